From an optimization exercise on the open Yosys and OpenROAD flow, aimed at small area, a short achievable clock period and few clock cycles; shortcuts taken in it are not production practice. RTL that was checked went through simulation tests only; none was proved equivalent to the original. The runs stand in the order in which they began. Some may have run side by side, so a run need not build on the results above it, and the first need not be the original design. Not every run is shown, and edits may drop behaviour that the tests do not exercise. Only the layout flow was run in runs 2 to 5, 8, 9, 21 and 22; the RTL was not checked for function there. Power figures rest on the tool's default switching activity, not on a simulated workload.

**flow/constraint.sdc**
```tcl
create_clock -name core_clock -period 10.0 [get_ports {clk}]
set_input_delay 2.0000 -clock core_clock [delete_from_list [all_inputs] [get_ports {clk}]]
set_output_delay 2.0000 -clock core_clock [all_outputs]
set_load 0.01 [all_outputs]
```
**flow/run.sh**
```bash
#!/bin/bash
# synth_recipe.tcl (not shown) runs the flow's synth.tcl, then flattens the netlist and writes it again
# the make line also repeats each setting of config.mk as NAME=value (left out here)
make -C /OpenROAD-flow-scripts/flow DESIGN_CONFIG=/design/flow/config.mk WORK_HOME=/design/flow/orfs CLKGATE_MAP_FILE= SYNTH_SCRIPT=/design/flow/synth_recipe.tcl finish
```
**flow/config.mk**
```make
export PLATFORM = sky130hd
export DESIGN_NAME = gift_shop_part1
export DESIGN_NICKNAME = gift_shop_part1
export VERILOG_FILES = /design/flow/design.v
export SDC_FILE = /design/flow/constraint.sdc
export NUM_CORES = 4
export LEC_CHECK = 0
export CAP_MARGIN = 20
export CORE_MARGIN = 2
export CORE_UTILIZATION = 40
export PLACE_DENSITY = 0.6
export SLEW_MARGIN = 20
```
**flow/design.v**
```verilog
module gift_shop_part1(
    input clk, 
    input rst,
    input [31:0] data_in,   
    input valid_in,         
    output ready,       
    output reg finished,
    output reg [63:0] result
);
    localparam LENGTH = 34; 
    localparam HEX_LENGTH = 40;
    reg [1:0] word_cnt;
    reg [79:0] range_buffer;
    reg range_ready;
    wire [HEX_LENGTH-1:0] range_start_in;
    wire [HEX_LENGTH-1:0] range_end_in;
    assign range_start_in = range_buffer[79:40];
    assign range_end_in = range_buffer[39:0];
    assign ready = !rst;  
    reg stage1_valid;
    reg [HEX_LENGTH-1:0] stage1_range_start;
    reg [HEX_LENGTH-1:0] stage1_range_end;
    reg [31:0] stage1_start_len;
    reg [31:0] stage1_end_len;
    reg stage2_valid;
    reg [HEX_LENGTH-1:0] stage2_range_start;
    reg [HEX_LENGTH-1:0] stage2_range_end;
    reg [31:0] stage2_start_len;
    reg stage3_valid;
    reg [39:0] stage3_high_nibbles_start, stage3_high_nibbles_end;
    reg [39:0] stage3_low_nibbles_start,  stage3_low_nibbles_end;
    reg [31:0] stage3_half_len;
    reg stage4_valid;
    reg [31:0] stage4_half_len;
    reg [319:0] stage4_t_fstart, stage4_t_fend;
    reg [319:0] stage4_t_sstart, stage4_t_send;
    reg stage5_valid;
    reg [31:0] stage5_half_len;
    reg [159:0] stage5_L1_fstart, stage5_L1_fend;
    reg [159:0] stage5_L1_sstart, stage5_L1_send;
    reg stage6_valid;
    reg [31:0] stage6_half_len;
    reg [31:0] stage6_f_start, stage6_f_end;
    reg [31:0] stage6_s_start, stage6_s_end;
    reg stage7_valid;
    reg stage7_range_valid;
    reg [31:0] stage7_half_start;
    reg [31:0] stage7_half_end;
    reg [31:0] stage7_half_len;
    wire [31:0] stage2_half_len_wire;
    reg stage8_valid;
    reg stage8_range_valid;
    reg [31:0] stage8_mul_const;
    reg [31:0] stage8_sum_const;
    reg [31:0] stage8_addition;
    reg [31:0] stage8_half_len;
    wire [31:0] stage7_sub_const;
    reg stage10_valid, stage10_range_valid;
    reg [63:0] stage10_prod_mid;    
    reg [31:0] stage10_addition_q; 
    reg [31:0] stage10_half_len_q;
    reg stage9_valid, stage9_range_valid;
    reg [63:0] stage9_prod_partial;
    reg [31:0] stage9_addition_q;
    reg [31:0] stage9_half_len_q;
    reg [63:0] stage12_factor;
    reg  stage11_valid;
    reg stage11_range_valid;
    reg [63:0] stage11_immediate_sum;
    reg [31:0] stage11_half_len;
    reg stage12_valid, stage12_range_valid;
    reg [63:0] stage12_immediate_sum;
    reg stage13_valid, stage13_range_valid;
    reg [63:0] stage13_prod_partial;
    reg stage14_valid;
    reg stage14_range_valid;
    reg [63:0] stage14_result;
    reg [63:0] sum;
    reg [31:0] ranges_completed;
    function [31:0] length;
        input [HEX_LENGTH-1:0] number;
        begin
            if(number[39:36] != 0) length = 32'd10;
            else if(number[35:32] != 0) length = 32'd9;
            else if(number[31:28] != 0) length = 32'd8;
            else if(number[27:24] != 0) length = 32'd7;
            else if(number[23:20] != 0) length = 32'd6;
            else if(number[19:16] != 0) length = 32'd5;
            else if(number[15:12] != 0) length = 32'd4;
            else if(number[11:8] != 0) length = 32'd3;
            else if(number[7:4] != 0) length = 32'd2;
            else length = 32'd1;
        end
    endfunction
    function [319:0] extract_decimal_stage1; 
        input [39:0] bcd;
        input [31:0] num_digits;
        reg [31:0] t0, t1, t2, t3, t4, t5, t6, t7, t8, t9;
        begin
            t0 = (num_digits >= 1) ? bcd[3:0] : 32'd0;
            t1 = (num_digits >= 2) ? bcd[7:4] * 10 : 32'd0;
            t2 = (num_digits >= 3) ? bcd[11:8] * 100 : 32'd0;
            t3 = (num_digits >= 4) ? bcd[15:12] * 1000 : 32'd0;
            t4 = (num_digits >= 5) ? bcd[19:16] * 10000 : 32'd0;
            t5 = (num_digits >= 6) ? bcd[23:20] * 100000 : 32'd0;
            t6 = (num_digits >= 7) ? bcd[27:24] * 1000000 : 32'd0;
            t7 = (num_digits >= 8) ? bcd[31:28] * 10000000 : 32'd0;
            t8 = (num_digits >= 9) ? bcd[35:32] * 100000000 : 32'd0;
            t9 = (num_digits >= 10) ? bcd[39:36] * 1000000000 : 32'd0;
            extract_decimal_stage1 = {t9, t8, t7, t6, t5, t4, t3, t2, t1, t0};
        end
    endfunction
    function [159:0] extract_decimal_stage2; 
        input [319:0] stage1_output;  
        reg [31:0] t0, t1, t2, t3, t4, t5, t6, t7, t8, t9;
        reg [31:0] sum_L1_0, sum_L1_1, sum_L1_2, sum_L1_3, sum_L1_4;
        begin
            t0 = stage1_output[31:0];
            t1 = stage1_output[63:32];
            t2 = stage1_output[95:64];
            t3 = stage1_output[127:96];
            t4 = stage1_output[159:128];
            t5 = stage1_output[191:160];
            t6 = stage1_output[223:192];
            t7 = stage1_output[255:224];
            t8 = stage1_output[287:256];
            t9 = stage1_output[319:288];
            sum_L1_0 = t0 + t1;
            sum_L1_1 = t2 + t3;
            sum_L1_2 = t4 + t5;
            sum_L1_3 = t6 + t7;
            sum_L1_4 = t8 + t9;
            extract_decimal_stage2 = {sum_L1_4, sum_L1_3, sum_L1_2, sum_L1_1, sum_L1_0};
        end
    endfunction
    function [31:0] extract_decimal_stage3;
        input [159:0] stage2_output; 
        reg [31:0] sum_L1_0, sum_L1_1, sum_L1_2, sum_L1_3, sum_L1_4;
        reg [31:0] sum_L2_0, sum_L2_1, sum_L2_2;
        begin
            sum_L1_0 = stage2_output[31:0];
            sum_L1_1 = stage2_output[63:32];
            sum_L1_2 = stage2_output[95:64];
            sum_L1_3 = stage2_output[127:96];
            sum_L1_4 = stage2_output[159:128];
            sum_L2_0 = sum_L1_0 + sum_L1_1;
            sum_L2_1 = sum_L1_2 + sum_L1_3;
            sum_L2_2 = sum_L1_4;
            extract_decimal_stage3 = sum_L2_0 + sum_L2_1 + sum_L2_2;
        end
    endfunction
    function [63:0] power_ten;
        input [31:0] exp;
        begin
            case(exp)
                0: power_ten = 64'd1;
                1: power_ten = 64'd10;
                2: power_ten = 64'd100;
                3: power_ten = 64'd1000;
                4: power_ten = 64'd10000;
                5: power_ten = 64'd100000;
                default: power_ten = 64'd1;
            endcase
        end
    endfunction
    localparam CHUNK1 = 2'd0;
    localparam CHUNK2 = 2'd1;
    localparam CHUNK3 = 2'd2;
    always @(posedge clk) begin
        if (rst) begin
            word_cnt <= 0;
            range_ready <= 0;
        end else begin
            range_ready <= 0;
            if (valid_in && ready) begin
                case(word_cnt)
                    CHUNK1: begin
                        range_buffer[31:0] <= data_in;
                        word_cnt <= 2'd1;
                    end
                    CHUNK2: begin
                        range_buffer[63:32] <= data_in;
                        word_cnt <= 2'd2;
                    end
                    CHUNK3: begin
                        range_buffer[79:64] <= data_in[15:0];
                        range_ready <= 1;
                        word_cnt <= 2'd0;
                    end
                endcase
            end
        end
    end
    always @(posedge clk) begin
        if (rst) begin
            stage1_valid <= 0;
        end else begin
            if (range_ready) begin
                stage1_valid <= 1;
                stage1_range_start <= range_start_in;
                stage1_range_end <= range_end_in;
                stage1_start_len <= length(range_start_in);
                stage1_end_len <= length(range_end_in);
            end else begin
                stage1_valid <= 0;
            end
        end
    end
    always @(posedge clk) begin
        if (rst) begin
            stage2_valid <= 0;
        end else begin
            if (stage1_valid) begin
                if (stage1_start_len[0] == 1'b1 && stage1_end_len[0] == 1'b1 && 
                    stage1_start_len >= stage1_end_len) begin
                    stage2_range_start <= 40'h0000000002;
                    stage2_range_end <= 40'h0000000001;
                    stage2_start_len <= 32'd2;
                    stage2_valid <= 1;
                end else begin
                    if (stage1_start_len[0] == 1'b1) begin
                        stage2_range_start <= 40'h1 << (stage1_start_len << 2);
                        stage2_start_len <= stage1_start_len + 1;
                    end else begin
                        stage2_range_start <= stage1_range_start;
                        stage2_start_len <= stage1_start_len;
                    end
                    if (stage1_end_len[0] == 1'b1) begin 
                        stage2_range_end <= 40'h9999999999;
                    end else begin
                        stage2_range_end <= stage1_range_end;
                    end
                    stage2_valid <= 1;
                end
            end else begin
                stage2_valid <= 0;
            end
        end
    end
    assign stage2_half_len_wire = stage2_start_len >> 1;
    always @(posedge clk) begin
        if (rst) begin
            stage3_valid <= 0;
        end else begin
            stage3_valid <= stage2_valid;
            if (stage2_valid) begin
                stage3_half_len <= stage2_half_len_wire;
                stage3_high_nibbles_start <= stage2_range_start >> (stage2_half_len_wire << 2);
                stage3_high_nibbles_end <= stage2_range_end >> (stage2_half_len_wire << 2);
                stage3_low_nibbles_start <= stage2_range_start;
                stage3_low_nibbles_end <= stage2_range_end;
            end
        end
    end
    always @(posedge clk) begin
        if (rst) begin
            stage4_valid <= 0;
        end else begin
            stage4_valid <= stage3_valid;
            if (stage3_valid) begin
                stage4_half_len <= stage3_half_len;
                stage4_t_fstart <= extract_decimal_stage1(stage3_high_nibbles_start, stage3_half_len);
                stage4_t_fend <= extract_decimal_stage1(stage3_high_nibbles_end, stage3_half_len);
                stage4_t_sstart <= extract_decimal_stage1(stage3_low_nibbles_start, stage3_half_len);
                stage4_t_send <= extract_decimal_stage1(stage3_low_nibbles_end, stage3_half_len);
            end
        end
    end
    always @(posedge clk) begin
        if (rst) begin
            stage5_valid <= 0;
        end else begin
            stage5_valid <= stage4_valid;
            if (stage4_valid) begin
                stage5_half_len <= stage4_half_len;
                stage5_L1_fstart <= extract_decimal_stage2(stage4_t_fstart);
                stage5_L1_fend <= extract_decimal_stage2(stage4_t_fend);
                stage5_L1_sstart <= extract_decimal_stage2(stage4_t_sstart);
                stage5_L1_send <= extract_decimal_stage2(stage4_t_send);
            end
        end
    end
    always @(posedge clk) begin
        if (rst) begin
            stage6_valid <= 0;
        end else begin
            stage6_valid <= stage5_valid;
            if (stage5_valid) begin
                stage6_half_len <= stage5_half_len;
                stage6_f_start <= extract_decimal_stage3(stage5_L1_fstart);
                stage6_f_end <= extract_decimal_stage3(stage5_L1_fend);
                stage6_s_start <= extract_decimal_stage3(stage5_L1_sstart);
                stage6_s_end <= extract_decimal_stage3(stage5_L1_send);
            end
        end
    end
    always @(posedge clk) begin
        if (rst) begin
            stage7_valid <= 0;
            stage7_range_valid <= 0;
        end else begin
            stage7_valid <= stage6_valid;
            stage7_range_valid <= stage6_valid;
            if (stage6_valid) begin
                stage7_half_len <= stage6_half_len;
                stage7_half_start <= (stage6_s_start > stage6_f_start) ? (stage6_f_start + 1) : stage6_f_start;
                stage7_half_end <= (stage6_s_end < stage6_f_end) ? (stage6_f_end - 1) : stage6_f_end;
            end
        end
    end 
    assign stage7_sub_const = stage7_half_end - stage7_half_start;
    always @(posedge clk) begin
        if (rst) begin
            stage8_valid <= 0;
            stage8_range_valid <= 0;
        end else begin
            stage8_range_valid <= stage7_range_valid;
            if (stage7_valid && (stage7_half_end >= stage7_half_start)) begin
                stage8_sum_const <= stage7_half_start + stage7_half_end;
                stage8_half_len <= stage7_half_len;
                if (stage7_sub_const[0]) begin
                    stage8_addition <= 0;
                    stage8_mul_const <= (stage7_sub_const >> 1) + 1;
                end else begin
                    stage8_addition <= (stage7_half_start + stage7_half_end) >> 1;
                    stage8_mul_const <= stage7_sub_const >> 1;
                end
                stage8_valid <= 1;
            end else begin
                stage8_valid <= 0;
            end
        end
    end
    always @(posedge clk) begin
        if (rst) begin
            stage9_valid <= 0;
            stage9_range_valid <= 0;
        end else begin
            stage9_valid <= stage8_valid;
            stage9_range_valid <= stage8_range_valid;
            if (stage8_valid) begin
                stage9_prod_partial <= stage8_mul_const * stage8_sum_const;
                stage9_addition_q <= stage8_addition;
                stage9_half_len_q <= stage8_half_len;
            end
        end
    end
    always @(posedge clk) begin
        if (rst) begin
            stage10_valid <= 0;
            stage10_range_valid <= 0;
        end else begin
            stage10_valid <= stage9_valid;
            stage10_range_valid <= stage9_range_valid;
            if (stage9_valid) begin
                stage10_prod_mid <= stage9_prod_partial;
                stage10_addition_q <= stage9_addition_q;
                stage10_half_len_q <= stage9_half_len_q;
            end
        end
    end
    always @(posedge clk) begin
        if (rst) begin
            stage11_valid <= 0;
            stage11_range_valid <= 0;
        end else begin
            stage11_valid <= stage10_valid;
            stage11_range_valid <= stage10_range_valid;
            if (stage10_valid) begin
                stage11_immediate_sum <= stage10_prod_mid + stage10_addition_q;
                stage11_half_len <= stage10_half_len_q;
            end
        end
    end
    always @(posedge clk) begin
        if(rst) begin
            stage12_valid <= 0;
            stage12_range_valid <= 0;
        end else begin
            stage12_valid <= stage11_valid;
            stage12_range_valid <= stage11_range_valid;
            stage12_immediate_sum <= stage11_immediate_sum;
            stage12_factor <= power_ten(stage11_half_len) + 1;
        end
    end
    always @(posedge clk) begin
        if (rst) begin
            stage13_valid <= 0;
            stage13_range_valid <= 0;
        end else begin
            stage13_valid <= stage12_valid;
            stage13_range_valid <= stage12_range_valid;
            if (stage12_valid) begin
                stage13_prod_partial <= stage12_immediate_sum * stage12_factor;
            end
        end
    end
    always @(posedge clk) begin
        if (rst) begin
            stage14_valid <= 0;
            stage14_range_valid <= 0;
        end else begin
            stage14_valid <= stage13_valid;
            stage14_range_valid <= stage13_range_valid;
            if (stage13_valid) begin
                stage14_result <= stage13_prod_partial;
            end
        end
    end
    always @(posedge clk) begin
        if (rst) begin
            sum <= 0;
            finished <= 0;
            result <= 0;
            ranges_completed <= 0;
        end else begin
            if (stage14_valid) begin
                sum <= sum + stage14_result;
            end
            if (stage14_range_valid) begin
                ranges_completed <= ranges_completed + 1;
            end
            if (ranges_completed == LENGTH - 1 && stage14_range_valid && !finished) begin
                finished <= 1;
                result <= sum + (stage14_valid ? stage14_result : 64'd0);
            end
        end
    end
endmodule
```
==> results of run 1 <==
[layout make-up]
class                   instances  share of cell area (%)
diodes                         10                  0.0118
clock buffers                 325                    3.37
clock inverters               156                   0.790
inverters                    2559                    4.54
multi-input cells           12686                    54.7
flip-flops and latches       2292                    31.6
well taps                    6450                    3.81
repair buffers                270                    1.12
[flip-flops by register name, summed over array words and instances, names as in the netlist, 64 cells and up]
| name | cells |
|---|---|
| stage4_t_fend | 141 |
| stage4_t_fstart | 141 |
| stage4_t_send | 141 |
| stage4_t_sstart | 141 |
| stage5_L1_fend | 87 |
| stage5_L1_fstart | 87 |
| stage5_L1_send | 87 |
| stage5_L1_sstart | 87 |
| range_buffer | 80 |
| result | 64 |
| stage10_prod_mid | 64 |
| stage11_immediate_sum | 64 |
| stage12_immediate_sum | 64 |
| stage13_prod_partial | 64 |
| stage14_result | 64 |
| stage9_prod_partial | 64 |
| sum | 64 |
[Yosys cell counts (195+ instances only)]
library cell,n,area share [%]
ha_1,2174,14
nand3_1,216,0.56
nor3_1,195,0.50
clkbuf_1,559,1.1
and2_1,1228,3.9
a21oi_1,793,2.0
nor2_1,993,1.9
xnor2_1,745,3.4
inv_1,2555,4.9
xor2_1,311,1.4
nand2_1,1508,2.9
a21o_1,364,1.4
nor2b_1,338,1.1
edfxtp_1,2107,33
o21ai_0,407,1.0
fa_1,1870,19
[layer usage]
| layer | vias up | track usage (%) | part of all wire (%) |
|---|---|---|---|
| li1 | 60203 | - | - |
| met1 | 61033 | 23.7 | 44 |
| met2 | 2292 | 31.7 | 48 |
| met3 | 666 | 1.97 | 4.0 |
| met4 | 6 | 6.60 | 3.9 |
| met5 | - | 0 | 0.0089 |
[power groups by stage]
stage               clock network (mW)  registers, mW  logic (mW)
finish                            9.85           11.0        12.2
global route                      10.5           11.0        14.1
CTS                               10.1           11.0        12.3
detailed placement                   0           11.2        12.3
global placement                     0           11.2        12.1
floorplan                            0           11.2        9.51
[cells by family (layout without fill, tap and decap cells)]
group,after synthesis,after routing
muxes,123,123
adders and majority gates,4044,4044
AOI/OAI and AO/OA,2394,2394
buffers and inverters,3155,3310
and+or+nand+nor,5067,5067
other,1,11
DFF,2292,2292
xor gates and xnor gates,1057,1057
[cells in the final DEF (no fill, tap or decap), types with 24 or more instances in the layout]
master and count:
clkbuf_1 45, dfxtp_1 184, fa_1 1870, nor2b_1 324, and3_1 105, xor2_1 311, a211oi_1 80, mux2i_1 107
xnor2_1 745, nand4_1 85, o31ai_1 32, nor2_1 990, clkinv_2 42, nor3_1 192, bufinv_16 24, nor3b_1 25
clkdlybuf4s50_1 99, a31o_2 26, o21bai_1 142, a21oi_1 790, ha_1 2174, nand2_1 1508, o21a_1 99, a21boi_0 59
nand2b_1 110, and2_1 1227, nor4_1 64, a21o_1 364, clkbuf_16 276, or2_2 61, inv_1 2555, buf_4 163
edfxtp_1 2107, or3_1 60, o211ai_1 31, clkinv_1 49, nand3_1 216, o21ai_0 407, a31oi_1 85
[how the worst max path moves through the flow]
stage	from	to	slack, ps	depth (start not counted)
floorplan	rst	stage4_half_len[0]$_DFFE_PP_	-1260	4
detailed placement	stage12_factor[2]$_DFFE_PN_	stage13_prod_partial[58]$_DFFE_PP_	510	30
global placement	stage12_factor[2]$_DFFE_PN_	stage13_prod_partial[58]$_DFFE_PP_	640	30
CTS	stage12_factor[2]$_DFFE_PN_	stage13_prod_partial[58]$_DFFE_PP_	500	30
finish	stage12_factor[2]$_DFFE_PN_	stage13_prod_partial[58]$_DFFE_PP_	510	30
global route	stage12_factor[2]$_DFFE_PN_	stage13_prod_partial[61]$_DFFE_PP_	90	31
[worst reg2reg max path: cells and delay by family (launching register included)]
family,cells,cell delay [ps]
adder cells (fa/ha/maj),11,4750
buffers and inverters,6,580
flip-flops,1,920
XOR/XNOR,1,170
AO/OA/AOI/OAI,10,2310
AND/OR/NAND/NOR,2,500
[per-stage QoR]
step	worst slack [ps]	instance area, sq um
2_1_floorplan	-1260	195000
3_3_place_gp	639	203000
3_5_place_dp	512	203000
4_1_cts	499	212000
5_1_grt	88.4	212000
6_report	512	212000
==> flow_summary.ini, run 1 <==
[power]
p_leak_nw = 93.1
power_switching_mw = 11.2
combPwrFrac_pct = 36.9
pwr-share-seq_pct = 33.3
power.density_nw_per_um2 = 156
p_clk_share_pct = 29.8
switching_share_pct = 33.8
power_mw = 33.1
ir_drop_mv = 0.350
power.internal_mw = 21.9

[die]
core_sq_um = 485000
start_util_pct = 40.1
rows = 256
num_io_pins = 101
die-area_sq_um = 492000
die_w_um = 701
die_y_um = 701

[layout]
final_core_util_pct = 43.7
drive_gt1_share_pct = 4.09
fin_cells = 24748
multi_input_area_sq_um = 116000
area_delta_synth_final_pct = 8.87
fin_nets = 22158
regArea_sq_um = 67000
fillers = 45679

[timing]
finalMaxSlewViolations = 0
timing.final.crit_share_pct = 94.9
setup_viol = 0
max_freq_mhz = 105
fin_worst_skew_ps = 97.9
hold_violations = 0
fin_crit_ps = 9490
hold_ws_ps = 399
relSlewSlack_pct = 23.4
setup_tns_ps = 0
tightest_slew_ps = 1150
rsz0062_at_grt = no

[drt]
ant_nets = 0
post_drt_wl_per_cell_um = 18.2
drt-total-wl_um = 449000
drc = 0
drtPass1Iterations = 7
dr.first_iter.drc_count = 6766
detail_route.vias_per_cell = 5.02
vias = 124200

[flow_run]
maxCapViolCount = 0

[synth]
synthSimpleGateAreaFrac_pct = 12.9
ys_warn_count = 1
synth_fa_ha_area_share_pct = 33.2
synth_compound_area_share_pct = 7.91
synthMuxAreaShare_pct = 0.655
ys_seq_area_share_pct = 34.4
synth-edff-count = 2107
postSynthAreaPerCell_sq_um = 10.7
synthFlopType = edfxtp_1
ys_ff_latch = 2292
yosys.cell_types.count = 111
synthCells = 18133
netlist_area_sq_um = 195000
async_flop_share_pct = 0
synth-xor-area-share_pct = 4.77
synth_top_family_by_area = adder cells

[worst_setup_path]
crit_family = adder cells
critPathLaunchType = register
crit_slowest_cell = edfxtp_1
r2r_setup_slack_ps = 510
end_kind = register
cp_num_buf_inv = 6
crit_path_frequent_cell = fa_1
r2r.worst_path.cells = 30
crit_type = register to register
reg2reg_to = stage13_prod_partial[58]$_DFFE_PP_
arrival_ps = 10090
required_ps = 10600
timing.rr.start = stage12_factor[2]$_DFFE_PN_
cp_max_fo = 21
critPathMaxStageDelay_ps = 920

[clock_network]
clock_path_buffers = 4
clock_sinks = 2292
cts-root-buf = clkbuf_16
htreeDepth = 5
clk_pin_slew_ps = 60
ctsResizeCount = 0
cts_tree = done
holdBufCountCts = 0
postCtsSetupRepairBufs = 0
clock_latency_ps = 970
cts_buffers = 270

[hold_path]
whs_endpoint = stage6_s_start[0]$_DFFE_PP_
min_from = stage5_L1_sstart[0]$_DFFE_PP_
min_path_cells = 0
min_path_type = register to register

[placed_design]
routabilityCongestion = 0.881
portBuffers = 100
dp_cells = 24255
hpwl_um = 357000

[global_route]
track_usage_pct = 18.3
grt_pass1_wl_um = 717000
grt_pass1_vias = 129367
antenna_found_initial = 22
grt_max_degree = 162
grt_remaining_overflow = 0

[outcome]
status = timing/DRC/antenna clean
Testbench counts, summed over its fixed seeds: cycles 7,488.
==> run 2: changes to the inputs <==
==> flow/design.v (replaced) <==
module gift_shop_part1(
    input clk,
    input rst,
    input [31:0] data_in,
    input valid_in,
    output ready,
    output reg finished,
    output [63:0] result
);
    assign ready = !rst;
    reg [1:0]  wc;
    reg [31:0] r0;       
    reg [31:0] r1;       
    reg [15:0] r2;       
    reg eph, sph;        
    reg m1, m2, m3;      
    reg [16:0] b_r;
    reg [2:0]  k_r;
    reg [37:0] z;
    reg [53:0] acc;
    reg [5:0]  rcnt;
    assign result = {10'd0, acc};
    function [16:0] pow10;
        input [2:0] e;
        case (e)
            3'd0: pow10 = 17'd1;
            3'd1: pow10 = 17'd10;
            3'd2: pow10 = 17'd100;
            3'd3: pow10 = 17'd1000;
            3'd4: pow10 = 17'd10000;
            default: pow10 = 17'd100000;
        endcase
    endfunction
    wire [39:0] un = eph ? {r1[7:0], r0} : {r2, r1[31:8]};
    reg  [3:0]  nd;
    integer i;
    always @* begin
        nd = 4'd1;
        for (i = 1; i < 10; i = i + 1)
            if (un[4*i +: 4] != 4'd0) nd = i + 1;
    end
    wire [2:0]  ku = eph ? nd[3:1] : k_r;
    wire [39:0] ush = un >> {ku, 2'b00};
    reg  [19:0] hmask;
    always @* begin
        case (ku)
            3'd1: hmask = 20'h0000f;
            3'd2: hmask = 20'h000ff;
            3'd3: hmask = 20'h00fff;
            3'd4: hmask = 20'h0ffff;
            3'd5: hmask = 20'hfffff;
            default: hmask = 20'h00000;
        endcase
    end
    wire [19:0] hh = ush[19:0] & hmask;
    wire [19:0] ll = un[19:0] & hmask;
    wire lt = ll < hh;
    wire gt = ll > hh;
    wire [16:0] hb = hh[3:0] + hh[7:4] * 4'd10 + hh[11:8] * 7'd100
                   + hh[15:12] * 10'd1000 + hh[19:16] * 14'd10000;
    wire [16:0] b_e = nd[0] ? pow10(nd[3:1]) - 17'd1 : hb - lt;
    wire [16:0] a_s = (nd == {k_r, 1'b0}) ? hb + gt : pow10(k_r - 3'd1);
    wire zero_s = (k_r == 3'd0) || (nd > {k_r, 1'b0});
    wire [17:0] u = a_s + b_r;
    wire [16:0] v = b_r + 17'd1 - a_s;
    wire [17:0] p_s = u[0] ? u : {1'b0, u[17:1]};
    wire [16:0] q_s = zero_s ? 17'd0 : (u[0] ? {1'b0, v[16:1]} : v);
    wire [16:0] mx = m3 ? z[33:17] : z[16:0];
    wire [17:0] my = m1 ? z[34:17] : {1'b0, pow10(z[37:35])};
    wire [34:0] pr = mx * my;
    always @(posedge clk) begin
        if (rst) begin
            wc <= 2'd0;
            eph <= 1'b0;
            sph <= 1'b0;
            m1 <= 1'b0;
            m2 <= 1'b0;
            m3 <= 1'b0;
            acc <= 54'd0;
            rcnt <= 6'd0;
            finished <= 1'b0;
        end else begin
            eph <= valid_in && wc == 2'd1;
            sph <= valid_in && wc == 2'd2;
            m1 <= sph;
            m2 <= m1;
            m3 <= m2;
            if (valid_in) wc <= (wc == 2'd2) ? 2'd0 : wc + 2'd1;
            if ((m1 || m2 || m3) && !finished)
                acc <= acc + (m3 ? {2'b0, pr, 17'd0} : {19'd0, pr});
            if (m3) rcnt <= rcnt + 6'd1;
            if (m3 && rcnt == 6'd33) finished <= 1'b1;
        end
        if (valid_in && wc == 2'd0) r0 <= data_in;
        if (valid_in && wc == 2'd1) r1 <= data_in;
        if (valid_in && wc == 2'd2) r2 <= data_in[15:0];
        if (eph) begin
            b_r <= b_e;
            k_r <= nd[3:1];
        end
        if (sph) z <= {k_r, p_s, q_s};
        if (m1) z[34:0] <= {2'b0, pr[32:0]};
    end
endmodule
==> run 2 against run 1 <==
Critical path depth up 5. Register-to-register slack worse by 60 ps. Via count down 81%. Critical path type unchanged.
==> flow_summary.ini, run 2 <==
[clock_network]
clk_pin_slew_ps = 60
cts_buffers = 25
clock_sinks = 206
cts-root-buf = clkbuf_16
holdBufCountCts = 0
clock_path_buffers = 3
clock_latency_ps = 570
htreeDepth = 1
cts_tree = done

[global_route]
met1_usage_pct = 32.1
grt_pass1_wl_um = 137000
grt-busiest-layer = met2
met2_usage_pct = 40.0
grt_pass1_vias = 23742
track_usage_pct = 23.7
grt_max_degree = 60
use_met3_pct = 1.94
grt_remaining_overflow = 0
antenna_found_initial = 0

[worst_setup_path]
end_kind = register
critPathLaunchType = register
crit_family = adder cells
crit_slowest_cell = or4_4
critPathMaxStageDelay_ps = 550
r2r.worst_path.cells = 35
crit_type = register to register
cp_max_fo = 11
r2r_setup_slack_ps = 450
cp_num_buf_inv = 5
arrival_ps = 9860
cp_num_cells = 35
crit_path_frequent_cell = fa_1
timing.rr.start = r1[25]$_DFFE_PP_
reg2reg_to = z[15]$_DFFE_PP_
required_ps = 10310

[die]
die_w_um = 271
num_io_pins = 101
core_sq_um = 70300
start_util_pct = 40.5
die-area_sq_um = 73300
die_y_um = 271
rows = 97

[drt]
drc = 0
vias = 24174
drtPass1Iterations = 6
dr.first_iter.drc_count = 1883
drt-total-wl_um = 87900
ant_nets = 0
post_drt_wl_per_cell_um = 19.8
detail_route.vias_per_cell = 5.44

[synth]
synth-edff-count = 133
async_flop_share_pct = 0
synth_compound_area_share_pct = 15.1
synthFlopType = edfxtp_1
post-synth-top-area-cell = fa_1
synth_fa_ha_area_share_pct = 32.2
postSynthAreaPerCell_sq_um = 8.46
synthSimpleGateAreaFrac_pct = 17.7
netlist_area_sq_um = 28500
ys_ff_latch = 206
ys_top_cells_by_area = fa_1, edfxtp_1, ha_1
ys_warn_count = 1
netlist_top_cells_count = nand2_1, inv_1, ha_1
synthCells = 3365
synth_top_area_share_pct = 18.7
yosys.cell_types.count = 90
synth_top_family_by_area = adder cells
synthMuxAreaShare_pct = 3.57
ys_seq_area_share_pct = 19.2
synth_most_common_cell = nand2_1
synth-xor-area-share_pct = 4.58

[layout]
regMostFlops = acc
fin_nets = 4091
final_common_cell = nand2_1
antenna_cells = 0
most-common-layout-cells = nand2_1, inv_1, ha_1
largest_reg_flops = 54
drive_gt1_share_pct = 8.51
final_core_util_pct = 45.8
fillers = 6942
area_delta_synth_final_pct = 13.1
multi_input_area_sq_um = 21100
reg_top3 = acc: 54 flops, z: 38 flops
regArea_sq_um = 5470

[hold_path]
min_path_cells = 2
whs_endpoint = acc[2]$_SDFFE_PP0P_
min_path_type = register to register
min_from = acc[2]$_SDFFE_PP0P_

[outcome]
status = timing/DRC/antenna clean

[timing]
tightest_slew_ps = 819
relSlewSlack_pct = 45.0
setup_viol = 0
fin_worst_skew_ps = 36.5
finalMaxSlewViolations = 0
timing.final.crit_share_pct = 95.5
fin_crit_ps = 9550
max_freq_mhz = 105
hold_violations = 0

[placed_design]
hpwl_um = 71700
portBuffers = 90
routabilityCongestion = 0.940

[flow_run]
maxCapViolCount = 0
## run 2: cell count changes after synthesis, sizes merged, moves of 1011 or more
| cell | before | now |
|---|---|---|
| and2 | 1229 | 52 |
| edfxtp | 2107 | 133 |
| fa | 1870 | 266 |
| ha | 2174 | 308 |
| inv | 2555 | 415 |
| nand2 | 1508 | 497 |
## run 2: area by class of cell
type                       count  area share [%]
inverter                     417            4.86
clock buffer                  33            2.23
tap                          940            3.65
timing repair buffer         229            6.12
sequential                   206            17.0
multi-input combinational   2603            65.7
clock inverter                13           0.493
## run 2: worst register-to-register path: cells and delay by family (launching register included)
family                     cells  cell delay (ps)
AOI/OAI and AO/OA              9             1720
xor gates and xnor gates       2              370
adders and majority gates      8             3210
buffers and inverters          5              590
DFF                            1              410
muxes                          2              580
and+or+nand+nor                9             2430
## run 2: stage by stage
step                instances  hold slack, ps  setup WS (ps)  TNS, ps  area [sq um]
finish                   4441             477            451        0         32200
global route             4441             506          -35.1    -77.7         32200
CTS                      4428             482           80.1        0         31900
detailed placement       4382             473          -37.8    -37.8         31000
global placement         4382             463            110        0         31000
floorplan                3374             406            178        0         28500
## run 2: worst max path at each step
stage / start / to
after global placement: r1[25]$_DFFE_PP_ / z[15]$_DFFE_PP_
after floorplan: eph$_SDFF_PP0_ / z[15]$_DFFE_PP_
after CTS: r1[25]$_DFFE_PP_ / z[15]$_DFFE_PP_
after global routing: r1[13]$_DFFE_PP_ / z[15]$_DFFE_PP_
after detailed placement: r1[25]$_DFFE_PP_ / z[15]$_DFFE_PP_
final: r1[25]$_DFFE_PP_ / z[15]$_DFFE_PP_
## run 2: cells by family after synthesis
| family | Yosys count |
|---|---|
| AND/OR/NAND/NOR | 1113 |
| AO/OA/AOI/OAI | 662 |
| adder cells (fa/ha/maj) | 574 |
| buffers and inverters | 565 |
| flip-flops | 206 |
| XOR/XNOR | 149 |
| multiplexers | 95 |
| other | 1 |
## run 2: repair_timing
item,CTS,global route
endpoints found under the setup margin,1,25
endpoints found under the hold margin,0,0
pin swaps,0,14
cloned,0,0
setup buffers,0,13
gates resized for setup,1,58
## run 2: routing by layer
| layer | share of wire [%] | vias up |
|---|---|---|
| li1 | - | 11583 |
| met1 | 44 | 11746 |
| met2 | 48 | 706 |
| met3 | 4.9 | 139 |
| met4 | 3.6 | 0 |
| met5 | 0 | - |
Power of run 2 is left out: the tool's default activity adds up to more than one toggle a clock period on the data nets, which glitch-free logic cannot reach.
==> run 3: changes to the inputs <==
==> flow/design.v (replaced) <==
module gift_shop_part1(
    input clk,
    input rst,
    input [31:0] data_in,
    input valid_in,
    output ready,
    output reg finished,
    output [63:0] result
);
    assign ready = !rst;
    reg [1:0]  wc;
    reg [31:0] r0;       
    reg [31:0] r1;       
    reg [15:0] r2;       
    reg eph, sph, s2, m1, m2, m3, m4;
    reg [16:0] b_r;      
    reg [16:0] c_r;      
    reg [2:0]  k_r;
    reg        zero_r;
    reg [37:0] z;        
    reg [34:0] pp;       
    reg [53:0] acc;
    reg [5:0]  rcnt;
    assign result = {10'd0, acc};
    function [16:0] pow10;
        input [2:0] e;
        case (e)
            3'd0: pow10 = 17'd1;
            3'd1: pow10 = 17'd10;
            3'd2: pow10 = 17'd100;
            3'd3: pow10 = 17'd1000;
            3'd4: pow10 = 17'd10000;
            default: pow10 = 17'd100000;
        endcase
    endfunction
    function [16:0] nines;
        input [2:0] e;
        case (e)
            3'd1: nines = 17'd9;
            3'd2: nines = 17'd99;
            3'd3: nines = 17'd999;
            3'd4: nines = 17'd9999;
            3'd5: nines = 17'd99999;
            default: nines = 17'd0;
        endcase
    endfunction
    wire [39:0] un = eph ? {r1[7:0], r0} : {r2, r1[31:8]};
    reg  [3:0]  nd;
    integer i;
    always @* begin
        nd = 4'd1;
        for (i = 1; i < 10; i = i + 1)
            if (un[4*i +: 4] != 4'd0) nd = i + 1;
    end
    wire [2:0] ku = eph ? nd[3:1] : k_r;
    reg  [19:0] hh, ll;
    always @* begin
        case (ku)
            3'd1: begin hh = {16'd0, un[7:4]};    ll = {16'd0, un[3:0]};  end
            3'd2: begin hh = {12'd0, un[15:8]};   ll = {12'd0, un[7:0]};  end
            3'd3: begin hh = {8'd0,  un[23:12]};  ll = {8'd0,  un[11:0]}; end
            3'd4: begin hh = {4'd0,  un[31:16]};  ll = {4'd0,  un[15:0]}; end
            3'd5: begin hh = un[39:20];           ll = un[19:0];          end
            default: begin hh = 20'd0; ll = 20'd0; end
        endcase
    end
    wire lt = ll < hh;
    wire gt = ll > hh;
    wire f  = eph ? lt : !gt;
    wire [16:0] hconv = hh[3:0] + hh[7:4] * 4'd10 + hh[11:8] * 7'd100
                      + hh[15:12] * 10'd1000 + hh[19:16] * 14'd10000 - f;
    wire [3:0] k2 = {k_r, 1'b0};
    wire use_alt = eph ? nd[0] : (nd != k2);
    wire [16:0] alt = nines(eph ? nd[3:1] : k_r - 3'd1);
    wire [16:0] ures = use_alt ? alt : hconv;
    wire zero_s = (k_r == 3'd0) || (nd > k2);
    wire [17:0] u = b_r + c_r + 18'd1;
    wire [16:0] v = b_r - c_r;
    wire [17:0] p_s = u[0] ? u : {1'b0, u[17:1]};
    wire [16:0] q_s = zero_r ? 17'd0 : (u[0] ? {1'b0, v[16:1]} : v);
    wire [16:0] mx = m1 ? z[16:0] : m2 ? pp[16:0] : z[33:17];
    wire [17:0] my = m1 ? z[34:17] : {1'b0, pow10(z[37:35])};
    wire [34:0] pr = mx * my;
    always @(posedge clk) begin
        if (rst) begin
            wc <= 2'd0;
            eph <= 1'b0;
            sph <= 1'b0;
            s2 <= 1'b0;
            m1 <= 1'b0;
            m2 <= 1'b0;
            m3 <= 1'b0;
            m4 <= 1'b0;
            acc <= 54'd0;
            rcnt <= 6'd0;
            finished <= 1'b0;
        end else begin
            eph <= valid_in && wc == 2'd1;
            sph <= valid_in && wc == 2'd2;
            s2 <= sph;
            m1 <= s2;
            m2 <= m1;
            m3 <= m2;
            m4 <= m3;
            if (valid_in) wc <= (wc == 2'd2) ? 2'd0 : wc + 2'd1;
            if ((m2 || m3 || m4) && !finished)
                acc <= acc + (m4 ? {2'b0, pp, 17'd0} : {19'd0, pp});
            if (m4) rcnt <= rcnt + 6'd1;
            if (m4 && rcnt == 6'd33) finished <= 1'b1;
        end
        if (valid_in && wc == 2'd0) r0 <= data_in;
        if (valid_in && wc == 2'd1) r1 <= data_in;
        if (valid_in && wc == 2'd2) r2 <= data_in[15:0];
        if (eph) begin
            b_r <= ures;
            k_r <= nd[3:1];
        end
        if (sph) begin
            c_r <= ures;
            zero_r <= zero_s;
        end
        if (s2) z <= {k_r, p_s, q_s};
        if (m2) z[33:17] <= {1'b0, pp[32:17]};
        pp <= pr;
    end
endmodule
==> run 3 against run 2 <==
Fmax is 9.1% higher. Cell count decreased by 6.6%. Still clean. Clock skew is 17 ps lower. Register-to-register slack gained 800 ps. Area after synthesis down 0.44%. Critical path depth decreased by 8. Non-clock buffer count is 105 lower. Utilization down 1.3 points. Hold slack got worse by 21 ps. Global-route usage shrank 2.0 points.
==> flow_summary.ini, run 3 <==
[outcome]
status = timing/DRC/antenna clean

[timing]
hold_ws_ps = 457
relSlewSlack_pct = 26.4
setup_tns_ps = 0
finalMaxSlewViolations = 0
hold_violations = 0
max_freq_mhz = 114
tightest_slew_ps = 1100
timing.final.crit_share_pct = 87.5
rsz0062_at_grt = no
setup_viol = 0
fin_crit_ps = 8750
fin_worst_skew_ps = 19.9

[power]
switching_share_pct = 40.9
power.density_nw_per_um2 = 201
ir_drop_mv = 0.323
power_switching_mw = 2.57
pwr-share-seq_pct = 25.8
power.internal_mw = 3.71
combPwrFrac_pct = 55.9
p_clk_share_pct = 18.4
power_mw = 6.28
p_leak_nw = 14.1

[synth]
ys_ff_latch = 261
synthCells = 3147
ys_top_cells_by_area = fa_1, edfxtp_1, ha_1
netlist_area_sq_um = 28400
post-synth-top-area-cell = fa_1
postSynthAreaPerCell_sq_um = 9.01
yosys.cell_types.count = 84
ys_seq_area_share_pct = 23.8
synth-edff-count = 152
async_flop_share_pct = 0
netlist_top_cells_count = inv_1, nand2_1, ha_1
synth_most_common_cell = inv_1
synth_top_area_share_pct = 19.0
synthFlopType = edfxtp_1
ys_warn_count = 1

[worst_setup_path]
startpoint = r2[4]$_DFFE_PP_
crit_slowest_cell = a22oi_2
timing.rr.start = r2[4]$_DFFE_PP_
crit_path_end = b_r[16]$_DFFE_PP_
end_kind = register
cp_max_fo = 19
critPathLaunchType = register
reg2reg_to = b_r[16]$_DFFE_PP_
arrival_ps = 9030
required_ps = 10280
critPathMaxStageDelay_ps = 790
crit_path_frequent_cell = ha_1
r2r.worst_path.cells = 27
crit_type = register to register
r2r_setup_slack_ps = 1250

[layout]
area_delta_synth_final_pct = 10.2
regMostFlops = acc
drive_gt1_share_pct = 5.33
postLayoutCellArea_sq_um = 31300
fin_cells = 4149
antenna_cells = 0
fin_nets = 3794
largest_reg_flops = 54
reg_top3 = acc: 54 flops, z: 38 flops, pp: 35 flops
final_common_cell = inv_1
most-common-layout-cells = inv_1, nand2_1, ha_1

[clock_network]
clk_pin_slew_ps = 60
clock_sinks = 261
postCtsSetupRepairBufs = 0
clock_latency_ps = 580
cts-root-buf = clkbuf_16
holdBufCountCts = 0
clock_path_buffers = 3
cts_buffers = 29
htreeDepth = 1
ctsResizeCount = 0
cts_tree = done

[global_route]
grt_max_degree = 70
grt_remaining_overflow = 0
grt_pass1_wl_um = 126000
grt_pass1_vias = 22158
track_usage_pct = 21.7
antenna_found_initial = 0

[drt]
drtPass1Iterations = 5
vias = 21820
dr.first_iter.drc_count = 1525
post_drt_wl_per_cell_um = 19.0
detail_route.vias_per_cell = 5.26
drt-total-wl_um = 78700
drc = 0
ant_nets = 0

[die]
start_util_pct = 40.4
die_w_um = 270
die_y_um = 270
die-area_sq_um = 73000
core_sq_um = 70100
rows = 97
num_io_pins = 101

[flow_run]
maxCapViolCount = 0

[placed_design]
place_area_sq_um = 30200
hpwl_um = 62700
portBuffers = 90
routabilityCongestion = 0.922
dp_cells = 4095

[hold_path]
min_from = m3$_SDFF_PP0_
min_path_type = register to register
[run 3: cell count changes after synthesis, sizes merged, moves of 14 or more]
cell and change:
a211oi -27, a31oi -27, clkbuf -14, dfxtp +36, edfxtp +19, nand2 -87, nor2 -33, nor3 -19
o211ai -19
[run 3: critical path, delay by kind of cell, from the launching register on]
kind	cells	cell delay, ps
fa+ha+maj	7	2910
flops	1	390
compound gates	10	3460
xor+xnor	2	290
buf+inv	3	240
simple gates	5	1130
[run 3: area by class of cell]
| class | instances | area, sq um |
|---|---|---|
| flip-flops and latches | 261 | 6750 |
| repair buffers | 124 | 1150 |
| well taps | 940 | 1180 |
| fillers | 7014 | 38900 |
| multi-input cells | 2353 | 19600 |
| inverters | 417 | 1570 |
| clock inverters | 16 | 204 |
| clock buffers | 38 | 821 |
[run 3: power groups by stage]
stage          Sequential [mW]  Combinational (mW)  Clock [mW]
2_1_floorplan             1.53                2.79           0
3_3_place_gp              1.64                3.48           0
3_5_place_dp              1.64                3.49           0
4_1_cts                   1.62                3.54        1.17
5_1_grt                   1.62                4.05        1.21
6_report                  1.62                3.51        1.15
[run 3: worst min-delay path by stage]
stage	slack [ps]	endpoint	cells after the start
after floorplan	430	z[36]$_DFFE_PP_	0
after global placement	450	m4$_SDFF_PP0_	1
after detailed placement	450	m4$_SDFF_PP0_	1
after CTS	460	m4$_SDFF_PP0_	1
after global routing	470	m4$_SDFF_PP0_	1
final	460	m4$_SDFF_PP0_	1
[run 3: logic make-up (layout without fill, tap and decap cells)]
kind of cell             count (synthesis)  after routing  share of synthesized area, %
AND/OR/NAND/NOR                        960            960                          15.4
adder cells (fa/ha/maj)                573            573                          32.4
multiplexers                           110            110                          4.43
XOR/XNOR                               125            125                          3.86
other                                    1             10                        0.0132
buffers and inverters                  542            595                          7.35
flip-flops                             261            261                          23.8
AO/OA/AOI/OAI                          575            575                          12.7
[run 3: per-stage QoR]
stage                     util (%)  setup WS, ps
after floorplan                  -          1830
after global placement        43.1          1430
after detailed placement      43.1          1300
after CTS                     44.6          1270
after global routing          44.6           605
final                         44.6          1250
[run 3: layer usage]
metal	GRT usage, %	share of wire (%)	vias up
met4	5.96	3.0	0
met2	36.8	48	529
met1	29.3	45	10565
met5	0	0	-
li1	-	-	10606
met3	2.42	4.4	120
==> run 4: changes to the inputs <==
==> flow/design.v (replaced) <==
module gift_shop_part1(
    input clk,
    input rst,
    input [31:0] data_in,
    input valid_in,
    output ready,
    output reg finished,
    output [63:0] result
);
    assign ready = !rst;
    reg [1:0]  wc;
    reg [31:0] ra, rb;
    reg eph, sph, m1, m2, m3, m4;
    reg [2:0]  kz;
    reg [17:0] zu;
    reg [16:0] zv;
    reg [15:0] th;
    reg [34:0] pp;
    reg [53:0] acc;
    reg [5:0]  rcnt;
    assign result = {10'd0, acc};
    function [16:0] nines;
        input [2:0] e;
        case (e)
            3'd1: nines = 17'd9;
            3'd2: nines = 17'd99;
            3'd3: nines = 17'd999;
            3'd4: nines = 17'd9999;
            3'd5: nines = 17'd99999;
            default: nines = 17'd0;
        endcase
    endfunction
    function [16:0] hfac;    
        input [2:0] e;
        case (e)
            3'd1: hfac = 17'd11;
            3'd2: hfac = 17'd101;
            3'd3: hfac = 17'd1001;
            3'd4: hfac = 17'd10001;
            default: hfac = 17'd100001;
        endcase
    endfunction
    function [6:0] m10; input [3:0] d;
        case (d) 4'd0: m10 = 0; 4'd1: m10 = 10; 4'd2: m10 = 20; 4'd3: m10 = 30; 4'd4: m10 = 40;
        4'd5: m10 = 50; 4'd6: m10 = 60; 4'd7: m10 = 70; 4'd8: m10 = 80; default: m10 = 90; endcase
    endfunction
    function [9:0] m100; input [3:0] d;
        case (d) 4'd0: m100 = 0; 4'd1: m100 = 100; 4'd2: m100 = 200; 4'd3: m100 = 300; 4'd4: m100 = 400;
        4'd5: m100 = 500; 4'd6: m100 = 600; 4'd7: m100 = 700; 4'd8: m100 = 800; default: m100 = 900; endcase
    endfunction
    function [13:0] m1000; input [3:0] d;
        case (d) 4'd0: m1000 = 0; 4'd1: m1000 = 1000; 4'd2: m1000 = 2000; 4'd3: m1000 = 3000; 4'd4: m1000 = 4000;
        4'd5: m1000 = 5000; 4'd6: m1000 = 6000; 4'd7: m1000 = 7000; 4'd8: m1000 = 8000; default: m1000 = 9000; endcase
    endfunction
    function [16:0] m10000; input [3:0] d;
        case (d) 4'd0: m10000 = 0; 4'd1: m10000 = 10000; 4'd2: m10000 = 20000; 4'd3: m10000 = 30000; 4'd4: m10000 = 40000;
        4'd5: m10000 = 50000; 4'd6: m10000 = 60000; 4'd7: m10000 = 70000; 4'd8: m10000 = 80000; default: m10000 = 90000; endcase
    endfunction
    wire [16:0] b_in = ra[16:0];
    wire [2:0]  k_in = ra[19:17];
    wire [39:0] un = eph ? {rb[7:0], ra} : {ra[31:24], rb[7:0], rb[31:8]};
    reg  [3:0]  nd;
    integer i;
    always @* begin
        nd = 4'd1;
        for (i = 1; i < 10; i = i + 1)
            if (un[4*i +: 4] != 4'd0) nd = i + 1;
    end
    wire [2:0] ku = eph ? nd[3:1] : k_in;
    reg  [19:0] hh, ll;
    always @* begin
        case (ku)
            3'd1: begin hh = {16'd0, un[7:4]};    ll = {16'd0, un[3:0]};  end
            3'd2: begin hh = {12'd0, un[15:8]};   ll = {12'd0, un[7:0]};  end
            3'd3: begin hh = {8'd0,  un[23:12]};  ll = {8'd0,  un[11:0]}; end
            3'd4: begin hh = {4'd0,  un[31:16]};  ll = {4'd0,  un[15:0]}; end
            3'd5: begin hh = un[39:20];           ll = un[19:0];          end
            default: begin hh = 20'd0; ll = 20'd0; end
        endcase
    end
    wire [20:0] cmp = {1'b0, ll} + {1'b0, ~hh} + {20'd0, eph};
    wire f = !cmp[20];
    wire [3:0] k2 = {k_in, 1'b0};
    wire use_alt = eph ? nd[0] : (nd != k2);
    wire zero_s = (k_in == 3'd0) || (nd > k2);
    wire [2:0] kalt = eph ? nd[3:1] : k_in - 3'd1;
    reg [19:0] hd;
    always @* begin
        case (kalt)
            3'd1: hd = 20'h00009;
            3'd2: hd = 20'h00099;
            3'd3: hd = 20'h00999;
            3'd4: hd = 20'h09999;
            3'd5: hd = 20'h99999;
            default: hd = 20'h00000;
        endcase
        if (!use_alt) hd = hh;
    end
    wire fx = f && !use_alt;
    wire [16:0] v0 = {13'd0, hd[3:0]};
    wire [16:0] v1 = {10'd0, m10(hd[7:4])};
    wire [16:0] v2 = {7'd0, m100(hd[11:8])};
    wire [16:0] v3 = {3'd0, m1000(hd[15:12])};
    wire [16:0] v4 = m10000(hd[19:16]);
    wire [16:0] xb = eph ? 17'h1ffff : b_in;
    wire [17:0] u_s = {1'b0, xb} + v0 + v1 + v2 + v3 + v4 + {17'd0, !fx};
    wire [16:0] v_s0 = b_in - (v0 + v1 + v2 + v3 + v4) + {16'd0, fx};
    wire [16:0] v_s = zero_s ? 17'd0 : v_s0;
    wire [16:0] ures = u_s[16:0];
    wire [16:0] mx = m1 ? zv : m2 ? pp[17:1] : {1'b0, th};
    wire [17:0] my = m1 ? zu : {1'b0, hfac(kz)};
    wire [34:0] pr = mx * my;
    always @(posedge clk) begin
        if (rst) begin
            wc <= 2'd0;
            eph <= 1'b0;
            sph <= 1'b0;
            m1 <= 1'b0;
            m2 <= 1'b0;
            m3 <= 1'b0;
            m4 <= 1'b0;
            acc <= 54'd0;
            rcnt <= 6'd0;
            finished <= 1'b0;
        end else begin
            eph <= valid_in && wc == 2'd1;
            sph <= valid_in && wc == 2'd2;
            m1 <= sph;
            m2 <= m1;
            m3 <= m2;
            m4 <= m3;
            if (valid_in) wc <= (wc == 2'd2) ? 2'd0 : wc + 2'd1;
            if ((m3 || m4) && !finished)
                acc <= acc + (m4 ? {2'b0, pp[34:0], 17'd0} : {19'd0, pp});
            if (m4) rcnt <= rcnt + 6'd1;
            if (m4 && rcnt == 6'd33) finished <= 1'b1;
        end
        if (valid_in && wc == 2'd0) ra <= data_in;
        if (valid_in && wc == 2'd1) rb <= data_in;
        if (valid_in && wc == 2'd2) begin
            rb[7:0] <= data_in[7:0];
            ra[31:24] <= data_in[15:8];
        end
        if (eph) ra[19:0] <= {nd[3:1], ures};
        if (sph) kz <= k_in;
        zu <= u_s;
        zv <= v_s;
        th <= pp[33:18];
        pp <= pr;
    end
endmodule
--- a/flow/config.mk
+++ b/flow/config.mk
@@ -11,2 +11,3 @@
 export PLACE_DENSITY = 0.6
+export SETUP_SLACK_MARGIN = 5
 export SLEW_MARGIN = 20
==> run 4 against run 3 <==
Still clean on timing, DRC and antenna. Cell count up 2.3%. Utilization rose by 6.4 points. Clock power is 9% lower. Critical path depth increased by 5. Largest cell class unchanged.
==> flow_summary.ini, run 4 <==
[outcome]
status = timing/DRC/antenna clean

[synth]
async_flop_share_pct = 0
netlist_top_cells_count = inv_1, nand2_1, fa_1
ys_ff_latch = 222
synthCells = 3086
postSynthAreaPerCell_sq_um = 8.73
ys_seq_area_share_pct = 19.0
synthFlopType = dfxtp_1
synth_most_common_cell = inv_1
post-synth-top-area-cell = fa_1
ys_warn_count = 1
yosys.cell_types.count = 87
ys_top_cells_by_area = fa_1, ha_1, dfxtp_1
synth_top_area_share_pct = 21.8
netlist_area_sq_um = 26900
synth-edff-count = 67

[clock_network]
cts_buffers = 26
clk_pin_slew_ps = 60
holdBufCountCts = 0
clock_path_buffers = 3
cts-root-buf = clkbuf_16
clock_sinks = 222
htreeDepth = 1
cts_tree = done
clock_latency_ps = 580

[layout]
area_delta_synth_final_pct = 26.5
fillers = 6130
regMostFlops = acc
drive_gt1_share_pct = 22.4
fin_cells = 4246
most-common-layout-cells = inv_1, nand2_1, fa_1
postLayoutCellArea_sq_um = 34100
fin_nets = 3971
largest_reg_flops = 54
final_common_cell = inv_1
reg_top3 = acc: 54 flops, pp: 35 flops

[worst_setup_path]
critPathLaunchType = register
critPathMaxStageDelay_ps = 600
crit_path_frequent_cell = ha_4
reg2reg_to = zv[14]$_SDFF_PP0_
crit_type = register to register
crit_slowest_cell = or4_4
cp_max_fo = 4
timing.rr.start = rb[26]$_DFFE_PP_
r2r.worst_path.cells = 32
required_ps = 10430
arrival_ps = 7770
end_kind = register
r2r_setup_slack_ps = 2670

[timing]
fin_worst_skew_ps = 45.4
tightest_slew_ps = 1060
hold_violations = 0
finalMaxSlewViolations = 0
setup_tns_ps = 0
setup_slack_ps = 2670
setup_viol = 0
timing.final.crit_share_pct = 73.3
fin_crit_ps = 7330
rsz0062_at_grt = yes
max_freq_mhz = 136
relSlewSlack_pct = 29.2

[global_route]
grt_remaining_overflow = 0
grt_max_degree = 61
grt_pass1_vias = 23606
grt_pass1_wl_um = 135000
track_usage_pct = 25.0
antenna_found_initial = 2

[drt]
drc = 0
post_drt_wl_per_cell_um = 20.7
vias = 23360
drt-total-wl_um = 87900
detail_route.vias_per_cell = 5.50
ant_nets = 0
drtPass1Iterations = 5
dr.first_iter.drc_count = 1985

[die]
num_io_pins = 101
die_w_um = 264
die-area_sq_um = 69400
core_sq_um = 66900
rows = 95
die_y_um = 264
start_util_pct = 40.3

[hold_path]
min_from = pp[21]$_DFF_P_
min_path_cells = 0
whs_endpoint = th[3]$_DFF_P_
min_path_type = register to register

[power]
ir_drop_mv = 0.282
p_leak_nw = 14.9
power_mw = 6.80
power.density_nw_per_um2 = 200

[placed_design]
post-place-ws_ps = 1900
place_area_sq_um = 29400
routabilityCongestion = 0.924
dp_cells = 3961
portBuffers = 90
hpwl_um = 65300

[flow_run]
maxCapViolCount = 0
run 4: layer usage:
metal  global-route usage (%)  vias up  part of all wire, %  routed length (um)
met1                     31.9    11484                   41               36300
met2                     43.3      799                   48               42600
met5                        0        -                0.014                  12
li1                         -    10842                    -                   -
met3                     2.49      233                  5.3                4630
met4                     10.6        2                  4.9                4320
run 4: critical path: cells and delay by family (launching register included):
kind / cells / cell delay [ps]
AO/OA/AOI/OAI: 13 / 2540
XOR/XNOR: 1 / 140
adder cells (fa/ha/maj): 7 / 2400
buffers and inverters: 6 / 580
flip-flops: 1 / 430
AND/OR/NAND/NOR: 5 / 1120
run 4: per-stage QoR:
stage               hold slack (ps)  utilization, %
floorplan                       340               -
global placement                366            44.0
detailed placement              367            44.0
global route                    384            50.9
CTS                             376            49.5
finish                          376            50.9
run 4: how the worst max path moves through the flow:
| stage | depth (start not counted) | to | from |
|---|---|---|---|
| 2_1_floorplan | 31 | zv[16]$_SDFF_PP0_ | rb[24]$_DFFE_PP_ |
| 3_3_place_gp | 29 | zv[16]$_SDFF_PP0_ | rb[0]$_DFFE_PP_ |
| 3_5_place_dp | 30 | ra[16]$_DFFE_PP_ | rb[0]$_DFFE_PP_ |
| 4_1_cts | 33 | ra[13]$_DFFE_PP_ | rb[21]$_DFFE_PP_ |
| 5_1_grt | 32 | zv[14]$_SDFF_PP0_ | rb[26]$_DFFE_PP_ |
| 6_report | 32 | zv[14]$_SDFF_PP0_ | rb[26]$_DFFE_PP_ |
run 4: timing repair:
item	4_1_cts	5_1_grt
resized for setup	266	107
setup endpoints to repair	81	79
buffers inserted	161	68
gates cloned	6	1
pin swaps	179	146
run 4: power by group:
part	internal, mW	leakage, nW	switching (mW)
registers	1.08	1.89	0.193
logic	2.15	12.6	2.33
clock network	0.631	0.465	0.422
total	3.86	14.9	2.95
run 4: layout make-up:
cell class | count | area, sq um | area share (%)
timing repair buffer | 352 | 3400 | 9.98
multi-input combinational | 2325 | 21900 | 64.3
clock buffer | 31 | 692 | 2.03
tap | 873 | 1090 | 3.20
inverter | 425 | 1620 | 4.74
antenna | 1 | 2.50 | 0.00734
clock inverter | 17 | 248 | 0.727
sequential | 222 | 5130 | 15.0
run 4: kinds of logic after synthesis:
kind of cell             count (synthesis)  share of synthesized area, %
buffers and inverters                  552                          7.94
AND/OR/NAND/NOR                        973                          16.8
AO/OA/AOI/OAI                          534                          12.7
adder cells (fa/ha/maj)                584                          35.3
XOR/XNOR                               105                          3.41
other                                    1                        0.0139
multiplexers                           115                          4.80
flip-flops                             222                          19.0
==> run 5: changes to the inputs <==
--- a/flow/config.mk
+++ b/flow/config.mk
@@ -11,3 +11,2 @@
 export PLACE_DENSITY = 0.6
-export SETUP_SLACK_MARGIN = 5
 export SLEW_MARGIN = 20
==> run 5 against run 4 <==
Synthesized cell count did not move. Sequential power about the same. Flip-flop and latch count stayed put. Via count down 6.0%. Routed wire length is 7.0% lower. Fmax fell by 16%. Register-to-register slack got worse by 1400 ps. Cell area decreased by 13%.
==> flow_summary.ini, run 5 <==
[layout]
final_core_util_pct = 44.3
drive_gt1_share_pct = 6.20
most-common-layout-cells = inv_1, nand2_1, fa_1
reg_top3 = acc: 54 flops, pp: 35 flops
regMostFlops = acc
final_common_cell = inv_1
postLayoutCellArea_sq_um = 29600
multi_input_area_sq_um = 19700
fin_cells = 4019
fin_nets = 3747
antenna_cells = 0
largest_reg_flops = 54
fillers = 6675
area_delta_synth_final_pct = 9.96
regArea_sq_um = 5120

[clock_network]
clk_pin_slew_ps = 70
ctsResizeCount = 0
cts_buffers = 25
clock_path_buffers = 3
clock_sinks = 222
postCtsSetupRepairBufs = 0
htreeDepth = 1
holdBufCountCts = 0
clock_latency_ps = 560
cts_tree = done
cts-root-buf = clkbuf_16

[synth]
synthCells = 3086
yosys.cell_types.count = 87
synth_compound_area_share_pct = 12.7
postSynthAreaPerCell_sq_um = 8.73
ys_ff_latch = 222
synth_most_common_cell = inv_1
synthSimpleGateAreaFrac_pct = 16.8
netlist_area_sq_um = 26900
synth-xor-area-share_pct = 3.41
ys_warn_count = 1
synth_top_family_by_area = adder cells
synth-edff-count = 67
synth_top_area_share_pct = 21.8
ys_top_cells_by_area = fa_1, ha_1, dfxtp_1
netlist_top_cells_count = inv_1, nand2_1, fa_1
async_flop_share_pct = 0
ys_seq_area_share_pct = 19.0
synthMuxAreaShare_pct = 4.80
synthFlopType = dfxtp_1
post-synth-top-area-cell = fa_1
synth_fa_ha_area_share_pct = 35.3

[worst_setup_path]
crit_slowest_cell = or4_1
r2r_setup_slack_ps = 1240
critPathLaunchType = register
cp_max_fo = 15
critPathMaxStageDelay_ps = 590
required_ps = 10320
crit_path_frequent_cell = inv_1
arrival_ps = 9080
crit_type = register to register
end_kind = register

[drt]
vias = 21956
drt-total-wl_um = 81700
post_drt_wl_per_cell_um = 20.3
drc = 0
drtPass1Iterations = 6
detail_route.vias_per_cell = 5.46
ant_nets = 0
dr.first_iter.drc_count = 1497

[placed_design]
hpwl_um = 66100
place_area_sq_um = 28800
dp_cells = 3974
portBuffers = 90
routabilityCongestion = 0.959

[timing]
fin_worst_skew_ps = 16.8
fin_crit_ps = 8760
max_freq_mhz = 114
finalMaxSlewViolations = 0
relSlewSlack_pct = 25.5
setup_tns_ps = 0
rsz0062_at_grt = no
hold_violations = 0
timing.final.crit_share_pct = 87.6
tightest_slew_ps = 1120
setup_viol = 0

[power]
power.density_nw_per_um2 = 174
p_leak_nw = 13.2
combPwrFrac_pct = 56.8
power.internal_mw = 2.83
ir_drop_mv = 0.250
power_switching_mw = 2.32
p_clk_share_pct = 18.7
pwr-share-seq_pct = 24.6
switching_share_pct = 45.1

[die]
core_sq_um = 66900
start_util_pct = 40.3
die_w_um = 264
num_io_pins = 101
die_y_um = 264
die-area_sq_um = 69400
rows = 95

[global_route]
track_usage_pct = 23.7
grt_pass1_wl_um = 129000
grt_pass1_vias = 22063
grt_remaining_overflow = 0
antenna_found_initial = 1
grt_max_degree = 73

[flow_run]
maxCapViolCount = 0

[hold_path]
min_path_type = register to register

[outcome]
status = timing/DRC/antenna clean
-- run 5: cell types whose count changed in the layout (fill, tap and decap cells not counted), moves of 39 or more --
cell | previous run | this run
a21oi_1 | 147 | 195
buf_4 | 187 | 43
buf_6 | 48 | 0
ha_1 | 247 | 291
nand2_1 | 372 | 411
-- run 5: cell type report --
type | count | area share, %
clock buffers | 31 | 2.36
multi-input cells | 2321 | 66.6
repair buffers | 133 | 4.11
clock inverters | 14 | 0.532
inverters | 425 | 5.39
well taps | 873 | 3.69
flip-flops and latches | 222 | 17.3
-- run 5: power by group through the flow --
stage          combinational, mW  clock [mW]  sequential [mW]
3_5_place_dp                2.91           0             1.28
2_1_floorplan               2.17           0             1.16
4_1_cts                     2.92       0.980             1.26
5_1_grt                     3.32        1.02             1.27
6_report                    2.92       0.961             1.27
3_3_place_gp                2.90           0             1.28
-- run 5: final timing paths --
kind                           end             start  cells after the start
hold reg to reg     th[14]$_DFF_P_    pp[32]$_DFF_P_                      0
hold / removal      th[14]$_DFF_P_    pp[32]$_DFF_P_                      0
setup reg to reg  ra[14]$_DFFE_PP_  rb[21]$_DFFE_PP_                     32
setup / recovery  ra[14]$_DFFE_PP_  rb[21]$_DFFE_PP_                     32
-- run 5: cell families (layout without fill, tap and decap cells) --
| family | after synthesis | after routing |
|---|---|---|
| other cells | 1 | 10 |
| xor+xnor | 105 | 105 |
| buf+inv | 552 | 603 |
| flops | 222 | 222 |
| simple gates | 973 | 973 |
| fa+ha+maj | 584 | 584 |
| compound gates | 534 | 534 |
| mux | 115 | 115 |
-- run 5: per-layer routing --
metal	share of wire (%)	vias to the layer above	global-route usage (%)
li1	-	10378	-
met1	45	10775	32.5
met2	48	668	40.0
met3	4.8	135	2.00
met4	2.9	0	6.16
met5	0	-	0
-- run 5: stage by stage --
step / hold slack [ps] / power (mW) / setup slack (ps)
after floorplan: 340 / 3.33 / 2290
after global placement: 362 / 4.17 / 1630
after detailed placement: 358 / 4.18 / 1400
after CTS: 366 / 5.16 / 1390
after global routing: 380 / 5.61 / 626
final: 364 / 5.15 / 1240
-- run 5: worst max-delay path, delay by kind of cell, from the launching register on --
kind                     cells  cell delay, ps
AND/OR/NAND/NOR              5            1460
XOR/XNOR                     1             160
AO/OA/AOI/OAI               12            2820
multiplexers                 1             260
buffers and inverters        7             890
adder cells (fa/ha/maj)      6            2470
flip-flops                   1             460
==> run 6: changes to the inputs <==
==> flow/design.v (replaced) <==
module gift_shop_part1(
    input clk,
    input rst,
    input [31:0] data_in,
    input valid_in,
    output ready,
    output reg finished,
    output [63:0] result
);
    assign ready = !rst;
    reg [1:0]  wc;
    reg [31:0] ra, rb;
    reg [2:0]  ke;       
    reg eph, sph;        
    reg [5:1]  sele, sels;   
    reg [4:1]  nsel;         
    reg        altp;         
    reg        zp;           
    reg [17:0] ws, wcr;
    reg        fr, e2, s2, z2;
    reg [16:0] bq;           
    reg [16:0] xr;
    reg [17:0] yr;
    reg [2:0]  ka, k3;
    reg [15:0] th;
    reg [33:0] scs, scc;
    reg s1p1, s1p2, s1p3, s2p1, s2p2, s2p3, defer3;
    reg [53:0] acc;
    reg [5:0]  rcnt;
    assign result = {10'd0, acc};
    function [6:0] m10; input [3:0] d;
        case (d) 4'd0: m10 = 0; 4'd1: m10 = 10; 4'd2: m10 = 20; 4'd3: m10 = 30; 4'd4: m10 = 40;
        4'd5: m10 = 50; 4'd6: m10 = 60; 4'd7: m10 = 70; 4'd8: m10 = 80; default: m10 = 90; endcase
    endfunction
    function [9:0] m100; input [3:0] d;
        case (d) 4'd0: m100 = 0; 4'd1: m100 = 100; 4'd2: m100 = 200; 4'd3: m100 = 300; 4'd4: m100 = 400;
        4'd5: m100 = 500; 4'd6: m100 = 600; 4'd7: m100 = 700; 4'd8: m100 = 800; default: m100 = 900; endcase
    endfunction
    function [13:0] m1000; input [3:0] d;
        case (d) 4'd0: m1000 = 0; 4'd1: m1000 = 1000; 4'd2: m1000 = 2000; 4'd3: m1000 = 3000; 4'd4: m1000 = 4000;
        4'd5: m1000 = 5000; 4'd6: m1000 = 6000; 4'd7: m1000 = 7000; 4'd8: m1000 = 8000; default: m1000 = 9000; endcase
    endfunction
    function [16:0] m10000; input [3:0] d;
        case (d) 4'd0: m10000 = 0; 4'd1: m10000 = 10000; 4'd2: m10000 = 20000; 4'd3: m10000 = 30000; 4'd4: m10000 = 40000;
        4'd5: m10000 = 50000; 4'd6: m10000 = 60000; 4'd7: m10000 = 70000; 4'd8: m10000 = 80000; default: m10000 = 90000; endcase
    endfunction
    function [16:0] hfac;    
        input [2:0] e;
        case (e)
            3'd1: hfac = 17'd11;
            3'd2: hfac = 17'd101;
            3'd3: hfac = 17'd1001;
            3'd4: hfac = 17'd10001;
            default: hfac = 17'd100001;
        endcase
    endfunction
    wire [39:0] ncand = (wc == 2'd1) ? {data_in[7:0], ra} : {data_in[15:0], rb[31:8]};
    reg  [3:0]  ndc;
    integer i;
    always @* begin
        ndc = 4'd1;
        for (i = 1; i < 10; i = i + 1)
            if (ncand[4*i +: 4] != 4'd0) ndc = i + 1;
    end
    wire [3:0] ed [0:9];
    wire [3:0] sd [0:9];
    genvar g;
    generate
        for (g = 0; g < 8; g = g + 1) begin : g_e
            assign ed[g] = ra[4*g +: 4];
        end
        for (g = 0; g < 6; g = g + 1) begin : g_s
            assign sd[g] = rb[8 + 4*g +: 4];
        end
    endgenerate
    assign ed[8] = rb[3:0];
    assign ed[9] = rb[7:4];
    assign sd[6] = rb[3:0];
    assign sd[7] = rb[7:4];
    assign sd[8] = ra[27:24];
    assign sd[9] = ra[31:28];
    reg [19:0] hd, ll;
    integer j, k;
    always @* begin
        hd = 20'd0;
        ll = 20'd0;
        for (j = 0; j < 5; j = j + 1)
            for (k = j + 1; k <= 5; k = k + 1) begin
                hd[4*j +: 4] = hd[4*j +: 4] | ({4{sele[k]}} & ed[j + k]) | ({4{sels[k]}} & sd[j + k]);
                ll[4*j +: 4] = ll[4*j +: 4] | ({4{sele[k]}} & ed[j]) | ({4{sels[k]}} & sd[j]);
            end
    end
    wire lt = ll < hd;
    wire eq = ll == hd;
    wire fx = (lt || (sph && eq)) && !altp;
    wire [16:0] nc = (nsel[1] ? 17'd9 : 17'd0) | (nsel[2] ? 17'd99 : 17'd0)
                   | (nsel[3] ? 17'd999 : 17'd0) | (nsel[4] ? 17'd9999 : 17'd0);
    wire [17:0] v0 = {14'd0, hd[3:0]} - 18'd1;
    wire [6:0]  v1 = m10(hd[7:4]);
    wire [9:0]  v2 = m100(hd[11:8]);
    wire [13:0] v3 = m1000(hd[15:12]);
    wire [16:0] v4 = m10000(hd[19:16]) | nc;
    wire [17:0] ws_n, wc_n;
    tree_w tw(.v0(v0), .v1(v1), .v2(v2), .v3(v3), .v4(v4), .ws(ws_n), .wc(wc_n));
    wire [17:0] xb = e2 ? 18'h1ffff : {1'b0, bq};
    wire [17:0] us_ = xb ^ ws ^ wcr;
    wire [17:0] uc_ = (xb & ws) | (xb & wcr) | (ws & wcr);
    wire [18:0] usum = {us_, 1'b1} + {uc_[16:0], 1'b1, !fr};
    wire [17:0] u_s = usum[18:1];
    wire [16:0] vs_ = bq ^ ~ws[16:0] ^ ~wcr[16:0];
    wire [16:0] vc_ = (bq & ~ws[16:0]) | (bq & ~wcr[16:0]) | (~ws[16:0] & ~wcr[16:0]);
    wire [17:0] vsum = {vs_, 1'b1} + {vc_[15:0], 1'b1, fr};
    wire [16:0] v_s = z2 ? 17'd0 : vsum[17:1];
    wire [2:0] kn = (wc == 2'd1) ? ndc[3:1] : ke;
    wire alte = ndc[0];
    wire [3:0] k2 = {ke, 1'b0};
    wire alts = ndc != k2;
    wire [2:0] knine = (wc == 2'd1) ? ndc[3:1] : ke - 3'd1;
    wire [34:0] ms, mc;
    mul_cs mul(.a(xr), .b(yr), .s(ms), .c(mc));
    wire [53:0] ad_s = s2p3 ? {3'd0, scs, 17'd0} : {20'd0, scs};
    wire [53:0] ad_c = s2p3 ? {3'd0, scc, 17'd0} : {20'd0, scc};
    wire [53:0] sum2 = (s2p1 ? 54'd0 : acc) + ad_s + ad_c;
    wire load1 = s2;
    wire load2 = s2p1;
    wire want3 = s2p2 || defer3;
    wire load3 = want3 && !load1;
    always @(posedge clk) begin
        if (rst) begin
            wc <= 2'd0;
            eph <= 1'b0;
            sph <= 1'b0;
            sele <= 5'd0;
            sels <= 5'd0;
            e2 <= 1'b0;
            s2 <= 1'b0;
            nsel <= 4'd0;
            altp <= 1'b0;
            s1p1 <= 1'b0; s1p2 <= 1'b0; s1p3 <= 1'b0;
            s2p1 <= 1'b0; s2p2 <= 1'b0; s2p3 <= 1'b0;
            defer3 <= 1'b0;
            acc <= 54'd0;
            rcnt <= 6'd0;
            finished <= 1'b0;
        end else begin
            eph <= valid_in && wc == 2'd1;
            sph <= valid_in && wc == 2'd2;
            e2 <= eph;
            s2 <= sph;
            for (j = 1; j <= 5; j = j + 1) begin
                sele[j] <= valid_in && wc == 2'd1 && !alte && kn == j;
                sels[j] <= valid_in && wc == 2'd2 && !alts && kn == j;
            end
            for (j = 1; j <= 4; j = j + 1)
                nsel[j] <= valid_in && (wc == 2'd1 ? alte : wc == 2'd2 ? alts : 1'b0) && knine == j;
            altp <= valid_in && (wc == 2'd1 ? alte : wc == 2'd2 ? alts : 1'b0);
            zp <= (ke == 3'd0) || (ndc > k2);
            if (valid_in) wc <= (wc == 2'd2) ? 2'd0 : wc + 2'd1;
            s1p1 <= load1;
            s1p2 <= load2;
            s1p3 <= load3;
            s2p1 <= s1p1;
            s2p2 <= s1p2;
            s2p3 <= s1p3;
            defer3 <= want3 && load1;
            if ((s2p2 || s2p3) && !finished) acc <= sum2;
            if (s2p3) rcnt <= rcnt + 6'd1;
            if (s2p3 && rcnt == 6'd33) finished <= 1'b1;
        end
        if (valid_in && wc == 2'd0) ra <= data_in;
        if (valid_in && wc == 2'd1) begin
            rb <= data_in;
            ke <= ndc[3:1];
        end
        if (valid_in && wc == 2'd2) begin
            rb[7:0] <= data_in[7:0];
            ra[31:24] <= data_in[15:8];
        end
        if (load1) begin
            xr <= v_s;
            yr <= u_s;
            ka <= ke;
        end else if (load2) begin
            xr <= sum2[17:1];
            yr <= {1'b0, hfac(ka)};
        end else if (load3) begin
            xr <= {1'b0, th};
            yr <= {1'b0, hfac(k3)};
        end
        if (load2) begin
            th <= sum2[33:18];
            k3 <= ka;
        end
        ws <= ws_n;
        wcr <= wc_n;
        fr <= fx;
        z2 <= zp;
        if (e2) bq <= u_s[16:0];
        scs <= ms[33:0];
        scc <= mc[33:0];
    end
endmodule
module tree_w(input [17:0] v0, input [6:0] v1, input [9:0] v2, input [13:0] v3, input [16:0] v4, output [17:0] ws, output [17:0] wc);
  wire tw_s0 = v4[0] ^ v3[0];
  wire tw_c0 = v4[0] & v3[0];
  wire tw_s1 = v4[1] ^ v3[1] ^ v2[1];
  wire tw_c1 = (v4[1] & v3[1]) | (v4[1] & v2[1]) | (v3[1] & v2[1]);
  wire tw_s2 = v4[2] ^ v3[2] ^ v2[2];
  wire tw_c2 = (v4[2] & v3[2]) | (v4[2] & v2[2]) | (v3[2] & v2[2]);
  wire tw_s3 = v4[3] ^ v3[3] ^ v2[3];
  wire tw_c3 = (v4[3] & v3[3]) | (v4[3] & v2[3]) | (v3[3] & v2[3]);
  wire tw_s4 = v4[4] ^ v3[4] ^ v2[4];
  wire tw_c4 = (v4[4] & v3[4]) | (v4[4] & v2[4]) | (v3[4] & v2[4]);
  wire tw_s5 = v4[5] ^ v3[5] ^ v2[5];
  wire tw_c5 = (v4[5] & v3[5]) | (v4[5] & v2[5]) | (v3[5] & v2[5]);
  wire tw_s6 = v4[6] ^ v3[6] ^ v2[6];
  wire tw_c6 = (v4[6] & v3[6]) | (v4[6] & v2[6]) | (v3[6] & v2[6]);
  wire tw_s7 = v4[7] ^ v3[7];
  wire tw_c7 = v4[7] & v3[7];
  wire tw_s8 = v4[8] ^ v3[8];
  wire tw_c8 = v4[8] & v3[8];
  wire tw_s9 = v4[9] ^ v3[9];
  wire tw_c9 = v4[9] & v3[9];
  wire tw_s10 = v2[0] ^ v1[0];
  wire tw_c10 = v2[0] & v1[0];
  wire tw_s11 = v1[1] ^ v0[1] ^ tw_s1;
  wire tw_c11 = (v1[1] & v0[1]) | (v1[1] & tw_s1) | (v0[1] & tw_s1);
  wire tw_s12 = v1[2] ^ v0[2] ^ tw_s2;
  wire tw_c12 = (v1[2] & v0[2]) | (v1[2] & tw_s2) | (v0[2] & tw_s2);
  wire tw_s13 = v1[3] ^ v0[3] ^ tw_s3;
  wire tw_c13 = (v1[3] & v0[3]) | (v1[3] & tw_s3) | (v0[3] & tw_s3);
  wire tw_s14 = v1[4] ^ v0[4] ^ tw_s4;
  wire tw_c14 = (v1[4] & v0[4]) | (v1[4] & tw_s4) | (v0[4] & tw_s4);
  wire tw_s15 = v1[5] ^ v0[5] ^ tw_s5;
  wire tw_c15 = (v1[5] & v0[5]) | (v1[5] & tw_s5) | (v0[5] & tw_s5);
  wire tw_s16 = v1[6] ^ v0[6] ^ tw_s6;
  wire tw_c16 = (v1[6] & v0[6]) | (v1[6] & tw_s6) | (v0[6] & tw_s6);
  wire tw_s17 = v2[7] ^ v0[7] ^ tw_s7;
  wire tw_c17 = (v2[7] & v0[7]) | (v2[7] & tw_s7) | (v0[7] & tw_s7);
  wire tw_s18 = v2[8] ^ v0[8] ^ tw_s8;
  wire tw_c18 = (v2[8] & v0[8]) | (v2[8] & tw_s8) | (v0[8] & tw_s8);
  wire tw_s19 = v2[9] ^ v0[9] ^ tw_s9;
  wire tw_c19 = (v2[9] & v0[9]) | (v2[9] & tw_s9) | (v0[9] & tw_s9);
  wire tw_s20 = v4[10] ^ v3[10] ^ v0[10];
  wire tw_c20 = (v4[10] & v3[10]) | (v4[10] & v0[10]) | (v3[10] & v0[10]);
  wire tw_s21 = v4[11] ^ v3[11];
  wire tw_c21 = v4[11] & v3[11];
  wire tw_s22 = v4[12] ^ v3[12];
  wire tw_c22 = v4[12] & v3[12];
  wire tw_s23 = v4[13] ^ v3[13];
  wire tw_c23 = v4[13] & v3[13];
  wire tw_s24 = v0[0] ^ tw_s0;
  wire tw_c24 = v0[0] & tw_s0;
  wire tw_s25 = tw_c0 ^ tw_s11 ^ tw_c10;
  wire tw_c25 = (tw_c0 & tw_s11) | (tw_c0 & tw_c10) | (tw_s11 & tw_c10);
  wire tw_s26 = tw_c1 ^ tw_s12 ^ tw_c11;
  wire tw_c26 = (tw_c1 & tw_s12) | (tw_c1 & tw_c11) | (tw_s12 & tw_c11);
  wire tw_s27 = tw_c2 ^ tw_s13 ^ tw_c12;
  wire tw_c27 = (tw_c2 & tw_s13) | (tw_c2 & tw_c12) | (tw_s13 & tw_c12);
  wire tw_s28 = tw_c3 ^ tw_s14 ^ tw_c13;
  wire tw_c28 = (tw_c3 & tw_s14) | (tw_c3 & tw_c13) | (tw_s14 & tw_c13);
  wire tw_s29 = tw_c4 ^ tw_s15 ^ tw_c14;
  wire tw_c29 = (tw_c4 & tw_s15) | (tw_c4 & tw_c14) | (tw_s15 & tw_c14);
  wire tw_s30 = tw_c5 ^ tw_s16 ^ tw_c15;
  wire tw_c30 = (tw_c5 & tw_s16) | (tw_c5 & tw_c15) | (tw_s16 & tw_c15);
  wire tw_s31 = tw_c6 ^ tw_s17 ^ tw_c16;
  wire tw_c31 = (tw_c6 & tw_s17) | (tw_c6 & tw_c16) | (tw_s17 & tw_c16);
  wire tw_s32 = tw_c7 ^ tw_s18 ^ tw_c17;
  wire tw_c32 = (tw_c7 & tw_s18) | (tw_c7 & tw_c17) | (tw_s18 & tw_c17);
  wire tw_s33 = tw_c8 ^ tw_s19 ^ tw_c18;
  wire tw_c33 = (tw_c8 & tw_s19) | (tw_c8 & tw_c18) | (tw_s19 & tw_c18);
  wire tw_s34 = tw_c9 ^ tw_s20 ^ tw_c19;
  wire tw_c34 = (tw_c9 & tw_s20) | (tw_c9 & tw_c19) | (tw_s20 & tw_c19);
  wire tw_s35 = v0[11] ^ tw_s21 ^ tw_c20;
  wire tw_c35 = (v0[11] & tw_s21) | (v0[11] & tw_c20) | (tw_s21 & tw_c20);
  wire tw_s36 = v0[12] ^ tw_s22 ^ tw_c21;
  wire tw_c36 = (v0[12] & tw_s22) | (v0[12] & tw_c21) | (tw_s22 & tw_c21);
  wire tw_s37 = v0[13] ^ tw_s23 ^ tw_c22;
  wire tw_c37 = (v0[13] & tw_s23) | (v0[13] & tw_c22) | (tw_s23 & tw_c22);
  wire tw_s38 = v4[14] ^ v0[14] ^ tw_c23;
  wire tw_c38 = (v4[14] & v0[14]) | (v4[14] & tw_c23) | (v0[14] & tw_c23);
  wire tw_s39 = v4[15] ^ v0[15];
  wire tw_c39 = v4[15] & v0[15];
  wire tw_s40 = v4[16] ^ v0[16];
  wire tw_c40 = v4[16] & v0[16];
  wire [17:0] tw_ra = {tw_c40, tw_c39, tw_c38, tw_c37, tw_c36, tw_c35, tw_c34, tw_c33, tw_c32, tw_c31, tw_c30, tw_c29, tw_c28, tw_c27, tw_c26, tw_c25, tw_c24, tw_s24};
  wire [17:0] tw_rb = {v0[17], tw_s40, tw_s39, tw_s38, tw_s37, tw_s36, tw_s35, tw_s34, tw_s33, tw_s32, tw_s31, tw_s30, tw_s29, tw_s28, tw_s27, tw_s26, tw_s25, tw_s10};
  assign ws = tw_ra;
  assign wc = tw_rb;
endmodule
module mul_cs(input [16:0] a, input [17:0] b, output [34:0] s, output [34:0] c);
  wire pp_0_0 = a[0] & b[0];
  wire pp_0_1 = a[0] & b[1];
  wire pp_0_2 = a[0] & b[2];
  wire pp_0_3 = a[0] & b[3];
  wire pp_0_4 = a[0] & b[4];
  wire pp_0_5 = a[0] & b[5];
  wire pp_0_6 = a[0] & b[6];
  wire pp_0_7 = a[0] & b[7];
  wire pp_0_8 = a[0] & b[8];
  wire pp_0_9 = a[0] & b[9];
  wire pp_0_10 = a[0] & b[10];
  wire pp_0_11 = a[0] & b[11];
  wire pp_0_12 = a[0] & b[12];
  wire pp_0_13 = a[0] & b[13];
  wire pp_0_14 = a[0] & b[14];
  wire pp_0_15 = a[0] & b[15];
  wire pp_0_16 = a[0] & b[16];
  wire pp_0_17 = a[0] & b[17];
  wire pp_1_0 = a[1] & b[0];
  wire pp_1_1 = a[1] & b[1];
  wire pp_1_2 = a[1] & b[2];
  wire pp_1_3 = a[1] & b[3];
  wire pp_1_4 = a[1] & b[4];
  wire pp_1_5 = a[1] & b[5];
  wire pp_1_6 = a[1] & b[6];
  wire pp_1_7 = a[1] & b[7];
  wire pp_1_8 = a[1] & b[8];
  wire pp_1_9 = a[1] & b[9];
  wire pp_1_10 = a[1] & b[10];
  wire pp_1_11 = a[1] & b[11];
  wire pp_1_12 = a[1] & b[12];
  wire pp_1_13 = a[1] & b[13];
  wire pp_1_14 = a[1] & b[14];
  wire pp_1_15 = a[1] & b[15];
  wire pp_1_16 = a[1] & b[16];
  wire pp_1_17 = a[1] & b[17];
  wire pp_2_0 = a[2] & b[0];
  wire pp_2_1 = a[2] & b[1];
  wire pp_2_2 = a[2] & b[2];
  wire pp_2_3 = a[2] & b[3];
  wire pp_2_4 = a[2] & b[4];
  wire pp_2_5 = a[2] & b[5];
  wire pp_2_6 = a[2] & b[6];
  wire pp_2_7 = a[2] & b[7];
  wire pp_2_8 = a[2] & b[8];
  wire pp_2_9 = a[2] & b[9];
  wire pp_2_10 = a[2] & b[10];
  wire pp_2_11 = a[2] & b[11];
  wire pp_2_12 = a[2] & b[12];
  wire pp_2_13 = a[2] & b[13];
  wire pp_2_14 = a[2] & b[14];
  wire pp_2_15 = a[2] & b[15];
  wire pp_2_16 = a[2] & b[16];
  wire pp_2_17 = a[2] & b[17];
  wire pp_3_0 = a[3] & b[0];
  wire pp_3_1 = a[3] & b[1];
  wire pp_3_2 = a[3] & b[2];
  wire pp_3_3 = a[3] & b[3];
  wire pp_3_4 = a[3] & b[4];
  wire pp_3_5 = a[3] & b[5];
  wire pp_3_6 = a[3] & b[6];
  wire pp_3_7 = a[3] & b[7];
  wire pp_3_8 = a[3] & b[8];
  wire pp_3_9 = a[3] & b[9];
  wire pp_3_10 = a[3] & b[10];
  wire pp_3_11 = a[3] & b[11];
  wire pp_3_12 = a[3] & b[12];
  wire pp_3_13 = a[3] & b[13];
  wire pp_3_14 = a[3] & b[14];
  wire pp_3_15 = a[3] & b[15];
  wire pp_3_16 = a[3] & b[16];
  wire pp_3_17 = a[3] & b[17];
  wire pp_4_0 = a[4] & b[0];
  wire pp_4_1 = a[4] & b[1];
  wire pp_4_2 = a[4] & b[2];
  wire pp_4_3 = a[4] & b[3];
  wire pp_4_4 = a[4] & b[4];
  wire pp_4_5 = a[4] & b[5];
  wire pp_4_6 = a[4] & b[6];
  wire pp_4_7 = a[4] & b[7];
  wire pp_4_8 = a[4] & b[8];
  wire pp_4_9 = a[4] & b[9];
  wire pp_4_10 = a[4] & b[10];
  wire pp_4_11 = a[4] & b[11];
  wire pp_4_12 = a[4] & b[12];
  wire pp_4_13 = a[4] & b[13];
  wire pp_4_14 = a[4] & b[14];
  wire pp_4_15 = a[4] & b[15];
  wire pp_4_16 = a[4] & b[16];
  wire pp_4_17 = a[4] & b[17];
  wire pp_5_0 = a[5] & b[0];
  wire pp_5_1 = a[5] & b[1];
  wire pp_5_2 = a[5] & b[2];
  wire pp_5_3 = a[5] & b[3];
  wire pp_5_4 = a[5] & b[4];
  wire pp_5_5 = a[5] & b[5];
  wire pp_5_6 = a[5] & b[6];
  wire pp_5_7 = a[5] & b[7];
  wire pp_5_8 = a[5] & b[8];
  wire pp_5_9 = a[5] & b[9];
  wire pp_5_10 = a[5] & b[10];
  wire pp_5_11 = a[5] & b[11];
  wire pp_5_12 = a[5] & b[12];
  wire pp_5_13 = a[5] & b[13];
  wire pp_5_14 = a[5] & b[14];
  wire pp_5_15 = a[5] & b[15];
  wire pp_5_16 = a[5] & b[16];
  wire pp_5_17 = a[5] & b[17];
  wire pp_6_0 = a[6] & b[0];
  wire pp_6_1 = a[6] & b[1];
  wire pp_6_2 = a[6] & b[2];
  wire pp_6_3 = a[6] & b[3];
  wire pp_6_4 = a[6] & b[4];
  wire pp_6_5 = a[6] & b[5];
  wire pp_6_6 = a[6] & b[6];
  wire pp_6_7 = a[6] & b[7];
  wire pp_6_8 = a[6] & b[8];
  wire pp_6_9 = a[6] & b[9];
  wire pp_6_10 = a[6] & b[10];
  wire pp_6_11 = a[6] & b[11];
  wire pp_6_12 = a[6] & b[12];
  wire pp_6_13 = a[6] & b[13];
  wire pp_6_14 = a[6] & b[14];
  wire pp_6_15 = a[6] & b[15];
  wire pp_6_16 = a[6] & b[16];
  wire pp_6_17 = a[6] & b[17];
  wire pp_7_0 = a[7] & b[0];
  wire pp_7_1 = a[7] & b[1];
  wire pp_7_2 = a[7] & b[2];
  wire pp_7_3 = a[7] & b[3];
  wire pp_7_4 = a[7] & b[4];
  wire pp_7_5 = a[7] & b[5];
  wire pp_7_6 = a[7] & b[6];
  wire pp_7_7 = a[7] & b[7];
  wire pp_7_8 = a[7] & b[8];
  wire pp_7_9 = a[7] & b[9];
  wire pp_7_10 = a[7] & b[10];
  wire pp_7_11 = a[7] & b[11];
  wire pp_7_12 = a[7] & b[12];
  wire pp_7_13 = a[7] & b[13];
  wire pp_7_14 = a[7] & b[14];
  wire pp_7_15 = a[7] & b[15];
  wire pp_7_16 = a[7] & b[16];
  wire pp_7_17 = a[7] & b[17];
  wire pp_8_0 = a[8] & b[0];
  wire pp_8_1 = a[8] & b[1];
  wire pp_8_2 = a[8] & b[2];
  wire pp_8_3 = a[8] & b[3];
  wire pp_8_4 = a[8] & b[4];
  wire pp_8_5 = a[8] & b[5];
  wire pp_8_6 = a[8] & b[6];
  wire pp_8_7 = a[8] & b[7];
  wire pp_8_8 = a[8] & b[8];
  wire pp_8_9 = a[8] & b[9];
  wire pp_8_10 = a[8] & b[10];
  wire pp_8_11 = a[8] & b[11];
  wire pp_8_12 = a[8] & b[12];
  wire pp_8_13 = a[8] & b[13];
  wire pp_8_14 = a[8] & b[14];
  wire pp_8_15 = a[8] & b[15];
  wire pp_8_16 = a[8] & b[16];
  wire pp_8_17 = a[8] & b[17];
  wire pp_9_0 = a[9] & b[0];
  wire pp_9_1 = a[9] & b[1];
  wire pp_9_2 = a[9] & b[2];
  wire pp_9_3 = a[9] & b[3];
  wire pp_9_4 = a[9] & b[4];
  wire pp_9_5 = a[9] & b[5];
  wire pp_9_6 = a[9] & b[6];
  wire pp_9_7 = a[9] & b[7];
  wire pp_9_8 = a[9] & b[8];
  wire pp_9_9 = a[9] & b[9];
  wire pp_9_10 = a[9] & b[10];
  wire pp_9_11 = a[9] & b[11];
  wire pp_9_12 = a[9] & b[12];
  wire pp_9_13 = a[9] & b[13];
  wire pp_9_14 = a[9] & b[14];
  wire pp_9_15 = a[9] & b[15];
  wire pp_9_16 = a[9] & b[16];
  wire pp_9_17 = a[9] & b[17];
  wire pp_10_0 = a[10] & b[0];
  wire pp_10_1 = a[10] & b[1];
  wire pp_10_2 = a[10] & b[2];
  wire pp_10_3 = a[10] & b[3];
  wire pp_10_4 = a[10] & b[4];
  wire pp_10_5 = a[10] & b[5];
  wire pp_10_6 = a[10] & b[6];
  wire pp_10_7 = a[10] & b[7];
  wire pp_10_8 = a[10] & b[8];
  wire pp_10_9 = a[10] & b[9];
  wire pp_10_10 = a[10] & b[10];
  wire pp_10_11 = a[10] & b[11];
  wire pp_10_12 = a[10] & b[12];
  wire pp_10_13 = a[10] & b[13];
  wire pp_10_14 = a[10] & b[14];
  wire pp_10_15 = a[10] & b[15];
  wire pp_10_16 = a[10] & b[16];
  wire pp_10_17 = a[10] & b[17];
  wire pp_11_0 = a[11] & b[0];
  wire pp_11_1 = a[11] & b[1];
  wire pp_11_2 = a[11] & b[2];
  wire pp_11_3 = a[11] & b[3];
  wire pp_11_4 = a[11] & b[4];
  wire pp_11_5 = a[11] & b[5];
  wire pp_11_6 = a[11] & b[6];
  wire pp_11_7 = a[11] & b[7];
  wire pp_11_8 = a[11] & b[8];
  wire pp_11_9 = a[11] & b[9];
  wire pp_11_10 = a[11] & b[10];
  wire pp_11_11 = a[11] & b[11];
  wire pp_11_12 = a[11] & b[12];
  wire pp_11_13 = a[11] & b[13];
  wire pp_11_14 = a[11] & b[14];
  wire pp_11_15 = a[11] & b[15];
  wire pp_11_16 = a[11] & b[16];
  wire pp_11_17 = a[11] & b[17];
  wire pp_12_0 = a[12] & b[0];
  wire pp_12_1 = a[12] & b[1];
  wire pp_12_2 = a[12] & b[2];
  wire pp_12_3 = a[12] & b[3];
  wire pp_12_4 = a[12] & b[4];
  wire pp_12_5 = a[12] & b[5];
  wire pp_12_6 = a[12] & b[6];
  wire pp_12_7 = a[12] & b[7];
  wire pp_12_8 = a[12] & b[8];
  wire pp_12_9 = a[12] & b[9];
  wire pp_12_10 = a[12] & b[10];
  wire pp_12_11 = a[12] & b[11];
  wire pp_12_12 = a[12] & b[12];
  wire pp_12_13 = a[12] & b[13];
  wire pp_12_14 = a[12] & b[14];
  wire pp_12_15 = a[12] & b[15];
  wire pp_12_16 = a[12] & b[16];
  wire pp_12_17 = a[12] & b[17];
  wire pp_13_0 = a[13] & b[0];
  wire pp_13_1 = a[13] & b[1];
  wire pp_13_2 = a[13] & b[2];
  wire pp_13_3 = a[13] & b[3];
  wire pp_13_4 = a[13] & b[4];
  wire pp_13_5 = a[13] & b[5];
  wire pp_13_6 = a[13] & b[6];
  wire pp_13_7 = a[13] & b[7];
  wire pp_13_8 = a[13] & b[8];
  wire pp_13_9 = a[13] & b[9];
  wire pp_13_10 = a[13] & b[10];
  wire pp_13_11 = a[13] & b[11];
  wire pp_13_12 = a[13] & b[12];
  wire pp_13_13 = a[13] & b[13];
  wire pp_13_14 = a[13] & b[14];
  wire pp_13_15 = a[13] & b[15];
  wire pp_13_16 = a[13] & b[16];
  wire pp_13_17 = a[13] & b[17];
  wire pp_14_0 = a[14] & b[0];
  wire pp_14_1 = a[14] & b[1];
  wire pp_14_2 = a[14] & b[2];
  wire pp_14_3 = a[14] & b[3];
  wire pp_14_4 = a[14] & b[4];
  wire pp_14_5 = a[14] & b[5];
  wire pp_14_6 = a[14] & b[6];
  wire pp_14_7 = a[14] & b[7];
  wire pp_14_8 = a[14] & b[8];
  wire pp_14_9 = a[14] & b[9];
  wire pp_14_10 = a[14] & b[10];
  wire pp_14_11 = a[14] & b[11];
  wire pp_14_12 = a[14] & b[12];
  wire pp_14_13 = a[14] & b[13];
  wire pp_14_14 = a[14] & b[14];
  wire pp_14_15 = a[14] & b[15];
  wire pp_14_16 = a[14] & b[16];
  wire pp_14_17 = a[14] & b[17];
  wire pp_15_0 = a[15] & b[0];
  wire pp_15_1 = a[15] & b[1];
  wire pp_15_2 = a[15] & b[2];
  wire pp_15_3 = a[15] & b[3];
  wire pp_15_4 = a[15] & b[4];
  wire pp_15_5 = a[15] & b[5];
  wire pp_15_6 = a[15] & b[6];
  wire pp_15_7 = a[15] & b[7];
  wire pp_15_8 = a[15] & b[8];
  wire pp_15_9 = a[15] & b[9];
  wire pp_15_10 = a[15] & b[10];
  wire pp_15_11 = a[15] & b[11];
  wire pp_15_12 = a[15] & b[12];
  wire pp_15_13 = a[15] & b[13];
  wire pp_15_14 = a[15] & b[14];
  wire pp_15_15 = a[15] & b[15];
  wire pp_15_16 = a[15] & b[16];
  wire pp_15_17 = a[15] & b[17];
  wire pp_16_0 = a[16] & b[0];
  wire pp_16_1 = a[16] & b[1];
  wire pp_16_2 = a[16] & b[2];
  wire pp_16_3 = a[16] & b[3];
  wire pp_16_4 = a[16] & b[4];
  wire pp_16_5 = a[16] & b[5];
  wire pp_16_6 = a[16] & b[6];
  wire pp_16_7 = a[16] & b[7];
  wire pp_16_8 = a[16] & b[8];
  wire pp_16_9 = a[16] & b[9];
  wire pp_16_10 = a[16] & b[10];
  wire pp_16_11 = a[16] & b[11];
  wire pp_16_12 = a[16] & b[12];
  wire pp_16_13 = a[16] & b[13];
  wire pp_16_14 = a[16] & b[14];
  wire pp_16_15 = a[16] & b[15];
  wire pp_16_16 = a[16] & b[16];
  wire pp_16_17 = a[16] & b[17];
  wire hs0 = pp_13_0 ^ pp_12_1;
  wire hc0 = pp_13_0 & pp_12_1;
  wire fs1 = pp_14_0 ^ pp_13_1 ^ pp_12_2;
  wire fc1 = (pp_14_0 & pp_13_1) | (pp_14_0 & pp_12_2) | (pp_13_1 & pp_12_2);
  wire hs2 = pp_11_3 ^ pp_10_4;
  wire hc2 = pp_11_3 & pp_10_4;
  wire fs3 = pp_15_0 ^ pp_14_1 ^ pp_13_2;
  wire fc3 = (pp_15_0 & pp_14_1) | (pp_15_0 & pp_13_2) | (pp_14_1 & pp_13_2);
  wire fs4 = pp_12_3 ^ pp_11_4 ^ pp_10_5;
  wire fc4 = (pp_12_3 & pp_11_4) | (pp_12_3 & pp_10_5) | (pp_11_4 & pp_10_5);
  wire hs5 = pp_9_6 ^ pp_8_7;
  wire hc5 = pp_9_6 & pp_8_7;
  wire fs6 = pp_16_0 ^ pp_15_1 ^ pp_14_2;
  wire fc6 = (pp_16_0 & pp_15_1) | (pp_16_0 & pp_14_2) | (pp_15_1 & pp_14_2);
  wire fs7 = pp_13_3 ^ pp_12_4 ^ pp_11_5;
  wire fc7 = (pp_13_3 & pp_12_4) | (pp_13_3 & pp_11_5) | (pp_12_4 & pp_11_5);
  wire fs8 = pp_10_6 ^ pp_9_7 ^ pp_8_8;
  wire fc8 = (pp_10_6 & pp_9_7) | (pp_10_6 & pp_8_8) | (pp_9_7 & pp_8_8);
  wire hs9 = pp_7_9 ^ pp_6_10;
  wire hc9 = pp_7_9 & pp_6_10;
  wire fs10 = pp_16_1 ^ pp_15_2 ^ pp_14_3;
  wire fc10 = (pp_16_1 & pp_15_2) | (pp_16_1 & pp_14_3) | (pp_15_2 & pp_14_3);
  wire fs11 = pp_13_4 ^ pp_12_5 ^ pp_11_6;
  wire fc11 = (pp_13_4 & pp_12_5) | (pp_13_4 & pp_11_6) | (pp_12_5 & pp_11_6);
  wire fs12 = pp_10_7 ^ pp_9_8 ^ pp_8_9;
  wire fc12 = (pp_10_7 & pp_9_8) | (pp_10_7 & pp_8_9) | (pp_9_8 & pp_8_9);
  wire fs13 = pp_7_10 ^ pp_6_11 ^ pp_5_12;
  wire fc13 = (pp_7_10 & pp_6_11) | (pp_7_10 & pp_5_12) | (pp_6_11 & pp_5_12);
  wire fs14 = pp_16_2 ^ pp_15_3 ^ pp_14_4;
  wire fc14 = (pp_16_2 & pp_15_3) | (pp_16_2 & pp_14_4) | (pp_15_3 & pp_14_4);
  wire fs15 = pp_13_5 ^ pp_12_6 ^ pp_11_7;
  wire fc15 = (pp_13_5 & pp_12_6) | (pp_13_5 & pp_11_7) | (pp_12_6 & pp_11_7);
  wire fs16 = pp_10_8 ^ pp_9_9 ^ pp_8_10;
  wire fc16 = (pp_10_8 & pp_9_9) | (pp_10_8 & pp_8_10) | (pp_9_9 & pp_8_10);
  wire hs17 = pp_7_11 ^ pp_6_12;
  wire hc17 = pp_7_11 & pp_6_12;
  wire fs18 = pp_16_3 ^ pp_15_4 ^ pp_14_5;
  wire fc18 = (pp_16_3 & pp_15_4) | (pp_16_3 & pp_14_5) | (pp_15_4 & pp_14_5);
  wire fs19 = pp_13_6 ^ pp_12_7 ^ pp_11_8;
  wire fc19 = (pp_13_6 & pp_12_7) | (pp_13_6 & pp_11_8) | (pp_12_7 & pp_11_8);
  wire fs20 = pp_10_9 ^ pp_9_10 ^ pp_8_11;
  wire fc20 = (pp_10_9 & pp_9_10) | (pp_10_9 & pp_8_11) | (pp_9_10 & pp_8_11);
  wire fs21 = pp_16_4 ^ pp_15_5 ^ pp_14_6;
  wire fc21 = (pp_16_4 & pp_15_5) | (pp_16_4 & pp_14_6) | (pp_15_5 & pp_14_6);
  wire fs22 = pp_13_7 ^ pp_12_8 ^ pp_11_9;
  wire fc22 = (pp_13_7 & pp_12_8) | (pp_13_7 & pp_11_9) | (pp_12_8 & pp_11_9);
  wire fs23 = pp_16_5 ^ pp_15_6 ^ pp_14_7;
  wire fc23 = (pp_16_5 & pp_15_6) | (pp_16_5 & pp_14_7) | (pp_15_6 & pp_14_7);
  wire hs24 = pp_9_0 ^ pp_8_1;
  wire hc24 = pp_9_0 & pp_8_1;
  wire fs25 = pp_10_0 ^ pp_9_1 ^ pp_8_2;
  wire fc25 = (pp_10_0 & pp_9_1) | (pp_10_0 & pp_8_2) | (pp_9_1 & pp_8_2);
  wire hs26 = pp_7_3 ^ pp_6_4;
  wire hc26 = pp_7_3 & pp_6_4;
  wire fs27 = pp_11_0 ^ pp_10_1 ^ pp_9_2;
  wire fc27 = (pp_11_0 & pp_10_1) | (pp_11_0 & pp_9_2) | (pp_10_1 & pp_9_2);
  wire fs28 = pp_8_3 ^ pp_7_4 ^ pp_6_5;
  wire fc28 = (pp_8_3 & pp_7_4) | (pp_8_3 & pp_6_5) | (pp_7_4 & pp_6_5);
  wire hs29 = pp_5_6 ^ pp_4_7;
  wire hc29 = pp_5_6 & pp_4_7;
  wire fs30 = pp_12_0 ^ pp_11_1 ^ pp_10_2;
  wire fc30 = (pp_12_0 & pp_11_1) | (pp_12_0 & pp_10_2) | (pp_11_1 & pp_10_2);
  wire fs31 = pp_9_3 ^ pp_8_4 ^ pp_7_5;
  wire fc31 = (pp_9_3 & pp_8_4) | (pp_9_3 & pp_7_5) | (pp_8_4 & pp_7_5);
  wire fs32 = pp_6_6 ^ pp_5_7 ^ pp_4_8;
  wire fc32 = (pp_6_6 & pp_5_7) | (pp_6_6 & pp_4_8) | (pp_5_7 & pp_4_8);
  wire hs33 = pp_3_9 ^ pp_2_10;
  wire hc33 = pp_3_9 & pp_2_10;
  wire fs34 = pp_11_2 ^ pp_10_3 ^ pp_9_4;
  wire fc34 = (pp_11_2 & pp_10_3) | (pp_11_2 & pp_9_4) | (pp_10_3 & pp_9_4);
  wire fs35 = pp_8_5 ^ pp_7_6 ^ pp_6_7;
  wire fc35 = (pp_8_5 & pp_7_6) | (pp_8_5 & pp_6_7) | (pp_7_6 & pp_6_7);
  wire fs36 = pp_5_8 ^ pp_4_9 ^ pp_3_10;
  wire fc36 = (pp_5_8 & pp_4_9) | (pp_5_8 & pp_3_10) | (pp_4_9 & pp_3_10);
  wire fs37 = pp_2_11 ^ pp_1_12 ^ pp_0_13;
  wire fc37 = (pp_2_11 & pp_1_12) | (pp_2_11 & pp_0_13) | (pp_1_12 & pp_0_13);
  wire fs38 = pp_9_5 ^ pp_8_6 ^ pp_7_7;
  wire fc38 = (pp_9_5 & pp_8_6) | (pp_9_5 & pp_7_7) | (pp_8_6 & pp_7_7);
  wire fs39 = pp_6_8 ^ pp_5_9 ^ pp_4_10;
  wire fc39 = (pp_6_8 & pp_5_9) | (pp_6_8 & pp_4_10) | (pp_5_9 & pp_4_10);
  wire fs40 = pp_3_11 ^ pp_2_12 ^ pp_1_13;
  wire fc40 = (pp_3_11 & pp_2_12) | (pp_3_11 & pp_1_13) | (pp_2_12 & pp_1_13);
  wire fs41 = pp_0_14 ^ hs2 ^ fs1;
  wire fc41 = (pp_0_14 & hs2) | (pp_0_14 & fs1) | (hs2 & fs1);
  wire fs42 = pp_7_8 ^ pp_6_9 ^ pp_5_10;
  wire fc42 = (pp_7_8 & pp_6_9) | (pp_7_8 & pp_5_10) | (pp_6_9 & pp_5_10);
  wire fs43 = pp_4_11 ^ pp_3_12 ^ pp_2_13;
  wire fc43 = (pp_4_11 & pp_3_12) | (pp_4_11 & pp_2_13) | (pp_3_12 & pp_2_13);
  wire fs44 = pp_1_14 ^ pp_0_15 ^ hs5;
  wire fc44 = (pp_1_14 & pp_0_15) | (pp_1_14 & hs5) | (pp_0_15 & hs5);
  wire fs45 = fs4 ^ fs3 ^ hc2;
  wire fc45 = (fs4 & fs3) | (fs4 & hc2) | (fs3 & hc2);
  wire fs46 = pp_5_11 ^ pp_4_12 ^ pp_3_13;
  wire fc46 = (pp_5_11 & pp_4_12) | (pp_5_11 & pp_3_13) | (pp_4_12 & pp_3_13);
  wire fs47 = pp_2_14 ^ pp_1_15 ^ pp_0_16;
  wire fc47 = (pp_2_14 & pp_1_15) | (pp_2_14 & pp_0_16) | (pp_1_15 & pp_0_16);
  wire fs48 = hs9 ^ fs8 ^ fs7;
  wire fc48 = (hs9 & fs8) | (hs9 & fs7) | (fs8 & fs7);
  wire fs49 = fs6 ^ hc5 ^ fc4;
  wire fc49 = (fs6 & hc5) | (fs6 & fc4) | (hc5 & fc4);
  wire fs50 = pp_4_13 ^ pp_3_14 ^ pp_2_15;
  wire fc50 = (pp_4_13 & pp_3_14) | (pp_4_13 & pp_2_15) | (pp_3_14 & pp_2_15);
  wire fs51 = pp_1_16 ^ pp_0_17 ^ fs13;
  wire fc51 = (pp_1_16 & pp_0_17) | (pp_1_16 & fs13) | (pp_0_17 & fs13);
  wire fs52 = fs12 ^ fs11 ^ fs10;
  wire fc52 = (fs12 & fs11) | (fs12 & fs10) | (fs11 & fs10);
  wire fs53 = hc9 ^ fc8 ^ fc7;
  wire fc53 = (hc9 & fc8) | (hc9 & fc7) | (fc8 & fc7);
  wire fs54 = pp_5_13 ^ pp_4_14 ^ pp_3_15;
  wire fc54 = (pp_5_13 & pp_4_14) | (pp_5_13 & pp_3_15) | (pp_4_14 & pp_3_15);
  wire fs55 = pp_2_16 ^ pp_1_17 ^ hs17;
  wire fc55 = (pp_2_16 & pp_1_17) | (pp_2_16 & hs17) | (pp_1_17 & hs17);
  wire fs56 = fs16 ^ fs15 ^ fs14;
  wire fc56 = (fs16 & fs15) | (fs16 & fs14) | (fs15 & fs14);
  wire fs57 = fc13 ^ fc12 ^ fc11;
  wire fc57 = (fc13 & fc12) | (fc13 & fc11) | (fc12 & fc11);
  wire fs58 = pp_7_12 ^ pp_6_13 ^ pp_5_14;
  wire fc58 = (pp_7_12 & pp_6_13) | (pp_7_12 & pp_5_14) | (pp_6_13 & pp_5_14);
  wire fs59 = pp_4_15 ^ pp_3_16 ^ pp_2_17;
  wire fc59 = (pp_4_15 & pp_3_16) | (pp_4_15 & pp_2_17) | (pp_3_16 & pp_2_17);
  wire fs60 = fs20 ^ fs19 ^ fs18;
  wire fc60 = (fs20 & fs19) | (fs20 & fs18) | (fs19 & fs18);
  wire fs61 = hc17 ^ fc16 ^ fc15;
  wire fc61 = (hc17 & fc16) | (hc17 & fc15) | (fc16 & fc15);
  wire fs62 = pp_10_10 ^ pp_9_11 ^ pp_8_12;
  wire fc62 = (pp_10_10 & pp_9_11) | (pp_10_10 & pp_8_12) | (pp_9_11 & pp_8_12);
  wire fs63 = pp_7_13 ^ pp_6_14 ^ pp_5_15;
  wire fc63 = (pp_7_13 & pp_6_14) | (pp_7_13 & pp_5_15) | (pp_6_14 & pp_5_15);
  wire fs64 = pp_4_16 ^ pp_3_17 ^ fs22;
  wire fc64 = (pp_4_16 & pp_3_17) | (pp_4_16 & fs22) | (pp_3_17 & fs22);
  wire fs65 = fs21 ^ fc20 ^ fc19;
  wire fc65 = (fs21 & fc20) | (fs21 & fc19) | (fc20 & fc19);
  wire fs66 = pp_13_8 ^ pp_12_9 ^ pp_11_10;
  wire fc66 = (pp_13_8 & pp_12_9) | (pp_13_8 & pp_11_10) | (pp_12_9 & pp_11_10);
  wire fs67 = pp_10_11 ^ pp_9_12 ^ pp_8_13;
  wire fc67 = (pp_10_11 & pp_9_12) | (pp_10_11 & pp_8_13) | (pp_9_12 & pp_8_13);
  wire fs68 = pp_7_14 ^ pp_6_15 ^ pp_5_16;
  wire fc68 = (pp_7_14 & pp_6_15) | (pp_7_14 & pp_5_16) | (pp_6_15 & pp_5_16);
  wire fs69 = pp_4_17 ^ fs23 ^ fc22;
  wire fc69 = (pp_4_17 & fs23) | (pp_4_17 & fc22) | (fs23 & fc22);
  wire fs70 = pp_16_6 ^ pp_15_7 ^ pp_14_8;
  wire fc70 = (pp_16_6 & pp_15_7) | (pp_16_6 & pp_14_8) | (pp_15_7 & pp_14_8);
  wire fs71 = pp_13_9 ^ pp_12_10 ^ pp_11_11;
  wire fc71 = (pp_13_9 & pp_12_10) | (pp_13_9 & pp_11_11) | (pp_12_10 & pp_11_11);
  wire fs72 = pp_10_12 ^ pp_9_13 ^ pp_8_14;
  wire fc72 = (pp_10_12 & pp_9_13) | (pp_10_12 & pp_8_14) | (pp_9_13 & pp_8_14);
  wire fs73 = pp_7_15 ^ pp_6_16 ^ pp_5_17;
  wire fc73 = (pp_7_15 & pp_6_16) | (pp_7_15 & pp_5_17) | (pp_6_16 & pp_5_17);
  wire fs74 = pp_16_7 ^ pp_15_8 ^ pp_14_9;
  wire fc74 = (pp_16_7 & pp_15_8) | (pp_16_7 & pp_14_9) | (pp_15_8 & pp_14_9);
  wire fs75 = pp_13_10 ^ pp_12_11 ^ pp_11_12;
  wire fc75 = (pp_13_10 & pp_12_11) | (pp_13_10 & pp_11_12) | (pp_12_11 & pp_11_12);
  wire fs76 = pp_10_13 ^ pp_9_14 ^ pp_8_15;
  wire fc76 = (pp_10_13 & pp_9_14) | (pp_10_13 & pp_8_15) | (pp_9_14 & pp_8_15);
  wire fs77 = pp_16_8 ^ pp_15_9 ^ pp_14_10;
  wire fc77 = (pp_16_8 & pp_15_9) | (pp_16_8 & pp_14_10) | (pp_15_9 & pp_14_10);
  wire fs78 = pp_13_11 ^ pp_12_12 ^ pp_11_13;
  wire fc78 = (pp_13_11 & pp_12_12) | (pp_13_11 & pp_11_13) | (pp_12_12 & pp_11_13);
  wire fs79 = pp_16_9 ^ pp_15_10 ^ pp_14_11;
  wire fc79 = (pp_16_9 & pp_15_10) | (pp_16_9 & pp_14_11) | (pp_15_10 & pp_14_11);
  wire hs80 = pp_6_0 ^ pp_5_1;
  wire hc80 = pp_6_0 & pp_5_1;
  wire fs81 = pp_7_0 ^ pp_6_1 ^ pp_5_2;
  wire fc81 = (pp_7_0 & pp_6_1) | (pp_7_0 & pp_5_2) | (pp_6_1 & pp_5_2);
  wire hs82 = pp_4_3 ^ pp_3_4;
  wire hc82 = pp_4_3 & pp_3_4;
  wire fs83 = pp_8_0 ^ pp_7_1 ^ pp_6_2;
  wire fc83 = (pp_8_0 & pp_7_1) | (pp_8_0 & pp_6_2) | (pp_7_1 & pp_6_2);
  wire fs84 = pp_5_3 ^ pp_4_4 ^ pp_3_5;
  wire fc84 = (pp_5_3 & pp_4_4) | (pp_5_3 & pp_3_5) | (pp_4_4 & pp_3_5);
  wire hs85 = pp_2_6 ^ pp_1_7;
  wire hc85 = pp_2_6 & pp_1_7;
  wire fs86 = pp_7_2 ^ pp_6_3 ^ pp_5_4;
  wire fc86 = (pp_7_2 & pp_6_3) | (pp_7_2 & pp_5_4) | (pp_6_3 & pp_5_4);
  wire fs87 = pp_4_5 ^ pp_3_6 ^ pp_2_7;
  wire fc87 = (pp_4_5 & pp_3_6) | (pp_4_5 & pp_2_7) | (pp_3_6 & pp_2_7);
  wire fs88 = pp_1_8 ^ pp_0_9 ^ hs24;
  wire fc88 = (pp_1_8 & pp_0_9) | (pp_1_8 & hs24) | (pp_0_9 & hs24);
  wire fs89 = pp_5_5 ^ pp_4_6 ^ pp_3_7;
  wire fc89 = (pp_5_5 & pp_4_6) | (pp_5_5 & pp_3_7) | (pp_4_6 & pp_3_7);
  wire fs90 = pp_2_8 ^ pp_1_9 ^ pp_0_10;
  wire fc90 = (pp_2_8 & pp_1_9) | (pp_2_8 & pp_0_10) | (pp_1_9 & pp_0_10);
  wire fs91 = hs26 ^ fs25 ^ hc24;
  wire fc91 = (hs26 & fs25) | (hs26 & hc24) | (fs25 & hc24);
  wire fs92 = pp_3_8 ^ pp_2_9 ^ pp_1_10;
  wire fc92 = (pp_3_8 & pp_2_9) | (pp_3_8 & pp_1_10) | (pp_2_9 & pp_1_10);
  wire fs93 = pp_0_11 ^ hs29 ^ fs28;
  wire fc93 = (pp_0_11 & hs29) | (pp_0_11 & fs28) | (hs29 & fs28);
  wire fs94 = fs27 ^ hc26 ^ fc25;
  wire fc94 = (fs27 & hc26) | (fs27 & fc25) | (hc26 & fc25);
  wire fs95 = pp_1_11 ^ pp_0_12 ^ hs33;
  wire fc95 = (pp_1_11 & pp_0_12) | (pp_1_11 & hs33) | (pp_0_12 & hs33);
  wire fs96 = fs32 ^ fs31 ^ fs30;
  wire fc96 = (fs32 & fs31) | (fs32 & fs30) | (fs31 & fs30);
  wire fs97 = hc29 ^ fc28 ^ fc27;
  wire fc97 = (hc29 & fc28) | (hc29 & fc27) | (fc28 & fc27);
  wire fs98 = hs0 ^ fs37 ^ fs36;
  wire fc98 = (hs0 & fs37) | (hs0 & fs36) | (fs37 & fs36);
  wire fs99 = fs35 ^ fs34 ^ hc33;
  wire fc99 = (fs35 & fs34) | (fs35 & hc33) | (fs34 & hc33);
  wire fs100 = fc32 ^ fc31 ^ fc30;
  wire fc100 = (fc32 & fc31) | (fc32 & fc30) | (fc31 & fc30);
  wire fs101 = hc0 ^ fs41 ^ fs40;
  wire fc101 = (hc0 & fs41) | (hc0 & fs40) | (fs41 & fs40);
  wire fs102 = fs39 ^ fs38 ^ fc37;
  wire fc102 = (fs39 & fs38) | (fs39 & fc37) | (fs38 & fc37);
  wire fs103 = fc36 ^ fc35 ^ fc34;
  wire fc103 = (fc36 & fc35) | (fc36 & fc34) | (fc35 & fc34);
  wire fs104 = fc1 ^ fs45 ^ fs44;
  wire fc104 = (fc1 & fs45) | (fc1 & fs44) | (fs45 & fs44);
  wire fs105 = fs43 ^ fs42 ^ fc41;
  wire fc105 = (fs43 & fs42) | (fs43 & fc41) | (fs42 & fc41);
  wire fs106 = fc40 ^ fc39 ^ fc38;
  wire fc106 = (fc40 & fc39) | (fc40 & fc38) | (fc39 & fc38);
  wire fs107 = fc3 ^ fs49 ^ fs48;
  wire fc107 = (fc3 & fs49) | (fc3 & fs48) | (fs49 & fs48);
  wire fs108 = fs47 ^ fs46 ^ fc45;
  wire fc108 = (fs47 & fs46) | (fs47 & fc45) | (fs46 & fc45);
  wire fs109 = fc44 ^ fc43 ^ fc42;
  wire fc109 = (fc44 & fc43) | (fc44 & fc42) | (fc43 & fc42);
  wire fs110 = fc6 ^ fs53 ^ fs52;
  wire fc110 = (fc6 & fs53) | (fc6 & fs52) | (fs53 & fs52);
  wire fs111 = fs51 ^ fs50 ^ fc49;
  wire fc111 = (fs51 & fs50) | (fs51 & fc49) | (fs50 & fc49);
  wire fs112 = fc48 ^ fc47 ^ fc46;
  wire fc112 = (fc48 & fc47) | (fc48 & fc46) | (fc47 & fc46);
  wire fs113 = fc10 ^ fs57 ^ fs56;
  wire fc113 = (fc10 & fs57) | (fc10 & fs56) | (fs57 & fs56);
  wire fs114 = fs55 ^ fs54 ^ fc53;
  wire fc114 = (fs55 & fs54) | (fs55 & fc53) | (fs54 & fc53);
  wire fs115 = fc52 ^ fc51 ^ fc50;
  wire fc115 = (fc52 & fc51) | (fc52 & fc50) | (fc51 & fc50);
  wire fs116 = fc14 ^ fs61 ^ fs60;
  wire fc116 = (fc14 & fs61) | (fc14 & fs60) | (fs61 & fs60);
  wire fs117 = fs59 ^ fs58 ^ fc57;
  wire fc117 = (fs59 & fs58) | (fs59 & fc57) | (fs58 & fc57);
  wire fs118 = fc56 ^ fc55 ^ fc54;
  wire fc118 = (fc56 & fc55) | (fc56 & fc54) | (fc55 & fc54);
  wire fs119 = fc18 ^ fs65 ^ fs64;
  wire fc119 = (fc18 & fs65) | (fc18 & fs64) | (fs65 & fs64);
  wire fs120 = fs63 ^ fs62 ^ fc61;
  wire fc120 = (fs63 & fs62) | (fs63 & fc61) | (fs62 & fc61);
  wire fs121 = fc60 ^ fc59 ^ fc58;
  wire fc121 = (fc60 & fc59) | (fc60 & fc58) | (fc59 & fc58);
  wire fs122 = fc21 ^ fs69 ^ fs68;
  wire fc122 = (fc21 & fs69) | (fc21 & fs68) | (fs69 & fs68);
  wire fs123 = fs67 ^ fs66 ^ fc65;
  wire fc123 = (fs67 & fs66) | (fs67 & fc65) | (fs66 & fc65);
  wire fs124 = fc64 ^ fc63 ^ fc62;
  wire fc124 = (fc64 & fc63) | (fc64 & fc62) | (fc63 & fc62);
  wire fs125 = fc23 ^ fs73 ^ fs72;
  wire fc125 = (fc23 & fs73) | (fc23 & fs72) | (fs73 & fs72);
  wire fs126 = fs71 ^ fs70 ^ fc69;
  wire fc126 = (fs71 & fs70) | (fs71 & fc69) | (fs70 & fc69);
  wire fs127 = fc68 ^ fc67 ^ fc66;
  wire fc127 = (fc68 & fc67) | (fc68 & fc66) | (fc67 & fc66);
  wire fs128 = pp_7_16 ^ pp_6_17 ^ fs76;
  wire fc128 = (pp_7_16 & pp_6_17) | (pp_7_16 & fs76) | (pp_6_17 & fs76);
  wire fs129 = fs75 ^ fs74 ^ fc73;
  wire fc129 = (fs75 & fs74) | (fs75 & fc73) | (fs74 & fc73);
  wire fs130 = fc72 ^ fc71 ^ fc70;
  wire fc130 = (fc72 & fc71) | (fc72 & fc70) | (fc71 & fc70);
  wire fs131 = pp_10_14 ^ pp_9_15 ^ pp_8_16;
  wire fc131 = (pp_10_14 & pp_9_15) | (pp_10_14 & pp_8_16) | (pp_9_15 & pp_8_16);
  wire fs132 = pp_7_17 ^ fs78 ^ fs77;
  wire fc132 = (pp_7_17 & fs78) | (pp_7_17 & fs77) | (fs78 & fs77);
  wire fs133 = fc76 ^ fc75 ^ fc74;
  wire fc133 = (fc76 & fc75) | (fc76 & fc74) | (fc75 & fc74);
  wire fs134 = pp_13_12 ^ pp_12_13 ^ pp_11_14;
  wire fc134 = (pp_13_12 & pp_12_13) | (pp_13_12 & pp_11_14) | (pp_12_13 & pp_11_14);
  wire fs135 = pp_10_15 ^ pp_9_16 ^ pp_8_17;
  wire fc135 = (pp_10_15 & pp_9_16) | (pp_10_15 & pp_8_17) | (pp_9_16 & pp_8_17);
  wire fs136 = fs79 ^ fc78 ^ fc77;
  wire fc136 = (fs79 & fc78) | (fs79 & fc77) | (fc78 & fc77);
  wire fs137 = pp_16_10 ^ pp_15_11 ^ pp_14_12;
  wire fc137 = (pp_16_10 & pp_15_11) | (pp_16_10 & pp_14_12) | (pp_15_11 & pp_14_12);
  wire fs138 = pp_13_13 ^ pp_12_14 ^ pp_11_15;
  wire fc138 = (pp_13_13 & pp_12_14) | (pp_13_13 & pp_11_15) | (pp_12_14 & pp_11_15);
  wire fs139 = pp_10_16 ^ pp_9_17 ^ fc79;
  wire fc139 = (pp_10_16 & pp_9_17) | (pp_10_16 & fc79) | (pp_9_17 & fc79);
  wire fs140 = pp_16_11 ^ pp_15_12 ^ pp_14_13;
  wire fc140 = (pp_16_11 & pp_15_12) | (pp_16_11 & pp_14_13) | (pp_15_12 & pp_14_13);
  wire fs141 = pp_13_14 ^ pp_12_15 ^ pp_11_16;
  wire fc141 = (pp_13_14 & pp_12_15) | (pp_13_14 & pp_11_16) | (pp_12_15 & pp_11_16);
  wire fs142 = pp_16_12 ^ pp_15_13 ^ pp_14_14;
  wire fc142 = (pp_16_12 & pp_15_13) | (pp_16_12 & pp_14_14) | (pp_15_13 & pp_14_14);
  wire hs143 = pp_4_0 ^ pp_3_1;
  wire hc143 = pp_4_0 & pp_3_1;
  wire fs144 = pp_5_0 ^ pp_4_1 ^ pp_3_2;
  wire fc144 = (pp_5_0 & pp_4_1) | (pp_5_0 & pp_3_2) | (pp_4_1 & pp_3_2);
  wire hs145 = pp_2_3 ^ pp_1_4;
  wire hc145 = pp_2_3 & pp_1_4;
  wire fs146 = pp_4_2 ^ pp_3_3 ^ pp_2_4;
  wire fc146 = (pp_4_2 & pp_3_3) | (pp_4_2 & pp_2_4) | (pp_3_3 & pp_2_4);
  wire fs147 = pp_1_5 ^ pp_0_6 ^ hs80;
  wire fc147 = (pp_1_5 & pp_0_6) | (pp_1_5 & hs80) | (pp_0_6 & hs80);
  wire fs148 = pp_2_5 ^ pp_1_6 ^ pp_0_7;
  wire fc148 = (pp_2_5 & pp_1_6) | (pp_2_5 & pp_0_7) | (pp_1_6 & pp_0_7);
  wire fs149 = hs82 ^ fs81 ^ hc80;
  wire fc149 = (hs82 & fs81) | (hs82 & hc80) | (fs81 & hc80);
  wire fs150 = pp_0_8 ^ hs85 ^ fs84;
  wire fc150 = (pp_0_8 & hs85) | (pp_0_8 & fs84) | (hs85 & fs84);
  wire fs151 = fs83 ^ hc82 ^ fc81;
  wire fc151 = (fs83 & hc82) | (fs83 & fc81) | (hc82 & fc81);
  wire fs152 = fs88 ^ fs87 ^ fs86;
  wire fc152 = (fs88 & fs87) | (fs88 & fs86) | (fs87 & fs86);
  wire fs153 = hc85 ^ fc84 ^ fc83;
  wire fc153 = (hc85 & fc84) | (hc85 & fc83) | (fc84 & fc83);
  wire fs154 = fs91 ^ fs90 ^ fs89;
  wire fc154 = (fs91 & fs90) | (fs91 & fs89) | (fs90 & fs89);
  wire fs155 = fc88 ^ fc87 ^ fc86;
  wire fc155 = (fc88 & fc87) | (fc88 & fc86) | (fc87 & fc86);
  wire fs156 = fs94 ^ fs93 ^ fs92;
  wire fc156 = (fs94 & fs93) | (fs94 & fs92) | (fs93 & fs92);
  wire fs157 = fc91 ^ fc90 ^ fc89;
  wire fc157 = (fc91 & fc90) | (fc91 & fc89) | (fc90 & fc89);
  wire fs158 = fs97 ^ fs96 ^ fs95;
  wire fc158 = (fs97 & fs96) | (fs97 & fs95) | (fs96 & fs95);
  wire fs159 = fc94 ^ fc93 ^ fc92;
  wire fc159 = (fc94 & fc93) | (fc94 & fc92) | (fc93 & fc92);
  wire fs160 = fs100 ^ fs99 ^ fs98;
  wire fc160 = (fs100 & fs99) | (fs100 & fs98) | (fs99 & fs98);
  wire fs161 = fc97 ^ fc96 ^ fc95;
  wire fc161 = (fc97 & fc96) | (fc97 & fc95) | (fc96 & fc95);
  wire fs162 = fs103 ^ fs102 ^ fs101;
  wire fc162 = (fs103 & fs102) | (fs103 & fs101) | (fs102 & fs101);
  wire fs163 = fc100 ^ fc99 ^ fc98;
  wire fc163 = (fc100 & fc99) | (fc100 & fc98) | (fc99 & fc98);
  wire fs164 = fs106 ^ fs105 ^ fs104;
  wire fc164 = (fs106 & fs105) | (fs106 & fs104) | (fs105 & fs104);
  wire fs165 = fc103 ^ fc102 ^ fc101;
  wire fc165 = (fc103 & fc102) | (fc103 & fc101) | (fc102 & fc101);
  wire fs166 = fs109 ^ fs108 ^ fs107;
  wire fc166 = (fs109 & fs108) | (fs109 & fs107) | (fs108 & fs107);
  wire fs167 = fc106 ^ fc105 ^ fc104;
  wire fc167 = (fc106 & fc105) | (fc106 & fc104) | (fc105 & fc104);
  wire fs168 = fs112 ^ fs111 ^ fs110;
  wire fc168 = (fs112 & fs111) | (fs112 & fs110) | (fs111 & fs110);
  wire fs169 = fc109 ^ fc108 ^ fc107;
  wire fc169 = (fc109 & fc108) | (fc109 & fc107) | (fc108 & fc107);
  wire fs170 = fs115 ^ fs114 ^ fs113;
  wire fc170 = (fs115 & fs114) | (fs115 & fs113) | (fs114 & fs113);
  wire fs171 = fc112 ^ fc111 ^ fc110;
  wire fc171 = (fc112 & fc111) | (fc112 & fc110) | (fc111 & fc110);
  wire fs172 = fs118 ^ fs117 ^ fs116;
  wire fc172 = (fs118 & fs117) | (fs118 & fs116) | (fs117 & fs116);
  wire fs173 = fc115 ^ fc114 ^ fc113;
  wire fc173 = (fc115 & fc114) | (fc115 & fc113) | (fc114 & fc113);
  wire fs174 = fs121 ^ fs120 ^ fs119;
  wire fc174 = (fs121 & fs120) | (fs121 & fs119) | (fs120 & fs119);
  wire fs175 = fc118 ^ fc117 ^ fc116;
  wire fc175 = (fc118 & fc117) | (fc118 & fc116) | (fc117 & fc116);
  wire fs176 = fs124 ^ fs123 ^ fs122;
  wire fc176 = (fs124 & fs123) | (fs124 & fs122) | (fs123 & fs122);
  wire fs177 = fc121 ^ fc120 ^ fc119;
  wire fc177 = (fc121 & fc120) | (fc121 & fc119) | (fc120 & fc119);
  wire fs178 = fs127 ^ fs126 ^ fs125;
  wire fc178 = (fs127 & fs126) | (fs127 & fs125) | (fs126 & fs125);
  wire fs179 = fc124 ^ fc123 ^ fc122;
  wire fc179 = (fc124 & fc123) | (fc124 & fc122) | (fc123 & fc122);
  wire fs180 = fs130 ^ fs129 ^ fs128;
  wire fc180 = (fs130 & fs129) | (fs130 & fs128) | (fs129 & fs128);
  wire fs181 = fc127 ^ fc126 ^ fc125;
  wire fc181 = (fc127 & fc126) | (fc127 & fc125) | (fc126 & fc125);
  wire fs182 = fs133 ^ fs132 ^ fs131;
  wire fc182 = (fs133 & fs132) | (fs133 & fs131) | (fs132 & fs131);
  wire fs183 = fc130 ^ fc129 ^ fc128;
  wire fc183 = (fc130 & fc129) | (fc130 & fc128) | (fc129 & fc128);
  wire fs184 = fs136 ^ fs135 ^ fs134;
  wire fc184 = (fs136 & fs135) | (fs136 & fs134) | (fs135 & fs134);
  wire fs185 = fc133 ^ fc132 ^ fc131;
  wire fc185 = (fc133 & fc132) | (fc133 & fc131) | (fc132 & fc131);
  wire fs186 = fs139 ^ fs138 ^ fs137;
  wire fc186 = (fs139 & fs138) | (fs139 & fs137) | (fs138 & fs137);
  wire fs187 = fc136 ^ fc135 ^ fc134;
  wire fc187 = (fc136 & fc135) | (fc136 & fc134) | (fc135 & fc134);
  wire fs188 = pp_10_17 ^ fs141 ^ fs140;
  wire fc188 = (pp_10_17 & fs141) | (pp_10_17 & fs140) | (fs141 & fs140);
  wire fs189 = fc139 ^ fc138 ^ fc137;
  wire fc189 = (fc139 & fc138) | (fc139 & fc137) | (fc138 & fc137);
  wire fs190 = pp_13_15 ^ pp_12_16 ^ pp_11_17;
  wire fc190 = (pp_13_15 & pp_12_16) | (pp_13_15 & pp_11_17) | (pp_12_16 & pp_11_17);
  wire fs191 = fs142 ^ fc141 ^ fc140;
  wire fc191 = (fs142 & fc141) | (fs142 & fc140) | (fc141 & fc140);
  wire fs192 = pp_16_13 ^ pp_15_14 ^ pp_14_15;
  wire fc192 = (pp_16_13 & pp_15_14) | (pp_16_13 & pp_14_15) | (pp_15_14 & pp_14_15);
  wire fs193 = pp_13_16 ^ pp_12_17 ^ fc142;
  wire fc193 = (pp_13_16 & pp_12_17) | (pp_13_16 & fc142) | (pp_12_17 & fc142);
  wire fs194 = pp_16_14 ^ pp_15_15 ^ pp_14_16;
  wire fc194 = (pp_16_14 & pp_15_15) | (pp_16_14 & pp_14_16) | (pp_15_15 & pp_14_16);
  wire hs195 = pp_3_0 ^ pp_2_1;
  wire hc195 = pp_3_0 & pp_2_1;
  wire fs196 = pp_2_2 ^ pp_1_3 ^ pp_0_4;
  wire fc196 = (pp_2_2 & pp_1_3) | (pp_2_2 & pp_0_4) | (pp_1_3 & pp_0_4);
  wire fs197 = pp_0_5 ^ hs145 ^ fs144;
  wire fc197 = (pp_0_5 & hs145) | (pp_0_5 & fs144) | (hs145 & fs144);
  wire fs198 = fs147 ^ fs146 ^ hc145;
  wire fc198 = (fs147 & fs146) | (fs147 & hc145) | (fs146 & hc145);
  wire fs199 = fs149 ^ fs148 ^ fc147;
  wire fc199 = (fs149 & fs148) | (fs149 & fc147) | (fs148 & fc147);
  wire fs200 = fs151 ^ fs150 ^ fc149;
  wire fc200 = (fs151 & fs150) | (fs151 & fc149) | (fs150 & fc149);
  wire fs201 = fs153 ^ fs152 ^ fc151;
  wire fc201 = (fs153 & fs152) | (fs153 & fc151) | (fs152 & fc151);
  wire fs202 = fs155 ^ fs154 ^ fc153;
  wire fc202 = (fs155 & fs154) | (fs155 & fc153) | (fs154 & fc153);
  wire fs203 = fs157 ^ fs156 ^ fc155;
  wire fc203 = (fs157 & fs156) | (fs157 & fc155) | (fs156 & fc155);
  wire fs204 = fs159 ^ fs158 ^ fc157;
  wire fc204 = (fs159 & fs158) | (fs159 & fc157) | (fs158 & fc157);
  wire fs205 = fs161 ^ fs160 ^ fc159;
  wire fc205 = (fs161 & fs160) | (fs161 & fc159) | (fs160 & fc159);
  wire fs206 = fs163 ^ fs162 ^ fc161;
  wire fc206 = (fs163 & fs162) | (fs163 & fc161) | (fs162 & fc161);
  wire fs207 = fs165 ^ fs164 ^ fc163;
  wire fc207 = (fs165 & fs164) | (fs165 & fc163) | (fs164 & fc163);
  wire fs208 = fs167 ^ fs166 ^ fc165;
  wire fc208 = (fs167 & fs166) | (fs167 & fc165) | (fs166 & fc165);
  wire fs209 = fs169 ^ fs168 ^ fc167;
  wire fc209 = (fs169 & fs168) | (fs169 & fc167) | (fs168 & fc167);
  wire fs210 = fs171 ^ fs170 ^ fc169;
  wire fc210 = (fs171 & fs170) | (fs171 & fc169) | (fs170 & fc169);
  wire fs211 = fs173 ^ fs172 ^ fc171;
  wire fc211 = (fs173 & fs172) | (fs173 & fc171) | (fs172 & fc171);
  wire fs212 = fs175 ^ fs174 ^ fc173;
  wire fc212 = (fs175 & fs174) | (fs175 & fc173) | (fs174 & fc173);
  wire fs213 = fs177 ^ fs176 ^ fc175;
  wire fc213 = (fs177 & fs176) | (fs177 & fc175) | (fs176 & fc175);
  wire fs214 = fs179 ^ fs178 ^ fc177;
  wire fc214 = (fs179 & fs178) | (fs179 & fc177) | (fs178 & fc177);
  wire fs215 = fs181 ^ fs180 ^ fc179;
  wire fc215 = (fs181 & fs180) | (fs181 & fc179) | (fs180 & fc179);
  wire fs216 = fs183 ^ fs182 ^ fc181;
  wire fc216 = (fs183 & fs182) | (fs183 & fc181) | (fs182 & fc181);
  wire fs217 = fs185 ^ fs184 ^ fc183;
  wire fc217 = (fs185 & fs184) | (fs185 & fc183) | (fs184 & fc183);
  wire fs218 = fs187 ^ fs186 ^ fc185;
  wire fc218 = (fs187 & fs186) | (fs187 & fc185) | (fs186 & fc185);
  wire fs219 = fs189 ^ fs188 ^ fc187;
  wire fc219 = (fs189 & fs188) | (fs189 & fc187) | (fs188 & fc187);
  wire fs220 = fs191 ^ fs190 ^ fc189;
  wire fc220 = (fs191 & fs190) | (fs191 & fc189) | (fs190 & fc189);
  wire fs221 = fs193 ^ fs192 ^ fc191;
  wire fc221 = (fs193 & fs192) | (fs193 & fc191) | (fs192 & fc191);
  wire fs222 = pp_13_17 ^ fs194 ^ fc193;
  wire fc222 = (pp_13_17 & fs194) | (pp_13_17 & fc193) | (fs194 & fc193);
  wire fs223 = pp_16_15 ^ pp_15_16 ^ pp_14_17;
  wire fc223 = (pp_16_15 & pp_15_16) | (pp_16_15 & pp_14_17) | (pp_15_16 & pp_14_17);
  wire hs224 = pp_2_0 ^ pp_1_1;
  wire hc224 = pp_2_0 & pp_1_1;
  wire fs225 = pp_1_2 ^ pp_0_3 ^ hs195;
  wire fc225 = (pp_1_2 & pp_0_3) | (pp_1_2 & hs195) | (pp_0_3 & hs195);
  wire fs226 = hs143 ^ fs196 ^ hc195;
  wire fc226 = (hs143 & fs196) | (hs143 & hc195) | (fs196 & hc195);
  wire fs227 = hc143 ^ fs197 ^ fc196;
  wire fc227 = (hc143 & fs197) | (hc143 & fc196) | (fs197 & fc196);
  wire fs228 = fc144 ^ fs198 ^ fc197;
  wire fc228 = (fc144 & fs198) | (fc144 & fc197) | (fs198 & fc197);
  wire fs229 = fc146 ^ fs199 ^ fc198;
  wire fc229 = (fc146 & fs199) | (fc146 & fc198) | (fs199 & fc198);
  wire fs230 = fc148 ^ fs200 ^ fc199;
  wire fc230 = (fc148 & fs200) | (fc148 & fc199) | (fs200 & fc199);
  wire fs231 = fc150 ^ fs201 ^ fc200;
  wire fc231 = (fc150 & fs201) | (fc150 & fc200) | (fs201 & fc200);
  wire fs232 = fc152 ^ fs202 ^ fc201;
  wire fc232 = (fc152 & fs202) | (fc152 & fc201) | (fs202 & fc201);
  wire fs233 = fc154 ^ fs203 ^ fc202;
  wire fc233 = (fc154 & fs203) | (fc154 & fc202) | (fs203 & fc202);
  wire fs234 = fc156 ^ fs204 ^ fc203;
  wire fc234 = (fc156 & fs204) | (fc156 & fc203) | (fs204 & fc203);
  wire fs235 = fc158 ^ fs205 ^ fc204;
  wire fc235 = (fc158 & fs205) | (fc158 & fc204) | (fs205 & fc204);
  wire fs236 = fc160 ^ fs206 ^ fc205;
  wire fc236 = (fc160 & fs206) | (fc160 & fc205) | (fs206 & fc205);
  wire fs237 = fc162 ^ fs207 ^ fc206;
  wire fc237 = (fc162 & fs207) | (fc162 & fc206) | (fs207 & fc206);
  wire fs238 = fc164 ^ fs208 ^ fc207;
  wire fc238 = (fc164 & fs208) | (fc164 & fc207) | (fs208 & fc207);
  wire fs239 = fc166 ^ fs209 ^ fc208;
  wire fc239 = (fc166 & fs209) | (fc166 & fc208) | (fs209 & fc208);
  wire fs240 = fc168 ^ fs210 ^ fc209;
  wire fc240 = (fc168 & fs210) | (fc168 & fc209) | (fs210 & fc209);
  wire fs241 = fc170 ^ fs211 ^ fc210;
  wire fc241 = (fc170 & fs211) | (fc170 & fc210) | (fs211 & fc210);
  wire fs242 = fc172 ^ fs212 ^ fc211;
  wire fc242 = (fc172 & fs212) | (fc172 & fc211) | (fs212 & fc211);
  wire fs243 = fc174 ^ fs213 ^ fc212;
  wire fc243 = (fc174 & fs213) | (fc174 & fc212) | (fs213 & fc212);
  wire fs244 = fc176 ^ fs214 ^ fc213;
  wire fc244 = (fc176 & fs214) | (fc176 & fc213) | (fs214 & fc213);
  wire fs245 = fc178 ^ fs215 ^ fc214;
  wire fc245 = (fc178 & fs215) | (fc178 & fc214) | (fs215 & fc214);
  wire fs246 = fc180 ^ fs216 ^ fc215;
  wire fc246 = (fc180 & fs216) | (fc180 & fc215) | (fs216 & fc215);
  wire fs247 = fc182 ^ fs217 ^ fc216;
  wire fc247 = (fc182 & fs217) | (fc182 & fc216) | (fs217 & fc216);
  wire fs248 = fc184 ^ fs218 ^ fc217;
  wire fc248 = (fc184 & fs218) | (fc184 & fc217) | (fs218 & fc217);
  wire fs249 = fc186 ^ fs219 ^ fc218;
  wire fc249 = (fc186 & fs219) | (fc186 & fc218) | (fs219 & fc218);
  wire fs250 = fc188 ^ fs220 ^ fc219;
  wire fc250 = (fc188 & fs220) | (fc188 & fc219) | (fs220 & fc219);
  wire fs251 = fc190 ^ fs221 ^ fc220;
  wire fc251 = (fc190 & fs221) | (fc190 & fc220) | (fs221 & fc220);
  wire fs252 = fc192 ^ fs222 ^ fc221;
  wire fc252 = (fc192 & fs222) | (fc192 & fc221) | (fs222 & fc221);
  wire fs253 = fc194 ^ fs223 ^ fc222;
  wire fc253 = (fc194 & fs223) | (fc194 & fc222) | (fs223 & fc222);
  wire fs254 = pp_16_16 ^ pp_15_17 ^ fc223;
  wire fc254 = (pp_16_16 & pp_15_17) | (pp_16_16 & fc223) | (pp_15_17 & fc223);
  wire [34:0] ra = {1'b0, fc254, fc253, fc252, fc251, fc250, fc249, fc248, fc247, fc246, fc245, fc244, fc243, fc242, fc241, fc240, fc239, fc238, fc237, fc236, fc235, fc234, fc233, fc232, fc231, fc230, fc229, fc228, fc227, fc226, fc225, hc224, hs224, pp_0_1, pp_0_0};
  wire [34:0] rb = {1'b0, pp_16_17, fs254, fs253, fs252, fs251, fs250, fs249, fs248, fs247, fs246, fs245, fs244, fs243, fs242, fs241, fs240, fs239, fs238, fs237, fs236, fs235, fs234, fs233, fs232, fs231, fs230, fs229, fs228, fs227, fs226, fs225, pp_0_2, pp_1_0, 1'b0};
  assign s = ra;
  assign c = rb;
endmodule
==> run 6 against run 5 <==
Still clean on timing, DRC and antenna. Utilization grew 0.28 points. Sequential power grew 29%. Clock-buffer cell count grew 18. Via count shrank 0.97%. Cell area grew 7.1%. Critical endpoint is now ready. Largest power group is now sequential cells. Highest routed layer unchanged.
==> flow_summary.ini, run 6 <==
[drt]
drtPass1Iterations = 6
detail_route.vias_per_cell = 5.40
dr.first_iter.drc_count = 1902
drt-total-wl_um = 86400
post_drt_wl_per_cell_um = 21.5
ant_nets = 0
drc = 0
vias = 21743

[die]
core_sq_um = 71200
die_y_um = 272
rows = 98
num_io_pins = 101
die_w_um = 272
die-area_sq_um = 74000
start_util_pct = 40.3

[synth]
yosys.cell_types.count = 78
synth_top_area_share_pct = 24.0
postSynthAreaPerCell_sq_um = 9.48
async_flop_share_pct = 0
post-synth-top-area-cell = fa_1
synth_most_common_cell = inv_1
synthCells = 3031
netlist_area_sq_um = 28700
synth-edff-count = 142
ys_seq_area_share_pct = 28.2
synthFlopType = dfxtp_1
netlist_top_cells_count = inv_1, fa_1, nand2_1
ys_warn_count = 1
ys_top_cells_by_area = fa_1, edfxtp_1, dfxtp_1
ys_ff_latch = 334

[power]
p_leak_nw = 13.7
ir_drop_mv = 0.0968
power.density_nw_per_um2 = 136

[timing]
finalMaxSlewViolations = 0
setup_viol = 0
fin_crit_ps = 5450
timing.final.crit_share_pct = 54.5
fin_worst_skew_ps = 30.2
relSlewSlack_pct = 29.0
max_freq_mhz = 183
tightest_slew_ps = 1060
rsz0062_at_grt = no
hold_ws_ps = 401
setup_tns_ps = 0
setup_slack_ps = 4550
hold_violations = 0

[global_route]
grt_max_degree = 101
antenna_found_initial = 1
grt_pass1_wl_um = 136000
track_usage_pct = 23.9
met1_usage_pct = 34.1
grt-busiest-layer = met2
grt_remaining_overflow = 0
grt_pass1_vias = 22270
met2_usage_pct = 37.0
use_met3_pct = 4.75

[clock_network]
cts_buffers = 40
cts_tree = done
htreeDepth = 2
holdBufCountCts = 0
clock_sinks = 334
postCtsSetupRepairBufs = 0
clock_latency_ps = 580
ctsResizeCount = 0
clk_pin_slew_ps = 60
clock_path_buffers = 3
cts-root-buf = clkbuf_16

[worst_setup_path]
critPathLaunchType = input pin
arrival_ps = 3450
crit_type = input pin to output port
end_kind = output port
r2r_setup_slack_ps = 4630
required_ps = 8000
cp_max_fo = 32

[placed_design]
portBuffers = 90
dp_cells = 3955
post-place-ws_ps = 4610
hpwl_um = 66400
routabilityCongestion = 0.941

[layout]
final_common_cell = inv_1
fin_cells = 4025
most-common-layout-cells = inv_1, fa_1, nand2_1
largest_reg_flops = 54
antenna_cells = 0
regMostFlops = acc
fillers = 6873
fin_nets = 3577
area_delta_synth_final_pct = 10.5
reg_top3 = acc: 54 flops, scs: 34 flops, scc: 33 flops
drive_gt1_share_pct = 5.30

[hold_path]
min_path_type = register to register

[outcome]
status = timing/DRC/antenna clean

[flow_run]
maxCapViolCount = 0
==> run 6: cell types whose count changed after synthesis, sizes merged, moves of 37 or more <==
| cell | before | now |
|---|---|---|
| ha | 291 | 150 |
| and2 | 51 | 182 |
| edfxtp | 67 | 142 |
| nor2 | 203 | 130 |
| nand2 | 412 | 341 |
| nand2b | 32 | 88 |
| a21oi | 196 | 144 |
| fa | 293 | 345 |
| a22oi | 0 | 40 |
| mux2i | 56 | 18 |
| dfxtp | 155 | 192 |
==> run 6: logic make-up after synthesis <==
family | Yosys count | synth area share (%)
other | 1 | 0.0131
muxes | 60 | 2.27
DFF | 334 | 28.2
adders and majority gates | 498 | 30.7
buffers and inverters | 587 | 7.86
xor gates and xnor gates | 83 | 2.53
and+or+nand+nor | 980 | 17.2
AOI/OAI and AO/OA | 488 | 11.2
==> run 6: worst paths after layout <==
kind	startpoint	endpoint	cells past startpoint
setup / recovery	rst	ready	4
hold / removal	zp$_DFFE_PN_	z2$_DFF_P_	0
setup reg to reg	s2p3$_SDFF_PP0_	acc[53]$_SDFFE_PP0P_	16
hold reg to reg	zp$_DFFE_PN_	z2$_DFF_P_	0
==> run 6: power breakdown <==
group	internal [mW]	switching, mW
Sequential	1.53	0.108
Combinational	0.460	0.731
Clock	0.852	0.627
==> run 6: metal layers <==
layer  wire [um]  vias to the layer above
li1            -                     9942
met1       39200                    10808
met2       37900                      824
met3        6730                      169
met4        2600                        0
met5           0                        -
==> run 6: worst max-delay path, stage by stage <==
cell	delay (ps)
buf_2	500
inv_1	120
buf_4	270
clkdlybuf4s50_1	530
==> run 6: final cells by class <==
cell class / instances / area [sq um] / share of cell area (%)
inverter: 442 / 1660 / 5.23
clock inverter: 21 / 213 / 0.670
sequential: 334 / 8120 / 25.6
timing repair buffer: 110 / 1050 / 3.30
multi-input combinational: 2119 / 18400 / 58.0
tap: 950 / 1190 / 3.75
clock buffer: 49 / 1110 / 3.50
==> run 6: metrics by stage <==
| stage | utilization (%) | area [sq um] | total power, mW |
|---|---|---|---|
| finish | 44.5 | 31700 | 4.31 |
| global route | 44.5 | 31700 | 4.53 |
| CTS | 44.5 | 31700 | 4.32 |
| detailed placement | 42.7 | 30400 | 2.83 |
| global placement | 42.7 | 30400 | 2.84 |
| floorplan | - | 28800 | 2.43 |
Testbench counts for the RTL of run 6, summed over its fixed seeds: cycles 7,040.
==> run 7: changes to the inputs <==
--- a/flow/config.mk
+++ b/flow/config.mk
@@ -11,2 +11,3 @@
 export PLACE_DENSITY = 0.6
+export SETUP_SLACK_MARGIN = 5
 export SLEW_MARGIN = 20
==> run 7 against run 6 <==
Setup slack gained 580 ps. Area after synthesis did not move. Critical path depth stayed put. First-iteration DRC count fell by 0.21%. Total power increased by 0.16%. Global-route usage did not move. Sequential share of layout area fell by 0.062 points. Die area did not move. Clock-buffer cell count stayed put.
==> flow_summary.ini, run 7 <==
[drt]
vias = 21762
ant_nets = 0
post_drt_wl_per_cell_um = 21.5
detail_route.vias_per_cell = 5.40
drtPass1Iterations = 6
drc = 0
drt-total-wl_um = 86600
dr.first_iter.drc_count = 1898

[die]
die_y_um = 272
core_sq_um = 71200
num_io_pins = 101
rows = 98
die-area_sq_um = 74000
start_util_pct = 40.3
die_w_um = 272

[clock_network]
htreeDepth = 2
cts-root-buf = clkbuf_16
holdBufCountCts = 0
clk_pin_slew_ps = 60
clock_sinks = 334
clock_latency_ps = 580
cts_tree = done
clock_path_buffers = 3
cts_buffers = 40

[worst_setup_path]
arrival_ps = 2870
r2r_setup_slack_ps = 5260
cp_max_fo = 32
timing.rr.start = xr[10]$_DFFE_PP_
r2r.worst_path.cells = 12
end_kind = output port
critPathLaunchType = input pin
required_ps = 8000
crit_type = input pin to output port
reg2reg_to = scc[18]$_DFF_P_
startpoint = rst

[global_route]
track_usage_pct = 23.9
met2_usage_pct = 37.0
grt_pass1_vias = 22272
grt_max_degree = 101
antenna_found_initial = 1
use_met3_pct = 4.77
grt_remaining_overflow = 0
grt-busiest-layer = met2
met1_usage_pct = 34.1
grt_pass1_wl_um = 136000

[synth]
post-synth-top-area-cell = fa_1
synth-edff-count = 142
async_flop_share_pct = 0
ys_ff_latch = 334
synth_most_common_cell = inv_1
synthFlopType = dfxtp_1
ys_warn_count = 1
ys_seq_area_share_pct = 28.2
synthCells = 3031
netlist_top_cells_count = inv_1, fa_1, nand2_1
netlist_area_sq_um = 28700
synth_top_area_share_pct = 24.0
ys_top_cells_by_area = fa_1, edfxtp_1, dfxtp_1
postSynthAreaPerCell_sq_um = 9.48
yosys.cell_types.count = 78

[layout]
reg_top3 = acc: 54 flops, scs: 34 flops, scc: 33 flops
fin_nets = 3578
area_delta_synth_final_pct = 10.8
regMostFlops = acc
final_common_cell = inv_1
fillers = 6869
most-common-layout-cells = inv_1, fa_1, nand2_1
fin_cells = 4027
drive_gt1_share_pct = 5.40
final_core_util_pct = 44.7
largest_reg_flops = 54
postLayoutCellArea_sq_um = 31800

[timing]
setup_tns_ps = 0
relSlewSlack_pct = 29.4
max_freq_mhz = 205
fin_worst_skew_ps = 32.4
hold_ws_ps = 408
rsz0062_at_grt = no
setup_viol = 0
finalMaxSlewViolations = 0
hold_violations = 0
fin_crit_ps = 4870
timing.final.crit_share_pct = 48.7
tightest_slew_ps = 1050
setup_slack_ps = 5130

[hold_path]
min_path_type = register to register
min_path_cells = 0
min_from = zp$_DFFE_PN_
whs_endpoint = z2$_DFF_P_

[placed_design]
post-place-ws_ps = 4610
place_area_sq_um = 30400
hpwl_um = 66400
portBuffers = 90
dp_cells = 3955
routabilityCongestion = 0.941

[flow_run]
maxCapViolCount = 0

[outcome]
status = timing/DRC/antenna clean

[power]
power_mw = 4.31
p_leak_nw = 13.7
power.density_nw_per_um2 = 136
ir_drop_mv = 0.0960
-- run 7: cell counts after synthesis --
No cell type changed its count.
-- run 7: repair_timing --
action	4_1_cts	5_1_grt
setup endpoints to repair	5	5
setup buffers	0	1
gates resized for setup	9	4
-- run 7: area by class of cell --
type | count | area, sq um | share of cell area [%]
antenna | 1 | 2.50 | 0.00787
clock buffer | 49 | 1110 | 3.49
clock inverter | 21 | 213 | 0.669
inverter | 442 | 1660 | 5.22
multi-input combinational | 2119 | 18400 | 57.9
sequential | 334 | 8120 | 25.5
tap | 950 | 1190 | 3.74
timing repair buffer | 111 | 1110 | 3.49
-- run 7: power breakdown --
group          total (mW)  leakage [nW]  switching [mW]  internal [mW]
Sequential           1.64          2.87           0.108           1.53
Combinational        1.20          10.2           0.735          0.460
Clock                1.48         0.649           0.629          0.852
Total                4.31          13.7            1.47           2.84
-- run 7: worst max-delay path by stage --
| stage | to | cells past startpoint |
|---|---|---|
| floorplan | ready | 3 |
| global placement | ready | 4 |
| detailed placement | ready | 4 |
| CTS | ready | 4 |
| global route | acc[49]$_SDFFE_PP0P_ | 16 |
| finish | ready | 4 |
-- run 7: metal layers --
| metal | up-vias | part of all wire [%] |
|---|---|---|
| li1 | 9943 | - |
| met1 | 10813 | 45 |
| met2 | 830 | 44 |
| met3 | 176 | 8.0 |
| met4 | 0 | 3.0 |
| met5 | - | 0 |
-- run 7: logic make-up (layout without fill, tap and decap cells) --
group | Yosys count | count (layout) | share of synthesized area (%)
AOI/OAI and AO/OA | 488 | 488 | 11.2
xor gates and xnor gates | 83 | 83 | 2.53
adders and majority gates | 498 | 498 | 30.7
buffers and inverters | 587 | 623 | 7.86
DFF | 334 | 334 | 28.2
muxes | 60 | 60 | 2.27
other | 1 | 11 | 0.0131
and+or+nand+nor | 980 | 980 | 17.2
-- run 7: worst max-delay path, cell delays in order --
cell           delay, ps
buf_6                230
inv_1                110
buf_8                190
dlygate4sd2_1        310
==> run 8: changes to the inputs <==
--- a/flow/design.v
+++ b/flow/design.v
@@ -28,2 +28,3 @@
     reg [53:0] acc;
+    reg        fresh;        
     reg [5:0]  rcnt;
@@ -92,5 +93,5 @@
     end
-    wire lt = ll < hd;
-    wire eq = ll == hd;
-    wire fx = (lt || (sph && eq)) && !altp;
+    wire cmp_co;
+    cout20 cmp(.a(ll), .b(~hd), .ci(eph), .co(cmp_co));
+    wire fx = !cmp_co && !altp;
     wire [16:0] nc = (nsel[1] ? 17'd9 : 17'd0) | (nsel[2] ? 17'd99 : 17'd0)
@@ -107,8 +108,9 @@
     wire [17:0] uc_ = (xb & ws) | (xb & wcr) | (ws & wcr);
-    wire [18:0] usum = {us_, 1'b1} + {uc_[16:0], 1'b1, !fr};
-    wire [17:0] u_s = usum[18:1];
+    wire [17:0] u_s;
+    padd18 uadd(.a(us_), .b({uc_[16:0], 1'b1}), .ci(!fr), .y(u_s));
     wire [16:0] vs_ = bq ^ ~ws[16:0] ^ ~wcr[16:0];
     wire [16:0] vc_ = (bq & ~ws[16:0]) | (bq & ~wcr[16:0]) | (~ws[16:0] & ~wcr[16:0]);
-    wire [17:0] vsum = {vs_, 1'b1} + {vc_[15:0], 1'b1, fr};
-    wire [16:0] v_s = z2 ? 17'd0 : vsum[17:1];
+    wire [16:0] v_sum;
+    padd17 vadd(.a(vs_), .b({vc_[15:0], 1'b1}), .ci(fr), .y(v_sum));
+    wire [16:0] v_s = z2 ? 17'd0 : v_sum;
     wire [2:0] kn = (wc == 2'd1) ? ndc[3:1] : ke;
@@ -122,3 +124,7 @@
     wire [53:0] ad_c = s2p3 ? {3'd0, scc, 17'd0} : {20'd0, scc};
-    wire [53:0] sum2 = (s2p1 ? 54'd0 : acc) + ad_s + ad_c;
+    wire [53:0] base = (s2p1 || fresh) ? 54'd0 : acc;
+    wire [53:0] a3s = base ^ ad_s ^ ad_c;
+    wire [53:0] a3c = (base & ad_s) | (base & ad_c) | (ad_s & ad_c);
+    wire [53:0] sum2;
+    padd54 aadd(.a(a3s), .b({a3c[52:0], 1'b0}), .ci(1'b0), .y(sum2));
     wire load1 = s2;
@@ -141,3 +147,3 @@
             defer3 <= 1'b0;
-            acc <= 54'd0;
+            fresh <= 1'b1;
             rcnt <= 6'd0;
@@ -165,3 +171,3 @@
             defer3 <= want3 && load1;
-            if ((s2p2 || s2p3) && !finished) acc <= sum2;
+            if ((s2p2 || s2p3) && !finished) fresh <= 1'b0;
             if (s2p3) rcnt <= rcnt + 6'd1;
@@ -181,3 +187,2 @@
             yr <= u_s;
-            ka <= ke;
         end else if (load2) begin
@@ -185,3 +190,3 @@
             yr <= {1'b0, hfac(ka)};
-        end else if (load3) begin
+        end else begin
             xr <= {1'b0, th};
@@ -189,2 +194,3 @@
         end
+        if (load1) ka <= ke;
         if (load2) begin
@@ -198,2 +204,3 @@
         if (e2) bq <= u_s[16:0];
+        if ((s2p2 || s2p3) && !finished) acc <= sum2;
         scs <= ms[33:0];
@@ -1112 +1119,410 @@
 endmodule
+module padd54(input [53:0] a, input [53:0] b, input ci, output [53:0] y);
+  wire [53:0] p0 = a ^ b;
+  wire [53:0] g0 = a & b;
+  wire gc0 = g0[0] | (p0[0] & ci);
+  wire ng0 = g0[1] | (p0[1] & gc0);
+  wire ng1 = g0[3] | (p0[3] & g0[2]);
+  wire np1 = p0[3] & p0[2];
+  wire ng2 = g0[5] | (p0[5] & g0[4]);
+  wire np2 = p0[5] & p0[4];
+  wire ng3 = g0[7] | (p0[7] & g0[6]);
+  wire np3 = p0[7] & p0[6];
+  wire ng4 = g0[9] | (p0[9] & g0[8]);
+  wire np4 = p0[9] & p0[8];
+  wire ng5 = g0[11] | (p0[11] & g0[10]);
+  wire np5 = p0[11] & p0[10];
+  wire ng6 = g0[13] | (p0[13] & g0[12]);
+  wire np6 = p0[13] & p0[12];
+  wire ng7 = g0[15] | (p0[15] & g0[14]);
+  wire np7 = p0[15] & p0[14];
+  wire ng8 = g0[17] | (p0[17] & g0[16]);
+  wire np8 = p0[17] & p0[16];
+  wire ng9 = g0[19] | (p0[19] & g0[18]);
+  wire np9 = p0[19] & p0[18];
+  wire ng10 = g0[21] | (p0[21] & g0[20]);
+  wire np10 = p0[21] & p0[20];
+  wire ng11 = g0[23] | (p0[23] & g0[22]);
+  wire np11 = p0[23] & p0[22];
+  wire ng12 = g0[25] | (p0[25] & g0[24]);
+  wire np12 = p0[25] & p0[24];
+  wire ng13 = g0[27] | (p0[27] & g0[26]);
+  wire np13 = p0[27] & p0[26];
+  wire ng14 = g0[29] | (p0[29] & g0[28]);
+  wire np14 = p0[29] & p0[28];
+  wire ng15 = g0[31] | (p0[31] & g0[30]);
+  wire np15 = p0[31] & p0[30];
+  wire ng16 = g0[33] | (p0[33] & g0[32]);
+  wire np16 = p0[33] & p0[32];
+  wire ng17 = g0[35] | (p0[35] & g0[34]);
+  wire np17 = p0[35] & p0[34];
+  wire ng18 = g0[37] | (p0[37] & g0[36]);
+  wire np18 = p0[37] & p0[36];
+  wire ng19 = g0[39] | (p0[39] & g0[38]);
+  wire np19 = p0[39] & p0[38];
+  wire ng20 = g0[41] | (p0[41] & g0[40]);
+  wire np20 = p0[41] & p0[40];
+  wire ng21 = g0[43] | (p0[43] & g0[42]);
+  wire np21 = p0[43] & p0[42];
+  wire ng22 = g0[45] | (p0[45] & g0[44]);
+  wire np22 = p0[45] & p0[44];
+  wire ng23 = g0[47] | (p0[47] & g0[46]);
+  wire np23 = p0[47] & p0[46];
+  wire ng24 = g0[49] | (p0[49] & g0[48]);
+  wire np24 = p0[49] & p0[48];
+  wire ng25 = g0[51] | (p0[51] & g0[50]);
+  wire np25 = p0[51] & p0[50];
+  wire ng26 = g0[53] | (p0[53] & g0[52]);
+  wire np26 = p0[53] & p0[52];
+  wire ng27 = g0[2] | (p0[2] & ng0);
+  wire ng28 = ng1 | (np1 & ng0);
+  wire ng29 = g0[6] | (p0[6] & ng2);
+  wire np29 = p0[6] & np2;
+  wire ng30 = ng3 | (np3 & ng2);
+  wire np30 = np3 & np2;
+  wire ng31 = g0[10] | (p0[10] & ng4);
+  wire np31 = p0[10] & np4;
+  wire ng32 = ng5 | (np5 & ng4);
+  wire np32 = np5 & np4;
+  wire ng33 = g0[14] | (p0[14] & ng6);
+  wire np33 = p0[14] & np6;
+  wire ng34 = ng7 | (np7 & ng6);
+  wire np34 = np7 & np6;
+  wire ng35 = g0[18] | (p0[18] & ng8);
+  wire np35 = p0[18] & np8;
+  wire ng36 = ng9 | (np9 & ng8);
+  wire np36 = np9 & np8;
+  wire ng37 = g0[22] | (p0[22] & ng10);
+  wire np37 = p0[22] & np10;
+  wire ng38 = ng11 | (np11 & ng10);
+  wire np38 = np11 & np10;
+  wire ng39 = g0[26] | (p0[26] & ng12);
+  wire np39 = p0[26] & np12;
+  wire ng40 = ng13 | (np13 & ng12);
+  wire np40 = np13 & np12;
+  wire ng41 = g0[30] | (p0[30] & ng14);
+  wire np41 = p0[30] & np14;
+  wire ng42 = ng15 | (np15 & ng14);
+  wire np42 = np15 & np14;
+  wire ng43 = g0[34] | (p0[34] & ng16);
+  wire np43 = p0[34] & np16;
+  wire ng44 = ng17 | (np17 & ng16);
+  wire np44 = np17 & np16;
+  wire ng45 = g0[38] | (p0[38] & ng18);
+  wire np45 = p0[38] & np18;
+  wire ng46 = ng19 | (np19 & ng18);
+  wire np46 = np19 & np18;
+  wire ng47 = g0[42] | (p0[42] & ng20);
+  wire np47 = p0[42] & np20;
+  wire ng48 = ng21 | (np21 & ng20);
+  wire np48 = np21 & np20;
+  wire ng49 = g0[46] | (p0[46] & ng22);
+  wire np49 = p0[46] & np22;
+  wire ng50 = ng23 | (np23 & ng22);
+  wire np50 = np23 & np22;
+  wire ng51 = g0[50] | (p0[50] & ng24);
+  wire np51 = p0[50] & np24;
+  wire ng52 = ng25 | (np25 & ng24);
+  wire np52 = np25 & np24;
+  wire ng53 = g0[4] | (p0[4] & ng28);
+  wire ng54 = ng2 | (np2 & ng28);
+  wire ng55 = ng29 | (np29 & ng28);
+  wire ng56 = ng30 | (np30 & ng28);
+  wire ng57 = g0[12] | (p0[12] & ng32);
+  wire np57 = p0[12] & np32;
+  wire ng58 = ng6 | (np6 & ng32);
+  wire np58 = np6 & np32;
+  wire ng59 = ng33 | (np33 & ng32);
+  wire np59 = np33 & np32;
+  wire ng60 = ng34 | (np34 & ng32);
+  wire np60 = np34 & np32;
+  wire ng61 = g0[20] | (p0[20] & ng36);
+  wire np61 = p0[20] & np36;
+  wire ng62 = ng10 | (np10 & ng36);
+  wire np62 = np10 & np36;
+  wire ng63 = ng37 | (np37 & ng36);
+  wire np63 = np37 & np36;
+  wire ng64 = ng38 | (np38 & ng36);
+  wire np64 = np38 & np36;
+  wire ng65 = g0[28] | (p0[28] & ng40);
+  wire np65 = p0[28] & np40;
+  wire ng66 = ng14 | (np14 & ng40);
+  wire np66 = np14 & np40;
+  wire ng67 = ng41 | (np41 & ng40);
+  wire np67 = np41 & np40;
+  wire ng68 = ng42 | (np42 & ng40);
+  wire np68 = np42 & np40;
+  wire ng69 = g0[36] | (p0[36] & ng44);
+  wire np69 = p0[36] & np44;
+  wire ng70 = ng18 | (np18 & ng44);
+  wire np70 = np18 & np44;
+  wire ng71 = ng45 | (np45 & ng44);
+  wire np71 = np45 & np44;
+  wire ng72 = ng46 | (np46 & ng44);
+  wire np72 = np46 & np44;
+  wire ng73 = g0[44] | (p0[44] & ng48);
+  wire np73 = p0[44] & np48;
+  wire ng74 = ng22 | (np22 & ng48);
+  wire np74 = np22 & np48;
+  wire ng75 = ng49 | (np49 & ng48);
+  wire np75 = np49 & np48;
+  wire ng76 = ng50 | (np50 & ng48);
+  wire np76 = np50 & np48;
+  wire ng77 = g0[52] | (p0[52] & ng52);
+  wire np77 = p0[52] & np52;
+  wire ng78 = ng26 | (np26 & ng52);
+  wire np78 = np26 & np52;
+  wire ng79 = g0[8] | (p0[8] & ng56);
+  wire ng80 = ng4 | (np4 & ng56);
+  wire ng81 = ng31 | (np31 & ng56);
+  wire ng82 = ng32 | (np32 & ng56);
+  wire ng83 = ng57 | (np57 & ng56);
+  wire ng84 = ng58 | (np58 & ng56);
+  wire ng85 = ng59 | (np59 & ng56);
+  wire ng86 = ng60 | (np60 & ng56);
+  wire ng87 = g0[24] | (p0[24] & ng64);
+  wire np87 = p0[24] & np64;
+  wire ng88 = ng12 | (np12 & ng64);
+  wire np88 = np12 & np64;
+  wire ng89 = ng39 | (np39 & ng64);
+  wire np89 = np39 & np64;
+  wire ng90 = ng40 | (np40 & ng64);
+  wire np90 = np40 & np64;
+  wire ng91 = ng65 | (np65 & ng64);
+  wire np91 = np65 & np64;
+  wire ng92 = ng66 | (np66 & ng64);
+  wire np92 = np66 & np64;
+  wire ng93 = ng67 | (np67 & ng64);
+  wire np93 = np67 & np64;
+  wire ng94 = ng68 | (np68 & ng64);
+  wire np94 = np68 & np64;
+  wire ng95 = g0[40] | (p0[40] & ng72);
+  wire np95 = p0[40] & np72;
+  wire ng96 = ng20 | (np20 & ng72);
+  wire np96 = np20 & np72;
+  wire ng97 = ng47 | (np47 & ng72);
+  wire np97 = np47 & np72;
+  wire ng98 = ng48 | (np48 & ng72);
+  wire np98 = np48 & np72;
+  wire ng99 = ng73 | (np73 & ng72);
+  wire np99 = np73 & np72;
+  wire ng100 = ng74 | (np74 & ng72);
+  wire np100 = np74 & np72;
+  wire ng101 = ng75 | (np75 & ng72);
+  wire np101 = np75 & np72;
+  wire ng102 = ng76 | (np76 & ng72);
+  wire np102 = np76 & np72;
+  wire ng103 = g0[16] | (p0[16] & ng86);
+  wire ng104 = ng8 | (np8 & ng86);
+  wire ng105 = ng35 | (np35 & ng86);
+  wire ng106 = ng36 | (np36 & ng86);
+  wire ng107 = ng61 | (np61 & ng86);
+  wire ng108 = ng62 | (np62 & ng86);
+  wire ng109 = ng63 | (np63 & ng86);
+  wire ng110 = ng64 | (np64 & ng86);
+  wire ng111 = ng87 | (np87 & ng86);
+  wire ng112 = ng88 | (np88 & ng86);
+  wire ng113 = ng89 | (np89 & ng86);
+  wire ng114 = ng90 | (np90 & ng86);
+  wire ng115 = ng91 | (np91 & ng86);
+  wire ng116 = ng92 | (np92 & ng86);
+  wire ng117 = ng93 | (np93 & ng86);
+  wire ng118 = ng94 | (np94 & ng86);
+  wire ng119 = g0[48] | (p0[48] & ng102);
+  wire np119 = p0[48] & np102;
+  wire ng120 = ng24 | (np24 & ng102);
+  wire np120 = np24 & np102;
+  wire ng121 = ng51 | (np51 & ng102);
+  wire np121 = np51 & np102;
+  wire ng122 = ng52 | (np52 & ng102);
+  wire np122 = np52 & np102;
+  wire ng123 = ng77 | (np77 & ng102);
+  wire np123 = np77 & np102;
+  wire ng124 = ng78 | (np78 & ng102);
+  wire np124 = np78 & np102;
+  wire ng125 = g0[32] | (p0[32] & ng118);
+  wire ng126 = ng16 | (np16 & ng118);
+  wire ng127 = ng43 | (np43 & ng118);
+  wire ng128 = ng44 | (np44 & ng118);
+  wire ng129 = ng69 | (np69 & ng118);
+  wire ng130 = ng70 | (np70 & ng118);
+  wire ng131 = ng71 | (np71 & ng118);
+  wire ng132 = ng72 | (np72 & ng118);
+  wire ng133 = ng95 | (np95 & ng118);
+  wire ng134 = ng96 | (np96 & ng118);
+  wire ng135 = ng97 | (np97 & ng118);
+  wire ng136 = ng98 | (np98 & ng118);
+  wire ng137 = ng99 | (np99 & ng118);
+  wire ng138 = ng100 | (np100 & ng118);
+  wire ng139 = ng101 | (np101 & ng118);
+  wire ng140 = ng102 | (np102 & ng118);
+  wire ng141 = ng119 | (np119 & ng118);
+  wire ng142 = ng120 | (np120 & ng118);
+  wire ng143 = ng121 | (np121 & ng118);
+  wire ng144 = ng122 | (np122 & ng118);
+  wire ng145 = ng123 | (np123 & ng118);
+  wire ng146 = ng124 | (np124 & ng118);
+  wire [53:0] cc = {ng145, ng144, ng143, ng142, ng141, ng140, ng139, ng138, ng137, ng136, ng135, ng134, ng133, ng132, ng131, ng130, ng129, ng128, ng127, ng126, ng125, ng118, ng117, ng116, ng115, ng114, ng113, ng112, ng111, ng110, ng109, ng108, ng107, ng106, ng105, ng104, ng103, ng86, ng85, ng84, ng83, ng82, ng81, ng80, ng79, ng56, ng55, ng54, ng53, ng28, ng27, ng0, gc0, ci};
+  assign y = p0 ^ cc;
+endmodule
+module padd18(input [17:0] a, input [17:0] b, input ci, output [17:0] y);
+  wire [17:0] p0 = a ^ b;
+  wire [17:0] g0 = a & b;
+  wire gc0 = g0[0] | (p0[0] & ci);
+  wire ng0 = g0[1] | (p0[1] & gc0);
+  wire ng1 = g0[3] | (p0[3] & g0[2]);
+  wire np1 = p0[3] & p0[2];
+  wire ng2 = g0[5] | (p0[5] & g0[4]);
+  wire np2 = p0[5] & p0[4];
+  wire ng3 = g0[7] | (p0[7] & g0[6]);
+  wire np3 = p0[7] & p0[6];
+  wire ng4 = g0[9] | (p0[9] & g0[8]);
+  wire np4 = p0[9] & p0[8];
+  wire ng5 = g0[11] | (p0[11] & g0[10]);
+  wire np5 = p0[11] & p0[10];
+  wire ng6 = g0[13] | (p0[13] & g0[12]);
+  wire np6 = p0[13] & p0[12];
+  wire ng7 = g0[15] | (p0[15] & g0[14]);
+  wire np7 = p0[15] & p0[14];
+  wire ng8 = g0[17] | (p0[17] & g0[16]);
+  wire np8 = p0[17] & p0[16];
+  wire ng9 = g0[2] | (p0[2] & ng0);
+  wire ng10 = ng1 | (np1 & ng0);
+  wire ng11 = g0[6] | (p0[6] & ng2);
+  wire np11 = p0[6] & np2;
+  wire ng12 = ng3 | (np3 & ng2);
+  wire np12 = np3 & np2;
+  wire ng13 = g0[10] | (p0[10] & ng4);
+  wire np13 = p0[10] & np4;
+  wire ng14 = ng5 | (np5 & ng4);
+  wire np14 = np5 & np4;
+  wire ng15 = g0[14] | (p0[14] & ng6);
+  wire np15 = p0[14] & np6;
+  wire ng16 = ng7 | (np7 & ng6);
+  wire np16 = np7 & np6;
+  wire ng17 = g0[4] | (p0[4] & ng10);
+  wire ng18 = ng2 | (np2 & ng10);
+  wire ng19 = ng11 | (np11 & ng10);
+  wire ng20 = ng12 | (np12 & ng10);
+  wire ng21 = g0[12] | (p0[12] & ng14);
+  wire np21 = p0[12] & np14;
+  wire ng22 = ng6 | (np6 & ng14);
+  wire np22 = np6 & np14;
+  wire ng23 = ng15 | (np15 & ng14);
+  wire np23 = np15 & np14;
+  wire ng24 = ng16 | (np16 & ng14);
+  wire np24 = np16 & np14;
+  wire ng25 = g0[8] | (p0[8] & ng20);
+  wire ng26 = ng4 | (np4 & ng20);
+  wire ng27 = ng13 | (np13 & ng20);
+  wire ng28 = ng14 | (np14 & ng20);
+  wire ng29 = ng21 | (np21 & ng20);
+  wire ng30 = ng22 | (np22 & ng20);
+  wire ng31 = ng23 | (np23 & ng20);
+  wire ng32 = ng24 | (np24 & ng20);
+  wire ng33 = g0[16] | (p0[16] & ng32);
+  wire ng34 = ng8 | (np8 & ng32);
+  wire [17:0] cc = {ng33, ng32, ng31, ng30, ng29, ng28, ng27, ng26, ng25, ng20, ng19, ng18, ng17, ng10, ng9, ng0, gc0, ci};
+  assign y = p0 ^ cc;
+endmodule
+module padd17(input [16:0] a, input [16:0] b, input ci, output [16:0] y);
+  wire [16:0] p0 = a ^ b;
+  wire [16:0] g0 = a & b;
+  wire gc0 = g0[0] | (p0[0] & ci);
+  wire ng0 = g0[1] | (p0[1] & gc0);
+  wire ng1 = g0[3] | (p0[3] & g0[2]);
+  wire np1 = p0[3] & p0[2];
+  wire ng2 = g0[5] | (p0[5] & g0[4]);
+  wire np2 = p0[5] & p0[4];
+  wire ng3 = g0[7] | (p0[7] & g0[6]);
+  wire np3 = p0[7] & p0[6];
+  wire ng4 = g0[9] | (p0[9] & g0[8]);
+  wire np4 = p0[9] & p0[8];
+  wire ng5 = g0[11] | (p0[11] & g0[10]);
+  wire np5 = p0[11] & p0[10];
+  wire ng6 = g0[13] | (p0[13] & g0[12]);
+  wire np6 = p0[13] & p0[12];
+  wire ng7 = g0[15] | (p0[15] & g0[14]);
+  wire np7 = p0[15] & p0[14];
+  wire ng8 = g0[2] | (p0[2] & ng0);
+  wire ng9 = ng1 | (np1 & ng0);
+  wire ng10 = g0[6] | (p0[6] & ng2);
+  wire np10 = p0[6] & np2;
+  wire ng11 = ng3 | (np3 & ng2);
+  wire np11 = np3 & np2;
+  wire ng12 = g0[10] | (p0[10] & ng4);
+  wire np12 = p0[10] & np4;
+  wire ng13 = ng5 | (np5 & ng4);
+  wire np13 = np5 & np4;
+  wire ng14 = g0[14] | (p0[14] & ng6);
+  wire np14 = p0[14] & np6;
+  wire ng15 = ng7 | (np7 & ng6);
+  wire np15 = np7 & np6;
+  wire ng16 = g0[4] | (p0[4] & ng9);
+  wire ng17 = ng2 | (np2 & ng9);
+  wire ng18 = ng10 | (np10 & ng9);
+  wire ng19 = ng11 | (np11 & ng9);
+  wire ng20 = g0[12] | (p0[12] & ng13);
+  wire np20 = p0[12] & np13;
+  wire ng21 = ng6 | (np6 & ng13);
+  wire np21 = np6 & np13;
+  wire ng22 = ng14 | (np14 & ng13);
+  wire np22 = np14 & np13;
+  wire ng23 = ng15 | (np15 & ng13);
+  wire np23 = np15 & np13;
+  wire ng24 = g0[8] | (p0[8] & ng19);
+  wire ng25 = ng4 | (np4 & ng19);
+  wire ng26 = ng12 | (np12 & ng19);
+  wire ng27 = ng13 | (np13 & ng19);
+  wire ng28 = ng20 | (np20 & ng19);
+  wire ng29 = ng21 | (np21 & ng19);
+  wire ng30 = ng22 | (np22 & ng19);
+  wire ng31 = ng23 | (np23 & ng19);
+  wire ng32 = g0[16] | (p0[16] & ng31);
+  wire [16:0] cc = {ng31, ng30, ng29, ng28, ng27, ng26, ng25, ng24, ng19, ng18, ng17, ng16, ng9, ng8, ng0, gc0, ci};
+  assign y = p0 ^ cc;
+endmodule
+module cout20(input [19:0] a, input [19:0] b, input ci, output co);
+  wire [19:0] p0 = a ^ b;
+  wire [19:0] g0 = a & b;
+  wire gc0 = g0[0] | (p0[0] & ci);
+  wire cg0 = g0[1] | (p0[1] & gc0);
+  wire cp0 = p0[1] & p0[0];
+  wire cg1 = g0[3] | (p0[3] & g0[2]);
+  wire cp1 = p0[3] & p0[2];
+  wire cg2 = g0[5] | (p0[5] & g0[4]);
+  wire cp2 = p0[5] & p0[4];
+  wire cg3 = g0[7] | (p0[7] & g0[6]);
+  wire cp3 = p0[7] & p0[6];
+  wire cg4 = g0[9] | (p0[9] & g0[8]);
+  wire cp4 = p0[9] & p0[8];
+  wire cg5 = g0[11] | (p0[11] & g0[10]);
+  wire cp5 = p0[11] & p0[10];
+  wire cg6 = g0[13] | (p0[13] & g0[12]);
+  wire cp6 = p0[13] & p0[12];
+  wire cg7 = g0[15] | (p0[15] & g0[14]);
+  wire cp7 = p0[15] & p0[14];
+  wire cg8 = g0[17] | (p0[17] & g0[16]);
+  wire cp8 = p0[17] & p0[16];
+  wire cg9 = g0[19] | (p0[19] & g0[18]);
+  wire cp9 = p0[19] & p0[18];
+  wire cg10 = cg1 | (cp1 & cg0);
+  wire cp10 = cp1 & cp0;
+  wire cg11 = cg3 | (cp3 & cg2);
+  wire cp11 = cp3 & cp2;
+  wire cg12 = cg5 | (cp5 & cg4);
+  wire cp12 = cp5 & cp4;
+  wire cg13 = cg7 | (cp7 & cg6);
+  wire cp13 = cp7 & cp6;
+  wire cg14 = cg9 | (cp9 & cg8);
+  wire cp14 = cp9 & cp8;
+  wire cg15 = cg11 | (cp11 & cg10);
+  wire cp15 = cp11 & cp10;
+  wire cg16 = cg13 | (cp13 & cg12);
+  wire cp16 = cp13 & cp12;
+  wire cg17 = cg16 | (cp16 & cg15);
+  wire cp17 = cp16 & cp15;
+  wire cg18 = cg14 | (cp14 & cg17);
+  wire cp18 = cp14 & cp17;
+  assign co = cg18;
+endmodule
==> run 8 against run 7 <==
Clock power fell by 4%. Hold slack lost 35 ps. Critical endpoint unchanged. Clock-buffer cell count increased by 1. Cell area down 5.3%. Still clean. Largest power group unchanged. First-iteration DRC count decreased by 35%. Total power down 8.4%.
==> flow_summary.ini, run 8 <==
[worst_setup_path]
cp_max_fo = 23
end_kind = output port
arrival_ps = 2920
required_ps = 8000
critPathLaunchType = input pin
crit_type = input pin to output port

[clock_network]
cts_tree = done
htreeDepth = 2
cts-root-buf = clkbuf_16
clock_latency_ps = 580
clock_sinks = 335
cts_buffers = 38
clk_pin_slew_ps = 60
clock_path_buffers = 3

[synth]
synthSimpleGateAreaFrac_pct = 15.6
ys_warn_count = 1
ys_top_cells_by_area = fa_1, edfxtp_1, dfxtp_1
synth_top_family_by_area = adder cells
synth_top_area_share_pct = 26.5
post-synth-top-area-cell = fa_1
synthCells = 2559
synth-xor-area-share_pct = 2.53
synth_most_common_cell = inv_1
synthMuxAreaShare_pct = 2.50
ys_ff_latch = 335
ys_seq_area_share_pct = 30.8
netlist_area_sq_um = 27000
postSynthAreaPerCell_sq_um = 10.6
synthFlopType = dfxtp_1
netlist_top_cells_count = inv_1, fa_1, and2_1
synth-edff-count = 161
async_flop_share_pct = 0
synth_fa_ha_area_share_pct = 33.6
synth_compound_area_share_pct = 8.20
yosys.cell_types.count = 67

[global_route]
track_usage_pct = 21.9
grt_pass1_vias = 20239
antenna_found_initial = 0
grt_remaining_overflow = 0
grt_max_degree = 61
grt_pass1_wl_um = 117000

[drt]
ant_nets = 0
post_drt_wl_per_cell_um = 21.2
detail_route.vias_per_cell = 5.27
vias = 18576
drtPass1Iterations = 5
dr.first_iter.drc_count = 1227
drt-total-wl_um = 74900
drc = 0

[layout]
drive_gt1_share_pct = 5.62
fin_nets = 3168
fillers = 6252
reg_top3 = acc: 54 flops, scs: 34 flops, scc: 33 flops
final_core_util_pct = 44.9
antenna_cells = 0
regMostFlops = acc
largest_reg_flops = 54
area_delta_synth_final_pct = 11.4
fin_cells = 3524
most-common-layout-cells = inv_1, fa_1, and2_1
final_common_cell = inv_1

[placed_design]
dp_cells = 3454
routabilityCongestion = 0.904
hpwl_um = 57400
post-place-ws_ps = 4210
portBuffers = 90

[timing]
fin_worst_skew_ps = 24.2
setup_tns_ps = 0
timing.final.crit_share_pct = 49.2
rsz0062_at_grt = no
fin_crit_ps = 4920
hold_violations = 0
tightest_slew_ps = 1030
max_freq_mhz = 203
setup_slack_ps = 5080
finalMaxSlewViolations = 0
setup_viol = 0
relSlewSlack_pct = 31.0

[power]
combPwrFrac_pct = 22.8
power.internal_mw = 2.73
power_switching_mw = 1.22
p_leak_nw = 13.2
ir_drop_mv = 0.108
pwr-share-seq_pct = 41.3
power_mw = 3.95
power.density_nw_per_um2 = 131
switching_share_pct = 30.9
p_clk_share_pct = 35.9

[die]
num_io_pins = 101
die-area_sq_um = 69700
die_y_um = 264
core_sq_um = 67000
rows = 95
start_util_pct = 40.3
die_w_um = 264

[flow_run]
maxCapViolCount = 0

[hold_path]
min_path_type = register to register

[outcome]
status = timing/DRC/antenna clean
==> run 8: logic make-up after synthesis <==
kind of cell             Yosys count
AND/OR/NAND/NOR                  778
adder cells (fa/ha/maj)          512
buffers and inverters            468
flip-flops                       335
AO/OA/AOI/OAI                    325
XOR/XNOR                          78
multiplexers                      62
other                              1
==> run 8: per-layer routing <==
metal  part of all wire [%]  wire [um]  vias up  track usage, %
met2                     50      37300      540            38.7
li1                       -          -     8453               -
met4                    5.1       3820        0            9.61
met1                     40      30000     9417            26.1
met3                    5.0       3730      166            3.72
met5                      0          0        -               0
==> run 8: what timing repair did <==
action                     in CTS  in global routing
setup buffers                   0                  1
resized for setup               8                  4
hold endpoints to repair        0                  0
setup endpoints to repair       2                  9
hold buffers                    0                  0
==> run 8: area by class of cell <==
class | count | area [sq um] | area share, %
inverters | 370 | 1390 | 4.61
repair buffers | 112 | 1090 | 3.61
well taps | 873 | 1090 | 3.63
clock buffers | 50 | 1090 | 3.62
multi-input cells | 1765 | 17000 | 56.3
clock inverters | 19 | 171 | 0.569
flip-flops and latches | 335 | 8320 | 27.6
==> run 8: stage by stage <==
stage,instance area (sq um),hold slack [ps]
3_3_place_gp,28800,374
5_1_grt,30100,386
3_5_place_dp,28800,359
2_1_floorplan,27100,323
6_report,30100,373
4_1_cts,30100,375
==> run 8: path summary, 6_finish.rpt <==
check	cells after the start	end	slack, ps	start
setup / recovery	3	ready	5080	rst
hold / removal	0	z2$_DFF_P_	370	zp$_DFFE_PN_
setup reg to reg	13	acc[53]$_DFFE_PP_	5320	s2p3$_SDFF_PP0_
hold reg to reg	0	z2$_DFF_P_	370	zp$_DFFE_PN_
==> run 8: power by group through the flow <==
stage,Clock [mW],Sequential [mW],Combinational (mW)
3_5_place_dp,0,1.66,0.896
2_1_floorplan,0,1.61,0.651
3_3_place_gp,0,1.66,0.877
5_1_grt,1.51,1.63,1.02
6_report,1.42,1.63,0.902
4_1_cts,1.45,1.63,0.908
==> run 8: worst max-delay path, cell delays in order <==
cell             delay (ps)
clkbuf_4                230
inv_2                   140
clkdlybuf4s50_1         540
==> run 9: changes to the inputs <==
--- a/flow/design.v
+++ b/flow/design.v
@@ -136,10 +136,4 @@
             wc <= 2'd0;
-            eph <= 1'b0;
             sph <= 1'b0;
-            sele <= 5'd0;
-            sels <= 5'd0;
-            e2 <= 1'b0;
             s2 <= 1'b0;
-            nsel <= 4'd0;
-            altp <= 1'b0;
             s1p1 <= 1'b0; s1p2 <= 1'b0; s1p3 <= 1'b0;
@@ -148,17 +142,6 @@
             fresh <= 1'b1;
-            rcnt <= 6'd0;
             finished <= 1'b0;
         end else begin
-            eph <= valid_in && wc == 2'd1;
             sph <= valid_in && wc == 2'd2;
-            e2 <= eph;
             s2 <= sph;
-            for (j = 1; j <= 5; j = j + 1) begin
-                sele[j] <= valid_in && wc == 2'd1 && !alte && kn == j;
-                sels[j] <= valid_in && wc == 2'd2 && !alts && kn == j;
-            end
-            for (j = 1; j <= 4; j = j + 1)
-                nsel[j] <= valid_in && (wc == 2'd1 ? alte : wc == 2'd2 ? alts : 1'b0) && knine == j;
-            altp <= valid_in && (wc == 2'd1 ? alte : wc == 2'd2 ? alts : 1'b0);
-            zp <= (ke == 3'd0) || (ndc > k2);
             if (valid_in) wc <= (wc == 2'd2) ? 2'd0 : wc + 2'd1;
@@ -172,5 +155,16 @@
             if ((s2p2 || s2p3) && !finished) fresh <= 1'b0;
-            if (s2p3) rcnt <= rcnt + 6'd1;
             if (s2p3 && rcnt == 6'd33) finished <= 1'b1;
         end
+        eph <= valid_in && wc == 2'd1;
+        e2 <= eph;
+        for (j = 1; j <= 5; j = j + 1) begin
+            sele[j] <= valid_in && wc == 2'd1 && !alte && kn == j;
+            sels[j] <= valid_in && wc == 2'd2 && !alts && kn == j;
+        end
+        for (j = 1; j <= 4; j = j + 1)
+            nsel[j] <= valid_in && (wc == 2'd1 ? alte : wc == 2'd2 ? alts : 1'b0) && knine == j;
+        altp <= valid_in && (wc == 2'd1 ? alte : wc == 2'd2 ? alts : 1'b0);
+        zp <= (ke == 3'd0) || (ndc > k2);
+        if (fresh) rcnt <= 6'd0;
+        else if (s2p3) rcnt <= rcnt + 6'd1;
         if (valid_in && wc == 2'd0) ra <= data_in;
==> run 9 against run 8 <==
Setup slack worse by 15 ps. Flip-flop and latch count did not move. Cell area increased by 0.17%. Clock-buffer cell count grew 5. Routed wire length barely moved. Sequential share of layout area decreased by 0.076 points. Global-route usage grew 0.13 points. Area after synthesis shrank 0.44%. Total power grew 34%. Critical path depth is the same. Critical path type unchanged. Critical endpoint unchanged. Largest cell class unchanged. Largest power group is now combinational logic.
==> flow_summary.ini, run 9 <==
[outcome]
status = timing/DRC/antenna clean

[clock_network]
clock_sinks = 335
htreeDepth = 2
holdBufCountCts = 0
clock_path_buffers = 3
clock_latency_ps = 580
cts_buffers = 40
cts_tree = done
cts-root-buf = clkbuf_16
clk_pin_slew_ps = 60

[global_route]
antenna_found_initial = 2
track_usage_pct = 22.0
grt_remaining_overflow = 0
grt_pass1_wl_um = 117000
grt_pass1_vias = 20162
grt_max_degree = 61

[timing]
hold_ws_ps = 338
setup_viol = 0
timing.final.crit_share_pct = 49.3
relSlewSlack_pct = 29.7
hold_violations = 0
rsz0062_at_grt = no
max_freq_mhz = 203
fin_worst_skew_ps = 34.9
setup_tns_ps = 0
finalMaxSlewViolations = 0
tightest_slew_ps = 1050
fin_crit_ps = 4930

[synth]
ys_warn_count = 1
netlist_area_sq_um = 26900
synthFlopType = dfxtp_1
postSynthAreaPerCell_sq_um = 10.7
ys_top_cells_by_area = fa_1, edfxtp_1, dfxtp_1
ys_seq_area_share_pct = 30.9
netlist_top_cells_count = fa_1, inv_1, and2_1
synthCells = 2519
synth_top_area_share_pct = 26.6
yosys.cell_types.count = 70
synth-edff-count = 160
synth_most_common_cell = fa_1
ys_ff_latch = 335
post-synth-top-area-cell = fa_1
async_flop_share_pct = 0

[layout]
final_core_util_pct = 45.1
drive_gt1_share_pct = 6.47
largest_reg_flops = 54
regMostFlops = acc
fin_nets = 3143
reg_top3 = acc: 54 flops, scs: 34 flops, scc: 33 flops
final_common_cell = fa_1
fin_cells = 3502
area_delta_synth_final_pct = 12.1
most-common-layout-cells = fa_1, inv_1, and2_1
antenna_cells = 0

[die]
num_io_pins = 101
die_w_um = 263
die-area_sq_um = 69400
rows = 95
core_sq_um = 66900
start_util_pct = 40.2
die_y_um = 263

[power]
power.density_nw_per_um2 = 175
p_leak_nw = 13.2
ir_drop_mv = 0.136

[worst_setup_path]
reg2reg_to = acc[53]$_DFFE_PP_
timing.rr.start = s2p3$_SDFF_PP0_
r2r_setup_slack_ps = 5320
critPathLaunchType = input pin
required_ps = 8000
arrival_ps = 2930
end_kind = output port
crit_type = input pin to output port
cp_max_fo = 12
r2r.worst_path.cells = 13

[drt]
vias = 18341
detail_route.vias_per_cell = 5.24
drc = 0
drtPass1Iterations = 6
post_drt_wl_per_cell_um = 21.4
dr.first_iter.drc_count = 1142
drt-total-wl_um = 74900
ant_nets = 0

[flow_run]
maxCapViolCount = 0

[placed_design]
portBuffers = 90
hpwl_um = 56700
dp_cells = 3426
routabilityCongestion = 0.955

[hold_path]
min_path_cells = 0
min_path_type = register to register
min_from = zp$_DFF_P_
whs_endpoint = z2$_DFF_P_
-- run 9: timing repair --
item                       4_1_cts  5_1_grt
setup buffers                    0        1
resized for setup                3        4
setup endpoints to repair        1       13
-- run 9: worst max-delay path by stage --
stage,endpoint,start,slack (ps),depth (start not counted)
floorplan,yr[17]$_SDFF_PN0_,e2$_DFF_P_,5540,18
global placement,ready,rst,4660,3
detailed placement,ready,rst,4650,3
CTS,acc[53]$_DFFE_PP_,s2p3$_SDFF_PP0_,5040,13
global route,ready,rst,5010,3
finish,ready,rst,5070,3
-- run 9: per-layer routing --
metal | vias up | track usage [%] | wire, um
li1 | 8344 | - | -
met4 | 0 | 9.75 | 3360
met3 | 150 | 2.60 | 3300
met1 | 9301 | 26.2 | 29900
met5 | - | 0 | 0
met2 | 546 | 39.9 | 38300
-- run 9: cell type report --
| class | count | area [sq um] |
|---|---|---|
| flip-flops and latches | 335 | 8310 |
| repair buffers | 124 | 1190 |
| clock inverters | 19 | 173 |
| multi-input cells | 1739 | 16900 |
| fillers | 6189 | 36800 |
| well taps | 873 | 1090 |
| inverters | 357 | 1340 |
| clock buffers | 55 | 1160 |
-- run 9: logic make-up after synthesis --
| family | Yosys count | share of synthesized area (%) |
|---|---|---|
| xor gates and xnor gates | 85 | 2.77 |
| and+or+nand+nor | 758 | 15.5 |
| muxes | 56 | 2.27 |
| DFF | 335 | 30.9 |
| buffers and inverters | 454 | 6.53 |
| other | 1 | 0.0139 |
| AOI/OAI and AO/OA | 319 | 8.34 |
| adders and majority gates | 511 | 33.7 |
-- run 9: critical path: stages --
cell,delay [ps]
clkdlybuf4s15_2,290
inv_1,110
clkdlybuf4s50_1,530
-- run 9: metrics by stage --
| step | worst slack, ps | area [sq um] | total power, mW |
|---|---|---|---|
| 2_1_floorplan | 5540 | 26900 | 3.23 |
| 3_3_place_gp | 4660 | 28800 | 3.77 |
| 3_5_place_dp | 4650 | 28800 | 3.83 |
| 4_1_cts | 5040 | 30100 | 5.32 |
| 5_1_grt | 5010 | 30200 | 5.65 |
| 6_report | 5070 | 30200 | 5.28 |
-- run 9: power by group --
part / total (mW) / switching [mW] / internal [mW]
clock: 1.46 / 0.618 / 0.847
combinational: 2.02 / 1.18 / 0.842
sequential: 1.79 / 0.120 / 1.67
total: 5.28 / 1.92 / 3.36
==> run 10: changes to the inputs <==
--- a/flow/design.v
+++ b/flow/design.v
@@ -131,3 +131,3 @@
     wire load2 = s2p1;
-    wire want3 = s2p2 || defer3;
+    wire want3 = s1p2 || defer3;
     wire load3 = want3 && !load1;
==> run 10 against run 9 <==
Cell count grew 0.14%. Area after synthesis is the same. Sequential power is essentially flat. Cell area about the same. Largest power group unchanged. Clock power about the same. Critical endpoint unchanged. Sequential share of layout area about the same. Clock-buffer cell count decreased by 1. Utilization barely moved.
==> flow_summary.ini, run 10 <==
[worst_setup_path]
critPathLaunchType = input pin
end_kind = output port
required_ps = 8000
crit_type = input pin to output port
r2r_setup_slack_ps = 5300
arrival_ps = 2920
cp_max_fo = 12
r2r.worst_path.cells = 13

[die]
die-area_sq_um = 69400
start_util_pct = 40.2
die_y_um = 263
die_w_um = 263
num_io_pins = 101
core_sq_um = 66900
rows = 95

[synth]
ys_warn_count = 1
synth-edff-count = 160
synthSimpleGateAreaFrac_pct = 15.5
post-synth-top-area-cell = fa_1
synthFlopType = dfxtp_1
ys_seq_area_share_pct = 30.9
synth_compound_area_share_pct = 8.34
synthCells = 2519
async_flop_share_pct = 0
synth_fa_ha_area_share_pct = 33.7
synthMuxAreaShare_pct = 2.27
synth_top_family_by_area = adder cells
synth_most_common_cell = fa_1
postSynthAreaPerCell_sq_um = 10.7
synth-xor-area-share_pct = 2.77
netlist_area_sq_um = 26900
synth_top_area_share_pct = 26.6
ys_top_cells_by_area = fa_1, edfxtp_1, dfxtp_1
netlist_top_cells_count = fa_1, inv_1, and2_1
yosys.cell_types.count = 70
ys_ff_latch = 335

[timing]
setup_slack_ps = 5080
hold_violations = 0
hold_ws_ps = 343
setup_viol = 0
relSlewSlack_pct = 28.9
rsz0062_at_grt = yes
finalMaxSlewViolations = 0
max_freq_mhz = 203
setup_tns_ps = 0
fin_worst_skew_ps = 22.6
fin_crit_ps = 4920
tightest_slew_ps = 1060
timing.final.crit_share_pct = 49.2

[layout]
drive_gt1_share_pct = 6.53
area_delta_synth_final_pct = 12.1
final_common_cell = fa_1
fin_nets = 3147
largest_reg_flops = 54
most-common-layout-cells = fa_1, inv_1, and2_1
final_core_util_pct = 45.1
fillers = 6253
regMostFlops = acc
reg_top3 = acc: 54 flops, scs: 34 flops, scc: 33 flops

[clock_network]
clock_sinks = 335
cts_tree = done
clock_latency_ps = 570
cts-root-buf = clkbuf_16
cts_buffers = 39
clk_pin_slew_ps = 60
clock_path_buffers = 3
htreeDepth = 2

[power]
p_leak_nw = 13.3
power.density_nw_per_um2 = 175
ir_drop_mv = 0.109

[global_route]
track_usage_pct = 21.9
grt_pass1_wl_um = 116000
grt_max_degree = 64
antenna_found_initial = 2
grt_remaining_overflow = 0
grt_pass1_vias = 20437

[drt]
drc = 0
vias = 18453
drtPass1Iterations = 5
drt-total-wl_um = 74200
dr.first_iter.drc_count = 1029
detail_route.vias_per_cell = 5.26
ant_nets = 0
post_drt_wl_per_cell_um = 21.2

[flow_run]
maxCapViolCount = 0

[placed_design]
post-place-ws_ps = 4670
routabilityCongestion = 0.956
portBuffers = 90
hpwl_um = 55900

[outcome]
status = timing/DRC/antenna clean

[hold_path]
min_path_type = register to register
min_path_cells = 0
-- run 10: worst max-delay path: stages --
cell             delay [ps]
clkdlybuf4s15_2         280
inv_1                   110
clkdlybuf4s50_1         530
-- run 10: final cells by class --
class	instances	area (sq um)	share of cell area (%)
clock inverters	18	209	0.692
flip-flops and latches	335	8310	27.5
repair buffers	129	1230	4.06
diodes	2	5.00	0.0166
clock buffers	54	1090	3.62
well taps	873	1090	3.62
multi-input cells	1739	16900	56.0
inverters	357	1340	4.44
-- run 10: cells by family (layout without fill, tap and decap cells) --
group | Yosys count | after routing
AO/OA/AOI/OAI | 319 | 319
XOR/XNOR | 85 | 85
adder cells (fa/ha/maj) | 511 | 511
buffers and inverters | 454 | 558
flip-flops | 335 | 335
multiplexers | 56 | 56
other | 1 | 12
AND/OR/NAND/NOR | 758 | 758
-- run 10: where the power goes --
part / switching [mW] / leakage (nW) / internal (mW)
registers: 0.117 / 2.89 / 1.67
clock network: 0.609 / 0.641 / 0.853
logic: 1.20 / 9.72 / 0.841
total: 1.92 / 13.3 / 3.37
-- run 10: per-stage QoR --
stage	instances	cell area (sq um)	total power, mW
after floorplan	2528	26900	3.23
after global placement	3432	28800	3.77
after detailed placement	3432	28800	3.84
after CTS	3504	30100	5.33
after global routing	3505	30200	5.66
final	3507	30200	5.29
-- run 10: final timing paths --
path / startpoint / end
worst max-delay path: rst / ready
worst min-delay path: zp$_DFF_P_ / z2$_DFF_P_
worst max register to register: s2p3$_SDFF_PP0_ / acc[53]$_DFFE_PP_
worst min register to register: zp$_DFF_P_ / z2$_DFF_P_
-- run 10: repair_timing --
action | in CTS | in global routing
gates cloned | 0 | 0
gates resized for setup | 3 | 4
setup buffers | 0 | 1
hold buffers | 0 | 0
setup endpoints to repair | 1 | 18
pin swaps | 0 | 0
-- run 10: routing by layer --
layer  vias up  wire length, um  GRT usage, %
met5         -                0             0
met4         0             4500          11.7
met3       203             3530          2.84
met2       579            36400          38.2
met1      9306            29800          26.2
li1       8365                -             -
Testbench counts for the RTL of run 10, summed over its fixed seeds: cycles 6,976.
==> run 11: changes to the inputs <==
==> flow/flow/run.sh (new file) <==
#!/bin/bash
set -euo pipefail
bash standard.sh BUFFER_PORTS_ARGS="-buffer_cell sky130_fd_sc_hd__buf_4" finish > standard_make.log 2>&1
==> flow/standard.sh (new file) <==
#!/bin/bash
# synth_recipe.tcl (not shown) runs the flow's synth.tcl, then flattens the netlist and writes it again
# the make line also repeats each setting of config.mk as NAME=value (left out here)
make -C /OpenROAD-flow-scripts/flow DESIGN_CONFIG=/design/flow/config.mk WORK_HOME=/design/flow/orfs CLKGATE_MAP_FILE= SYNTH_SCRIPT=/design/flow/synth_recipe.tcl "${@:-finish}"
removed: flow/run.sh
==> run 11 against run 10 <==
Fmax is 4.6% higher. Via count is 0.96% higher. Cell area is 0.74% lower. Clock skew increased by 2.7 ps. Combinational power fell by 2%. Setup slack improved by 220 ps. Register-to-register slack is essentially flat. Die area stayed put. First-iteration DRC count up 14%. Critical path depth is 15 higher.
==> flow_summary.ini, run 11 <==
[timing]
tightest_slew_ps = 1000
setup_viol = 0
rsz0062_at_grt = no
setup_slack_ps = 5300
hold_violations = 0
relSlewSlack_pct = 33.2
setup_tns_ps = 0
fin_crit_ps = 4700
max_freq_mhz = 213
finalMaxSlewViolations = 0
timing.final.crit_share_pct = 47.0
fin_worst_skew_ps = 25.3

[clock_network]
clock_latency_ps = 570
cts-root-buf = clkbuf_16
clock_path_buffers = 3
cts_buffers = 39
clk_pin_slew_ps = 60
holdBufCountCts = 0
htreeDepth = 2
cts_tree = done
clock_sinks = 335

[synth]
ys_top_cells_by_area = fa_1, edfxtp_1, dfxtp_1
post-synth-top-area-cell = fa_1
synthCells = 2519
ys_seq_area_share_pct = 30.9
yosys.cell_types.count = 70
synth_top_area_share_pct = 26.6
netlist_top_cells_count = fa_1, inv_1, and2_1
synthFlopType = dfxtp_1
async_flop_share_pct = 0
synth-edff-count = 160
ys_warn_count = 1
synth_most_common_cell = fa_1
ys_ff_latch = 335
netlist_area_sq_um = 26900
postSynthAreaPerCell_sq_um = 10.7

[worst_setup_path]
r2r.worst_path.cells = 18
required_ps = 10450
critPathLaunchType = register
r2r_setup_slack_ps = 5300
crit_type = register to register
arrival_ps = 5150
reg2reg_to = yr[17]$_SDFF_PN0_
cp_max_fo = 34
timing.rr.start = e2$_DFF_P_
end_kind = register

[layout]
fin_cells = 3503
largest_reg_flops = 54
drive_gt1_share_pct = 9.55
area_delta_synth_final_pct = 11.3
most-common-layout-cells = fa_1, inv_1, and2_1
reg_top3 = acc: 54 flops, scs: 34 flops, scc: 33 flops
final_common_cell = fa_1
regMostFlops = acc
fin_nets = 3142

[global_route]
track_usage_pct = 22.2
antenna_found_initial = 1
grt_pass1_wl_um = 118000
grt_remaining_overflow = 0
grt_pass1_vias = 20331
grt_max_degree = 59

[hold_path]
min_from = zp$_DFF_P_
whs_endpoint = z2$_DFF_P_
min_path_cells = 0
min_path_type = register to register

[drt]
drc = 0
detail_route.vias_per_cell = 5.32
dr.first_iter.drc_count = 1170
post_drt_wl_per_cell_um = 21.6
drtPass1Iterations = 5
drt-total-wl_um = 75500
ant_nets = 0
vias = 18630

[placed_design]
routabilityCongestion = 0.929
portBuffers = 90
dp_cells = 3427
post-place-ws_ps = 5200
hpwl_um = 56900

[die]
start_util_pct = 40.2
num_io_pins = 101
die_w_um = 263
die_y_um = 263
core_sq_um = 66900
rows = 95
die-area_sq_um = 69400

[outcome]
status = timing/DRC/antenna clean

[flow_run]
maxCapViolCount = 0

[power]
power.density_nw_per_um2 = 177
p_leak_nw = 13.3
ir_drop_mv = 0.120
run 11: cell counts after synthesis:
Identical to the previous run, type by type.
run 11: layer usage:
metal	GRT usage, %	up-vias	routed length, um
li1	-	8351	-
met1	26.8	9494	29700
met2	38.8	596	37500
met3	3.02	189	3970
met4	11.1	0	4300
met5	0	-	0
run 11: through the flow:
step / area, sq um / hold WS, ps / util [%] / power [mW]
after CTS: 29900 / 344 / 44.7 / 5.35
after floorplan: 26900 / 310 / - / 3.23
after global routing: 30000 / 355 / 44.8 / 5.69
after detailed placement: 28600 / 329 / 42.7 / 3.82
after global placement: 28600 / 321 / 42.7 / 3.78
final: 30000 / 342 / 44.8 / 5.31
run 11: worst max-delay path by stage:
stage | cells past startpoint | start | slack, ps | endpoint
2_1_floorplan | 18 | e2$_DFF_P_ | 5540 | yr[17]$_SDFF_PN0_
3_3_place_gp | 13 | s2p3$_SDFF_PP0_ | 5270 | acc[53]$_DFFE_PP_
3_5_place_dp | 13 | s2p3$_SDFF_PP0_ | 5200 | acc[53]$_DFFE_PP_
4_1_cts | 13 | s2p3$_SDFF_PP0_ | 5160 | acc[53]$_DFFE_PP_
5_1_grt | 17 | e2$_DFF_P_ | 5070 | yr[17]$_SDFF_PN0_
6_report | 18 | e2$_DFF_P_ | 5300 | yr[17]$_SDFF_PN0_
run 11: where the power goes:
group          internal (mW)  leakage [nW]  switching, mW
sequential              1.67          2.89          0.127
clock                  0.899         0.647          0.609
combinational          0.831          9.76           1.17
total                   3.40          13.3           1.91
run 11: cells by family after synthesis:
kind of cell / share of synthesized area, %
and+or+nand+nor: 15.5
adders and majority gates: 33.7
buffers and inverters: 6.53
DFF: 30.9
AOI/OAI and AO/OA: 8.34
xor gates and xnor gates: 2.77
muxes: 2.27
other: 0.0139
run 11: area by class of cell:
class,instances,area [sq um]
inverters,357,1340
clock buffers,51,1040
flip-flops and latches,335,8310
clock inverters,21,303
repair buffers,124,958
multi-input cells,1739,16900
diodes,3,7.51
well taps,873,1090
fillers,6216,37000
run 11: timing repair:
| item | in CTS | in global routing |
|---|---|---|
| setup buffers | 0 | 1 |
| resized for setup | 0 | 2 |
| setup endpoints to repair | 0 | 7 |
run 11: worst max-delay path, stage by stage, from the launching register on:
cell	delay, ps
dfxtp_1	300
buf_4	240
or2_2	340
ha_1	270
inv_1	60
ha_1	160
fa_1	210
nor2b_1	60
o21ai_0	210
a21boi_0	180
o311ai_0	600
o21ai_0	340
a41oi_1	390
a21oi_1	150
a21o_1	210
fa_1	370
xor2_1	180
xnor2_1	130
and2_1	160
==> run 12: changes to the inputs <==
==> flow/flow/run.sh (replaced) <==
#!/bin/bash
set -euo pipefail
bash standard.sh BUFFER_PORTS_ARGS="-buffer_cell sky130_fd_sc_hd__buf_4" SETUP_SLACK_MARGIN=5.7 finish > standard_make.log 2>&1
==> run 12 against run 11 <==
Register-to-register slack improved by 520 ps. Cell count increased by 0.20%. Via count is 0.31% lower. Area after synthesis did not move. Fmax is 10% higher. Routed wire length rose by 0.61%. Flip-flop and latch count did not move. First-iteration DRC count is 4.3% lower. Clock-buffer cell count up 6. Clock skew up 0.98 ps. Combinational power is essentially flat. Critical path depth decreased by 15. Critical path type is now input pin to output port.
==> flow_summary.ini, run 12 <==
[synth]
ys_warn_count = 1
ys_ff_latch = 335
netlist_area_sq_um = 26900
netlist_top_cells_count = fa_1, inv_1, and2_1
synth-edff-count = 160
async_flop_share_pct = 0
synthCells = 2519
ys_top_cells_by_area = fa_1, edfxtp_1, dfxtp_1
yosys.cell_types.count = 70
postSynthAreaPerCell_sq_um = 10.7
synth_top_area_share_pct = 26.6
synth_most_common_cell = fa_1
ys_seq_area_share_pct = 30.9
synthFlopType = dfxtp_1
post-synth-top-area-cell = fa_1

[timing]
tightest_slew_ps = 1010
fin_worst_skew_ps = 26.2
timing.final.crit_share_pct = 42.7
setup_viol = 0
hold_violations = 0
max_freq_mhz = 234
relSlewSlack_pct = 32.6
hold_ws_ps = 331
setup_tns_ps = 0
finalMaxSlewViolations = 0
rsz0062_at_grt = no
fin_crit_ps = 4270

[worst_setup_path]
crit_type = input pin to output port
reg2reg_to = scc[16]$_DFF_P_
timing.rr.start = xr[16]$_DFF_P_
end_kind = output port
cp_max_fo = 12
required_ps = 8000
arrival_ps = 2270
r2r_setup_slack_ps = 5820
r2r.worst_path.cells = 11
critPathLaunchType = input pin

[drt]
post_drt_wl_per_cell_um = 21.7
vias = 18573
dr.first_iter.drc_count = 1120
drc = 0
ant_nets = 0
drt-total-wl_um = 76000
drtPass1Iterations = 7
detail_route.vias_per_cell = 5.29

[clock_network]
clk_pin_slew_ps = 60
clock_sinks = 335
cts_tree = done
holdBufCountCts = 0
cts-root-buf = clkbuf_16
clock_latency_ps = 570
htreeDepth = 2
clock_path_buffers = 3
cts_buffers = 40

[global_route]
grt_pass1_wl_um = 117000
track_usage_pct = 22.1
antenna_found_initial = 2
grt_remaining_overflow = 0
grt_max_degree = 56
grt_pass1_vias = 20063

[layout]
multi_input_area_sq_um = 17000
regArea_sq_um = 8330
drive_gt1_share_pct = 10.6
final_common_cell = fa_1
regMostFlops = acc
largest_reg_flops = 54
area_delta_synth_final_pct = 12.2
reg_top3 = acc: 54 flops, scs: 34 flops, scc: 33 flops
final_core_util_pct = 45.1
fin_nets = 3151
fillers = 6203
most-common-layout-cells = fa_1, inv_1, and2_1

[die]
die_y_um = 263
core_sq_um = 66900
die_w_um = 263
rows = 95
num_io_pins = 101
start_util_pct = 40.2
die-area_sq_um = 69400

[power]
switching_share_pct = 35.8
p_leak_nw = 13.4
power_switching_mw = 1.91
p_clk_share_pct = 28.1
power.internal_mw = 3.43
pwr-share-seq_pct = 33.8
power.density_nw_per_um2 = 177
combPwrFrac_pct = 38.0
ir_drop_mv = 0.129

[outcome]
status = timing/DRC/antenna clean

[flow_run]
maxCapViolCount = 0

[hold_path]
min_path_type = register to register
min_from = zp$_DFF_P_
min_path_cells = 0
whs_endpoint = z2$_DFF_P_

[placed_design]
routabilityCongestion = 0.946
portBuffers = 90
hpwl_um = 56900
run 12: kinds of logic (layout without fill, tap and decap cells):
| logic type | Yosys count | in the layout | share of synthesized area (%) |
|---|---|---|---|
| other | 1 | 11 | 0.0139 |
| AND/OR/NAND/NOR | 758 | 758 | 15.5 |
| AO/OA/AOI/OAI | 319 | 319 | 8.34 |
| XOR/XNOR | 85 | 85 | 2.77 |
| adder cells (fa/ha/maj) | 511 | 511 | 33.7 |
| multiplexers | 56 | 56 | 2.27 |
| buffers and inverters | 454 | 562 | 6.53 |
| flip-flops | 335 | 335 | 30.9 |
run 12: routing by layer:
metal  wire [um]  part of all wire [%]  track usage, %
met5           0                     0               0
met2       39000                    51            40.1
met1       30300                    40            26.6
met4        3380                   4.4            9.25
met3        3330                   4.4            2.56
run 12: how the worst max path moves through the flow:
stage | end | cells after the start | from
3_3_place_gp | acc[53]$_DFFE_PP_ | 13 | s2p3$_SDFF_PP0_
4_1_cts | acc[53]$_DFFE_PP_ | 15 | s2p1$_SDFF_PP0_
3_5_place_dp | acc[53]$_DFFE_PP_ | 13 | s2p3$_SDFF_PP0_
6_report | ready | 3 | rst
5_1_grt | scc[16]$_DFF_P_ | 11 | xr[16]$_DFF_P_
2_1_floorplan | yr[17]$_SDFF_PN0_ | 18 | e2$_DFF_P_
run 12: critical path, cell delays in order:
cell	delay (ps)
buf_12	120
inv_2	50
buf_4	110
run 12: through the flow:
| step | total power, mW | cell area (sq um) | worst slack (ps) | instances |
|---|---|---|---|---|
| 2_1_floorplan | 3.23 | 26900 | 5720 | 2528 |
| 3_3_place_gp | 3.77 | 28600 | 5290 | 3425 |
| 3_5_place_dp | 3.82 | 28600 | 5070 | 3426 |
| 4_1_cts | 5.35 | 30000 | 5710 | 3501 |
| 5_1_grt | 5.71 | 30200 | 5700 | 3509 |
| 6_report | 5.34 | 30200 | 5730 | 3510 |
run 12: layout make-up:
| cell class | instances | area share, % |
|---|---|---|
| antenna | 1 | 0.00829 |
| clock inverter | 16 | 0.750 |
| multi-input combinational | 1739 | 56.2 |
| tap | 873 | 3.62 |
| sequential | 335 | 27.6 |
| clock buffer | 57 | 3.70 |
| timing repair buffer | 132 | 3.66 |
| inverter | 357 | 4.44 |
run 12: power by group through the flow:
stage	logic [mW]	clock network [mW]	registers (mW)
detailed placement	1.98	0	1.84
global route	2.31	1.59	1.81
finish	2.03	1.50	1.81
global placement	1.92	0	1.84
CTS	2.01	1.53	1.81
floorplan	1.49	0	1.74
run 12: repair_timing:
action,4_1_cts,5_1_grt
pin swaps,0,3
buffers inserted,1,6
gates cloned,1,1
setup endpoints to repair,64,22
resized for setup,25,16
==> run 13: changes to the inputs <==
--- a/flow/design.v
+++ b/flow/design.v
@@ -105,3 +105,3 @@
     tree_w tw(.v0(v0), .v1(v1), .v2(v2), .v3(v3), .v4(v4), .ws(ws_n), .wc(wc_n));
-    wire [17:0] xb = e2 ? 18'h1ffff : {1'b0, bq};
+    wire [17:0] xb = {1'b0, bq};
     wire [17:0] us_ = xb ^ ws ^ wcr;
@@ -198,2 +198,3 @@
         if (e2) bq <= u_s[16:0];
+        else if (eph) bq <= 17'h1ffff;
         if ((s2p2 || s2p3) && !finished) acc <= sum2;
==> flow/flow/run.sh (replaced) <==
#!/bin/bash
set -euo pipefail
bash standard.sh BUFFER_PORTS_ARGS="-buffer_cell sky130_fd_sc_hd__buf_1" SETUP_SLACK_MARGIN=5.7 finish > standard_make.log 2>&1
--- a/flow/config.mk
+++ b/flow/config.mk
@@ -10,2 +10,3 @@
 export CORE_UTILIZATION = 40
+export CTS_BUF_LIST = sky130_fd_sc_hd__clkbuf_4 sky130_fd_sc_hd__clkbuf_8
 export PLACE_DENSITY = 0.6
==> run 13 against run 12 <==
Utilization is 0.54 points lower. Clock skew down 3.6 ps. Routed wire length is 1.5% higher. Clock power fell by 8%. Global-route usage increased by 0.27 points. First-iteration DRC count increased by 16%. Non-clock buffer count is 6 higher. Synthesized cell count rose by 0.44%. Total power decreased by 18%. Combinational power fell by 34%. Die area grew 0.28%. Setup slack worse by 4.6 ps. Critical endpoint unchanged. Largest power group is now sequential cells.
==> flow_summary.ini, run 13 <==
[synth]
synth_top_area_share_pct = 26.6
async_flop_share_pct = 0
ys_ff_latch = 335
ys_seq_area_share_pct = 30.8
ys_top_cells_by_area = fa_1, edfxtp_1, dfxtp_1
synth-edff-count = 160
postSynthAreaPerCell_sq_um = 10.7
synth_most_common_cell = fa_1
synthCells = 2530
netlist_top_cells_count = fa_1, and2_1, inv_1
post-synth-top-area-cell = fa_1
ys_warn_count = 1
netlist_area_sq_um = 27000
yosys.cell_types.count = 79
synthFlopType = dfxtp_1

[worst_setup_path]
r2r_setup_slack_ps = 5880
crit_slowest_cell = buf_8
reg2reg_to = acc[52]$_DFFE_PP_
r2r.worst_path.cells = 12
arrival_ps = 2280
crit_path_cell_trace = buf_8 -> inv_2 -> buf_6
cp_num_buf_inv = 3
critPathMaxStageDelay_ps = 120
crit_type = input pin to output port
critPathLaunchType = input pin
timing.rr.start = s2p3$_SDFF_PP0_
crit_family = buffers and inverters
required_ps = 8000
cp_max_fo = 13
end_kind = output port

[timing]
relSlewSlack_pct = 25.8
fin_crit_ps = 4280
fin_worst_skew_ps = 22.6
finalMaxSlewViolations = 0
max_freq_mhz = 234
setup_slack_ps = 5720
timing.final.crit_share_pct = 42.8
setup_tns_ps = 0
tightest_slew_ps = 1100
hold_ws_ps = 340
rsz0062_at_grt = yes
setup_viol = 0
hold_violations = 0

[drt]
post_drt_wl_per_cell_um = 21.7
ant_nets = 0
drt-total-wl_um = 77100
drtPass1Iterations = 5
vias = 18951
drc = 0
dr.first_iter.drc_count = 1304
detail_route.vias_per_cell = 5.33

[layout]
fin_nets = 3180
drive_gt1_share_pct = 8.69
most-common-layout-cells = fa_1, and2_1, inv_1
area_delta_synth_final_pct = 10.7
regMostFlops = acc
final_core_util_pct = 44.6
largest_reg_flops = 54
final_common_cell = fa_1
postLayoutCellArea_sq_um = 29900
fillers = 6379
reg_top3 = acc: 54 flops, scs: 34 flops, scc: 33 flops
fin_cells = 3554

[hold_path]
min_path_type = register to register
min_path_cells = 0
min_from = zp$_DFF_P_
whs_endpoint = z2$_DFF_P_

[clock_network]
clock_sinks = 335
cts_tree = done
cts-root-buf = clkbuf_8
clock_latency_ps = 670
htreeDepth = 2
clock_path_buffers = 3
cts_buffers = 55
clk_pin_slew_ps = 60

[die]
die_w_um = 264
die_y_um = 264
core_sq_um = 67000
num_io_pins = 101
start_util_pct = 40.3
die-area_sq_um = 69600
rows = 95

[placed_design]
dp_cells = 3435
routabilityCongestion = 0.954
post-place-ws_ps = 5060
place_area_sq_um = 28300
hpwl_um = 57900
portBuffers = 90

[global_route]
grt_pass1_vias = 20309
track_usage_pct = 22.4
grt_pass1_wl_um = 119000
antenna_found_initial = 2
grt_remaining_overflow = 0
grt_max_degree = 58

[power]
p_leak_nw = 12.8
power.density_nw_per_um2 = 147
power_mw = 4.40
ir_drop_mv = 0.0955

[flow_run]
maxCapViolCount = 0

[outcome]
status = timing/DRC/antenna clean
==> run 13: cell types whose count changed after synthesis, sizes merged, moves of 10 or more <==
cell,previous run,this run
a21oi,66,79
nor2b,56,46
nand2,143,157
nor3,11,24
xor2,41,31
inv,356,326
==> run 13: report_power, final <==
part / internal, mW / switching (mW)
Clock: 0.780 / 0.597
Sequential: 1.57 / 0.113
Combinational: 0.554 / 0.788
Total: 2.90 / 1.50
==> run 13: kinds of logic after synthesis <==
logic type / count (synthesis) / synth area share, %
simple gates: 790 / 16.2
fa+ha+maj: 512 / 33.7
buf+inv: 429 / 6.11
flops: 335 / 30.8
compound gates: 327 / 8.35
xor+xnor: 82 / 2.66
mux: 54 / 2.19
other cells: 1 / 0.0139
==> run 13: worst max-delay path by stage <==
stage / slack (ps) / endpoint / depth (start not counted) / start
2_1_floorplan: 5710 / acc[52]$_DFFE_PP_ / 13 / s2p3$_SDFF_PP0_
3_3_place_gp: 5200 / acc[44]$_DFFE_PP_ / 12 / s2p3$_SDFF_PP0_
3_5_place_dp: 5060 / acc[44]$_DFFE_PP_ / 12 / s2p3$_SDFF_PP0_
4_1_cts: 5700 / acc[52]$_DFFE_PP_ / 13 / fresh$_SDFFE_PP1P_
5_1_grt: 5670 / acc[38]$_DFFE_PP_ / 14 / s2p3$_SDFF_PP0_
6_report: 5720 / ready / 3 / rst
==> run 13: repair_timing <==
item / CTS / global route
endpoints found under the setup margin: 66 / 26
setup buffers: 5 / 7
gates cloned: 1 / 2
pin swaps: 2 / 3
gates resized for setup: 18 / 20
hold buffers: 0 / 0
==> run 13: final cells by class <==
class | instances | area [sq um] | area share, %
repair buffers | 138 | 810 | 2.71
clock inverters | 27 | 307 | 1.03
diodes | 1 | 2.50 | 0.00837
inverters | 329 | 1230 | 4.13
clock buffers | 76 | 952 | 3.19
flip-flops and latches | 335 | 8320 | 27.9
multi-input cells | 1775 | 17200 | 57.4
well taps | 873 | 1090 | 3.66
==> run 13: layer usage <==
metal  up-vias  global-route usage [%]  wire length (um)
li1       8505                       -                 -
met1      9666                    27.4             30500
met2       607                    39.5             39000
met3       173                    3.00              4170
met4         0                    9.66              3500
met5         -                       0                 0
Testbench counts for the RTL of run 13, summed over its fixed seeds: cycles 6,976.
==> run 14: changes to the inputs <==
==> flow/flow/run.sh (replaced) <==
#!/bin/bash
set -euo pipefail
bash standard.sh BUFFER_PORTS_ARGS="-buffer_cell sky130_fd_sc_hd__buf_2" SETUP_SLACK_MARGIN=5.7 finish > standard_make.log 2>&1
--- a/flow/config.mk
+++ b/flow/config.mk
@@ -10,3 +10,2 @@
 export CORE_UTILIZATION = 40
-export CTS_BUF_LIST = sky130_fd_sc_hd__clkbuf_4 sky130_fd_sc_hd__clkbuf_8
 export PLACE_DENSITY = 0.6
==> run 14 against run 13 <==
Still clean. Hold slack worse by 5.4 ps. Utilization up 0.11 points. Via count fell by 1.3%. Global-route usage shrank 0.096 points. Critical path type unchanged. Largest cell class unchanged.
==> flow_summary.ini, run 14 <==
[drt]
drc = 0
ant_nets = 0
detail_route.vias_per_cell = 5.33
vias = 18710
dr.first_iter.drc_count = 1242
post_drt_wl_per_cell_um = 21.7
drt-total-wl_um = 76200
drtPass1Iterations = 5

[global_route]
grt_pass1_vias = 20272
grt_remaining_overflow = 0
grt_max_degree = 58
track_usage_pct = 22.3
grt_pass1_wl_um = 119000
antenna_found_initial = 1

[power]
p_clk_share_pct = 32.5
power.density_nw_per_um2 = 150
p_leak_nw = 13.0
switching_share_pct = 33.7
pwr-share-seq_pct = 37.6
power.internal_mw = 2.97
combPwrFrac_pct = 29.9
ir_drop_mv = 0.113
power_switching_mw = 1.51

[synth]
synth_top_family_by_area = adder cells
postSynthAreaPerCell_sq_um = 10.7
synth-edff-count = 160
async_flop_share_pct = 0
netlist_area_sq_um = 27000
ys_ff_latch = 335
netlist_top_cells_count = fa_1, and2_1, inv_1
post-synth-top-area-cell = fa_1
yosys.cell_types.count = 79
synthSimpleGateAreaFrac_pct = 16.2
ys_top_cells_by_area = fa_1, edfxtp_1, dfxtp_1
synth_top_area_share_pct = 26.6
synth_compound_area_share_pct = 8.35
synth_fa_ha_area_share_pct = 33.7
ys_warn_count = 1
synth-xor-area-share_pct = 2.66
synth_most_common_cell = fa_1
synthFlopType = dfxtp_1
synthCells = 2530
ys_seq_area_share_pct = 30.8
synthMuxAreaShare_pct = 2.19

[timing]
fin_crit_ps = 4280
rsz0062_at_grt = yes
relSlewSlack_pct = 27.3
fin_worst_skew_ps = 14.6
hold_violations = 0
tightest_slew_ps = 1080
setup_slack_ps = 5720
finalMaxSlewViolations = 0
timing.final.crit_share_pct = 42.8
setup_tns_ps = 0
setup_viol = 0
max_freq_mhz = 234

[die]
core_sq_um = 67000
rows = 95
die_y_um = 264
num_io_pins = 101
die-area_sq_um = 69600
die_w_um = 264
start_util_pct = 40.3

[layout]
final_common_cell = fa_1
reg_top3 = acc: 54 flops, scs: 34 flops, scc: 33 flops
regMostFlops = acc
drive_gt1_share_pct = 10.8
area_delta_synth_final_pct = 11.0
final_core_util_pct = 44.7
fin_cells = 3511
multi_input_area_sq_um = 17100
fillers = 6303
largest_reg_flops = 54
fin_nets = 3152
most-common-layout-cells = fa_1, and2_1, inv_1
regArea_sq_um = 8350

[outcome]
status = timing/DRC/antenna clean

[worst_setup_path]
required_ps = 8000
critPathLaunchType = input pin
crit_slowest_cell = buf_12
crit_type = input pin to output port
r2r.worst_path.cells = 11
r2r_setup_slack_ps = 5760
crit_path_cell_trace = buf_12 -> inv_2 -> buf_6
critPathMaxStageDelay_ps = 120
crit_family = buffers and inverters
cp_max_fo = 13
reg2reg_to = acc[31]$_DFFE_PP_
arrival_ps = 2280
timing.rr.start = s2p3$_SDFF_PP0_
cp_num_cells = 3
cp_num_buf_inv = 3
end_kind = output port

[clock_network]
clock_path_buffers = 3
clock_latency_ps = 570
clk_pin_slew_ps = 60
clock_sinks = 335
holdBufCountCts = 0
htreeDepth = 2
cts_buffers = 38
cts-root-buf = clkbuf_16
cts_tree = done

[flow_run]
maxCapViolCount = 0

[placed_design]
portBuffers = 90
dp_cells = 3430
post-place-ws_ps = 5090
routabilityCongestion = 0.926
hpwl_um = 57300

[hold_path]
min_from = zp$_DFF_P_
whs_endpoint = z2$_DFF_P_
min_path_type = register to register
min_path_cells = 0
run 14: changes by cell type in the layout (fill, tap and decap cells not counted), moves of 4 or more:
cell | before | now
buf_1 | 88 | 0
dfxtp_1 | 168 | 161
clkinv_1 | 9 | 3
buf_2 | 0 | 89
bufinv_16 | 6 | 2
clkbuf_8 | 61 | 5
clkbuf_16 | 2 | 41
clkbuf_4 | 15 | 0
dfxtp_4 | 3 | 9
clkbuf_1 | 0 | 4
buf_4 | 43 | 30
run 14: routing by layer:
metal,global-route usage [%],wire [um],part of all wire [%],vias to the layer above
li1,-,-,-,8457
met3,2.54,3640,4.8,161
met4,9.20,3350,4.4,0
met1,27.6,30800,40,9493
met2,39.5,38400,50,599
met5,0,0,0,-
run 14: how the worst max path moves through the flow:
stage | startpoint | end | slack (ps)
2_1_floorplan | s2p3$_SDFF_PP0_ | acc[52]$_DFFE_PP_ | 5710
3_3_place_gp | s2p3$_SDFF_PP0_ | acc[42]$_DFFE_PP_ | 5240
3_5_place_dp | s2p3$_SDFF_PP0_ | acc[44]$_DFFE_PP_ | 5090
4_1_cts | fresh$_SDFFE_PP1P_ | xr[15]$_DFF_P_ | 5620
5_1_grt | fresh$_SDFFE_PP1P_ | acc[31]$_DFFE_PP_ | 5550
6_report | rst | ready | 5720
run 14: what timing repair did:
action | in CTS | in global routing
setup endpoints to repair | 68 | 43
cloned | 2 | 0
resized for setup | 22 | 23
buffers inserted | 6 | 1
pin swaps | 3 | 3
run 14: area by class of cell:
type                    instances  share of cell area, %
well taps                     873                   3.65
multi-input cells            1775                   57.2
inverters                     329                   4.12
diodes                          2                 0.0167
clock buffers                  50                   3.70
repair buffers                127                   2.81
flip-flops and latches        335                   27.9
clock inverters                20                  0.656
run 14: kinds of logic (layout without fill, tap and decap cells):
| family | count (synthesis) | count (layout) |
|---|---|---|
| AND/OR/NAND/NOR | 790 | 790 |
| flip-flops | 335 | 335 |
| multiplexers | 54 | 54 |
| adder cells (fa/ha/maj) | 512 | 512 |
| AO/OA/AOI/OAI | 327 | 327 |
| buffers and inverters | 429 | 526 |
| XOR/XNOR | 82 | 82 |
| other | 1 | 12 |
run 14: through the flow:
step / cell area, sq um / hold slack [ps] / power (mW)
detailed placement: 28400 / 327 / 3.03
floorplan: 27000 / 310 / 2.61
global route: 30000 / 352 / 4.74
finish: 30000 / 334 / 4.48
global placement: 28400 / 320 / 3.01
CTS: 29900 / 344 / 4.52
run 14: power groups by stage:
stage / registers [mW] / clock network [mW] / logic [mW]
2_1_floorplan: 1.64 / 0 / 0.969
3_3_place_gp: 1.72 / 0 / 1.29
3_5_place_dp: 1.72 / 0 / 1.32
4_1_cts: 1.69 / 1.50 / 1.34
5_1_grt: 1.69 / 1.55 / 1.51
6_report: 1.69 / 1.46 / 1.34
==> run 15: changes to the inputs <==
==> flow/flow/run.sh (replaced) <==
#!/bin/bash
set -euo pipefail
R=orfs/results/sky130hd/gift_shop_part1/base
KNOBS=(BUFFER_PORTS_ARGS="-buffer_cell sky130_fd_sc_hd__buf_1" SETUP_SLACK_MARGIN=5.7)
bash standard.sh "${KNOBS[@]}" synth > standard_synth.log 2>&1
cp $R/1_2_yosys.v $R/1_2_yosys.orig.v
python3 flow/polar.py $R/1_2_yosys.orig.v $R/1_2_yosys.v > polar.log 2>&1
rm -f $R/1_synth.odb
bash standard.sh "${KNOBS[@]}" finish > standard_make.log 2>&1
==> flow/flow/polar.py (new file) <==
#!/usr/bin/env python3
"""Inverter-aware polarity optimization of a Yosys-written gate netlist.

Full adders are self-dual: FA(~a,~b,~c) = (~sum, ~cout). Flipping a full adder
(inverting all its inputs and outputs) and swapping and2 <-> nand2 drivers lets
most inverters between adders disappear. The function of the netlist does not
change; registers and ports are untouched.

usage: polar.py in.v out.v
"""
import re, sys
from collections import defaultdict

OUT_PINS = {"X", "Y", "Q", "Q_N", "SUM", "COUT", "HI", "LO"}
P = "sky130_fd_sc_hd__"
AREA = {"inv_1": 3.7536, "and2_1": 6.256, "nand2_1": 3.7536, "and2_0": 6.256}

def main(src, dst):
    text = open(src).read()
    mstart = text.index("module ")
    # cell instances: type name ( .PIN(net), ... );
    cell_re = re.compile(r"^(\s*)(" + P + r"\w+)\s+(\S+)\s*\((.*?)\);\n", re.S | re.M)
    pin_re = re.compile(r"\.(\w+)\(([^()]*)\)")
    cells = []
    for m in cell_re.finditer(text):
        pins = [(p, n.strip()) for p, n in pin_re.findall(m.group(4))]
        cells.append({"type": m.group(2)[len(P):], "name": m.group(3), "pins": pins,
                      "span": m.span(), "indent": m.group(1)})
    # ports
    hdr = text[mstart:text.index(";", mstart)]
    outports = set(); inports = set()
    for kind, rng, names in re.findall(r"^\s*(input|output)\s+(\[[^\]]*\])?\s*([^;]+);", text, re.M):
        for nm in names.split(","):
            nm = nm.strip()
            if rng:
                hi, lo = map(int, rng[1:-1].split(":"))
                bits = [f"{nm}[{i}]" for i in range(min(hi, lo), max(hi, lo) + 1)]
            else:
                bits = [nm]
            (outports if kind == "output" else inports).update(bits)
    # assigns may alias nets; be conservative: nets used in assigns are fixed
    assigned = set()
    for lhs, rhs in re.findall(r"^\s*assign\s+(.+?)\s*=\s*(.+?);", text, re.M):
        for part in re.findall(r"[\\\w\[\]\.$]+", lhs + " " + rhs):
            assigned.add(part)
    driver = {}
    loads = defaultdict(list)
    for ci, c in enumerate(cells):
        for p, n in c["pins"]:
            if p in OUT_PINS:
                driver[n] = (ci, p)
            else:
                loads[n].append((ci, p))
    def is_inv(c):
        return c["type"].startswith("inv_") or c["type"].startswith("clkinv_")
    # roots: follow inverters back
    def root(n):
        par = 0
        seen = 0
        while n in driver and is_inv(cells[driver[n][0]]) and seen < 10:
            ci = driver[n][0]
            n = dict(cells[ci]["pins"])["A"]
            par ^= 1
            seen += 1
        return n, par
    inv_cells = [ci for ci, c in enumerate(cells) if is_inv(c)]
    # removable inverters: output net internal, not assigned, not a port
    removable = set()
    for ci in inv_cells:
        y = dict(cells[ci]["pins"])["Y"]
        if y in outports or y in assigned or y in inports:
            continue
        removable.add(ci)
    # load requirements: for every non-removable-inverter load pin, (root, parity)
    reqs = []  # (ci, pin, root, parity)
    for ci, c in enumerate(cells):
        if ci in removable:
            continue
        for p, n in c["pins"]:
            if p in OUT_PINS:
                continue
            r, par = root_limited(n, driver, cells, removable)
            reqs.append((ci, p, r, par, n))
    # output ports fed by removable inverters: keep those inverters (mark non-removable)
    for n in list(outports):
        if n in driver and driver[n][0] in removable:
            removable.discard(driver[n][0])
    # recompute after discard
    reqs = []
    for ci, c in enumerate(cells):
        if ci in removable:
            continue
        for p, n in c["pins"]:
            if p in OUT_PINS:
                continue
            r, par = root_limited(n, driver, cells, removable)
            reqs.append((ci, p, r, par, n))
    flippable_fa = {ci for ci, c in enumerate(cells) if c["type"] in ("fa_1", "fa_2", "fa_4")}
    flippable_g = {ci for ci, c in enumerate(cells) if c["type"] in ("and2_1", "nand2_1", "and2_0")}
    x = defaultdict(int)
    by_root = defaultdict(list)
    for i, (ci, p, r, par, n) in enumerate(reqs):
        by_root[r].append(i)
    def drv_flip(r):
        if r in driver:
            ci = driver[r][0]
            if ci in flippable_fa or ci in flippable_g:
                return x[ci]
        return 0
    def need(i):
        ci, p, r, par, n = reqs[i]
        lx = x[ci] if ci in flippable_fa else 0
        return par ^ drv_flip(r) ^ lx
    def root_cost(r):
        return AREA["inv_1"] if any(need(i) for i in by_root[r]) else 0.0
    def cell_cost(ci):
        if ci in flippable_g:
            t = cells[ci]["type"]
            a_and = 6.256; a_nand = 3.7536
            is_and_now = (t.startswith("and2")) ^ bool(x[ci])
            return a_and if is_and_now else a_nand
        return 0.0
    # roots touched by a cell: its outputs and its input roots
    touch = defaultdict(set)
    for i, (ci, p, r, par, n) in enumerate(reqs):
        if ci in flippable_fa:
            touch[ci].add(r)
    for ci in flippable_fa | flippable_g:
        for p, n in cells[ci]["pins"]:
            if p in OUT_PINS:
                touch[ci].add(n)
    def local(ci):
        return sum(root_cost(r) for r in touch[ci]) + cell_cost(ci)
    before = sum(root_cost(r) for r in by_root) + sum(cell_cost(ci) for ci in flippable_g)
    improved = True
    it = 0
    while improved and it < 50:
        improved = False
        it += 1
        for ci in sorted(flippable_fa | flippable_g):
            c0 = local(ci)
            x[ci] ^= 1
            c1 = local(ci)
            if c1 < c0 - 1e-9:
                improved = True
            else:
                x[ci] ^= 1
    after = sum(root_cost(r) for r in by_root) + sum(cell_cost(ci) for ci in flippable_g)
    orig_inv = len(removable) * AREA["inv_1"]
    print(f"removable inverters {len(removable)}, fa {len(flippable_fa)}, gates {len(flippable_g)}; "
          f"cost before {before:.1f} (plus {orig_inv:.1f} of old inverters), after {after:.1f}, iterations {it}",
          file=sys.stderr)
    # rewrite
    def esc(n):
        return n + " " if n.startswith("\\") else n
    new_inv = {}
    extra_wires = []
    out_cells = []
    k = 0
    for r in by_root:
        if any(need(i) for i in by_root[r]):
            nn = f"_polar_n{k}_"
            new_inv[r] = nn
            extra_wires.append(nn)
            out_cells.append(f"  {P}inv_1 _polar_i{k}_ (\n    .A({esc(r)}),\n    .Y({nn})\n  );\n")
            k += 1
    def esc(n):
        return n + " " if n.startswith("\\") else n
    pin_sub = {}
    for i, (ci, p, r, par, n) in enumerate(reqs):
        pin_sub[(ci, p)] = new_inv[r] if need(i) else r
    pieces = []
    last = 0
    for ci, c in enumerate(cells):
        s, e = c["span"]
        pieces.append(text[last:s])
        last = e
        if ci in removable:
            continue
        t = c["type"]
        if ci in flippable_g and x[ci]:
            t = {"and2_1": "nand2_1", "and2_0": "nand2_1", "nand2_1": "and2_1"}[t]
        pins = []
        for p, n in c["pins"]:
            if p in OUT_PINS:
                if ci in flippable_g and x[ci]:
                    p = "Y" if t.startswith("nand") else "X"
                pins.append(f".{p}({esc(n)})")
            else:
                pins.append(f".{p}({esc(pin_sub[(ci, p)])})")
        pieces.append(f"{c['indent']}{P}{t} {c['name']} (\n    " + ",\n    ".join(pins) + "\n  );\n")
    pieces.append(text[last:])
    out = "".join(pieces)
    # declare new wires and add new inverters before endmodule
    decl = "".join(f"  wire {w};\n" for w in extra_wires)
    i = out.index(";", out.index("module ")) + 2
    out = out[:i] + decl + out[i:]
    j = out.rindex("endmodule")
    out = out[:j] + "".join(out_cells) + out[j:]
    open(dst, "w").write(out)
    print(f"new inverters {k}, removed {len(removable)}", file=sys.stderr)

def root_limited(n, driver, cells, removable):
    par = 0
    for _ in range(20):
        if n in driver and driver[n][0] in removable:
            n = dict(cells[driver[n][0]]["pins"])["A"]
            par ^= 1
        else:
            break
    return n, par

if __name__ == "__main__":
    main(sys.argv[1], sys.argv[2])
--- a/flow/config.mk
+++ b/flow/config.mk
@@ -10,2 +10,3 @@
 export CORE_UTILIZATION = 40
+export CTS_BUF_LIST = sky130_fd_sc_hd__clkbuf_4 sky130_fd_sc_hd__clkbuf_8
 export PLACE_DENSITY = 0.6
==> run 15 against run 14 <==
First-iteration DRC count increased by 6.2%. Critical path depth unchanged. Clock power decreased by 5%. Flip-flop and latch count unchanged. Still clean. Largest cell class unchanged. Via count decreased by 2.4%. Utilization increased by 0.34 points. Setup slack improved by 1.4 ps.
==> flow_summary.ini, run 15 <==
[worst_setup_path]
r2r.worst_path.cells = 14
reg2reg_to = th[15]$_DFFE_PP_
required_ps = 8000
end_kind = output port
arrival_ps = 2280
r2r_setup_slack_ps = 5810
cp_max_fo = 13
crit_path_end = ready
timing.rr.start = s2p3$_SDFF_PP0_
startpoint = rst
crit_type = input pin to output port
critPathLaunchType = input pin

[clock_network]
cts_tree = done
cts-root-buf = clkbuf_8
clock_latency_ps = 680
htreeDepth = 2
clock_sinks = 335
clock_path_buffers = 3
clk_pin_slew_ps = 70
cts_buffers = 54
holdBufCountCts = 0

[global_route]
grt_max_degree = 58
grt_pass1_wl_um = 118000
track_usage_pct = 23.1
grt_pass1_vias = 19529
grt_remaining_overflow = 0
antenna_found_initial = 0

[drt]
ant_nets = 0
drt-total-wl_um = 77900
vias = 18266
drtPass1Iterations = 6
drc = 0
dr.first_iter.drc_count = 1319
post_drt_wl_per_cell_um = 23.4
detail_route.vias_per_cell = 5.50

[layout]
reg_top3 = acc: 54 flops, scs: 34 flops, scc: 33 flops
fin_nets = 2969
fin_cells = 3324
regArea_sq_um = 8340
largest_reg_flops = 54
final_common_cell = and2_1
area_delta_synth_final_pct = 10.9
regMostFlops = acc
drive_gt1_share_pct = 9.76
most-common-layout-cells = and2_1, fa_1, edfxtp_1
multi_input_area_sq_um = 17200
fillers = 6037

[placed_design]
hpwl_um = 58100
portBuffers = 90
dp_cells = 3201
routabilityCongestion = 0.995

[timing]
setup_tns_ps = 0
hold_violations = 0
timing.final.crit_share_pct = 42.8
max_freq_mhz = 234
setup_viol = 0
fin_worst_skew_ps = 37.5
fin_crit_ps = 4280
rsz0062_at_grt = yes
tightest_slew_ps = 919
relSlewSlack_pct = 38.6
finalMaxSlewViolations = 0

[die]
start_util_pct = 40.6
core_sq_um = 64700
die-area_sq_um = 67700
num_io_pins = 101
die_y_um = 260
die_w_um = 260
rows = 93

[power]
power_mw = 4.42
ir_drop_mv = 0.0933
p_leak_nw = 12.5
power.density_nw_per_um2 = 152

[flow_run]
maxCapViolCount = 0

[synth]
synthCells = 2326
ys_warn_count = 1
netlist_area_sq_um = 26300
postSynthAreaPerCell_sq_um = 11.3

[hold_path]
min_path_type = register to register

[outcome]
status = timing/DRC/antenna clean
## run 15: how the worst min path moves through the flow
stage	startpoint	endpoint	cells after the start
2_1_floorplan	zp$_DFF_P_	z2$_DFF_P_	0
6_report	zp$_DFF_P_	z2$_DFF_P_	0
3_5_place_dp	zp$_DFF_P_	z2$_DFF_P_	0
5_1_grt	zp$_DFF_P_	z2$_DFF_P_	0
4_1_cts	zp$_DFF_P_	z2$_DFF_P_	0
3_3_place_gp	zp$_DFF_P_	z2$_DFF_P_	0
## run 15: worst max-delay path, stage by stage
cell and delay [ps]:
buf_8 120, inv_2 60, buf_6 90
## run 15: what timing repair did
item | CTS | global route
setup endpoints to repair | 57 | 43
resized for setup | 18 | 28
pin swaps | 2 | 7
gates cloned | 1 | 2
buffers inserted | 7 | 10
## run 15: area by class of cell
| cell class | instances | share of cell area (%) |
|---|---|---|
| clock buffer | 82 | 3.57 |
| tap | 855 | 3.67 |
| sequential | 335 | 28.6 |
| clock inverter | 19 | 0.795 |
| inverter | 125 | 1.61 |
| multi-input combinational | 1775 | 59.1 |
| timing repair buffer | 132 | 2.67 |
| antenna | 1 | 0.00859 |
## run 15: metal layers
metal	GRT usage [%]	up-vias	wire length [um]
met5	0	-	0
met4	10.3	0	3690
met3	3.02	169	4110
met2	39.2	653	37900
met1	29.6	9359	32300
li1	-	8085	-
## run 15: power by group
group | switching, mW | internal, mW | total [mW]
Clock | 0.602 | 0.776 | 1.38
Sequential | 0.108 | 1.57 | 1.68
Combinational | 0.801 | 0.566 | 1.37
## run 15: through the flow
stage	util [%]	setup WS (ps)	instance area (sq um)	hold slack (ps)
2_1_floorplan	-	5700	26300	310
3_3_place_gp	42.5	5110	27500	318
3_5_place_dp	42.5	4990	27500	313
4_1_cts	44.7	5710	28900	342
5_1_grt	45.0	5640	29100	343
6_report	45.0	5720	29100	341
==> run 16: changes to the inputs <==
--- a/flow/flow/polar.py
+++ b/flow/flow/polar.py
@@ -15,5 +15,23 @@
 P = "sky130_fd_sc_hd__"
-AREA = {"inv_1": 3.7536, "and2_1": 6.256, "nand2_1": 3.7536, "and2_0": 6.256}
+PAIRS = [("and2", "nand2"), ("or2", "nor2"), ("and3", "nand3"), ("or3", "nor3"), ("xor2", "xnor2"),
+         ("a21o", "a21oi"), ("o21a", "o21ai"), ("a22o", "a22oi"), ("o22a", "o22ai"), ("a31o", "a31oi"),
+         ("a211o", "a211oi"), ("o211a", "o211ai"), ("mux2", "mux2i"), ("and4", "nand4"), ("or4", "nor4")]
+AREA = {}
+def load_areas():
+    lib = open("/OpenROAD-flow-scripts/flow/platforms/sky130hd/lib/sky130_fd_sc_hd__tt_025C_1v80.lib").read()
+    for m in re.finditer(r'cell \("?sky130_fd_sc_hd__(\w+)"?\)\s*\{', lib):
+        seg = lib[m.end():m.end() + 60000]
+        AREA[m.group(1)] = float(re.search(r"area\s*:\s*([\d.]+)", seg).group(1))
+COMP = {}
+def build_comp():
+    for a, b in PAIRS:
+        for d in ("0", "1", "2", "4"):
+            x, y = f"{a}_{d}", f"{b}_{d}"
+            if x in AREA and y in AREA:
+                COMP[x] = y
+                COMP[y] = x
 
 def main(src, dst):
+    load_areas()
+    build_comp()
     text = open(src).read()
@@ -98,3 +116,3 @@
     flippable_fa = {ci for ci, c in enumerate(cells) if c["type"] in ("fa_1", "fa_2", "fa_4")}
-    flippable_g = {ci for ci, c in enumerate(cells) if c["type"] in ("and2_1", "nand2_1", "and2_0")}
+    flippable_g = {ci for ci, c in enumerate(cells) if c["type"] in COMP}
     x = defaultdict(int)
@@ -118,5 +136,3 @@
             t = cells[ci]["type"]
-            a_and = 6.256; a_nand = 3.7536
-            is_and_now = (t.startswith("and2")) ^ bool(x[ci])
-            return a_and if is_and_now else a_nand
+            return AREA[COMP[t]] if x[ci] else AREA[t]
         return 0.0
@@ -147,3 +163,27 @@
                 x[ci] ^= 1
-    after = sum(root_cost(r) for r in by_root) + sum(cell_cost(ci) for ci in flippable_g)
+    import random
+    rnd = random.Random(1)
+    allc = sorted(flippable_fa | flippable_g)
+    def total():
+        return sum(root_cost(r) for r in by_root) + sum(cell_cost(ci) for ci in flippable_g)
+    best = total(); bestx = dict(x)
+    for rnd_i in range(30):
+        for ci in rnd.sample(allc, max(1, len(allc) // 20)):
+            x[ci] ^= 1
+        improved = True
+        while improved:
+            improved = False
+            for ci in allc:
+                c0 = local(ci)
+                x[ci] ^= 1
+                if local(ci) < c0 - 1e-9:
+                    improved = True
+                else:
+                    x[ci] ^= 1
+        t = total()
+        if t < best - 1e-9:
+            best = t; bestx = dict(x)
+        else:
+            x.clear(); x.update(bestx)
+    after = total()
     orig_inv = len(removable) * AREA["inv_1"]
@@ -181,3 +221,3 @@
         if ci in flippable_g and x[ci]:
-            t = {"and2_1": "nand2_1", "and2_0": "nand2_1", "nand2_1": "and2_1"}[t]
+            t = COMP[t]
         pins = []
@@ -185,4 +225,4 @@
             if p in OUT_PINS:
-                if ci in flippable_g and x[ci]:
-                    p = "Y" if t.startswith("nand") else "X"
+                if ci in flippable_g and x[ci] and p in ("X", "Y"):
+                    p = "Y" if p == "X" else "X"
                 pins.append(f".{p}({esc(n)})")
--- a/flow/config.mk
+++ b/flow/config.mk
@@ -9,5 +9,5 @@
 export CORE_MARGIN = 2
-export CORE_UTILIZATION = 40
+export CORE_UTILIZATION = 60
 export CTS_BUF_LIST = sky130_fd_sc_hd__clkbuf_4 sky130_fd_sc_hd__clkbuf_8
-export PLACE_DENSITY = 0.6
+export PLACE_DENSITY = 0.75
 export SETUP_SLACK_MARGIN = 5
==> run 16 against run 15 <==
Die area down 33%. Synthesized cell count down 0.17%. Still clean on timing, DRC and antenna. Critical path type unchanged. Routed wire length down 4.1%.
==> flow_summary.ini, run 16 <==
[die]
start_util_pct = 60.8
die_w_um = 213
rows = 76
core_sq_um = 43200
num_io_pins = 101
die-area_sq_um = 45400
die_y_um = 213

[worst_setup_path]
startpoint = rst
cp_max_fo = 13
crit_slowest_cell = buf_8
end_kind = output port
required_ps = 8000
r2r_setup_slack_ps = 5740
reg2reg_to = acc[52]$_DFFE_PP_
timing.rr.start = s2p3$_SDFF_PP0_
critPathLaunchType = input pin
critPathMaxStageDelay_ps = 120
crit_path_cell_trace = buf_8 -> inv_2 -> buf_6
arrival_ps = 2280
r2r.worst_path.cells = 12
crit_path_end = ready
crit_type = input pin to output port

[flow_run]
maxCapViolCount = 0

[layout]
fin_nets = 2978
area_delta_synth_final_pct = 10.8
largest_reg_flops = 54
regMostFlops = acc
postLayoutCellArea_sq_um = 29100
final_common_cell = fa_1
most-common-layout-cells = fa_1, and2_1, edfxtp_1, dfxtp_1, ha_1
reg_top3 = acc: 54 flops, scs: 34 flops, scc: 33 flops
drive_gt1_share_pct = 10.9

[timing]
max_freq_mhz = 234
tightest_slew_ps = 1030
relSlewSlack_pct = 30.4
setup_viol = 0
hold_violations = 0
finalMaxSlewViolations = 0
timing.final.crit_share_pct = 42.8
fin_worst_skew_ps = 35.9
setup_tns_ps = 0
fin_crit_ps = 4280
rsz0062_at_grt = yes
hold_ws_ps = 339

[power]
combPwrFrac_pct = 31.8
power.internal_mw = 2.90
power_switching_mw = 1.53
pwr-share-seq_pct = 38.2
power.density_nw_per_um2 = 152
ir_drop_mv = 0.133
p_clk_share_pct = 30.1
switching_share_pct = 34.5
p_leak_nw = 12.6

[placed_design]
hpwl_um = 54200
routabilityCongestion = 0.939
place_area_sq_um = 27100
portBuffers = 90

[drt]
detail_route.vias_per_cell = 6.06
vias = 18572
ant_nets = 0
post_drt_wl_per_cell_um = 24.4
dr.first_iter.drc_count = 1428
drt-total-wl_um = 74800
drc = 0
drtPass1Iterations = 5

[clock_network]
clock_latency_ps = 670
cts-root-buf = clkbuf_8
cts_tree = done
clock_sinks = 335
cts_buffers = 56
clk_pin_slew_ps = 60
clock_path_buffers = 3
htreeDepth = 2
holdBufCountCts = 0

[global_route]
grt_remaining_overflow = 0
grt_pass1_wl_um = 113000
antenna_found_initial = 1
grt_pass1_vias = 19612
track_usage_pct = 33.4
grt_max_degree = 55

[synth]
netlist_area_sq_um = 26300
postSynthAreaPerCell_sq_um = 11.3
ys_warn_count = 1
synthCells = 2322

[outcome]
status = timing/DRC/antenna clean

[hold_path]
min_path_type = register to register
min_path_cells = 0
run 16: how the worst min path moves through the flow:
stage                       to  slack (ps)  startpoint
global placement    z2$_DFF_P_         320  zp$_DFF_P_
floorplan           z2$_DFF_P_         310  zp$_DFF_P_
global route        z2$_DFF_P_         350  zp$_DFF_P_
CTS                 z2$_DFF_P_         340  zp$_DFF_P_
finish              z2$_DFF_P_         340  zp$_DFF_P_
detailed placement  z2$_DFF_P_         310  zp$_DFF_P_
run 16: power groups by stage:
stage	clock, mW	combinational (mW)	sequential [mW]
after global placement	0	1.28	1.71
after floorplan	0	0.963	1.64
after detailed placement	0	1.32	1.71
after CTS	1.35	1.34	1.68
final	1.33	1.40	1.69
after global routing	1.40	1.55	1.69
run 16: through the flow:
| stage | util [%] | total power, mW | setup slack [ps] | cells |
|---|---|---|---|---|
| finish | 67.4 | 4.42 | 5720 | 3067 |
| global placement | 62.8 | 2.99 | 4970 | 2927 |
| detailed placement | 62.8 | 3.03 | 4740 | 2927 |
| global route | 67.4 | 4.64 | 5600 | 3065 |
| floorplan | - | 2.60 | 5700 | 2331 |
| CTS | 66.3 | 4.37 | 5640 | 3040 |
run 16: repair_timing:
item,4_1_cts,5_1_grt
gates cloned,4,4
setup endpoints to repair,59,49
pin swaps,3,22
resized for setup,25,48
hold endpoints to repair,0,0
setup buffers,3,21
run 16: area by class of cell:
class / count / area (sq um)
inverters: 121 / 458
well taps: 585 / 732
flip-flops and latches: 335 / 8330
multi-input cells: 1775 / 17400
fillers: 3266 / 14100
repair buffers: 143 / 952
clock inverters: 22 / 186
clock buffers: 84 / 1060
diodes: 2 / 5.00
run 16: critical path, delay by kind of cell:
family | cells | cell delay, ps
buffers and inverters | 3 | 270
run 16: per-layer routing:
layer | track usage (%) | part of all wire, % | vias up
met5 | 0 | 0 | -
met4 | 21.8 | 7.3 | 0
met3 | 4.78 | 6.7 | 270
met2 | 56.8 | 49 | 881
met1 | 40.0 | 37 | 9307
li1 | - | - | 8114
==> run 17: changes to the inputs <==
--- a/flow/flow/polar.py
+++ b/flow/flow/polar.py
@@ -165,2 +165,29 @@
     rnd = random.Random(1)
+    # second start: every full adder flipped, with the gates that feed them; keep the better
+    def greedy():
+        improved = True
+        while improved:
+            improved = False
+            for ci in sorted(flippable_fa | flippable_g):
+                c0 = local(ci)
+                x[ci] ^= 1
+                if local(ci) < c0 - 1e-9:
+                    improved = True
+                else:
+                    x[ci] ^= 1
+    def total0():
+        return sum(root_cost(r) for r in by_root) + sum(cell_cost(ci) for ci in flippable_g)
+    xa = dict(x); ca = total0()
+    x.clear()
+    feeds_fa = set()
+    for i, (ci, p, r, par, n) in enumerate(reqs):
+        if ci in flippable_fa and r in driver and driver[r][0] in flippable_g:
+            feeds_fa.add(driver[r][0])
+    for ci in flippable_fa | feeds_fa:
+        x[ci] = 1
+    greedy()
+    cb = total0()
+    print(f"start A {ca:.1f}, start B {cb:.1f}", file=sys.stderr)
+    if ca <= cb:
+        x.clear(); x.update(xa)
     allc = sorted(flippable_fa | flippable_g)
--- a/flow/config.mk
+++ b/flow/config.mk
@@ -9,5 +9,5 @@
 export CORE_MARGIN = 2
-export CORE_UTILIZATION = 60
+export CORE_UTILIZATION = 30
 export CTS_BUF_LIST = sky130_fd_sc_hd__clkbuf_4 sky130_fd_sc_hd__clkbuf_8
-export PLACE_DENSITY = 0.75
+export PLACE_DENSITY = 0.5
 export SETUP_SLACK_MARGIN = 5
==> run 17 against run 16 <==
Cell count rose by 18%. Fmax up 0.25%. Combinational power down 5%. Cell area increased by 1.5%. First-iteration DRC count down 25%. Setup slack better by 11 ps. Clock-buffer cell count rose by 7. Via count shrank 2.9%. Global-route usage fell by 15 points. Critical endpoint unchanged. Largest cell class unchanged.
==> flow_summary.ini, run 17 <==
[placed_design]
routabilityCongestion = 0.912
post-place-ws_ps = 4700
portBuffers = 90
hpwl_um = 61200

[outcome]
status = timing/DRC/antenna clean

[timing]
setup_slack_ps = 5730
tightest_slew_ps = 1050
setup_tns_ps = 0
max_freq_mhz = 234
relSlewSlack_pct = 30.0
hold_violations = 0
finalMaxSlewViolations = 0
timing.final.crit_share_pct = 42.7
fin_crit_ps = 4270
rsz0062_at_grt = yes
setup_viol = 0
fin_worst_skew_ps = 45.1

[drt]
vias = 18028
ant_nets = 0
drt-total-wl_um = 82200
dr.first_iter.drc_count = 1069
post_drt_wl_per_cell_um = 22.6
drc = 0
drtPass1Iterations = 5
detail_route.vias_per_cell = 4.97

[die]
core_sq_um = 86800
start_util_pct = 30.3
die-area_sq_um = 89900
num_io_pins = 101
rows = 108
die_w_um = 300
die_y_um = 300

[global_route]
grt_pass1_wl_um = 124000
grt_max_degree = 58
track_usage_pct = 18.4
grt_pass1_vias = 19718
antenna_found_initial = 2
grt_remaining_overflow = 0

[hold_path]
min_path_type = register to register

[flow_run]
maxCapViolCount = 0

[clock_network]
cts_buffers = 59
holdBufCountCts = 0
clock_path_buffers = 3
htreeDepth = 2
clock_sinks = 335
cts_tree = done
clock_latency_ps = 680
clk_pin_slew_ps = 60
cts-root-buf = clkbuf_8

[layout]
largest_reg_flops = 54
reg_top3 = acc: 54 flops, scs: 34 flops, scc: 33 flops
area_delta_synth_final_pct = 12.5
fin_nets = 2972
drive_gt1_share_pct = 10.1
most-common-layout-cells = and2_1, fa_1, dfxtp_1
final_common_cell = and2_1
antenna_cells = 0
regMostFlops = acc

[worst_setup_path]
r2r_setup_slack_ps = 5830
crit_path_cell_trace = buf_12 -> inv_4 -> buf_6
critPathMaxStageDelay_ps = 120
arrival_ps = 2270
crit_type = input pin to output port
end_kind = output port
critPathLaunchType = input pin
cp_num_buf_inv = 3
required_ps = 8000
crit_slowest_cell = buf_12
cp_max_fo = 13
crit_family = buffers and inverters

[power]
power.internal_mw = 2.90
switching_share_pct = 34.2
p_clk_share_pct = 31.3
pwr-share-seq_pct = 38.4
power.density_nw_per_um2 = 149
p_leak_nw = 12.5
combPwrFrac_pct = 30.3
ir_drop_mv = 0.113
power_switching_mw = 1.50

[synth]
synthCells = 2322
postSynthAreaPerCell_sq_um = 11.3
netlist_area_sq_um = 26300
ys_warn_count = 1
## run 17: metal layers
layer	wire, um	global-route usage (%)
met1	34400	22.9
met2	40400	31.8
met3	4280	3.27
met4	3050	6.52
met5	0	0
## run 17: final cells by class
cell class	count	area, sq um
clock buffer	91	1120
clock inverter	20	160
fill	8732	57200
inverter	121	460
multi-input combinational	1775	17200
sequential	335	8320
tap	1155	1450
timing repair buffer	134	791
## run 17: timing repair
item                                    CTS  global route
gates cloned                              1             1
buffers inserted                          7             4
hold endpoints to repair                  0             0
pin swaps                                 2             5
endpoints found under the setup margin   65            34
resized for setup                        27            19
## run 17: through the flow
stage | total power [mW] | hold slack [ps] | instances | utilization [%] | area (sq um)
floorplan | 2.60 | 310 | 2331 | - | 26300
global placement | 3.03 | 315 | 3507 | 32.2 | 27900
detailed placement | 3.04 | 315 | 3507 | 32.2 | 27900
CTS | 4.46 | 330 | 3626 | 33.9 | 29400
global route | 4.69 | 345 | 3631 | 34.0 | 29500
finish | 4.40 | 329 | 3631 | 34.0 | 29500
## run 17: power groups by stage
stage               logic, mW  registers (mW)  clock network [mW]
finish                   1.33            1.69                1.38
global route             1.51            1.69                1.49
CTS                      1.34            1.70                1.43
detailed placement       1.31            1.73                   0
global placement         1.30            1.73                   0
floorplan               0.963            1.64                   0
## run 17: worst paths after layout
kind                   startpoint  cells after the start                 to
setup reg to reg  s2p3$_SDFF_PP0_                     13  acc[42]$_DFFE_PP_
setup / recovery              rst                      3              ready
hold reg to reg        zp$_DFF_P_                      0         z2$_DFF_P_
hold / removal         zp$_DFF_P_                      0         z2$_DFF_P_
## run 17: worst reg2reg max path: stages, from the launching register on
cell        delay (ps)
dfxtp_4            410
buf_16             210
mux2_2             380
fa_1               460
ha_1               360
and3_1             230
a221o_1            410
a21oi_2            220
nor2_1              70
or3_4              360
clkinvlp_4         200
nor3_1             100
a2111oi_2          410
xnor2_1            130
==> run 18: changes to the inputs <==
--- a/flow/config.mk
+++ b/flow/config.mk
@@ -9,5 +9,7 @@
 export CORE_MARGIN = 2
-export CORE_UTILIZATION = 30
-export CTS_BUF_LIST = sky130_fd_sc_hd__clkbuf_4 sky130_fd_sc_hd__clkbuf_8
-export PLACE_DENSITY = 0.5
+export CORE_UTILIZATION = 40
+export CTS_BUF_LIST = sky130_fd_sc_hd__clkbuf_8 sky130_fd_sc_hd__clkbuf_16
+export CTS_CLUSTER_DIAMETER = 80
+export CTS_CLUSTER_SIZE = 20
+export PLACE_DENSITY = 0.6
 export SETUP_SLACK_MARGIN = 5
==> run 18 against run 17 <==
Still clean on timing, DRC and antenna. Non-clock buffer count fell by 11. Synthesized cell count is the same. Area after synthesis stayed put. Clock skew fell by 20 ps. Utilization up 10 points. Setup slack got worse by 3.4 ps. Clock power fell by about 30%. Sequential power barely moved. Flip-flop and latch count unchanged. Cell area decreased by 3.4%. First-iteration DRC count grew 23%. Critical path type unchanged. Largest power group unchanged. Highest routed layer unchanged.
==> flow_summary.ini, run 18 <==
[global_route]
grt_remaining_overflow = 0
track_usage_pct = 22.3
grt_pass1_vias = 19061
grt_pass1_wl_um = 114000
antenna_found_initial = 0
grt_max_degree = 58

[drt]
drc = 0
drtPass1Iterations = 7
post_drt_wl_per_cell_um = 23.1
drt-total-wl_um = 75100
ant_nets = 0
detail_route.vias_per_cell = 5.54
vias = 18025
dr.first_iter.drc_count = 1311

[worst_setup_path]
cp_max_fo = 13
critPathMaxStageDelay_ps = 120
crit_path_cell_trace = buf_8 -> inv_4 -> buf_6
required_ps = 8000
critPathLaunchType = input pin
timing.rr.start = yr[11]$_SDFF_PN0_
end_kind = output port
crit_slowest_cell = buf_8
arrival_ps = 2270
crit_type = input pin to output port
startpoint = rst

[layout]
drive_gt1_share_pct = 7.06
most-common-layout-cells = and2_1, fa_1, dfxtp_1
reg_top3 = acc: 54 flops, scs: 34 flops, scc: 33 flops
area_delta_synth_final_pct = 8.61
regMostFlops = acc
multi_input_area_sq_um = 17200
fillers = 6077
final_common_cell = and2_1
fin_nets = 2925
largest_reg_flops = 54
regArea_sq_um = 8330

[clock_network]
cts_tree = done
holdBufCountCts = 0
clock_path_buffers = 3
clk_pin_slew_ps = 80
clock_latency_ps = 560
clock_sinks = 335
htreeDepth = 1
cts_buffers = 23
cts-root-buf = clkbuf_16

[hold_path]
min_path_type = register to register
min_from = zp$_DFF_P_

[die]
die_w_um = 260
rows = 93
die_y_um = 260
num_io_pins = 101
start_util_pct = 40.6
core_sq_um = 64700
die-area_sq_um = 67700

[timing]
tightest_slew_ps = 1040
hold_ws_ps = 334
finalMaxSlewViolations = 0
rsz0062_at_grt = yes
max_freq_mhz = 234
hold_violations = 0
setup_viol = 0
setup_tns_ps = 0
relSlewSlack_pct = 30.4
fin_crit_ps = 4270
fin_worst_skew_ps = 24.7
timing.final.crit_share_pct = 42.7

[power]
power.density_nw_per_um2 = 141
power_mw = 4.01
ir_drop_mv = 0.123
p_leak_nw = 12.2

[placed_design]
hpwl_um = 56800
routabilityCongestion = 0.911
portBuffers = 90

[synth]
synthCells = 2322
netlist_area_sq_um = 26300
ys_warn_count = 1
postSynthAreaPerCell_sq_um = 11.3

[outcome]
status = timing/DRC/antenna clean

[flow_run]
maxCapViolCount = 0
==> run 18: layout make-up <==
cell class	count	share of cell area [%]
multi-input combinational	1775	60.5
sequential	335	29.2
tap	855	3.75
timing repair buffer	123	2.42
clock buffer	23	2.02
inverter	121	1.61
clock inverter	18	0.483
antenna	2	0.0176
==> run 18: power breakdown <==
group	internal, mW	leakage, nW	switching (mW)
clock	0.457	0.384	0.512
combinational	0.569	8.92	0.793
sequential	1.57	2.86	0.113
==> run 18: worst max-delay path, delay by kind of cell <==
kind / cells / cell delay, ps
buffers and inverters: 3 / 260
==> run 18: through the flow <==
step	std cells	worst slack (ps)	utilization (%)	area (sq um)
global placement	3201	4920	42.5	27500
detailed placement	3201	4800	42.5	27500
global route	3250	5670	44.1	28500
finish	3252	5730	44.1	28500
CTS	3247	5700	43.8	28300
floorplan	2331	5700	-	26300
==> run 18: final timing paths <==
check                    end  slack, ps  cells past startpoint
max                    ready       5730                      3
min               z2$_DFF_P_        330                      0
max reg2reg  scc[17]$_DFF_P_       5840                      7
min reg2reg       z2$_DFF_P_        330                      0
==> run 18: per-layer routing <==
layer | track usage, % | share of wire, % | wire length [um]
met2 | 38.6 | 49 | 37100
met1 | 28.9 | 42 | 31300
met3 | 2.33 | 4.7 | 3520
met4 | 8.25 | 4.4 | 3280
met5 | 0 | 0 | 0
==> run 18: what timing repair did <==
| action | in CTS | in global routing |
|---|---|---|
| setup buffers | 4 | 2 |
| resized for setup | 21 | 34 |
| pin swaps | 2 | 3 |
| gates cloned | 1 | 1 |
| setup endpoints to repair | 60 | 44 |
==> run 19: changes to the inputs <==
--- a/flow/flow/run.sh
+++ b/flow/flow/run.sh
@@ -3,3 +3,4 @@
 R=orfs/results/sky130hd/gift_shop_part1/base
-KNOBS=(BUFFER_PORTS_ARGS="-buffer_cell sky130_fd_sc_hd__buf_1" SETUP_SLACK_MARGIN=5.7)
+CTS="-sink_clustering_enable -repair_clock_nets -sink_clustering_size 20 -sink_clustering_max_diameter 80 -buf_list {sky130_fd_sc_hd__clkbuf_8 sky130_fd_sc_hd__clkbuf_16} -dont_use_dummy_load"
+KNOBS=(BUFFER_PORTS_ARGS="-buffer_cell sky130_fd_sc_hd__buf_1" SETUP_SLACK_MARGIN=5.7 CTS_ARGS="$CTS")
 bash standard.sh "${KNOBS[@]}" synth > standard_synth.log 2>&1
--- a/flow/config.mk
+++ b/flow/config.mk
@@ -10,5 +10,2 @@
 export CORE_UTILIZATION = 40
-export CTS_BUF_LIST = sky130_fd_sc_hd__clkbuf_8 sky130_fd_sc_hd__clkbuf_16
-export CTS_CLUSTER_DIAMETER = 80
-export CTS_CLUSTER_SIZE = 20
 export PLACE_DENSITY = 0.6
==> run 19 against run 18 <==
Still clean. Flip-flop and latch count did not move. Clock skew rose by 14 ps. Clock power shrank 11%. Via count about the same. Setup slack about the same. Highest routed layer unchanged.
==> flow_summary.ini, run 19 <==
[layout]
fin_nets = 2926
fin_cells = 3234
drive_gt1_share_pct = 6.73
largest_reg_flops = 54
postLayoutCellArea_sq_um = 28400
reg_top3 = acc: 54 flops, scs: 34 flops, scc: 33 flops
fillers = 6086
area_delta_synth_final_pct = 8.11
final_common_cell = and2_1
regMostFlops = acc
final_core_util_pct = 43.9
most-common-layout-cells = and2_1, fa_1, dfxtp_1

[timing]
tightest_slew_ps = 1040
fin_worst_skew_ps = 38.7
hold_violations = 0
setup_viol = 0
finalMaxSlewViolations = 0
fin_crit_ps = 4270
rsz0062_at_grt = yes
setup_slack_ps = 5730
hold_ws_ps = 332
relSlewSlack_pct = 30.6
max_freq_mhz = 234
timing.final.crit_share_pct = 42.7
setup_tns_ps = 0

[synth]
synthCells = 2322
postSynthAreaPerCell_sq_um = 11.3
netlist_area_sq_um = 26300
ys_warn_count = 1

[die]
die-area_sq_um = 67700
start_util_pct = 40.6
core_sq_um = 64700
die_y_um = 260
rows = 93
die_w_um = 260
num_io_pins = 101

[worst_setup_path]
end_kind = output port
timing.rr.start = yr[11]$_SDFF_PN0_
cp_max_fo = 13
required_ps = 8000
arrival_ps = 2270
startpoint = rst
critPathLaunchType = input pin
crit_type = input pin to output port

[placed_design]
portBuffers = 90
hpwl_um = 56800
dp_cells = 3201
post-place-ws_ps = 4800
routabilityCongestion = 0.911
place_area_sq_um = 27500

[clock_network]
cts_tree = done
clock_sinks = 335
cts-root-buf = clkbuf_16
clock_latency_ps = 550
htreeDepth = 1
holdBufCountCts = 0
clock_path_buffers = 3
clk_pin_slew_ps = 80
cts_buffers = 23

[drt]
dr.first_iter.drc_count = 1347
drt-total-wl_um = 75100
ant_nets = 0
vias = 18018
drtPass1Iterations = 5
drc = 0
post_drt_wl_per_cell_um = 23.2
detail_route.vias_per_cell = 5.57

[power]
ir_drop_mv = 0.120
p_leak_nw = 12.1
power_switching_mw = 1.37
pwr-share-seq_pct = 43.0
power_mw = 3.91
p_clk_share_pct = 22.2
power.internal_mw = 2.54
power.density_nw_per_um2 = 138
switching_share_pct = 35.0
combPwrFrac_pct = 34.9

[global_route]
grt_pass1_vias = 19074
antenna_found_initial = 0
grt_pass1_wl_um = 114000
grt_max_degree = 58
track_usage_pct = 22.3
grt_remaining_overflow = 0

[hold_path]
min_from = zp$_DFF_P_
min_path_type = register to register

[outcome]
status = timing/DRC/antenna clean

[flow_run]
maxCapViolCount = 0
## run 19: power by group through the flow
stage / logic [mW] / registers [mW] / clock network [mW]
2_1_floorplan: 0.963 / 1.64 / 0
3_5_place_dp: 1.32 / 1.71 / 0
4_1_cts: 1.34 / 1.68 / 0.891
6_report: 1.36 / 1.68 / 0.867
5_1_grt: 1.52 / 1.68 / 0.935
3_3_place_gp: 1.30 / 1.71 / 0
## run 19: cell type report
cell class | count | area (sq um) | share of cell area (%)
multi-input combinational | 1775 | 17200 | 60.8
antenna | 1 | 2.50 | 0.00882
timing repair buffer | 124 | 698 | 2.46
sequential | 335 | 8330 | 29.3
inverter | 121 | 460 | 1.62
tap | 855 | 1070 | 3.77
clock buffer | 23 | 576 | 2.03
## run 19: path summary, 6_finish.rpt
check,endpoint,slack [ps],cells after the start
worst max-delay path,ready,5730,3
worst min-delay path,z2$_DFF_P_,330,0
worst max register to register,scc[17]$_DFF_P_,5830,7
worst min register to register,z2$_DFF_P_,330,0
## run 19: what timing repair did
item	in CTS	in global routing
pin swaps	1	4
cloned	1	1
resized for setup	24	32
setup buffers	3	4
endpoints found under the setup margin	61	45
## run 19: critical path: stages
cell   delay (ps)
buf_8         120
inv_4          50
buf_6          90
## run 19: per-layer routing
layer  wire (um)  global-route usage (%)  vias to the layer above
met2       37200                    38.7                      636
li1            -                       -                     7961
met4        3280                    8.27                        0
met1       30700                    28.7                     9270
met3        3960                    2.48                      151
met5           0                       0                        -
==> run 20: changes to the inputs <==
--- a/flow/flow/run.sh
+++ b/flow/flow/run.sh
@@ -3,3 +3,3 @@
 R=orfs/results/sky130hd/gift_shop_part1/base
-CTS="-sink_clustering_enable -repair_clock_nets -sink_clustering_size 20 -sink_clustering_max_diameter 80 -buf_list {sky130_fd_sc_hd__clkbuf_8 sky130_fd_sc_hd__clkbuf_16} -dont_use_dummy_load"
+CTS="-sink_clustering_enable -repair_clock_nets -sink_clustering_size 25 -sink_clustering_max_diameter 100 -buf_list {sky130_fd_sc_hd__clkbuf_16} -dont_use_dummy_load"
 KNOBS=(BUFFER_PORTS_ARGS="-buffer_cell sky130_fd_sc_hd__buf_1" SETUP_SLACK_MARGIN=5.7 CTS_ARGS="$CTS")
==> run 20 against run 19 <==
Via count rose by 0.22%. Fmax hardly changed. Synthesized cell count unchanged. Hold slack improved by 4.7 ps. Register-to-register slack got worse by 70 ps. Critical path type unchanged. Largest cell class unchanged. Largest power group unchanged. Highest routed layer unchanged.
==> flow_summary.ini, run 20 <==
[outcome]
status = timing/DRC/antenna clean

[die]
num_io_pins = 101
die-area_sq_um = 67700
start_util_pct = 40.6
core_sq_um = 64700
die_w_um = 260
die_y_um = 260
rows = 93

[layout]
drive_gt1_share_pct = 7.46
final_common_cell = and2_1
most-common-layout-cells = and2_1, fa_1, edfxtp_1
reg_top3 = acc: 54 flops, scs: 34 flops, scc: 33 flops
fin_nets = 2935
fin_cells = 3242
antenna_cells = 0
regMostFlops = acc
area_delta_synth_final_pct = 8.69
largest_reg_flops = 54

[global_route]
grt_pass1_vias = 19001
track_usage_pct = 22.3
grt_max_degree = 58
grt_pass1_wl_um = 114000
antenna_found_initial = 0
grt_remaining_overflow = 0

[worst_setup_path]
critPathMaxStageDelay_ps = 120
arrival_ps = 2270
cp_max_fo = 13
end_kind = output port
r2r_setup_slack_ps = 5760
critPathLaunchType = input pin
crit_type = input pin to output port
cp_num_buf_inv = 3
required_ps = 8000
timing.rr.start = s2p3$_SDFF_PP0_
startpoint = rst
crit_family = buffers and inverters
crit_slowest_cell = buf_8
crit_path_cell_trace = buf_8 -> inv_4 -> buf_6

[timing]
max_freq_mhz = 234
finalMaxSlewViolations = 0
timing.final.crit_share_pct = 42.7
relSlewSlack_pct = 32.0
hold_violations = 0
setup_tns_ps = 0
setup_viol = 0
rsz0062_at_grt = yes
tightest_slew_ps = 1020
fin_worst_skew_ps = 39.6
fin_crit_ps = 4270

[synth]
ys_warn_count = 1
netlist_area_sq_um = 26300
synthCells = 2322
postSynthAreaPerCell_sq_um = 11.3

[clock_network]
holdBufCountCts = 0
cts_buffers = 18
cts_tree = done
clock_latency_ps = 550
clk_pin_slew_ps = 100
htreeDepth = 1
clock_sinks = 335
cts-root-buf = clkbuf_16
clock_path_buffers = 3

[placed_design]
hpwl_um = 56800
dp_cells = 3201
routabilityCongestion = 0.911
portBuffers = 90

[drt]
ant_nets = 0
vias = 18057
dr.first_iter.drc_count = 1395
drtPass1Iterations = 6
drc = 0
drt-total-wl_um = 75900
detail_route.vias_per_cell = 5.57
post_drt_wl_per_cell_um = 23.4

[hold_path]
min_from = zp$_DFF_P_
min_path_type = register to register

[power]
ir_drop_mv = 0.108
p_leak_nw = 12.1
power.density_nw_per_um2 = 135
power_mw = 3.85

[flow_run]
maxCapViolCount = 0
-- run 20: metrics by stage --
stage	utilization, %	hold WS, ps	cell area, sq um	setup slack [ps]
finish	44.1	337	28500	5730
global route	44.1	345	28500	5660
CTS	43.4	339	28100	5690
detailed placement	42.5	315	27500	4800
global placement	42.5	314	27500	4920
floorplan	-	310	26300	5700
-- run 20: path summary, 6_finish.rpt --
path | cells after the start | to
worst max-delay path | 3 | ready
worst min register to register | 0 | z2$_DFF_P_
worst min-delay path | 0 | z2$_DFF_P_
worst max register to register | 14 | acc[52]$_DFFE_PP_
-- run 20: area by class of cell --
cell class	instances	area, sq um
flip-flops and latches	335	8330
inverters	121	460
clock buffers	18	450
multi-input cells	1775	17300
fillers	6078	36200
well taps	855	1070
repair buffers	138	886
-- run 20: metal layers --
layer | share of wire (%) | global-route usage, % | vias up
li1 | - | - | 7978
met1 | 41 | 29.0 | 9293
met2 | 49 | 38.9 | 654
met3 | 5.2 | 2.21 | 132
met4 | 4.0 | 7.67 | 0
met5 | 0 | 0 | -
-- run 20: worst register-to-register path, stage by stage, from the launching register on --
cell and delay (ps):
dfxtp_4 430, buf_12 150, buf_4 130, clkbuf_16 120, mux2_2 330, fa_2 370, ha_4 290, nand2_2 60
or3_4 390, or4_4 530, nor4_4 390, a2111oi_4 150, a211oi_4 380, a21oi_2 100, xor2_1 160
-- run 20: power by group --
| part | switching, mW | total [mW] | leakage, nW | internal (mW) |
|---|---|---|---|---|
| Combinational | 0.805 | 1.39 | 9.02 | 0.584 |
| Clock | 0.454 | 0.778 | 0.222 | 0.324 |
| Sequential | 0.114 | 1.68 | 2.86 | 1.57 |
-- run 20: timing repair --
action                                  CTS  global route
gates cloned                              1             4
resized for setup                        24            47
pin swaps                                 2            19
setup buffers                             4            14
endpoints found under the setup margin   65            46
==> run 21: changes to the inputs <==
--- a/flow/design.v
+++ b/flow/design.v
@@ -14,4 +14,2 @@
     reg eph, sph;        
-    reg [5:1]  sele, sels;   
-    reg [4:1]  nsel;         
     reg        altp;         
@@ -57,3 +55,5 @@
     endfunction
-    wire [39:0] ncand = (wc == 2'd1) ? {data_in[7:0], ra} : {data_in[15:0], rb[31:8]};
+    wire [39:0] ecand = {data_in[7:0], ra};
+    wire [39:0] scand = {data_in[15:0], rb[31:8]};
+    reg  [9:0]  nz;
     reg  [3:0]  ndc;
@@ -61,5 +61,7 @@
     always @* begin
+        for (i = 0; i < 10; i = i + 1)
+            nz[i] = (wc == 2'd1) ? (ecand[4*i +: 4] != 4'd0) : (scand[4*i +: 4] != 4'd0);
         ndc = 4'd1;
         for (i = 1; i < 10; i = i + 1)
-            if (ncand[4*i +: 4] != 4'd0) ndc = i + 1;
+            if (nz[i]) ndc = i + 1;
     end
@@ -82,4 +84,14 @@
     assign sd[9] = ra[31:28];
-    reg [19:0] hd, ll;
     integer j, k;
+    reg [5:1] sele, sels;
+    reg [4:1] nsel;
+    always @* begin
+        for (j = 1; j <= 5; j = j + 1) begin
+            sele[j] = eph && !altp && ke == j;
+            sels[j] = sph && !altp && ke == j;
+        end
+        for (j = 1; j <= 4; j = j + 1)
+            nsel[j] = altp && ((eph && ke == j) || (sph && ke == j + 1));
+    end
+    reg [19:0] hd, ll;
     always @* begin
@@ -115,3 +127,2 @@
     wire [16:0] v_s = z2 ? 17'd0 : v_sum;
-    wire [2:0] kn = (wc == 2'd1) ? ndc[3:1] : ke;
     wire alte = ndc[0];
@@ -119,3 +130,2 @@
     wire alts = ndc != k2;
-    wire [2:0] knine = (wc == 2'd1) ? ndc[3:1] : ke - 3'd1;
     wire [34:0] ms, mc;
@@ -159,8 +169,2 @@
         e2 <= eph;
-        for (j = 1; j <= 5; j = j + 1) begin
-            sele[j] <= valid_in && wc == 2'd1 && !alte && kn == j;
-            sels[j] <= valid_in && wc == 2'd2 && !alts && kn == j;
-        end
-        for (j = 1; j <= 4; j = j + 1)
-            nsel[j] <= valid_in && (wc == 2'd1 ? alte : wc == 2'd2 ? alts : 1'b0) && knine == j;
         altp <= valid_in && (wc == 2'd1 ? alte : wc == 2'd2 ? alts : 1'b0);
==> flow/flow/run.sh (replaced) <==
#!/bin/bash
set -euo pipefail
R=orfs/results/sky130hd/gift_shop_part1/base
KNOBS=(BUFFER_PORTS_ARGS="-buffer_cell sky130_fd_sc_hd__buf_1" SETUP_SLACK_MARGIN=5.7)
bash standard.sh "${KNOBS[@]}" synth > standard_synth.log 2>&1
cp $R/1_2_yosys.v $R/1_2_yosys.orig.v
python3 flow/polar.py $R/1_2_yosys.orig.v $R/1_2_yosys.v > polar.log 2>&1
rm -f $R/1_synth.odb
bash standard.sh "${KNOBS[@]}" finish > standard_make.log 2>&1
--- a/flow/config.mk
+++ b/flow/config.mk
@@ -10,2 +10,5 @@
 export CORE_UTILIZATION = 40
+export CTS_BUF_LIST = sky130_fd_sc_hd__clkbuf_8 sky130_fd_sc_hd__clkbuf_16
+export CTS_CLUSTER_DIAMETER = 80
+export CTS_CLUSTER_SIZE = 20
 export PLACE_DENSITY = 0.6
==> run 21 against run 20 <==
Hold slack improved by 1.7 ps. Cell area fell by 0.56%. First-iteration DRC count increased by 2.7%. Clock-buffer cell count grew 7.
==> flow_summary.ini, run 21 <==
[timing]
finalMaxSlewViolations = 0
setup_viol = 0
tightest_slew_ps = 933
fin_crit_ps = 4370
setup_tns_ps = 0
hold_violations = 0
fin_worst_skew_ps = 18.8
timing.final.crit_share_pct = 43.7
max_freq_mhz = 229
relSlewSlack_pct = 37.7
rsz0062_at_grt = yes

[drt]
detail_route.vias_per_cell = 5.44
drtPass1Iterations = 6
vias = 17508
drt-total-wl_um = 72900
drc = 0
post_drt_wl_per_cell_um = 22.6
ant_nets = 0
dr.first_iter.drc_count = 1433

[global_route]
grt_remaining_overflow = 0
grt_max_degree = 55
grt_pass1_vias = 18736
antenna_found_initial = 1
track_usage_pct = 22.1
grt_pass1_wl_um = 112000

[layout]
regMostFlops = acc
most-common-layout-cells = fa_1, and2_1, nand2_1
final_core_util_pct = 44.9
drive_gt1_share_pct = 9.18
largest_reg_flops = 54
fillers = 5848
area_delta_synth_final_pct = 10.6
fin_nets = 2902
final_common_cell = fa_1
reg_top3 = acc: 54 flops, scs: 34 flops, scc: 33 flops

[clock_network]
cts-root-buf = clkbuf_16
clock_path_buffers = 3
holdBufCountCts = 0
clock_sinks = 321
cts_tree = done
clk_pin_slew_ps = 80
htreeDepth = 1
clock_latency_ps = 560
cts_buffers = 23

[die]
die_y_um = 257
core_sq_um = 63200
start_util_pct = 40.6
num_io_pins = 101
die_w_um = 257
rows = 92
die-area_sq_um = 66200

[flow_run]
maxCapViolCount = 0

[placed_design]
routabilityCongestion = 0.950
portBuffers = 90
hpwl_um = 54900

[worst_setup_path]
crit_type = input pin to output port
cp_max_fo = 2
arrival_ps = 2370
required_ps = 8000
critPathLaunchType = input pin
end_kind = output port

[hold_path]
min_path_type = register to register

[outcome]
status = timing/DRC/antenna clean

[synth]
ys_warn_count = 1
synthCells = 2274
netlist_area_sq_um = 25700
postSynthAreaPerCell_sq_um = 11.3

[power]
ir_drop_mv = 0.122
power.density_nw_per_um2 = 129
p_leak_nw = 12.2
run 21: changes by cell type in the layout (fill, tap and decap cells not counted), sizes merged, moves of 7 or more:
cell / previous run / this run
and2: 359 / 350
nor4: 22 / 14
dfxtp: 175 / 161
buf: 133 / 145
nand2: 138 / 162
nand3: 28 / 21
a222oi: 0 / 9
mux2i: 13 / 27
o21ai: 45 / 70
a22oi: 47 / 11
or4: 10 / 2
inv: 120 / 139
a21oi: 79 / 65
run 21: layer usage:
metal  vias up  GRT usage, %  routed length [um]
met1      8924          27.7               30000
met3       166          3.22                3970
met5         -             0                   0
met4         0          9.00                3650
li1       7799             -                   -
met2       619          38.1               35300
run 21: path summary, 6_finish.rpt:
check,slack (ps),depth (start not counted),end,start
min,340,0,z2$_DFF_P_,zp$_DFF_P_
min reg2reg,340,0,z2$_DFF_P_,zp$_DFF_P_
max reg2reg,5750,17,acc[51]$_DFFE_PP_,s2p1$_SDFF_PP0_
max,5630,4,ready,rst
run 21: timing repair:
action                                  CTS  global route
endpoints found under the setup margin   88            59
setup buffers                            11            17
resized for setup                        27            60
pin swaps                                 4            20
gates cloned                              4             1
run 21: final cells by class:
cell class	instances	area, sq um	share of cell area [%]
clock buffer	25	614	2.17
timing repair buffer	148	950	3.35
sequential	321	8060	28.4
clock inverter	16	116	0.410
multi-input combinational	1738	17100	60.2
tap	846	1060	3.73
antenna	1	2.50	0.00882
inverter	126	480	1.69
run 21: per-stage QoR:
stage	cells	power [mW]	worst slack [ps]	area [sq um]	hold WS, ps
CTS	3202	3.65	5580	27900	339
floorplan	2283	2.32	5720	25700	310
finish	3221	3.66	5630	28400	339
detailed placement	3146	2.68	4710	26900	319
global placement	3146	2.66	4790	26900	311
global route	3221	3.86	5540	28400	353
run 21: where the power goes:
group | internal [mW] | leakage (nW) | total (mW) | switching, mW
combinational | 0.473 | 9.05 | 1.11 | 0.641
sequential | 1.49 | 2.75 | 1.59 | 0.100
clock | 0.458 | 0.391 | 0.951 | 0.493
total | 2.43 | 12.2 | 3.66 | 1.23
run 21: worst max-delay path, stage by stage:
cell      delay (ps)
buf_6            100
buf_12           130
clkinv_4          50
buf_6             90
==> run 22: changes to the inputs <==
--- a/flow/config.mk
+++ b/flow/config.mk
@@ -10,5 +10,5 @@
 export CORE_UTILIZATION = 40
-export CTS_BUF_LIST = sky130_fd_sc_hd__clkbuf_8 sky130_fd_sc_hd__clkbuf_16
-export CTS_CLUSTER_DIAMETER = 80
-export CTS_CLUSTER_SIZE = 20
+export CTS_BUF_LIST = sky130_fd_sc_hd__clkbuf_16
+export CTS_CLUSTER_DIAMETER = 100
+export CTS_CLUSTER_SIZE = 25
 export PLACE_DENSITY = 0.6
==> run 22 against run 21 <==
Cell area hardly changed. Die area unchanged. Utilization hardly changed. Critical path depth stayed put. Highest routed layer unchanged. Sequential power is essentially flat. Via count fell by 0.62%. Combinational power about the same. Hold slack got worse by 3.5 ps.
==> flow_summary.ini, run 22 <==
[power]
ir_drop_mv = 0.118
power.density_nw_per_um2 = 129
p_leak_nw = 12.2

[worst_setup_path]
critPathMaxStageDelay_ps = 130
startpoint = rst
crit_slowest_cell = buf_12
crit_family = buffers and inverters
cp_num_buf_inv = 4
critPathLaunchType = input pin
reg2reg_to = acc[51]$_DFFE_PP_
cp_num_cells = 4
r2r_setup_slack_ps = 5780
arrival_ps = 2370
crit_path_end = ready
end_kind = output port
crit_path_frequent_cell = buf_6
crit_type = input pin to output port
timing.rr.start = s2p1$_SDFF_PP0_
crit_path_cell_trace = buf_6 -> buf_12 -> clkinv_4 -> buf_6
required_ps = 8000
r2r.worst_path.cells = 18
cp_max_fo = 2

[timing]
finalMaxSlewViolations = 0
hold_ws_ps = 335
max_freq_mhz = 229
setup_viol = 0
timing.final.crit_share_pct = 43.7
rsz0062_at_grt = yes
fin_worst_skew_ps = 53.6
hold_violations = 0
fin_crit_ps = 4370
setup_tns_ps = 0
relSlewSlack_pct = 37.8
tightest_slew_ps = 926

[global_route]
grt_max_degree = 55
grt_pass1_wl_um = 112000
track_usage_pct = 22.1
grt_remaining_overflow = 0
grt_pass1_vias = 18742
antenna_found_initial = 1

[drt]
drtPass1Iterations = 9
drt-total-wl_um = 72700
detail_route.vias_per_cell = 5.41
post_drt_wl_per_cell_um = 22.6
drc = 0
ant_nets = 0
vias = 17400
dr.first_iter.drc_count = 1491

[placed_design]
routabilityCongestion = 0.950
hpwl_um = 54900
portBuffers = 90

[synth]
synthCells = 2274
netlist_area_sq_um = 25700
postSynthAreaPerCell_sq_um = 11.3
ys_warn_count = 1

[die]
die_w_um = 257
rows = 92
die_y_um = 257
core_sq_um = 63200
start_util_pct = 40.6
num_io_pins = 101
die-area_sq_um = 66200

[layout]
reg_top3 = acc: 54 flops, scs: 34 flops, scc: 33 flops
largest_reg_flops = 54
fin_nets = 2901
final_common_cell = fa_1
area_delta_synth_final_pct = 10.5
regMostFlops = acc
drive_gt1_share_pct = 9.07
most-common-layout-cells = fa_1, and2_1, nand2_1
fillers = 5851

[flow_run]
maxCapViolCount = 0

[clock_network]
clock_latency_ps = 570
clock_sinks = 321
cts_tree = done
clock_path_buffers = 3
cts-root-buf = clkbuf_16
htreeDepth = 1
clk_pin_slew_ps = 100
cts_buffers = 20

[hold_path]
min_path_type = register to register

[outcome]
status = timing/DRC/antenna clean
[run 22: repair_timing]
item / CTS / global route
endpoints found under the hold margin: 0 / 0
gates resized for setup: 26 / 54
endpoints found under the setup margin: 90 / 66
cloned: 5 / 0
pin swaps: 4 / 23
hold buffers: 0 / 0
buffers inserted: 10 / 20
[run 22: worst min path at each step]
stage | depth (start not counted) | from | endpoint
after detailed placement | 0 | zp$_DFF_P_ | z2$_DFF_P_
final | 0 | zp$_DFF_P_ | z2$_DFF_P_
after CTS | 0 | zp$_DFF_P_ | z2$_DFF_P_
after floorplan | 0 | zp$_DFF_P_ | z2$_DFF_P_
after global routing | 0 | zp$_DFF_P_ | z2$_DFF_P_
after global placement | 0 | zp$_DFF_P_ | z2$_DFF_P_
[run 22: area by class of cell]
cell class	instances	area, sq um	area share, %
multi-input cells	1738	17000	60.1
flip-flops and latches	321	8060	28.4
well taps	846	1060	3.73
repair buffers	150	997	3.52
clock buffers	22	551	1.94
inverters	126	480	1.69
clock inverters	14	154	0.543
diodes	1	2.50	0.00883
[run 22: routing by layer]
layer,part of all wire [%],track usage [%],vias to the layer above
met2,49,38.1,591
met3,5.3,3.13,157
met5,0,0,-
met1,41,27.9,8859
met4,4.7,9.14,0
li1,-,-,7793
[run 22: where the power goes]
part,internal (mW),switching (mW)
clock network,0.437,0.507
registers,1.49,0.0982
logic,0.470,0.639
[run 22: through the flow]
stage	worst slack (ps)	instance area, sq um	total power [mW]	utilization [%]	std cells
finish	5630	28300	3.65	44.9	3218
global route	5620	28300	3.85	44.9	3218
CTS	5580	27900	3.64	44.2	3197
detailed placement	4710	26900	2.68	42.6	3146
global placement	4790	26900	2.66	42.6	3146
floorplan	5720	25700	2.32	-	2283
==> run 23: changes to the inputs <==
--- a/flow/design.v
+++ b/flow/design.v
@@ -14,2 +14,4 @@
     reg eph, sph;        
+    reg [5:1]  sele, sels;   
+    reg [4:1]  nsel;         
     reg        altp;         
@@ -55,5 +57,3 @@
     endfunction
-    wire [39:0] ecand = {data_in[7:0], ra};
-    wire [39:0] scand = {data_in[15:0], rb[31:8]};
-    reg  [9:0]  nz;
+    wire [39:0] ncand = (wc == 2'd1) ? {data_in[7:0], ra} : {data_in[15:0], rb[31:8]};
     reg  [3:0]  ndc;
@@ -61,7 +61,5 @@
     always @* begin
-        for (i = 0; i < 10; i = i + 1)
-            nz[i] = (wc == 2'd1) ? (ecand[4*i +: 4] != 4'd0) : (scand[4*i +: 4] != 4'd0);
         ndc = 4'd1;
         for (i = 1; i < 10; i = i + 1)
-            if (nz[i]) ndc = i + 1;
+            if (ncand[4*i +: 4] != 4'd0) ndc = i + 1;
     end
@@ -84,14 +82,4 @@
     assign sd[9] = ra[31:28];
-    integer j, k;
-    reg [5:1] sele, sels;
-    reg [4:1] nsel;
-    always @* begin
-        for (j = 1; j <= 5; j = j + 1) begin
-            sele[j] = eph && !altp && ke == j;
-            sels[j] = sph && !altp && ke == j;
-        end
-        for (j = 1; j <= 4; j = j + 1)
-            nsel[j] = altp && ((eph && ke == j) || (sph && ke == j + 1));
-    end
     reg [19:0] hd, ll;
+    integer j, k;
     always @* begin
@@ -127,2 +115,3 @@
     wire [16:0] v_s = z2 ? 17'd0 : v_sum;
+    wire [2:0] kn = (wc == 2'd1) ? ndc[3:1] : ke;
     wire alte = ndc[0];
@@ -130,2 +119,3 @@
     wire alts = ndc != k2;
+    wire [2:0] knine = (wc == 2'd1) ? ndc[3:1] : ke - 3'd1;
     wire [34:0] ms, mc;
@@ -169,2 +159,8 @@
         e2 <= eph;
+        for (j = 1; j <= 5; j = j + 1) begin
+            sele[j] <= valid_in && wc == 2'd1 && !alte && kn == j;
+            sels[j] <= valid_in && wc == 2'd2 && !alts && kn == j;
+        end
+        for (j = 1; j <= 4; j = j + 1)
+            nsel[j] <= valid_in && (wc == 2'd1 ? alte : wc == 2'd2 ? alts : 1'b0) && knine == j;
         altp <= valid_in && (wc == 2'd1 ? alte : wc == 2'd2 ? alts : 1'b0);
==> run 23 against run 22 <==
Combinational power up 23%. Clock power down 11%. Area after synthesis up 2.3%. Sequential power up 6%. Via count up 3.4%. Setup slack better by 98 ps. Utilization down 1.0 points. Fmax up 2.3%. Clock-buffer cell count down 3. Non-clock buffer count down 26. Total power up 6.4%. Register-to-register slack better by 40 ps. Largest power group unchanged.
==> flow_summary.ini, run 23 <==
[die]
rows = 93
num_io_pins = 101
die-area_sq_um = 67700
die_y_um = 260
core_sq_um = 64700
start_util_pct = 40.6
die_w_um = 260

[timing]
tightest_slew_ps = 1030
hold_ws_ps = 339
relSlewSlack_pct = 31.4
hold_violations = 0
setup_tns_ps = 0
max_freq_mhz = 234
fin_crit_ps = 4270
fin_worst_skew_ps = 21.4
timing.final.crit_share_pct = 42.7
setup_viol = 0
finalMaxSlewViolations = 0
rsz0062_at_grt = no

[synth]
synthCells = 2322
ys_warn_count = 1
netlist_area_sq_um = 26300
postSynthAreaPerCell_sq_um = 11.3

[layout]
final_common_cell = and2_1
most-common-layout-cells = and2_1, fa_1, edfxtp_1, dfxtp_1, ha_1
area_delta_synth_final_pct = 8.05
regMostFlops = acc
fin_nets = 2921
antenna_cells = 0
reg_top3 = acc: 54 flops, scs: 34 flops, scc: 33 flops
drive_gt1_share_pct = 6.79
largest_reg_flops = 54
fillers = 6100
final_core_util_pct = 43.8

[global_route]
grt_pass1_vias = 19041
grt_max_degree = 58
grt_remaining_overflow = 0
grt_pass1_wl_um = 114000
track_usage_pct = 22.3
antenna_found_initial = 0

[drt]
drtPass1Iterations = 5
dr.first_iter.drc_count = 1339
drc = 0
post_drt_wl_per_cell_um = 23.1
drt-total-wl_um = 75000
vias = 17990
ant_nets = 0
detail_route.vias_per_cell = 5.55

[clock_network]
holdBufCountCts = 0
cts_tree = done
clk_pin_slew_ps = 100
clock_latency_ps = 550
clock_path_buffers = 3
cts-root-buf = clkbuf_16
clock_sinks = 335
htreeDepth = 1
cts_buffers = 18

[power]
power.density_nw_per_um2 = 137
power_mw = 3.88
switching_share_pct = 35.8
p_clk_share_pct = 21.7
power_switching_mw = 1.39
combPwrFrac_pct = 35.0
power.internal_mw = 2.49
pwr-share-seq_pct = 43.3
ir_drop_mv = 0.111
p_leak_nw = 12.1

[worst_setup_path]
critPathLaunchType = input pin
required_ps = 8000
end_kind = output port
cp_max_fo = 13
arrival_ps = 2270
crit_type = input pin to output port

[placed_design]
routabilityCongestion = 0.911
portBuffers = 90
hpwl_um = 56800

[hold_path]
min_path_type = register to register

[flow_run]
maxCapViolCount = 0

[outcome]
status = timing/DRC/antenna clean
[run 23: per-layer routing]
layer / up-vias / global-route usage, % / part of all wire, %
met5: - / 0 / 0
met4: 0 / 8.08 / 4.2
met3: 141 / 2.22 / 4.6
met2: 617 / 38.7 / 50
met1: 9272 / 28.9 / 42
li1: 7960 / - / -
[run 23: final timing paths]
check	start	end	slack, ps	cells after the start
worst max-delay path	rst	ready	5730	3
worst min-delay path	zp$_DFF_P_	z2$_DFF_P_	340	0
worst max register to register	yr[11]$_SDFF_PN0_	scc[17]$_DFF_P_	5820	7
worst min register to register	zp$_DFF_P_	z2$_DFF_P_	340	0
[run 23: stage by stage]
stage | setup WS, ps | cells | area (sq um)
floorplan | 5700 | 2331 | 26300
global placement | 4920 | 3201 | 27500
detailed placement | 4800 | 3201 | 27500
CTS | 5690 | 3238 | 28200
global route | 5650 | 3242 | 28400
finish | 5730 | 3242 | 28400
[run 23: final cells by class]
cell class                 count  area [sq um]  area share [%]
sequential                   335          8330            29.4
tap                          855          1070            3.77
multi-input combinational   1775         17200            60.8
timing repair buffer         124           707            2.49
inverter                     121           460            1.62
clock inverter                13          78.8           0.278
clock buffer                  19           475            1.68
[run 23: worst max-delay path, cell delays in order]
cell   delay [ps]
buf_8         120
inv_4          50
buf_6          90
[run 23: power groups by stage]
stage | Sequential [mW] | Combinational (mW) | Clock, mW
5_1_grt | 1.68 | 1.52 | 0.906
2_1_floorplan | 1.64 | 0.963 | 0
6_report | 1.68 | 1.36 | 0.842
3_5_place_dp | 1.71 | 1.32 | 0
3_3_place_gp | 1.71 | 1.30 | 0
4_1_cts | 1.68 | 1.34 | 0.867
[run 23: timing repair]
action	CTS	global route
gates cloned	1	1
pin swaps	1	5
gates resized for setup	23	31
endpoints found under the setup margin	61	45
setup buffers	4	3
endpoints found under the hold margin	0	0
Testbench counts for the RTL of run 23, summed over its fixed seeds: cycles 6,976.
==> run 24: changes to the inputs <==
--- a/flow/design.v
+++ b/flow/design.v
@@ -14,4 +14,2 @@
     reg eph, sph;        
-    reg [5:1]  sele, sels;   
-    reg [4:1]  nsel;         
     reg        altp;         
@@ -57,3 +55,5 @@
     endfunction
-    wire [39:0] ncand = (wc == 2'd1) ? {data_in[7:0], ra} : {data_in[15:0], rb[31:8]};
+    wire [39:0] ecand = {data_in[7:0], ra};
+    wire [39:0] scand = {data_in[15:0], rb[31:8]};
+    reg  [9:0]  nz;
     reg  [3:0]  ndc;
@@ -61,5 +61,7 @@
     always @* begin
+        for (i = 0; i < 10; i = i + 1)
+            nz[i] = (wc == 2'd1) ? (ecand[4*i +: 4] != 4'd0) : (scand[4*i +: 4] != 4'd0);
         ndc = 4'd1;
         for (i = 1; i < 10; i = i + 1)
-            if (ncand[4*i +: 4] != 4'd0) ndc = i + 1;
+            if (nz[i]) ndc = i + 1;
     end
@@ -82,4 +84,14 @@
     assign sd[9] = ra[31:28];
-    reg [19:0] hd, ll;
     integer j, k;
+    reg [5:1] sele, sels;
+    reg [4:1] nsel;
+    always @* begin
+        for (j = 1; j <= 5; j = j + 1) begin
+            sele[j] = eph && !altp && ke == j;
+            sels[j] = sph && !altp && ke == j;
+        end
+        for (j = 1; j <= 4; j = j + 1)
+            nsel[j] = altp && ((eph && ke == j) || (sph && ke == j + 1));
+    end
+    reg [19:0] hd, ll;
     always @* begin
@@ -115,3 +127,2 @@
     wire [16:0] v_s = z2 ? 17'd0 : v_sum;
-    wire [2:0] kn = (wc == 2'd1) ? ndc[3:1] : ke;
     wire alte = ndc[0];
@@ -119,3 +130,2 @@
     wire alts = ndc != k2;
-    wire [2:0] knine = (wc == 2'd1) ? ndc[3:1] : ke - 3'd1;
     wire [34:0] ms, mc;
@@ -129,6 +139,8 @@
     padd54 aadd(.a(a3s), .b({a3c[52:0], 1'b0}), .ci(1'b0), .y(sum2));
-    wire load1 = s2;
-    wire load2 = s2p1;
+    reg  r1;
+    wire load1 = s2 && !r1;
+    wire load2 = s2p1 && !r1;
     wire want3 = s1p2 || defer3;
-    wire load3 = want3 && !load1;
+    wire load3 = want3 && !load1 && !r1;
+    wire accw  = (s2p2 || s2p3) && !finished && !r1;
     always @(posedge clk) begin
@@ -136,31 +148,21 @@
             wc <= 2'd0;
-            sph <= 1'b0;
-            s2 <= 1'b0;
-            s1p1 <= 1'b0; s1p2 <= 1'b0; s1p3 <= 1'b0;
-            s2p1 <= 1'b0; s2p2 <= 1'b0; s2p3 <= 1'b0;
-            defer3 <= 1'b0;
-            fresh <= 1'b1;
             finished <= 1'b0;
         end else begin
-            sph <= valid_in && wc == 2'd2;
-            s2 <= sph;
             if (valid_in) wc <= (wc == 2'd2) ? 2'd0 : wc + 2'd1;
-            s1p1 <= load1;
-            s1p2 <= load2;
-            s1p3 <= load3;
-            s2p1 <= s1p1;
-            s2p2 <= s1p2;
-            s2p3 <= s1p3;
-            defer3 <= want3 && load1;
-            if ((s2p2 || s2p3) && !finished) fresh <= 1'b0;
-            if (s2p3 && rcnt == 6'd33) finished <= 1'b1;
+            if (s2p3 && rcnt == 6'd33 && !r1) finished <= 1'b1;
         end
+        r1 <= rst;
+        sph <= valid_in && wc == 2'd2;
+        s2 <= sph && !r1;
+        s1p1 <= load1;
+        s1p2 <= load2;
+        s1p3 <= load3;
+        s2p1 <= s1p1 && !r1;
+        s2p2 <= s1p2 && !r1;
+        s2p3 <= s1p3 && !r1;
+        defer3 <= want3 && load1;
+        if (r1) fresh <= 1'b1;
+        else if (accw) fresh <= 1'b0;
         eph <= valid_in && wc == 2'd1;
         e2 <= eph;
-        for (j = 1; j <= 5; j = j + 1) begin
-            sele[j] <= valid_in && wc == 2'd1 && !alte && kn == j;
-            sels[j] <= valid_in && wc == 2'd2 && !alts && kn == j;
-        end
-        for (j = 1; j <= 4; j = j + 1)
-            nsel[j] <= valid_in && (wc == 2'd1 ? alte : wc == 2'd2 ? alts : 1'b0) && knine == j;
         altp <= valid_in && (wc == 2'd1 ? alte : wc == 2'd2 ? alts : 1'b0);
@@ -199,3 +201,3 @@
         else if (eph) bq <= 17'h1ffff;
-        if ((s2p2 || s2p3) && !finished) acc <= sum2;
+        if (accw) acc <= sum2;
         scs <= ms[33:0];
--- a/flow/config.mk
+++ b/flow/config.mk
@@ -10,5 +10,5 @@
 export CORE_UTILIZATION = 40
-export CTS_BUF_LIST = sky130_fd_sc_hd__clkbuf_16
-export CTS_CLUSTER_DIAMETER = 100
-export CTS_CLUSTER_SIZE = 25
+export CTS_BUF_LIST = sky130_fd_sc_hd__clkbuf_8 sky130_fd_sc_hd__clkbuf_16
+export CTS_CLUSTER_DIAMETER = 80
+export CTS_CLUSTER_SIZE = 20
 export PLACE_DENSITY = 0.6
==> run 24 against run 23 <==
Still clean. Non-clock buffer count rose by 32. Setup slack got worse by 0.75 ps. Flip-flop and latch count shrank 13. Sequential share of layout area down 0.79 points. Largest cell class unchanged. Largest power group unchanged.
==> flow_summary.ini, run 24 <==
[placed_design]
hpwl_um = 55100
routabilityCongestion = 0.931
post-place-ws_ps = 5040
portBuffers = 90

[die]
num_io_pins = 101
die_y_um = 257
core_sq_um = 63200
rows = 92
die-area_sq_um = 66100
start_util_pct = 40.6
die_w_um = 257

[drt]
vias = 17549
ant_nets = 0
detail_route.vias_per_cell = 5.47
dr_wl_met2_um = 37800
dr.first_iter.drc_count = 1214
wl_met1_um = 29200
drtPass1Iterations = 5
top_layer = met4
drc = 0
post_drt_wl_per_cell_um = 22.8
wl_met3_um = 3260
drt-total-wl_um = 73200

[layout]
fin_nets = 2887
regMostFlops = acc
reg_top3 = acc: 54 flops, scs: 34 flops, scc: 33 flops
most-common-layout-cells = and2_1, fa_1, edfxtp_1
area_delta_synth_final_pct = 10.2
final_common_cell = and2_1
antenna_cells = 0
drive_gt1_share_pct = 9.02
largest_reg_flops = 54

[worst_setup_path]
arrival_ps = 2270
crit_type = input pin to output port
end_kind = output port
cp_max_fo = 5
required_ps = 8000
critPathLaunchType = input pin

[timing]
setup_tns_ps = 0
hold_violations = 0
setup_viol = 0
timing.final.crit_share_pct = 42.7
fin_crit_ps = 4270
relSlewSlack_pct = 30.4
tightest_slew_ps = 1040
finalMaxSlewViolations = 0
setup_slack_ps = 5730
rsz0062_at_grt = yes
max_freq_mhz = 234
fin_worst_skew_ps = 28.3

[power]
power.density_nw_per_um2 = 134
ir_drop_mv = 0.138
power_mw = 3.79
p_leak_nw = 12.2

[clock_network]
cts_buffers = 24
htreeDepth = 1
cts-root-buf = clkbuf_16
clock_sinks = 322
cts_tree = done
clock_latency_ps = 560
clk_pin_slew_ps = 90
clock_path_buffers = 3

[synth]
ys_warn_count = 1
netlist_area_sq_um = 25600
synthCells = 2244
postSynthAreaPerCell_sq_um = 11.4

[global_route]
grt_max_degree = 56
grt_pass1_wl_um = 113000
grt_pass1_vias = 18956
grt_remaining_overflow = 0
track_usage_pct = 22.3
antenna_found_initial = 3

[flow_run]
maxCapViolCount = 0

[hold_path]
min_path_type = register to register

[outcome]
status = timing/DRC/antenna clean
[run 24: layout make-up]
type	instances	area (sq um)
Fill cell	5860	34900
Multi-Input combinational cell	1722	16900
Sequential cell	322	8070
Tap cell	846	1060
Timing Repair Buffer	156	938
Clock buffer	27	664
Inverter	117	439
Clock inverter	17	140
[run 24: per-layer routing]
layer  up-vias  global-route usage (%)
li1       7802                       -
met1      9072                    27.7
met2       530                    40.0
met3       145                    2.51
met4         0                    8.16
met5         -                       0
[run 24: worst max-delay path, stage by stage]
cell	delay (ps)
buf_4	130
inv_2	50
buf_6	90
[run 24: report_power, final]
part           internal [mW]  leakage [nW]  total, mW  switching, mW
clock network          0.498         0.418       1.02          0.519
registers               1.50          2.78       1.60          0.101
logic                  0.508          9.04       1.17          0.661
total                   2.51          12.2       3.79           1.28
[run 24: path summary, 6_finish.rpt]
path,from,end,slack (ps),cells past startpoint
worst max-delay path,rst,ready,5730,3
worst min-delay path,zp$_DFF_P_,z2$_DFF_P_,340,0
worst min register to register,zp$_DFF_P_,z2$_DFF_P_,340,0
worst max register to register,yr[11]$_SDFF_PN0_,scc[19]$_DFF_P_,5810,7
[run 24: through the flow]
step / utilization [%] / hold WS, ps / instance area (sq um) / std cells
2_1_floorplan: - / 310 / 25700 / 2253
3_3_place_gp: 42.6 / 313 / 26900 / 3127
3_5_place_dp: 42.6 / 312 / 26900 / 3128
4_1_cts: 44.3 / 343 / 28000 / 3189
5_1_grt: 44.7 / 363 / 28300 / 3207
6_report: 44.7 / 345 / 28300 / 3207
[run 24: what timing repair did]
item / CTS / global route
setup endpoints to repair: 64 / 37
cloned: 1 / 1
pin swaps: 5 / 14
buffers inserted: 16 / 16
hold buffers: 0 / 0
gates resized for setup: 29 / 28
Testbench counts for the RTL of run 24, summed over its fixed seeds: cycles 6,976.
==> run 25: changes to the inputs <==
--- a/flow/design.v
+++ b/flow/design.v
@@ -55,3 +55,3 @@
     endfunction
-    wire [39:0] ecand = {data_in[7:0], ra};
+    wire [39:0] ecand = {data_in[7:0], rb};
     wire [39:0] scand = {data_in[15:0], rb[31:8]};
@@ -75,3 +75,3 @@
         for (g = 0; g < 6; g = g + 1) begin : g_s
-            assign sd[g] = rb[8 + 4*g +: 4];
+            assign sd[g] = ra[8 + 4*g +: 4];
         end
@@ -82,4 +82,4 @@
     assign sd[7] = rb[7:4];
-    assign sd[8] = ra[27:24];
-    assign sd[9] = ra[31:28];
+    assign sd[8] = rb[11:8];
+    assign sd[9] = rb[15:12];
     integer j, k;
@@ -171,11 +171,7 @@
         else if (s2p3) rcnt <= rcnt + 6'd1;
-        if (valid_in && wc == 2'd0) ra <= data_in;
-        if (valid_in && wc == 2'd1) begin
+        if (valid_in) begin
+            ra <= rb;
             rb <= data_in;
-            ke <= ndc[3:1];
-        end
-        if (valid_in && wc == 2'd2) begin
-            rb[7:0] <= data_in[7:0];
-            ra[31:24] <= data_in[15:8];
         end
+        if (valid_in && wc == 2'd1) ke <= ndc[3:1];
         if (load1) begin
==> run 25 against run 24 <==
Still clean. Flip-flop and latch count unchanged. Combinational power is 14% higher. Sequential power rose by 3%. Area after synthesis fell by 0.85%. Sequential share of layout area is 0.48 points higher. Critical path type unchanged.
==> flow_summary.ini, run 25 <==
[worst_setup_path]
timing.rr.start = fresh$_SDFFE_PP1P_
end_kind = output port
cp_num_cells = 3
arrival_ps = 2260
crit_path_end = ready
r2r.worst_path.cells = 15
startpoint = rst
crit_path_cell_trace = buf_6 -> inv_1 -> buf_2
crit_family = buffers and inverters
crit_type = input pin to output port
cp_max_fo = 5
reg2reg_to = xr[13]$_DFF_P_
required_ps = 8000
critPathMaxStageDelay_ps = 110
cp_num_buf_inv = 3
r2r_setup_slack_ps = 5770
crit_slowest_cell = buf_2
critPathLaunchType = input pin

[timing]
fin_worst_skew_ps = 23.0
setup_tns_ps = 0
hold_violations = 0
relSlewSlack_pct = 29.7
setup_viol = 0
hold_ws_ps = 335
tightest_slew_ps = 1050
max_freq_mhz = 235
rsz0062_at_grt = yes
fin_crit_ps = 4260
finalMaxSlewViolations = 0
timing.final.crit_share_pct = 42.6
setup_slack_ps = 5740

[drt]
detail_route.vias_per_cell = 5.42
drt-total-wl_um = 71400
wl_met1_um = 29400
ant_nets = 0
wl_met3_um = 3060
top_layer = met4
drc = 0
dr.first_iter.drc_count = 1158
drtPass1Iterations = 7
vias = 17158
post_drt_wl_per_cell_um = 22.5
dr_wl_met2_um = 35700

[layout]
final_core_util_pct = 44.2
largest_reg_flops = 54
fin_nets = 2848
most-common-layout-cells = and2_1, fa_1, edfxtp_1
multi_input_area_sq_um = 16700
drive_gt1_share_pct = 7.72
regArea_sq_um = 8080
area_delta_synth_final_pct = 9.35
regMostFlops = acc
final_common_cell = and2_1
fillers = 5910
reg_top3 = acc: 54 flops, scs: 34 flops, scc: 33 flops

[die]
core_sq_um = 63000
die_y_um = 256
rows = 92
die_w_um = 256
num_io_pins = 101
start_util_pct = 40.4
die-area_sq_um = 65600

[placed_design]
post-place-ws_ps = 4790
routabilityCongestion = 0.923
portBuffers = 90
hpwl_um = 52500

[synth]
ys_warn_count = 1
synthCells = 2225
postSynthAreaPerCell_sq_um = 11.4
netlist_area_sq_um = 25400

[clock_network]
clk_pin_slew_ps = 80
cts_buffers = 23
htreeDepth = 1
cts-root-buf = clkbuf_16
clock_path_buffers = 3
clock_latency_ps = 560
cts_tree = done
holdBufCountCts = 0
clock_sinks = 322

[power]
ir_drop_mv = 0.163
power.density_nw_per_um2 = 142
power_mw = 3.96
p_leak_nw = 12.1

[outcome]
status = timing/DRC/antenna clean

[global_route]
grt_max_degree = 65
grt_pass1_wl_um = 109000
antenna_found_initial = 2
grt_pass1_vias = 18467
grt_remaining_overflow = 0
track_usage_pct = 21.6

[hold_path]
min_from = zp$_DFF_P_
min_path_type = register to register

[flow_run]
maxCapViolCount = 0
run 25: area by class of cell:
class	instances	area share (%)
diodes	1	0.00900
clock buffers	25	2.21
clock inverters	16	0.450
inverters	113	1.53
multi-input cells	1710	60.1
flip-flops and latches	322	29.1
well taps	846	3.81
repair buffers	134	2.83
run 25: worst min-delay path by stage:
stage | end | slack (ps) | depth (start not counted)
4_1_cts | z2$_DFF_P_ | 340 | 0
3_3_place_gp | z2$_DFF_P_ | 320 | 0
3_5_place_dp | z2$_DFF_P_ | 320 | 0
2_1_floorplan | z2$_DFF_P_ | 310 | 0
5_1_grt | z2$_DFF_P_ | 350 | 0
6_report | z2$_DFF_P_ | 340 | 0
run 25: where the power goes:
part           total (mW)  internal [mW]  switching (mW)
clock network       0.978          0.471           0.507
registers            1.65           1.53           0.123
logic                1.33          0.576           0.752
total                3.96           2.57            1.38
run 25: worst register-to-register path, cell delays in order (launching register included):
cell and delay [ps]:
dfxtp_2 380, nor2_4 250, buf_12 190, and2_1 160, fa_1 420, ha_1 350
o211ai_1 120, o211a_1 340, buf_4 180, o31ai_1 360, a21oi_1 170, nor2b_1 210
nor2_1 100, xnor2_1 180, a22oi_1 540, o21ai_0 170
run 25: routing by layer:
metal	track usage (%)	vias to the layer above
li1	-	7642
met1	27.3	8867
met2	38.1	498
met3	1.97	151
met4	8.82	0
met5	0	-
run 25: repair_timing:
| item | CTS | global route |
|---|---|---|
| setup buffers | 3 | 19 |
| resized for setup | 34 | 15 |
| setup endpoints to repair | 77 | 40 |
| cloned | 1 | 3 |
| pin swaps | 1 | 10 |
run 25: metrics by stage:
| step | instances | instance area [sq um] |
|---|---|---|
| 2_1_floorplan | 2234 | 25500 |
| 3_5_place_dp | 3098 | 26600 |
| 4_1_cts | 3143 | 27500 |
| 5_1_grt | 3166 | 27800 |
| 3_3_place_gp | 3097 | 26600 |
| 6_report | 3167 | 27800 |
Testbench counts for the RTL of run 25, summed over its fixed seeds: cycles 6,976.
==> run 26: changes to the inputs <==
--- a/flow/design.v
+++ b/flow/design.v
@@ -55,3 +55,3 @@
     endfunction
-    wire [39:0] ecand = {data_in[7:0], rb};
+    wire [39:0] ecand = {data_in[7:0], ra};
     wire [39:0] scand = {data_in[15:0], rb[31:8]};
@@ -75,3 +75,3 @@
         for (g = 0; g < 6; g = g + 1) begin : g_s
-            assign sd[g] = ra[8 + 4*g +: 4];
+            assign sd[g] = rb[8 + 4*g +: 4];
         end
@@ -82,4 +82,4 @@
     assign sd[7] = rb[7:4];
-    assign sd[8] = rb[11:8];
-    assign sd[9] = rb[15:12];
+    assign sd[8] = ra[27:24];
+    assign sd[9] = ra[31:28];
     integer j, k;
@@ -171,7 +171,11 @@
         else if (s2p3) rcnt <= rcnt + 6'd1;
-        if (valid_in) begin
-            ra <= rb;
+        if (valid_in && wc == 2'd0) ra <= data_in;
+        if (valid_in && wc == 2'd1) begin
             rb <= data_in;
+            ke <= ndc[3:1];
+        end
+        if (valid_in && wc == 2'd2) begin
+            rb[7:0] <= data_in[7:0];
+            ra[31:24] <= data_in[15:8];
         end
-        if (valid_in && wc == 2'd1) ke <= ndc[3:1];
         if (load1) begin
--- a/flow/config.mk
+++ b/flow/config.mk
@@ -10,5 +10,5 @@
 export CORE_UTILIZATION = 40
-export CTS_BUF_LIST = sky130_fd_sc_hd__clkbuf_8 sky130_fd_sc_hd__clkbuf_16
-export CTS_CLUSTER_DIAMETER = 80
-export CTS_CLUSTER_SIZE = 20
+export CTS_BUF_LIST = sky130_fd_sc_hd__clkbuf_16
+export CTS_CLUSTER_DIAMETER = 100
+export CTS_CLUSTER_SIZE = 25
 export PLACE_DENSITY = 0.6
==> run 26 against run 25 <==
Still clean. Total power fell by 8.6%. Setup slack got worse by 9.9 ps. Synthesized cell count rose by 0.85%. First-iteration DRC count rose by 4.6%. Critical path type unchanged. Largest cell class unchanged.
==> flow_summary.ini, run 26 <==
[power]
power_mw = 3.61
power_switching_mw = 1.24
ir_drop_mv = 0.180
combPwrFrac_pct = 32.4
pwr-share-seq_pct = 44.4
switching_share_pct = 34.4
power.density_nw_per_um2 = 129
p_leak_nw = 12.1
power.internal_mw = 2.37
p_clk_share_pct = 23.3

[die]
start_util_pct = 40.6
die-area_sq_um = 66100
num_io_pins = 101
die_y_um = 257
core_sq_um = 63200
die_w_um = 257
rows = 92

[clock_network]
clock_latency_ps = 560
cts_tree = done
clk_pin_slew_ps = 110
holdBufCountCts = 0
clock_sinks = 322
cts_buffers = 18
cts-root-buf = clkbuf_16
htreeDepth = 1
clock_path_buffers = 3

[layout]
fin_nets = 2880
multi_input_area_sq_um = 16900
regMostFlops = acc
postLayoutCellArea_sq_um = 28000
fillers = 5891
most-common-layout-cells = and2_1, fa_1, edfxtp_1
drive_gt1_share_pct = 8.48
regArea_sq_um = 8070
area_delta_synth_final_pct = 9.24
largest_reg_flops = 54
reg_top3 = acc: 54 flops, scs: 34 flops, scc: 33 flops
fin_cells = 3196
final_core_util_pct = 44.3
final_common_cell = and2_1

[timing]
rsz0062_at_grt = yes
fin_crit_ps = 4270
setup_slack_ps = 5730
finalMaxSlewViolations = 0
setup_tns_ps = 0
tightest_slew_ps = 1020
max_freq_mhz = 234
hold_violations = 0
fin_worst_skew_ps = 33.0
hold_ws_ps = 349
setup_viol = 0
relSlewSlack_pct = 31.9
timing.final.crit_share_pct = 42.7

[global_route]
track_usage_pct = 22.3
grt_remaining_overflow = 0
antenna_found_initial = 3
grt_pass1_vias = 18868
grt_pass1_wl_um = 113000
grt_max_degree = 56

[worst_setup_path]
cp_num_buf_inv = 3
crit_path_cell_trace = buf_4 -> inv_2 -> buf_6
critPathLaunchType = input pin
crit_slowest_cell = buf_4
r2r.worst_path.cells = 14
critPathMaxStageDelay_ps = 130
arrival_ps = 2270
cp_max_fo = 5
crit_type = input pin to output port
crit_family = buffers and inverters
cp_num_cells = 3
end_kind = output port
required_ps = 8000

[placed_design]
dp_cells = 3128
routabilityCongestion = 0.931
hpwl_um = 55100
post-place-ws_ps = 5040
portBuffers = 90
place_area_sq_um = 26900

[drt]
ant_nets = 0
drt-total-wl_um = 73100
post_drt_wl_per_cell_um = 22.9
drc = 0
detail_route.vias_per_cell = 5.46
vias = 17442
drtPass1Iterations = 6
dr.first_iter.drc_count = 1211

[synth]
netlist_area_sq_um = 25600
ys_warn_count = 1
synthCells = 2244
postSynthAreaPerCell_sq_um = 11.4

[hold_path]
min_path_type = register to register
min_path_cells = 0

[outcome]
status = timing/DRC/antenna clean

[flow_run]
maxCapViolCount = 0
-- run 26: path summary, 6_finish.rpt --
check,from,endpoint,slack [ps]
setup / recovery,rst,ready,5730
hold reg to reg,zp$_DFF_P_,z2$_DFF_P_,350
setup reg to reg,s2p3$_DFF_P_,acc[43]$_DFFE_PP_,5830
hold / removal,zp$_DFF_P_,z2$_DFF_P_,350
-- run 26: metal layers --
layer / vias up / GRT usage, % / wire length, um
met5: - / 0 / 0
met4: 0 / 6.99 / 2500
met3: 125 / 2.67 / 3500
met2: 533 / 40.4 / 38100
li1: 7782 / - / -
met1: 9002 / 27.6 / 29000
-- run 26: repair_timing --
item	CTS	global route
pin swaps	5	15
gates cloned	1	1
buffers inserted	16	15
gates resized for setup	30	27
setup endpoints to repair	63	38
-- run 26: power by group through the flow --
stage / Combinational (mW) / Sequential [mW] / Clock, mW
6_report: 1.17 / 1.60 / 0.841
5_1_grt: 1.31 / 1.61 / 0.906
4_1_cts: 1.14 / 1.61 / 0.862
3_5_place_dp: 1.12 / 1.64 / 0
3_3_place_gp: 1.09 / 1.64 / 0
2_1_floorplan: 0.829 / 1.57 / 0
-- run 26: area by class of cell --
cell class | count | share of cell area, %
Timing Repair Buffer | 155 | 3.32
Inverter | 117 | 1.57
Clock buffer | 19 | 1.70
Clock inverter | 13 | 0.322
Sequential cell | 322 | 28.8
Multi-Input combinational cell | 1722 | 60.5
Antenna cell | 2 | 0.0179
Tap cell | 846 | 3.78
Testbench counts for the RTL of run 26, summed over its fixed seeds: cycles 6,976.
==> run 27: changes to the inputs <==
--- a/flow/design.v
+++ b/flow/design.v
@@ -27,2 +27,3 @@
     reg        fresh;        
+    reg        zbase;        
     reg [5:0]  rcnt;
@@ -55,3 +56,3 @@
     endfunction
-    wire [39:0] ecand = {data_in[7:0], ra};
+    wire [39:0] ecand = {data_in[7:0], rb};
     wire [39:0] scand = {data_in[15:0], rb[31:8]};
@@ -75,3 +76,3 @@
         for (g = 0; g < 6; g = g + 1) begin : g_s
-            assign sd[g] = rb[8 + 4*g +: 4];
+            assign sd[g] = ra[8 + 4*g +: 4];
         end
@@ -82,4 +83,4 @@
     assign sd[7] = rb[7:4];
-    assign sd[8] = ra[27:24];
-    assign sd[9] = ra[31:28];
+    assign sd[8] = rb[11:8];
+    assign sd[9] = rb[15:12];
     integer j, k;
@@ -134,3 +135,3 @@
     wire [53:0] ad_c = s2p3 ? {3'd0, scc, 17'd0} : {20'd0, scc};
-    wire [53:0] base = (s2p1 || fresh) ? 54'd0 : acc;
+    wire [53:0] base = zbase ? 54'd0 : acc;
     wire [53:0] a3s = base ^ ad_s ^ ad_c;
@@ -165,2 +166,3 @@
         else if (accw) fresh <= 1'b0;
+        zbase <= (s1p1 && !r1) || r1 || (fresh && !accw);
         eph <= valid_in && wc == 2'd1;
@@ -171,11 +173,7 @@
         else if (s2p3) rcnt <= rcnt + 6'd1;
-        if (valid_in && wc == 2'd0) ra <= data_in;
-        if (valid_in && wc == 2'd1) begin
+        if (valid_in) begin
+            ra <= rb;
             rb <= data_in;
-            ke <= ndc[3:1];
-        end
-        if (valid_in && wc == 2'd2) begin
-            rb[7:0] <= data_in[7:0];
-            ra[31:24] <= data_in[15:8];
         end
+        if (valid_in && wc == 2'd1) ke <= ndc[3:1];
         if (load1) begin
--- a/flow/config.mk
+++ b/flow/config.mk
@@ -10,5 +10,5 @@
 export CORE_UTILIZATION = 40
-export CTS_BUF_LIST = sky130_fd_sc_hd__clkbuf_16
-export CTS_CLUSTER_DIAMETER = 100
-export CTS_CLUSTER_SIZE = 25
+export CTS_BUF_LIST = sky130_fd_sc_hd__clkbuf_8 sky130_fd_sc_hd__clkbuf_16
+export CTS_CLUSTER_DIAMETER = 80
+export CTS_CLUSTER_SIZE = 20
 export PLACE_DENSITY = 0.6
==> run 27 against run 26 <==
Cell area is 0.13% lower. Non-clock buffer count down 11. Utilization up 0.10 points. Die area fell by 0.90%. Largest cell class unchanged. Highest routed layer is now met5.
==> flow_summary.ini, run 27 <==
[hold_path]
min_path_cells = 0
whs_endpoint = z2$_DFF_P_
min_from = zp$_DFF_P_
min_path_type = register to register

[power]
pwr-share-seq_pct = 40.0
power.internal_mw = 2.64
combPwrFrac_pct = 33.8
ir_drop_mv = 0.131
power.density_nw_per_um2 = 149
switching_share_pct = 36.4
p_clk_share_pct = 26.2
p_leak_nw = 11.0
power_switching_mw = 1.51

[global_route]
track_usage_pct = 21.7
antenna_found_initial = 1
grt_pass1_vias = 18747
grt_pass1_wl_um = 109000
grt_max_degree = 66
grt_remaining_overflow = 0

[worst_setup_path]
crit_type = input pin to output port
cp_max_fo = 5
critPathLaunchType = input pin
end_kind = output port
timing.rr.start = s2p3$_DFF_P_
r2r_setup_slack_ps = 5770
r2r.worst_path.cells = 14
startpoint = rst
arrival_ps = 2260
required_ps = 8000
reg2reg_to = acc[45]$_DFFE_PP_

[clock_network]
holdBufCountCts = 0
cts-root-buf = clkbuf_16
htreeDepth = 1
clk_pin_slew_ps = 70
clock_latency_ps = 600
clock_path_buffers = 3
clock_sinks = 323
cts_tree = done
cts_buffers = 27

[timing]
fin_crit_ps = 4260
max_freq_mhz = 235
relSlewSlack_pct = 24.1
finalMaxSlewViolations = 0
hold_violations = 0
setup_tns_ps = 0
fin_worst_skew_ps = 37.1
setup_viol = 0
rsz0062_at_grt = yes
timing.final.crit_share_pct = 42.6
tightest_slew_ps = 1140

[layout]
final_common_cell = fa_1
reg_top3 = acc: 54 flops, scs: 34 flops, scc: 33 flops
most-common-layout-cells = fa_1, nand2_1, inv_1
regMostFlops = acc
fillers = 5929
fin_nets = 2936
antenna_cells = 0
largest_reg_flops = 54
area_delta_synth_final_pct = 10.1
postLayoutCellArea_sq_um = 28000
drive_gt1_share_pct = 8.42

[die]
die-area_sq_um = 65600
num_io_pins = 101
rows = 92
die_w_um = 256
core_sq_um = 63000
die_y_um = 256
start_util_pct = 40.4

[flow_run]
maxCapViolCount = 0

[placed_design]
hpwl_um = 53400
portBuffers = 90
routabilityCongestion = 0.935
place_area_sq_um = 26600

[synth]
postSynthAreaPerCell_sq_um = 11.0
ys_warn_count = 1
synthCells = 2301
netlist_area_sq_um = 25400

[drt]
ant_nets = 0
dr.first_iter.drc_count = 1125
drt-total-wl_um = 71300
vias = 17589
drtPass1Iterations = 8
detail_route.vias_per_cell = 5.40
drc = 0
post_drt_wl_per_cell_um = 21.9

[outcome]
status = timing/DRC/antenna clean
==> run 27: changes by cell type in the layout (fill, tap and decap cells not counted), moves of 9 or more <==
cell	before	now
a21o_1	18	29
and2_1	363	131
buf_4	57	48
clkbuf_16	20	29
inv_1	123	195
nand2_1	131	304
nor2b_1	49	106
==> run 27: layout make-up <==
class	count	area, sq um	area share [%]
clock buffers	27	676	2.42
multi-input cells	1706	16400	58.6
flip-flops and latches	323	8100	28.9
well taps	846	1060	3.78
repair buffers	144	828	2.96
clock inverters	22	205	0.734
inverters	190	713	2.55
==> run 27: worst max-delay path, stage by stage <==
cell   delay, ps
buf_6        110
inv_1         40
buf_2        110
==> run 27: worst max path at each step <==
stage / end / slack, ps / depth (start not counted)
after floorplan: acc[53]$_DFFE_PP_ / 5710 / 14
after global placement: wcr[5]$_DFF_P_ / 5220 / 12
after detailed placement: wcr[5]$_DFF_P_ / 5130 / 12
after CTS: ready / 5700 / 3
after global routing: acc[45]$_DFFE_PP_ / 5660 / 14
final: ready / 5740 / 3
==> run 27: power by group through the flow <==
| stage | logic [mW] | registers (mW) | clock network [mW] |
|---|---|---|---|
| after CTS | 1.37 | 1.66 | 1.12 |
| after detailed placement | 1.35 | 1.69 | 0 |
| final | 1.40 | 1.66 | 1.09 |
| after global placement | 1.32 | 1.69 | 0 |
| after floorplan | 1.01 | 1.61 | 0 |
| after global routing | 1.57 | 1.67 | 1.16 |
==> run 27: timing repair <==
| action | 4_1_cts | 5_1_grt |
|---|---|---|
| buffers inserted | 7 | 22 |
| gates resized for setup | 29 | 21 |
| setup endpoints to repair | 62 | 45 |
| endpoints found under the hold margin | 0 | 0 |
| pin swaps | 1 | 9 |
| gates cloned | 0 | 3 |
==> run 27: through the flow <==
step                hold WS, ps  std cells  util [%]  worst slack, ps  total power [mW]
floorplan                   310       2310         -             5710              2.62
global route                339       3258      44.4             5660              4.40
global placement            319       3177      42.3             5220              3.02
detailed placement          318       3177      42.3             5130              3.05
CTS                         335       3233      43.9             5700              4.15
finish                      333       3258      44.4             5740              4.15
==> run 27: metal layers <==
metal  wire [um]  part of all wire, %  vias up  track usage [%]
met5          12                0.017        -                0
met4        3930                  5.5        2             10.6
met3        3870                  5.4      194             2.98
met2       34900                   49      644             37.4
met1       28600                   40     8906             26.7
li1            -                    -     7843                -
Testbench counts for the RTL of run 27, summed over its fixed seeds: cycles 6,976.
==> run 28: changes to the inputs <==
--- a/flow/design.v
+++ b/flow/design.v
@@ -27,3 +27,2 @@
     reg        fresh;        
-    reg        zbase;        
     reg [5:0]  rcnt;
@@ -135,3 +134,3 @@
     wire [53:0] ad_c = s2p3 ? {3'd0, scc, 17'd0} : {20'd0, scc};
-    wire [53:0] base = zbase ? 54'd0 : acc;
+    wire [53:0] base = (s2p1 || fresh) ? 54'd0 : acc;
     wire [53:0] a3s = base ^ ad_s ^ ad_c;
@@ -166,3 +165,2 @@
         else if (accw) fresh <= 1'b0;
-        zbase <= (s1p1 && !r1) || r1 || (fresh && !accw);
         eph <= valid_in && wc == 2'd1;
--- a/flow/config.mk
+++ b/flow/config.mk
@@ -10,5 +10,5 @@
 export CORE_UTILIZATION = 40
-export CTS_BUF_LIST = sky130_fd_sc_hd__clkbuf_8 sky130_fd_sc_hd__clkbuf_16
-export CTS_CLUSTER_DIAMETER = 80
-export CTS_CLUSTER_SIZE = 20
+export CTS_BUF_LIST = sky130_fd_sc_hd__clkbuf_16
+export CTS_CLUSTER_DIAMETER = 100
+export CTS_CLUSTER_SIZE = 25
 export PLACE_DENSITY = 0.6
==> run 28 against run 27 <==
Still clean on timing, DRC and antenna. Total power fell by 7.6%. Combinational power is 6% lower. Cell area decreased by 1.3%. Register-to-register slack improved by 100 ps.
==> flow_summary.ini, run 28 <==
[worst_setup_path]
critPathLaunchType = input pin
critPathMaxStageDelay_ps = 110
r2r_setup_slack_ps = 5870
cp_max_fo = 5
crit_slowest_cell = buf_2
required_ps = 8000
crit_path_cell_trace = buf_6 -> inv_1 -> buf_2
arrival_ps = 2260
cp_num_buf_inv = 3
end_kind = output port
crit_type = input pin to output port
crit_family = buffers and inverters

[die]
die_w_um = 256
core_sq_um = 63000
rows = 92
num_io_pins = 101
start_util_pct = 40.4
die_y_um = 256
die-area_sq_um = 65600

[layout]
largest_reg_flops = 54
area_delta_synth_final_pct = 8.65
fin_cells = 3154
regMostFlops = acc
antenna_cells = 0
fillers = 5925
multi_input_area_sq_um = 16700
final_common_cell = and2_1
drive_gt1_share_pct = 7.11
postLayoutCellArea_sq_um = 27600
reg_top3 = acc: 54 flops, scs: 34 flops, scc: 33 flops
fin_nets = 2840
final_core_util_pct = 43.9
regArea_sq_um = 8080
most-common-layout-cells = and2_1, fa_1, edfxtp_1

[drt]
ant_nets = 0
drt-total-wl_um = 71100
vias = 17099
detail_route.vias_per_cell = 5.42
dr.first_iter.drc_count = 1183
post_drt_wl_per_cell_um = 22.5
drtPass1Iterations = 7
drc = 0

[outcome]
status = timing/DRC/antenna clean

[placed_design]
dp_cells = 3098
routabilityCongestion = 0.923
post-place-ws_ps = 4790
place_area_sq_um = 26600
hpwl_um = 52500
portBuffers = 90

[timing]
finalMaxSlewViolations = 0
hold_violations = 0
setup_slack_ps = 5740
fin_worst_skew_ps = 29.9
timing.final.crit_share_pct = 42.6
fin_crit_ps = 4260
setup_viol = 0
relSlewSlack_pct = 30.0
rsz0062_at_grt = no
max_freq_mhz = 235
setup_tns_ps = 0
tightest_slew_ps = 1050

[clock_network]
cts-root-buf = clkbuf_16
cts_buffers = 18
clock_latency_ps = 540
clk_pin_slew_ps = 100
clock_sinks = 322
holdBufCountCts = 0
cts_tree = done
clock_path_buffers = 3
htreeDepth = 1

[global_route]
grt_pass1_wl_um = 108000
grt_pass1_vias = 18366
grt_max_degree = 65
antenna_found_initial = 2
track_usage_pct = 21.5
grt_remaining_overflow = 0

[synth]
ys_warn_count = 1
netlist_area_sq_um = 25400
postSynthAreaPerCell_sq_um = 11.4
synthCells = 2225

[power]
p_clk_share_pct = 22.5
switching_share_pct = 35.1
pwr-share-seq_pct = 43.0
combPwrFrac_pct = 34.5
power_switching_mw = 1.35
power.density_nw_per_um2 = 139
power.internal_mw = 2.49
p_leak_nw = 12.1
ir_drop_mv = 0.118

[hold_path]
min_path_type = register to register

[flow_run]
maxCapViolCount = 0
run 28: final cells by class:
cell class	instances	area share (%)
Inverter	113	1.54
Timing Repair Buffer	131	2.76
Multi-Input combinational cell	1710	60.5
Clock buffer	20	1.81
Sequential cell	322	29.2
Tap cell	846	3.83
Clock inverter	12	0.362
run 28: routing by layer:
| layer | share of wire, % | vias up | global-route usage [%] |
|---|---|---|---|
| met5 | 0 | - | 0 |
| met4 | 4.0 | 0 | 7.96 |
| met3 | 4.1 | 136 | 1.88 |
| met2 | 50 | 491 | 38.3 |
| met1 | 42 | 8852 | 27.2 |
| li1 | - | 7620 | - |
run 28: final timing paths:
path                                   start           endpoint  cells past startpoint
worst max-delay path                     rst              ready                      3
worst min-delay path              zp$_DFF_P_         z2$_DFF_P_                      0
worst max register to register  s2p3$_DFF_P_  acc[52]$_DFFE_PP_                     13
worst min register to register    zp$_DFF_P_         z2$_DFF_P_                      0
run 28: power by group through the flow:
stage	Sequential [mW]	Clock [mW]	Combinational, mW
6_report	1.65	0.864	1.32
5_1_grt	1.66	0.927	1.49
4_1_cts	1.65	0.885	1.32
3_5_place_dp	1.68	0	1.30
3_3_place_gp	1.68	0	1.27
2_1_floorplan	1.60	0	0.968
run 28: timing repair:
item | 4_1_cts | 5_1_grt
setup endpoints to repair | 75 | 40
pin swaps | 1 | 9
buffers inserted | 3 | 16
gates resized for setup | 33 | 13
gates cloned | 1 | 3
run 28: through the flow:
stage | hold WS (ps) | power [mW]
final | 340 | 3.84
after global routing | 353 | 4.07
after CTS | 344 | 3.86
after detailed placement | 320 | 2.98
after global placement | 321 | 2.95
after floorplan | 310 | 2.57
Testbench counts for the RTL of run 28, summed over its fixed seeds: cycles 6,976.
==> run 29: changes to the inputs <==
--- a/flow/design.v
+++ b/flow/design.v
@@ -27,2 +27,3 @@
     reg        fresh;        
+    reg        zbase;        
     reg [5:0]  rcnt;
@@ -134,3 +135,3 @@
     wire [53:0] ad_c = s2p3 ? {3'd0, scc, 17'd0} : {20'd0, scc};
-    wire [53:0] base = (s2p1 || fresh) ? 54'd0 : acc;
+    wire [53:0] base = zbase ? 54'd0 : acc;
     wire [53:0] a3s = base ^ ad_s ^ ad_c;
@@ -165,2 +166,3 @@
         else if (accw) fresh <= 1'b0;
+        zbase <= (s1p1 && !r1) || r1 || (fresh && !accw);
         eph <= valid_in && wc == 2'd1;
==> run 29 against run 28 <==
Utilization shrank 0.065 points. Highest routed layer unchanged. Clock power fell by 0.5%. Cell area decreased by 0.15%. Sequential power about the same.
==> flow_summary.ini, run 29 <==
[outcome]
status = timing/DRC/antenna clean

[placed_design]
post-place-ws_ps = 5130
hpwl_um = 53400
routabilityCongestion = 0.935
dp_cells = 3177
portBuffers = 90

[synth]
ys_warn_count = 1
netlist_area_sq_um = 25400
postSynthAreaPerCell_sq_um = 11.0
synthCells = 2301

[clock_network]
clock_latency_ps = 560
htreeDepth = 1
clock_sinks = 323
cts-root-buf = clkbuf_16
clock_path_buffers = 3
cts_tree = done
holdBufCountCts = 0
cts_buffers = 19
clk_pin_slew_ps = 100

[hold_path]
min_path_type = register to register

[worst_setup_path]
crit_type = input pin to output port
end_kind = output port
critPathMaxStageDelay_ps = 110
required_ps = 8000
critPathLaunchType = input pin
crit_slowest_cell = buf_6
arrival_ps = 2260
crit_family = buffers and inverters
cp_max_fo = 5
crit_path_cell_trace = buf_6 -> inv_1 -> buf_2
cp_num_buf_inv = 3

[global_route]
grt_pass1_vias = 18626
grt_pass1_wl_um = 109000
grt_remaining_overflow = 0
grt_max_degree = 66
antenna_found_initial = 0
track_usage_pct = 21.6

[drt]
ant_nets = 0
dr.first_iter.drc_count = 1159
vias = 17561
post_drt_wl_per_cell_um = 21.8
drtPass1Iterations = 5
drc = 0
drt-total-wl_um = 70700
detail_route.vias_per_cell = 5.43

[timing]
hold_violations = 0
fin_crit_ps = 4260
setup_tns_ps = 0
max_freq_mhz = 235
setup_viol = 0
fin_worst_skew_ps = 26.4
hold_ws_ps = 335
finalMaxSlewViolations = 0
setup_slack_ps = 5740
rsz0062_at_grt = yes
relSlewSlack_pct = 21.9
tightest_slew_ps = 1170
timing.final.crit_share_pct = 42.6

[layout]
regArea_sq_um = 8090
fillers = 5929
fin_nets = 2922
multi_input_area_sq_um = 16400
area_delta_synth_final_pct = 8.55
reg_top3 = acc: 54 flops, scs: 34 flops, scc: 33 flops
final_common_cell = fa_1
final_core_util_pct = 43.8
most-common-layout-cells = fa_1, nand2_1, inv_1
drive_gt1_share_pct = 7.57
largest_reg_flops = 54
fin_cells = 3237
regMostFlops = acc

[die]
die_y_um = 256
num_io_pins = 101
rows = 92
start_util_pct = 40.4
die_w_um = 256
die-area_sq_um = 65600
core_sq_um = 63000

[power]
p_leak_nw = 10.8
power.density_nw_per_um2 = 142
ir_drop_mv = 0.129

[flow_run]
maxCapViolCount = 0
## run 29: area by class of cell
type                       count  share of cell area, %
antenna                        1                0.00907
sequential                   323                   29.3
tap                          846                   3.84
timing repair buffer         138                   2.70
inverter                     190                   2.59
multi-input combinational   1706                   59.4
clock inverter                14                  0.390
clock buffer                  19                   1.72
## run 29: timing repair
action,CTS,global route
resized for setup,27,19
pin swaps,1,6
cloned,0,1
buffers inserted,7,18
endpoints found under the setup margin,63,46
## run 29: path summary, 6_finish.rpt
check                     from                end  slack [ps]  cells past startpoint
setup / recovery           rst              ready        5740                      3
hold / removal      zp$_DFF_P_         z2$_DFF_P_         340                      0
setup reg to reg  s2p3$_DFF_P_  acc[53]$_DFFE_PP_        5800                     14
hold reg to reg     zp$_DFF_P_         z2$_DFF_P_         340                      0
## run 29: layer usage
metal / global-route usage [%] / vias to the layer above / share of wire, %
li1: - / 7806 / -
met2: 37.1 / 652 / 49
met5: 0 / - / 0
met3: 2.57 / 177 / 5.4
met4: 10.4 / 0 / 5.5
met1: 27.0 / 8926 / 40
## run 29: power breakdown
part           leakage [nW]  switching [mW]  internal (mW)
registers              2.82           0.129           1.53
clock network         0.299           0.495          0.365
logic                  7.71           0.805          0.582
total                  10.8            1.43           2.48
## run 29: metrics by stage
step	power, mW	instance area (sq um)
2_1_floorplan	2.62	25400
3_3_place_gp	3.02	26600
3_5_place_dp	3.05	26600
4_1_cts	3.92	27400
5_1_grt	4.15	27600
6_report	3.91	27600
Testbench counts for the RTL of run 29, summed over its fixed seeds: cycles 6,976.

==> port drivers added, routing unchanged <==
The flow's constraints put no driver on any port. The routed layouts listed below were extracted and timed again, unchanged, in two steps. Step 1 (the two cells are an assumption about what drives the block):
set clk [get_ports {clk}]
set_driving_cell -lib_cell sky130_fd_sc_hd__clkbuf_16 $clk
set_driving_cell -lib_cell sky130_fd_sc_hd__buf_2 [delete_from_list [all_inputs] $clk]
Step 2 times the ports against the registers' clock, not the clock port: input delays grow and output delays shrink by t, the midpoint of the rising clock arrivals with the driver on. a / b / c = no drivers / after step 1 / after step 2; a / b = the first two.
| run | shift t [ns] | setup slack, ns | worst hold slack (ns) | worst data-port slew with drivers (ns) | pins driven straight from the clock port |
|---|---|---|---|---|---|
| run 1 | 1.022 | 0.512 / 0.512 / 0.512 | 0.399 / 0.399 / 0.399 | 0.04 | 1 |
| run 2 | 0.615 | 0.451 / 0.451 / 0.451 | 0.477 / 0.477 / 0.477 | 0.04 | 1 |
| run 3 | 0.627 | 1.250 / 1.250 / 1.250 | 0.457 / 0.457 / 0.457 | 0.04 | 1 |
| run 4 | 0.623 | 2.666 / 2.666 / 2.666 | 0.376 / 0.376 / 0.376 | 0.05 | 1 |
| run 5 | 0.601 | 1.239 / 1.239 / 1.239 | 0.364 / 0.364 / 0.364 | 0.06 | 1 |
| run 6 | 0.633 | 4.546 / 4.513 / 4.513 | 0.401 / 0.401 / 0.401 | 0.03 | 1 |
| run 7 | 0.633 | 5.127 / 5.082 / 4.819 | 0.408 / 0.408 / 0.408 | 0.04 | 1 |
| run 8 | 0.627 | 5.083 / 5.060 / 5.017 | 0.373 / 0.373 / 0.373 | 0.04 | 1 |
| run 9 | 0.619 | 5.068 / 5.047 / 4.829 | 0.338 / 0.338 / 0.338 | 0.04 | 1 |
| run 10 | 0.618 | 5.082 / 5.061 / 4.867 | 0.343 / 0.343 / 0.343 | 0.04 | 1 |
| run 11 | 0.617 | 5.300 / 5.300 / 5.165 | 0.342 / 0.342 / 0.342 | 0.04 | 1 |
| run 12 | 0.618 | 5.726 / 5.667 / 5.302 | 0.331 / 0.331 / 0.331 | 0.06 | 1 |
| run 13 | 0.719 | 5.721 / 5.673 / 5.165 | 0.340 / 0.340 / 0.340 | 0.05 | 1 |
| run 14 | 0.621 | 5.723 / 5.672 / 5.258 | 0.334 / 0.334 / 0.334 | 0.06 | 1 |
| run 15 | 0.718 | 5.725 / 5.675 / 5.232 | 0.341 / 0.341 / 0.341 | 0.05 | 1 |
| run 16 | 0.707 | 5.724 / 5.676 / 5.199 | 0.339 / 0.339 / 0.339 | 0.05 | 1 |
| run 17 | 0.712 | 5.734 / 5.679 / 5.190 | 0.329 / 0.329 / 0.329 | 0.06 | 1 |
| run 18 | 0.603 | 5.731 / 5.679 / 5.244 | 0.334 / 0.334 / 0.334 | 0.05 | 1 |
| run 19 | 0.589 | 5.731 / 5.679 / 5.244 | 0.332 / 0.332 / 0.332 | 0.05 | 1 |
| run 20 | 0.585 | 5.731 / 5.681 / 5.248 | 0.337 / 0.337 / 0.337 | 0.05 | 1 |
| run 21 | 0.611 | 5.629 / 5.588 / 5.588 | 0.339 / 0.339 / 0.339 | 0.04 | 1 |
| run 22 | 0.605 | 5.633 / 5.596 / 5.596 | 0.335 / 0.335 / 0.335 | 0.04 | 1 |
| run 23 | 0.595 | 5.731 / 5.681 / 5.313 | 0.339 / 0.339 / 0.339 | 0.05 | 1 |
| run 24 | 0.607 | 5.731 / 5.706 / 5.567 | 0.345 / 0.345 / 0.345 | 0.04 | 1 |
| run 25 | 0.615 | 5.741 / 5.708 / 5.643 | 0.335 / 0.335 / 0.335 | 0.04 | 1 |
| run 26 | 0.594 | 5.731 / 5.706 / 5.591 | 0.349 / 0.349 / 0.349 | 0.03 | 1 |
| run 27 | 0.636 | 5.741 / 5.709 / 5.629 | 0.333 / 0.333 / 0.333 | 0.04 | 1 |
| run 28 | 0.595 | 5.741 / 5.709 / 5.653 | 0.340 / 0.340 / 0.340 | 0.04 | 1 |
| run 29 | 0.607 | 5.741 / 5.709 / 5.638 | 0.335 / 0.335 / 0.335 | 0.04 | 1 |
After both steps setup and hold are still met in every run listed. The setup slack of run 13, which loses most, moves by -0.048 ns with the drivers and by -0.556 ns with both steps.
